Source: an optimization exercise on an open RTL-to-GDS flow (aim: small area and a short achievable clock period). Production flows keep margins and buffers that such runs may drop.
RTL that was checked went through simulation tests only; none was proved equivalent to the original.
Runs are listed by start time; runs that overlapped did not see each other's results, and the first one shown may already differ from the original design.
Some runs may be left out. An edit can pass the tests and still lose a function that they never use.
No functional check of the RTL was part of runs 4 to 8 and 16.

===== flow/config.mk =====
export PLATFORM = sky130hd
export DESIGN_NAME = div32p2
export DESIGN_NICKNAME = div32p2
export VERILOG_FILES = /design/flow/design.v
export SDC_FILE = /design/flow/constraint.sdc
export NUM_CORES = 4
export LEC_CHECK = 0
export CAP_MARGIN = 20
export CORE_MARGIN = 2
export CORE_UTILIZATION = 45
export PLACE_DENSITY = 0.6
export SLEW_MARGIN = 20

===== flow/design.v =====
`default_nettype none
`timescale 10ps / 1ps
module div1(
    input wire [63:0]  x,
    input wire [31:0]  d,
    output wire        q,
    output wire [63:0] r);
    wire [64:0] xh = {x,1'b0} - {d, 32'b0};
    assign q = ~xh[64];
    assign r = xh[64] ? {x[62:0], 1'b0} : xh[63:0]; 
endmodule
module div2(
    input wire [63:0]  x,
    input wire [31:0]  d,
    output wire [1:0]  q,
    output wire [63:0] r);
    wire [63:0] xh;
    div1 div1_1(x, d, q[1], xh);
    div1 div1_2(xh, d, q[0], r);
endmodule
module div4(
    input wire [63:0]  x,
    input wire [31:0]  d,
    output wire [3:0]  q,
    output wire [63:0] r);
    wire [63:0] xh;
    div2 div2_1(x, d, q[3:2], xh);
    div2 div2_2(xh, d, q[1:0], r);
endmodule
module div8(
    input wire [63:0]  x,
    input wire [31:0]  d,
    output wire [7:0] q,
    output wire [63:0] r);
    wire [63:0] xh;
    div4 div4_1(x, d, q[7:4], xh);
    div4 div4_2(xh, d, q[3:0], r);
endmodule
module div16(
    input wire [63:0]  x,
    input wire [31:0]  d,
    output wire [15:0] q,
    output wire [63:0] r);
    wire [63:0] xh;
    div8 div8_1(x, d, q[15:8], xh);
    div8 div8_2(xh, d, q[7:0], r);
endmodule
module div32p2(
    input wire [63:0] x,
    input wire [31:0] d,
    output reg [31:0] q,
    output reg [31:0] r,
    input wire clk,
    input wire rstn );
    wire [63:0] xh, xl;
    wire[15:0] q1, q2;
    reg [63:0] xhreg;
    reg [31:0] dreg;
    reg [15:0] qreg;
    div16 div16_1(x, d, q1, xh);
    div16 div16_2(xhreg, dreg, q2, xl);
    always @(posedge clk) begin
        if (~rstn) begin
        q <= 0;
        r <= 0;
        xhreg <= 0;
        dreg <= 0;
        qreg <= 0;
        end else begin
        dreg <= d;
        xhreg <= xh;
        qreg <= q1;
        r <= xl[63:32];
        q <= {qreg, q2};
        end
    end
endmodule
`default_nettype wire

===== flow/constraint.sdc =====
create_clock -name core_clock -period 95.0 [get_ports {clk}]
set_input_delay 19.0000 -clock core_clock [delete_from_list [all_inputs] [get_ports {clk}]]
set_output_delay 19.0000 -clock core_clock [all_outputs]
set_load 0.01 [all_outputs]

===== flow/run.sh =====
#!/bin/bash
# synth_recipe.tcl (not shown) runs the flow's synth.tcl, then flattens the netlist and writes it again
# the make line also repeats each setting of config.mk as NAME=value (left out here)
make -C /OpenROAD-flow-scripts/flow DESIGN_CONFIG=/design/flow/config.mk WORK_HOME=/design/flow/orfs CLKGATE_MAP_FILE= SYNTH_SCRIPT=/design/flow/synth_recipe.tcl finish

==> flow_metrics.tcl, run 1 <==
set metrics [dict create \
    die_y_um 374.4 \
    cpMostUsedCell "o21ai_1" \
    synthFlopType "dfxtp_1" \
    cpMaxStageDelayCell "clkdlybuf4s50_1" \
    core_um2 135800 \
    clockBufferDepth 2 \
    cts_tree "built" \
    cp.required_ps 95440 \
    synth_xor_area_frac 0.09014 \
    path_max_fanout 26 \
    gp_congestion 0.9660 \
    ant_nets 0 \
    layout_commonest_cell "ha_1" \
    utilization 0.4948 \
    syn_area_um2 61730 \
    muxShareOfSynthArea 0.1046 \
    grt_setup_unrepaired "yes" \
    max_freq_ghz 0.01130 \
    worst_slew_pin_slew_ps 1191 \
    met2WireLength_um 95130 \
    crit_family "compound AO/OA/AOI/OAI gates" \
    ios 162 \
    vias 63054 \
    first_global_vias 59297 \
    synth_top_family_by_area "compound AO/OA/AOI/OAI gates" \
    viasPerCell 5.904 \
    drcViolationCount 0 \
    setup_viol 0 \
    synth-seq-area-share 0.05189 \
    synthTopCellsByArea "ha_1 (21%), mux2_2 (8.0%), o21ai_0 (5.9%)" \
    wl_um 211600 \
    clockRootBuffer "clkbuf_16" \
    slew_violations 0 \
    max_cap_viol_count 0 \
    clock_skew_ps 36.61 \
    synth_adder_area_share 0.2179 \
    timing.hold.ws_ps 436.6 \
    grt-ovfl-total 0 \
    drt_first_pass_iters 6 \
    cts_buffers 17 \
    wl_met1_um 96370 \
    h-tree-depth 4 \
    die_w_um 374.4 \
    std_cell_rows 135 \
    clock_latency_ps 540 \
    synth.avg_cell_area_um2 7.090 \
    max_stage_delay_ps 540 \
    clk_pin_slew_ps 80 \
    maxSlewHeadroom 0.2053 \
    synth_compound_area_frac 0.2698 \
    nets 10039 \
    crit_path_end_kind "flop" \
    yosysWarnings 1 \
    fillers 13577 \
    grt_first_pass_wirelength_um 326400 \
    holdCritPathClass "reg2reg" \
    status "timing/DRC/antenna clean" \
    wl_per_cell_um 19.81 \
    dp_hpwl_um 168600 \
    grt_max_degree 76 \
    cts.sinks 160 \
    post-route-period-util 0.9319 \
    synth_fp_nets 9861 \
    wl_met3_um 9874 \
    ys_ff_latch 160 \
    drive_gt1_frac 0.09856 \
    criticalPathCategory "in2reg" \
    critical_path_arrival_ps 88970 \
    syn-instance-count 8707 \
    post-route-min-period_ps 88530 \
    synth_edf_count 0 \
    grt_antenna_before_repair 7 \
    synthSimpleGateAreaFrac 0.2142 \
    crit_path_start_kind "input pin" \
    hold_viol_final 0 \
    area_growth_pct 8.862 \
    yosysTopAreaCellShare 0.2076 \
    io_buffers 161 \
    floorplan.initialDensity 0.4545 \
    drt_iter0_drc 4321 \
    grt_use_total 0.2904 \
    final_cell_mix "ha_1 (1024), nor2_1 (923), nand2_1 (806)" \
    synthArstFlopShare 0 \
    critPathBufInv 18 \
    synth_top_cell_by_area "ha_1" \
    ys_types 122 \
    routed.top_layer "met5" \
    dieArea_um2 140200 \
]
[registers in the layout (all words and copies together) (netlist names)]
register	flops
r	32
dreg	32
q	32
xhreg	48
qreg	16
[per-layer routing]
layer,vias up,global-route usage
li1,31715,-
met1,29375,0.3777
met2,1603,0.4862
met3,357,0.02680
met4,4,0.1271
met5,-,0
[final timing paths]
kind / start / endpoint / slack [ps] / cells past startpoint
worst max-delay path: x[31] / xhreg[42]$_SDFF_PN0_ / 6470 / 363
worst min-delay path: qreg[10]$_SDFF_PN0_ / q[26]$_SDFF_PN0_ / 440 / 1
worst max register to register: dreg[6]$_SDFF_PN0_ / r[10]$_SDFF_PN0_ / 8850 / 367
worst min register to register: qreg[10]$_SDFF_PN0_ / q[26]$_SDFF_PN0_ / 440 / 1
[cell families (layout without fill, tap and decap cells)]
logic type / count (synthesis) / count (layout)
AO/OA/AOI/OAI: 2629 / 2629
XOR/XNOR: 629 / 629
adder cells (fa/ha/maj): 1056 / 1056
buffers and inverters: 806 / 997
flip-flops: 160 / 160
multiplexers: 585 / 585
other: 0 / 1
AND/OR/NAND/NOR: 2842 / 2842
[cells in the mapped netlist, types with 46 or more instances]
library cell / count
a211oi_1: 71
a21boi_0: 229
a21o_1: 239
a21oi_1: 678
a31oi_1: 56
and2_1: 93
and3_1: 68
clkbuf_1: 108
dfxtp_1: 160
ha_1: 1024
inv_1: 624
mux2_2: 438
mux2i_1: 122
nand2_1: 811
nand2b_1: 154
nand3_1: 211
nor2_1: 927
nor2b_1: 140
nor3_1: 146
o211ai_1: 46
o21a_1: 124
o21ai_0: 731
o21bai_1: 55
o31ai_1: 90
or2_2: 48
or3_1: 82
xnor2_1: 395
xor2_1: 229
[worst reg2reg max path, delay by kind of cell, from the launching register on]
kind	cells	cell delay (ps)
flip-flops	1	320
XOR/XNOR	5	930
AND/OR/NAND/NOR	56	10300
adder cells (fa/ha/maj)	16	6460
multiplexers	6	2530
AO/OA/AOI/OAI	265	58200
buffers and inverters	19	7290
[final cells by class]
type                            instances  area [µm²]  share of cell area
Multi-Input combinational cell       7741       55730              0.8293
Sequential cell                       160        3204             0.04768
Timing Repair Buffer                  340        3087             0.04593
Inverter                              625        2347             0.03493
Tap cell                             1781        2228             0.03316
Clock buffer                           18       439.2            0.006535
Clock inverter                         14       161.4            0.002402
Antenna cell                            1       2.502          0.00003724
[metrics by stage]
step           TNS (ps)  setup slack, ps  area [µm²]  std cells
2_1_floorplan         0             3568       61730       8707
3_3_place_gp          0            399.8       66090      10632
3_5_place_dp     -41640            -1304       66130      10634
4_1_cts               0            20.29       66790      10666
5_1_grt          -561.0           -62.48       67200      10680
6_report              0             6470       67200      10680
[repair_timing]
item | in CTS | in global routing
pin swaps | 0 | 15
cloned | 0 | 1
setup endpoints to repair | 33 | 34
hold buffers | 0 | 0
resized for setup | 16 | 145
setup buffers | 0 | 11
Power of run 1 is left out: the tool's default activity adds up to more than one toggle a clock period on the data nets, which glitch-free logic cannot reach.
==> run 2, diff against run 1 <==
==> flow/design.v (replaced) <==
`default_nettype none
module dstep (
    input  wire [31:0] p,
    input  wire        b,
    input  wire [31:0] d,
    output wire        q,
    output wire [31:0] pn);
    wire [32:0] r_a = {p, b};
    wire [32:0] r_bb = {1'b0, d};
    wire [32:0] r_g = r_a & ~r_bb;
    wire [32:0] r_t = r_a | ~r_bb;
    wire r_G1 = r_g[1] | (r_t[1] & r_t[0]);
    wire r_G2 = r_g[3] | (r_t[3] & r_g[2]);
    wire r_P2 = r_t[3] & r_t[2];
    wire r_G3 = r_g[5] | (r_t[5] & r_g[4]);
    wire r_P3 = r_t[5] & r_t[4];
    wire r_G4 = r_g[7] | (r_t[7] & r_g[6]);
    wire r_P4 = r_t[7] & r_t[6];
    wire r_G5 = r_g[9] | (r_t[9] & r_g[8]);
    wire r_P5 = r_t[9] & r_t[8];
    wire r_G6 = r_g[11] | (r_t[11] & r_g[10]);
    wire r_P6 = r_t[11] & r_t[10];
    wire r_G7 = r_g[13] | (r_t[13] & r_g[12]);
    wire r_P7 = r_t[13] & r_t[12];
    wire r_G8 = r_g[15] | (r_t[15] & r_g[14]);
    wire r_P8 = r_t[15] & r_t[14];
    wire r_G9 = r_g[17] | (r_t[17] & r_g[16]);
    wire r_P9 = r_t[17] & r_t[16];
    wire r_G10 = r_g[19] | (r_t[19] & r_g[18]);
    wire r_P10 = r_t[19] & r_t[18];
    wire r_G11 = r_g[21] | (r_t[21] & r_g[20]);
    wire r_P11 = r_t[21] & r_t[20];
    wire r_G12 = r_g[23] | (r_t[23] & r_g[22]);
    wire r_P12 = r_t[23] & r_t[22];
    wire r_G13 = r_g[25] | (r_t[25] & r_g[24]);
    wire r_P13 = r_t[25] & r_t[24];
    wire r_G14 = r_g[27] | (r_t[27] & r_g[26]);
    wire r_P14 = r_t[27] & r_t[26];
    wire r_G15 = r_g[29] | (r_t[29] & r_g[28]);
    wire r_P15 = r_t[29] & r_t[28];
    wire r_G16 = r_g[31] | (r_t[31] & r_g[30]);
    wire r_P16 = r_t[31] & r_t[30];
    wire r_G17 = r_G2 | (r_P2 & r_G1);
    wire r_G18 = r_G4 | (r_P4 & r_G3);
    wire r_P18 = r_P4 & r_P3;
    wire r_G19 = r_G6 | (r_P6 & r_G5);
    wire r_P19 = r_P6 & r_P5;
    wire r_G20 = r_G8 | (r_P8 & r_G7);
    wire r_P20 = r_P8 & r_P7;
    wire r_G21 = r_G10 | (r_P10 & r_G9);
    wire r_P21 = r_P10 & r_P9;
    wire r_G22 = r_G12 | (r_P12 & r_G11);
    wire r_P22 = r_P12 & r_P11;
    wire r_G23 = r_G14 | (r_P14 & r_G13);
    wire r_P23 = r_P14 & r_P13;
    wire r_G24 = r_G16 | (r_P16 & r_G15);
    wire r_P24 = r_P16 & r_P15;
    wire r_G25 = r_G18 | (r_P18 & r_G17);
    wire r_G26 = r_G20 | (r_P20 & r_G19);
    wire r_P26 = r_P20 & r_P19;
    wire r_G27 = r_G22 | (r_P22 & r_G21);
    wire r_P27 = r_P22 & r_P21;
    wire r_G28 = r_G24 | (r_P24 & r_G23);
    wire r_P28 = r_P24 & r_P23;
    wire r_G29 = r_G26 | (r_P26 & r_G25);
    wire r_G30 = r_G28 | (r_P28 & r_G27);
    wire r_P30 = r_P28 & r_P27;
    wire r_G31 = r_G30 | (r_P30 & r_G29);
    wire r_G32 = r_G27 | (r_P27 & r_G29);
    wire r_G33 = r_G19 | (r_P19 & r_G25);
    wire r_G34 = r_G21 | (r_P21 & r_G29);
    wire r_G35 = r_G23 | (r_P23 & r_G32);
    wire r_G36 = r_G3 | (r_P3 & r_G17);
    wire r_G37 = r_G5 | (r_P5 & r_G25);
    wire r_G38 = r_G7 | (r_P7 & r_G33);
    wire r_G39 = r_G9 | (r_P9 & r_G29);
    wire r_G40 = r_G11 | (r_P11 & r_G34);
    wire r_G41 = r_G13 | (r_P13 & r_G32);
    wire r_G42 = r_G15 | (r_P15 & r_G35);
    wire r_G43 = r_g[2] | (r_t[2] & r_G1);
    wire r_G44 = r_g[4] | (r_t[4] & r_G17);
    wire r_G45 = r_g[6] | (r_t[6] & r_G36);
    wire r_G46 = r_g[8] | (r_t[8] & r_G25);
    wire r_G47 = r_g[10] | (r_t[10] & r_G37);
    wire r_G48 = r_g[12] | (r_t[12] & r_G33);
    wire r_G49 = r_g[14] | (r_t[14] & r_G38);
    wire r_G50 = r_g[16] | (r_t[16] & r_G29);
    wire r_G51 = r_g[18] | (r_t[18] & r_G39);
    wire r_G52 = r_g[20] | (r_t[20] & r_G34);
    wire r_G53 = r_g[22] | (r_t[22] & r_G40);
    wire r_G54 = r_g[24] | (r_t[24] & r_G32);
    wire r_G55 = r_g[26] | (r_t[26] & r_G41);
    wire r_G56 = r_g[28] | (r_t[28] & r_G35);
    wire r_G57 = r_g[30] | (r_t[30] & r_G42);
    wire r_G58 = r_g[32] | (r_t[32] & r_G31);
    wire [32:0] r_c = {r_G31, r_G57, r_G42, r_G56, r_G35, r_G55, r_G41, r_G54, r_G32, r_G53, r_G40, r_G52, r_G34, r_G51, r_G39, r_G50, r_G29, r_G49, r_G38, r_G48, r_G33, r_G47, r_G37, r_G46, r_G25, r_G45, r_G36, r_G44, r_G17, r_G43, r_G1, r_t[0], 1'b1};
    wire [32:0] r_s = (r_a ^ r_c) ^ ~r_bb;
    wire r_q = ~r_s[32];
    wire [31:0] r_pn = r_q ? r_s[31:0] : r_a[31:0];
    assign q = r_q;
    assign pn = r_pn;
endmodule
module div32p2(
    input  wire [63:0] x,
    input  wire [31:0] d,
    output wire [31:0] q,
    output wire [31:0] r,
    input  wire        clk,
    input  wire        rstn);
    wire sa0_q;
    wire [31:0] sa0_pn;
    dstep u_sa0 (.p(x[63:32]), .b(x[31]), .d(d), .q(sa0_q), .pn(sa0_pn));
    wire sa1_q;
    wire [31:0] sa1_pn;
    dstep u_sa1 (.p(sa0_pn), .b(x[30]), .d(d), .q(sa1_q), .pn(sa1_pn));
    wire sa2_q;
    wire [31:0] sa2_pn;
    dstep u_sa2 (.p(sa1_pn), .b(x[29]), .d(d), .q(sa2_q), .pn(sa2_pn));
    wire sa3_q;
    wire [31:0] sa3_pn;
    dstep u_sa3 (.p(sa2_pn), .b(x[28]), .d(d), .q(sa3_q), .pn(sa3_pn));
    wire sa4_q;
    wire [31:0] sa4_pn;
    dstep u_sa4 (.p(sa3_pn), .b(x[27]), .d(d), .q(sa4_q), .pn(sa4_pn));
    wire sa5_q;
    wire [31:0] sa5_pn;
    dstep u_sa5 (.p(sa4_pn), .b(x[26]), .d(d), .q(sa5_q), .pn(sa5_pn));
    wire sa6_q;
    wire [31:0] sa6_pn;
    dstep u_sa6 (.p(sa5_pn), .b(x[25]), .d(d), .q(sa6_q), .pn(sa6_pn));
    reg [31:0] p1;
    reg [31:0] d1;
    reg [24:0] x1;
    reg [31:25] q1;
    always @(posedge clk) begin
        p1 <= sa6_pn;
        d1 <= d;
        x1 <= x[24:0];
        q1 <= {sa0_q, sa1_q, sa2_q, sa3_q, sa4_q, sa5_q, sa6_q};
    end
    wire sb0_q;
    wire [31:0] sb0_pn;
    dstep u_sb0 (.p(p1), .b(x1[24]), .d(d1), .q(sb0_q), .pn(sb0_pn));
    wire sb1_q;
    wire [31:0] sb1_pn;
    dstep u_sb1 (.p(sb0_pn), .b(x1[23]), .d(d1), .q(sb1_q), .pn(sb1_pn));
    wire sb2_q;
    wire [31:0] sb2_pn;
    dstep u_sb2 (.p(sb1_pn), .b(x1[22]), .d(d1), .q(sb2_q), .pn(sb2_pn));
    wire sb3_q;
    wire [31:0] sb3_pn;
    dstep u_sb3 (.p(sb2_pn), .b(x1[21]), .d(d1), .q(sb3_q), .pn(sb3_pn));
    wire sb4_q;
    wire [31:0] sb4_pn;
    dstep u_sb4 (.p(sb3_pn), .b(x1[20]), .d(d1), .q(sb4_q), .pn(sb4_pn));
    wire sb5_q;
    wire [31:0] sb5_pn;
    dstep u_sb5 (.p(sb4_pn), .b(x1[19]), .d(d1), .q(sb5_q), .pn(sb5_pn));
    wire sb6_q;
    wire [31:0] sb6_pn;
    dstep u_sb6 (.p(sb5_pn), .b(x1[18]), .d(d1), .q(sb6_q), .pn(sb6_pn));
    wire sb7_q;
    wire [31:0] sb7_pn;
    dstep u_sb7 (.p(sb6_pn), .b(x1[17]), .d(d1), .q(sb7_q), .pn(sb7_pn));
    wire sb8_q;
    wire [31:0] sb8_pn;
    dstep u_sb8 (.p(sb7_pn), .b(x1[16]), .d(d1), .q(sb8_q), .pn(sb8_pn));
    wire sb9_q;
    wire [31:0] sb9_pn;
    dstep u_sb9 (.p(sb8_pn), .b(x1[15]), .d(d1), .q(sb9_q), .pn(sb9_pn));
    wire sb10_q;
    wire [31:0] sb10_pn;
    dstep u_sb10 (.p(sb9_pn), .b(x1[14]), .d(d1), .q(sb10_q), .pn(sb10_pn));
    wire sb11_q;
    wire [31:0] sb11_pn;
    dstep u_sb11 (.p(sb10_pn), .b(x1[13]), .d(d1), .q(sb11_q), .pn(sb11_pn));
    wire sb12_q;
    wire [31:0] sb12_pn;
    dstep u_sb12 (.p(sb11_pn), .b(x1[12]), .d(d1), .q(sb12_q), .pn(sb12_pn));
    wire sb13_q;
    wire [31:0] sb13_pn;
    dstep u_sb13 (.p(sb12_pn), .b(x1[11]), .d(d1), .q(sb13_q), .pn(sb13_pn));
    wire sb14_q;
    wire [31:0] sb14_pn;
    dstep u_sb14 (.p(sb13_pn), .b(x1[10]), .d(d1), .q(sb14_q), .pn(sb14_pn));
    wire sb15_q;
    wire [31:0] sb15_pn;
    dstep u_sb15 (.p(sb14_pn), .b(x1[9]), .d(d1), .q(sb15_q), .pn(sb15_pn));
    wire sb16_q;
    wire [31:0] sb16_pn;
    dstep u_sb16 (.p(sb15_pn), .b(x1[8]), .d(d1), .q(sb16_q), .pn(sb16_pn));
    wire sb17_q;
    wire [31:0] sb17_pn;
    dstep u_sb17 (.p(sb16_pn), .b(x1[7]), .d(d1), .q(sb17_q), .pn(sb17_pn));
    reg [31:0] p2;
    reg [31:0] d2;
    reg [6:0] x2;
    reg [31:7] q2;
    reg        rz;   
    always @(posedge clk) begin
        p2 <= sb17_pn;
        d2 <= d1;
        x2 <= x1[6:0];
        q2 <= {q1, sb0_q, sb1_q, sb2_q, sb3_q, sb4_q, sb5_q, sb6_q, sb7_q, sb8_q, sb9_q, sb10_q, sb11_q, sb12_q, sb13_q, sb14_q, sb15_q, sb16_q, sb17_q};
        rz <= ~rstn;
    end
    wire sc0_q;
    wire [31:0] sc0_pn;
    dstep u_sc0 (.p(p2), .b(x2[6]), .d(d2), .q(sc0_q), .pn(sc0_pn));
    wire sc1_q;
    wire [31:0] sc1_pn;
    dstep u_sc1 (.p(sc0_pn), .b(x2[5]), .d(d2), .q(sc1_q), .pn(sc1_pn));
    wire sc2_q;
    wire [31:0] sc2_pn;
    dstep u_sc2 (.p(sc1_pn), .b(x2[4]), .d(d2), .q(sc2_q), .pn(sc2_pn));
    wire sc3_q;
    wire [31:0] sc3_pn;
    dstep u_sc3 (.p(sc2_pn), .b(x2[3]), .d(d2), .q(sc3_q), .pn(sc3_pn));
    wire sc4_q;
    wire [31:0] sc4_pn;
    dstep u_sc4 (.p(sc3_pn), .b(x2[2]), .d(d2), .q(sc4_q), .pn(sc4_pn));
    wire sc5_q;
    wire [31:0] sc5_pn;
    dstep u_sc5 (.p(sc4_pn), .b(x2[1]), .d(d2), .q(sc5_q), .pn(sc5_pn));
    wire sc6_q;
    wire [31:0] sc6_pn;
    dstep u_sc6 (.p(sc5_pn), .b(x2[0]), .d(d2), .q(sc6_q), .pn(sc6_pn));
    wire [31:0] qc = {q2, sc0_q, sc1_q, sc2_q, sc3_q, sc4_q, sc5_q, sc6_q};
    assign q = rz ? 32'd0 : qc;
    assign r = rz ? 32'd0 : sc6_pn;
endmodule
`default_nettype wire
--- a/flow/config.mk
+++ b/flow/config.mk
@@ -5,8 +5,10 @@
 export SDC_FILE = /design/flow/constraint.sdc
 export NUM_CORES = 4
 export LEC_CHECK = 0
+export ABC_AREA = 1
 export CAP_MARGIN = 20
 export CORE_MARGIN = 2
 export CORE_UTILIZATION = 45
 export PLACE_DENSITY = 0.6
 export SLEW_MARGIN = 20
+export SYNTH_HIERARCHICAL = 1
==> run 2 against run 1 <==
Worst hold slack got worse by 100 ps. Global-route usage decreased by 0.75 points. First-iteration DRC count grew 27%. Utilization decreased by 2.6 points. Maximum frequency rose by 91%. Via count up 12%. Critical endpoint is now p2[19]$_DFF_P_. Largest cell class unchanged. Highest routed layer unchanged.
==> flow_metrics.tcl, run 2 <==
set metrics [dict create \
    rr_startpoint "d1[2]$_DFF_P_" \
    maxSlewHeadroom 0.2589 \
    clockBufferDepth 2 \
    cpMostUsedCell "nand2_1" \
    cp-startpoint "d1[2]$_DFF_P_" \
    synth.avg_cell_area_um2 5.426 \
    r2r_cells 215 \
    grt_use_total 0.2830 \
    crit_path_end_kind "flop" \
    synth_fp_nets 12939 \
    critPathBufInv 17 \
    clock_latency_ps 570 \
    grt-ovfl-total 0 \
    nets 12878 \
    h-tree-depth 4 \
    cts_resized 0 \
    yosysTopAreaCellShare 0.2538 \
    core_um2 147500 \
    cts.sinks 193 \
    holdCritPathClass "reg2reg" \
    synth_edf_count 0 \
    cpMaxStageDelayCell "dfxtp_4" \
    drt_first_pass_iters 7 \
    synthTopCellsByArea "nand2_1 (25%), fa_1 (15%), inv_1 (15%)" \
    endpoint "p2[19]$_DFF_P_" \
    final.setup.tns_ps 0 \
    synth-seq-area-share 0.05790 \
    drive_gt1_frac 0.03641 \
    ys_ff_latch 193 \
    first_global_vias 64382 \
    dieArea_um2 151400 \
    yosysWarnings 7 \
    path_max_fanout 55 \
    cts_tree "built" \
    die_y_um 389.1 \
    fillers 15983 \
    synth.most_common_cell "nand2_1" \
    setup_viol 0 \
    ant_nets 0 \
    ctsHoldBuffers 0 \
    synth_top_cell_by_area "nand2_1" \
    worst-r2r-setup-slack_ps 48550 \
    max_stage_delay_ps 1080 \
    max_cap_viol_count 0 \
    cts_setup_buffers 0 \
    grt_first_pass_wirelength_um 346100 \
    grt_max_degree 56 \
    hold_viol_final 0 \
    layout_commonest_cell "nand2_1" \
    floorplan.initialDensity 0.4524 \
    synthFlopType "dfxtp_1" \
    cts_buffers 17 \
    post-route-period-util 0.4890 \
    io_buffers 161 \
    std_cell_rows 141 \
    critical_path_arrival_ps 46930 \
    clock_skew_ps 33.91 \
    die_w_um 389.1 \
    slew_violations 0 \
    status "timing/DRC/antenna clean" \
    synthArstFlopShare 0 \
    final_cell_mix "nand2_1 (4507), inv_1 (2721), nand3_1 (1216)" \
    reg2reg_to "p2[19]$_DFF_P_" \
    utilization 0.4691 \
    ys_types 26 \
    criticalPathCategory "reg2reg" \
    clockRootBuffer "clkbuf_16" \
    gp_congestion 0.9185 \
    ios 162 \
    crit_family "simple AND/OR/NAND/NOR gates" \
    drt_iter0_drc 5474 \
    crit_path_start_kind "flop" \
    syn-instance-count 12297 \
    wl_um 216000 \
    max_freq_ghz 0.02153 \
    cp.required_ps 95480 \
    viasPerCell 4.961 \
    clk_pin_slew_ps 100 \
    wl_per_cell_um 15.23 \
    vias 70350 \
    syn_area_um2 66730 \
    area_growth_pct 3.679 \
    ys_top_cells_by_count "nand2_1 (4512), inv_1 (2721), nand3_1 (1216)" \
    grt_setup_unrepaired "no" \
    worst_slew_pin_slew_ps 1112 \
    dp_hpwl_um 171300 \
    cp.depth 215 \
    post-route-min-period_ps 46460 \
    drcViolationCount 0 \
    grt_antenna_before_repair 2 \
]
==> run 2: modules after synthesis, one instance, submodules excluded <==
module,flops+latches,cells inside,times used
dstep,0,374,32
div32p2,193,329,1
==> run 2: routing by layer <==
| layer | global-route usage | wire, µm |
|---|---|---|
| met5 | 0 | 13 |
| met4 | 0.07639 | 6155 |
| met3 | 0.02233 | 10750 |
| met2 | 0.4661 | 96960 |
| met1 | 0.3968 | 102100 |
==> run 2: worst min-delay path by stage <==
| stage | start | endpoint | depth (start not counted) |
|---|---|---|---|
| CTS | q1[26]$_DFF_P_ | q2[26]$_DFF_P_ | 0 |
| finish | q1[27]$_DFF_P_ | q2[27]$_DFF_P_ | 0 |
| global route | q1[27]$_DFF_P_ | q2[27]$_DFF_P_ | 0 |
| floorplan | q1[25]$_DFF_P_ | q2[25]$_DFF_P_ | 0 |
| detailed placement | q1[26]$_DFF_P_ | q2[26]$_DFF_P_ | 0 |
| global placement | q1[25]$_DFF_P_ | q2[25]$_DFF_P_ | 0 |
==> run 2: metrics by stage <==
stage          instance area, µm²  setup WS, ps  hold WS (ps)  std cells
2_1_floorplan               66730         64590         309.6      12297
3_3_place_gp                68530         49390         310.9      14145
3_5_place_dp                68520         48670         312.1      14145
4_1_cts                     69150         48510         335.0      14177
5_1_grt                     69180         42830         341.7      14179
6_report                    69180         48550         335.7      14180
==> run 2: final cells by class <==
cell class                 instances  area (µm²)  area share
tap                             1930        2415     0.03491
clock inverter                    13       163.9    0.002369
timing repair buffer             215        2012     0.02908
sequential                       193        3930     0.05681
multi-input combinational       9056       49860      0.7207
inverter                        2753       10330      0.1494
clock buffer                      19       464.2    0.006710
antenna                            1       2.502  0.00003617
==> run 2: cells by family after synthesis <==
kind of cell | share of synthesized area
AND/OR/NAND/NOR | 0.4500
buffers and inverters | 0.1950
AO/OA/AOI/OAI | 0.07440
adder cells (fa/ha/maj) | 0.1596
XOR/XNOR | 0.06300
flip-flops | 0.05790
Power of run 2 is left out for the same reason.
==> run 3, diff against run 2 <==
--- a/flow/config.mk
+++ b/flow/config.mk
@@ -9,6 +9,7 @@
 export CAP_MARGIN = 20
 export CORE_MARGIN = 2
 export CORE_UTILIZATION = 45
+export GPL_TIMING_DRIVEN = 0
 export PLACE_DENSITY = 0.6
 export SLEW_MARGIN = 20
 export SYNTH_HIERARCHICAL = 1
==> run 3 against run 2 <==
Still clean. Synthesized area unchanged. Via count increased by 0.78%. Die area is the same. First-iteration DRC count shrank 13%. Synthesized cell count unchanged. Global-route usage up 0.082 points. Maximum frequency rose by 36%. Critical path type is now reg2out.
==> flow_metrics.tcl, run 3 <==
set metrics [dict create \
    grt_setup_unrepaired "no" \
    timing.hold.ws_ps 334.6 \
    viasPerCell 4.906 \
    h-tree-depth 4 \
    die_w_um 389.1 \
    dieArea_um2 151400 \
    post-route-min-period_ps 34270 \
    synthTopCellsByArea "nand2_1 (25%), fa_1 (15%), inv_1 (15%)" \
    yosysTopAreaCellShare 0.2538 \
    synth_edf_count 0 \
    ant_nets 0 \
    max_cap_viol_count 0 \
    grt_antenna_before_repair 2 \
    nets 13147 \
    setup_viol 0 \
    crit_path_end_kind "primary output" \
    ys_top_cells_by_count "nand2_1 (4512), inv_1 (2721), nand3_1 (1216)" \
    synth.avg_cell_area_um2 5.426 \
    layout_commonest_cell "nand2_1" \
    vias 70896 \
    clock_latency_ps 590 \
    post-route-period-util 0.3607 \
    worst_slew_pin_slew_ps 1092 \
    maxSlewHeadroom 0.2707 \
    grt_first_pass_wirelength_um 346000 \
    drt_first_pass_iters 6 \
    cts.sinks 193 \
    synth.most_common_cell "nand2_1" \
    cts_tree "built" \
    synth_top_cell_by_area "nand2_1" \
    max_stage_delay_ps 1040 \
    hold_viol_final 0 \
    holdPathEnd "x2[5]$_DFF_P_" \
    cts_setup_buffers 0 \
    yosysWarnings 7 \
    synth-seq-area-share 0.05790 \
    dp_hpwl_um 178700 \
    reg2reg_to "p2[31]$_DFF_P_" \
    first_global_vias 66311 \
    cpMaxStageDelayCell "dfxtp_1" \
    cts_resized 0 \
    hold_path_startpoint "x1[5]$_DFF_P_" \
    gp_congestion 0.9015 \
    grt-ovfl-total 0 \
    io_buffers 161 \
    drive_gt1_frac 0.05752 \
    ys_types 26 \
    setup_slack_ps 60730 \
    final_cell_mix "nand2_1 (4512), inv_1 (2721), nand3_1 (1216)" \
    max_freq_ghz 0.02918 \
    clockBufferDepth 2 \
    r2r_cells 259 \
    crit_path_start_kind "flop" \
    area_growth_pct 8.082 \
    ys_ff_latch 193 \
    synthFlopType "dfxtp_1" \
    synth_fp_nets 12939 \
    cp.required_ps 76000 \
    drt_iter0_drc 4764 \
    hold_depth 0 \
    clk_pin_slew_ps 90 \
    syn-instance-count 12297 \
    status "timing/DRC/antenna clean" \
    grt_max_degree 44 \
    dp_slack_ps 61240 \
    std_cell_rows 141 \
    slew_violations 0 \
    rr_startpoint "d1[0]$_DFF_P_" \
    die_y_um 389.1 \
    final.setup.tns_ps 0 \
    wl_per_cell_um 14.89 \
    ios 162 \
    core_um2 147500 \
    syn_area_um2 66730 \
    floorplan.initialDensity 0.4524 \
    criticalPathCategory "reg2out" \
    wl_um 215200 \
    worst-r2r-setup-slack_ps 60780 \
    holdCritPathClass "reg2reg" \
    critical_path_arrival_ps 15270 \
    cpMostUsedCell "nand2_1" \
    clockRootBuffer "clkbuf_16" \
    grt_use_total 0.2838 \
    synthArstFlopShare 0 \
    clock_skew_ps 44.55 \
    drcViolationCount 0 \
    cts_buffers 17 \
    ctsHoldBuffers 0 \
    path_max_fanout 14 \
]
==> run 3: cell counts after synthesis <==
Identical to the previous run, type by type.
==> run 3: per-layer routing <==
metal / share of wire / track usage
met5: 0 / 0
met1: 0.46 / 0.3786
met2: 0.47 / 0.4899
met4: 0.028 / 0.07879
met3: 0.043 / 0.02271
==> run 3: per-stage QoR <==
stage               instances  utilization  cell area, µm²
CTS                     14448       0.4891           72130
global route            14448       0.4890           72110
global placement        14388       0.4797           70750
detailed placement      14416       0.4851           71540
finish                  14450       0.4890           72120
floorplan               12297            -           66730
==> run 3: kinds of logic (layout without fill, tap and decap cells) <==
| family | after synthesis | count (layout) | share of synthesized area |
|---|---|---|---|
| xor+xnor | 480 | 480 | 0.06300 |
| buf+inv | 3048 | 3269 | 0.1950 |
| fa+ha+maj | 544 | 544 | 0.1596 |
| compound gates | 864 | 864 | 0.07440 |
| other cells | 0 | 2 | 0 |
| simple gates | 7168 | 7168 | 0.4500 |
| flops | 193 | 193 | 0.05790 |
==> run 3: layout make-up <==
class	count	area, µm²
fill	15906	75370
multi-input combinational	9056	49850
inverter	2753	10330
sequential	193	3971
buffer	295	2681
tap	1930	2415
timing repair buffer	189	2275
clock buffer	17	425.4
clock inverter	15	165.2
antenna	2	5.005
==> run 3: worst max path at each step <==
| stage | start | end | slack [ps] | cells past startpoint |
|---|---|---|---|---|
| 5_1_grt | d1[0]$_DFF_P_ | p2[27]$_DFF_P_ | 57340 | 264 |
| 6_report | d2[6]$_DFF_P_ | r[31] | 60730 | 103 |
| 4_1_cts | d2[4]$_DFF_P_ | r[31] | 60680 | 105 |
| 3_3_place_gp | d1[2]$_DFF_P_ | p2[31]$_DFF_P_ | 59000 | 273 |
| 2_1_floorplan | d2[0]$_DFF_P_ | r[29] | 64590 | 95 |
| 3_5_place_dp | d1[0]$_DFF_P_ | p2[31]$_DFF_P_ | 61240 | 267 |
==> run 3: per-module statistics from Yosys, one instance, submodules excluded <==
module	cell area, µm²	cells
div32p2	4427	329
dstep	1947	374
==> run 3: critical path: cells and delay by family (launching register included) <==
kind / cells / cell delay, ps
adders and majority gates: 7 / 3070
DFF: 1 / 1040
buffers and inverters: 14 / 1500
and+or+nand+nor: 75 / 7880
AOI/OAI and AO/OA: 6 / 970
xor gates and xnor gates: 1 / 160
Power of run 3 is left out for the same reason.
==> run 4, diff against run 3 <==
--- a/flow/design.v
+++ b/flow/design.v
@@ -95,8 +95,8 @@
     wire r_G58 = r_g[32] | (r_t[32] & r_G31);
     wire [32:0] r_c = {r_G31, r_G57, r_G42, r_G56, r_G35, r_G55, r_G41, r_G54, r_G32, r_G53, r_G40, r_G52, r_G34, r_G51, r_G39, r_G50, r_G29, r_G49, r_G38, r_G48, r_G33, r_G47, r_G37, r_G46, r_G25, r_G45, r_G36, r_G44, r_G17, r_G43, r_G1, r_t[0], 1'b1};
     wire [32:0] r_s = (r_a ^ r_c) ^ ~r_bb;
-    wire r_q = ~r_s[32];
-    wire [31:0] r_pn = r_q ? r_s[31:0] : r_a[31:0];
+    wire r_q = r_a[32] ^ r_c[32];
+    wire [31:0] r_pn = r_a[31:0] ^ ({32{r_q}} & ~(r_bb[31:0] ^ r_c[31:0]));
     assign q = r_q;
     assign pn = r_pn;
 endmodule
==> run 4 against run 3 <==
Still clean on timing, DRC and antenna. Utilization down 0.073 points. Sequential share of layout area up 0.38 points. Die area down 6.8%. First-iteration DRC count down 39%. Worst hold slack worse by 1.7 ps. Clock skew down 19 ps. Cell count down 7.4%. Synthesized cell count down 7.5%. Non-clock buffer count down 206. Critical path depth up 101. Via count down 8.5%. Critical path type is now reg2reg. Critical endpoint is now p2[20]$_DFF_P_. Largest cell class unchanged.
==> flow_metrics.tcl, run 4 <==
set metrics [dict create \
    clock_latency_ps 550 \
    rr_startpoint "d1[22]$_DFF_P_" \
    synth-seq-area-share 0.06216 \
    path_max_fanout 19 \
    grt_antenna_before_repair 4 \
    core_um2 137300 \
    clock_skew_ps 25.28 \
    std_cell_rows 136 \
    clockBufferDepth 2 \
    fillers 14546 \
    worst_slew_pin_slew_ps 1076 \
    final_cell_mix "nand2_1 (3680), inv_1 (1889), xor2_1 (1344)" \
    wl_um 163200 \
    grt_max_degree 74 \
    criticalPathCategory "reg2reg" \
    final.setup.tns_ps 0 \
    synthArstFlopShare 0 \
    hold_viol_final 0 \
    cts_buffers 17 \
    yosysWarnings 7 \
    worst-r2r-setup-slack_ps 56800 \
    ant_nets 0 \
    slew_violations 0 \
    ys_ff_latch 193 \
    met3_usage 0.01921 \
    ys_top_cells_by_count "nand2_1 (3680), inv_1 (1889), xor2_1 (1344)" \
    viasPerCell 4.852 \
    max_freq_ghz 0.02618 \
    synth.avg_cell_area_um2 5.468 \
    grt_first_pass_wirelength_um 277800 \
    seq_area_um2 3945 \
    io_buffers 161 \
    crit_path_start_kind "flop" \
    syn_area_um2 62160 \
    synth_edf_count 0 \
    endpoint "p2[20]$_DFF_P_" \
    cpMostUsedCell "nand2_1" \
    die_w_um 375.7 \
    gp_congestion 0.8842 \
    grtUsageMet1 0.2514 \
    nets 11661 \
    cpMaxStageDelayCell "dfxtp_1" \
    h-tree-depth 4 \
    drt_iter0_drc 2909 \
    grt.busiest_layer "met2" \
    cp-startpoint "d1[22]$_DFF_P_" \
    post-route-period-util 0.4021 \
    critical_path_arrival_ps 38650 \
    dieArea_um2 141100 \
    first_global_vias 60974 \
    clk_pin_slew_ps 90 \
    cts_tree "built" \
    synth.most_common_cell "nand2_1" \
    multi_input_area_um2 50050 \
    synthFlopType "dfxtp_1" \
    die_y_um 375.7 \
    ios 162 \
    cts_resized 0 \
    drive_gt1_frac 0.09589 \
    hold_path_startpoint "x1[3]$_DFF_P_" \
    synth_top_cell_by_area "nand2_1" \
    ctsHoldBuffers 0 \
    area_growth_pct 7.860 \
    r2r_cells 204 \
    maxSlewHeadroom 0.2807 \
    vias 64896 \
    synthTopCellsByArea "nand2_1 (22%), xor2_1 (19%), inv_1 (11%)" \
    cp.required_ps 95450 \
    cts.sinks 193 \
    setup_viol 0 \
    synth_fp_nets 11467 \
    grt_use_total 0.2322 \
    crit_path_end_kind "flop" \
    status "timing/DRC/antenna clean" \
    reg2reg_to "p2[20]$_DFF_P_" \
    drt_first_pass_iters 6 \
    grt_use_met2 0.4602 \
    holdCritPathClass "reg2reg" \
    grt_setup_unrepaired "no" \
    cts_setup_buffers 0 \
    syn-instance-count 11369 \
    dp_hpwl_um 138900 \
    max_stage_delay_ps 1020 \
    post-route-min-period_ps 38200 \
    wl_per_cell_um 12.20 \
    layout_commonest_cell "nand2_1" \
    ys_types 29 \
    clockRootBuffer "clkbuf_16" \
    floorplan.initialDensity 0.4527 \
    drcViolationCount 0 \
    yosysTopAreaCellShare 0.2222 \
    grt-ovfl-total 0 \
    max_cap_viol_count 0 \
]
==> run 4: cell types whose count changed after synthesis, moves of 160 or more <==
cell     before   now
o21ai_0     416   576
inv_1      2721  1889
xnor2_1       0   256
nand3_1    1216   384
nor2_1      896  1184
nand2_1    4512  3680
nand4_1       0   192
fa_1        512     0
xor2_1      480  1344
nand2_2     128   512
a21oi_1     192   384
==> run 4: logic make-up after synthesis <==
logic type	share of synthesized area
AOI/OAI and AO/OA	0.1134
xor gates and xnor gates	0.2480
buffers and inverters	0.1327
DFF	0.06216
and+or+nand+nor	0.4438
==> run 4: layout make-up <==
| class | instances | area share |
|---|---|---|
| clock inverters | 15 | 0.003247 |
| repair buffers | 175 | 0.02840 |
| flip-flops and latches | 193 | 0.05884 |
| plain buffers | 103 | 0.01551 |
| diodes | 5 | 0.0001866 |
| multi-input cells | 9152 | 0.7464 |
| clock buffers | 17 | 0.006345 |
| inverters | 1921 | 0.1075 |
| well taps | 1794 | 0.03348 |
==> run 4: routing by layer <==
| metal | routed length [µm] | up-vias |
|---|---|---|
| met5 | 0 | - |
| met4 | 5957 | 0 |
| met3 | 3331 | 237 |
| met2 | 84150 | 759 |
| met1 | 69750 | 28905 |
| li1 | - | 34995 |
==> run 4: how the worst min path moves through the flow <==
stage	end	slack, ps	depth (start not counted)
after global routing	q2[29]$_DFF_P_	340	0
after CTS	x2[3]$_DFF_P_	330	0
after detailed placement	q2[27]$_DFF_P_	310	0
after floorplan	q2[25]$_DFF_P_	310	0
final	x2[3]$_DFF_P_	330	0
after global placement	x2[0]$_DFF_P_	310	0
==> run 4: worst max-delay path, delay by kind of cell (launching register included) <==
family	cells	cell delay, ps
simple gates	91	10330
xor+xnor	32	10230
flops	1	1020
buf+inv	33	6120
compound gates	48	10200
==> run 4: modules after synthesis, one instance, submodules excluded <==
| module | cells inside | flops+latches | times used | area [µm²] |
|---|---|---|---|---|
| dstep | 345 | 0 | 32 | 1804 |
| div32p2 | 329 | 193 | 1 | 4427 |
==> run 4: through the flow <==
step / cells / hold WS (ps) / cell area [µm²] / setup slack [ps] / utilization
3_5_place_dp: 13338 / 312.1 / 66400 / 56280 / 0.4836
4_1_cts: 13370 / 334.5 / 67050 / 56170 / 0.4882
6_report: 13375 / 333.0 / 67050 / 56800 / 0.4883
3_3_place_gp: 13324 / 309.7 / 66020 / 54620 / 0.4808
5_1_grt: 13370 / 343.9 / 67040 / 53550 / 0.4882
2_1_floorplan: 11369 / 309.6 / 62160 / 64460 / -
Power of run 4 is left out for the same reason.
==> run 5, diff against run 4 <==
--- a/flow/design.v
+++ b/flow/design.v
@@ -9,7 +9,7 @@
     wire [32:0] r_bb = {1'b0, d};
     wire [32:0] r_g = r_a & ~r_bb;
     wire [32:0] r_t = r_a | ~r_bb;
-    wire r_G1 = r_g[1] | (r_t[1] & r_t[0]);
+    wire r_G1 = r_g[1] | (r_t[1] & r_a[0]) | (r_t[1] & ~r_bb[0]);
     wire r_G2 = r_g[3] | (r_t[3] & r_g[2]);
     wire r_P2 = r_t[3] & r_t[2];
     wire r_G3 = r_g[5] | (r_t[5] & r_g[4]);
@@ -77,26 +77,43 @@
     wire r_G40 = r_G11 | (r_P11 & r_G34);
     wire r_G41 = r_G13 | (r_P13 & r_G32);
     wire r_G42 = r_G15 | (r_P15 & r_G35);
-    wire r_G43 = r_g[2] | (r_t[2] & r_G1);
-    wire r_G44 = r_g[4] | (r_t[4] & r_G17);
-    wire r_G45 = r_g[6] | (r_t[6] & r_G36);
-    wire r_G46 = r_g[8] | (r_t[8] & r_G25);
-    wire r_G47 = r_g[10] | (r_t[10] & r_G37);
-    wire r_G48 = r_g[12] | (r_t[12] & r_G33);
-    wire r_G49 = r_g[14] | (r_t[14] & r_G38);
-    wire r_G50 = r_g[16] | (r_t[16] & r_G29);
-    wire r_G51 = r_g[18] | (r_t[18] & r_G39);
-    wire r_G52 = r_g[20] | (r_t[20] & r_G34);
-    wire r_G53 = r_g[22] | (r_t[22] & r_G40);
-    wire r_G54 = r_g[24] | (r_t[24] & r_G32);
-    wire r_G55 = r_g[26] | (r_t[26] & r_G41);
-    wire r_G56 = r_g[28] | (r_t[28] & r_G35);
-    wire r_G57 = r_g[30] | (r_t[30] & r_G42);
-    wire r_G58 = r_g[32] | (r_t[32] & r_G31);
-    wire [32:0] r_c = {r_G31, r_G57, r_G42, r_G56, r_G35, r_G55, r_G41, r_G54, r_G32, r_G53, r_G40, r_G52, r_G34, r_G51, r_G39, r_G50, r_G29, r_G49, r_G38, r_G48, r_G33, r_G47, r_G37, r_G46, r_G25, r_G45, r_G36, r_G44, r_G17, r_G43, r_G1, r_t[0], 1'b1};
-    wire [32:0] r_s = (r_a ^ r_c) ^ ~r_bb;
-    wire r_q = r_a[32] ^ r_c[32];
-    wire [31:0] r_pn = r_a[31:0] ^ ({32{r_q}} & ~(r_bb[31:0] ^ r_c[31:0]));
+    wire [32:0] r_c = {r_G31, r_g[30], r_G42, r_g[28], r_G35, r_g[26], r_G41, r_g[24], r_G32, r_g[22], r_G40, r_g[20], r_G34, r_g[18], r_G39, r_g[16], r_G29, r_g[14], r_G38, r_g[12], r_G33, r_g[10], r_G37, r_g[8], r_G25, r_g[6], r_G36, r_g[4], r_G17, r_g[2], r_G1, r_t[0], 1'b1};
+    wire r_s0 = (r_a[0] ^ 1'b1) ^ ~r_bb[0];
+    wire r_s1 = (r_a[1] ^ (1'b1 ? r_t[0] : r_g[0])) ^ ~r_bb[1];
+    wire r_s2 = (r_a[2] ^ r_G1) ^ ~r_bb[2];
+    wire r_s3 = (r_a[3] ^ (r_G1 ? r_t[2] : r_g[2])) ^ ~r_bb[3];
+    wire r_s4 = (r_a[4] ^ r_G17) ^ ~r_bb[4];
+    wire r_s5 = (r_a[5] ^ (r_G17 ? r_t[4] : r_g[4])) ^ ~r_bb[5];
+    wire r_s6 = (r_a[6] ^ r_G36) ^ ~r_bb[6];
+    wire r_s7 = (r_a[7] ^ (r_G36 ? r_t[6] : r_g[6])) ^ ~r_bb[7];
+    wire r_s8 = (r_a[8] ^ r_G25) ^ ~r_bb[8];
+    wire r_s9 = (r_a[9] ^ (r_G25 ? r_t[8] : r_g[8])) ^ ~r_bb[9];
+    wire r_s10 = (r_a[10] ^ r_G37) ^ ~r_bb[10];
+    wire r_s11 = (r_a[11] ^ (r_G37 ? r_t[10] : r_g[10])) ^ ~r_bb[11];
+    wire r_s12 = (r_a[12] ^ r_G33) ^ ~r_bb[12];
+    wire r_s13 = (r_a[13] ^ (r_G33 ? r_t[12] : r_g[12])) ^ ~r_bb[13];
+    wire r_s14 = (r_a[14] ^ r_G38) ^ ~r_bb[14];
+    wire r_s15 = (r_a[15] ^ (r_G38 ? r_t[14] : r_g[14])) ^ ~r_bb[15];
+    wire r_s16 = (r_a[16] ^ r_G29) ^ ~r_bb[16];
+    wire r_s17 = (r_a[17] ^ (r_G29 ? r_t[16] : r_g[16])) ^ ~r_bb[17];
+    wire r_s18 = (r_a[18] ^ r_G39) ^ ~r_bb[18];
+    wire r_s19 = (r_a[19] ^ (r_G39 ? r_t[18] : r_g[18])) ^ ~r_bb[19];
+    wire r_s20 = (r_a[20] ^ r_G34) ^ ~r_bb[20];
+    wire r_s21 = (r_a[21] ^ (r_G34 ? r_t[20] : r_g[20])) ^ ~r_bb[21];
+    wire r_s22 = (r_a[22] ^ r_G40) ^ ~r_bb[22];
+    wire r_s23 = (r_a[23] ^ (r_G40 ? r_t[22] : r_g[22])) ^ ~r_bb[23];
+    wire r_s24 = (r_a[24] ^ r_G32) ^ ~r_bb[24];
+    wire r_s25 = (r_a[25] ^ (r_G32 ? r_t[24] : r_g[24])) ^ ~r_bb[25];
+    wire r_s26 = (r_a[26] ^ r_G41) ^ ~r_bb[26];
+    wire r_s27 = (r_a[27] ^ (r_G41 ? r_t[26] : r_g[26])) ^ ~r_bb[27];
+    wire r_s28 = (r_a[28] ^ r_G35) ^ ~r_bb[28];
+    wire r_s29 = (r_a[29] ^ (r_G35 ? r_t[28] : r_g[28])) ^ ~r_bb[29];
+    wire r_s30 = (r_a[30] ^ r_G42) ^ ~r_bb[30];
+    wire r_s31 = (r_a[31] ^ (r_G42 ? r_t[30] : r_g[30])) ^ ~r_bb[31];
+    wire r_s32 = (r_a[32] ^ r_G31) ^ ~r_bb[32];
+    wire [32:0] r_s = {r_s32, r_s31, r_s30, r_s29, r_s28, r_s27, r_s26, r_s25, r_s24, r_s23, r_s22, r_s21, r_s20, r_s19, r_s18, r_s17, r_s16, r_s15, r_s14, r_s13, r_s12, r_s11, r_s10, r_s9, r_s8, r_s7, r_s6, r_s5, r_s4, r_s3, r_s2, r_s1, r_s0};
+    wire r_q = ~r_s[32];
+    wire [31:0] r_pn = r_q ? r_s[31:0] : r_a[31:0];
     assign q = r_q;
     assign pn = r_pn;
 endmodule
--- a/flow/config.mk
+++ b/flow/config.mk
@@ -8,8 +8,8 @@
 export ABC_AREA = 1
 export CAP_MARGIN = 20
 export CORE_MARGIN = 2
-export CORE_UTILIZATION = 45
+export CORE_UTILIZATION = 70
 export GPL_TIMING_DRIVEN = 0
-export PLACE_DENSITY = 0.6
+export PLACE_DENSITY = 0.8
 export SLEW_MARGIN = 20
 export SYNTH_HIERARCHICAL = 1
==> run 5 against run 4 <==
Critical path depth is 37 higher. Sequential cell count stayed put. Worst hold slack better by 1.0 ps. Global-route usage is 16 points higher. Via count is 18% higher. Synthesized cell count is 14% higher. Clock skew is 2.3 ps higher. Cell area is 3.4% higher. Register-to-register slack better by 3200 ps. Routed wire length is 16% higher. Utilization is 27 points higher.
==> flow_metrics.tcl, run 5 <==
set metrics [dict create \
    h-tree-depth 4 \
    max_stage_delay_ps 1030 \
    io_buffers 161 \
    grt_setup_unrepaired "no" \
    dp_slack_ps 61490 \
    cts_tree "built" \
    cts_resized 0 \
    synthFlopType "dfxtp_1" \
    setup_viol 0 \
    ys_types 29 \
    nets 13300 \
    synth_fp_nets 13099 \
    grt_first_pass_wirelength_um 312900 \
    grt-ovfl-total 0 \
    cts.sinks 193 \
    cp.depth 241 \
    vias 76679 \
    path_max_fanout 19 \
    r2r_cells 241 \
    post-route-min-period_ps 35040 \
    layout_commonest_cell "nand2_1" \
    hold_viol_final 0 \
    synthTopCellsByArea "nand2_1 (31%), inv_1 (14%), xor2_1 (6.5%)" \
    met2WireLength_um 84740 \
    final.setup.tns_ps 0 \
    floorplan.initialDensity 0.7072 \
    clock_skew_ps 27.58 \
    dieArea_um2 95200 \
    slew_violations 0 \
    reg2reg_to "p2[15]$_DFF_P_" \
    final_cell_mix "nand2_1 (5312), inv_1 (2337), nor2_1 (1056)" \
    synth-seq-area-share 0.05951 \
    rr_startpoint "d1[1]$_DFF_P_" \
    cp-startpoint "d1[1]$_DFF_P_" \
    synth.most_common_cell "nand2_1" \
    ctsHoldBuffers 0 \
    wl_um 189900 \
    core_um2 91800 \
    yosysWarnings 7 \
    ys_top_cells_by_count "nand2_1 (5312), inv_1 (2337), nor2_1 (1056)" \
    dp_hpwl_um 157700 \
    cts_setup_buffers 0 \
    worst_slew_pin_slew_ps 1078 \
    ant_nets 0 \
    clockBufferDepth 2 \
    hold_depth 0 \
    ios 162 \
    clockRootBuffer "clkbuf_16" \
    area_growth_pct 6.753 \
    viasPerCell 5.315 \
    endpoint "p2[15]$_DFF_P_" \
    crit_path_end_kind "flop" \
    synth_top_cell_by_area "nand2_1" \
    clk_pin_slew_ps 90 \
    post-route-period-util 0.3688 \
    ys_ff_latch 193 \
    drt_iter0_drc 6004 \
    holdCritPathClass "reg2reg" \
    critical_path_arrival_ps 35460 \
    die_w_um 308.6 \
    worst-r2r-setup-slack_ps 59960 \
    std_cell_rows 111 \
    cpMostUsedCell "nand2_1" \
    yosysTopAreaCellShare 0.3071 \
    first_global_vias 69237 \
    syn-instance-count 12969 \
    wl_per_cell_um 13.16 \
    routed.top_layer "met4" \
    drt_first_pass_iters 7 \
    synth.avg_cell_area_um2 5.006 \
    cpMaxStageDelayCell "dfxtp_1" \
    setup_slack_ps 59960 \
    crit_path_start_kind "flop" \
    die_y_um 308.6 \
    wl_met3_um 16320 \
    crit_family "simple AND/OR/NAND/NOR gates" \
    status "timing/DRC/antenna clean" \
    max_cap_viol_count 0 \
    cts_buffers 17 \
    critPathBufInv 37 \
    grt_use_total 0.3886 \
    clock_latency_ps 550 \
    grt_max_degree 38 \
    synthArstFlopShare 0 \
    wl_met1_um 80280 \
    max_freq_ghz 0.02854 \
    synth_edf_count 0 \
    criticalPathCategory "reg2reg" \
    drive_gt1_frac 0.07730 \
    cp.required_ps 95420 \
    maxSlewHeadroom 0.2803 \
    grt_antenna_before_repair 0 \
    syn_area_um2 64920 \
    gp_congestion 0.9531 \
    drcViolationCount 0 \
]
==> run 5: final cells by class <==
class | instances | area [µm²]
clock buffers | 17 | 425.4
plain buffers | 199 | 2241
repair buffers | 182 | 2130
flip-flops and latches | 193 | 3902
multi-input cells | 10208 | 49850
clock inverters | 15 | 230.2
well taps | 1243 | 1555
inverters | 2369 | 8972
diodes | 2 | 5.005
fillers | 8264 | 22490
==> run 5: layer usage <==
metal	up-vias	GRT usage
li1	39730	-
met1	33704	0.4791
met2	2666	0.6607
met3	579	0.06337
met4	0	0.1786
met5	-	0
==> run 5: cells by family (layout without fill, tap and decap cells) <==
family                     Yosys count  count (layout)  synth area share
AOI/OAI and AO/OA                 1664            1664            0.1449
DFF                                193             193           0.05951
adders and majority gates           32              32          0.006167
buffers and inverters             2568            2782            0.1727
xor gates and xnor gates           896             896            0.1209
other                                0               2                 0
and+or+nand+nor                   7616            7616            0.4958
==> run 5: stage by stage <==
step	hold slack, ps	instances	cell area, µm²	util
4_1_cts	335.7	14426	69300	0.7549
3_3_place_gp	309.6	14373	68090	0.7417
2_1_floorplan	309.6	12969	64920	-
3_5_place_dp	312.8	14394	68650	0.7478
5_1_grt	336.6	14426	69300	0.7549
6_report	334.0	14428	69310	0.7550
==> run 5: worst min-delay path by stage <==
| stage | from | end | slack [ps] |
|---|---|---|---|
| after global placement | x1[4]$_DFF_P_ | x2[4]$_DFF_P_ | 310 |
| after detailed placement | x1[3]$_DFF_P_ | x2[3]$_DFF_P_ | 310 |
| final | x1[1]$_DFF_P_ | x2[1]$_DFF_P_ | 330 |
| after global routing | x1[3]$_DFF_P_ | x2[3]$_DFF_P_ | 340 |
| after CTS | x1[3]$_DFF_P_ | x2[3]$_DFF_P_ | 340 |
| after floorplan | q1[25]$_DFF_P_ | q2[25]$_DFF_P_ | 310 |
==> run 5: worst register-to-register path: cells and delay by family (launching register included) <==
| kind | cells | cell delay (ps) |
|---|---|---|
| AO/OA/AOI/OAI | 23 | 8100 |
| AND/OR/NAND/NOR | 181 | 20810 |
| flip-flops | 1 | 1030 |
| buffers and inverters | 37 | 4980 |
==> run 5: modules after synthesis, one instance, submodules excluded <==
module | flops+latches | cells | cell area, µm² | copies in the design
dstep | 0 | 395 | 1891 | 32
div32p2 | 193 | 329 | 4427 | 1
Power of run 5 is left out for the same reason.
==> run 6, diff against run 5 <==
--- a/flow/config.mk
+++ b/flow/config.mk
@@ -8,8 +8,8 @@
 export ABC_AREA = 1
 export CAP_MARGIN = 20
 export CORE_MARGIN = 2
-export CORE_UTILIZATION = 70
+export CORE_UTILIZATION = 45
 export GPL_TIMING_DRIVEN = 0
-export PLACE_DENSITY = 0.8
+export PLACE_DENSITY = 0.6
 export SLEW_MARGIN = 20
 export SYNTH_HIERARCHICAL = 1
==> run 6 against run 5 <==
Still clean on timing, DRC and antenna. Clock skew increased by 13 ps. Routed wire length grew 3.3%. Non-clock buffer count increased by 6. Highest routed layer unchanged.
==> flow_metrics.tcl, run 6 <==
set metrics [dict create \
    cpMaxStageDelayCell "dfxtp_1" \
    die_y_um 383.8 \
    critical_path_arrival_ps 34940 \
    routed.top_layer "met4" \
    ant_nets 0 \
    crit_family "simple AND/OR/NAND/NOR gates" \
    clk_pin_slew_ps 80 \
    wl_met3_um 7968 \
    clock_skew_ps 40.70 \
    grt_max_degree 38 \
    grt_antenna_before_repair 5 \
    final_cell_mix "nand2_1 (5312), inv_1 (2337), nor2_1 (1056)" \
    wl_met1_um 93180 \
    synth.most_common_cell "nand2_1" \
    path_max_fanout 19 \
    nets 13306 \
    hold_viol_final 0 \
    yosysTopAreaCellShare 0.3071 \
    max_stage_delay_ps 1020 \
    hold_depth 0 \
    ys_ff_latch 193 \
    crit_path_end_kind "flop" \
    post-route-min-period_ps 34490 \
    holdPathEnd "x2[6]$_DFF_P_" \
    wl_um 196300 \
    clock_latency_ps 570 \
    setup_viol 0 \
    syn-instance-count 12969 \
    viasPerCell 4.851 \
    drcViolationCount 0 \
    core_um2 143500 \
    synthTopCellsByArea "nand2_1 (31%), inv_1 (14%), xor2_1 (6.5%)" \
    synth-seq-area-share 0.05951 \
    ctsHoldBuffers 0 \
    worst_slew_pin_slew_ps 1076 \
    cts_tree "built" \
    cts_setup_buffers 0 \
    drive_gt1_frac 0.07772 \
    maxSlewHeadroom 0.2817 \
    cpMostUsedCell "nand2_1" \
    grt_first_pass_wirelength_um 321700 \
    reg2reg_to "p2[19]$_DFF_P_" \
    io_buffers 161 \
    status "timing/DRC/antenna clean" \
    grt_setup_unrepaired "no" \
    area_growth_pct 8.044 \
    floorplan.initialDensity 0.4525 \
    criticalPathCategory "reg2reg" \
    cts_resized 0 \
    drt_first_pass_iters 6 \
    cts.sinks 193 \
    h-tree-depth 4 \
    fillers 15626 \
    drt_iter0_drc 4530 \
    ys_top_cells_by_count "nand2_1 (5312), inv_1 (2337), nor2_1 (1056)" \
    gp_congestion 0.9058 \
    holdCritPathClass "reg2reg" \
    worst-r2r-setup-slack_ps 60510 \
    max_freq_ghz 0.02900 \
    clockBufferDepth 2 \
    cp.required_ps 95450 \
    synthFlopType "dfxtp_1" \
    met2WireLength_um 90730 \
    grt_use_total 0.2621 \
    cts_buffers 17 \
    rr_startpoint "d1[1]$_DFF_P_" \
    synth_edf_count 0 \
    placed_cell_area_um2 69580 \
    multi_input_area_um2 49850 \
    max_cap_viol_count 0 \
    dieArea_um2 147300 \
    clockRootBuffer "clkbuf_16" \
    synth_top_cell_by_area "nand2_1" \
    critPathBufInv 37 \
    dp_hpwl_um 168100 \
    slew_violations 0 \
    vias 73210 \
    post-route-period-util 0.3630 \
    final.setup.tns_ps 0 \
    ys_types 29 \
    yosysWarnings 7 \
    layout_commonest_cell "nand2_1" \
    synth_fp_nets 13099 \
    first_global_vias 65990 \
    synthArstFlopShare 0 \
    r2r_cells 239 \
    std_cell_rows 139 \
    ios 162 \
    timing.hold.ws_ps 320.9 \
    seq_area_um2 3910 \
    crit_path_start_kind "flop" \
    syn_area_um2 64920 \
    design_area_um2 70150 \
    synth.avg_cell_area_um2 5.006 \
    die_w_um 383.8 \
    hold_path_startpoint "x1[6]$_DFF_P_" \
    wl_per_cell_um 13.00 \
    grt-ovfl-total 0 \
]
run 6: cell types whose count changed in the layout (fill, tap and decap cells not counted), sizes merged:
cell,delta
buf,+6
clkbuf,+1
clkinv,+2
clkinvlp,+5
diode,-1
inv,-8
run 6: area by class of cell:
cell class              instances  share of cell area
diodes                          1          0.00003567
plain buffers                 199             0.03195
clock buffers                  18            0.006261
clock inverters                14            0.001802
inverters                    2369              0.1279
multi-input cells           10208              0.7106
flip-flops and latches        193             0.05574
well taps                    1903             0.03394
repair buffers                188             0.03175
run 6: worst max path at each step:
stage	from	to	slack [ps]	depth (start not counted)
finish	d1[1]$_DFF_P_	p2[19]$_DFF_P_	60510	239
global route	d1[1]$_DFF_P_	p2[19]$_DFF_P_	57200	244
CTS	d1[1]$_DFF_P_	p2[15]$_DFF_P_	60830	243
detailed placement	d1[1]$_DFF_P_	p2[15]$_DFF_P_	60960	244
global placement	d1[27]$_DFF_P_	p2[15]$_DFF_P_	60150	239
floorplan	d2[3]$_DFF_P_	r[31]	65410	103
run 6: cells by family after synthesis:
| kind of cell | Yosys count | share of synthesized area |
|---|---|---|
| and+or+nand+nor | 7616 | 0.4958 |
| adders and majority gates | 32 | 0.006167 |
| buffers and inverters | 2568 | 0.1727 |
| xor gates and xnor gates | 896 | 0.1209 |
| AOI/OAI and AO/OA | 1664 | 0.1449 |
| DFF | 193 | 0.05951 |
run 6: modules after synthesis (local to each module, per instance):
module	cell area, µm²	copies in the design
div32p2	4427	1
dstep	1891	32
run 6: metrics by stage:
| step | utilization | instances | worst slack [ps] |
|---|---|---|---|
| final | 0.4889 | 15093 | 60510 |
| after global routing | 0.4889 | 15092 | 57200 |
| after CTS | 0.4889 | 15092 | 60830 |
| after detailed placement | 0.4849 | 15060 | 60960 |
| after global placement | 0.4803 | 15033 | 60150 |
| after floorplan | - | 12969 | 65410 |
run 6: routing by layer:
layer,track usage,vias up
met1,0.3404,32033
met2,0.4647,1256
met3,0.02283,233
met5,0,-
met4,0.06151,0
li1,-,39688
Power of run 6 is left out for the same reason.
==> run 7, diff against run 6 <==
--- a/flow/config.mk
+++ b/flow/config.mk
@@ -6,10 +6,10 @@
 export NUM_CORES = 4
 export LEC_CHECK = 0
 export ABC_AREA = 1
-export CAP_MARGIN = 20
+export CAP_MARGIN = 50
 export CORE_MARGIN = 2
 export CORE_UTILIZATION = 45
 export GPL_TIMING_DRIVEN = 0
 export PLACE_DENSITY = 0.6
-export SLEW_MARGIN = 20
+export SLEW_MARGIN = 70
 export SYNTH_HIERARCHICAL = 1
==> run 7 against run 6 <==
Maximum frequency grew 4.4%. Sequential share of layout area grew 0.061 points. Still clean. Routed wire length grew 0.58%. Worst hold slack gained 12 ps. Critical path depth grew 28. Sequential cell count is the same. Die area is the same. Cell area grew 1.6%. Critical path type unchanged. Critical endpoint is now p2[15]$_DFF_P_. Largest cell class unchanged. Non-clock buffer count grew 27. Utilization grew 0.79 points. First-iteration DRC count shrank 9.8%.
==> flow_metrics.tcl, run 7 <==
set metrics [dict create \
    status "timing/DRC/antenna clean" \
    io_buffers 161 \
    ant_nets 0 \
    yosysWarnings 7 \
    grt_antenna_before_repair 4 \
    synthTopCellsByArea "nand2_1 (31%), inv_1 (14%), xor2_1 (6.5%)" \
    h-tree-depth 4 \
    max_freq_ghz 0.03027 \
    max_stage_delay_ps 510 \
    floorplan.initialDensity 0.4525 \
    cpMostUsedCell "nand2_1" \
    clockRootBuffer "clkbuf_16" \
    crit_path_start_kind "flop" \
    drive_gt1_frac 0.08792 \
    cpMaxStageDelayCell "dfxtp_4" \
    dp_hpwl_um 171200 \
    viasPerCell 4.848 \
    critical_path_arrival_ps 33460 \
    grt_max_degree 27 \
    grt_first_pass_wirelength_um 323100 \
    hold_path_startpoint "x1[6]$_DFF_P_" \
    die_y_um 383.8 \
    cts_resized 0 \
    holdCritPathClass "reg2reg" \
    maxSlewHeadroom 0.6809 \
    ios 162 \
    routed.top_layer "met4" \
    criticalPathCategory "reg2reg" \
    grt-ovfl-total 0 \
    fillers 15542 \
    synth-seq-area-share 0.05951 \
    rr_startpoint "d1[12]$_DFF_P_" \
    cts_buffers 17 \
    nets 13333 \
    synth.avg_cell_area_um2 5.006 \
    ys_types 29 \
    cp.required_ps 95430 \
    grt_use_total 0.2633 \
    cts_tree "built" \
    synth_edf_count 0 \
    drt_iter0_drc 4086 \
    clock_skew_ps 30.13 \
    dieArea_um2 147300 \
    synthArstFlopShare 0 \
    syn_area_um2 64920 \
    post-route-min-period_ps 33030 \
    slew_violations 0 \
    cp-startpoint "d1[12]$_DFF_P_" \
    timing.hold.ws_ps 333.2 \
    synth_fp_nets 13099 \
    wl_um 197400 \
    clock_latency_ps 560 \
    wl_met3_um 7987 \
    syn-instance-count 12969 \
    placed_cells 15087 \
    ys_top_cells_by_count "nand2_1 (5312), inv_1 (2337), nor2_1 (1056)" \
    die_w_um 383.8 \
    clockBufferDepth 2 \
    core_um2 143500 \
    drcViolationCount 0 \
    std_cell_rows 139 \
    grt_setup_unrepaired "no" \
    setup_viol 0 \
    synth_top_cell_by_area "nand2_1" \
    cts.sinks 193 \
    instances_no_fill 15120 \
    gp_congestion 0.9058 \
    layout_commonest_cell "nand2_1" \
    drt_first_pass_iters 9 \
    clk_pin_slew_ps 110 \
    worst_slew_pin_slew_ps 475.4 \
    ctsHoldBuffers 0 \
    path_max_fanout 11 \
    crit_path_end_kind "flop" \
    max_cap_viol_count 0 \
    synthFlopType "dfxtp_1" \
    ys_ff_latch 193 \
    hold_viol_final 0 \
    post-route-period-util 0.3477 \
    vias 73300 \
    yosysTopAreaCellShare 0.3071 \
    final_cell_mix "nand2_1 (5312), inv_1 (2337), nor2_1 (1056)" \
    utilization 0.4968 \
    wl_per_cell_um 13.06 \
    met2WireLength_um 91620 \
    final.setup.tns_ps 0 \
    wl_met1_um 93240 \
    area_growth_pct 9.788 \
    cts_setup_buffers 0 \
    synth.most_common_cell "nand2_1" \
    first_global_vias 66463 \
]
-- run 7: cell counts after synthesis --
Identical to the previous run, type by type.
-- run 7: per-layer routing --
| layer | GRT usage | vias up |
|---|---|---|
| li1 | - | 39767 |
| met1 | 0.3426 | 31997 |
| met2 | 0.4665 | 1313 |
| met3 | 0.01931 | 223 |
| met4 | 0.06674 | 0 |
| met5 | 0 | - |
-- run 7: cell type report --
type / instances / area, µm² / area share
antenna: 1 / 2.502 / 0.00003511
buffer: 199 / 2241 / 0.03144
clock buffer: 18 / 439.2 / 0.006161
clock inverter: 14 / 207.7 / 0.002914
inverter: 2369 / 8972 / 0.1259
multi-input combinational: 10208 / 50120 / 0.7031
sequential: 193 / 4016 / 0.05635
tap: 1903 / 2381 / 0.03340
timing repair buffer: 215 / 2900 / 0.04069
-- run 7: per-stage QoR --
step / area, µm² / setup slack [ps]
floorplan: 64920 / 65410
global placement: 68920 / 60150
detailed placement: 70610 / 62120
CTS: 71250 / 61960
global route: 71280 / 58850
finish: 71280 / 61970
-- run 7: worst max-delay path: cells and delay by family, from the launching register on --
family          cells  cell delay [ps]
compound gates     32             6680
buf+inv            52             6220
flops               1              510
simple gates      183            19180
-- run 7: logic make-up after synthesis --
group / Yosys count / share of synthesized area
simple gates: 7616 / 0.4958
xor+xnor: 896 / 0.1209
compound gates: 1664 / 0.1449
fa+ha+maj: 32 / 0.006167
buf+inv: 2568 / 0.1727
flops: 193 / 0.05951
-- run 7: worst paths after layout --
path,slack (ps),cells past startpoint,to
worst max-delay path,61970,267,p2[15]$_DFF_P_
worst min-delay path,330,0,x2[6]$_DFF_P_
worst max register to register,61970,267,p2[15]$_DFF_P_
worst min register to register,330,0,x2[6]$_DFF_P_
-- run 7: Yosys stat by module (local to each module, per instance) --
module | flip-flops and latches | cells inside
div32p2 | 193 | 329
dstep | 0 | 395
Power of run 7 is left out for the same reason.
==> run 8, diff against run 7 <==
==> flow/design.v (replaced) <==
`default_nettype none
module dstep1 (
    input  wire [31:0] p,
    input  wire [0:0] b,    
    input  wire [31:0] d,
    output wire [0:0] q,
    output wire [31:0] pn);
    wire [32:0] r0_a = {p, b[0]};
    wire [32:0] r0_bb = {1'b0, d};
    wire [32:0] r0_g = r0_a & ~r0_bb;
    wire [32:0] r0_t = r0_a | ~r0_bb;
    wire r0_G1 = r0_g[1] | (r0_t[1] & r0_a[0]) | (r0_t[1] & ~r0_bb[0]);
    wire r0_G2 = r0_g[3] | (r0_t[3] & r0_g[2]);
    wire r0_P2 = r0_t[3] & r0_t[2];
    wire r0_G3 = r0_g[5] | (r0_t[5] & r0_g[4]);
    wire r0_P3 = r0_t[5] & r0_t[4];
    wire r0_G4 = r0_g[7] | (r0_t[7] & r0_g[6]);
    wire r0_P4 = r0_t[7] & r0_t[6];
    wire r0_G5 = r0_g[9] | (r0_t[9] & r0_g[8]);
    wire r0_P5 = r0_t[9] & r0_t[8];
    wire r0_G6 = r0_g[11] | (r0_t[11] & r0_g[10]);
    wire r0_P6 = r0_t[11] & r0_t[10];
    wire r0_G7 = r0_g[13] | (r0_t[13] & r0_g[12]);
    wire r0_P7 = r0_t[13] & r0_t[12];
    wire r0_G8 = r0_g[15] | (r0_t[15] & r0_g[14]);
    wire r0_P8 = r0_t[15] & r0_t[14];
    wire r0_G9 = r0_g[17] | (r0_t[17] & r0_g[16]);
    wire r0_P9 = r0_t[17] & r0_t[16];
    wire r0_G10 = r0_g[19] | (r0_t[19] & r0_g[18]);
    wire r0_P10 = r0_t[19] & r0_t[18];
    wire r0_G11 = r0_g[21] | (r0_t[21] & r0_g[20]);
    wire r0_P11 = r0_t[21] & r0_t[20];
    wire r0_G12 = r0_g[23] | (r0_t[23] & r0_g[22]);
    wire r0_P12 = r0_t[23] & r0_t[22];
    wire r0_G13 = r0_g[25] | (r0_t[25] & r0_g[24]);
    wire r0_P13 = r0_t[25] & r0_t[24];
    wire r0_G14 = r0_g[27] | (r0_t[27] & r0_g[26]);
    wire r0_P14 = r0_t[27] & r0_t[26];
    wire r0_G15 = r0_g[29] | (r0_t[29] & r0_g[28]);
    wire r0_P15 = r0_t[29] & r0_t[28];
    wire r0_G16 = r0_g[31] | (r0_t[31] & r0_g[30]);
    wire r0_P16 = r0_t[31] & r0_t[30];
    wire r0_G17 = r0_G2 | (r0_P2 & r0_G1);
    wire r0_G18 = r0_G4 | (r0_P4 & r0_G3);
    wire r0_P18 = r0_P4 & r0_P3;
    wire r0_G19 = r0_G6 | (r0_P6 & r0_G5);
    wire r0_P19 = r0_P6 & r0_P5;
    wire r0_G20 = r0_G8 | (r0_P8 & r0_G7);
    wire r0_P20 = r0_P8 & r0_P7;
    wire r0_G21 = r0_G10 | (r0_P10 & r0_G9);
    wire r0_P21 = r0_P10 & r0_P9;
    wire r0_G22 = r0_G12 | (r0_P12 & r0_G11);
    wire r0_P22 = r0_P12 & r0_P11;
    wire r0_G23 = r0_G14 | (r0_P14 & r0_G13);
    wire r0_P23 = r0_P14 & r0_P13;
    wire r0_G24 = r0_G16 | (r0_P16 & r0_G15);
    wire r0_P24 = r0_P16 & r0_P15;
    wire r0_G25 = r0_G18 | (r0_P18 & r0_G17);
    wire r0_G26 = r0_G20 | (r0_P20 & r0_G19);
    wire r0_P26 = r0_P20 & r0_P19;
    wire r0_G27 = r0_G22 | (r0_P22 & r0_G21);
    wire r0_P27 = r0_P22 & r0_P21;
    wire r0_G28 = r0_G24 | (r0_P24 & r0_G23);
    wire r0_P28 = r0_P24 & r0_P23;
    wire r0_G29 = r0_G26 | (r0_P26 & r0_G25);
    wire r0_G30 = r0_G28 | (r0_P28 & r0_G27);
    wire r0_P30 = r0_P28 & r0_P27;
    wire r0_G31 = r0_G30 | (r0_P30 & r0_G29);
    wire r0_G32 = r0_G27 | (r0_P27 & r0_G29);
    wire r0_G33 = r0_G19 | (r0_P19 & r0_G25);
    wire r0_G34 = r0_G21 | (r0_P21 & r0_G29);
    wire r0_G35 = r0_G23 | (r0_P23 & r0_G32);
    wire r0_G36 = r0_G3 | (r0_P3 & r0_G17);
    wire r0_G37 = r0_G5 | (r0_P5 & r0_G25);
    wire r0_G38 = r0_G7 | (r0_P7 & r0_G33);
    wire r0_G39 = r0_G9 | (r0_P9 & r0_G29);
    wire r0_G40 = r0_G11 | (r0_P11 & r0_G34);
    wire r0_G41 = r0_G13 | (r0_P13 & r0_G32);
    wire r0_G42 = r0_G15 | (r0_P15 & r0_G35);
    wire [32:0] r0_c = {r0_G31, r0_g[30], r0_G42, r0_g[28], r0_G35, r0_g[26], r0_G41, r0_g[24], r0_G32, r0_g[22], r0_G40, r0_g[20], r0_G34, r0_g[18], r0_G39, r0_g[16], r0_G29, r0_g[14], r0_G38, r0_g[12], r0_G33, r0_g[10], r0_G37, r0_g[8], r0_G25, r0_g[6], r0_G36, r0_g[4], r0_G17, r0_g[2], r0_G1, r0_t[0], 1'b1};
    wire r0_s0 = (r0_a[0] ^ 1'b1) ^ ~r0_bb[0];
    wire r0_s1 = (r0_a[1] ^ (1'b1 ? r0_t[0] : r0_g[0])) ^ ~r0_bb[1];
    wire r0_s2 = (r0_a[2] ^ r0_G1) ^ ~r0_bb[2];
    wire r0_s3 = (r0_a[3] ^ (r0_G1 ? r0_t[2] : r0_g[2])) ^ ~r0_bb[3];
    wire r0_s4 = (r0_a[4] ^ r0_G17) ^ ~r0_bb[4];
    wire r0_s5 = (r0_a[5] ^ (r0_G17 ? r0_t[4] : r0_g[4])) ^ ~r0_bb[5];
    wire r0_s6 = (r0_a[6] ^ r0_G36) ^ ~r0_bb[6];
    wire r0_s7 = (r0_a[7] ^ (r0_G36 ? r0_t[6] : r0_g[6])) ^ ~r0_bb[7];
    wire r0_s8 = (r0_a[8] ^ r0_G25) ^ ~r0_bb[8];
    wire r0_s9 = (r0_a[9] ^ (r0_G25 ? r0_t[8] : r0_g[8])) ^ ~r0_bb[9];
    wire r0_s10 = (r0_a[10] ^ r0_G37) ^ ~r0_bb[10];
    wire r0_s11 = (r0_a[11] ^ (r0_G37 ? r0_t[10] : r0_g[10])) ^ ~r0_bb[11];
    wire r0_s12 = (r0_a[12] ^ r0_G33) ^ ~r0_bb[12];
    wire r0_s13 = (r0_a[13] ^ (r0_G33 ? r0_t[12] : r0_g[12])) ^ ~r0_bb[13];
    wire r0_s14 = (r0_a[14] ^ r0_G38) ^ ~r0_bb[14];
    wire r0_s15 = (r0_a[15] ^ (r0_G38 ? r0_t[14] : r0_g[14])) ^ ~r0_bb[15];
    wire r0_s16 = (r0_a[16] ^ r0_G29) ^ ~r0_bb[16];
    wire r0_s17 = (r0_a[17] ^ (r0_G29 ? r0_t[16] : r0_g[16])) ^ ~r0_bb[17];
    wire r0_s18 = (r0_a[18] ^ r0_G39) ^ ~r0_bb[18];
    wire r0_s19 = (r0_a[19] ^ (r0_G39 ? r0_t[18] : r0_g[18])) ^ ~r0_bb[19];
    wire r0_s20 = (r0_a[20] ^ r0_G34) ^ ~r0_bb[20];
    wire r0_s21 = (r0_a[21] ^ (r0_G34 ? r0_t[20] : r0_g[20])) ^ ~r0_bb[21];
    wire r0_s22 = (r0_a[22] ^ r0_G40) ^ ~r0_bb[22];
    wire r0_s23 = (r0_a[23] ^ (r0_G40 ? r0_t[22] : r0_g[22])) ^ ~r0_bb[23];
    wire r0_s24 = (r0_a[24] ^ r0_G32) ^ ~r0_bb[24];
    wire r0_s25 = (r0_a[25] ^ (r0_G32 ? r0_t[24] : r0_g[24])) ^ ~r0_bb[25];
    wire r0_s26 = (r0_a[26] ^ r0_G41) ^ ~r0_bb[26];
    wire r0_s27 = (r0_a[27] ^ (r0_G41 ? r0_t[26] : r0_g[26])) ^ ~r0_bb[27];
    wire r0_s28 = (r0_a[28] ^ r0_G35) ^ ~r0_bb[28];
    wire r0_s29 = (r0_a[29] ^ (r0_G35 ? r0_t[28] : r0_g[28])) ^ ~r0_bb[29];
    wire r0_s30 = (r0_a[30] ^ r0_G42) ^ ~r0_bb[30];
    wire r0_s31 = (r0_a[31] ^ (r0_G42 ? r0_t[30] : r0_g[30])) ^ ~r0_bb[31];
    wire r0_s32 = (r0_a[32] ^ r0_G31) ^ ~r0_bb[32];
    wire [32:0] r0_s = {r0_s32, r0_s31, r0_s30, r0_s29, r0_s28, r0_s27, r0_s26, r0_s25, r0_s24, r0_s23, r0_s22, r0_s21, r0_s20, r0_s19, r0_s18, r0_s17, r0_s16, r0_s15, r0_s14, r0_s13, r0_s12, r0_s11, r0_s10, r0_s9, r0_s8, r0_s7, r0_s6, r0_s5, r0_s4, r0_s3, r0_s2, r0_s1, r0_s0};
    wire r0_q = ~r0_s[32];
    wire [31:0] r0_pn = r0_q ? r0_s[31:0] : r0_a[31:0];
    assign q = {r0_q};
    assign pn = r0_pn;
endmodule
module dstep2 (
    input  wire [31:0] p,
    input  wire [1:0] b,    
    input  wire [31:0] d,
    output wire [1:0] q,
    output wire [31:0] pn);
    wire [32:0] r0_a = {p, b[1]};
    wire [32:0] r0_bb = {1'b0, d};
    wire [32:0] r0_g = r0_a & ~r0_bb;
    wire [32:0] r0_t = r0_a | ~r0_bb;
    wire r0_G1 = r0_g[1] | (r0_t[1] & r0_a[0]) | (r0_t[1] & ~r0_bb[0]);
    wire r0_G2 = r0_g[3] | (r0_t[3] & r0_g[2]);
    wire r0_P2 = r0_t[3] & r0_t[2];
    wire r0_G3 = r0_g[5] | (r0_t[5] & r0_g[4]);
    wire r0_P3 = r0_t[5] & r0_t[4];
    wire r0_G4 = r0_g[7] | (r0_t[7] & r0_g[6]);
    wire r0_P4 = r0_t[7] & r0_t[6];
    wire r0_G5 = r0_g[9] | (r0_t[9] & r0_g[8]);
    wire r0_P5 = r0_t[9] & r0_t[8];
    wire r0_G6 = r0_g[11] | (r0_t[11] & r0_g[10]);
    wire r0_P6 = r0_t[11] & r0_t[10];
    wire r0_G7 = r0_g[13] | (r0_t[13] & r0_g[12]);
    wire r0_P7 = r0_t[13] & r0_t[12];
    wire r0_G8 = r0_g[15] | (r0_t[15] & r0_g[14]);
    wire r0_P8 = r0_t[15] & r0_t[14];
    wire r0_G9 = r0_g[17] | (r0_t[17] & r0_g[16]);
    wire r0_P9 = r0_t[17] & r0_t[16];
    wire r0_G10 = r0_g[19] | (r0_t[19] & r0_g[18]);
    wire r0_P10 = r0_t[19] & r0_t[18];
    wire r0_G11 = r0_g[21] | (r0_t[21] & r0_g[20]);
    wire r0_P11 = r0_t[21] & r0_t[20];
    wire r0_G12 = r0_g[23] | (r0_t[23] & r0_g[22]);
    wire r0_P12 = r0_t[23] & r0_t[22];
    wire r0_G13 = r0_g[25] | (r0_t[25] & r0_g[24]);
    wire r0_P13 = r0_t[25] & r0_t[24];
    wire r0_G14 = r0_g[27] | (r0_t[27] & r0_g[26]);
    wire r0_P14 = r0_t[27] & r0_t[26];
    wire r0_G15 = r0_g[29] | (r0_t[29] & r0_g[28]);
    wire r0_P15 = r0_t[29] & r0_t[28];
    wire r0_G16 = r0_g[31] | (r0_t[31] & r0_g[30]);
    wire r0_P16 = r0_t[31] & r0_t[30];
    wire r0_G17 = r0_G2 | (r0_P2 & r0_G1);
    wire r0_G18 = r0_G4 | (r0_P4 & r0_G3);
    wire r0_P18 = r0_P4 & r0_P3;
    wire r0_G19 = r0_G6 | (r0_P6 & r0_G5);
    wire r0_P19 = r0_P6 & r0_P5;
    wire r0_G20 = r0_G8 | (r0_P8 & r0_G7);
    wire r0_P20 = r0_P8 & r0_P7;
    wire r0_G21 = r0_G10 | (r0_P10 & r0_G9);
    wire r0_P21 = r0_P10 & r0_P9;
    wire r0_G22 = r0_G12 | (r0_P12 & r0_G11);
    wire r0_P22 = r0_P12 & r0_P11;
    wire r0_G23 = r0_G14 | (r0_P14 & r0_G13);
    wire r0_P23 = r0_P14 & r0_P13;
    wire r0_G24 = r0_G16 | (r0_P16 & r0_G15);
    wire r0_P24 = r0_P16 & r0_P15;
    wire r0_G25 = r0_G18 | (r0_P18 & r0_G17);
    wire r0_G26 = r0_G20 | (r0_P20 & r0_G19);
    wire r0_P26 = r0_P20 & r0_P19;
    wire r0_G27 = r0_G22 | (r0_P22 & r0_G21);
    wire r0_P27 = r0_P22 & r0_P21;
    wire r0_G28 = r0_G24 | (r0_P24 & r0_G23);
    wire r0_P28 = r0_P24 & r0_P23;
    wire r0_G29 = r0_G26 | (r0_P26 & r0_G25);
    wire r0_G30 = r0_G28 | (r0_P28 & r0_G27);
    wire r0_P30 = r0_P28 & r0_P27;
    wire r0_G31 = r0_G30 | (r0_P30 & r0_G29);
    wire r0_G32 = r0_G27 | (r0_P27 & r0_G29);
    wire r0_G33 = r0_G19 | (r0_P19 & r0_G25);
    wire r0_G34 = r0_G21 | (r0_P21 & r0_G29);
    wire r0_G35 = r0_G23 | (r0_P23 & r0_G32);
    wire r0_G36 = r0_G3 | (r0_P3 & r0_G17);
    wire r0_G37 = r0_G5 | (r0_P5 & r0_G25);
    wire r0_G38 = r0_G7 | (r0_P7 & r0_G33);
    wire r0_G39 = r0_G9 | (r0_P9 & r0_G29);
    wire r0_G40 = r0_G11 | (r0_P11 & r0_G34);
    wire r0_G41 = r0_G13 | (r0_P13 & r0_G32);
    wire r0_G42 = r0_G15 | (r0_P15 & r0_G35);
    wire [32:0] r0_c = {r0_G31, r0_g[30], r0_G42, r0_g[28], r0_G35, r0_g[26], r0_G41, r0_g[24], r0_G32, r0_g[22], r0_G40, r0_g[20], r0_G34, r0_g[18], r0_G39, r0_g[16], r0_G29, r0_g[14], r0_G38, r0_g[12], r0_G33, r0_g[10], r0_G37, r0_g[8], r0_G25, r0_g[6], r0_G36, r0_g[4], r0_G17, r0_g[2], r0_G1, r0_t[0], 1'b1};
    wire r0_s0 = (r0_a[0] ^ 1'b1) ^ ~r0_bb[0];
    wire r0_s1 = (r0_a[1] ^ (1'b1 ? r0_t[0] : r0_g[0])) ^ ~r0_bb[1];
    wire r0_s2 = (r0_a[2] ^ r0_G1) ^ ~r0_bb[2];
    wire r0_s3 = (r0_a[3] ^ (r0_G1 ? r0_t[2] : r0_g[2])) ^ ~r0_bb[3];
    wire r0_s4 = (r0_a[4] ^ r0_G17) ^ ~r0_bb[4];
    wire r0_s5 = (r0_a[5] ^ (r0_G17 ? r0_t[4] : r0_g[4])) ^ ~r0_bb[5];
    wire r0_s6 = (r0_a[6] ^ r0_G36) ^ ~r0_bb[6];
    wire r0_s7 = (r0_a[7] ^ (r0_G36 ? r0_t[6] : r0_g[6])) ^ ~r0_bb[7];
    wire r0_s8 = (r0_a[8] ^ r0_G25) ^ ~r0_bb[8];
    wire r0_s9 = (r0_a[9] ^ (r0_G25 ? r0_t[8] : r0_g[8])) ^ ~r0_bb[9];
    wire r0_s10 = (r0_a[10] ^ r0_G37) ^ ~r0_bb[10];
    wire r0_s11 = (r0_a[11] ^ (r0_G37 ? r0_t[10] : r0_g[10])) ^ ~r0_bb[11];
    wire r0_s12 = (r0_a[12] ^ r0_G33) ^ ~r0_bb[12];
    wire r0_s13 = (r0_a[13] ^ (r0_G33 ? r0_t[12] : r0_g[12])) ^ ~r0_bb[13];
    wire r0_s14 = (r0_a[14] ^ r0_G38) ^ ~r0_bb[14];
    wire r0_s15 = (r0_a[15] ^ (r0_G38 ? r0_t[14] : r0_g[14])) ^ ~r0_bb[15];
    wire r0_s16 = (r0_a[16] ^ r0_G29) ^ ~r0_bb[16];
    wire r0_s17 = (r0_a[17] ^ (r0_G29 ? r0_t[16] : r0_g[16])) ^ ~r0_bb[17];
    wire r0_s18 = (r0_a[18] ^ r0_G39) ^ ~r0_bb[18];
    wire r0_s19 = (r0_a[19] ^ (r0_G39 ? r0_t[18] : r0_g[18])) ^ ~r0_bb[19];
    wire r0_s20 = (r0_a[20] ^ r0_G34) ^ ~r0_bb[20];
    wire r0_s21 = (r0_a[21] ^ (r0_G34 ? r0_t[20] : r0_g[20])) ^ ~r0_bb[21];
    wire r0_s22 = (r0_a[22] ^ r0_G40) ^ ~r0_bb[22];
    wire r0_s23 = (r0_a[23] ^ (r0_G40 ? r0_t[22] : r0_g[22])) ^ ~r0_bb[23];
    wire r0_s24 = (r0_a[24] ^ r0_G32) ^ ~r0_bb[24];
    wire r0_s25 = (r0_a[25] ^ (r0_G32 ? r0_t[24] : r0_g[24])) ^ ~r0_bb[25];
    wire r0_s26 = (r0_a[26] ^ r0_G41) ^ ~r0_bb[26];
    wire r0_s27 = (r0_a[27] ^ (r0_G41 ? r0_t[26] : r0_g[26])) ^ ~r0_bb[27];
    wire r0_s28 = (r0_a[28] ^ r0_G35) ^ ~r0_bb[28];
    wire r0_s29 = (r0_a[29] ^ (r0_G35 ? r0_t[28] : r0_g[28])) ^ ~r0_bb[29];
    wire r0_s30 = (r0_a[30] ^ r0_G42) ^ ~r0_bb[30];
    wire r0_s31 = (r0_a[31] ^ (r0_G42 ? r0_t[30] : r0_g[30])) ^ ~r0_bb[31];
    wire r0_s32 = (r0_a[32] ^ r0_G31) ^ ~r0_bb[32];
    wire [32:0] r0_s = {r0_s32, r0_s31, r0_s30, r0_s29, r0_s28, r0_s27, r0_s26, r0_s25, r0_s24, r0_s23, r0_s22, r0_s21, r0_s20, r0_s19, r0_s18, r0_s17, r0_s16, r0_s15, r0_s14, r0_s13, r0_s12, r0_s11, r0_s10, r0_s9, r0_s8, r0_s7, r0_s6, r0_s5, r0_s4, r0_s3, r0_s2, r0_s1, r0_s0};
    wire r0_q = ~r0_s[32];
    wire [31:0] r0_pn = r0_q ? r0_s[31:0] : r0_a[31:0];
    wire [32:0] r1_a = {r0_pn, b[0]};
    wire [32:0] r1_bb = {1'b0, d};
    wire [32:0] r1_g = r1_a & ~r1_bb;
    wire [32:0] r1_t = r1_a | ~r1_bb;
    wire r1_G1 = r1_g[1] | (r1_t[1] & r1_a[0]) | (r1_t[1] & ~r1_bb[0]);
    wire r1_G2 = r1_g[3] | (r1_t[3] & r1_g[2]);
    wire r1_P2 = r1_t[3] & r1_t[2];
    wire r1_G3 = r1_g[5] | (r1_t[5] & r1_g[4]);
    wire r1_P3 = r1_t[5] & r1_t[4];
    wire r1_G4 = r1_g[7] | (r1_t[7] & r1_g[6]);
    wire r1_P4 = r1_t[7] & r1_t[6];
    wire r1_G5 = r1_g[9] | (r1_t[9] & r1_g[8]);
    wire r1_P5 = r1_t[9] & r1_t[8];
    wire r1_G6 = r1_g[11] | (r1_t[11] & r1_g[10]);
    wire r1_P6 = r1_t[11] & r1_t[10];
    wire r1_G7 = r1_g[13] | (r1_t[13] & r1_g[12]);
    wire r1_P7 = r1_t[13] & r1_t[12];
    wire r1_G8 = r1_g[15] | (r1_t[15] & r1_g[14]);
    wire r1_P8 = r1_t[15] & r1_t[14];
    wire r1_G9 = r1_g[17] | (r1_t[17] & r1_g[16]);
    wire r1_P9 = r1_t[17] & r1_t[16];
    wire r1_G10 = r1_g[19] | (r1_t[19] & r1_g[18]);
    wire r1_P10 = r1_t[19] & r1_t[18];
    wire r1_G11 = r1_g[21] | (r1_t[21] & r1_g[20]);
    wire r1_P11 = r1_t[21] & r1_t[20];
    wire r1_G12 = r1_g[23] | (r1_t[23] & r1_g[22]);
    wire r1_P12 = r1_t[23] & r1_t[22];
    wire r1_G13 = r1_g[25] | (r1_t[25] & r1_g[24]);
    wire r1_P13 = r1_t[25] & r1_t[24];
    wire r1_G14 = r1_g[27] | (r1_t[27] & r1_g[26]);
    wire r1_P14 = r1_t[27] & r1_t[26];
    wire r1_G15 = r1_g[29] | (r1_t[29] & r1_g[28]);
    wire r1_P15 = r1_t[29] & r1_t[28];
    wire r1_G16 = r1_g[31] | (r1_t[31] & r1_g[30]);
    wire r1_P16 = r1_t[31] & r1_t[30];
    wire r1_G17 = r1_G2 | (r1_P2 & r1_G1);
    wire r1_G18 = r1_G4 | (r1_P4 & r1_G3);
    wire r1_P18 = r1_P4 & r1_P3;
    wire r1_G19 = r1_G6 | (r1_P6 & r1_G5);
    wire r1_P19 = r1_P6 & r1_P5;
    wire r1_G20 = r1_G8 | (r1_P8 & r1_G7);
    wire r1_P20 = r1_P8 & r1_P7;
    wire r1_G21 = r1_G10 | (r1_P10 & r1_G9);
    wire r1_P21 = r1_P10 & r1_P9;
    wire r1_G22 = r1_G12 | (r1_P12 & r1_G11);
    wire r1_P22 = r1_P12 & r1_P11;
    wire r1_G23 = r1_G14 | (r1_P14 & r1_G13);
    wire r1_P23 = r1_P14 & r1_P13;
    wire r1_G24 = r1_G16 | (r1_P16 & r1_G15);
    wire r1_P24 = r1_P16 & r1_P15;
    wire r1_G25 = r1_G18 | (r1_P18 & r1_G17);
    wire r1_G26 = r1_G20 | (r1_P20 & r1_G19);
    wire r1_P26 = r1_P20 & r1_P19;
    wire r1_G27 = r1_G22 | (r1_P22 & r1_G21);
    wire r1_P27 = r1_P22 & r1_P21;
    wire r1_G28 = r1_G24 | (r1_P24 & r1_G23);
    wire r1_P28 = r1_P24 & r1_P23;
    wire r1_G29 = r1_G26 | (r1_P26 & r1_G25);
    wire r1_G30 = r1_G28 | (r1_P28 & r1_G27);
    wire r1_P30 = r1_P28 & r1_P27;
    wire r1_G31 = r1_G30 | (r1_P30 & r1_G29);
    wire r1_G32 = r1_G27 | (r1_P27 & r1_G29);
    wire r1_G33 = r1_G19 | (r1_P19 & r1_G25);
    wire r1_G34 = r1_G21 | (r1_P21 & r1_G29);
    wire r1_G35 = r1_G23 | (r1_P23 & r1_G32);
    wire r1_G36 = r1_G3 | (r1_P3 & r1_G17);
    wire r1_G37 = r1_G5 | (r1_P5 & r1_G25);
    wire r1_G38 = r1_G7 | (r1_P7 & r1_G33);
    wire r1_G39 = r1_G9 | (r1_P9 & r1_G29);
    wire r1_G40 = r1_G11 | (r1_P11 & r1_G34);
    wire r1_G41 = r1_G13 | (r1_P13 & r1_G32);
    wire r1_G42 = r1_G15 | (r1_P15 & r1_G35);
    wire [32:0] r1_c = {r1_G31, r1_g[30], r1_G42, r1_g[28], r1_G35, r1_g[26], r1_G41, r1_g[24], r1_G32, r1_g[22], r1_G40, r1_g[20], r1_G34, r1_g[18], r1_G39, r1_g[16], r1_G29, r1_g[14], r1_G38, r1_g[12], r1_G33, r1_g[10], r1_G37, r1_g[8], r1_G25, r1_g[6], r1_G36, r1_g[4], r1_G17, r1_g[2], r1_G1, r1_t[0], 1'b1};
    wire r1_s0 = (r1_a[0] ^ 1'b1) ^ ~r1_bb[0];
    wire r1_s1 = (r1_a[1] ^ (1'b1 ? r1_t[0] : r1_g[0])) ^ ~r1_bb[1];
    wire r1_s2 = (r1_a[2] ^ r1_G1) ^ ~r1_bb[2];
    wire r1_s3 = (r1_a[3] ^ (r1_G1 ? r1_t[2] : r1_g[2])) ^ ~r1_bb[3];
    wire r1_s4 = (r1_a[4] ^ r1_G17) ^ ~r1_bb[4];
    wire r1_s5 = (r1_a[5] ^ (r1_G17 ? r1_t[4] : r1_g[4])) ^ ~r1_bb[5];
    wire r1_s6 = (r1_a[6] ^ r1_G36) ^ ~r1_bb[6];
    wire r1_s7 = (r1_a[7] ^ (r1_G36 ? r1_t[6] : r1_g[6])) ^ ~r1_bb[7];
    wire r1_s8 = (r1_a[8] ^ r1_G25) ^ ~r1_bb[8];
    wire r1_s9 = (r1_a[9] ^ (r1_G25 ? r1_t[8] : r1_g[8])) ^ ~r1_bb[9];
    wire r1_s10 = (r1_a[10] ^ r1_G37) ^ ~r1_bb[10];
    wire r1_s11 = (r1_a[11] ^ (r1_G37 ? r1_t[10] : r1_g[10])) ^ ~r1_bb[11];
    wire r1_s12 = (r1_a[12] ^ r1_G33) ^ ~r1_bb[12];
    wire r1_s13 = (r1_a[13] ^ (r1_G33 ? r1_t[12] : r1_g[12])) ^ ~r1_bb[13];
    wire r1_s14 = (r1_a[14] ^ r1_G38) ^ ~r1_bb[14];
    wire r1_s15 = (r1_a[15] ^ (r1_G38 ? r1_t[14] : r1_g[14])) ^ ~r1_bb[15];
    wire r1_s16 = (r1_a[16] ^ r1_G29) ^ ~r1_bb[16];
    wire r1_s17 = (r1_a[17] ^ (r1_G29 ? r1_t[16] : r1_g[16])) ^ ~r1_bb[17];
    wire r1_s18 = (r1_a[18] ^ r1_G39) ^ ~r1_bb[18];
    wire r1_s19 = (r1_a[19] ^ (r1_G39 ? r1_t[18] : r1_g[18])) ^ ~r1_bb[19];
    wire r1_s20 = (r1_a[20] ^ r1_G34) ^ ~r1_bb[20];
    wire r1_s21 = (r1_a[21] ^ (r1_G34 ? r1_t[20] : r1_g[20])) ^ ~r1_bb[21];
    wire r1_s22 = (r1_a[22] ^ r1_G40) ^ ~r1_bb[22];
    wire r1_s23 = (r1_a[23] ^ (r1_G40 ? r1_t[22] : r1_g[22])) ^ ~r1_bb[23];
    wire r1_s24 = (r1_a[24] ^ r1_G32) ^ ~r1_bb[24];
    wire r1_s25 = (r1_a[25] ^ (r1_G32 ? r1_t[24] : r1_g[24])) ^ ~r1_bb[25];
    wire r1_s26 = (r1_a[26] ^ r1_G41) ^ ~r1_bb[26];
    wire r1_s27 = (r1_a[27] ^ (r1_G41 ? r1_t[26] : r1_g[26])) ^ ~r1_bb[27];
    wire r1_s28 = (r1_a[28] ^ r1_G35) ^ ~r1_bb[28];
    wire r1_s29 = (r1_a[29] ^ (r1_G35 ? r1_t[28] : r1_g[28])) ^ ~r1_bb[29];
    wire r1_s30 = (r1_a[30] ^ r1_G42) ^ ~r1_bb[30];
    wire r1_s31 = (r1_a[31] ^ (r1_G42 ? r1_t[30] : r1_g[30])) ^ ~r1_bb[31];
    wire r1_s32 = (r1_a[32] ^ r1_G31) ^ ~r1_bb[32];
    wire [32:0] r1_s = {r1_s32, r1_s31, r1_s30, r1_s29, r1_s28, r1_s27, r1_s26, r1_s25, r1_s24, r1_s23, r1_s22, r1_s21, r1_s20, r1_s19, r1_s18, r1_s17, r1_s16, r1_s15, r1_s14, r1_s13, r1_s12, r1_s11, r1_s10, r1_s9, r1_s8, r1_s7, r1_s6, r1_s5, r1_s4, r1_s3, r1_s2, r1_s1, r1_s0};
    wire r1_q = ~r1_s[32];
    wire [31:0] r1_pn = r1_q ? r1_s[31:0] : r1_a[31:0];
    assign q = {r0_q, r1_q};
    assign pn = r1_pn;
endmodule
module dstep3 (
    input  wire [31:0] p,
    input  wire [2:0] b,    
    input  wire [31:0] d,
    output wire [2:0] q,
    output wire [31:0] pn);
    wire [32:0] r0_a = {p, b[2]};
    wire [32:0] r0_bb = {1'b0, d};
    wire [32:0] r0_g = r0_a & ~r0_bb;
    wire [32:0] r0_t = r0_a | ~r0_bb;
    wire r0_G1 = r0_g[1] | (r0_t[1] & r0_a[0]) | (r0_t[1] & ~r0_bb[0]);
    wire r0_G2 = r0_g[3] | (r0_t[3] & r0_g[2]);
    wire r0_P2 = r0_t[3] & r0_t[2];
    wire r0_G3 = r0_g[5] | (r0_t[5] & r0_g[4]);
    wire r0_P3 = r0_t[5] & r0_t[4];
    wire r0_G4 = r0_g[7] | (r0_t[7] & r0_g[6]);
    wire r0_P4 = r0_t[7] & r0_t[6];
    wire r0_G5 = r0_g[9] | (r0_t[9] & r0_g[8]);
    wire r0_P5 = r0_t[9] & r0_t[8];
    wire r0_G6 = r0_g[11] | (r0_t[11] & r0_g[10]);
    wire r0_P6 = r0_t[11] & r0_t[10];
    wire r0_G7 = r0_g[13] | (r0_t[13] & r0_g[12]);
    wire r0_P7 = r0_t[13] & r0_t[12];
    wire r0_G8 = r0_g[15] | (r0_t[15] & r0_g[14]);
    wire r0_P8 = r0_t[15] & r0_t[14];
    wire r0_G9 = r0_g[17] | (r0_t[17] & r0_g[16]);
    wire r0_P9 = r0_t[17] & r0_t[16];
    wire r0_G10 = r0_g[19] | (r0_t[19] & r0_g[18]);
    wire r0_P10 = r0_t[19] & r0_t[18];
    wire r0_G11 = r0_g[21] | (r0_t[21] & r0_g[20]);
    wire r0_P11 = r0_t[21] & r0_t[20];
    wire r0_G12 = r0_g[23] | (r0_t[23] & r0_g[22]);
    wire r0_P12 = r0_t[23] & r0_t[22];
    wire r0_G13 = r0_g[25] | (r0_t[25] & r0_g[24]);
    wire r0_P13 = r0_t[25] & r0_t[24];
    wire r0_G14 = r0_g[27] | (r0_t[27] & r0_g[26]);
    wire r0_P14 = r0_t[27] & r0_t[26];
    wire r0_G15 = r0_g[29] | (r0_t[29] & r0_g[28]);
    wire r0_P15 = r0_t[29] & r0_t[28];
    wire r0_G16 = r0_g[31] | (r0_t[31] & r0_g[30]);
    wire r0_P16 = r0_t[31] & r0_t[30];
    wire r0_G17 = r0_G2 | (r0_P2 & r0_G1);
    wire r0_G18 = r0_G4 | (r0_P4 & r0_G3);
    wire r0_P18 = r0_P4 & r0_P3;
    wire r0_G19 = r0_G6 | (r0_P6 & r0_G5);
    wire r0_P19 = r0_P6 & r0_P5;
    wire r0_G20 = r0_G8 | (r0_P8 & r0_G7);
    wire r0_P20 = r0_P8 & r0_P7;
    wire r0_G21 = r0_G10 | (r0_P10 & r0_G9);
    wire r0_P21 = r0_P10 & r0_P9;
    wire r0_G22 = r0_G12 | (r0_P12 & r0_G11);
    wire r0_P22 = r0_P12 & r0_P11;
    wire r0_G23 = r0_G14 | (r0_P14 & r0_G13);
    wire r0_P23 = r0_P14 & r0_P13;
    wire r0_G24 = r0_G16 | (r0_P16 & r0_G15);
    wire r0_P24 = r0_P16 & r0_P15;
    wire r0_G25 = r0_G18 | (r0_P18 & r0_G17);
    wire r0_G26 = r0_G20 | (r0_P20 & r0_G19);
    wire r0_P26 = r0_P20 & r0_P19;
    wire r0_G27 = r0_G22 | (r0_P22 & r0_G21);
    wire r0_P27 = r0_P22 & r0_P21;
    wire r0_G28 = r0_G24 | (r0_P24 & r0_G23);
    wire r0_P28 = r0_P24 & r0_P23;
    wire r0_G29 = r0_G26 | (r0_P26 & r0_G25);
    wire r0_G30 = r0_G28 | (r0_P28 & r0_G27);
    wire r0_P30 = r0_P28 & r0_P27;
    wire r0_G31 = r0_G30 | (r0_P30 & r0_G29);
    wire r0_G32 = r0_G27 | (r0_P27 & r0_G29);
    wire r0_G33 = r0_G19 | (r0_P19 & r0_G25);
    wire r0_G34 = r0_G21 | (r0_P21 & r0_G29);
    wire r0_G35 = r0_G23 | (r0_P23 & r0_G32);
    wire r0_G36 = r0_G3 | (r0_P3 & r0_G17);
    wire r0_G37 = r0_G5 | (r0_P5 & r0_G25);
    wire r0_G38 = r0_G7 | (r0_P7 & r0_G33);
    wire r0_G39 = r0_G9 | (r0_P9 & r0_G29);
    wire r0_G40 = r0_G11 | (r0_P11 & r0_G34);
    wire r0_G41 = r0_G13 | (r0_P13 & r0_G32);
    wire r0_G42 = r0_G15 | (r0_P15 & r0_G35);
    wire [32:0] r0_c = {r0_G31, r0_g[30], r0_G42, r0_g[28], r0_G35, r0_g[26], r0_G41, r0_g[24], r0_G32, r0_g[22], r0_G40, r0_g[20], r0_G34, r0_g[18], r0_G39, r0_g[16], r0_G29, r0_g[14], r0_G38, r0_g[12], r0_G33, r0_g[10], r0_G37, r0_g[8], r0_G25, r0_g[6], r0_G36, r0_g[4], r0_G17, r0_g[2], r0_G1, r0_t[0], 1'b1};
    wire r0_s0 = (r0_a[0] ^ 1'b1) ^ ~r0_bb[0];
    wire r0_s1 = (r0_a[1] ^ (1'b1 ? r0_t[0] : r0_g[0])) ^ ~r0_bb[1];
    wire r0_s2 = (r0_a[2] ^ r0_G1) ^ ~r0_bb[2];
    wire r0_s3 = (r0_a[3] ^ (r0_G1 ? r0_t[2] : r0_g[2])) ^ ~r0_bb[3];
    wire r0_s4 = (r0_a[4] ^ r0_G17) ^ ~r0_bb[4];
    wire r0_s5 = (r0_a[5] ^ (r0_G17 ? r0_t[4] : r0_g[4])) ^ ~r0_bb[5];
    wire r0_s6 = (r0_a[6] ^ r0_G36) ^ ~r0_bb[6];
    wire r0_s7 = (r0_a[7] ^ (r0_G36 ? r0_t[6] : r0_g[6])) ^ ~r0_bb[7];
    wire r0_s8 = (r0_a[8] ^ r0_G25) ^ ~r0_bb[8];
    wire r0_s9 = (r0_a[9] ^ (r0_G25 ? r0_t[8] : r0_g[8])) ^ ~r0_bb[9];
    wire r0_s10 = (r0_a[10] ^ r0_G37) ^ ~r0_bb[10];
    wire r0_s11 = (r0_a[11] ^ (r0_G37 ? r0_t[10] : r0_g[10])) ^ ~r0_bb[11];
    wire r0_s12 = (r0_a[12] ^ r0_G33) ^ ~r0_bb[12];
    wire r0_s13 = (r0_a[13] ^ (r0_G33 ? r0_t[12] : r0_g[12])) ^ ~r0_bb[13];
    wire r0_s14 = (r0_a[14] ^ r0_G38) ^ ~r0_bb[14];
    wire r0_s15 = (r0_a[15] ^ (r0_G38 ? r0_t[14] : r0_g[14])) ^ ~r0_bb[15];
    wire r0_s16 = (r0_a[16] ^ r0_G29) ^ ~r0_bb[16];
    wire r0_s17 = (r0_a[17] ^ (r0_G29 ? r0_t[16] : r0_g[16])) ^ ~r0_bb[17];
    wire r0_s18 = (r0_a[18] ^ r0_G39) ^ ~r0_bb[18];
    wire r0_s19 = (r0_a[19] ^ (r0_G39 ? r0_t[18] : r0_g[18])) ^ ~r0_bb[19];
    wire r0_s20 = (r0_a[20] ^ r0_G34) ^ ~r0_bb[20];
    wire r0_s21 = (r0_a[21] ^ (r0_G34 ? r0_t[20] : r0_g[20])) ^ ~r0_bb[21];
    wire r0_s22 = (r0_a[22] ^ r0_G40) ^ ~r0_bb[22];
    wire r0_s23 = (r0_a[23] ^ (r0_G40 ? r0_t[22] : r0_g[22])) ^ ~r0_bb[23];
    wire r0_s24 = (r0_a[24] ^ r0_G32) ^ ~r0_bb[24];
    wire r0_s25 = (r0_a[25] ^ (r0_G32 ? r0_t[24] : r0_g[24])) ^ ~r0_bb[25];
    wire r0_s26 = (r0_a[26] ^ r0_G41) ^ ~r0_bb[26];
    wire r0_s27 = (r0_a[27] ^ (r0_G41 ? r0_t[26] : r0_g[26])) ^ ~r0_bb[27];
    wire r0_s28 = (r0_a[28] ^ r0_G35) ^ ~r0_bb[28];
    wire r0_s29 = (r0_a[29] ^ (r0_G35 ? r0_t[28] : r0_g[28])) ^ ~r0_bb[29];
    wire r0_s30 = (r0_a[30] ^ r0_G42) ^ ~r0_bb[30];
    wire r0_s31 = (r0_a[31] ^ (r0_G42 ? r0_t[30] : r0_g[30])) ^ ~r0_bb[31];
    wire r0_s32 = (r0_a[32] ^ r0_G31) ^ ~r0_bb[32];
    wire [32:0] r0_s = {r0_s32, r0_s31, r0_s30, r0_s29, r0_s28, r0_s27, r0_s26, r0_s25, r0_s24, r0_s23, r0_s22, r0_s21, r0_s20, r0_s19, r0_s18, r0_s17, r0_s16, r0_s15, r0_s14, r0_s13, r0_s12, r0_s11, r0_s10, r0_s9, r0_s8, r0_s7, r0_s6, r0_s5, r0_s4, r0_s3, r0_s2, r0_s1, r0_s0};
    wire r0_q = ~r0_s[32];
    wire [31:0] r0_pn = r0_q ? r0_s[31:0] : r0_a[31:0];
    wire [32:0] r1_a = {r0_pn, b[1]};
    wire [32:0] r1_bb = {1'b0, d};
    wire [32:0] r1_g = r1_a & ~r1_bb;
    wire [32:0] r1_t = r1_a | ~r1_bb;
    wire r1_G1 = r1_g[1] | (r1_t[1] & r1_a[0]) | (r1_t[1] & ~r1_bb[0]);
    wire r1_G2 = r1_g[3] | (r1_t[3] & r1_g[2]);
    wire r1_P2 = r1_t[3] & r1_t[2];
    wire r1_G3 = r1_g[5] | (r1_t[5] & r1_g[4]);
    wire r1_P3 = r1_t[5] & r1_t[4];
    wire r1_G4 = r1_g[7] | (r1_t[7] & r1_g[6]);
    wire r1_P4 = r1_t[7] & r1_t[6];
    wire r1_G5 = r1_g[9] | (r1_t[9] & r1_g[8]);
    wire r1_P5 = r1_t[9] & r1_t[8];
    wire r1_G6 = r1_g[11] | (r1_t[11] & r1_g[10]);
    wire r1_P6 = r1_t[11] & r1_t[10];
    wire r1_G7 = r1_g[13] | (r1_t[13] & r1_g[12]);
    wire r1_P7 = r1_t[13] & r1_t[12];
    wire r1_G8 = r1_g[15] | (r1_t[15] & r1_g[14]);
    wire r1_P8 = r1_t[15] & r1_t[14];
    wire r1_G9 = r1_g[17] | (r1_t[17] & r1_g[16]);
    wire r1_P9 = r1_t[17] & r1_t[16];
    wire r1_G10 = r1_g[19] | (r1_t[19] & r1_g[18]);
    wire r1_P10 = r1_t[19] & r1_t[18];
    wire r1_G11 = r1_g[21] | (r1_t[21] & r1_g[20]);
    wire r1_P11 = r1_t[21] & r1_t[20];
    wire r1_G12 = r1_g[23] | (r1_t[23] & r1_g[22]);
    wire r1_P12 = r1_t[23] & r1_t[22];
    wire r1_G13 = r1_g[25] | (r1_t[25] & r1_g[24]);
    wire r1_P13 = r1_t[25] & r1_t[24];
    wire r1_G14 = r1_g[27] | (r1_t[27] & r1_g[26]);
    wire r1_P14 = r1_t[27] & r1_t[26];
    wire r1_G15 = r1_g[29] | (r1_t[29] & r1_g[28]);
    wire r1_P15 = r1_t[29] & r1_t[28];
    wire r1_G16 = r1_g[31] | (r1_t[31] & r1_g[30]);
    wire r1_P16 = r1_t[31] & r1_t[30];
    wire r1_G17 = r1_G2 | (r1_P2 & r1_G1);
    wire r1_G18 = r1_G4 | (r1_P4 & r1_G3);
    wire r1_P18 = r1_P4 & r1_P3;
    wire r1_G19 = r1_G6 | (r1_P6 & r1_G5);
    wire r1_P19 = r1_P6 & r1_P5;
    wire r1_G20 = r1_G8 | (r1_P8 & r1_G7);
    wire r1_P20 = r1_P8 & r1_P7;
    wire r1_G21 = r1_G10 | (r1_P10 & r1_G9);
    wire r1_P21 = r1_P10 & r1_P9;
    wire r1_G22 = r1_G12 | (r1_P12 & r1_G11);
    wire r1_P22 = r1_P12 & r1_P11;
    wire r1_G23 = r1_G14 | (r1_P14 & r1_G13);
    wire r1_P23 = r1_P14 & r1_P13;
    wire r1_G24 = r1_G16 | (r1_P16 & r1_G15);
    wire r1_P24 = r1_P16 & r1_P15;
    wire r1_G25 = r1_G18 | (r1_P18 & r1_G17);
    wire r1_G26 = r1_G20 | (r1_P20 & r1_G19);
    wire r1_P26 = r1_P20 & r1_P19;
    wire r1_G27 = r1_G22 | (r1_P22 & r1_G21);
    wire r1_P27 = r1_P22 & r1_P21;
    wire r1_G28 = r1_G24 | (r1_P24 & r1_G23);
    wire r1_P28 = r1_P24 & r1_P23;
    wire r1_G29 = r1_G26 | (r1_P26 & r1_G25);
    wire r1_G30 = r1_G28 | (r1_P28 & r1_G27);
    wire r1_P30 = r1_P28 & r1_P27;
    wire r1_G31 = r1_G30 | (r1_P30 & r1_G29);
    wire r1_G32 = r1_G27 | (r1_P27 & r1_G29);
    wire r1_G33 = r1_G19 | (r1_P19 & r1_G25);
    wire r1_G34 = r1_G21 | (r1_P21 & r1_G29);
    wire r1_G35 = r1_G23 | (r1_P23 & r1_G32);
    wire r1_G36 = r1_G3 | (r1_P3 & r1_G17);
    wire r1_G37 = r1_G5 | (r1_P5 & r1_G25);
    wire r1_G38 = r1_G7 | (r1_P7 & r1_G33);
    wire r1_G39 = r1_G9 | (r1_P9 & r1_G29);
    wire r1_G40 = r1_G11 | (r1_P11 & r1_G34);
    wire r1_G41 = r1_G13 | (r1_P13 & r1_G32);
    wire r1_G42 = r1_G15 | (r1_P15 & r1_G35);
    wire [32:0] r1_c = {r1_G31, r1_g[30], r1_G42, r1_g[28], r1_G35, r1_g[26], r1_G41, r1_g[24], r1_G32, r1_g[22], r1_G40, r1_g[20], r1_G34, r1_g[18], r1_G39, r1_g[16], r1_G29, r1_g[14], r1_G38, r1_g[12], r1_G33, r1_g[10], r1_G37, r1_g[8], r1_G25, r1_g[6], r1_G36, r1_g[4], r1_G17, r1_g[2], r1_G1, r1_t[0], 1'b1};
    wire r1_s0 = (r1_a[0] ^ 1'b1) ^ ~r1_bb[0];
    wire r1_s1 = (r1_a[1] ^ (1'b1 ? r1_t[0] : r1_g[0])) ^ ~r1_bb[1];
    wire r1_s2 = (r1_a[2] ^ r1_G1) ^ ~r1_bb[2];
    wire r1_s3 = (r1_a[3] ^ (r1_G1 ? r1_t[2] : r1_g[2])) ^ ~r1_bb[3];
    wire r1_s4 = (r1_a[4] ^ r1_G17) ^ ~r1_bb[4];
    wire r1_s5 = (r1_a[5] ^ (r1_G17 ? r1_t[4] : r1_g[4])) ^ ~r1_bb[5];
    wire r1_s6 = (r1_a[6] ^ r1_G36) ^ ~r1_bb[6];
    wire r1_s7 = (r1_a[7] ^ (r1_G36 ? r1_t[6] : r1_g[6])) ^ ~r1_bb[7];
    wire r1_s8 = (r1_a[8] ^ r1_G25) ^ ~r1_bb[8];
    wire r1_s9 = (r1_a[9] ^ (r1_G25 ? r1_t[8] : r1_g[8])) ^ ~r1_bb[9];
    wire r1_s10 = (r1_a[10] ^ r1_G37) ^ ~r1_bb[10];
    wire r1_s11 = (r1_a[11] ^ (r1_G37 ? r1_t[10] : r1_g[10])) ^ ~r1_bb[11];
    wire r1_s12 = (r1_a[12] ^ r1_G33) ^ ~r1_bb[12];
    wire r1_s13 = (r1_a[13] ^ (r1_G33 ? r1_t[12] : r1_g[12])) ^ ~r1_bb[13];
    wire r1_s14 = (r1_a[14] ^ r1_G38) ^ ~r1_bb[14];
    wire r1_s15 = (r1_a[15] ^ (r1_G38 ? r1_t[14] : r1_g[14])) ^ ~r1_bb[15];
    wire r1_s16 = (r1_a[16] ^ r1_G29) ^ ~r1_bb[16];
    wire r1_s17 = (r1_a[17] ^ (r1_G29 ? r1_t[16] : r1_g[16])) ^ ~r1_bb[17];
    wire r1_s18 = (r1_a[18] ^ r1_G39) ^ ~r1_bb[18];
    wire r1_s19 = (r1_a[19] ^ (r1_G39 ? r1_t[18] : r1_g[18])) ^ ~r1_bb[19];
    wire r1_s20 = (r1_a[20] ^ r1_G34) ^ ~r1_bb[20];
    wire r1_s21 = (r1_a[21] ^ (r1_G34 ? r1_t[20] : r1_g[20])) ^ ~r1_bb[21];
    wire r1_s22 = (r1_a[22] ^ r1_G40) ^ ~r1_bb[22];
    wire r1_s23 = (r1_a[23] ^ (r1_G40 ? r1_t[22] : r1_g[22])) ^ ~r1_bb[23];
    wire r1_s24 = (r1_a[24] ^ r1_G32) ^ ~r1_bb[24];
    wire r1_s25 = (r1_a[25] ^ (r1_G32 ? r1_t[24] : r1_g[24])) ^ ~r1_bb[25];
    wire r1_s26 = (r1_a[26] ^ r1_G41) ^ ~r1_bb[26];
    wire r1_s27 = (r1_a[27] ^ (r1_G41 ? r1_t[26] : r1_g[26])) ^ ~r1_bb[27];
    wire r1_s28 = (r1_a[28] ^ r1_G35) ^ ~r1_bb[28];
    wire r1_s29 = (r1_a[29] ^ (r1_G35 ? r1_t[28] : r1_g[28])) ^ ~r1_bb[29];
    wire r1_s30 = (r1_a[30] ^ r1_G42) ^ ~r1_bb[30];
    wire r1_s31 = (r1_a[31] ^ (r1_G42 ? r1_t[30] : r1_g[30])) ^ ~r1_bb[31];
    wire r1_s32 = (r1_a[32] ^ r1_G31) ^ ~r1_bb[32];
    wire [32:0] r1_s = {r1_s32, r1_s31, r1_s30, r1_s29, r1_s28, r1_s27, r1_s26, r1_s25, r1_s24, r1_s23, r1_s22, r1_s21, r1_s20, r1_s19, r1_s18, r1_s17, r1_s16, r1_s15, r1_s14, r1_s13, r1_s12, r1_s11, r1_s10, r1_s9, r1_s8, r1_s7, r1_s6, r1_s5, r1_s4, r1_s3, r1_s2, r1_s1, r1_s0};
    wire r1_q = ~r1_s[32];
    wire [31:0] r1_pn = r1_q ? r1_s[31:0] : r1_a[31:0];
    wire [32:0] r2_a = {r1_pn, b[0]};
    wire [32:0] r2_bb = {1'b0, d};
    wire [32:0] r2_g = r2_a & ~r2_bb;
    wire [32:0] r2_t = r2_a | ~r2_bb;
    wire r2_G1 = r2_g[1] | (r2_t[1] & r2_a[0]) | (r2_t[1] & ~r2_bb[0]);
    wire r2_G2 = r2_g[3] | (r2_t[3] & r2_g[2]);
    wire r2_P2 = r2_t[3] & r2_t[2];
    wire r2_G3 = r2_g[5] | (r2_t[5] & r2_g[4]);
    wire r2_P3 = r2_t[5] & r2_t[4];
    wire r2_G4 = r2_g[7] | (r2_t[7] & r2_g[6]);
    wire r2_P4 = r2_t[7] & r2_t[6];
    wire r2_G5 = r2_g[9] | (r2_t[9] & r2_g[8]);
    wire r2_P5 = r2_t[9] & r2_t[8];
    wire r2_G6 = r2_g[11] | (r2_t[11] & r2_g[10]);
    wire r2_P6 = r2_t[11] & r2_t[10];
    wire r2_G7 = r2_g[13] | (r2_t[13] & r2_g[12]);
    wire r2_P7 = r2_t[13] & r2_t[12];
    wire r2_G8 = r2_g[15] | (r2_t[15] & r2_g[14]);
    wire r2_P8 = r2_t[15] & r2_t[14];
    wire r2_G9 = r2_g[17] | (r2_t[17] & r2_g[16]);
    wire r2_P9 = r2_t[17] & r2_t[16];
    wire r2_G10 = r2_g[19] | (r2_t[19] & r2_g[18]);
    wire r2_P10 = r2_t[19] & r2_t[18];
    wire r2_G11 = r2_g[21] | (r2_t[21] & r2_g[20]);
    wire r2_P11 = r2_t[21] & r2_t[20];
    wire r2_G12 = r2_g[23] | (r2_t[23] & r2_g[22]);
    wire r2_P12 = r2_t[23] & r2_t[22];
    wire r2_G13 = r2_g[25] | (r2_t[25] & r2_g[24]);
    wire r2_P13 = r2_t[25] & r2_t[24];
    wire r2_G14 = r2_g[27] | (r2_t[27] & r2_g[26]);
    wire r2_P14 = r2_t[27] & r2_t[26];
    wire r2_G15 = r2_g[29] | (r2_t[29] & r2_g[28]);
    wire r2_P15 = r2_t[29] & r2_t[28];
    wire r2_G16 = r2_g[31] | (r2_t[31] & r2_g[30]);
    wire r2_P16 = r2_t[31] & r2_t[30];
    wire r2_G17 = r2_G2 | (r2_P2 & r2_G1);
    wire r2_G18 = r2_G4 | (r2_P4 & r2_G3);
    wire r2_P18 = r2_P4 & r2_P3;
    wire r2_G19 = r2_G6 | (r2_P6 & r2_G5);
    wire r2_P19 = r2_P6 & r2_P5;
    wire r2_G20 = r2_G8 | (r2_P8 & r2_G7);
    wire r2_P20 = r2_P8 & r2_P7;
    wire r2_G21 = r2_G10 | (r2_P10 & r2_G9);
    wire r2_P21 = r2_P10 & r2_P9;
    wire r2_G22 = r2_G12 | (r2_P12 & r2_G11);
    wire r2_P22 = r2_P12 & r2_P11;
    wire r2_G23 = r2_G14 | (r2_P14 & r2_G13);
    wire r2_P23 = r2_P14 & r2_P13;
    wire r2_G24 = r2_G16 | (r2_P16 & r2_G15);
    wire r2_P24 = r2_P16 & r2_P15;
    wire r2_G25 = r2_G18 | (r2_P18 & r2_G17);
    wire r2_G26 = r2_G20 | (r2_P20 & r2_G19);
    wire r2_P26 = r2_P20 & r2_P19;
    wire r2_G27 = r2_G22 | (r2_P22 & r2_G21);
    wire r2_P27 = r2_P22 & r2_P21;
    wire r2_G28 = r2_G24 | (r2_P24 & r2_G23);
    wire r2_P28 = r2_P24 & r2_P23;
    wire r2_G29 = r2_G26 | (r2_P26 & r2_G25);
    wire r2_G30 = r2_G28 | (r2_P28 & r2_G27);
    wire r2_P30 = r2_P28 & r2_P27;
    wire r2_G31 = r2_G30 | (r2_P30 & r2_G29);
    wire r2_G32 = r2_G27 | (r2_P27 & r2_G29);
    wire r2_G33 = r2_G19 | (r2_P19 & r2_G25);
    wire r2_G34 = r2_G21 | (r2_P21 & r2_G29);
    wire r2_G35 = r2_G23 | (r2_P23 & r2_G32);
    wire r2_G36 = r2_G3 | (r2_P3 & r2_G17);
    wire r2_G37 = r2_G5 | (r2_P5 & r2_G25);
    wire r2_G38 = r2_G7 | (r2_P7 & r2_G33);
    wire r2_G39 = r2_G9 | (r2_P9 & r2_G29);
    wire r2_G40 = r2_G11 | (r2_P11 & r2_G34);
    wire r2_G41 = r2_G13 | (r2_P13 & r2_G32);
    wire r2_G42 = r2_G15 | (r2_P15 & r2_G35);
    wire [32:0] r2_c = {r2_G31, r2_g[30], r2_G42, r2_g[28], r2_G35, r2_g[26], r2_G41, r2_g[24], r2_G32, r2_g[22], r2_G40, r2_g[20], r2_G34, r2_g[18], r2_G39, r2_g[16], r2_G29, r2_g[14], r2_G38, r2_g[12], r2_G33, r2_g[10], r2_G37, r2_g[8], r2_G25, r2_g[6], r2_G36, r2_g[4], r2_G17, r2_g[2], r2_G1, r2_t[0], 1'b1};
    wire r2_s0 = (r2_a[0] ^ 1'b1) ^ ~r2_bb[0];
    wire r2_s1 = (r2_a[1] ^ (1'b1 ? r2_t[0] : r2_g[0])) ^ ~r2_bb[1];
    wire r2_s2 = (r2_a[2] ^ r2_G1) ^ ~r2_bb[2];
    wire r2_s3 = (r2_a[3] ^ (r2_G1 ? r2_t[2] : r2_g[2])) ^ ~r2_bb[3];
    wire r2_s4 = (r2_a[4] ^ r2_G17) ^ ~r2_bb[4];
    wire r2_s5 = (r2_a[5] ^ (r2_G17 ? r2_t[4] : r2_g[4])) ^ ~r2_bb[5];
    wire r2_s6 = (r2_a[6] ^ r2_G36) ^ ~r2_bb[6];
    wire r2_s7 = (r2_a[7] ^ (r2_G36 ? r2_t[6] : r2_g[6])) ^ ~r2_bb[7];
    wire r2_s8 = (r2_a[8] ^ r2_G25) ^ ~r2_bb[8];
    wire r2_s9 = (r2_a[9] ^ (r2_G25 ? r2_t[8] : r2_g[8])) ^ ~r2_bb[9];
    wire r2_s10 = (r2_a[10] ^ r2_G37) ^ ~r2_bb[10];
    wire r2_s11 = (r2_a[11] ^ (r2_G37 ? r2_t[10] : r2_g[10])) ^ ~r2_bb[11];
    wire r2_s12 = (r2_a[12] ^ r2_G33) ^ ~r2_bb[12];
    wire r2_s13 = (r2_a[13] ^ (r2_G33 ? r2_t[12] : r2_g[12])) ^ ~r2_bb[13];
    wire r2_s14 = (r2_a[14] ^ r2_G38) ^ ~r2_bb[14];
    wire r2_s15 = (r2_a[15] ^ (r2_G38 ? r2_t[14] : r2_g[14])) ^ ~r2_bb[15];
    wire r2_s16 = (r2_a[16] ^ r2_G29) ^ ~r2_bb[16];
    wire r2_s17 = (r2_a[17] ^ (r2_G29 ? r2_t[16] : r2_g[16])) ^ ~r2_bb[17];
    wire r2_s18 = (r2_a[18] ^ r2_G39) ^ ~r2_bb[18];
    wire r2_s19 = (r2_a[19] ^ (r2_G39 ? r2_t[18] : r2_g[18])) ^ ~r2_bb[19];
    wire r2_s20 = (r2_a[20] ^ r2_G34) ^ ~r2_bb[20];
    wire r2_s21 = (r2_a[21] ^ (r2_G34 ? r2_t[20] : r2_g[20])) ^ ~r2_bb[21];
    wire r2_s22 = (r2_a[22] ^ r2_G40) ^ ~r2_bb[22];
    wire r2_s23 = (r2_a[23] ^ (r2_G40 ? r2_t[22] : r2_g[22])) ^ ~r2_bb[23];
    wire r2_s24 = (r2_a[24] ^ r2_G32) ^ ~r2_bb[24];
    wire r2_s25 = (r2_a[25] ^ (r2_G32 ? r2_t[24] : r2_g[24])) ^ ~r2_bb[25];
    wire r2_s26 = (r2_a[26] ^ r2_G41) ^ ~r2_bb[26];
    wire r2_s27 = (r2_a[27] ^ (r2_G41 ? r2_t[26] : r2_g[26])) ^ ~r2_bb[27];
    wire r2_s28 = (r2_a[28] ^ r2_G35) ^ ~r2_bb[28];
    wire r2_s29 = (r2_a[29] ^ (r2_G35 ? r2_t[28] : r2_g[28])) ^ ~r2_bb[29];
    wire r2_s30 = (r2_a[30] ^ r2_G42) ^ ~r2_bb[30];
    wire r2_s31 = (r2_a[31] ^ (r2_G42 ? r2_t[30] : r2_g[30])) ^ ~r2_bb[31];
    wire r2_s32 = (r2_a[32] ^ r2_G31) ^ ~r2_bb[32];
    wire [32:0] r2_s = {r2_s32, r2_s31, r2_s30, r2_s29, r2_s28, r2_s27, r2_s26, r2_s25, r2_s24, r2_s23, r2_s22, r2_s21, r2_s20, r2_s19, r2_s18, r2_s17, r2_s16, r2_s15, r2_s14, r2_s13, r2_s12, r2_s11, r2_s10, r2_s9, r2_s8, r2_s7, r2_s6, r2_s5, r2_s4, r2_s3, r2_s2, r2_s1, r2_s0};
    wire r2_q = ~r2_s[32];
    wire [31:0] r2_pn = r2_q ? r2_s[31:0] : r2_a[31:0];
    assign q = {r0_q, r1_q, r2_q};
    assign pn = r2_pn;
endmodule
module div32p2(
    input  wire [63:0] x,
    input  wire [31:0] d,
    output wire [31:0] q,
    output wire [31:0] r,
    input  wire        clk,
    input  wire        rstn);
    wire [2:0] sa0_q;
    wire [31:0] sa0_pn;
    dstep3 u_sa0 (.p(x[63:32]), .b({x[31], x[30], x[29]}), .d(d), .q(sa0_q), .pn(sa0_pn));
    wire [2:0] sa1_q;
    wire [31:0] sa1_pn;
    dstep3 u_sa1 (.p(sa0_pn), .b({x[28], x[27], x[26]}), .d(d), .q(sa1_q), .pn(sa1_pn));
    wire [1:0] sa2_q;
    wire [31:0] sa2_pn;
    dstep2 u_sa2 (.p(sa1_pn), .b({x[25], x[24]}), .d(d), .q(sa2_q), .pn(sa2_pn));
    reg [31:0] p1;
    reg [31:0] d1;
    reg [23:0] x1;
    reg [31:24] q1;
    always @(posedge clk) begin
        p1 <= sa2_pn;
        d1 <= d;
        x1 <= x[23:0];
        q1 <= {sa0_q, sa1_q, sa2_q};
    end
    wire [2:0] sb0_q;
    wire [31:0] sb0_pn;
    dstep3 u_sb0 (.p(p1), .b({x1[23], x1[22], x1[21]}), .d(d1), .q(sb0_q), .pn(sb0_pn));
    wire [2:0] sb1_q;
    wire [31:0] sb1_pn;
    dstep3 u_sb1 (.p(sb0_pn), .b({x1[20], x1[19], x1[18]}), .d(d1), .q(sb1_q), .pn(sb1_pn));
    wire [2:0] sb2_q;
    wire [31:0] sb2_pn;
    dstep3 u_sb2 (.p(sb1_pn), .b({x1[17], x1[16], x1[15]}), .d(d1), .q(sb2_q), .pn(sb2_pn));
    wire [2:0] sb3_q;
    wire [31:0] sb3_pn;
    dstep3 u_sb3 (.p(sb2_pn), .b({x1[14], x1[13], x1[12]}), .d(d1), .q(sb3_q), .pn(sb3_pn));
    wire [2:0] sb4_q;
    wire [31:0] sb4_pn;
    dstep3 u_sb4 (.p(sb3_pn), .b({x1[11], x1[10], x1[9]}), .d(d1), .q(sb4_q), .pn(sb4_pn));
    wire [1:0] sb5_q;
    wire [31:0] sb5_pn;
    dstep2 u_sb5 (.p(sb4_pn), .b({x1[8], x1[7]}), .d(d1), .q(sb5_q), .pn(sb5_pn));
    reg [31:0] p2;
    reg [31:0] d2;
    reg [6:0] x2;
    reg [31:7] q2;
    reg        rz;   
    always @(posedge clk) begin
        p2 <= sb5_pn;
        d2 <= d1;
        x2 <= x1[6:0];
        q2 <= {q1, sb0_q, sb1_q, sb2_q, sb3_q, sb4_q, sb5_q};
        rz <= ~rstn;
    end
    wire [2:0] sc0_q;
    wire [31:0] sc0_pn;
    dstep3 u_sc0 (.p(p2), .b({x2[6], x2[5], x2[4]}), .d(d2), .q(sc0_q), .pn(sc0_pn));
    wire [2:0] sc1_q;
    wire [31:0] sc1_pn;
    dstep3 u_sc1 (.p(sc0_pn), .b({x2[3], x2[2], x2[1]}), .d(d2), .q(sc1_q), .pn(sc1_pn));
    wire [0:0] sc2_q;
    wire [31:0] sc2_pn;
    dstep1 u_sc2 (.p(sc1_pn), .b({x2[0]}), .d(d2), .q(sc2_q), .pn(sc2_pn));
    wire [31:0] qc = {q2, sc0_q, sc1_q, sc2_q};
    assign q = rz ? 32'd0 : qc;
    assign r = rz ? 32'd0 : sc2_pn;
endmodule
`default_nettype wire
==> run 8 against run 7 <==
Clock-buffer cell count decreased by 1. Worst hold slack lost 1.6 ps. Cell area increased by 3.1%. Setup slack lost 540 ps. Routed wire length grew 19%. Global-route usage increased by 3.9 points. Clock skew rose by 1.5 ps. Die area up 3.4%. Highest routed layer is now met5.
==> flow_metrics.tcl, run 8 <==
set metrics [dict create \
    status "timing/DRC/antenna clean" \
    io_buffers 161 \
    max_freq_ghz 0.02978 \
    ys_top_cells_by_count "nand2_1 (6415), inv_1 (1984), nand3_1 (1508)" \
    synthFlopType "dfxtp_1" \
    cpMostUsedCell "nand2_1" \
    post-route-min-period_ps 33580 \
    grt_use_total 0.3021 \
    ys_ff_latch 193 \
    layout_commonest_cell "nand2_1" \
    synth-seq-area-share 0.05756 \
    critical_path_arrival_ps 14580 \
    holdCritPathClass "reg2reg" \
    cts_buffers 17 \
    vias 82024 \
    clockBufferDepth 2 \
    synth.avg_cell_area_um2 4.777 \
    die_w_um 390.2 \
    die_y_um 390.2 \
    syn_area_um2 67130 \
    grt-ovfl-total 0 \
    cts_tree "built" \
    clk_pin_slew_ps 100 \
    criticalPathCategory "reg2out" \
    clockRootBuffer "clkbuf_16" \
    worst_slew_pin_slew_ps 494.6 \
    hold_viol_final 0 \
    grt_antenna_before_repair 3 \
    dieArea_um2 152300 \
    final_cell_mix "nand2_1 (6414), inv_1 (1982), nand3_1 (1508)" \
    grt_first_pass_wirelength_um 373900 \
    cpMaxStageDelayCell "dfxtp_1" \
    path_max_fanout 10 \
    synth.most_common_cell "nand2_1" \
    drive_gt1_frac 0.08167 \
    drcViolationCount 0 \
    clock_skew_ps 31.64 \
    cts_resized 0 \
    synthArstFlopShare 0 \
    critPathBufInv 18 \
    first_global_vias 73444 \
    crit_path_end_kind "primary output" \
    fillers 16274 \
    drt_first_pass_iters 9 \
    utilization 0.4969 \
    max_stage_delay_ps 580 \
    wl_per_cell_um 14.49 \
    dp_hpwl_um 203400 \
    floorplan.initialDensity 0.4541 \
    post-route-period-util 0.3534 \
    grt_max_degree 25 \
    syn-instance-count 14052 \
    synthTopCellsByArea "nand2_1 (36%), nand3_1 (11%), inv_1 (11%)" \
    synth_top_cell_by_area "nand2_1" \
    cts_setup_buffers 0 \
    synth_edf_count 0 \
    core_um2 147800 \
    nets 14419 \
    clock_latency_ps 580 \
    yosysTopAreaCellShare 0.3587 \
    h-tree-depth 4 \
    setup_viol 0 \
    cts.sinks 193 \
    viasPerCell 5.053 \
    yosysWarnings 7 \
    cp.required_ps 76000 \
    crit_family "simple AND/OR/NAND/NOR gates" \
    gp_congestion 0.9686 \
    synth_fp_nets 14182 \
    crit_path_start_kind "flop" \
    grt_setup_unrepaired "no" \
    ios 162 \
    slew_violations 0 \
    area_growth_pct 9.426 \
    maxSlewHeadroom 0.6681 \
    wl_um 235100 \
    final.setup.tns_ps 0 \
    ys_types 49 \
    max_cap_viol_count 0 \
    ctsHoldBuffers 0 \
    drt_iter0_drc 6035 \
    std_cell_rows 141 \
    ant_nets 0 \
]
run 8: cell types whose count changed after synthesis, sizes merged, moves of 47 or more:
cell,before,now
nor3,96,45
nand2,5504,6658
or2,352,128
a21oi,480,338
xnor2,416,260
a21boi,0,47
nand3,512,1535
o21ai,1056,622
inv,2369,2209
a31oi,64,15
xor2,480,395
nand3b,0,85
run 8: worst paths after layout:
check,startpoint,endpoint,slack (ps),depth (start not counted)
setup / recovery,d2[4]$_DFF_P_,r[31],61420,101
hold / removal,x1[5]$_DFF_P_,x2[5]$_DFF_P_,330,0
setup reg to reg,d1[31]$_DFF_P_,p2[3]$_DFF_P_,63330,235
hold reg to reg,x1[5]$_DFF_P_,x2[5]$_DFF_P_,330,0
run 8: cell type report:
cell class                 count  area, µm²  share of cell area
multi-input combinational  11407      53000              0.7215
inverter                    2222       8348              0.1136
sequential                   193       4014             0.05464
timing repair buffer         218       2910             0.03962
tap                         1930       2415             0.03287
buffer                       230       2115             0.02879
clock buffer                  17      425.4            0.005791
clock inverter                15      226.5            0.003083
antenna                        1      2.502          0.00003407
run 8: logic make-up (layout without fill, tap and decap cells):
group	after synthesis	count (layout)	synth area share
AOI/OAI and AO/OA	1070	1070	0.09461
xor gates and xnor gates	655	655	0.08546
adders and majority gates	32	32	0.005964
buffers and inverters	2452	2702	0.1559
DFF	193	193	0.05756
other	0	1	0
and+or+nand+nor	9650	9650	0.6006
run 8: stage by stage:
stage	instances	area, µm²	hold WS (ps)	setup slack [ps]
4_1_cts	16232	73410	334.8	61170
5_1_grt	16232	73450	344.6	60210
6_report	16233	73460	331.6	61420
3_3_place_gp	16143	71160	310.1	61090
2_1_floorplan	14052	67130	309.6	65410
3_5_place_dp	16200	72760	313.5	61620
run 8: worst register-to-register path, delay by kind of cell (launching register included):
family / cells / cell delay [ps]
flops: 1 / 560
buf+inv: 34 / 6650
simple gates: 191 / 22310
compound gates: 10 / 1960
run 8: metal layers:
metal	vias to the layer above	wire length [µm]	track usage
met2	2267	104200	0.5107
met3	324	14550	0.02488
met5	-	13	0
met1	35797	106700	0.3963
met4	2	9632	0.1178
li1	43634	-	-
run 8: Yosys stat by module (local to each module, per instance):
module | cells inside | area, µm² | times used | flops+latches
dstep3 | 1298 | 5907 | 9 | 0
div32p2 | 329 | 4427 | 1 | 193
dstep2 | 823 | 3825 | 2 | 0
dstep1 | 395 | 1891 | 1 | 0
Power of run 8 is left out for the same reason.
==> run 9, diff against run 8 <==
==> flow/design.v (replaced) <==
`default_nettype none
module dstep (
    input  wire [31:0] p,
    input  wire        b,
    input  wire [31:0] d,
    output wire        q,
    output wire [31:0] pn);
    wire [32:0] r_a = {p, b};
    wire [32:0] r_bb = {1'b0, d};
    wire [32:0] r_g = r_a & ~r_bb;
    wire [32:0] r_t = r_a | ~r_bb;
    wire r_G1 = r_g[1] | (r_t[1] & r_a[0]) | (r_t[1] & ~r_bb[0]);
    wire r_G2 = r_g[3] | (r_t[3] & r_g[2]);
    wire r_P2 = r_t[3] & r_t[2];
    wire r_G3 = r_g[5] | (r_t[5] & r_g[4]);
    wire r_P3 = r_t[5] & r_t[4];
    wire r_G4 = r_g[7] | (r_t[7] & r_g[6]);
    wire r_P4 = r_t[7] & r_t[6];
    wire r_G5 = r_g[9] | (r_t[9] & r_g[8]);
    wire r_P5 = r_t[9] & r_t[8];
    wire r_G6 = r_g[11] | (r_t[11] & r_g[10]);
    wire r_P6 = r_t[11] & r_t[10];
    wire r_G7 = r_g[13] | (r_t[13] & r_g[12]);
    wire r_P7 = r_t[13] & r_t[12];
    wire r_G8 = r_g[15] | (r_t[15] & r_g[14]);
    wire r_P8 = r_t[15] & r_t[14];
    wire r_G9 = r_g[17] | (r_t[17] & r_g[16]);
    wire r_P9 = r_t[17] & r_t[16];
    wire r_G10 = r_g[19] | (r_t[19] & r_g[18]);
    wire r_P10 = r_t[19] & r_t[18];
    wire r_G11 = r_g[21] | (r_t[21] & r_g[20]);
    wire r_P11 = r_t[21] & r_t[20];
    wire r_G12 = r_g[23] | (r_t[23] & r_g[22]);
    wire r_P12 = r_t[23] & r_t[22];
    wire r_G13 = r_g[25] | (r_t[25] & r_g[24]);
    wire r_P13 = r_t[25] & r_t[24];
    wire r_G14 = r_g[27] | (r_t[27] & r_g[26]);
    wire r_P14 = r_t[27] & r_t[26];
    wire r_G15 = r_g[29] | (r_t[29] & r_g[28]);
    wire r_P15 = r_t[29] & r_t[28];
    wire r_G16 = r_g[31] | (r_t[31] & r_g[30]);
    wire r_P16 = r_t[31] & r_t[30];
    wire r_G17 = r_G2 | (r_P2 & r_G1);
    wire r_G18 = r_G4 | (r_P4 & r_G3);
    wire r_P18 = r_P4 & r_P3;
    wire r_G19 = r_G6 | (r_P6 & r_G5);
    wire r_P19 = r_P6 & r_P5;
    wire r_G20 = r_G8 | (r_P8 & r_G7);
    wire r_P20 = r_P8 & r_P7;
    wire r_G21 = r_G10 | (r_P10 & r_G9);
    wire r_P21 = r_P10 & r_P9;
    wire r_G22 = r_G12 | (r_P12 & r_G11);
    wire r_P22 = r_P12 & r_P11;
    wire r_G23 = r_G14 | (r_P14 & r_G13);
    wire r_P23 = r_P14 & r_P13;
    wire r_G24 = r_G16 | (r_P16 & r_G15);
    wire r_P24 = r_P16 & r_P15;
    wire r_G25 = r_G18 | (r_P18 & r_G17);
    wire r_G26 = r_G20 | (r_P20 & r_G19);
    wire r_P26 = r_P20 & r_P19;
    wire r_G27 = r_G22 | (r_P22 & r_G21);
    wire r_P27 = r_P22 & r_P21;
    wire r_G28 = r_G24 | (r_P24 & r_G23);
    wire r_P28 = r_P24 & r_P23;
    wire r_G29 = r_G26 | (r_P26 & r_G25);
    wire r_G30 = r_G28 | (r_P28 & r_G27);
    wire r_P30 = r_P28 & r_P27;
    wire r_G31 = r_G30 | (r_P30 & r_G29);
    wire r_G32 = r_G27 | (r_P27 & r_G29);
    wire r_G33 = r_G19 | (r_P19 & r_G25);
    wire r_G34 = r_G21 | (r_P21 & r_G29);
    wire r_G35 = r_G23 | (r_P23 & r_G32);
    wire r_G36 = r_G3 | (r_P3 & r_G17);
    wire r_G37 = r_G5 | (r_P5 & r_G25);
    wire r_G38 = r_G7 | (r_P7 & r_G33);
    wire r_G39 = r_G9 | (r_P9 & r_G29);
    wire r_G40 = r_G11 | (r_P11 & r_G34);
    wire r_G41 = r_G13 | (r_P13 & r_G32);
    wire r_G42 = r_G15 | (r_P15 & r_G35);
    wire [32:0] r_c = {r_G31, r_g[30], r_G42, r_g[28], r_G35, r_g[26], r_G41, r_g[24], r_G32, r_g[22], r_G40, r_g[20], r_G34, r_g[18], r_G39, r_g[16], r_G29, r_g[14], r_G38, r_g[12], r_G33, r_g[10], r_G37, r_g[8], r_G25, r_g[6], r_G36, r_g[4], r_G17, r_g[2], r_G1, r_t[0], 1'b1};
    wire r_s0 = (r_a[0] ^ 1'b1) ^ ~r_bb[0];
    wire r_s1 = (r_a[1] ^ (1'b1 ? r_t[0] : r_g[0])) ^ ~r_bb[1];
    wire r_s2 = (r_a[2] ^ r_G1) ^ ~r_bb[2];
    wire r_s3 = (r_a[3] ^ (r_G1 ? r_t[2] : r_g[2])) ^ ~r_bb[3];
    wire r_s4 = (r_a[4] ^ r_G17) ^ ~r_bb[4];
    wire r_s5 = (r_a[5] ^ (r_G17 ? r_t[4] : r_g[4])) ^ ~r_bb[5];
    wire r_s6 = (r_a[6] ^ r_G36) ^ ~r_bb[6];
    wire r_s7 = (r_a[7] ^ (r_G36 ? r_t[6] : r_g[6])) ^ ~r_bb[7];
    wire r_s8 = (r_a[8] ^ r_G25) ^ ~r_bb[8];
    wire r_s9 = (r_a[9] ^ (r_G25 ? r_t[8] : r_g[8])) ^ ~r_bb[9];
    wire r_s10 = (r_a[10] ^ r_G37) ^ ~r_bb[10];
    wire r_s11 = (r_a[11] ^ (r_G37 ? r_t[10] : r_g[10])) ^ ~r_bb[11];
    wire r_s12 = (r_a[12] ^ r_G33) ^ ~r_bb[12];
    wire r_s13 = (r_a[13] ^ (r_G33 ? r_t[12] : r_g[12])) ^ ~r_bb[13];
    wire r_s14 = (r_a[14] ^ r_G38) ^ ~r_bb[14];
    wire r_s15 = (r_a[15] ^ (r_G38 ? r_t[14] : r_g[14])) ^ ~r_bb[15];
    wire r_s16 = (r_a[16] ^ r_G29) ^ ~r_bb[16];
    wire r_s17 = (r_a[17] ^ (r_G29 ? r_t[16] : r_g[16])) ^ ~r_bb[17];
    wire r_s18 = (r_a[18] ^ r_G39) ^ ~r_bb[18];
    wire r_s19 = (r_a[19] ^ (r_G39 ? r_t[18] : r_g[18])) ^ ~r_bb[19];
    wire r_s20 = (r_a[20] ^ r_G34) ^ ~r_bb[20];
    wire r_s21 = (r_a[21] ^ (r_G34 ? r_t[20] : r_g[20])) ^ ~r_bb[21];
    wire r_s22 = (r_a[22] ^ r_G40) ^ ~r_bb[22];
    wire r_s23 = (r_a[23] ^ (r_G40 ? r_t[22] : r_g[22])) ^ ~r_bb[23];
    wire r_s24 = (r_a[24] ^ r_G32) ^ ~r_bb[24];
    wire r_s25 = (r_a[25] ^ (r_G32 ? r_t[24] : r_g[24])) ^ ~r_bb[25];
    wire r_s26 = (r_a[26] ^ r_G41) ^ ~r_bb[26];
    wire r_s27 = (r_a[27] ^ (r_G41 ? r_t[26] : r_g[26])) ^ ~r_bb[27];
    wire r_s28 = (r_a[28] ^ r_G35) ^ ~r_bb[28];
    wire r_s29 = (r_a[29] ^ (r_G35 ? r_t[28] : r_g[28])) ^ ~r_bb[29];
    wire r_s30 = (r_a[30] ^ r_G42) ^ ~r_bb[30];
    wire r_s31 = (r_a[31] ^ (r_G42 ? r_t[30] : r_g[30])) ^ ~r_bb[31];
    wire r_s32 = (r_a[32] ^ r_G31) ^ ~r_bb[32];
    wire [32:0] r_s = {r_s32, r_s31, r_s30, r_s29, r_s28, r_s27, r_s26, r_s25, r_s24, r_s23, r_s22, r_s21, r_s20, r_s19, r_s18, r_s17, r_s16, r_s15, r_s14, r_s13, r_s12, r_s11, r_s10, r_s9, r_s8, r_s7, r_s6, r_s5, r_s4, r_s3, r_s2, r_s1, r_s0};
    wire r_q = ~r_s[32];
    wire [31:0] r_pn = r_q ? r_s[31:0] : r_a[31:0];
    assign q = r_q;
    assign pn = r_pn;
endmodule
module div32p2(
    input  wire [63:0] x,
    input  wire [31:0] d,
    output wire [31:0] q,
    output wire [31:0] r,
    input  wire        clk,
    input  wire        rstn);
    wire sa0_q;
    wire [31:0] sa0_pn;
    dstep u_sa0 (.p(x[63:32]), .b(x[31]), .d(d), .q(sa0_q), .pn(sa0_pn));
    wire sa1_q;
    wire [31:0] sa1_pn;
    dstep u_sa1 (.p(sa0_pn), .b(x[30]), .d(d), .q(sa1_q), .pn(sa1_pn));
    wire sa2_q;
    wire [31:0] sa2_pn;
    dstep u_sa2 (.p(sa1_pn), .b(x[29]), .d(d), .q(sa2_q), .pn(sa2_pn));
    wire sa3_q;
    wire [31:0] sa3_pn;
    dstep u_sa3 (.p(sa2_pn), .b(x[28]), .d(d), .q(sa3_q), .pn(sa3_pn));
    wire sa4_q;
    wire [31:0] sa4_pn;
    dstep u_sa4 (.p(sa3_pn), .b(x[27]), .d(d), .q(sa4_q), .pn(sa4_pn));
    wire sa5_q;
    wire [31:0] sa5_pn;
    dstep u_sa5 (.p(sa4_pn), .b(x[26]), .d(d), .q(sa5_q), .pn(sa5_pn));
    wire sa6_q;
    wire [31:0] sa6_pn;
    dstep u_sa6 (.p(sa5_pn), .b(x[25]), .d(d), .q(sa6_q), .pn(sa6_pn));
    wire sa7_q;
    wire [31:0] sa7_pn;
    dstep u_sa7 (.p(sa6_pn), .b(x[24]), .d(d), .q(sa7_q), .pn(sa7_pn));
    reg [31:0] p1;
    reg [31:0] d1;
    reg [23:0] x1;
    reg [31:24] q1;
    always @(posedge clk) begin
        p1 <= sa7_pn;
        d1 <= d;
        x1 <= x[23:0];
        q1 <= {sa0_q, sa1_q, sa2_q, sa3_q, sa4_q, sa5_q, sa6_q, sa7_q};
    end
    wire sb0_q;
    wire [31:0] sb0_pn;
    dstep u_sb0 (.p(p1), .b(x1[23]), .d(d1), .q(sb0_q), .pn(sb0_pn));
    wire sb1_q;
    wire [31:0] sb1_pn;
    dstep u_sb1 (.p(sb0_pn), .b(x1[22]), .d(d1), .q(sb1_q), .pn(sb1_pn));
    wire sb2_q;
    wire [31:0] sb2_pn;
    dstep u_sb2 (.p(sb1_pn), .b(x1[21]), .d(d1), .q(sb2_q), .pn(sb2_pn));
    wire sb3_q;
    wire [31:0] sb3_pn;
    dstep u_sb3 (.p(sb2_pn), .b(x1[20]), .d(d1), .q(sb3_q), .pn(sb3_pn));
    wire sb4_q;
    wire [31:0] sb4_pn;
    dstep u_sb4 (.p(sb3_pn), .b(x1[19]), .d(d1), .q(sb4_q), .pn(sb4_pn));
    wire sb5_q;
    wire [31:0] sb5_pn;
    dstep u_sb5 (.p(sb4_pn), .b(x1[18]), .d(d1), .q(sb5_q), .pn(sb5_pn));
    wire sb6_q;
    wire [31:0] sb6_pn;
    dstep u_sb6 (.p(sb5_pn), .b(x1[17]), .d(d1), .q(sb6_q), .pn(sb6_pn));
    wire sb7_q;
    wire [31:0] sb7_pn;
    dstep u_sb7 (.p(sb6_pn), .b(x1[16]), .d(d1), .q(sb7_q), .pn(sb7_pn));
    wire sb8_q;
    wire [31:0] sb8_pn;
    dstep u_sb8 (.p(sb7_pn), .b(x1[15]), .d(d1), .q(sb8_q), .pn(sb8_pn));
    wire sb9_q;
    wire [31:0] sb9_pn;
    dstep u_sb9 (.p(sb8_pn), .b(x1[14]), .d(d1), .q(sb9_q), .pn(sb9_pn));
    wire sb10_q;
    wire [31:0] sb10_pn;
    dstep u_sb10 (.p(sb9_pn), .b(x1[13]), .d(d1), .q(sb10_q), .pn(sb10_pn));
    wire sb11_q;
    wire [31:0] sb11_pn;
    dstep u_sb11 (.p(sb10_pn), .b(x1[12]), .d(d1), .q(sb11_q), .pn(sb11_pn));
    wire sb12_q;
    wire [31:0] sb12_pn;
    dstep u_sb12 (.p(sb11_pn), .b(x1[11]), .d(d1), .q(sb12_q), .pn(sb12_pn));
    wire sb13_q;
    wire [31:0] sb13_pn;
    dstep u_sb13 (.p(sb12_pn), .b(x1[10]), .d(d1), .q(sb13_q), .pn(sb13_pn));
    wire sb14_q;
    wire [31:0] sb14_pn;
    dstep u_sb14 (.p(sb13_pn), .b(x1[9]), .d(d1), .q(sb14_q), .pn(sb14_pn));
    wire sb15_q;
    wire [31:0] sb15_pn;
    dstep u_sb15 (.p(sb14_pn), .b(x1[8]), .d(d1), .q(sb15_q), .pn(sb15_pn));
    wire sb16_q;
    wire [31:0] sb16_pn;
    dstep u_sb16 (.p(sb15_pn), .b(x1[7]), .d(d1), .q(sb16_q), .pn(sb16_pn));
    reg [31:0] p2;
    reg [31:0] d2;
    reg [6:0] x2;
    reg [31:7] q2;
    reg        rz;   
    always @(posedge clk) begin
        p2 <= sb16_pn;
        d2 <= d1;
        x2 <= x1[6:0];
        q2 <= {q1, sb0_q, sb1_q, sb2_q, sb3_q, sb4_q, sb5_q, sb6_q, sb7_q, sb8_q, sb9_q, sb10_q, sb11_q, sb12_q, sb13_q, sb14_q, sb15_q, sb16_q};
        rz <= ~rstn;
    end
    wire sc0_q;
    wire [31:0] sc0_pn;
    dstep u_sc0 (.p(p2), .b(x2[6]), .d(d2), .q(sc0_q), .pn(sc0_pn));
    wire sc1_q;
    wire [31:0] sc1_pn;
    dstep u_sc1 (.p(sc0_pn), .b(x2[5]), .d(d2), .q(sc1_q), .pn(sc1_pn));
    wire sc2_q;
    wire [31:0] sc2_pn;
    dstep u_sc2 (.p(sc1_pn), .b(x2[4]), .d(d2), .q(sc2_q), .pn(sc2_pn));
    wire sc3_q;
    wire [31:0] sc3_pn;
    dstep u_sc3 (.p(sc2_pn), .b(x2[3]), .d(d2), .q(sc3_q), .pn(sc3_pn));
    wire sc4_q;
    wire [31:0] sc4_pn;
    dstep u_sc4 (.p(sc3_pn), .b(x2[2]), .d(d2), .q(sc4_q), .pn(sc4_pn));
    wire sc5_q;
    wire [31:0] sc5_pn;
    dstep u_sc5 (.p(sc4_pn), .b(x2[1]), .d(d2), .q(sc5_q), .pn(sc5_pn));
    wire sc6_q;
    wire [31:0] sc6_pn;
    dstep u_sc6 (.p(sc5_pn), .b(x2[0]), .d(d2), .q(sc6_q), .pn(sc6_pn));
    wire [31:0] qc = {q2, sc0_q, sc1_q, sc2_q, sc3_q, sc4_q, sc5_q, sc6_q};
    assign q = rz ? 32'd0 : qc;
    assign r = rz ? 32'd0 : sc6_pn;
endmodule
`default_nettype wire
==> run 9 against run 8 <==
Cell area fell by 3.2%. Critical path depth increased by 5. Synthesized area fell by 3.3%. Routed wire length shrank 16%. Non-clock buffer count is 38 lower. Worst hold slack improved by 0.73 ps. Cell count down 6.9%. Maximum frequency is 1.8% higher. Sequential share of layout area is 0.18 points higher. Global-route usage fell by 3.9 points. Utilization shrank 0.11 points. Synthesized cell count decreased by 7.7%. Critical endpoint unchanged. Highest routed layer is now met4.
==> flow_metrics.tcl, run 9 <==
set metrics [dict create \
    drive_gt1_frac 0.08787 \
    setup_viol 0 \
    die_y_um 383.8 \
    reg2reg_to "p2[31]$_DFF_P_" \
    cp.depth 106 \
    grt-ovfl-total 0 \
    synth_xor_area_frac 0.1209 \
    nets 13329 \
    synth_fp_nets 13099 \
    drt_first_pass_iters 6 \
    worst-r2r-setup-slack_ps 63950 \
    cp.required_ps 76000 \
    cpMaxStageDelayCell "dfxtp_1" \
    synthArstFlopShare 0 \
    synth_compound_area_frac 0.1449 \
    fillers 15427 \
    syn-instance-count 12969 \
    clock_skew_ps 35.49 \
    floorplan.initialDensity 0.4525 \
    synth_top_cell_by_area "nand2_1" \
    clockBufferDepth 2 \
    synth_adder_area_share 0.006167 \
    path_max_fanout 10 \
    holdCritPathClass "reg2reg" \
    hold_viol_final 0 \
    critPathBufInv 22 \
    viasPerCell 4.849 \
    ys_ff_latch 193 \
    clockRootBuffer "clkbuf_16" \
    yosysTopAreaCellShare 0.3071 \
    cts_resized 0 \
    area_growth_pct 9.553 \
    final.setup.tns_ps 0 \
    synth.avg_cell_area_um2 5.006 \
    vias 73297 \
    layout_commonest_cell "nand2_1" \
    synthFlopType "dfxtp_1" \
    crit_family "simple AND/OR/NAND/NOR gates" \
    synthTopCellsByArea "nand2_1 (31%), inv_1 (14%), xor2_1 (6.5%)" \
    cpMostUsedCell "nand2_1" \
    cts_tree "built" \
    synth.most_common_cell "nand2_1" \
    hold_path_startpoint "x1[5]$_DFF_P_" \
    timing.hold.ws_ps 332.4 \
    max_cap_viol_count 0 \
    h-tree-depth 4 \
    cts.sinks 193 \
    slew_violations 0 \
    cts_setup_buffers 0 \
    ys_types 29 \
    ant_nets 0 \
    dp_hpwl_um 170100 \
    r2r_cells 258 \
    std_cell_rows 139 \
    seq_area_um2 4016 \
    multi_input_area_um2 50130 \
    max_freq_ghz 0.03033 \
    ios 162 \
    instances_no_fill 15116 \
    cts_buffers 17 \
    final_cell_mix "nand2_1 (5312), inv_1 (2336), nor2_1 (1056)" \
    post-route-min-period_ps 32970 \
    crit_path_end_kind "primary output" \
    clock_latency_ps 580 \
    grt_setup_unrepaired "no" \
    clk_pin_slew_ps 90 \
    synth_edf_count 0 \
    wl_um 196700 \
    core_um2 143500 \
    synth_top_family_by_area "simple AND/OR/NAND/NOR gates" \
    io_buffers 161 \
    ctsHoldBuffers 0 \
    max_stage_delay_ps 530 \
    die_w_um 383.8 \
    synth-seq-area-share 0.05951 \
    critical_path_arrival_ps 13970 \
    rr_startpoint "d1[4]$_DFF_P_" \
    dieArea_um2 147300 \
    gp_congestion 0.9136 \
    holdPathEnd "x2[5]$_DFF_P_" \
    post-route-period-util 0.3471 \
    criticalPathCategory "reg2out" \
    yosysWarnings 7 \
    syn_area_um2 64920 \
    grt_max_degree 27 \
    first_global_vias 66406 \
    wl_per_cell_um 13.01 \
    grt_first_pass_wirelength_um 322300 \
    hold_depth 0 \
    drcViolationCount 0 \
    synthSimpleGateAreaFrac 0.4958 \
    placed_cells 15082 \
    drt_iter0_drc 4498 \
    crit_path_start_kind "flop" \
    grt_antenna_before_repair 5 \
    ys_top_cells_by_count "nand2_1 (5312), inv_1 (2337), nor2_1 (1056)" \
    muxShareOfSynthArea 0 \
    status "timing/DRC/antenna clean" \
    grt_use_total 0.2628 \
    worst_slew_pin_slew_ps 458.4 \
    maxSlewHeadroom 0.6911 \
]
==> run 9: cell families (layout without fill, tap and decap cells) <==
| group | count (synthesis) | after routing |
|---|---|---|
| XOR/XNOR | 896 | 896 |
| AND/OR/NAND/NOR | 7616 | 7616 |
| AO/OA/AOI/OAI | 1664 | 1664 |
| flip-flops | 193 | 193 |
| adder cells (fa/ha/maj) | 32 | 32 |
| buffers and inverters | 2568 | 2811 |
| other | 0 | 1 |
==> run 9: final cells by class <==
class	instances	share of cell area
clock inverter	15	0.002955
buffer	199	0.03151
sequential	193	0.05647
antenna	1	0.00003518
tap	1903	0.03348
inverter	2369	0.1261
clock buffer	17	0.005981
timing repair buffer	211	0.03865
multi-input combinational	10208	0.7048
==> run 9: layer usage <==
layer	global-route usage	vias to the layer above	routed length, µm
met5	0	-	0
met4	0.07618	0	5276
met3	0.01632	256	7270
met2	0.4672	1263	91680
met1	0.3390	32020	92440
li1	-	39758	-
==> run 9: worst reg2reg max path, delay by kind of cell (launching register included) <==
family                 cells  cell delay, ps
AND/OR/NAND/NOR          189           19290
buffers and inverters     44            5320
flip-flops                 1             580
AO/OA/AOI/OAI             25            5720
==> run 9: stage by stage <==
step,utilization,area (µm²),setup WS (ps)
6_report,0.4957,71130,62030
5_1_grt,0.4957,71130,60460
4_1_cts,0.4954,71080,61660
3_5_place_dp,0.4910,70440,61100
3_3_place_gp,0.4803,68920,60730
2_1_floorplan,-,64920,64610
==> run 9: worst max-delay path by stage <==
stage                     endpoint  slack [ps]            from
floorplan           p1[31]$_DFF_P_       64610            d[1]
global placement     p1[5]$_DFF_P_       60730           d[22]
detailed placement   p1[1]$_DFF_P_       61100            d[1]
CTS                  p1[1]$_DFF_P_       61660            d[1]
global route         p1[1]$_DFF_P_       60460           x[34]
finish                       r[31]       62030  d2[29]$_DFF_P_
==> run 9: per-module statistics from Yosys, one instance, submodules excluded <==
module   area, µm²  copies in the design  cells
div32p2       4427                     1    329
dstep         1891                    32    395
Power of run 9 is left out for the same reason.
==> run 10, diff against run 9 <==
==> flow/flow/run.sh (new file) <==
#!/bin/bash
# Standard layout, unchanged (probe run).
bash standard.sh > standard.log 2>&1
==> flow/standard.sh (new file) <==
#!/bin/bash
# synth_recipe.tcl (not shown) runs the flow's synth.tcl, then flattens the netlist and writes it again
# the make line also repeats each setting of config.mk as NAME=value (left out here)
make -C /OpenROAD-flow-scripts/flow DESIGN_CONFIG=/design/flow/config.mk WORK_HOME=/design/flow/orfs CLKGATE_MAP_FILE= SYNTH_SCRIPT=/design/flow/synth_recipe.tcl "${@:-finish}"
removed: flow/run.sh
==> run 10 against run 9 <==
Still clean on timing, DRC and antenna. Setup slack did not move. Via count unchanged. Synthesized area unchanged. Synthesized cell count is the same. First-iteration DRC count did not move. Sequential share of layout area did not move. Global-route usage is the same. Cell count unchanged.
==> flow_metrics.tcl, run 10 <==
set metrics [dict create \
    status "timing/DRC/antenna clean" \
    cts_tree "built" \
    final_cell_mix "nand2_1 (5312), inv_1 (2336), nor2_1 (1056)" \
    r2r_cells 258 \
    crit_family "simple AND/OR/NAND/NOR gates" \
    path_max_fanout 10 \
    ys_types 29 \
    setup_slack_ps 62030 \
    post-route-min-period_ps 32970 \
    synth-seq-area-share 0.05951 \
    clockRootBuffer "clkbuf_16" \
    clk_pin_slew_ps 90 \
    max_cap_viol_count 0 \
    holdCritPathClass "reg2reg" \
    ys_top_cells_by_count "nand2_1 (5312), inv_1 (2337), nor2_1 (1056)" \
    first_global_vias 66406 \
    setup_viol 0 \
    std_cell_rows 139 \
    critical_path_arrival_ps 13970 \
    die_y_um 383.8 \
    yosysTopAreaCellShare 0.3071 \
    drcViolationCount 0 \
    crit_path_start_kind "flop" \
    drt_iter0_drc 4498 \
    wl_um 196700 \
    hold_viol_final 0 \
    grt_setup_unrepaired "no" \
    gp_congestion 0.9136 \
    criticalPathCategory "reg2out" \
    ys_ff_latch 193 \
    dieArea_um2 147300 \
    endpoint "r[31]" \
    clock_skew_ps 35.49 \
    synth_fp_nets 13099 \
    clockBufferDepth 2 \
    worst-r2r-setup-slack_ps 63950 \
    clock_latency_ps 580 \
    syn_area_um2 64920 \
    ant_nets 0 \
    critPathBufInv 22 \
    grt_use_total 0.2628 \
    worst_slew_pin_slew_ps 458.4 \
    ctsHoldBuffers 0 \
    h-tree-depth 4 \
    slew_violations 0 \
    instances_no_fill 15116 \
    cts.sinks 193 \
    cpMaxStageDelayCell "dfxtp_1" \
    floorplan.initialDensity 0.4525 \
    dp_slack_ps 61100 \
    grt_antenna_before_repair 5 \
    cp-startpoint "d2[29]$_DFF_P_" \
    grt_max_degree 27 \
    synthArstFlopShare 0 \
    cts_buffers 17 \
    die_w_um 383.8 \
    synth.most_common_cell "nand2_1" \
    nets 13329 \
    area_growth_pct 9.553 \
    vias 73297 \
    core_um2 143500 \
    maxSlewHeadroom 0.6911 \
    grt-ovfl-total 0 \
    grt_first_pass_wirelength_um 322300 \
    placed_cells 15082 \
    post-route-period-util 0.3471 \
    ios 162 \
    reg2reg_to "p2[31]$_DFF_P_" \
    io_buffers 161 \
    synthFlopType "dfxtp_1" \
    utilization 0.4957 \
    layout_commonest_cell "nand2_1" \
    cts_setup_buffers 0 \
    yosysWarnings 7 \
    hold_depth 0 \
    dp_hpwl_um 170100 \
    wl_per_cell_um 13.01 \
    max_stage_delay_ps 530 \
    synth_edf_count 0 \
    final.setup.tns_ps 0 \
    syn-instance-count 12969 \
    cp.required_ps 76000 \
    max_freq_ghz 0.03033 \
    cp.depth 106 \
    viasPerCell 4.849 \
    crit_path_end_kind "primary output" \
    rr_startpoint "d1[4]$_DFF_P_" \
    synthTopCellsByArea "nand2_1 (31%), inv_1 (14%), xor2_1 (6.5%)" \
    cts_resized 0 \
    drt_first_pass_iters 6 \
    synth.avg_cell_area_um2 5.006 \
    synth_top_cell_by_area "nand2_1" \
    drive_gt1_frac 0.08787 \
    cpMostUsedCell "nand2_1" \
]
[run 10: layout make-up]
class,instances,area [µm²]
Sequential cell,193,4016
Timing Repair Buffer,211,2749
Tap cell,1903,2381
Inverter,2369,8972
Antenna cell,1,2.502
Buffer,199,2241
Clock inverter,15,210.2
Multi-Input combinational cell,10208,50130
Clock buffer,17,425.4
Fill cell,15427,72350
[run 10: worst min-delay path by stage]
stage / slack [ps] / from / to
floorplan: 310 / q1[24]$_DFF_P_ / q2[24]$_DFF_P_
global placement: 310 / x1[2]$_DFF_P_ / x2[2]$_DFF_P_
detailed placement: 310 / x1[5]$_DFF_P_ / x2[5]$_DFF_P_
CTS: 330 / q1[28]$_DFF_P_ / q2[28]$_DFF_P_
global route: 340 / q1[26]$_DFF_P_ / q2[26]$_DFF_P_
finish: 330 / x1[5]$_DFF_P_ / x2[5]$_DFF_P_
[run 10: cells by family (layout without fill, tap and decap cells)]
kind of cell    Yosys count  in the layout  share of synthesized area
xor+xnor                896            896                     0.1209
buf+inv                2568           2811                     0.1727
flops                   193            193                    0.05951
other cells               0              1                          0
simple gates           7616           7616                     0.4958
compound gates         1664           1664                     0.1449
fa+ha+maj                32             32                   0.006167
[run 10: layer usage]
layer  GRT usage  vias to the layer above  part of all wire
met5           0                        -                 0
met4     0.07618                        0             0.027
met3     0.01632                      256             0.037
met2      0.4672                     1263              0.47
met1      0.3390                    32020              0.47
li1            -                    39758                 -
[run 10: per-stage QoR]
stage	hold slack (ps)	instance area, µm²
finish	332.4	71130
global placement	309.5	68920
global route	340.2	71130
CTS	333.9	71080
floorplan	309.6	64920
detailed placement	313.2	70440
[run 10: Yosys stat by module (local to each module, per instance)]
module,flops+latches,cell area [µm²]
dstep,0,1891
div32p2,193,4427
Power of run 10 is left out for the same reason.
==> run 11, diff against run 10 <==
==> flow/flow/run.sh (replaced) <==
#!/bin/bash
# The standard layout (standard.sh, synthesis unchanged), with ORFS's timing repair
# asked to leave 64 ns of setup slack at the design's clock period: it sizes up and
# buffers the long paths further than it does by default (which stops at 0 ns).
set -euo pipefail
export SETUP_SLACK_MARGIN=64
bash standard.sh > standard.log 2>&1
==> run 11 against run 10 <==
Still clean. Utilization is 7.6 points higher. Cell count grew 2.8%. Global-route usage rose by 0.17 points. Worst hold slack about the same. Sequential share of layout area is 0.64 points lower. Synthesized area unchanged. Maximum frequency grew 3.1%. Non-clock buffer count increased by 401. Routed wire length grew 11%. Critical path type is now in2reg. Largest cell class unchanged. Highest routed layer unchanged.
==> flow_metrics.tcl, run 11 <==
set metrics [dict create \
    cp.required_ps 95430 \
    synth.avg_cell_area_um2 5.006 \
    synth_fp_nets 13099 \
    crit_path_end_kind "flop" \
    std_cell_rows 139 \
    ys_types 29 \
    clockRootBuffer "clkbuf_16" \
    syn_area_um2 64920 \
    yosysTopAreaCellShare 0.3071 \
    clock_skew_ps 34.79 \
    hold_viol_final 0 \
    grt_antenna_before_repair 5 \
    ios 162 \
    cpMostUsedCell "nand2_2" \
    max_stage_delay_ps 320 \
    floorplan.initialDensity 0.4525 \
    yosysWarnings 7 \
    final.setup.tns_ps 0 \
    worst-r2r-setup-slack_ps 66260 \
    dieArea_um2 147300 \
    drive_gt1_frac 0.2133 \
    clock_latency_ps 580 \
    cts.sinks 193 \
    gp_congestion 0.9136 \
    holdCritPathClass "reg2reg" \
    synth-seq-area-share 0.05951 \
    synthArstFlopShare 0 \
    grt_use_total 0.2645 \
    setup_viol 0 \
    synthFlopType "dfxtp_1" \
    post-route-min-period_ps 31980 \
    area_growth_pct 26.39 \
    wl_um 217600 \
    crit_family "simple AND/OR/NAND/NOR gates" \
    path_max_fanout 8 \
    placed_cell_area_um2 70440 \
    max_cap_viol_count 0 \
    maxSlewHeadroom 0.6956 \
    synth_top_cell_by_area "nand2_1" \
    h-tree-depth 4 \
    ys_ff_latch 193 \
    ant_nets 0 \
    grt_setup_unrepaired "yes" \
    slew_violations 0 \
    io_buffers 161 \
    status "timing/DRC/antenna clean" \
    final_cell_mix "nand2_1 (4792), inv_1 (2180), nor2_1 (1001)" \
    cts_buffers 17 \
    die_w_um 383.8 \
    clk_pin_slew_ps 90 \
    timing.hold.ws_ps 332.5 \
    critical_path_arrival_ps 32410 \
    synth.most_common_cell "nand2_1" \
    dp_hpwl_um 170100 \
    vias 76903 \
    crit_path_start_kind "input pin" \
    clockBufferDepth 2 \
    grt-ovfl-total 0 \
    dp_slack_ps 61100 \
    die_y_um 383.8 \
    criticalPathCategory "in2reg" \
    synth_edf_count 0 \
    ys_top_cells_by_count "nand2_1 (5312), inv_1 (2337), nor2_1 (1056)" \
    drcViolationCount 0 \
    cts_tree "built" \
    ctsHoldBuffers 0 \
    drt_first_pass_iters 6 \
    first_global_vias 67046 \
    critPathBufInv 29 \
    core_um2 143500 \
    drt_iter0_drc 4481 \
    max_freq_ghz 0.03127 \
    syn-instance-count 12969 \
    post-route-period-util 0.3366 \
    grt_first_pass_wirelength_um 324500 \
    viasPerCell 4.950 \
    wl_per_cell_um 14.00 \
    grt_max_degree 27 \
    design_area_um2 82060 \
    nets 13744 \
    synthTopCellsByArea "nand2_1 (31%), inv_1 (14%), xor2_1 (6.5%)" \
    setup_slack_ps 63020 \
    cpMaxStageDelayCell "or2_4" \
    worst_slew_pin_slew_ps 451.8 \
    layout_commonest_cell "nand2_1" \
]
run 11: cell counts after synthesis:
Identical to the previous run, type by type.
run 11: worst reg2reg max path: cells and delay by family, from the launching register on:
family | cells | cell delay [ps]
AND/OR/NAND/NOR | 145 | 17000
AO/OA/AOI/OAI | 46 | 6230
buffers and inverters | 44 | 4980
flip-flops | 1 | 380
run 11: final timing paths:
| kind | start | endpoint | depth (start not counted) |
|---|---|---|---|
| worst max register to register | d1[6]$_DFF_P_ | p2[15]$_DFF_P_ | 235 |
| worst max-delay path | d[1] | p1[31]$_DFF_P_ | 120 |
| worst min register to register | x1[5]$_DFF_P_ | x2[5]$_DFF_P_ | 0 |
| worst min-delay path | x1[5]$_DFF_P_ | x2[5]$_DFF_P_ | 0 |
run 11: layout make-up:
cell class	count	area (µm²)
multi-input combinational	10222	55800
buffer	199	2877
clock inverter	15	210.2
tap	1903	2381
antenna	6	15.01
sequential	193	4110
timing repair buffer	612	7152
inverter	2369	9082
fill	14356	61420
clock buffer	17	425.4
run 11: cell families after synthesis:
logic type	after synthesis	share of synthesized area
AOI/OAI and AO/OA	1664	0.1449
xor gates and xnor gates	896	0.1209
adders and majority gates	32	0.006167
buffers and inverters	2568	0.1727
DFF	193	0.05951
and+or+nand+nor	7616	0.4958
run 11: per-stage QoR:
step	utilization	std cells
2_1_floorplan	-	12969
3_3_place_gp	0.4803	15033
3_5_place_dp	0.4910	15082
4_1_cts	0.5033	15157
5_1_grt	0.5718	15531
6_report	0.5719	15536
run 11: per-layer routing:
metal | GRT usage | vias to the layer above | share of wire
li1 | - | 40706 | -
met1 | 0.3397 | 34214 | 0.44
met2 | 0.4713 | 1568 | 0.48
met3 | 0.01865 | 415 | 0.043
met4 | 0.07458 | 0 | 0.039
met5 | 0 | - | 0
run 11: timing repair:
item,CTS,global route
pin swaps,36,347
gates resized for setup,470,2062
setup buffers,41,300
gates cloned,2,72
setup endpoints to repair,80,102
run 11: modules after synthesis (local to each module, per instance):
| module | times used | cells |
|---|---|---|
| div32p2 | 1 | 329 |
| dstep | 32 | 395 |
Power of run 11 is left out for the same reason.
==> run 12, diff against run 11 <==
==> flow/run.sh (new file) <==
#!/bin/bash
# synth_recipe.tcl (not shown) runs the flow's synth.tcl, then flattens the netlist and writes it again
# the make line also repeats each setting of config.mk as NAME=value (left out here)
make -C /OpenROAD-flow-scripts/flow DESIGN_CONFIG=/design/flow/config.mk WORK_HOME=/design/flow/orfs CLKGATE_MAP_FILE= SYNTH_SCRIPT=/design/flow/synth_recipe.tcl finish
--- a/flow/config.mk
+++ b/flow/config.mk
@@ -6,10 +6,10 @@
 export NUM_CORES = 4
 export LEC_CHECK = 0
 export ABC_AREA = 1
-export CAP_MARGIN = 50
+export CAP_MARGIN = 40
 export CORE_MARGIN = 2
 export CORE_UTILIZATION = 45
 export GPL_TIMING_DRIVEN = 0
 export PLACE_DENSITY = 0.6
-export SLEW_MARGIN = 70
+export SLEW_MARGIN = 60
 export SYNTH_HIERARCHICAL = 1
removed: flow/flow/run.sh
removed: flow/standard.sh
==> run 12 against run 11 <==
Clock skew up 2.2 ps. Clock-buffer cell count unchanged. Via count down 4.8%. Die area unchanged. Sequential share of layout area up 0.69 points. Critical endpoint is now p1[5]$_DFF_P_.
==> flow_metrics.tcl, run 12 <==
set metrics [dict create \
    status "timing/DRC/antenna clean" \
    fillers 15681 \
    multi_input_area_um2 49930 \
    floorplan.initialDensity 0.4525 \
    synthArstFlopShare 0 \
    worst_slew_pin_slew_ps 640.0 \
    dieArea_um2 147300 \
    ys_types 29 \
    vias 73239 \
    grt_antenna_before_repair 2 \
    area_growth_pct 8.291 \
    crit_path_end_kind "flop" \
    grt.busiest_layer "met2" \
    drcViolationCount 0 \
    cts.sinks 193 \
    r2r_cells 227 \
    max_stage_delay_ps 790 \
    synth.avg_cell_area_um2 5.006 \
    placed_cell_area_um2 69620 \
    critical_path_arrival_ps 34030 \
    ant_nets 0 \
    clockRootBuffer "clkbuf_16" \
    synth_edf_count 0 \
    cts_resized 0 \
    clock_skew_ps 37.02 \
    syn-instance-count 12969 \
    clk_pin_slew_ps 90 \
    synth_top_cell_by_area "nand2_1" \
    die_y_um 383.8 \
    max_freq_ghz 0.02972 \
    first_global_vias 66701 \
    hold_depth 0 \
    drive_gt1_frac 0.08270 \
    nets 13309 \
    gp_congestion 0.9136 \
    yosysWarnings 7 \
    grt_setup_unrepaired "no" \
    final_cell_mix "nand2_1 (5312), inv_1 (2337), nor2_1 (1056)" \
    grt-ovfl-total 0 \
    maxSlewHeadroom 0.5704 \
    grt_max_degree 33 \
    ctsHoldBuffers 0 \
    final.setup.tns_ps 0 \
    cts_tree "built" \
    io_buffers 161 \
    seq_area_um2 4009 \
    die_w_um 383.8 \
    yosysTopAreaCellShare 0.3071 \
    synth-seq-area-share 0.05951 \
    synthFlopType "dfxtp_1" \
    synthTopCellsByArea "nand2_1 (31%), inv_1 (14%), xor2_1 (6.5%)" \
    design_area_um2 70310 \
    synth_fp_nets 13099 \
    holdCritPathClass "reg2reg" \
    ys_top_cells_by_count "nand2_1 (5312), inv_1 (2337), nor2_1 (1056)" \
    ios 162 \
    cpMaxStageDelayCell "clkdlybuf4s50_1" \
    grtUsageMet1 0.3328 \
    clockBufferDepth 2 \
    post-route-period-util 0.3541 \
    grt_use_met2 0.4682 \
    viasPerCell 4.851 \
    hold_viol_final 0 \
    wl_per_cell_um 13.00 \
    cpMostUsedCell "nand2_1" \
    drt_first_pass_iters 8 \
    met3_usage 0.02454 \
    utilization 0.4900 \
    grt_first_pass_wirelength_um 322100 \
    std_cell_rows 139 \
    max_cap_viol_count 0 \
    criticalPathCategory "in2reg" \
    core_um2 143500 \
    cts_buffers 17 \
    wl_um 196200 \
    syn_area_um2 64920 \
    drt_iter0_drc 4160 \
    post-route-min-period_ps 33640 \
    setup_viol 0 \
    slew_violations 0 \
    grt_use_total 0.2625 \
    ys_ff_latch 193 \
    h-tree-depth 4 \
    crit_path_start_kind "input pin" \
    synth.most_common_cell "nand2_1" \
    dp_hpwl_um 170000 \
    cp.required_ps 95390 \
    layout_commonest_cell "nand2_1" \
    cts_setup_buffers 0 \
    clock_latency_ps 570 \
    path_max_fanout 10 \
]
run 12: changes by cell type in the layout (fill, tap and decap cells not counted), sizes merged:
cell,previous run,this run
bufbuf,1,0
nand2,5518,5504
clkdlybuf4s50,64,135
diode,6,3
buf,641,255
dlymetal6s2s,16,0
clkbuf,86,17
clkdlybuf4s15,20,0
run 12: worst paths after layout:
check / start / to / slack (ps)
worst min-delay path: x1[5]$_DFF_P_ / x2[5]$_DFF_P_ / 330
worst max register to register: d1[21]$_DFF_P_ / p2[31]$_DFF_P_ / 63330
worst max-delay path: d[29] / p1[5]$_DFF_P_ / 61360
worst min register to register: x1[5]$_DFF_P_ / x2[5]$_DFF_P_ / 330
run 12: through the flow:
step	cells	hold slack [ps]	worst slack (ps)
floorplan	12969	309.6	64610
finish	15098	331.4	61360
detailed placement	15063	313.2	60910
CTS	15095	334.3	61460
global placement	15033	309.5	60730
global route	15095	339.4	59800
run 12: Yosys stat by module (local to each module, per instance):
module,times used,cells
div32p2,1,329
dstep,32,395
run 12: worst max-delay path: cells and delay by family:
kind	cells	cell delay (ps)
AND/OR/NAND/NOR	68	7510
buffers and inverters	21	3250
AO/OA/AOI/OAI	20	4170
run 12: logic make-up (layout without fill, tap and decap cells):
logic type	after synthesis	count (layout)	share of synthesized area
AO/OA/AOI/OAI	1664	1664	0.1449
XOR/XNOR	896	896	0.1209
adder cells (fa/ha/maj)	32	32	0.006167
buffers and inverters	2568	2791	0.1727
flip-flops	193	193	0.05951
other	0	3	0
AND/OR/NAND/NOR	7616	7616	0.4958
run 12: final cells by class:
type / instances / area share
Multi-Input combinational cell: 10208 / 0.7101
Inverter: 2369 / 0.1276
Sequential cell: 193 / 0.05702
Tap cell: 1903 / 0.03387
Buffer: 199 / 0.03187
Timing Repair Buffer: 191 / 0.03068
Clock buffer: 17 / 0.006051
Clock inverter: 15 / 0.002652
Antenna cell: 3 / 0.0001068
run 12: per-layer routing:
metal,up-vias,part of all wire
li1,39740,-
met1,32014,0.47
met2,1211,0.47
met3,274,0.039
met4,0,0.027
met5,-,0
Power of run 12 is left out for the same reason.
==> run 13, diff against run 12 <==
--- a/flow/config.mk
+++ b/flow/config.mk
@@ -6,10 +6,10 @@
 export NUM_CORES = 4
 export LEC_CHECK = 0
 export ABC_AREA = 1
-export CAP_MARGIN = 40
+export CAP_MARGIN = 60
 export CORE_MARGIN = 2
 export CORE_UTILIZATION = 45
 export GPL_TIMING_DRIVEN = 0
 export PLACE_DENSITY = 0.6
-export SLEW_MARGIN = 60
+export SLEW_MARGIN = 78
 export SYNTH_HIERARCHICAL = 1
==> run 13 against run 12 <==
Clock-buffer cell count unchanged. First-iteration DRC count grew 1.4%. Clock skew is 1.8 ps lower. Still clean on timing, DRC and antenna. Via count is 0.64% higher. Cell count up 0.42%. Die area stayed put. Routed wire length rose by 0.98%. Critical path type unchanged.
==> flow_metrics.tcl, run 13 <==
set metrics [dict create \
    status "timing/DRC/antenna clean" \
    synth-seq-area-share 0.05951 \
    max_cap_viol_count 0 \
    final.setup.tns_ps 0 \
    grt_max_degree 24 \
    fillers 15467 \
    nets 13374 \
    cpMaxStageDelayCell "clkdlybuf4s50_1" \
    synth.avg_cell_area_um2 5.006 \
    slew_violations 0 \
    drcViolationCount 0 \
    post-route-min-period_ps 33190 \
    post-route-period-util 0.3494 \
    ys_types 29 \
    ctsHoldBuffers 0 \
    cts_setup_buffers 0 \
    yosysTopAreaCellShare 0.3071 \
    crit_family "simple AND/OR/NAND/NOR gates" \
    path_max_fanout 10 \
    die_y_um 383.8 \
    syn_area_um2 64920 \
    clockRootBuffer "clkbuf_16" \
    yosysWarnings 7 \
    ys_ff_latch 193 \
    grt_first_pass_wirelength_um 324600 \
    die_w_um 383.8 \
    clock_latency_ps 570 \
    wl_per_cell_um 13.07 \
    area_growth_pct 11.37 \
    ios 162 \
    clockBufferDepth 2 \
    synth_top_cell_by_area "nand2_1" \
    wl_um 198200 \
    first_global_vias 67229 \
    critical_path_arrival_ps 33620 \
    syn-instance-count 12969 \
    floorplan.initialDensity 0.4525 \
    cpMostUsedCell "nand2_1" \
    grt-ovfl-total 0 \
    synth_fp_nets 13099 \
    ant_nets 0 \
    worst_slew_pin_slew_ps 375.6 \
    hold_path_startpoint "q1[31]$_DFF_P_" \
    grt_antenna_before_repair 5 \
    gp_congestion 0.9136 \
    clock_skew_ps 35.22 \
    critPathBufInv 26 \
    drt_first_pass_iters 6 \
    core_um2 143500 \
    cts_buffers 17 \
    criticalPathCategory "in2reg" \
    final_cell_mix "nand2_1 (5164), inv_1 (2336), nor2_1 (1013)" \
    cts_tree "built" \
    io_buffers 161 \
    crit_path_end_kind "flop" \
    drt_iter0_drc 4217 \
    layout_commonest_cell "nand2_1" \
    grt_use_total 0.2642 \
    viasPerCell 4.862 \
    cts.sinks 193 \
    rr_startpoint "d1[6]$_DFF_P_" \
    maxSlewHeadroom 0.7479 \
    holdCritPathClass "reg2reg" \
    setup_viol 0 \
    ys_top_cells_by_count "nand2_1 (5312), inv_1 (2337), nor2_1 (1056)" \
    grt_setup_unrepaired "no" \
    h-tree-depth 4 \
    drive_gt1_frac 0.1144 \
    dieArea_um2 147300 \
    crit_path_start_kind "input pin" \
    hold_viol_final 0 \
    synthTopCellsByArea "nand2_1 (31%), inv_1 (14%), xor2_1 (6.5%)" \
    max_freq_ghz 0.03013 \
    synth.most_common_cell "nand2_1" \
    std_cell_rows 139 \
    synthArstFlopShare 0 \
    clk_pin_slew_ps 100 \
    dp_hpwl_um 173000 \
    synthFlopType "dfxtp_1" \
    cp-startpoint "x[56]" \
    max_stage_delay_ps 560 \
    cts_resized 0 \
    cp.required_ps 95430 \
    synth_edf_count 0 \
    vias 73708 \
]
run 13: logic make-up after synthesis:
| kind of cell | synth area share |
|---|---|
| adders and majority gates | 0.006167 |
| AOI/OAI and AO/OA | 0.1449 |
| buffers and inverters | 0.1727 |
| xor gates and xnor gates | 0.1209 |
| and+or+nand+nor | 0.4958 |
| DFF | 0.05951 |
run 13: per-module statistics from Yosys (local to each module, per instance):
module	flops+latches	cell area (µm²)
dstep	0	1891
div32p2	193	4427
run 13: path summary, 6_finish.rpt:
| kind | end | slack [ps] | cells past startpoint |
|---|---|---|---|
| setup reg to reg | p2[31]$_DFF_P_ | 64190 | 249 |
| setup / recovery | p1[5]$_DFF_P_ | 61810 | 112 |
| hold reg to reg | q2[31]$_DFF_P_ | 330 | 0 |
| hold / removal | q2[31]$_DFF_P_ | 330 | 0 |
run 13: final cells by class:
type | count | area (µm²) | share of cell area
diodes | 1 | 2.502 | 0.00003461
plain buffers | 199 | 2241 | 0.03099
clock buffers | 17 | 425.4 | 0.005884
clock inverters | 15 | 215.2 | 0.002976
inverters | 2369 | 8972 | 0.1241
multi-input cells | 10208 | 51410 | 0.7110
flip-flops and latches | 193 | 4074 | 0.05634
well taps | 1903 | 2381 | 0.03293
repair buffers | 256 | 2582 | 0.03572
run 13: stage by stage:
stage          utilization  hold slack, ps  worst slack (ps)  std cells  area [µm²]
6_report            0.5039           331.5             61810      15161       72300
5_1_grt             0.5039           340.4             60280      15160       72300
4_1_cts             0.5003           334.4             61860      15160       71790
2_1_floorplan            -           309.6             64610      12969       64920
3_5_place_dp        0.4959           313.2             61290      15128       71150
3_3_place_gp        0.4803           309.5             60730      15033       68920
run 13: routing by layer:
layer | track usage | share of wire | vias to the layer above
met5 | 0 | 0 | -
met4 | 0.07538 | 0.028 | 0
met3 | 0.02076 | 0.034 | 267
met2 | 0.4699 | 0.47 | 1212
met1 | 0.3384 | 0.47 | 32370
li1 | - | - | 39859
Power of run 13 is left out for the same reason.
==> run 14, diff against run 13 <==
==> flow/flow/run.sh (new file) <==
#!/bin/bash
# The standard layout (standard.sh, synthesis unchanged), except that the port
# buffers that placement inserts on every input and output are sky130_fd_sc_hd__buf_4
# instead of the delay cell clkdlybuf4s50_1 the default picks.
set -euo pipefail
export BUFFER_PORTS_ARGS="-buffer_cell sky130_fd_sc_hd__buf_4"
bash standard.sh > standard.log 2>&1
==> flow/standard.sh (new file) <==
#!/bin/bash
# synth_recipe.tcl (not shown) runs the flow's synth.tcl, then flattens the netlist and writes it again
# the make line also repeats each setting of config.mk as NAME=value (left out here)
make -C /OpenROAD-flow-scripts/flow DESIGN_CONFIG=/design/flow/config.mk WORK_HOME=/design/flow/orfs CLKGATE_MAP_FILE= SYNTH_SCRIPT=/design/flow/synth_recipe.tcl "${@:-finish}"
--- a/flow/config.mk
+++ b/flow/config.mk
@@ -6,10 +6,10 @@
 export NUM_CORES = 4
 export LEC_CHECK = 0
 export ABC_AREA = 1
-export CAP_MARGIN = 60
+export CAP_MARGIN = 50
 export CORE_MARGIN = 2
 export CORE_UTILIZATION = 45
 export GPL_TIMING_DRIVEN = 0
 export PLACE_DENSITY = 0.6
-export SLEW_MARGIN = 78
+export SLEW_MARGIN = 70
 export SYNTH_HIERARCHICAL = 1
removed: flow/run.sh
==> run 14 against run 13 <==
Utilization shrank 1.0 points. Non-clock buffer count down 46. Register-to-register slack lost 310 ps. Cell area decreased by 2.0%. Cell count shrank 0.30%. Routed wire length decreased by 0.88%. Critical endpoint is now p1[0]$_DFF_P_. Largest cell class unchanged.
==> flow_metrics.tcl, run 14 <==
set metrics [dict create \
    synthFlopType "dfxtp_1" \
    worst-r2r-setup-slack_ps 63880 \
    syn-instance-count 12969 \
    final_cell_mix "nand2_1 (5312), inv_1 (2336), nor2_1 (1056)" \
    io_buffers 161 \
    first_global_vias 66220 \
    synthTopCellsByArea "nand2_1 (31%), inv_1 (14%), xor2_1 (6.5%)" \
    final.setup.tns_ps 0 \
    ys_top_cells_by_count "nand2_1 (5312), inv_1 (2337), nor2_1 (1056)" \
    cp.required_ps 95400 \
    std_cell_rows 139 \
    ios 162 \
    yosysTopAreaCellShare 0.3071 \
    grt-ovfl-total 0 \
    cts_tree "built" \
    cpMostUsedCell "nand2_1" \
    dp_hpwl_um 170700 \
    drt_first_pass_iters 6 \
    die_w_um 383.8 \
    critPathBufInv 24 \
    layout_commonest_cell "nand2_1" \
    design_area_um2 70830 \
    maxSlewHeadroom 0.6822 \
    grt_setup_unrepaired "no" \
    reg2reg_to "p2[31]$_DFF_P_" \
    ys_ff_latch 193 \
    worst_slew_pin_slew_ps 471.7 \
    drcViolationCount 0 \
    crit_family "simple AND/OR/NAND/NOR gates" \
    grt_max_degree 27 \
    clockBufferDepth 2 \
    synthArstFlopShare 0 \
    critical_path_arrival_ps 33110 \
    slew_violations 0 \
    r2r_cells 258 \
    synth-seq-area-share 0.05951 \
    placed_cell_area_um2 70180 \
    criticalPathCategory "in2reg" \
    syn_area_um2 64920 \
    synth_fp_nets 13099 \
    synth.avg_cell_area_um2 5.006 \
    cpMaxStageDelayCell "o21ai_0" \
    holdCritPathClass "reg2reg" \
    grt_first_pass_wirelength_um 321000 \
    status "timing/DRC/antenna clean" \
    post-route-min-period_ps 32710 \
    hold_viol_final 0 \
    ant_nets 0 \
    setup_viol 0 \
    wl_um 196400 \
    holdPathEnd "x2[6]$_DFF_P_" \
    vias 73331 \
    hold_path_startpoint "x1[6]$_DFF_P_" \
    dp_slack_ps 61710 \
    hold_depth 0 \
    core_um2 143500 \
    max_cap_viol_count 0 \
    cts.sinks 193 \
    grt_use_total 0.2620 \
    cts_buffers 17 \
    ys_types 29 \
    clk_pin_slew_ps 90 \
    area_growth_pct 9.088 \
    setup_slack_ps 62290 \
    path_max_fanout 17 \
    h-tree-depth 4 \
    rr_startpoint "d1[20]$_DFF_P_" \
    synth_edf_count 0 \
    gp_congestion 0.9065 \
    drt_iter0_drc 4437 \
    dieArea_um2 147300 \
    nets 13328 \
    synth_top_cell_by_area "nand2_1" \
    cts_resized 0 \
    fillers 15545 \
    clock_skew_ps 47.45 \
    max_freq_ghz 0.03058 \
    synth.most_common_cell "nand2_1" \
    yosysWarnings 7 \
    crit_path_start_kind "input pin" \
    cts_setup_buffers 0 \
    crit_path_end_kind "flop" \
    drive_gt1_frac 0.09742 \
    grt_antenna_before_repair 5 \
    clock_latency_ps 580 \
    post-route-period-util 0.3443 \
    viasPerCell 4.852 \
    die_y_um 383.8 \
    wl_per_cell_um 13.00 \
    max_stage_delay_ps 360 \
    ctsHoldBuffers 0 \
    clockRootBuffer "clkbuf_16" \
    floorplan.initialDensity 0.4525 \
]
-- run 14: worst max path at each step --
stage / start / to / slack (ps) / depth (start not counted)
final: d[21] / p1[0]$_DFF_P_ / 62290 / 117
after global routing: d1[20]$_DFF_P_ / p2[31]$_DFF_P_ / 60440 / 259
after CTS: d2[1]$_DFF_P_ / r[13] / 62180 / 104
after detailed placement: d[25] / p1[0]$_DFF_P_ / 61710 / 110
after global placement: d[25] / p1[3]$_DFF_P_ / 61780 / 109
after floorplan: d[1] / p1[31]$_DFF_P_ / 64610 / 114
-- run 14: per-module statistics from Yosys (local to each module, per instance) --
module | times used | cells | flops+latches | area (µm²)
dstep | 32 | 395 | 0 | 1891
div32p2 | 1 | 329 | 193 | 4427
-- run 14: metal layers --
layer | wire, µm | track usage | share of wire | vias to the layer above
met5 | 0 | 0 | 0 | -
met4 | 5292 | 0.07386 | 0.027 | 0
met3 | 8184 | 0.02454 | 0.042 | 247
met2 | 91640 | 0.4676 | 0.47 | 1294
met1 | 91320 | 0.3321 | 0.46 | 32049
li1 | - | - | - | 39741
-- run 14: kinds of logic (layout without fill, tap and decap cells) --
| family | Yosys count | in the layout | synth area share |
|---|---|---|---|
| other cells | 0 | 1 | 0 |
| simple gates | 7616 | 7616 | 0.4958 |
| xor+xnor | 896 | 896 | 0.1209 |
| compound gates | 1664 | 1664 | 0.1449 |
| flops | 193 | 193 | 0.05951 |
| fa+ha+maj | 32 | 32 | 0.006167 |
| buf+inv | 2568 | 2810 | 0.1727 |
-- run 14: per-stage QoR --
stage,instances,hold WS (ps),util
after floorplan,12969,309.6,-
after global placement,15033,309.7,0.4775
after detailed placement,15082,312.1,0.4891
after CTS,15114,334.7,0.4935
after global routing,15114,341.4,0.4936
final,15115,332.6,0.4936
-- run 14: final cells by class --
type                            count  area, µm²  share of cell area
Tap cell                         1903       2381             0.03362
Antenna cell                        1      2.502          0.00003533
Inverter                         2369       8972              0.1267
Multi-Input combinational cell  10208      50120              0.7076
Sequential cell                   193       4016             0.05671
Buffer                            199       2241             0.03164
Clock inverter                     15      197.7            0.002791
Clock buffer                       17      425.4            0.006006
Timing Repair Buffer              210       2470             0.03487
Power of run 14 is left out for the same reason.
==> run 15, diff against run 14 <==
==> flow/flow/run.sh (replaced) <==
#!/bin/bash
# The standard layout (standard.sh, synthesis unchanged), except that the port
# buffers that placement inserts on every input and output are sky130_fd_sc_hd__buf_2
# instead of the delay cell clkdlybuf4s50_1 the default picks.
set -euo pipefail
export BUFFER_PORTS_ARGS="-buffer_cell sky130_fd_sc_hd__buf_2"
bash standard.sh > standard.log 2>&1
==> run 15 against run 14 <==
Setup slack lost 22 ps. Highest routed layer is now met5. Die area is the same. Maximum frequency is essentially flat. Largest cell class unchanged.
==> flow_metrics.tcl, run 15 <==
set metrics [dict create \
    status "timing/DRC/antenna clean" \
    criticalPathCategory "in2reg" \
    grt_setup_unrepaired "no" \
    h-tree-depth 4 \
    cts_tree "built" \
    ys_top_cells_by_count "nand2_1 (5312), inv_1 (2337), nor2_1 (1056)" \
    synth_fp_nets 13099 \
    cp.required_ps 95410 \
    wl_per_cell_um 12.99 \
    cts.sinks 193 \
    dieArea_um2 147300 \
    multi_input_area_um2 50130 \
    final_cell_mix "nand2_1 (5312), inv_1 (2336), nor2_1 (1056)" \
    die_w_um 383.8 \
    clock_skew_ps 36.42 \
    ant_nets 0 \
    path_max_fanout 17 \
    drt_iter0_drc 4061 \
    vias 73445 \
    critical_path_arrival_ps 33130 \
    grt_max_degree 26 \
    drcViolationCount 0 \
    first_global_vias 66413 \
    cts_resized 0 \
    grt_antenna_before_repair 5 \
    hold_viol_final 0 \
    core_um2 143500 \
    max_cap_viol_count 0 \
    final.setup.tns_ps 0 \
    seq_area_um2 4016 \
    synth-seq-area-share 0.05951 \
    die_y_um 383.8 \
    synth.avg_cell_area_um2 5.006 \
    cpMaxStageDelayCell "o21ai_0" \
    ctsHoldBuffers 0 \
    ys_ff_latch 193 \
    yosysTopAreaCellShare 0.3071 \
    maxSlewHeadroom 0.6652 \
    synthTopCellsByArea "nand2_1 (31%), inv_1 (14%), xor2_1 (6.5%)" \
    crit_path_end_kind "flop" \
    fillers 15465 \
    drt_first_pass_iters 5 \
    grt_use_total 0.2619 \
    drive_gt1_frac 0.09771 \
    synth_edf_count 0 \
    syn-instance-count 12969 \
    post-route-period-util 0.3445 \
    synthArstFlopShare 0 \
    cts_buffers 17 \
    layout_commonest_cell "nand2_1" \
    wl_um 196300 \
    cts_setup_buffers 0 \
    grt-ovfl-total 0 \
    nets 13329 \
    clock_latency_ps 570 \
    synth.most_common_cell "nand2_1" \
    grt_first_pass_wirelength_um 321400 \
    clockRootBuffer "clkbuf_16" \
    floorplan.initialDensity 0.4525 \
    worst_slew_pin_slew_ps 496.9 \
    viasPerCell 4.858 \
    dp_hpwl_um 170200 \
    clockBufferDepth 2 \
    max_stage_delay_ps 380 \
    ys_types 29 \
    max_freq_ghz 0.03056 \
    synth_top_cell_by_area "nand2_1" \
    synthFlopType "dfxtp_1" \
    syn_area_um2 64920 \
    clk_pin_slew_ps 90 \
    setup_viol 0 \
    io_buffers 161 \
    post-route-min-period_ps 32730 \
    std_cell_rows 139 \
    area_growth_pct 8.609 \
    ios 162 \
    gp_congestion 0.9116 \
    yosysWarnings 7 \
    cpMostUsedCell "nand2_1" \
    crit_path_start_kind "input pin" \
    slew_violations 0 \
    holdCritPathClass "reg2reg" \
]
==> run 15: cell counts after synthesis <==
No cell type changed its count.
==> run 15: cell families after synthesis <==
kind of cell,count (synthesis),synth area share
buffers and inverters,2568,0.1727
AND/OR/NAND/NOR,7616,0.4958
AO/OA/AOI/OAI,1664,0.1449
adder cells (fa/ha/maj),32,0.006167
flip-flops,193,0.05951
XOR/XNOR,896,0.1209
==> run 15: critical path, delay by kind of cell <==
| kind | cells | cell delay [ps] |
|---|---|---|
| AND/OR/NAND/NOR | 62 | 6990 |
| buffers and inverters | 22 | 2820 |
| AO/OA/AOI/OAI | 27 | 4210 |
==> run 15: through the flow <==
step | hold WS [ps] | cells | instance area [µm²] | util | setup WS [ps]
floorplan | 309.6 | 12969 | 64920 | - | 64610
global placement | 309.5 | 15033 | 68110 | 0.4747 | 61610
detailed placement | 312.1 | 15083 | 69840 | 0.4867 | 61530
CTS | 334.6 | 15115 | 70470 | 0.4912 | 62110
global route | 341.4 | 15115 | 70510 | 0.4914 | 60560
finish | 332.6 | 15118 | 70510 | 0.4915 | 62270
==> run 15: worst paths after layout <==
| kind | to | startpoint | cells after the start | slack [ps] |
|---|---|---|---|---|
| worst max-delay path | p1[2]$_DFF_P_ | d[28] | 111 | 62270 |
| worst min-delay path | x2[6]$_DFF_P_ | x1[6]$_DFF_P_ | 0 | 330 |
| worst max register to register | p2[31]$_DFF_P_ | d1[20]$_DFF_P_ | 260 | 63880 |
| worst min register to register | x2[6]$_DFF_P_ | x1[6]$_DFF_P_ | 0 | 330 |
==> run 15: area by class of cell <==
class / count / area share
clock buffers: 17 / 0.006033
flip-flops and latches: 193 / 0.05696
well taps: 1903 / 0.03377
clock inverters: 15 / 0.002981
repair buffers: 211 / 0.03020
multi-input cells: 10208 / 0.7109
inverters: 2369 / 0.1272
diodes: 3 / 0.0001065
plain buffers: 199 / 0.03178
==> run 15: modules after synthesis (local to each module, per instance) <==
module | flip-flops and latches | copies in the design | area [µm²] | cells inside
div32p2 | 193 | 1 | 4427 | 329
dstep | 0 | 32 | 1891 | 395
==> run 15: layer usage <==
metal  global-route usage  up-vias  part of all wire
met5                    0        -          0.000081
met4              0.07059        2             0.027
met3              0.02362      241             0.038
met2               0.4727     1227              0.47
met1               0.3296    32232              0.46
li1                     -    39743                 -
Power of run 15 is left out for the same reason.
==> run 16, diff against run 15 <==
==> flow/design.v (replaced) <==
`default_nettype none
module dstep (
    input  wire [31:0] p,
    input  wire        b,
    input  wire [31:0] d,
    output wire        q,
    output wire [31:0] pn);
    wire [32:0] r_a = {p, b};
    wire [32:0] r_nb = {1'b1, d};   
    wire [32:0] r_g = r_a & r_nb;
    wire [32:0] r_t = r_a | r_nb;
    wire r_G1 = r_g[1] | (r_t[1] & r_a[0]) | (r_t[1] & r_nb[0]);
    wire r_G2 = r_g[3] | (r_t[3] & r_g[2]);
    wire r_P2 = r_t[3] & r_t[2];
    wire r_G3 = r_g[5] | (r_t[5] & r_g[4]);
    wire r_P3 = r_t[5] & r_t[4];
    wire r_G4 = r_g[7] | (r_t[7] & r_g[6]);
    wire r_P4 = r_t[7] & r_t[6];
    wire r_G5 = r_g[9] | (r_t[9] & r_g[8]);
    wire r_P5 = r_t[9] & r_t[8];
    wire r_G6 = r_g[11] | (r_t[11] & r_g[10]);
    wire r_P6 = r_t[11] & r_t[10];
    wire r_G7 = r_g[13] | (r_t[13] & r_g[12]);
    wire r_P7 = r_t[13] & r_t[12];
    wire r_G8 = r_g[15] | (r_t[15] & r_g[14]);
    wire r_P8 = r_t[15] & r_t[14];
    wire r_G9 = r_g[17] | (r_t[17] & r_g[16]);
    wire r_P9 = r_t[17] & r_t[16];
    wire r_G10 = r_g[19] | (r_t[19] & r_g[18]);
    wire r_P10 = r_t[19] & r_t[18];
    wire r_G11 = r_g[21] | (r_t[21] & r_g[20]);
    wire r_P11 = r_t[21] & r_t[20];
    wire r_G12 = r_g[23] | (r_t[23] & r_g[22]);
    wire r_P12 = r_t[23] & r_t[22];
    wire r_G13 = r_g[25] | (r_t[25] & r_g[24]);
    wire r_P13 = r_t[25] & r_t[24];
    wire r_G14 = r_g[27] | (r_t[27] & r_g[26]);
    wire r_P14 = r_t[27] & r_t[26];
    wire r_G15 = r_g[29] | (r_t[29] & r_g[28]);
    wire r_P15 = r_t[29] & r_t[28];
    wire r_G16 = r_g[31] | (r_t[31] & r_g[30]);
    wire r_P16 = r_t[31] & r_t[30];
    wire r_G17 = r_G2 | (r_P2 & r_G1);
    wire r_G18 = r_G4 | (r_P4 & r_G3);
    wire r_P18 = r_P4 & r_P3;
    wire r_G19 = r_G6 | (r_P6 & r_G5);
    wire r_P19 = r_P6 & r_P5;
    wire r_G20 = r_G8 | (r_P8 & r_G7);
    wire r_P20 = r_P8 & r_P7;
    wire r_G21 = r_G10 | (r_P10 & r_G9);
    wire r_P21 = r_P10 & r_P9;
    wire r_G22 = r_G12 | (r_P12 & r_G11);
    wire r_P22 = r_P12 & r_P11;
    wire r_G23 = r_G14 | (r_P14 & r_G13);
    wire r_P23 = r_P14 & r_P13;
    wire r_G24 = r_G16 | (r_P16 & r_G15);
    wire r_P24 = r_P16 & r_P15;
    wire r_G25 = r_G18 | (r_P18 & r_G17);
    wire r_G26 = r_G20 | (r_P20 & r_G19);
    wire r_P26 = r_P20 & r_P19;
    wire r_G27 = r_G22 | (r_P22 & r_G21);
    wire r_P27 = r_P22 & r_P21;
    wire r_G28 = r_G24 | (r_P24 & r_G23);
    wire r_P28 = r_P24 & r_P23;
    wire r_G29 = r_G26 | (r_P26 & r_G25);
    wire r_G30 = r_G28 | (r_P28 & r_G27);
    wire r_P30 = r_P28 & r_P27;
    wire r_G31 = r_G30 | (r_P30 & r_G29);
    wire r_G32 = r_G27 | (r_P27 & r_G29);
    wire r_G33 = r_G19 | (r_P19 & r_G25);
    wire r_G34 = r_G21 | (r_P21 & r_G29);
    wire r_G35 = r_G23 | (r_P23 & r_G32);
    wire r_G36 = r_G3 | (r_P3 & r_G17);
    wire r_G37 = r_G5 | (r_P5 & r_G25);
    wire r_G38 = r_G7 | (r_P7 & r_G33);
    wire r_G39 = r_G9 | (r_P9 & r_G29);
    wire r_G40 = r_G11 | (r_P11 & r_G34);
    wire r_G41 = r_G13 | (r_P13 & r_G32);
    wire r_G42 = r_G15 | (r_P15 & r_G35);
    wire [32:0] r_c = {r_G31, r_g[30], r_G42, r_g[28], r_G35, r_g[26], r_G41, r_g[24], r_G32, r_g[22], r_G40, r_g[20], r_G34, r_g[18], r_G39, r_g[16], r_G29, r_g[14], r_G38, r_g[12], r_G33, r_g[10], r_G37, r_g[8], r_G25, r_g[6], r_G36, r_g[4], r_G17, r_g[2], r_G1, r_t[0], 1'b1};
    wire r_s0 = (r_a[0] ^ 1'b1) ^ r_nb[0];
    wire r_s1 = (r_a[1] ^ (1'b1 ? r_t[0] : r_g[0])) ^ r_nb[1];
    wire r_s2 = (r_a[2] ^ r_G1) ^ r_nb[2];
    wire r_s3 = (r_a[3] ^ (r_G1 ? r_t[2] : r_g[2])) ^ r_nb[3];
    wire r_s4 = (r_a[4] ^ r_G17) ^ r_nb[4];
    wire r_s5 = (r_a[5] ^ (r_G17 ? r_t[4] : r_g[4])) ^ r_nb[5];
    wire r_s6 = (r_a[6] ^ r_G36) ^ r_nb[6];
    wire r_s7 = (r_a[7] ^ (r_G36 ? r_t[6] : r_g[6])) ^ r_nb[7];
    wire r_s8 = (r_a[8] ^ r_G25) ^ r_nb[8];
    wire r_s9 = (r_a[9] ^ (r_G25 ? r_t[8] : r_g[8])) ^ r_nb[9];
    wire r_s10 = (r_a[10] ^ r_G37) ^ r_nb[10];
    wire r_s11 = (r_a[11] ^ (r_G37 ? r_t[10] : r_g[10])) ^ r_nb[11];
    wire r_s12 = (r_a[12] ^ r_G33) ^ r_nb[12];
    wire r_s13 = (r_a[13] ^ (r_G33 ? r_t[12] : r_g[12])) ^ r_nb[13];
    wire r_s14 = (r_a[14] ^ r_G38) ^ r_nb[14];
    wire r_s15 = (r_a[15] ^ (r_G38 ? r_t[14] : r_g[14])) ^ r_nb[15];
    wire r_s16 = (r_a[16] ^ r_G29) ^ r_nb[16];
    wire r_s17 = (r_a[17] ^ (r_G29 ? r_t[16] : r_g[16])) ^ r_nb[17];
    wire r_s18 = (r_a[18] ^ r_G39) ^ r_nb[18];
    wire r_s19 = (r_a[19] ^ (r_G39 ? r_t[18] : r_g[18])) ^ r_nb[19];
    wire r_s20 = (r_a[20] ^ r_G34) ^ r_nb[20];
    wire r_s21 = (r_a[21] ^ (r_G34 ? r_t[20] : r_g[20])) ^ r_nb[21];
    wire r_s22 = (r_a[22] ^ r_G40) ^ r_nb[22];
    wire r_s23 = (r_a[23] ^ (r_G40 ? r_t[22] : r_g[22])) ^ r_nb[23];
    wire r_s24 = (r_a[24] ^ r_G32) ^ r_nb[24];
    wire r_s25 = (r_a[25] ^ (r_G32 ? r_t[24] : r_g[24])) ^ r_nb[25];
    wire r_s26 = (r_a[26] ^ r_G41) ^ r_nb[26];
    wire r_s27 = (r_a[27] ^ (r_G41 ? r_t[26] : r_g[26])) ^ r_nb[27];
    wire r_s28 = (r_a[28] ^ r_G35) ^ r_nb[28];
    wire r_s29 = (r_a[29] ^ (r_G35 ? r_t[28] : r_g[28])) ^ r_nb[29];
    wire r_s30 = (r_a[30] ^ r_G42) ^ r_nb[30];
    wire r_s31 = (r_a[31] ^ (r_G42 ? r_t[30] : r_g[30])) ^ r_nb[31];
    wire r_s32 = (r_a[32] ^ r_G31) ^ r_nb[32];
    wire [32:0] r_s = {r_s32, r_s31, r_s30, r_s29, r_s28, r_s27, r_s26, r_s25, r_s24, r_s23, r_s22, r_s21, r_s20, r_s19, r_s18, r_s17, r_s16, r_s15, r_s14, r_s13, r_s12, r_s11, r_s10, r_s9, r_s8, r_s7, r_s6, r_s5, r_s4, r_s3, r_s2, r_s1, r_s0};
    wire r_q = ~r_s[32];
    wire [31:0] r_pn = r_q ? r_s[31:0] : r_a[31:0];
    assign q = r_q;
    assign pn = r_pn;
endmodule
module div32p2(
    input  wire [63:0] x,
    input  wire [31:0] d,
    output wire [31:0] q,
    output wire [31:0] r,
    input  wire        clk,
    input  wire        rstn);
    wire [31:0] dn = ~d;
    wire sa0_q;
    wire [31:0] sa0_pn;
    dstep u_sa0 (.p(x[63:32]), .b(x[31]), .d(dn), .q(sa0_q), .pn(sa0_pn));
    wire sa1_q;
    wire [31:0] sa1_pn;
    dstep u_sa1 (.p(sa0_pn), .b(x[30]), .d(dn), .q(sa1_q), .pn(sa1_pn));
    wire sa2_q;
    wire [31:0] sa2_pn;
    dstep u_sa2 (.p(sa1_pn), .b(x[29]), .d(dn), .q(sa2_q), .pn(sa2_pn));
    wire sa3_q;
    wire [31:0] sa3_pn;
    dstep u_sa3 (.p(sa2_pn), .b(x[28]), .d(dn), .q(sa3_q), .pn(sa3_pn));
    wire sa4_q;
    wire [31:0] sa4_pn;
    dstep u_sa4 (.p(sa3_pn), .b(x[27]), .d(dn), .q(sa4_q), .pn(sa4_pn));
    wire sa5_q;
    wire [31:0] sa5_pn;
    dstep u_sa5 (.p(sa4_pn), .b(x[26]), .d(dn), .q(sa5_q), .pn(sa5_pn));
    wire sa6_q;
    wire [31:0] sa6_pn;
    dstep u_sa6 (.p(sa5_pn), .b(x[25]), .d(dn), .q(sa6_q), .pn(sa6_pn));
    reg [31:0] p1;
    reg [31:0] d1;   
    reg [24:0] x1;
    reg [31:25] q1;
    always @(posedge clk) begin
        p1 <= sa6_pn;
        d1 <= dn;
        x1 <= x[24:0];
        q1 <= {sa0_q, sa1_q, sa2_q, sa3_q, sa4_q, sa5_q, sa6_q};
    end
    wire sb0_q;
    wire [31:0] sb0_pn;
    dstep u_sb0 (.p(p1), .b(x1[24]), .d(d1), .q(sb0_q), .pn(sb0_pn));
    wire sb1_q;
    wire [31:0] sb1_pn;
    dstep u_sb1 (.p(sb0_pn), .b(x1[23]), .d(d1), .q(sb1_q), .pn(sb1_pn));
    wire sb2_q;
    wire [31:0] sb2_pn;
    dstep u_sb2 (.p(sb1_pn), .b(x1[22]), .d(d1), .q(sb2_q), .pn(sb2_pn));
    wire sb3_q;
    wire [31:0] sb3_pn;
    dstep u_sb3 (.p(sb2_pn), .b(x1[21]), .d(d1), .q(sb3_q), .pn(sb3_pn));
    wire sb4_q;
    wire [31:0] sb4_pn;
    dstep u_sb4 (.p(sb3_pn), .b(x1[20]), .d(d1), .q(sb4_q), .pn(sb4_pn));
    wire sb5_q;
    wire [31:0] sb5_pn;
    dstep u_sb5 (.p(sb4_pn), .b(x1[19]), .d(d1), .q(sb5_q), .pn(sb5_pn));
    wire sb6_q;
    wire [31:0] sb6_pn;
    dstep u_sb6 (.p(sb5_pn), .b(x1[18]), .d(d1), .q(sb6_q), .pn(sb6_pn));
    wire sb7_q;
    wire [31:0] sb7_pn;
    dstep u_sb7 (.p(sb6_pn), .b(x1[17]), .d(d1), .q(sb7_q), .pn(sb7_pn));
    wire sb8_q;
    wire [31:0] sb8_pn;
    dstep u_sb8 (.p(sb7_pn), .b(x1[16]), .d(d1), .q(sb8_q), .pn(sb8_pn));
    wire sb9_q;
    wire [31:0] sb9_pn;
    dstep u_sb9 (.p(sb8_pn), .b(x1[15]), .d(d1), .q(sb9_q), .pn(sb9_pn));
    wire sb10_q;
    wire [31:0] sb10_pn;
    dstep u_sb10 (.p(sb9_pn), .b(x1[14]), .d(d1), .q(sb10_q), .pn(sb10_pn));
    wire sb11_q;
    wire [31:0] sb11_pn;
    dstep u_sb11 (.p(sb10_pn), .b(x1[13]), .d(d1), .q(sb11_q), .pn(sb11_pn));
    wire sb12_q;
    wire [31:0] sb12_pn;
    dstep u_sb12 (.p(sb11_pn), .b(x1[12]), .d(d1), .q(sb12_q), .pn(sb12_pn));
    wire sb13_q;
    wire [31:0] sb13_pn;
    dstep u_sb13 (.p(sb12_pn), .b(x1[11]), .d(d1), .q(sb13_q), .pn(sb13_pn));
    wire sb14_q;
    wire [31:0] sb14_pn;
    dstep u_sb14 (.p(sb13_pn), .b(x1[10]), .d(d1), .q(sb14_q), .pn(sb14_pn));
    wire sb15_q;
    wire [31:0] sb15_pn;
    dstep u_sb15 (.p(sb14_pn), .b(x1[9]), .d(d1), .q(sb15_q), .pn(sb15_pn));
    wire sb16_q;
    wire [31:0] sb16_pn;
    dstep u_sb16 (.p(sb15_pn), .b(x1[8]), .d(d1), .q(sb16_q), .pn(sb16_pn));
    reg [31:0] p2;
    reg [31:0] d2;   
    reg [7:0] x2;
    reg [31:8] q2;
    reg        rz;   
    always @(posedge clk) begin
        p2 <= sb16_pn;
        d2 <= d1;
        x2 <= x1[7:0];
        q2 <= {q1, sb0_q, sb1_q, sb2_q, sb3_q, sb4_q, sb5_q, sb6_q, sb7_q, sb8_q, sb9_q, sb10_q, sb11_q, sb12_q, sb13_q, sb14_q, sb15_q, sb16_q};
        rz <= ~rstn;
    end
    wire sc0_q;
    wire [31:0] sc0_pn;
    dstep u_sc0 (.p(p2), .b(x2[7]), .d(d2), .q(sc0_q), .pn(sc0_pn));
    wire sc1_q;
    wire [31:0] sc1_pn;
    dstep u_sc1 (.p(sc0_pn), .b(x2[6]), .d(d2), .q(sc1_q), .pn(sc1_pn));
    wire sc2_q;
    wire [31:0] sc2_pn;
    dstep u_sc2 (.p(sc1_pn), .b(x2[5]), .d(d2), .q(sc2_q), .pn(sc2_pn));
    wire sc3_q;
    wire [31:0] sc3_pn;
    dstep u_sc3 (.p(sc2_pn), .b(x2[4]), .d(d2), .q(sc3_q), .pn(sc3_pn));
    wire sc4_q;
    wire [31:0] sc4_pn;
    dstep u_sc4 (.p(sc3_pn), .b(x2[3]), .d(d2), .q(sc4_q), .pn(sc4_pn));
    wire sc5_q;
    wire [31:0] sc5_pn;
    dstep u_sc5 (.p(sc4_pn), .b(x2[2]), .d(d2), .q(sc5_q), .pn(sc5_pn));
    wire sc6_q;
    wire [31:0] sc6_pn;
    dstep u_sc6 (.p(sc5_pn), .b(x2[1]), .d(d2), .q(sc6_q), .pn(sc6_pn));
    wire sc7_q;
    wire [31:0] sc7_pn;
    dstep u_sc7 (.p(sc6_pn), .b(x2[0]), .d(d2), .q(sc7_q), .pn(sc7_pn));
    wire [31:0] qc = {q2, sc0_q, sc1_q, sc2_q, sc3_q, sc4_q, sc5_q, sc6_q, sc7_q};
    assign q = rz ? 32'd0 : qc;
    assign r = rz ? 32'd0 : sc7_pn;
endmodule
`default_nettype wire
==> flow/run.sh (new file) <==
#!/bin/bash
# synth_recipe.tcl (not shown) runs the flow's synth.tcl, then flattens the netlist and writes it again
# the make line also repeats each setting of config.mk as NAME=value (left out here)
make -C /OpenROAD-flow-scripts/flow DESIGN_CONFIG=/design/flow/config.mk WORK_HOME=/design/flow/orfs CLKGATE_MAP_FILE= SYNTH_SCRIPT=/design/flow/synth_recipe.tcl finish
removed: flow/flow/run.sh
removed: flow/standard.sh
==> run 16 against run 15 <==
Die area decreased by 5.9%. Sequential cell count unchanged. Clock skew shrank 15 ps. Sequential share of layout area grew 0.40 points. Synthesized cell count shrank 6.9%. Maximum frequency fell by 9.7%. Register-to-register slack worse by 2500 ps. Cell area down 6.3%.
==> flow_metrics.tcl, run 16 <==
set metrics [dict create \
    worst_slew_pin_slew_ps 456.1 \
    holdCritPathClass "reg2reg" \
    drt_iter0_drc 2670 \
    core_um2 135100 \
    cpMaxStageDelayCell "clkdlybuf4s50_1" \
    synthTopCellsByArea "nand2_1 (27%), nor2_1 (13%), inv_1 (8.3%)" \
    clockRootBuffer "clkbuf_16" \
    post-route-min-period_ps 36240 \
    nets 12394 \
    grt_max_degree 53 \
    die_w_um 372.3 \
    holdPathEnd "x2[7]$_DFF_P_" \
    path_max_fanout 16 \
    clock_skew_ps 21.49 \
    synthArstFlopShare 0 \
    vias 70883 \
    grt_first_pass_wirelength_um 300600 \
    setup_viol 0 \
    ys_types 30 \
    wl_um 178200 \
    cp.required_ps 76000 \
    dieArea_um2 138600 \
    drive_gt1_frac 0.1027 \
    final_cell_mix "nand2_1 (4320), nor2_1 (2048), inv_1 (1313)" \
    clock_latency_ps 550 \
    muxShareOfSynthArea 0 \
    ys_top_cells_by_count "nand2_1 (4320), nor2_1 (2048), inv_1 (1345)" \
    first_global_vias 70155 \
    status "timing/DRC/antenna clean" \
    hold_path_startpoint "x1[7]$_DFF_P_" \
    grt_use_total 0.2570 \
    max_cap_viol_count 0 \
    yosysTopAreaCellShare 0.2656 \
    viasPerCell 5.042 \
    cpMostUsedCell "nand2_4" \
    num_antenna_cells 0 \
    gp_congestion 0.9216 \
    ctsHoldBuffers 0 \
    slew_violations 0 \
    synth-seq-area-share 0.06330 \
    ant_nets 0 \
    criticalPathCategory "reg2out" \
    r2r_cells 230 \
    max_stage_delay_ps 550 \
    area_growth_pct 8.297 \
    ios 162 \
    placed_cell_area_um2 65180 \
    syn-instance-count 12073 \
    maxSlewHeadroom 0.6943 \
    synth_fp_nets 12203 \
    layout_commonest_cell "nand2_1" \
    syn_area_um2 61040 \
    crit_family "simple AND/OR/NAND/NOR gates" \
    worst-r2r-setup-slack_ps 61350 \
    critPathBufInv 23 \
    synth_xor_area_frac 0.1148 \
    cts_tree "built" \
    critical_path_arrival_ps 17240 \
    clk_pin_slew_ps 80 \
    reg2reg_to "p2[19]$_DFF_P_" \
    grt_setup_unrepaired "no" \
    hold_viol_final 0 \
    design_area_um2 66110 \
    synth_compound_area_frac 0.1738 \
    yosysWarnings 7 \
    synth_top_family_by_area "simple AND/OR/NAND/NOR gates" \
    wl_per_cell_um 12.67 \
    cts_setup_buffers 0 \
    hold_depth 0 \
    synthSimpleGateAreaFrac 0.5261 \
    synth_top_cell_by_area "nand2_1" \
    grt_antenna_before_repair 0 \
    post-route-period-util 0.3814 \
    std_cell_rows 135 \
    floorplan.initialDensity 0.4517 \
    cts_resized 0 \
    ys_ff_latch 193 \
    synth_adder_area_share 0.006559 \
    cts.sinks 193 \
    drcViolationCount 0 \
    io_buffers 161 \
    synth_edf_count 0 \
    dp_hpwl_um 157100 \
    synthFlopType "dfxtp_1" \
    synth.most_common_cell "nand2_1" \
    cts_buffers 17 \
    max_freq_ghz 0.02760 \
    drt_first_pass_iters 7 \
    clockBufferDepth 2 \
    crit_path_start_kind "flop" \
    grt-ovfl-total 0 \
    h-tree-depth 4 \
    synth.avg_cell_area_um2 5.056 \
    final.setup.tns_ps 0 \
    die_y_um 372.3 \
    rr_startpoint "d1[3]$_DFF_P_" \
    crit_path_end_kind "primary output" \
]
run 16: changes by cell type in the layout (fill, tap and decap cells not counted), moves of 118 or more:
cell             previous run  this run
inv_1                    2336      1313
nand2_1                  5312      4320
nor2_1                   1056      2048
nand3_1                   416       672
o21ai_2                   150       320
clkdlybuf4s50_1             0       161
xnor2_1                   416       288
o21ai_1                   361       243
run 16: logic make-up (layout without fill, tap and decap cells):
| kind of cell | Yosys count | in the layout |
|---|---|---|
| simple gates | 7680 | 7680 |
| xor+xnor | 800 | 800 |
| flops | 193 | 193 |
| buf+inv | 1640 | 1844 |
| fa+ha+maj | 32 | 32 |
| compound gates | 1728 | 1728 |
run 16: cell type report:
class | instances | area (µm²)
inverters | 1441 | 5409
fillers | 14431 | 69020
well taps | 1781 | 2228
clock inverters | 14 | 172.7
clock buffers | 18 | 429.2
plain buffers | 199 | 1640
multi-input cells | 10240 | 50280
repair buffers | 172 | 1914
flip-flops and latches | 193 | 4029
run 16: worst max path at each step:
stage | from | endpoint | cells after the start
after global placement | d2[18]$_DFF_P_ | r[22] | 100
after detailed placement | d2[1]$_DFF_P_ | r[22] | 112
after global routing | d2[3]$_DFF_P_ | r[22] | 109
after floorplan | d2[7]$_DFF_P_ | r[24] | 115
after CTS | d2[1]$_DFF_P_ | r[22] | 112
final | d2[3]$_DFF_P_ | r[22] | 109
run 16: per-layer routing:
metal / part of all wire / global-route usage / vias to the layer above
met4: 0.070 / 0.1745 / 0
met5: 0 / 0 / -
met2: 0.58 / 0.5751 / 916
li1: - / - / 38064
met3: 0.013 / 0.01417 / 444
met1: 0.33 / 0.2013 / 31459
run 16: worst reg2reg max path: cells and delay by family (launching register included):
| kind | cells | cell delay, ps |
|---|---|---|
| compound gates | 41 | 10040 |
| flops | 1 | 580 |
| simple gates | 150 | 17510 |
| buf+inv | 39 | 5420 |
run 16: through the flow:
step / hold WS [ps] / util / setup slack, ps / cells
after global routing: 336.9 / 0.4892 / 57070 / 14058
after detailed placement: 313.6 / 0.4824 / 59170 / 14016
after floorplan: 309.6 / - / 63160 / 12073
after CTS: 335.3 / 0.4868 / 58530 / 14048
after global placement: 313.6 / 0.4801 / 58880 / 14015
final: 332.1 / 0.4892 / 58760 / 14058
run 16: modules after synthesis, one instance, submodules excluded:
module	cells	area (µm²)
div32p2	361	4547
dstep	366	1765
Power of run 16 is left out for the same reason.
==> run 17, diff against run 16 <==
--- a/flow/design.v
+++ b/flow/design.v
@@ -146,105 +146,105 @@
     wire sa6_q;
     wire [31:0] sa6_pn;
     dstep u_sa6 (.p(sa5_pn), .b(x[25]), .d(dn), .q(sa6_q), .pn(sa6_pn));
+    wire sa7_q;
+    wire [31:0] sa7_pn;
+    dstep u_sa7 (.p(sa6_pn), .b(x[24]), .d(dn), .q(sa7_q), .pn(sa7_pn));
     reg [31:0] p1;
     reg [31:0] d1;   
-    reg [24:0] x1;
-    reg [31:25] q1;
+    reg [23:0] x1;
+    reg [31:24] q1;
     always @(posedge clk) begin
-        p1 <= sa6_pn;
+        p1 <= sa7_pn;
         d1 <= dn;
-        x1 <= x[24:0];
-        q1 <= {sa0_q, sa1_q, sa2_q, sa3_q, sa4_q, sa5_q, sa6_q};
+        x1 <= x[23:0];
+        q1 <= {sa0_q, sa1_q, sa2_q, sa3_q, sa4_q, sa5_q, sa6_q, sa7_q};
     end
     wire sb0_q;
     wire [31:0] sb0_pn;
-    dstep u_sb0 (.p(p1), .b(x1[24]), .d(d1), .q(sb0_q), .pn(sb0_pn));
+    dstep u_sb0 (.p(p1), .b(x1[23]), .d(d1), .q(sb0_q), .pn(sb0_pn));
     wire sb1_q;
     wire [31:0] sb1_pn;
-    dstep u_sb1 (.p(sb0_pn), .b(x1[23]), .d(d1), .q(sb1_q), .pn(sb1_pn));
+    dstep u_sb1 (.p(sb0_pn), .b(x1[22]), .d(d1), .q(sb1_q), .pn(sb1_pn));
     wire sb2_q;
     wire [31:0] sb2_pn;
-    dstep u_sb2 (.p(sb1_pn), .b(x1[22]), .d(d1), .q(sb2_q), .pn(sb2_pn));
+    dstep u_sb2 (.p(sb1_pn), .b(x1[21]), .d(d1), .q(sb2_q), .pn(sb2_pn));
     wire sb3_q;
     wire [31:0] sb3_pn;
-    dstep u_sb3 (.p(sb2_pn), .b(x1[21]), .d(d1), .q(sb3_q), .pn(sb3_pn));
+    dstep u_sb3 (.p(sb2_pn), .b(x1[20]), .d(d1), .q(sb3_q), .pn(sb3_pn));
     wire sb4_q;
     wire [31:0] sb4_pn;
-    dstep u_sb4 (.p(sb3_pn), .b(x1[20]), .d(d1), .q(sb4_q), .pn(sb4_pn));
+    dstep u_sb4 (.p(sb3_pn), .b(x1[19]), .d(d1), .q(sb4_q), .pn(sb4_pn));
     wire sb5_q;
     wire [31:0] sb5_pn;
-    dstep u_sb5 (.p(sb4_pn), .b(x1[19]), .d(d1), .q(sb5_q), .pn(sb5_pn));
+    dstep u_sb5 (.p(sb4_pn), .b(x1[18]), .d(d1), .q(sb5_q), .pn(sb5_pn));
     wire sb6_q;
     wire [31:0] sb6_pn;
-    dstep u_sb6 (.p(sb5_pn), .b(x1[18]), .d(d1), .q(sb6_q), .pn(sb6_pn));
+    dstep u_sb6 (.p(sb5_pn), .b(x1[17]), .d(d1), .q(sb6_q), .pn(sb6_pn));
     wire sb7_q;
     wire [31:0] sb7_pn;
-    dstep u_sb7 (.p(sb6_pn), .b(x1[17]), .d(d1), .q(sb7_q), .pn(sb7_pn));
+    dstep u_sb7 (.p(sb6_pn), .b(x1[16]), .d(d1), .q(sb7_q), .pn(sb7_pn));
     wire sb8_q;
     wire [31:0] sb8_pn;
-    dstep u_sb8 (.p(sb7_pn), .b(x1[16]), .d(d1), .q(sb8_q), .pn(sb8_pn));
+    dstep u_sb8 (.p(sb7_pn), .b(x1[15]), .d(d1), .q(sb8_q), .pn(sb8_pn));
     wire sb9_q;
     wire [31:0] sb9_pn;
-    dstep u_sb9 (.p(sb8_pn), .b(x1[15]), .d(d1), .q(sb9_q), .pn(sb9_pn));
+    dstep u_sb9 (.p(sb8_pn), .b(x1[14]), .d(d1), .q(sb9_q), .pn(sb9_pn));
     wire sb10_q;
     wire [31:0] sb10_pn;
-    dstep u_sb10 (.p(sb9_pn), .b(x1[14]), .d(d1), .q(sb10_q), .pn(sb10_pn));
+    dstep u_sb10 (.p(sb9_pn), .b(x1[13]), .d(d1), .q(sb10_q), .pn(sb10_pn));
     wire sb11_q;
     wire [31:0] sb11_pn;
-    dstep u_sb11 (.p(sb10_pn), .b(x1[13]), .d(d1), .q(sb11_q), .pn(sb11_pn));
+    dstep u_sb11 (.p(sb10_pn), .b(x1[12]), .d(d1), .q(sb11_q), .pn(sb11_pn));
     wire sb12_q;
     wire [31:0] sb12_pn;
-    dstep u_sb12 (.p(sb11_pn), .b(x1[12]), .d(d1), .q(sb12_q), .pn(sb12_pn));
+    dstep u_sb12 (.p(sb11_pn), .b(x1[11]), .d(d1), .q(sb12_q), .pn(sb12_pn));
     wire sb13_q;
     wire [31:0] sb13_pn;
-    dstep u_sb13 (.p(sb12_pn), .b(x1[11]), .d(d1), .q(sb13_q), .pn(sb13_pn));
+    dstep u_sb13 (.p(sb12_pn), .b(x1[10]), .d(d1), .q(sb13_q), .pn(sb13_pn));
     wire sb14_q;
     wire [31:0] sb14_pn;
-    dstep u_sb14 (.p(sb13_pn), .b(x1[10]), .d(d1), .q(sb14_q), .pn(sb14_pn));
+    dstep u_sb14 (.p(sb13_pn), .b(x1[9]), .d(d1), .q(sb14_q), .pn(sb14_pn));
     wire sb15_q;
     wire [31:0] sb15_pn;
-    dstep u_sb15 (.p(sb14_pn), .b(x1[9]), .d(d1), .q(sb15_q), .pn(sb15_pn));
+    dstep u_sb15 (.p(sb14_pn), .b(x1[8]), .d(d1), .q(sb15_q), .pn(sb15_pn));
     wire sb16_q;
     wire [31:0] sb16_pn;
-    dstep u_sb16 (.p(sb15_pn), .b(x1[8]), .d(d1), .q(sb16_q), .pn(sb16_pn));
+    dstep u_sb16 (.p(sb15_pn), .b(x1[7]), .d(d1), .q(sb16_q), .pn(sb16_pn));
     reg [31:0] p2;
     reg [31:0] d2;   
-    reg [7:0] x2;
-    reg [31:8] q2;
+    reg [6:0] x2;
+    reg [31:7] q2;
     reg        rz;   
     always @(posedge clk) begin
         p2 <= sb16_pn;
         d2 <= d1;
-        x2 <= x1[7:0];
+        x2 <= x1[6:0];
         q2 <= {q1, sb0_q, sb1_q, sb2_q, sb3_q, sb4_q, sb5_q, sb6_q, sb7_q, sb8_q, sb9_q, sb10_q, sb11_q, sb12_q, sb13_q, sb14_q, sb15_q, sb16_q};
         rz <= ~rstn;
     end
     wire sc0_q;
     wire [31:0] sc0_pn;
-    dstep u_sc0 (.p(p2), .b(x2[7]), .d(d2), .q(sc0_q), .pn(sc0_pn));
+    dstep u_sc0 (.p(p2), .b(x2[6]), .d(d2), .q(sc0_q), .pn(sc0_pn));
     wire sc1_q;
     wire [31:0] sc1_pn;
-    dstep u_sc1 (.p(sc0_pn), .b(x2[6]), .d(d2), .q(sc1_q), .pn(sc1_pn));
+    dstep u_sc1 (.p(sc0_pn), .b(x2[5]), .d(d2), .q(sc1_q), .pn(sc1_pn));
     wire sc2_q;
     wire [31:0] sc2_pn;
-    dstep u_sc2 (.p(sc1_pn), .b(x2[5]), .d(d2), .q(sc2_q), .pn(sc2_pn));
+    dstep u_sc2 (.p(sc1_pn), .b(x2[4]), .d(d2), .q(sc2_q), .pn(sc2_pn));
     wire sc3_q;
     wire [31:0] sc3_pn;
-    dstep u_sc3 (.p(sc2_pn), .b(x2[4]), .d(d2), .q(sc3_q), .pn(sc3_pn));
+    dstep u_sc3 (.p(sc2_pn), .b(x2[3]), .d(d2), .q(sc3_q), .pn(sc3_pn));
     wire sc4_q;
     wire [31:0] sc4_pn;
-    dstep u_sc4 (.p(sc3_pn), .b(x2[3]), .d(d2), .q(sc4_q), .pn(sc4_pn));
+    dstep u_sc4 (.p(sc3_pn), .b(x2[2]), .d(d2), .q(sc4_q), .pn(sc4_pn));
     wire sc5_q;
     wire [31:0] sc5_pn;
-    dstep u_sc5 (.p(sc4_pn), .b(x2[2]), .d(d2), .q(sc5_q), .pn(sc5_pn));
+    dstep u_sc5 (.p(sc4_pn), .b(x2[1]), .d(d2), .q(sc5_q), .pn(sc5_pn));
     wire sc6_q;
     wire [31:0] sc6_pn;
-    dstep u_sc6 (.p(sc5_pn), .b(x2[1]), .d(d2), .q(sc6_q), .pn(sc6_pn));
-    wire sc7_q;
-    wire [31:0] sc7_pn;
-    dstep u_sc7 (.p(sc6_pn), .b(x2[0]), .d(d2), .q(sc7_q), .pn(sc7_pn));
-    wire [31:0] qc = {q2, sc0_q, sc1_q, sc2_q, sc3_q, sc4_q, sc5_q, sc6_q, sc7_q};
+    dstep u_sc6 (.p(sc5_pn), .b(x2[0]), .d(d2), .q(sc6_q), .pn(sc6_pn));
+    wire [31:0] qc = {q2, sc0_q, sc1_q, sc2_q, sc3_q, sc4_q, sc5_q, sc6_q};
     assign q = rz ? 32'd0 : qc;
-    assign r = rz ? 32'd0 : sc7_pn;
+    assign r = rz ? 32'd0 : sc6_pn;
 endmodule
 `default_nettype wire
==> run 17 against run 16 <==
Maximum frequency increased by 3.9%. Highest routed layer unchanged. Still clean. First-iteration DRC count up 6.1%. Sequential cell count unchanged. Cell area shrank 0.15%. Critical path type is now in2reg. Clock-buffer cell count did not move. Sequential share of layout area hardly changed. Utilization decreased by 0.071 points.
==> flow_metrics.tcl, run 17 <==
set metrics [dict create \
    status "timing/DRC/antenna clean" \
    drt_iter0_drc 2833 \
    syn_area_um2 61040 \
    grt_max_degree 53 \
    multi_input_area_um2 50280 \
    cts_tree "built" \
    drcViolationCount 0 \
    timing.hold.ws_ps 327.8 \
    synthArstFlopShare 0 \
    drive_gt1_frac 0.1027 \
    cts_setup_buffers 0 \
    dieArea_um2 138600 \
    setup_viol 0 \
    grt_antenna_before_repair 0 \
    cp.required_ps 95430 \
    grt-ovfl-total 0 \
    max_freq_ghz 0.02867 \
    wl_per_cell_um 12.71 \
    ys_ff_latch 193 \
    std_cell_rows 135 \
    grt_setup_unrepaired "no" \
    synthTopCellsByArea "nand2_1 (27%), nor2_1 (13%), inv_1 (8.3%)" \
    ys_top_cells_by_count "nand2_1 (4320), nor2_1 (2048), inv_1 (1345)" \
    ctsHoldBuffers 0 \
    dp_slack_ps 59450 \
    worst_slew_pin_slew_ps 462.4 \
    placed_cell_area_um2 65220 \
    synth_edf_count 0 \
    die_y_um 372.3 \
    final_cell_mix "nand2_1 (4320), nor2_1 (2048), inv_1 (1313)" \
    die_w_um 372.3 \
    cts.sinks 193 \
    synth.avg_cell_area_um2 5.056 \
    post-route-period-util 0.3671 \
    hold_viol_final 0 \
    grt_use_total 0.2571 \
    clock_latency_ps 550 \
    critical_path_arrival_ps 35310 \
    io_buffers 161 \
    seq_area_um2 4025 \
    nets 12390 \
    synth.most_common_cell "nand2_1" \
    max_stage_delay_ps 470 \
    floorplan.initialDensity 0.4517 \
    slew_violations 0 \
    fillers 14398 \
    gp_congestion 0.9298 \
    grt_use_met2 0.5708 \
    grt.busiest_layer "met2" \
    clock_skew_ps 17.21 \
    core_um2 135100 \
    setup_slack_ps 60120 \
    cts_buffers 17 \
    synth-seq-area-share 0.06330 \
    h-tree-depth 4 \
    maxSlewHeadroom 0.6901 \
    wl_um 178600 \
    holdCritPathClass "reg2reg" \
    ios 162 \
    clockRootBuffer "clkbuf_16" \
    final.setup.tns_ps 0 \
    clk_pin_slew_ps 90 \
    design_area_um2 66010 \
    syn-instance-count 12073 \
    viasPerCell 5.072 \
    cpMostUsedCell "nand2_4" \
    synth_fp_nets 12203 \
    ant_nets 0 \
    post-route-min-period_ps 34880 \
    synth_top_cell_by_area "nand2_1" \
    yosysWarnings 7 \
    yosysTopAreaCellShare 0.2656 \
    crit_path_end_kind "flop" \
    max_cap_viol_count 0 \
    met3_usage 0.01356 \
    area_growth_pct 8.140 \
    num_antenna_cells 0 \
    ys_types 30 \
    path_max_fanout 25 \
    cts_resized 0 \
    synthFlopType "dfxtp_1" \
    criticalPathCategory "in2reg" \
    grt_first_pass_wirelength_um 301000 \
    grtUsageMet1 0.2035 \
    first_global_vias 70106 \
    clockBufferDepth 2 \
    vias 71286 \
    cpMaxStageDelayCell "clkdlybuf4s50_1" \
    layout_commonest_cell "nand2_1" \
    dp_hpwl_um 157200 \
    drt_first_pass_iters 6 \
    crit_path_start_kind "input pin" \
]
run 17: cell types whose count changed in the layout (fill, tap and decap cells not counted), sizes merged:
cell	before	now
inv	1411	1415
buf	178	174
clkinv	44	40
run 17: layer usage:
| layer | vias to the layer above | share of wire | routed length (µm) |
|---|---|---|---|
| met2 | 1026 | 0.58 | 103500 |
| met4 | 0 | 0.071 | 12680 |
| met1 | 31669 | 0.33 | 59740 |
| li1 | 38107 | - | - |
| met3 | 484 | 0.015 | 2696 |
| met5 | - | 0 | 0 |
run 17: per-module statistics from Yosys (local to each module, per instance):
module	times used	flops+latches	area (µm²)
div32p2	1	193	4547
dstep	32	0	1765
run 17: kinds of logic (layout without fill, tap and decap cells):
logic type                 count (synthesis)  in the layout  share of synthesized area
adders and majority gates                 32             32                   0.006559
AOI/OAI and AO/OA                       1728           1728                     0.1738
xor gates and xnor gates                 800            800                     0.1148
and+or+nand+nor                         7680           7680                     0.5261
DFF                                      193            193                    0.06330
buffers and inverters                   1640           1840                     0.1155
run 17: worst max-delay path, delay by kind of cell:
family | cells | cell delay, ps
buffers and inverters | 23 | 3370
AO/OA/AOI/OAI | 20 | 5040
AND/OR/NAND/NOR | 69 | 7760
run 17: worst paths after layout:
path	depth (start not counted)	start	slack, ps	to
worst min-delay path	0	x1[6]$_DFF_P_	330	x2[6]$_DFF_P_
worst min register to register	0	x1[6]$_DFF_P_	330	x2[6]$_DFF_P_
worst max-delay path	112	d[18]	60120	p1[19]$_DFF_P_
worst max register to register	224	d1[3]$_DFF_P_	61100	p2[26]$_DFF_P_
run 17: metrics by stage:
step | util | std cells
finish | 0.4885 | 14054
global route | 0.4885 | 14054
CTS | 0.4872 | 14049
detailed placement | 0.4826 | 14017
global placement | 0.4801 | 14015
floorplan | - | 12073
run 17: final cells by class:
cell class	instances	share of cell area
Multi-Input combinational cell	10240	0.7618
Inverter	1441	0.08196
Sequential cell	193	0.06098
Tap cell	1781	0.03376
Timing Repair Buffer	168	0.02733
Buffer	199	0.02485
Clock buffer	18	0.006502
Clock inverter	14	0.002843
Power of run 17 is left out for the same reason.
==> run 18, diff against run 17 <==
==> flow/flow/run.sh (new file) <==
#!/bin/bash
# The standard layout (standard.sh, synthesis unchanged), except that the port
# buffers that placement inserts on every input and output are sky130_fd_sc_hd__buf_2
# instead of the delay cell clkdlybuf4s50_1 the default picks.
set -euo pipefail
export BUFFER_PORTS_ARGS="-buffer_cell sky130_fd_sc_hd__buf_2"
bash standard.sh > standard.log 2>&1
==> flow/standard.sh (new file) <==
#!/bin/bash
# synth_recipe.tcl (not shown) runs the flow's synth.tcl, then flattens the netlist and writes it again
# the make line also repeats each setting of config.mk as NAME=value (left out here)
make -C /OpenROAD-flow-scripts/flow DESIGN_CONFIG=/design/flow/config.mk WORK_HOME=/design/flow/orfs CLKGATE_MAP_FILE= SYNTH_SCRIPT=/design/flow/synth_recipe.tcl "${@:-finish}"
removed: flow/run.sh
==> run 18 against run 17 <==
Clock-buffer cell count did not move. Worst hold slack got worse by 1.9 ps. Cell area fell by 1.2%. Global-route usage fell by 0.13 points. Maximum frequency rose by 1.3%. Clock skew rose by 3.0 ps. Sequential cell count did not move. Routed wire length fell by 1.6%. Setup slack improved by 430 ps. Synthesized cell count did not move. Synthesized area did not move.
==> flow_metrics.tcl, run 18 <==
set metrics [dict create \
    status "timing/DRC/antenna clean" \
    die_y_um 372.3 \
    die_w_um 372.3 \
    cts_resized 0 \
    final_cell_mix "nand2_1 (4320), nor2_1 (2048), inv_1 (1313)" \
    grt_antenna_before_repair 2 \
    clockRootBuffer "clkbuf_16" \
    fillers 14520 \
    multi_input_area_um2 50290 \
    worst_slew_pin_slew_ps 476.4 \
    syn_area_um2 61040 \
    ctsHoldBuffers 0 \
    utilization 0.4827 \
    synth_top_cell_by_area "nand2_1" \
    nets 12391 \
    critical_path_arrival_ps 34860 \
    max_freq_ghz 0.02903 \
    ys_types 30 \
    area_growth_pct 6.863 \
    path_max_fanout 25 \
    floorplan.initialDensity 0.4517 \
    hold_viol_final 0 \
    crit_path_end_kind "flop" \
    clk_pin_slew_ps 90 \
    grt_use_total 0.2558 \
    io_buffers 161 \
    drcViolationCount 0 \
    yosysTopAreaCellShare 0.2656 \
    grt_first_pass_wirelength_um 300000 \
    grt-ovfl-total 0 \
    std_cell_rows 135 \
    syn-instance-count 12073 \
    synthArstFlopShare 0 \
    ant_nets 0 \
    clock_latency_ps 540 \
    yosysWarnings 7 \
    cts.sinks 193 \
    synth_fp_nets 12203 \
    drive_gt1_frac 0.1159 \
    ys_ff_latch 193 \
    synth-seq-area-share 0.06330 \
    max_cap_viol_count 0 \
    synth_edf_count 0 \
    synthFlopType "dfxtp_1" \
    grt_use_met2 0.5666 \
    crit_path_start_kind "input pin" \
    grtUsageMet1 0.2043 \
    viasPerCell 5.048 \
    cts_buffers 17 \
    cts_tree "built" \
    num_antenna_cells 0 \
    ios 162 \
    core_um2 135100 \
    post-route-min-period_ps 34450 \
    grt_setup_unrepaired "no" \
    drt_first_pass_iters 6 \
    cts_setup_buffers 0 \
    synth.avg_cell_area_um2 5.056 \
    ys_top_cells_by_count "nand2_1 (4320), nor2_1 (2048), inv_1 (1345)" \
    wl_per_cell_um 12.50 \
    setup_viol 0 \
    gp_congestion 0.9331 \
    dieArea_um2 138600 \
    cpMaxStageDelayCell "o21ai_0" \
    post-route-period-util 0.3626 \
    h-tree-depth 4 \
    maxSlewHeadroom 0.6800 \
    seq_area_um2 4024 \
    dp_hpwl_um 155600 \
    synth.most_common_cell "nand2_1" \
    slew_violations 0 \
    criticalPathCategory "in2reg" \
    vias 70947 \
    layout_commonest_cell "nand2_1" \
    grt.busiest_layer "met2" \
    synthTopCellsByArea "nand2_1 (27%), nor2_1 (13%), inv_1 (8.3%)" \
    cpMostUsedCell "nand2_4" \
    timing.hold.ws_ps 325.9 \
    max_stage_delay_ps 370 \
    grt_max_degree 53 \
    holdCritPathClass "reg2reg" \
    cp.required_ps 95420 \
    first_global_vias 69979 \
    wl_um 175800 \
    drt_iter0_drc 2758 \
    final.setup.tns_ps 0 \
    clockBufferDepth 2 \
    clock_skew_ps 20.18 \
    met3_usage 0.01478 \
]
-- run 18: cell counts after synthesis --
Identical to the previous run, type by type.
-- run 18: layout make-up --
type	instances	share of cell area
multi-input combinational	10240	0.7709
tap	1781	0.03416
clock buffer	18	0.006579
sequential	193	0.06169
buffer	199	0.02515
clock inverter	14	0.002839
timing repair buffer	169	0.01573
inverter	1441	0.08294
-- run 18: through the flow --
step,worst slack [ps],cell area [µm²],cells
after floorplan,63570,61040,12073
after global placement,59620,64080,14015
after detailed placement,59880,64390,14016
after CTS,60430,65000,14048
after global routing,57820,65230,14055
final,60550,65230,14055
-- run 18: logic make-up (layout without fill, tap and decap cells) --
family / count (synthesis) / count (layout) / synth area share
AND/OR/NAND/NOR: 7680 / 7680 / 0.5261
AO/OA/AOI/OAI: 1728 / 1728 / 0.1738
buffers and inverters: 1640 / 1841 / 0.1155
XOR/XNOR: 800 / 800 / 0.1148
flip-flops: 193 / 193 / 0.06330
adder cells (fa/ha/maj): 32 / 32 / 0.006559
-- run 18: critical path: cells and delay by family --
family / cells / cell delay (ps)
AOI/OAI and AO/OA: 22 / 5340
buffers and inverters: 22 / 2930
and+or+nand+nor: 66 / 7480
-- run 18: final timing paths --
kind	start	to	slack, ps	cells after the start
setup reg to reg	d1[4]$_DFF_P_	p2[21]$_DFF_P_	61520	228
hold reg to reg	x1[6]$_DFF_P_	x2[6]$_DFF_P_	330	0
setup / recovery	d[18]	p1[21]$_DFF_P_	60550	110
hold / removal	x1[6]$_DFF_P_	x2[6]$_DFF_P_	330	0
-- run 18: modules after synthesis, one instance, submodules excluded --
module	cells inside	flip-flops and latches
div32p2	361	193
dstep	366	0
-- run 18: metal layers --
metal  wire (µm)  up-vias  part of all wire
met5          13        -          0.000074
met4       12010        2             0.068
met3        2617      464             0.015
met2      102200      963              0.58
met1       58870    31434              0.33
li1            -    38084                 -
Power of run 18 is left out for the same reason.
==> run 19, diff against run 18 <==
--- a/flow/config.mk
+++ b/flow/config.mk
@@ -10,6 +10,6 @@
 export CORE_MARGIN = 2
 export CORE_UTILIZATION = 45
 export GPL_TIMING_DRIVEN = 0
-export PLACE_DENSITY = 0.6
+export PLACE_DENSITY = 0.72
 export SLEW_MARGIN = 70
 export SYNTH_HIERARCHICAL = 1
==> run 19 against run 18 <==
Still clean on timing, DRC and antenna. Via count shrank 3.1%. Non-clock buffer count shrank 5. Worst hold slack gained 5.8 ps. Utilization fell by 0.11 points. Clock-buffer cell count is 1 higher. Global-route usage shrank 3.2 points. Largest cell class unchanged.
==> flow_metrics.tcl, run 19 <==
set metrics [dict create \
    status "timing/DRC/antenna clean" \
    cpMaxStageDelayCell "o21ai_0" \
    maxSlewHeadroom 0.6993 \
    slew_violations 0 \
    cts_resized 0 \
    cts_tree "built" \
    gp_congestion 0.8786 \
    synth_top_family_by_area "simple AND/OR/NAND/NOR gates" \
    ctsHoldBuffers 0 \
    synth.avg_cell_area_um2 5.056 \
    floorplan.initialDensity 0.4517 \
    std_cell_rows 135 \
    cts.sinks 193 \
    endpoint "p1[22]$_DFF_P_" \
    die_y_um 372.3 \
    drt_iter0_drc 2534 \
    synth-seq-area-share 0.06330 \
    first_global_vias 64189 \
    hold_viol_final 0 \
    yosysWarnings 7 \
    ys_ff_latch 193 \
    holdCritPathClass "reg2reg" \
    cts_setup_buffers 0 \
    path_max_fanout 17 \
    synth_edf_count 0 \
    viasPerCell 4.894 \
    yosysTopAreaCellShare 0.2656 \
    crit_family "simple AND/OR/NAND/NOR gates" \
    ys_types 30 \
    area_growth_pct 6.623 \
    setup_viol 0 \
    cpMostUsedCell "nand2_4" \
    synth_xor_area_frac 0.1148 \
    grt_setup_unrepaired "no" \
    drcViolationCount 0 \
    muxShareOfSynthArea 0 \
    multi_input_area_um2 50280 \
    synthTopCellsByArea "nand2_1 (27%), nor2_1 (13%), inv_1 (8.3%)" \
    critPathBufInv 22 \
    ant_nets 0 \
    worst-r2r-setup-slack_ps 62500 \
    ys_top_cells_by_count "nand2_1 (4320), nor2_1 (2048), inv_1 (1345)" \
    vias 68772 \
    post-route-min-period_ps 33790 \
    crit_path_start_kind "input pin" \
    wl_um 153900 \
    synth_top_cell_by_area "nand2_1" \
    synthSimpleGateAreaFrac 0.5261 \
    core_um2 135100 \
    synth_compound_area_frac 0.1738 \
    grt_max_degree 36 \
    cp.depth 110 \
    syn-instance-count 12073 \
    layout_commonest_cell "nand2_1" \
    die_w_um 372.3 \
    timing.hold.ws_ps 331.6 \
    io_buffers 161 \
    r2r_cells 232 \
    cp.required_ps 95430 \
    seq_area_um2 4024 \
    post-route-period-util 0.3556 \
    wl_per_cell_um 10.95 \
    fillers 14917 \
    nets 12386 \
    grt_use_total 0.2233 \
    max_cap_viol_count 0 \
    dp_hpwl_um 137200 \
    reg2reg_to "p2[22]$_DFF_P_" \
    grt_antenna_before_repair 1 \
    dieArea_um2 138600 \
    crit_path_end_kind "flop" \
    criticalPathCategory "in2reg" \
    drt_first_pass_iters 6 \
    h-tree-depth 4 \
    final.setup.tns_ps 0 \
    clockRootBuffer "clkbuf_16" \
    clock_latency_ps 550 \
    final_cell_mix "nand2_1 (4320), nor2_1 (2048), inv_1 (1313)" \
    rr_startpoint "d1[3]$_DFF_P_" \
    syn_area_um2 61040 \
    clockBufferDepth 2 \
    worst_slew_pin_slew_ps 446.3 \
    synth.most_common_cell "nand2_1" \
    hold_depth 0 \
    synth_adder_area_share 0.006559 \
    drive_gt1_frac 0.1154 \
    cts_buffers 17 \
    max_stage_delay_ps 370 \
    synthArstFlopShare 0 \
    synth_fp_nets 12203 \
    max_freq_ghz 0.02960 \
    grt-ovfl-total 0 \
    critical_path_arrival_ps 34210 \
    ios 162 \
    clock_skew_ps 27.54 \
    synthFlopType "dfxtp_1" \
    cp-startpoint "d[7]" \
    clk_pin_slew_ps 80 \
    grt_first_pass_wirelength_um 266000 \
]
-- run 19: cell types whose count changed in the layout (fill, tap and decap cells not counted) --
cell	delta
o21ai_0	+8
o21ai_1	-7
buf_16	-5
clkinv_8	-3
inv_8	+2
clkbuf_16	+1
clkinvlp_4	+1
diode_2	+1
inv_6	-1
nor3_1	+1
nor3_2	-1
o21ai_2	-1
-- run 19: per-module statistics from Yosys, one instance, submodules excluded --
| module | copies in the design | cell area [µm²] | cells inside | flip-flops and latches |
|---|---|---|---|---|
| div32p2 | 1 | 4547 | 361 | 193 |
| dstep | 32 | 1765 | 366 | 0 |
-- run 19: through the flow --
stage	instances	worst slack (ps)	area [µm²]	utilization
global placement	14015	59980	64080	0.4742
global route	14050	59100	65080	0.4816
floorplan	12073	63570	61040	-
detailed placement	14018	60490	64430	0.4768
finish	14051	61210	65080	0.4816
CTS	14050	61060	65040	0.4813
-- run 19: routing by layer --
metal,part of all wire,track usage
met1,0.37,0.1933
met2,0.56,0.4873
met3,0.014,0.01441
met4,0.055,0.1253
met5,0,0
-- run 19: final cells by class --
type | instances | share of cell area
clock buffers | 19 | 0.006978
inverters | 1441 | 0.08313
flip-flops and latches | 193 | 0.06183
clock inverters | 13 | 0.002422
multi-input cells | 10240 | 0.7725
repair buffers | 164 | 0.01365
plain buffers | 199 | 0.02520
well taps | 1781 | 0.03424
diodes | 1 | 0.00003845
-- run 19: worst reg2reg max path: cells and delay by family, from the launching register on --
family	cells	cell delay [ps]
and+or+nand+nor	152	16170
buffers and inverters	38	4690
AOI/OAI and AO/OA	42	10870
DFF	1	580
-- run 19: worst min-delay path by stage --
stage                         from             end  slack, ps
finish              q1[29]$_DFF_P_  q2[29]$_DFF_P_        330
detailed placement  q1[28]$_DFF_P_  q2[28]$_DFF_P_        310
floorplan           q1[24]$_DFF_P_  q2[24]$_DFF_P_        310
CTS                 q1[28]$_DFF_P_  q2[28]$_DFF_P_        330
global route        q1[28]$_DFF_P_  q2[28]$_DFF_P_        340
global placement    q1[28]$_DFF_P_  q2[28]$_DFF_P_        310
-- run 19: cell families (layout without fill, tap and decap cells) --
kind of cell	count (synthesis)	count (layout)
other	0	1
XOR/XNOR	800	800
AND/OR/NAND/NOR	7680	7680
flip-flops	193	193
AO/OA/AOI/OAI	1728	1728
adder cells (fa/ha/maj)	32	32
buffers and inverters	1640	1836
Power of run 19 is left out for the same reason.
==> run 20, diff against run 19 <==
--- a/flow/config.mk
+++ b/flow/config.mk
@@ -8,8 +8,8 @@
 export ABC_AREA = 1
 export CAP_MARGIN = 50
 export CORE_MARGIN = 2
-export CORE_UTILIZATION = 45
+export CORE_UTILIZATION = 58
 export GPL_TIMING_DRIVEN = 0
-export PLACE_DENSITY = 0.72
+export PLACE_DENSITY = 0.85
 export SLEW_MARGIN = 70
 export SYNTH_HIERARCHICAL = 1
==> run 20 against run 19 <==
Still clean. Routed wire length up 7.6%. Setup slack worse by 460 ps. Sequential share of layout area is essentially flat. Synthesized area did not move. Critical path depth grew 4. Via count grew 5.0%. Critical path type unchanged. Largest cell class unchanged.
==> flow_metrics.tcl, run 20 <==
set metrics [dict create \
    synth_top_cell_by_area "nand2_1" \
    clockRootBuffer "clkbuf_16" \
    die_y_um 328.4 \
    core_um2 104800 \
    hold_path_startpoint "q1[27]$_DFF_P_" \
    cts_setup_buffers 0 \
    crit_path_start_kind "input pin" \
    criticalPathCategory "in2reg" \
    grt.busiest_layer "met2" \
    cp.required_ps 95410 \
    ys_top_cells_by_count "nand2_1 (4320), nor2_1 (2048), inv_1 (1345)" \
    post-route-min-period_ps 34250 \
    max_stage_delay_ps 370 \
    met3_usage 0.02858 \
    yosysWarnings 7 \
    crit_path_end_kind "flop" \
    ios 162 \
    rr_startpoint "d1[2]$_DFF_P_" \
    max_cap_viol_count 0 \
    wl_um 165600 \
    cp-startpoint "d[3]" \
    syn_area_um2 61040 \
    drt_first_pass_iters 8 \
    floorplan.initialDensity 0.5823 \
    cts.sinks 193 \
    synthFlopType "dfxtp_1" \
    vias 72186 \
    status "timing/DRC/antenna clean" \
    final.setup.tns_ps 0 \
    post-route-period-util 0.3605 \
    critical_path_arrival_ps 34660 \
    setup_viol 0 \
    nets 12386 \
    std_cell_rows 119 \
    grt_max_degree 53 \
    holdCritPathClass "reg2reg" \
    cpMostUsedCell "nand2_4" \
    wl_per_cell_um 12.12 \
    syn-instance-count 12073 \
    slew_violations 0 \
    first_global_vias 69997 \
    cts_resized 0 \
    cpMaxStageDelayCell "o21ai_0" \
    synth.avg_cell_area_um2 5.056 \
    synthArstFlopShare 0 \
    synthTopCellsByArea "nand2_1 (27%), nor2_1 (13%), inv_1 (8.3%)" \
    yosysTopAreaCellShare 0.2656 \
    io_buffers 161 \
    synth-seq-area-share 0.06330 \
    gp_congestion 0.9626 \
    dp_hpwl_um 142100 \
    grt_use_met2 0.6218 \
    final_cell_mix "nand2_1 (4320), nor2_1 (2048), inv_1 (1313)" \
    h-tree-depth 4 \
    layout_commonest_cell "nand2_1" \
    drive_gt1_frac 0.1154 \
    drt_iter0_drc 3535 \
    critPathBufInv 22 \
    worst_slew_pin_slew_ps 462.9 \
    ys_ff_latch 193 \
    grt_setup_unrepaired "no" \
    ys_types 30 \
    grt_use_total 0.3047 \
    clock_latency_ps 540 \
    maxSlewHeadroom 0.6890 \
    grt-ovfl-total 0 \
    path_max_fanout 17 \
    cts_tree "built" \
    area_growth_pct 5.856 \
    synth_edf_count 0 \
    grt_antenna_before_repair 3 \
    cts_buffers 17 \
    viasPerCell 5.284 \
    ctsHoldBuffers 0 \
    crit_family "simple AND/OR/NAND/NOR gates" \
    dieArea_um2 107900 \
    grt_first_pass_wirelength_um 285500 \
    grtUsageMet1 0.2584 \
    synth_fp_nets 12203 \
    timing.hold.ws_ps 327.0 \
    hold_viol_final 0 \
    die_w_um 328.4 \
    clockBufferDepth 2 \
    clock_skew_ps 30.45 \
    clk_pin_slew_ps 90 \
    drcViolationCount 0 \
    ant_nets 0 \
    max_freq_ghz 0.02920 \
    synth.most_common_cell "nand2_1" \
]
## run 20: routing by layer
| metal | part of all wire | vias to the layer above |
|---|---|---|
| met1 | 0.35 | 31831 |
| met2 | 0.54 | 1587 |
| met3 | 0.026 | 688 |
| met5 | 0.00014 | - |
| met4 | 0.087 | 4 |
| li1 | - | 38076 |
## run 20: layout make-up
type                            instances  area [µm²]
Multi-Input combinational cell      10240       50290
Fill cell                           10097       40200
Inverter                             1441        5409
Sequential cell                       193        4024
Tap cell                             1391        1740
Buffer                                199        1640
Timing Repair Buffer                  164       888.4
Clock buffer                           18       439.2
Clock inverter                         14       185.2
Antenna cell                            1       2.502
## run 20: modules after synthesis, one instance, submodules excluded
module   flip-flops and latches  copies in the design
div32p2                     193                     1
dstep                         0                    32
## run 20: cells by family after synthesis
kind of cell    Yosys count  synth area share
fa+ha+maj                32          0.006559
xor+xnor                800            0.1148
compound gates         1728            0.1738
flops                   193           0.06330
buf+inv                1640            0.1155
simple gates           7680            0.5261
## run 20: stage by stage
step,instance area (µm²),cells,worst slack [ps],util
finish,64620,13661,60750,0.6164
global route,64620,13661,58870,0.6164
CTS,64500,13658,60760,0.6153
detailed placement,63870,13626,60270,0.6094
global placement,63590,13625,60320,0.6066
floorplan,61040,12073,63570,-
## run 20: path summary, 6_finish.rpt
kind | end | slack [ps] | cells past startpoint
max reg2reg | p2[28]$_DFF_P_ | 61890 | 231
min reg2reg | q2[27]$_DFF_P_ | 330 | 0
max | p1[22]$_DFF_P_ | 60750 | 114
min | q2[27]$_DFF_P_ | 330 | 0
Power of run 20 is left out for the same reason.
==> run 21, diff against run 20 <==
--- a/flow/config.mk
+++ b/flow/config.mk
@@ -8,8 +8,8 @@
 export ABC_AREA = 1
 export CAP_MARGIN = 50
 export CORE_MARGIN = 2
-export CORE_UTILIZATION = 58
+export CORE_UTILIZATION = 45
 export GPL_TIMING_DRIVEN = 0
-export PLACE_DENSITY = 0.85
+export PLACE_DENSITY = 0.95
 export SLEW_MARGIN = 70
 export SYNTH_HIERARCHICAL = 1
==> run 21 against run 20 <==
Routed wire length decreased by 7.8%. First-iteration DRC count up 4.4%. Setup slack improved by 390 ps. Sequential share of layout area hardly changed. Synthesized area unchanged. Clock-buffer cell count is 1 higher. Maximum frequency rose by 1.2%. Sequential cell count did not move. Critical path type unchanged. Critical endpoint is now p1[26]$_DFF_P_. Largest cell class unchanged. Highest routed layer unchanged.
==> flow_metrics.tcl, run 21 <==
set metrics [dict create \
    grt_antenna_before_repair 4 \
    area_growth_pct 6.631 \
    final.setup.tns_ps 0 \
    synthTopCellsByArea "nand2_1 (27%), nor2_1 (13%), inv_1 (8.3%)" \
    drive_gt1_frac 0.1154 \
    wl_per_cell_um 10.86 \
    post-route-min-period_ps 33850 \
    wl_um 152600 \
    post-route-period-util 0.3564 \
    critical_path_arrival_ps 34270 \
    yosysWarnings 7 \
    status "timing/DRC/antenna clean" \
    max_freq_ghz 0.02954 \
    layout_commonest_cell "nand2_1" \
    setup_slack_ps 61150 \
    criticalPathCategory "in2reg" \
    synth.avg_cell_area_um2 5.056 \
    grt_max_degree 53 \
    ys_ff_latch 193 \
    cts_setup_buffers 0 \
    setup_viol 0 \
    ys_types 30 \
    max_stage_delay_ps 360 \
    cts.sinks 193 \
    cpMaxStageDelayCell "o21ai_0" \
    cpMostUsedCell "nand2_4" \
    drt_iter0_drc 3690 \
    synthArstFlopShare 0 \
    cts_resized 0 \
    crit_family "simple AND/OR/NAND/NOR gates" \
    synth_top_cell_by_area "nand2_1" \
    clockRootBuffer "clkbuf_16" \
    hold_viol_final 0 \
    dp_slack_ps 60570 \
    dieArea_um2 138600 \
    grt_setup_unrepaired "no" \
    nets 12386 \
    path_max_fanout 17 \
    synth_edf_count 0 \
    core_um2 135100 \
    clockBufferDepth 2 \
    final_cell_mix "nand2_1 (4320), nor2_1 (2048), inv_1 (1313)" \
    cp.required_ps 95410 \
    clk_pin_slew_ps 70 \
    gp_congestion 0.9236 \
    die_w_um 372.3 \
    critPathBufInv 23 \
    ant_nets 0 \
    drt_first_pass_iters 6 \
    io_buffers 161 \
    die_y_um 372.3 \
    cts_tree "built" \
    yosysTopAreaCellShare 0.2656 \
    synthFlopType "dfxtp_1" \
    synth.most_common_cell "nand2_1" \
    synth_fp_nets 12203 \
    fillers 13077 \
    crit_path_start_kind "input pin" \
    h-tree-depth 4 \
    std_cell_rows 135 \
    grt_use_total 0.2182 \
    holdCritPathClass "reg2reg" \
    clock_latency_ps 530 \
    ios 162 \
    slew_violations 0 \
    ys_top_cells_by_count "nand2_1 (4320), nor2_1 (2048), inv_1 (1345)" \
    drcViolationCount 0 \
    syn_area_um2 61040 \
    dp_hpwl_um 131600 \
    syn-instance-count 12073 \
    floorplan.initialDensity 0.4517 \
    ctsHoldBuffers 0 \
    clock_skew_ps 16.90 \
    viasPerCell 5.093 \
    first_global_vias 66274 \
    grt_first_pass_wirelength_um 266600 \
    placed_cell_area_um2 64360 \
    synth-seq-area-share 0.06330 \
    vias 71572 \
    design_area_um2 65090 \
    grt-ovfl-total 0 \
    maxSlewHeadroom 0.6608 \
    worst_slew_pin_slew_ps 508.1 \
    cts_buffers 17 \
    crit_path_end_kind "flop" \
    max_cap_viol_count 0 \
]
[run 21: changes by cell type in the layout (fill, tap and decap cells not counted), moves of 3 or more]
cell	previous run	this run
o21ai_0	504	490
clkinv_2	0	3
nor3_2	26	30
clkinv_8	6	0
bufinv_16	0	3
o21ai_1	232	246
[run 21: per-layer routing]
metal  part of all wire  vias to the layer above  track usage
met5           0.000085                        -            0
met4              0.064                        2       0.1542
met3              0.031                      531      0.02062
met2               0.52                     1658       0.4336
met1               0.38                    31207       0.2070
li1                   -                    38174            -
[run 21: layout make-up]
class	count	area (µm²)	area share
clock buffers	19	432.9	0.006651
well taps	1781	2228	0.03424
repair buffers	164	888.4	0.01365
diodes	2	5.005	0.00007689
inverters	1441	5410	0.08312
multi-input cells	10240	50280	0.7726
flip-flops and latches	193	4024	0.06182
clock inverters	13	175.2	0.002691
plain buffers	199	1640	0.02520
[run 21: cells by family after synthesis]
group / share of synthesized area
compound gates: 0.1738
xor+xnor: 0.1148
fa+ha+maj: 0.006559
buf+inv: 0.1155
flops: 0.06330
simple gates: 0.5261
[run 21: worst paths after layout]
kind | start | to | slack, ps | cells after the start
worst max-delay path | d[7] | p1[26]$_DFF_P_ | 61150 | 112
worst min-delay path | q1[24]$_DFF_P_ | q2[24]$_DFF_P_ | 330 | 0
worst max register to register | d1[9]$_DFF_P_ | p2[24]$_DFF_P_ | 62830 | 224
worst min register to register | q1[24]$_DFF_P_ | q2[24]$_DFF_P_ | 330 | 0
[run 21: metrics by stage]
step           hold slack (ps)    util  cells
2_1_floorplan            309.6       -  12073
3_3_place_gp             310.6  0.4742  14015
3_5_place_dp             313.2  0.4763  14016
4_1_cts                  332.4  0.4808  14048
5_1_grt                  336.6  0.4817  14051
6_report                 328.8  0.4817  14052
[run 21: Yosys stat by module (local to each module, per instance)]
module	times used	flops+latches	cells inside
dstep	32	0	366
div32p2	1	193	361
Power of run 21 is left out for the same reason.
==> run 22, diff against run 21 <==
--- a/flow/config.mk
+++ b/flow/config.mk
@@ -10,6 +10,6 @@
 export CORE_MARGIN = 2
 export CORE_UTILIZATION = 45
 export GPL_TIMING_DRIVEN = 0
-export PLACE_DENSITY = 0.95
+export PLACE_DENSITY = 0.85
 export SLEW_MARGIN = 70
 export SYNTH_HIERARCHICAL = 1
==> run 22 against run 21 <==
Still clean on timing, DRC and antenna. Cell count is the same. Non-clock buffer count is the same. Worst hold slack gained 3.2 ps. Synthesized area is the same. Via count shrank 2.2%. Setup slack gained 160 ps. Register-to-register slack lost 80 ps. Clock skew grew 7.0 ps. Clock-buffer cell count shrank 2. Critical path type unchanged. Highest routed layer unchanged.
==> flow_metrics.tcl, run 22 <==
set metrics [dict create \
    synthTopCellsByArea "nand2_1 (27%), nor2_1 (13%), inv_1 (8.3%)" \
    grt_setup_unrepaired "no" \
    syn_area_um2 61040 \
    worst-r2r-setup-slack_ps 62750 \
    cpMostUsedCell "nand2_4" \
    cts_setup_buffers 0 \
    holdCritPathClass "reg2reg" \
    die_y_um 372.3 \
    h-tree-depth 4 \
    cts_tree "built" \
    max_stage_delay_ps 360 \
    clk_pin_slew_ps 80 \
    floorplan.initialDensity 0.4517 \
    critical_path_arrival_ps 34120 \
    nets 12386 \
    hold_viol_final 0 \
    grt_antenna_before_repair 3 \
    dp_hpwl_um 132000 \
    drt_iter0_drc 2788 \
    met3_usage 0.01789 \
    clock_skew_ps 23.88 \
    ios 162 \
    ys_top_cells_by_count "nand2_1 (4320), nor2_1 (2048), inv_1 (1345)" \
    slew_violations 0 \
    synthFlopType "dfxtp_1" \
    synth.most_common_cell "nand2_1" \
    crit_path_start_kind "input pin" \
    grt_first_pass_wirelength_um 262300 \
    max_cap_viol_count 0 \
    wl_um 150300 \
    drive_gt1_frac 0.1152 \
    synth.avg_cell_area_um2 5.056 \
    viasPerCell 4.979 \
    synth-seq-area-share 0.06330 \
    maxSlewHeadroom 0.7047 \
    grtUsageMet1 0.1978 \
    cts.sinks 193 \
    clockRootBuffer "clkbuf_16" \
    grt_use_total 0.2164 \
    synth_fp_nets 12203 \
    status "timing/DRC/antenna clean" \
    grt-ovfl-total 0 \
    vias 69965 \
    path_max_fanout 17 \
    crit_path_end_kind "flop" \
    wl_per_cell_um 10.70 \
    layout_commonest_cell "nand2_1" \
    first_global_vias 64838 \
    final_cell_mix "nand2_1 (4320), nor2_1 (2048), inv_1 (1313)" \
    synth_top_cell_by_area "nand2_1" \
    post-route-min-period_ps 33700 \
    dieArea_um2 138600 \
    die_w_um 372.3 \
    cp.required_ps 95420 \
    drcViolationCount 0 \
    synthArstFlopShare 0 \
    post-route-period-util 0.3547 \
    grt_max_degree 53 \
    grt_use_met2 0.4489 \
    fillers 14132 \
    io_buffers 161 \
    setup_viol 0 \
    ctsHoldBuffers 0 \
    clock_latency_ps 540 \
    core_um2 135100 \
    cts_buffers 17 \
    ys_types 30 \
    synth_edf_count 0 \
    area_growth_pct 6.639 \
    gp_congestion 0.9158 \
    final.setup.tns_ps 0 \
    drt_first_pass_iters 7 \
    syn-instance-count 12073 \
    grt.busiest_layer "met2" \
    yosysWarnings 7 \
    clockBufferDepth 2 \
    std_cell_rows 135 \
    yosysTopAreaCellShare 0.2656 \
    ant_nets 0 \
    max_freq_ghz 0.02968 \
    cts_resized 0 \
    criticalPathCategory "in2reg" \
    worst_slew_pin_slew_ps 442.3 \
    cpMaxStageDelayCell "o21ai_0" \
    ys_ff_latch 193 \
]
-- run 22: final timing paths --
check / startpoint / end / cells after the start
setup / recovery: d[7] / p1[22]$_DFF_P_ / 116
hold / removal: q1[24]$_DFF_P_ / q2[24]$_DFF_P_ / 0
setup reg to reg: d1[3]$_DFF_P_ / p2[28]$_DFF_P_ / 233
hold reg to reg: q1[24]$_DFF_P_ / q2[24]$_DFF_P_ / 0
-- run 22: critical path: cells and delay by family --
| family | cells | cell delay, ps |
|---|---|---|
| compound gates | 16 | 4270 |
| buf+inv | 22 | 2720 |
| simple gates | 78 | 8040 |
-- run 22: logic make-up after synthesis --
| kind of cell | after synthesis | share of synthesized area |
|---|---|---|
| buffers and inverters | 1640 | 0.1155 |
| AOI/OAI and AO/OA | 1728 | 0.1738 |
| DFF | 193 | 0.06330 |
| and+or+nand+nor | 7680 | 0.5261 |
| xor gates and xnor gates | 800 | 0.1148 |
| adders and majority gates | 32 | 0.006559 |
-- run 22: metrics by stage --
step                worst slack [ps]  hold WS [ps]  cell area [µm²]  utilization  std cells
floorplan                      63570         309.6            61040            -      12073
global placement               60460         310.7            64080       0.4742      14015
detailed placement             60650         312.1            64390       0.4765      14017
CTS                            61220         333.7            65020       0.4812      14049
global route                   59390         338.1            65090       0.4817      14051
finish                         61310         332.0            65090       0.4817      14052
-- run 22: layout make-up --
class                   count  area (µm²)  area share
diodes                      2       5.005  0.00007689
plain buffers             199        1640     0.02520
clock buffers              17       425.4    0.006535
clock inverters            15       210.2    0.003229
inverters                1441        5409     0.08309
multi-input cells       10240       50260      0.7722
flip-flops and latches    193        4024     0.06182
well taps                1781        2228     0.03423
repair buffers            164       888.4     0.01365
-- run 22: layer usage --
metal	routed length, µm	vias up
met2	80090	1049
met1	57840	30376
met3	3076	420
met4	9265	2
met5	20	-
li1	-	38118
-- run 22: per-module statistics from Yosys (local to each module, per instance) --
module	cells inside	copies in the design	flip-flops and latches	area [µm²]
dstep	366	32	0	1765
div32p2	361	1	193	4547
Power of run 22 is left out for the same reason.
==> run 23, diff against run 22 <==
--- a/flow/design.v
+++ b/flow/design.v
@@ -1,4 +1,122 @@
 `default_nettype none
+module dstep_td (
+    input  wire [31:0] p,
+    input  wire        b,
+    input  wire [31:0] d,
+    output wire        q,
+    output wire [31:0] pn);
+    wire [32:0] r_a = {p, b};
+    wire [32:0] r_bb = {1'b0, d};
+    wire [32:0] r_g = r_a & ~r_bb;
+    wire [32:0] r_t = r_a | ~r_bb;
+    wire r_G1 = r_g[1] | (r_t[1] & r_a[0]) | (r_t[1] & ~r_bb[0]);
+    wire r_G2 = r_g[3] | (r_t[3] & r_g[2]);
+    wire r_P2 = r_t[3] & r_t[2];
+    wire r_G3 = r_g[5] | (r_t[5] & r_g[4]);
+    wire r_P3 = r_t[5] & r_t[4];
+    wire r_G4 = r_g[7] | (r_t[7] & r_g[6]);
+    wire r_P4 = r_t[7] & r_t[6];
+    wire r_G5 = r_g[9] | (r_t[9] & r_g[8]);
+    wire r_P5 = r_t[9] & r_t[8];
+    wire r_G6 = r_g[11] | (r_t[11] & r_g[10]);
+    wire r_P6 = r_t[11] & r_t[10];
+    wire r_G7 = r_g[13] | (r_t[13] & r_g[12]);
+    wire r_P7 = r_t[13] & r_t[12];
+    wire r_G8 = r_g[15] | (r_t[15] & r_g[14]);
+    wire r_P8 = r_t[15] & r_t[14];
+    wire r_G9 = r_g[17] | (r_t[17] & r_g[16]);
+    wire r_P9 = r_t[17] & r_t[16];
+    wire r_G10 = r_g[19] | (r_t[19] & r_g[18]);
+    wire r_P10 = r_t[19] & r_t[18];
+    wire r_G11 = r_g[21] | (r_t[21] & r_g[20]);
+    wire r_P11 = r_t[21] & r_t[20];
+    wire r_G12 = r_g[23] | (r_t[23] & r_g[22]);
+    wire r_P12 = r_t[23] & r_t[22];
+    wire r_G13 = r_g[25] | (r_t[25] & r_g[24]);
+    wire r_P13 = r_t[25] & r_t[24];
+    wire r_G14 = r_g[27] | (r_t[27] & r_g[26]);
+    wire r_P14 = r_t[27] & r_t[26];
+    wire r_G15 = r_g[29] | (r_t[29] & r_g[28]);
+    wire r_P15 = r_t[29] & r_t[28];
+    wire r_G16 = r_g[31] | (r_t[31] & r_g[30]);
+    wire r_P16 = r_t[31] & r_t[30];
+    wire r_G17 = r_G2 | (r_P2 & r_G1);
+    wire r_G18 = r_G4 | (r_P4 & r_G3);
+    wire r_P18 = r_P4 & r_P3;
+    wire r_G19 = r_G6 | (r_P6 & r_G5);
+    wire r_P19 = r_P6 & r_P5;
+    wire r_G20 = r_G8 | (r_P8 & r_G7);
+    wire r_P20 = r_P8 & r_P7;
+    wire r_G21 = r_G10 | (r_P10 & r_G9);
+    wire r_P21 = r_P10 & r_P9;
+    wire r_G22 = r_G12 | (r_P12 & r_G11);
+    wire r_P22 = r_P12 & r_P11;
+    wire r_G23 = r_G14 | (r_P14 & r_G13);
+    wire r_P23 = r_P14 & r_P13;
+    wire r_G24 = r_G16 | (r_P16 & r_G15);
+    wire r_P24 = r_P16 & r_P15;
+    wire r_G25 = r_G18 | (r_P18 & r_G17);
+    wire r_G26 = r_G20 | (r_P20 & r_G19);
+    wire r_P26 = r_P20 & r_P19;
+    wire r_G27 = r_G22 | (r_P22 & r_G21);
+    wire r_P27 = r_P22 & r_P21;
+    wire r_G28 = r_G24 | (r_P24 & r_G23);
+    wire r_P28 = r_P24 & r_P23;
+    wire r_G29 = r_G26 | (r_P26 & r_G25);
+    wire r_G30 = r_G28 | (r_P28 & r_G27);
+    wire r_P30 = r_P28 & r_P27;
+    wire r_G31 = r_G30 | (r_P30 & r_G29);
+    wire r_G32 = r_G27 | (r_P27 & r_G29);
+    wire r_G33 = r_G19 | (r_P19 & r_G25);
+    wire r_G34 = r_G21 | (r_P21 & r_G29);
+    wire r_G35 = r_G23 | (r_P23 & r_G32);
+    wire r_G36 = r_G3 | (r_P3 & r_G17);
+    wire r_G37 = r_G5 | (r_P5 & r_G25);
+    wire r_G38 = r_G7 | (r_P7 & r_G33);
+    wire r_G39 = r_G9 | (r_P9 & r_G29);
+    wire r_G40 = r_G11 | (r_P11 & r_G34);
+    wire r_G41 = r_G13 | (r_P13 & r_G32);
+    wire r_G42 = r_G15 | (r_P15 & r_G35);
+    wire [32:0] r_c = {r_G31, r_g[30], r_G42, r_g[28], r_G35, r_g[26], r_G41, r_g[24], r_G32, r_g[22], r_G40, r_g[20], r_G34, r_g[18], r_G39, r_g[16], r_G29, r_g[14], r_G38, r_g[12], r_G33, r_g[10], r_G37, r_g[8], r_G25, r_g[6], r_G36, r_g[4], r_G17, r_g[2], r_G1, r_t[0], 1'b1};
+    wire r_s0 = (r_a[0] ^ 1'b1) ^ ~r_bb[0];
+    wire r_s1 = (r_a[1] ^ (1'b1 ? r_t[0] : r_g[0])) ^ ~r_bb[1];
+    wire r_s2 = (r_a[2] ^ r_G1) ^ ~r_bb[2];
+    wire r_s3 = (r_a[3] ^ (r_G1 ? r_t[2] : r_g[2])) ^ ~r_bb[3];
+    wire r_s4 = (r_a[4] ^ r_G17) ^ ~r_bb[4];
+    wire r_s5 = (r_a[5] ^ (r_G17 ? r_t[4] : r_g[4])) ^ ~r_bb[5];
+    wire r_s6 = (r_a[6] ^ r_G36) ^ ~r_bb[6];
+    wire r_s7 = (r_a[7] ^ (r_G36 ? r_t[6] : r_g[6])) ^ ~r_bb[7];
+    wire r_s8 = (r_a[8] ^ r_G25) ^ ~r_bb[8];
+    wire r_s9 = (r_a[9] ^ (r_G25 ? r_t[8] : r_g[8])) ^ ~r_bb[9];
+    wire r_s10 = (r_a[10] ^ r_G37) ^ ~r_bb[10];
+    wire r_s11 = (r_a[11] ^ (r_G37 ? r_t[10] : r_g[10])) ^ ~r_bb[11];
+    wire r_s12 = (r_a[12] ^ r_G33) ^ ~r_bb[12];
+    wire r_s13 = (r_a[13] ^ (r_G33 ? r_t[12] : r_g[12])) ^ ~r_bb[13];
+    wire r_s14 = (r_a[14] ^ r_G38) ^ ~r_bb[14];
+    wire r_s15 = (r_a[15] ^ (r_G38 ? r_t[14] : r_g[14])) ^ ~r_bb[15];
+    wire r_s16 = (r_a[16] ^ r_G29) ^ ~r_bb[16];
+    wire r_s17 = (r_a[17] ^ (r_G29 ? r_t[16] : r_g[16])) ^ ~r_bb[17];
+    wire r_s18 = (r_a[18] ^ r_G39) ^ ~r_bb[18];
+    wire r_s19 = (r_a[19] ^ (r_G39 ? r_t[18] : r_g[18])) ^ ~r_bb[19];
+    wire r_s20 = (r_a[20] ^ r_G34) ^ ~r_bb[20];
+    wire r_s21 = (r_a[21] ^ (r_G34 ? r_t[20] : r_g[20])) ^ ~r_bb[21];
+    wire r_s22 = (r_a[22] ^ r_G40) ^ ~r_bb[22];
+    wire r_s23 = (r_a[23] ^ (r_G40 ? r_t[22] : r_g[22])) ^ ~r_bb[23];
+    wire r_s24 = (r_a[24] ^ r_G32) ^ ~r_bb[24];
+    wire r_s25 = (r_a[25] ^ (r_G32 ? r_t[24] : r_g[24])) ^ ~r_bb[25];
+    wire r_s26 = (r_a[26] ^ r_G41) ^ ~r_bb[26];
+    wire r_s27 = (r_a[27] ^ (r_G41 ? r_t[26] : r_g[26])) ^ ~r_bb[27];
+    wire r_s28 = (r_a[28] ^ r_G35) ^ ~r_bb[28];
+    wire r_s29 = (r_a[29] ^ (r_G35 ? r_t[28] : r_g[28])) ^ ~r_bb[29];
+    wire r_s30 = (r_a[30] ^ r_G42) ^ ~r_bb[30];
+    wire r_s31 = (r_a[31] ^ (r_G42 ? r_t[30] : r_g[30])) ^ ~r_bb[31];
+    wire r_s32 = (r_a[32] ^ r_G31) ^ ~r_bb[32];
+    wire [32:0] r_s = {r_s32, r_s31, r_s30, r_s29, r_s28, r_s27, r_s26, r_s25, r_s24, r_s23, r_s22, r_s21, r_s20, r_s19, r_s18, r_s17, r_s16, r_s15, r_s14, r_s13, r_s12, r_s11, r_s10, r_s9, r_s8, r_s7, r_s6, r_s5, r_s4, r_s3, r_s2, r_s1, r_s0};
+    wire r_q = ~r_s[32];
+    wire [31:0] r_pn = r_q ? r_s[31:0] : r_a[31:0];
+    assign q = r_q;
+    assign pn = r_pn;
+endmodule
 module dstep (
     input  wire [31:0] p,
     input  wire        b,
@@ -127,28 +245,28 @@
     wire [31:0] dn = ~d;
     wire sa0_q;
     wire [31:0] sa0_pn;
-    dstep u_sa0 (.p(x[63:32]), .b(x[31]), .d(dn), .q(sa0_q), .pn(sa0_pn));
+    dstep_td u_sa0 (.p(x[63:32]), .b(x[31]), .d(d), .q(sa0_q), .pn(sa0_pn));
     wire sa1_q;
     wire [31:0] sa1_pn;
-    dstep u_sa1 (.p(sa0_pn), .b(x[30]), .d(dn), .q(sa1_q), .pn(sa1_pn));
+    dstep_td u_sa1 (.p(sa0_pn), .b(x[30]), .d(d), .q(sa1_q), .pn(sa1_pn));
     wire sa2_q;
     wire [31:0] sa2_pn;
-    dstep u_sa2 (.p(sa1_pn), .b(x[29]), .d(dn), .q(sa2_q), .pn(sa2_pn));
+    dstep_td u_sa2 (.p(sa1_pn), .b(x[29]), .d(d), .q(sa2_q), .pn(sa2_pn));
     wire sa3_q;
     wire [31:0] sa3_pn;
-    dstep u_sa3 (.p(sa2_pn), .b(x[28]), .d(dn), .q(sa3_q), .pn(sa3_pn));
+    dstep_td u_sa3 (.p(sa2_pn), .b(x[28]), .d(d), .q(sa3_q), .pn(sa3_pn));
     wire sa4_q;
     wire [31:0] sa4_pn;
-    dstep u_sa4 (.p(sa3_pn), .b(x[27]), .d(dn), .q(sa4_q), .pn(sa4_pn));
+    dstep_td u_sa4 (.p(sa3_pn), .b(x[27]), .d(d), .q(sa4_q), .pn(sa4_pn));
     wire sa5_q;
     wire [31:0] sa5_pn;
-    dstep u_sa5 (.p(sa4_pn), .b(x[26]), .d(dn), .q(sa5_q), .pn(sa5_pn));
+    dstep_td u_sa5 (.p(sa4_pn), .b(x[26]), .d(d), .q(sa5_q), .pn(sa5_pn));
     wire sa6_q;
     wire [31:0] sa6_pn;
-    dstep u_sa6 (.p(sa5_pn), .b(x[25]), .d(dn), .q(sa6_q), .pn(sa6_pn));
+    dstep_td u_sa6 (.p(sa5_pn), .b(x[25]), .d(d), .q(sa6_q), .pn(sa6_pn));
     wire sa7_q;
     wire [31:0] sa7_pn;
-    dstep u_sa7 (.p(sa6_pn), .b(x[24]), .d(dn), .q(sa7_q), .pn(sa7_pn));
+    dstep_td u_sa7 (.p(sa6_pn), .b(x[24]), .d(d), .q(sa7_q), .pn(sa7_pn));
     reg [31:0] p1;
     reg [31:0] d1;   
     reg [23:0] x1;
==> run 23 against run 22 <==
Clock skew is 21 ps higher. Utilization barely moved. Critical path type is now reg2out. Register-to-register slack worse by 320 ps. Cell count up 1.7%. Via count up 0.71%. Cell area is 1.5% higher. Sequential cell count unchanged. Non-clock buffer count stayed put. Largest cell class unchanged.
==> flow_metrics.tcl, run 23 <==
set metrics [dict create \
    status "timing/DRC/antenna clean" \
    first_global_vias 66110 \
    drcViolationCount 0 \
    ys_ff_latch 193 \
    ant_nets 0 \
    crit_path_end_kind "primary output" \
    clockRootBuffer "clkbuf_16" \
    fillers 14356 \
    die_w_um 375.3 \
    synth.avg_cell_area_um2 5.042 \
    slew_violations 0 \
    cts_setup_buffers 0 \
    drt_iter0_drc 3066 \
    ys_top_cells_by_count "nand2_1 (4568), nor2_1 (1800), inv_1 (1601)" \
    cpMostUsedCell "nand2_4" \
    synth_fp_nets 12435 \
    clk_pin_slew_ps 80 \
    std_cell_rows 136 \
    drt_first_pass_iters 6 \
    max_freq_ghz 0.03021 \
    drive_gt1_frac 0.1074 \
    grt_first_pass_wirelength_um 266200 \
    h-tree-depth 4 \
    hold_viol_final 0 \
    synthFlopType "dfxtp_1" \
    layout_commonest_cell "nand2_1" \
    endpoint "r[27]" \
    synth_edf_count 0 \
    ctsHoldBuffers 0 \
    viasPerCell 4.929 \
    max_cap_viol_count 0 \
    die_y_um 375.3 \
    cts_resized 0 \
    r2r_cells 232 \
    wl_um 151600 \
    clock_latency_ps 560 \
    grt_max_degree 53 \
    yosysTopAreaCellShare 0.2764 \
    core_um2 137200 \
    critical_path_arrival_ps 14100 \
    post-route-min-period_ps 33100 \
    syn_area_um2 62040 \
    floorplan.initialDensity 0.4524 \
    cp.required_ps 76000 \
    rr_startpoint "d1[3]$_DFF_P_" \
    synth-seq-area-share 0.06228 \
    grt_use_total 0.2148 \
    setup_viol 0 \
    post-route-period-util 0.3485 \
    io_buffers 161 \
    nets 12618 \
    grt_antenna_before_repair 4 \
    gp_congestion 0.9125 \
    cts_buffers 17 \
    cpMaxStageDelayCell "dfxtp_2" \
    worst-r2r-setup-slack_ps 62430 \
    syn-instance-count 12305 \
    cp-startpoint "d2[7]$_DFF_P_" \
    cts_tree "built" \
    vias 70463 \
    synthArstFlopShare 0 \
    criticalPathCategory "reg2out" \
    dieArea_um2 140900 \
    synthTopCellsByArea "nand2_1 (28%), nor2_1 (11%), inv_1 (9.7%)" \
    ys_types 37 \
    synth.most_common_cell "nand2_1" \
    holdCritPathClass "reg2reg" \
    yosysWarnings 7 \
    worst_slew_pin_slew_ps 415.3 \
    grt-ovfl-total 0 \
    ios 162 \
    path_max_fanout 14 \
    synth_top_cell_by_area "nand2_1" \
    clock_skew_ps 45.21 \
    final_cell_mix "nand2_1 (4568), nor2_1 (1800), inv_1 (1601)" \
    reg2reg_to "p2[24]$_DFF_P_" \
    crit_path_start_kind "flop" \
    max_stage_delay_ps 540 \
    wl_per_cell_um 10.61 \
    cts.sinks 193 \
    grt_setup_unrepaired "no" \
    maxSlewHeadroom 0.7202 \
    clockBufferDepth 2 \
    final.setup.tns_ps 0 \
    dp_hpwl_um 133900 \
    area_growth_pct 6.538 \
]
## run 23: changes by cell type in the layout (fill, tap and decap cells not counted), moves of 32 or more
cell,before,now
inv_1,1313,1601
nand2_1,4320,4568
nor2_1,2048,1800
nand3_1,672,608
inv_2,96,48
o21ai_2,320,272
o21ai_0,484,527
xnor2_1,288,320
## run 23: cell families after synthesis
kind of cell / count (synthesis) / synth area share
AO/OA/AOI/OAI: 1712 / 0.1662
XOR/XNOR: 824 / 0.1163
adder cells (fa/ha/maj): 32 / 0.006453
buffers and inverters: 1880 / 0.1309
flip-flops: 193 / 0.06228
AND/OR/NAND/NOR: 7664 / 0.5179
## run 23: per-layer routing
metal	GRT usage	vias up	part of all wire
met1	0.1947	30415	0.38
met4	0.1434	2	0.065
li1	-	38513	-
met5	0	-	0.000073
met3	0.01647	455	0.019
met2	0.4459	1078	0.53
## run 23: through the flow
step                hold slack (ps)  setup slack, ps  cells  cell area (µm²)  utilization
detailed placement            313.2            61720  14262            65430       0.4770
global route                  338.0            59410  14295            66100       0.4819
floorplan                     309.6            64610  12305            62040            -
CTS                           332.9            61590  14294            66040       0.4815
finish                        329.0            61900  14296            66100       0.4819
global placement              310.8            61300  14260            65090       0.4746
## run 23: area by class of cell
| cell class | instances | area, µm² | area share |
|---|---|---|---|
| inverter | 1681 | 6330 | 0.09576 |
| antenna | 1 | 2.502 | 0.00003786 |
| clock inverter | 15 | 188.9 | 0.002858 |
| multi-input combinational | 10232 | 50200 | 0.7595 |
| timing repair buffer | 164 | 888.4 | 0.01344 |
| sequential | 193 | 4025 | 0.06090 |
| buffer | 199 | 1790 | 0.02709 |
| tap | 1794 | 2245 | 0.03396 |
| clock buffer | 17 | 425.4 | 0.006436 |
## run 23: worst min-delay path by stage
stage / to / depth (start not counted) / startpoint / slack, ps
final: q2[29]$_DFF_P_ / 0 / q1[29]$_DFF_P_ / 330
after global routing: x2[2]$_DFF_P_ / 0 / x1[2]$_DFF_P_ / 340
after CTS: q2[26]$_DFF_P_ / 0 / q1[26]$_DFF_P_ / 330
after detailed placement: q2[26]$_DFF_P_ / 0 / q1[26]$_DFF_P_ / 310
after global placement: x2[2]$_DFF_P_ / 0 / x1[2]$_DFF_P_ / 310
after floorplan: q2[24]$_DFF_P_ / 0 / q1[24]$_DFF_P_ / 310
## run 23: per-module statistics from Yosys, one instance, submodules excluded
module	times used	flops+latches
dstep	24	0
div32p2	1	193
dstep_td	8	0
## run 23: critical path, delay by kind of cell, from the launching register on
kind / cells / cell delay [ps]
AOI/OAI and AO/OA: 18 / 4270
buffers and inverters: 20 / 2370
DFF: 1 / 540
and+or+nand+nor: 60 / 6350
Power of run 23 is left out for the same reason.
==> run 24, diff against run 23 <==
--- a/flow/config.mk
+++ b/flow/config.mk
@@ -8,7 +8,7 @@
 export ABC_AREA = 1
 export CAP_MARGIN = 50
 export CORE_MARGIN = 2
-export CORE_UTILIZATION = 45
+export CORE_UTILIZATION = 38
 export GPL_TIMING_DRIVEN = 0
 export PLACE_DENSITY = 0.85
 export SLEW_MARGIN = 70
==> run 24 against run 23 <==
Sequential cell count is the same. Clock-buffer cell count grew 1. Setup slack lost 50 ps. Die area grew 18%. Register-to-register slack gained 710 ps. Critical path depth is the same. Worst hold slack lost 1.1 ps. Maximum frequency shrank 0.15%. Clock skew shrank 30 ps. Global-route usage shrank 3.6 points. Sequential share of layout area is essentially flat. Utilization shrank 7.2 points.
==> flow_metrics.tcl, run 24 <==
set metrics [dict create \
    status "timing/DRC/antenna clean" \
    placed_cells 14643 \
    core_um2 162400 \
    wl_per_cell_um 10.24 \
    grt_first_pass_wirelength_um 264600 \
    final.setup.tns_ps 0 \
    ys_ff_latch 193 \
    drt_iter0_drc 3088 \
    grt-ovfl-total 0 \
    io_buffers 161 \
    ant_nets 0 \
    clockRootBuffer "clkbuf_16" \
    cts_buffers 17 \
    std_cell_rows 148 \
    synth_fp_nets 12435 \
    dp_hpwl_um 133000 \
    grt_use_total 0.1791 \
    seq_area_um2 4025 \
    ys_top_cells_by_count "nand2_1 (4568), nor2_1 (1800), inv_1 (1601)" \
    synthTopCellsByArea "nand2_1 (28%), nor2_1 (11%), inv_1 (9.7%)" \
    slew_violations 0 \
    synthFlopType "dfxtp_1" \
    crit_path_end_kind "primary output" \
    cts_setup_buffers 0 \
    gp_congestion 0.8980 \
    viasPerCell 4.764 \
    floorplan.initialDensity 0.3820 \
    cts.sinks 193 \
    synth.avg_cell_area_um2 5.042 \
    clock_skew_ps 15.11 \
    holdCritPathClass "reg2reg" \
    die_y_um 408.1 \
    cpMostUsedCell "nand2_4" \
    maxSlewHeadroom 0.7036 \
    yosysTopAreaCellShare 0.2764 \
    syn_area_um2 62040 \
    max_freq_ghz 0.03016 \
    synth.most_common_cell "nand2_1" \
    clock_latency_ps 540 \
    num_antenna_cells 0 \
    r2r_cells 222 \
    hold_path_startpoint "x1[6]$_DFF_P_" \
    critical_path_arrival_ps 14150 \
    worst_slew_pin_slew_ps 440.0 \
    post-route-period-util 0.3490 \
    max_cap_viol_count 0 \
    synth-seq-area-share 0.06228 \
    ys_types 37 \
    clk_pin_slew_ps 70 \
    max_stage_delay_ps 490 \
    synth_top_cell_by_area "nand2_1" \
    fillers 17248 \
    setup_viol 0 \
    grt_setup_unrepaired "no" \
    first_global_vias 64383 \
    drcViolationCount 0 \
    criticalPathCategory "reg2out" \
    die_w_um 408.1 \
    h-tree-depth 4 \
    dieArea_um2 166500 \
    rr_startpoint "d1[4]$_DFF_P_" \
    instances_no_fill 14676 \
    grt_max_degree 53 \
    cts_tree "built" \
    yosysWarnings 7 \
    drive_gt1_frac 0.1078 \
    hold_depth 0 \
    reg2reg_to "p2[24]$_DFF_P_" \
    final_cell_mix "nand2_1 (4568), nor2_1 (1800), inv_1 (1601)" \
    path_max_fanout 14 \
    synth_edf_count 0 \
    worst-r2r-setup-slack_ps 63140 \
    area_growth_pct 7.329 \
    layout_commonest_cell "nand2_1" \
    holdPathEnd "x2[6]$_DFF_P_" \
    nets 12618 \
    cts_resized 0 \
    hold_viol_final 0 \
    clockBufferDepth 2 \
    cpMaxStageDelayCell "dfxtp_2" \
    multi_input_area_um2 50230 \
    grt_antenna_before_repair 15 \
    drt_first_pass_iters 6 \
    syn-instance-count 12305 \
    cp.required_ps 76000 \
    ios 162 \
    synthArstFlopShare 0 \
    crit_path_start_kind "flop" \
    ctsHoldBuffers 0 \
    vias 69912 \
    post-route-min-period_ps 33150 \
    wl_um 150200 \
]
[run 24: per-module statistics from Yosys (local to each module, per instance)]
module	times used	cells inside	area, µm²
div32p2	1	361	4547
dstep_td	8	395	1891
dstep	24	366	1765
[run 24: per-stage QoR]
step	hold WS, ps	area [µm²]	utilization	setup slack, ps
finish	328.0	66590	0.4100	61850
global route	336.6	66590	0.4100	59860
CTS	330.6	66540	0.4097	61580
detailed placement	313.2	65930	0.4060	61900
global placement	310.6	65570	0.4037	62070
floorplan	309.6	62040	-	64610
[run 24: routing by layer]
| layer | GRT usage | up-vias | share of wire |
|---|---|---|---|
| li1 | - | 38524 | - |
| met1 | 0.1742 | 30073 | 0.40 |
| met2 | 0.3742 | 980 | 0.54 |
| met3 | 0.01453 | 331 | 0.020 |
| met4 | 0.07969 | 4 | 0.041 |
| met5 | 0 | - | 0.00013 |
[run 24: worst max path at each step]
stage,start,end,slack [ps]
after floorplan,d[1],p1[31]$_DFF_P_,64610
after global placement,d1[18]$_DFF_P_,p2[28]$_DFF_P_,62070
after detailed placement,d[6],p1[31]$_DFF_P_,61900
after CTS,d2[3]$_DFF_P_,r[28],61580
after global routing,d1[3]$_DFF_P_,p2[19]$_DFF_P_,59860
final,d2[3]$_DFF_P_,r[28],61850
[run 24: final cells by class]
cell class	count	area share
Multi-Input combinational cell	10232	0.7543
Inverter	1681	0.09506
Sequential cell	193	0.06045
Tap cell	2175	0.04087
Buffer	199	0.02689
Timing Repair Buffer	164	0.01334
Clock buffer	18	0.006764
Clock inverter	14	0.002330
[run 24: kinds of logic (layout without fill, tap and decap cells)]
group           after synthesis  count (layout)  synth area share
xor+xnor                    824             824            0.1163
simple gates               7664            7664            0.5179
buf+inv                    1880            2076            0.1309
flops                       193             193           0.06228
fa+ha+maj                    32              32          0.006453
compound gates             1712            1712            0.1662
[run 24: worst max-delay path, delay by kind of cell, from the launching register on]
| family | cells | cell delay [ps] |
|---|---|---|
| and+or+nand+nor | 62 | 6530 |
| AOI/OAI and AO/OA | 18 | 4460 |
| DFF | 1 | 490 |
| buffers and inverters | 18 | 2110 |
Power of run 24 is left out for the same reason.
==> run 25, diff against run 24 <==
--- a/flow/config.mk
+++ b/flow/config.mk
@@ -6,10 +6,10 @@
 export NUM_CORES = 4
 export LEC_CHECK = 0
 export ABC_AREA = 1
-export CAP_MARGIN = 50
+export CAP_MARGIN = 45
 export CORE_MARGIN = 2
-export CORE_UTILIZATION = 38
+export CORE_UTILIZATION = 45
 export GPL_TIMING_DRIVEN = 0
 export PLACE_DENSITY = 0.85
-export SLEW_MARGIN = 70
+export SLEW_MARGIN = 65
 export SYNTH_HIERARCHICAL = 1
==> run 25 against run 24 <==
Still clean. Global-route usage up 3.4 points. First-iteration DRC count up 1.8%. Synthesized area unchanged.
==> flow_metrics.tcl, run 25 <==
set metrics [dict create \
    status "timing/DRC/antenna clean" \
    area_growth_pct 6.373 \
    viasPerCell 4.926 \
    clockRootBuffer "clkbuf_16" \
    yosysWarnings 7 \
    h-tree-depth 4 \
    fillers 14350 \
    synthTopCellsByArea "nand2_1 (28%), nor2_1 (11%), inv_1 (9.7%)" \
    core_um2 137200 \
    cts_setup_buffers 0 \
    syn-instance-count 12305 \
    worst_slew_pin_slew_ps 585.8 \
    post-route-min-period_ps 33420 \
    die_y_um 375.3 \
    drive_gt1_frac 0.1054 \
    wl_per_cell_um 10.54 \
    cts_resized 0 \
    clock_latency_ps 530 \
    wl_um 150700 \
    setup_viol 0 \
    cts_tree "built" \
    gp_congestion 0.9125 \
    rr_startpoint "d1[5]$_DFF_P_" \
    layout_commonest_cell "nand2_1" \
    cp-startpoint "d2[23]$_DFF_P_" \
    utilization 0.4812 \
    synth_fp_nets 12435 \
    cpMaxStageDelayCell "dfxtp_1" \
    std_cell_rows 136 \
    ys_types 37 \
    dieArea_um2 140900 \
    wl_met3_um 2979 \
    endpoint "r[28]" \
    reg2reg_to "p2[24]$_DFF_P_" \
    synthArstFlopShare 0 \
    die_w_um 375.3 \
    yosysTopAreaCellShare 0.2764 \
    drt_first_pass_iters 8 \
    crit_path_start_kind "flop" \
    path_max_fanout 14 \
    synthFlopType "dfxtp_1" \
    wl_met1_um 57400 \
    post-route-period-util 0.3518 \
    synth_edf_count 0 \
    crit_path_end_kind "primary output" \
    drcViolationCount 0 \
    maxSlewHeadroom 0.6065 \
    critical_path_arrival_ps 14420 \
    synth.most_common_cell "nand2_1" \
    final.setup.tns_ps 0 \
    floorplan.initialDensity 0.4524 \
    max_cap_viol_count 0 \
    grt_setup_unrepaired "no" \
    cpMostUsedCell "nand2_4" \
    routed.top_layer "met5" \
    worst-r2r-setup-slack_ps 62340 \
    max_freq_ghz 0.02992 \
    ant_nets 0 \
    final_cell_mix "nand2_1 (4568), nor2_1 (1800), inv_1 (1601)" \
    clock_skew_ps 21.03 \
    io_buffers 161 \
    synth.avg_cell_area_um2 5.042 \
    slew_violations 0 \
    nets 12617 \
    clk_pin_slew_ps 70 \
    grt-ovfl-total 0 \
    ctsHoldBuffers 0 \
    hold_viol_final 0 \
    clockBufferDepth 2 \
    cts_buffers 17 \
    vias 70418 \
    r2r_cells 206 \
    max_stage_delay_ps 600 \
    drt_iter0_drc 3144 \
    grt_max_degree 53 \
    holdCritPathClass "reg2reg" \
    ys_ff_latch 193 \
    criticalPathCategory "reg2out" \
    met2WireLength_um 80800 \
    synth-seq-area-share 0.06228 \
    grt_first_pass_wirelength_um 264700 \
    syn_area_um2 62040 \
    ios 162 \
    grt_antenna_before_repair 3 \
    cp.required_ps 76000 \
    synth_top_cell_by_area "nand2_1" \
    first_global_vias 65956 \
    cts.sinks 193 \
    grt_use_total 0.2135 \
    dp_hpwl_um 133700 \
    ys_top_cells_by_count "nand2_1 (4568), nor2_1 (1800), inv_1 (1601)" \
]
[run 25: changes by cell type in the layout (fill, tap and decap cells not counted), sizes merged]
cell / change
inv: +1
diode: +1
buf: -1
clkinv: -1
[run 25: cell type report]
type | instances | area (µm²) | area share
Tap cell | 1794 | 2245 | 0.03401
Clock buffer | 18 | 450.4 | 0.006825
Antenna cell | 1 | 2.502 | 0.00003792
Timing Repair Buffer | 163 | 853.3 | 0.01293
Buffer | 199 | 1790 | 0.02713
Sequential cell | 193 | 4011 | 0.06078
Inverter | 1681 | 6330 | 0.09591
Clock inverter | 14 | 175.2 | 0.002654
Multi-Input combinational cell | 10232 | 50140 | 0.7597
[run 25: critical path: cells and delay by family, from the launching register on]
kind	cells	cell delay [ps]
simple gates	58	6610
compound gates	17	4170
buf+inv	21	2410
flops	1	600
[run 25: routing by layer]
metal,GRT usage,vias up
met5,0,-
met4,0.1384,2
met3,0.01505,428
met2,0.4456,1054
met1,0.1940,30431
li1,-,38503
[run 25: per-module statistics from Yosys, one instance, submodules excluded]
| module | cells inside | area, µm² | flip-flops and latches | times used |
|---|---|---|---|---|
| dstep_td | 395 | 1891 | 0 | 8 |
| dstep | 366 | 1765 | 0 | 24 |
| div32p2 | 361 | 4547 | 193 | 1 |
[run 25: worst min-delay path by stage]
stage | end | slack, ps | from | cells after the start
after CTS | q2[29]$_DFF_P_ | 330 | q1[29]$_DFF_P_ | 0
after global routing | x2[2]$_DFF_P_ | 340 | x1[2]$_DFF_P_ | 0
final | q2[29]$_DFF_P_ | 330 | q1[29]$_DFF_P_ | 0
after floorplan | q2[24]$_DFF_P_ | 310 | q1[24]$_DFF_P_ | 0
after global placement | x2[2]$_DFF_P_ | 310 | x1[2]$_DFF_P_ | 0
after detailed placement | q2[26]$_DFF_P_ | 310 | q1[26]$_DFF_P_ | 0
[run 25: through the flow]
| stage | instances | hold WS, ps | instance area, µm² | setup slack (ps) |
|---|---|---|---|---|
| global placement | 14260 | 310.8 | 65090 | 61300 |
| floorplan | 12305 | 309.6 | 62040 | 64610 |
| CTS | 14293 | 331.5 | 65920 | 61520 |
| detailed placement | 14261 | 313.2 | 65290 | 61720 |
| finish | 14295 | 329.0 | 66000 | 61580 |
| global route | 14294 | 338.4 | 65990 | 59300 |
[run 25: cells by family after synthesis]
kind of cell | count (synthesis) | share of synthesized area
xor+xnor | 824 | 0.1163
buf+inv | 1880 | 0.1309
simple gates | 7664 | 0.5179
compound gates | 1712 | 0.1662
fa+ha+maj | 32 | 0.006453
flops | 193 | 0.06228
Power of run 25 is left out for the same reason.
==> run 26, diff against run 25 <==
==> flow/run.sh (new file) <==
#!/bin/bash
# synth_recipe.tcl (not shown) runs the flow's synth.tcl, then flattens the netlist and writes it again
# the make line also repeats each setting of config.mk as NAME=value (left out here)
make -C /OpenROAD-flow-scripts/flow DESIGN_CONFIG=/design/flow/config.mk WORK_HOME=/design/flow/orfs CLKGATE_MAP_FILE= SYNTH_SCRIPT=/design/flow/synth_recipe.tcl finish
--- a/flow/config.mk
+++ b/flow/config.mk
@@ -6,10 +6,10 @@
 export NUM_CORES = 4
 export LEC_CHECK = 0
 export ABC_AREA = 1
-export CAP_MARGIN = 45
+export CAP_MARGIN = 50
 export CORE_MARGIN = 2
 export CORE_UTILIZATION = 45
 export GPL_TIMING_DRIVEN = 0
 export PLACE_DENSITY = 0.85
-export SLEW_MARGIN = 65
+export SLEW_MARGIN = 70
 export SYNTH_HIERARCHICAL = 1
removed: flow/flow/run.sh
removed: flow/standard.sh
==> run 26 against run 25 <==
Still clean. Sequential share of layout area fell by 0.050 points. Register-to-register slack improved by 340 ps. First-iteration DRC count decreased by 1.2%. Non-clock buffer count increased by 1. Highest routed layer is now met4.
==> flow_metrics.tcl, run 26 <==
set metrics [dict create \
    status "timing/DRC/antenna clean" \
    path_max_fanout 14 \
    grt_setup_unrepaired "no" \
    dp_hpwl_um 133900 \
    nets 12618 \
    synthArstFlopShare 0 \
    maxSlewHeadroom 0.6927 \
    clockBufferDepth 2 \
    final.setup.tns_ps 0 \
    cts.sinks 193 \
    cts_buffers 17 \
    criticalPathCategory "reg2out" \
    ys_ff_latch 193 \
    die_w_um 375.3 \
    viasPerCell 4.924 \
    clock_skew_ps 28.48 \
    die_y_um 375.3 \
    ant_nets 0 \
    synth.most_common_cell "nand2_1" \
    grt_antenna_before_repair 1 \
    syn-instance-count 12305 \
    drive_gt1_frac 0.09679 \
    dieArea_um2 140900 \
    ctsHoldBuffers 0 \
    setup_viol 0 \
    synth-seq-area-share 0.06228 \
    yosysTopAreaCellShare 0.2764 \
    num_antenna_cells 0 \
    design_area_um2 66770 \
    ys_top_cells_by_count "nand2_1 (4568), nor2_1 (1800), inv_1 (1601)" \
    first_global_vias 65608 \
    drt_first_pass_iters 8 \
    vias 70392 \
    floorplan.initialDensity 0.4524 \
    layout_commonest_cell "nand2_1" \
    post-route-period-util 0.3541 \
    synth_top_cell_by_area "nand2_1" \
    core_um2 137200 \
    cp.required_ps 76000 \
    grt_max_degree 53 \
    placed_cell_area_um2 66100 \
    critPathBufInv 20 \
    cpMostUsedCell "nand2_4" \
    cts_tree "built" \
    clk_pin_slew_ps 90 \
    yosysWarnings 7 \
    clockRootBuffer "clkbuf_16" \
    post-route-min-period_ps 33640 \
    wl_per_cell_um 10.61 \
    max_cap_viol_count 0 \
    ys_types 37 \
    syn_area_um2 62040 \
    synth.avg_cell_area_um2 5.042 \
    wl_um 151600 \
    crit_family "simple AND/OR/NAND/NOR gates" \
    gp_congestion 0.9053 \
    max_freq_ghz 0.02973 \
    critical_path_arrival_ps 14640 \
    max_stage_delay_ps 550 \
    seq_area_um2 4025 \
    synth_fp_nets 12435 \
    cts_resized 0 \
    drcViolationCount 0 \
    grt_first_pass_wirelength_um 266500 \
    io_buffers 161 \
    area_growth_pct 7.627 \
    ios 162 \
    synthTopCellsByArea "nand2_1 (28%), nor2_1 (11%), inv_1 (9.7%)" \
    crit_path_start_kind "flop" \
    crit_path_end_kind "primary output" \
    h-tree-depth 4 \
    hold_viol_final 0 \
    grt-ovfl-total 0 \
    clock_latency_ps 550 \
    fillers 14242 \
    std_cell_rows 136 \
    cpMaxStageDelayCell "clkdlybuf4s50_1" \
    grt_use_total 0.2149 \
    worst_slew_pin_slew_ps 457.4 \
    multi_input_area_um2 50200 \
    final_cell_mix "nand2_1 (4568), nor2_1 (1800), inv_1 (1601)" \
    worst-r2r-setup-slack_ps 62680 \
    drt_iter0_drc 3106 \
    slew_violations 0 \
    holdCritPathClass "reg2reg" \
    cts_setup_buffers 0 \
    synth_edf_count 0 \
    synthFlopType "dfxtp_1" \
]
-- run 26: final cells by class --
class                   instances  area share
plain buffers                 199     0.02681
clock buffers                  18    0.006746
clock inverters                14    0.002642
inverters                    1681     0.09479
multi-input cells           10232      0.7518
flip-flops and latches        193     0.06028
well taps                    1794     0.03362
repair buffers                164     0.02327
-- run 26: kinds of logic (layout without fill, tap and decap cells) --
group                    after synthesis  after routing  synth area share
AND/OR/NAND/NOR                     7664           7664            0.5179
AO/OA/AOI/OAI                       1712           1712            0.1662
adder cells (fa/ha/maj)               32             32          0.006453
buffers and inverters               1880           2076            0.1309
XOR/XNOR                             824            824            0.1163
flip-flops                           193            193           0.06228
-- run 26: metrics by stage --
| step | hold WS [ps] | util | worst slack, ps | std cells |
|---|---|---|---|---|
| after floorplan | 309.6 | - | 64610 | 12305 |
| after global placement | 310.3 | 0.4805 | 61110 | 14260 |
| after detailed placement | 312.1 | 0.4819 | 61190 | 14262 |
| after CTS | 326.8 | 0.4865 | 61010 | 14294 |
| after global routing | 337.7 | 0.4869 | 59330 | 14295 |
| final | 325.3 | 0.4869 | 61360 | 14295 |
-- run 26: final timing paths --
| path | startpoint | endpoint | cells past startpoint |
|---|---|---|---|
| worst min register to register | x1[6]$_DFF_P_ | x2[6]$_DFF_P_ | 0 |
| worst min-delay path | x1[6]$_DFF_P_ | x2[6]$_DFF_P_ | 0 |
| worst max-delay path | d2[2]$_DFF_P_ | r[1] | 102 |
| worst max register to register | d1[3]$_DFF_P_ | p2[28]$_DFF_P_ | 222 |
-- run 26: modules after synthesis (local to each module, per instance) --
module	flops+latches	cells inside	cell area, µm²
div32p2	193	361	4547
dstep_td	0	395	1891
dstep	0	366	1765
-- run 26: worst reg2reg max path, delay by kind of cell, from the launching register on --
kind | cells | cell delay, ps
and+or+nand+nor | 137 | 15120
buffers and inverters | 37 | 4570
AOI/OAI and AO/OA | 48 | 11910
DFF | 1 | 580
-- run 26: layer usage --
layer | GRT usage | share of wire | vias up
met4 | 0.1297 | 0.061 | 0
met3 | 0.01706 | 0.019 | 414
li1 | - | - | 38536
met2 | 0.4505 | 0.54 | 1043
met5 | 0 | 0 | -
met1 | 0.1960 | 0.38 | 30399
Power of run 26 is left out for the same reason.

## re-timing with driven ports
The results above use ideal ports. As a check the final layouts listed here were re-extracted and re-timed, cells and wires unchanged.
Step 1 sets driving cells, clkbuf_16 on the clock port and buf_2 on the other inputs (assumed; they add their load-dependent delay and slew).
Step 2, shift: input delay + t, output delay - t, t = (earliest + latest rising clock arrival at the registers) / 2. This alone moves slack from input paths to output paths.
a / b / c = ideal ports / drivers / drivers and shift; a / b = the first two.
run	t, ns	setup WS [ns]	clock arrival spread, ns	worst slew at a driven data input, ns
run 1	0.600	6.470 / 6.434 / 5.834	0.037 / 0.038	0.14
run 2	0.635	48.545 / 48.545 / 48.545	0.036 / 0.036	0.06
run 3	0.640	60.733 / 60.657 / 60.777	0.045 / 0.044	0.06
run 4	0.615	56.801 / 56.801 / 56.801	0.026 / 0.025	0.04
run 5	0.609	59.964 / 59.964 / 59.964	0.027 / 0.027	0.05
run 6	0.617	60.514 / 60.514 / 60.514	0.040 / 0.041	0.20
run 7	0.624	61.968 / 61.968 / 61.968	0.031 / 0.032	0.22
run 8	0.639	61.424 / 61.350 / 61.628	0.034 / 0.033	0.05
run 9	0.638	62.028 / 61.948 / 61.478	0.035 / 0.036	0.18
run 10	0.638	62.028 / 61.948 / 61.478	0.035 / 0.036	0.18
run 11	0.645	63.022 / 62.958 / 62.396	0.035 / 0.035	0.20
run 12	0.623	61.358 / 61.402 / 60.779	0.037 / 0.037	0.16
run 13	0.633	61.810 / 61.863 / 61.231	0.035 / 0.035	0.20
run 14	0.641	62.294 / 62.262 / 61.710	0.047 / 0.047	0.17
run 15	0.619	62.272 / 62.247 / 61.697	0.038 / 0.038	0.19
run 16	0.620	58.765 / 58.685 / 59.305	0.021 / 0.022	0.04
run 17	0.614	60.122 / 60.173 / 59.559	0.021 / 0.020	0.05
run 18	0.609	60.554 / 60.615 / 60.006	0.023 / 0.022	0.05
run 19	0.616	61.214 / 61.275 / 60.659	0.027 / 0.028	0.06
run 20	0.605	60.753 / 60.807 / 60.202	0.030 / 0.030	0.08
run 21	0.595	61.146 / 61.203 / 60.608	0.017 / 0.017	0.11
run 22	0.605	61.305 / 61.354 / 60.750	0.025 / 0.025	0.09
run 23	0.615	61.896 / 61.820 / 61.712	0.048 / 0.049	0.07
run 24	0.611	61.846 / 61.769 / 61.888	0.020 / 0.020	0.07
run 25	0.601	61.582 / 61.506 / 61.632	0.021 / 0.021	0.06
run 26	0.609	61.359 / 61.282 / 61.103	0.029 / 0.028	0.06
After both steps setup and hold are still met in every run listed. For run 1, which loses most, drivers alone change the setup slack by -0.036 ns; drivers and shift together by -0.636 ns.
